Context: an optimization exercise on an open-source flow, tuned for small area and a short achievable clock period. The choices shown serve that exercise and are no tape-out recipe. At most, simulation tests tie the RTL to the original design; equivalence was not proved. Runs are listed by start time; runs that overlapped did not see each other's results, and the first one shown may already differ from the original design. Not every run is shown, and edits may drop behaviour that the tests do not exercise. Only the layout flow was run in runs 5 to 9, 13, 14, 16, 17, 22, 23 and 26; the RTL was not checked for function there.

### run.sh
#!/bin/bash
# synth_recipe.tcl (not shown) runs the flow's synth.tcl, then flattens the netlist and writes it again
# the make line also repeats each setting of config.mk as NAME=value (left out here)
make -C /OpenROAD-flow-scripts/flow DESIGN_CONFIG=/design/flow/config.mk WORK_HOME=/design/flow/orfs CLKGATE_MAP_FILE= SYNTH_SCRIPT=/design/flow/synth_recipe.tcl finish
### config.mk
export PLATFORM = sky130hd
export DESIGN_NAME = UART_TRANSMITTER
export DESIGN_NICKNAME = UART_TRANSMITTER
export VERILOG_FILES = /design/flow/design.v
export SDC_FILE = /design/flow/constraint.sdc
export NUM_CORES = 4
export LEC_CHECK = 0
export CAP_MARGIN = 20
export CORE_MARGIN = 2
export CORE_UTILIZATION = 40
export SLEW_MARGIN = 20
### constraint.sdc
create_clock -name core_clock -period 6.0 [get_ports {clock_i}]
set_input_delay 1.2000 -clock core_clock [delete_from_list [all_inputs] [get_ports {clock_i}]]
set_output_delay 1.2000 -clock core_clock [all_outputs]
set_load 0.01 [all_outputs]
### design.v
module FIFO (
	input clock, reset_n, write_enable, read_enable,
	input [7:0] data_in,
	input [5:0] full_thres,
	output [7:0] data_out,
	output reg empty, output reg full 
);
reg wr_en_mem;
reg [4:0]write_ptr;
always@(posedge clock)
	write_ptr <= reset_n ? wr_en_mem ? write_ptr + 1 : write_ptr : 0;
reg rd_en_mem;
reg [4:0]read_ptr;
always@(posedge clock)
	read_ptr <= reset_n ? rd_en_mem ? read_ptr + 1 : read_ptr : 0;
reg [5:0] fifo_cnt;
always@(posedge clock) begin
	fifo_cnt <= reset_n ? fifo_cnt + (wr_en_mem ? 1 : 0) + (rd_en_mem ? -1 : 0) : 0;
end
always@(*) begin
	empty = fifo_cnt == 0;
	full = fifo_cnt == full_thres;
	wr_en_mem = write_enable & ~full;
	rd_en_mem = read_enable & ~empty;
end
reg [7:0] mem [0:31];
always@(posedge clock) begin
	mem[write_ptr] <= wr_en_mem ? data_in : mem[write_ptr];
end
assign data_out = mem[read_ptr];	
endmodule
module TX_BAUD_GEN (
	input clock,
	input reset_n,
	input [1:0] baudrate_select,
	output tx_baud
);
reg [7:0] num;
reg w;
always@(posedge clock)
	num <= reset_n ? w ? 0 : num + 1 : 0;
always@(*)
case (baudrate_select)
	0: w = num[4];
	1: w = num[5];
	2: w = num[6];
	3: w = num[7];
	default: w = 1;
endcase
assign tx_baud = reset_n & w;
endmodule
module UART_TX (
	input clock, reset_n, tx_start, tx_baud, 
	input [7:0] data_in,
	output reg tx_done, output reg tx
); 
localparam STATE_IDLE = 2'b00;
localparam STATE_START = 2'b01;
localparam STATE_DATA = 2'b10;
localparam STATE_STOP = 2'b11;
reg [1:0] state, state_next;
always@(posedge clock)
	state <= reset_n ? state_next : STATE_IDLE;
reg [4:0] bit_counter;
always@(posedge clock)
	bit_counter <= tx_baud ? state == STATE_IDLE ? 0 : bit_counter + (state == STATE_DATA) : bit_counter;
always@(*) begin
	state_next = state;
	case (state)
		STATE_IDLE: state_next = tx_start & tx_baud ? STATE_START : STATE_IDLE;
		STATE_START: state_next = tx_baud ? STATE_DATA : STATE_START;
		STATE_DATA: state_next = bit_counter == 8 & tx_baud ? STATE_STOP : STATE_DATA;
		STATE_STOP: state_next = tx_baud ? STATE_IDLE : STATE_STOP;
	endcase
end
reg [8:0] aux;
always@(*) begin
	tx_done = 0;
	aux = {^data_in, data_in};
	if (state == STATE_IDLE)
		tx = 1;
	else if (state == STATE_START)
		tx = 0;
	else if (state == STATE_DATA) begin
		tx = aux[bit_counter];
		end
	else begin
		tx_done = tx_baud;
		tx = 1;
	end
end
endmodule
module UART_TRANSMITTER (
	input clock_i, reset_n_i, data_write_i,
	input [7:0] data_i,
	input [5:0] data_buffer_full_thres_i,
	input [1:0] baudrate_select_i,
	output data_buffer_full_o,
	output uart_tx_o
);
wire [7:0] data;
wire fifo_empty, fifo_read;
FIFO dut_0 (
	.clock(clock_i),
	.reset_n(reset_n_i),
	.write_enable(data_write_i),
	.data_in(data_i),
	.full_thres(data_buffer_full_thres_i),
	.full(data_buffer_full_o),
	.data_out(data),
	.empty(fifo_empty),
	.read_enable(fifo_read)
);
wire tx_baud;
TX_BAUD_GEN dut_1 (
	.clock(clock_i),
	.reset_n(reset_n_i),
	.baudrate_select(baudrate_select_i),
	.tx_baud(tx_baud)
);
UART_TX dut_2 (
	.clock(clock_i),
	.reset_n(reset_n_i),
	.tx_start(~fifo_empty),
	.tx_baud(tx_baud),
	.data_in(data),
	.tx(uart_tx_o),
	.tx_done(fifo_read)
);
endmodule
==> results of run 1 <==
-- worst max-delay path by stage --
stage	endpoint	depth (start not counted)
after floorplan	uart_tx_o	9
after global placement	uart_tx_o	10
after detailed placement	uart_tx_o	10
after CTS	uart_tx_o	10
after global routing	uart_tx_o	8
final	uart_tx_o	8
-- cell usage in the layout, fill, tap and decap left out, types with 4 or more instances in the layout --
master,count
o211ai_1,4
dfxtp_1,29
clkinvlp_4,4
and2_1,17
o21ai_0,10
buf_4,15
bufinv_16,5
nand3_1,9
buf_2,5
mux2i_1,29
clkinv_2,8
nor2_1,54
mux4_2,34
nand4_1,4
mux4_1,21
edfxtp_1,261
xnor2_1,21
clkdlybuf4s50_1,15
ha_1,12
nand2_1,21
nor2b_1,9
a221oi_1,14
a22oi_1,11
xor2_1,12
clkbuf_16,31
inv_1,15
a21oi_1,6
-- kinds of logic after synthesis --
group                    count (synthesis)  share of synthesized area, %
XOR/XNOR                                34                          2.60
buffers and inverters                   45                          2.09
AND/OR/NAND/NOR                        132                          5.32
flip-flops                             292                          70.6
AO/OA/AOI/OAI                           67                          4.14
multiplexers                            86                          13.6
adder cells (fa/ha/maj)                 14                          1.59
-- routing by layer --
| metal | share of wire [%] | vias up | track usage [%] |
|---|---|---|---|
| li1 | - | 2738 | - |
| met1 | 42 | 3223 | 23.6 |
| met2 | 49 | 206 | 28.8 |
| met3 | 6.1 | 44 | 2.64 |
| met4 | 2.5 | 0 | 5.30 |
| met5 | 0 | - | 0 |
-- Yosys cell counts, types with 4 or more instances --
| cell | instances |
|---|---|
| a21oi_1 | 6 |
| a221oi_1 | 14 |
| a22oi_1 | 11 |
| and2_1 | 17 |
| buf_2 | 9 |
| buf_6 | 4 |
| clkbuf_1 | 12 |
| dfxtp_1 | 31 |
| edfxtp_1 | 261 |
| ha_1 | 12 |
| inv_1 | 15 |
| mux2i_1 | 29 |
| mux4_1 | 21 |
| mux4_2 | 34 |
| nand2_1 | 21 |
| nand3_1 | 9 |
| nand4_1 | 4 |
| nor2_1 | 54 |
| nor2b_1 | 9 |
| o211ai_1 | 4 |
| o21ai_0 | 10 |
| xnor2_1 | 21 |
| xor2_1 | 12 |
-- state kept, by name (all words and copies together), names as in the netlist, named ones only --
register	cells
dut_0.mem	256
dut_1.num	8
dut_0.fifo_cnt	6
dut_0.read_ptr	5
dut_0.write_ptr	5
dut_2.bit_counter	5
dut_2.state	2
-- area by class of cell --
type                       instances  area, µm²  area share (%)
sequential                       292       8470            62.2
clock inverter                    21        245            1.80
timing repair buffer              35        288            2.11
clock buffer                      35        811            5.95
multi-input combinational        333       3260            24.0
inverter                          15       56.3           0.413
tap                              390        488            3.58
-- per-stage QoR --
| step | cell area [µm²] | worst slack, ns | std cells | hold WS [ns] | util, % |
|---|---|---|---|---|---|
| 2_1_floorplan | 12000 | 2.37 | 670 | 0.426 | - |
| 6_report | 13600 | 0.386 | 1121 | 0.485 | 46.1 |
| 4_1_cts | 13600 | 0.329 | 1121 | 0.490 | 46.1 |
| 3_3_place_gp | 12600 | 0.971 | 1065 | 0.441 | 42.6 |
| 5_1_grt | 13600 | 0.123 | 1121 | 0.519 | 46.1 |
| 3_5_place_dp | 12600 | 0.929 | 1065 | 0.474 | 42.5 |
-- worst max-delay path: stages, from the launching register on --
cell and delay (ns):
dfxtp_4 0.86, mux4_1 0.67, a221oi_1 0.52, a31oi_1 0.11
o21ai_0 0.27, xnor2_1 0.19, xnor3_1 0.36, o221ai_2 0.26
clkdlybuf4s50_1 0.59
==> reports/results.env, run 1 <==
OUTCOME='complete, no violations'
SYNTH.YOSYS.WARNINGS=3
SYNTHESIS.AREA_MM2=0.0120
DIE_HEIGHT_UM=177
REPORT.FINAL.SETUP_VIOL=0
WIRE_PER_INST_UM=23.6
GRT_SETUP_UNREPAIRED='no'
SYNTH-ASYNC-RESET-RATIO_PCT=0
WORST_R2R_PATH_DEPTH=12
NUMBER_OF_INSERTED_FILLER_CELLS_IN_THE_FINAL_LAYOUT=2466
SYNTH-MAIN-FF-CELL='edfxtp_1'
NETLIST-CELL-TYPE-COUNT=53
TIMING.FINAL.MAX_SLEW_VIOLATIONS=0
YOSYS.AREA.TOP_TYPE_SHARE_PCT=65.5
SYNTH_NETS=703
GRT_PASS1_WL_UM=39800
FIRST_PASS_ITERS=5
CTS-ROOT-TO-SINK-BUFFERS=3
TIMING.FINAL.CRIT_PERIOD_NS=5.61
NETS=740
YS_SEQ_ELEMENTS=292
CTS-BUFFERS-INSERTED=30
RRSETUPSLACK_NS=2.92
REG2REG_TO='dut_0.fifo_cnt[4]'
AVGSYNTHCELLAREA_UM2=17.9
FULL_DIE_AREA_MM2=0.0313
CLOCK-SKEW-FINAL_NS=0.00878
VIAS=6211
TIMING.FINAL.HOLD_VIOLATIONS=0
HTREE_NUM_LEVELS=1
CRIT_TYPE='reg2out'
DIE_W_UM=177
CTS.REPAIR.RESIZED=0
WORST_R2R_STARTPOINT='dut_0.fifo_cnt[2]'
HOLD_DEPTH=1
SYNTH.TOP_CELLS.BY_AREA='edfxtp_1 65%, mux4_2 6.4%, dfxtp_1 5.2%'
HOLD_CRITICAL_PATH_ENDPOINT='dut_1.num[0]'
VIAS_IN_THE_FIRST_GLOBAL_ROUTE=6418
CAP_VIOLATIONS=0
CTS_TREE='built'
CRITICAL_PATH.ENDPOINT_TYPE='primary output'
DRIVE_GT1_SHARE_PCT=16.0
FIN_TNS_SETUP_NS=0
FIN_CRIT_SH_PCT=93.6
GRT-OVFL-TOTAL=0
POST_DETAILED_ROUTE_DRC_MARKER_COUNT=0
CTS_POST_SETUP_BUFFERS_INSERTED=0
CLKTRANSATPATHREGS_NS=0.06
WORST_PIN_SLEW_NS=0.908
TIMING.SLEW.HEADROOM_PCT=39.2
WORSTHOLDSTART='dut_1.num[0]'
CTS_HOLD_BUFFERS=0
SYN_INST=670
SYNTH-EDFF-COUNT=261
PLACE_HPWL_UM=17200
POST-SYNTH-TOP-AREA-CELL='edfxtp_1'
CRIT_FANOUT=41
CLOCK_TREE.ROOT_CELL='clkbuf_16'
SYNTH_SEQUENTIAL_AREA_RATIO_PCT=70.6
FLOORPLAN.IO_PINS=21
SYN_TO_FINAL_GROWTH_PCT=13.7
GROUTE.USAGE.OVERALL_PCT=17.3
GRT_ANTENNA_BEFORE_REPAIR=0
N_ANTENNA_CELL=0
WORSTPATHREQUIRED_NS=4.80
FINALWIRELENGTH_UM=26500
GRT_MAX_DEGREE=42
POST_DRT_VIA_CELL_RATIO=5.54
PORTBUFFERS=20
FIRST_ITER_VIOLATIONS=547
ROUTE.ANTENNA.REMAINING_NETS=0
HOLD_CLASS='reg2reg'
FLOORPLAN.INITIALDENSITY_PCT=40.5
INSERTION_DELAY_NS=0.55
MAX_FREQ_MHz=178
GLOBALPLACE.CONGESTION=0.910
START_KIND='flip-flop'
CORE_AREA_MM2=0.0296
NUM_ROWS=63
CTS_SINKS=292
CP_DATA_ARRIVAL_TIME_NS=4.41
Power of run 1 is not shown: the default activity estimate is doubtful for this run.
==> run 2: changes to the inputs <==
==> design.v (replaced) <==
module UART_TRANSMITTER (
	input clock_i, reset_n_i, data_write_i,
	input [7:0] data_i,
	input [5:0] data_buffer_full_thres_i,
	input [1:0] baudrate_select_i,
	output data_buffer_full_o,
	output uart_tx_o
);
reg [7:0] num;
reg w;
always @(*)
	case (baudrate_select_i)
		2'd0: w = num[4];
		2'd1: w = num[5];
		2'd2: w = num[6];
		default: w = num[7];
	endcase
always @(posedge clock_i)
	num <= reset_n_i ? (w ? 8'd0 : num + 8'd1) : 8'd0;
wire tick = reset_n_i & w;
reg [3:0] ph;
reg [5:0] cnt;
wire nonempty = cnt != 6'd0;
wire done = tick & (ph == 4'd11);
assign data_buffer_full_o = cnt == data_buffer_full_thres_i;
wire wr = data_write_i & ~data_buffer_full_o & reset_n_i;
always @(posedge clock_i)
	cnt <= reset_n_i ? cnt + {5'd0, wr} - {5'd0, done} : 6'd0;
always @(posedge clock_i)
	if (!reset_n_i)
		ph <= 4'd0;
	else if (tick)
		ph <= (ph == 4'd0) ? {3'd0, nonempty} : (ph == 4'd11) ? 4'd0 : ph + 4'd1;
reg [7:0] H;
reg hv, par, txq;
wire shift = tick & (ph >= 4'd1) & (ph <= 4'd8);
always @(posedge clock_i)
	if (!reset_n_i)
		txq <= 1'b1;
	else if (tick)
		txq <= (ph == 4'd0) ? ~nonempty :
		       (ph <= 4'd8) ? H[0] :
		       (ph == 4'd9) ? par : 1'b1;
always @(posedge clock_i)
	if (shift)
		par <= (ph == 4'd1 ? 1'b0 : par) ^ H[0];
assign uart_tx_o = txq;
reg [255:0] R;             
reg [4:0] sw, sr;          
reg cm;                    
wire rempty = sw == sr;
wire ld = ~hv & ~rempty & (sr == 5'd0);
wire direct = wr & ~hv & rempty;
wire rw = wr & ~direct;
wire clr = ~reset_n_i | ld | (cm & (sr != 5'd0));
wire [7:0] tapv = ~R[255:248];
always @(posedge clock_i)
	if (!reset_n_i) begin
		sw <= 5'd1;
		sr <= 5'd1;
		cm <= 1'b1;
	end else begin
		sw <= sw + {4'd0, ~rw};
		sr <= sr + {4'd0, ~ld};
		cm <= cm & (sr != 5'd0);
	end
always @(posedge clock_i) begin
	if (ld)
		H <= tapv;
	else if (direct)
		H <= data_i;
	else if (shift)
		H <= {1'b0, H[7:1]};
end
always @(posedge clock_i)
	if (!reset_n_i)
		hv <= 1'b0;
	else if (ld | direct)
		hv <= 1'b1;
	else if (shift & (ph == 4'd8))
		hv <= 1'b0;
genvar p;
generate
	for (p = 0; p < 32; p = p + 1) begin : stage
		wire sel = rw & (sw == p);
		wire [7:0] ins = {8{sel}} & data_i;
		if (p == 0) begin : tap
			always @(posedge clock_i)
				R[7:0] <= (tapv & {8{~clr}}) | ins;
		end else if (p % 2 == 1) begin : inv
			always @(posedge clock_i)
				R[8*p +: 8] <= ~(R[8*(p-1) +: 8] | ins);
		end else begin : noninv
			always @(posedge clock_i)
				R[8*p +: 8] <= ~(R[8*(p-1) +: 8] & ~ins);
		end
	end
endgenerate
endmodule
==> run 2 against run 1 <==
  * Sequential cell count is 4 higher
  * Critical path depth is 3 lower
  * Synthesized area is 20% lower
  * Maximum frequency is 33% higher
  * First-iteration DRC count is 26% lower
  * Worst hold slack worse by 0.11 ns
  * Non-clock buffer count is 5 lower
  * Synthesized cell count is 31% higher
  * Clock skew is 0.0014 ns lower
  * Via count is 3.5% higher
  * Final cell count is 9.4% higher
==> reports/results.env, run 2 <==
OUTCOME='complete, no violations'
GRT_MAX_DEGREE=34  # -19%
WORST_R2R_PATH_DEPTH=12  # unchanged
GRT_ANTENNA_BEFORE_REPAIR=0  # unchanged
MAX_FREQ_MHz=238  # +33%
CTS-BUFFERS-INSERTED=29  # -3.3%
WIRE_PER_INST_UM=17.7  # -25%
CTS_SINKS=296  # +1.4%
VIAS=6429  # +3.5%
SYNTH-EDFF-COUNT=9  # -97%
SYNTHESIS.AREA_MM2=0.00958  # -20%
FULL_DIE_AREA_MM2=0.0252  # -20%
N_ANTENNA_CELL=0  # unchanged
NETS=922  # +25%
SYNTH-ASYNC-RESET-RATIO_PCT=0  # unchanged
FINALWIRELENGTH_UM=21600  # -18%
HOLD_DEPTH=1  # unchanged
POST_DETAILED_ROUTE_DRC_MARKER_COUNT=0  # unchanged
WORST_PIN_SLEW_NS=0.990  # +0.0820 ns
VIAS_IN_THE_FIRST_GLOBAL_ROUTE=6267  # -2.4%
LARGEST_REGISTER_FFS=256  # unchanged
CTS.REPAIR.RESIZED=0  # unchanged
TIMING.FINAL.CRIT_PERIOD_NS=4.21  # -1.40 ns
POST_DRT_VIA_CELL_RATIO=5.24  # -5.4%
WORST_R2R_STARTPOINT='cnt[1]'
REPORT.FINAL.SETUP_VIOL=0  # unchanged
FIRST_ITER_VIOLATIONS=403  # -26%
FLOORPLAN.INITIALDENSITY_PCT=40.8  # +0.32 points
AVGSYNTHCELLAREA_UM2=10.9  # -39%
CRIT_TYPE='in2out'
START_KIND='input pin'
NUM_ROWS=56  # -11%
TIMING.FINAL.HOLD_VIOLATIONS=0  # unchanged
GRT-OVFL-TOTAL=0  # unchanged
HOLD_CLASS='reg2reg'
CTS-ROOT-TO-SINK-BUFFERS=3  # unchanged
REG2REG_TO='cnt[5]'
CAP_VIOLATIONS=0  # unchanged
WORSTHOLDSTART='R[92]'
YOSYSMOSTFREQUENTCELL='dfxtp_1'
WORSTPATHREQUIRED_NS=4.80  # about the same
HOLD_CRITICAL_PATH_ENDPOINT='R[100]'
MOST_USED_CELLS_IN_THE_LAYOUT_EXCLUDING_FILL_AND_TAP_CELLS='287 x dfxtp_1, 102 x a21oi_1, 80 x o21ai_0'
YS_SEQ_ELEMENTS=296  # +1.4%
CLOCK-SKEW-FINAL_NS=0.00742  # -0.00136 ns
GLOBALPLACE.CONGESTION=0.748  # -18%
TIMING.SLEW.HEADROOM_PCT=33.7  # -5.5 points
CRIT_FANOUT=3  # -93%
FIN_CRIT_SH_PCT=70.2  # -23 points
GRT_SETUP_UNREPAIRED='no'
FLOORPLAN.IO_PINS=21  # unchanged
TIMING.FINAL.MAX_SLEW_VIOLATIONS=0  # unchanged
ROUTE.ANTENNA.REMAINING_NETS=0  # unchanged
CLOCK_TREE.ROOT_CELL='clkbuf_16'
PLACE_HPWL_UM=12200  # -29%
YOSYS.AREA.TOP_TYPE_SHARE_PCT=60.0  # -5.5 points
SYNTH.TOP_CELLS.BY_AREA='dfxtp_1 60%, a21oi_1 5.3%, o21ai_0 4.2%'
NETLIST_TOP_CELLS_COUNT='287 x dfxtp_1, 102 x a21oi_1, 80 x o21ai_0'
CTS_HOLD_BUFFERS=0  # unchanged
NETLIST-CELL-TYPE-COUNT=59  # +11%
LAYOUT_TOP_REGISTERS='R: 256 flops, H: 8 flops, num: 8 flops'
FIN_TNS_SETUP_NS=0  # unchanged
SYNTH_SEQUENTIAL_AREA_RATIO_PCT=62.8  # -7.9 points
LARGEST-REGISTER='R'
SYNTH_NETS=914  # +30%
SYN_TO_FINAL_GROWTH_PCT=15.6
SYNTH-MAIN-FF-CELL='dfxtp_1'
SYN_INST=878  # +31%
PORTBUFFERS=20  # unchanged
CP_DATA_ARRIVAL_TIME_NS=3.01  # -1.40 ns
GROUTE.USAGE.OVERALL_PCT=17.0  # -0.35 points
FIRST_PASS_ITERS=5  # unchanged
RRSETUPSLACK_NS=2.51  # -0.41 ns
HTREE_NUM_LEVELS=1  # unchanged
CRITICAL_PATH.ENDPOINT_TYPE='primary output'
GRT_PASS1_WL_UM=34600  # -13%
INSERTION_DELAY_NS=0.56  # about the same
CORE_AREA_MM2=0.0235  # -21%
DRIVE_GT1_SHARE_PCT=10.6  # -5.4 points
CLKTRANSATPATHREGS_NS=0.06  # about the same
POST-SYNTH-TOP-AREA-CELL='dfxtp_1'
DIE_HEIGHT_UM=159  # -10%
COMMONEST_NON_FILL_NON_TAP_CELL_IN_THE_LAYOUT='dfxtp_1'
CTS_POST_SETUP_BUFFERS_INSERTED=0  # unchanged
CTS_TREE='built'
NUMBER_OF_INSERTED_FILLER_CELLS_IN_THE_FINAL_LAYOUT=2186  # -11%
DIE_W_UM=159  # -10%
SYNTH.YOSYS.WARNINGS=1  # -2
-- run 2: cell types whose count changed in the layout (fill, tap and decap cells not counted), moves of 37 or more --
cell      before  now
a21oi_1        6  102
nor2_1        54   14
a31oi_1        3   40
o21ai_0       10   80
dfxtp_1       29  287
edfxtp_1     261    9
-- run 2: critical path: stages --
cell and delay [ns]:
clkdlybuf4s50_1 0.42, xor2_1 0.17, nor4_2 0.46, and2_2 0.22, clkdlybuf4s50_1 0.53
-- run 2: through the flow --
step	std cells	util [%]	area, µm²	hold WS, ns	setup slack, ns
finish	1226	47.2	11100	0.370	1.79
global route	1226	47.2	11100	0.377	1.55
CTS	1226	47.2	11100	0.366	1.77
detailed placement	1174	42.6	10000	0.358	1.26
global placement	1174	42.6	10000	0.354	1.32
floorplan	878	-	9580	0.353	2.06
-- run 2: worst max-delay path by stage --
stage                                startpoint                 end  slack [ns]  cells past startpoint
floorplan           data_buffer_full_thres_i[2]              cnt[5]        2.06                     13
global placement    data_buffer_full_thres_i[2]              cnt[5]        1.32                     13
detailed placement  data_buffer_full_thres_i[1]              cnt[5]        1.26                     13
CTS                 data_buffer_full_thres_i[1]  data_buffer_full_o        1.77                      5
global route        data_buffer_full_thres_i[1]              cnt[5]        1.55                     13
finish              data_buffer_full_thres_i[1]  data_buffer_full_o        1.79                      5
-- run 2: routing by layer --
metal	vias to the layer above	track usage, %	routed length [µm]
li1	3150	-	-
met1	3145	23.3	10600
met2	103	28.3	9940
met3	31	2.22	785
met4	0	4.17	359
met5	-	0	0
-- run 2: cell families (layout without fill, tap and decap cells) --
kind of cell / after synthesis / in the layout / share of synthesized area (%)
XOR/XNOR: 25 / 25 / 2.29
AND/OR/NAND/NOR: 178 / 178 / 11.3
flip-flops: 296 / 296 / 62.8
adder cells (fa/ha/maj): 17 / 17 / 2.30
buffers and inverters: 69 / 98 / 3.29
multiplexers: 2 / 2 / 0.340
AO/OA/AOI/OAI: 291 / 291 / 17.7
-- run 2: area by class of cell --
type | count | area [µm²] | area share, %
Clock buffer | 44 | 903 | 8.16
Timing Repair Buffer | 30 | 275 | 2.49
Multi-Input combinational cell | 513 | 3260 | 29.4
Tap cell | 319 | 399 | 3.60
Sequential cell | 296 | 6020 | 54.3
Clock inverter | 8 | 159 | 1.44
Inverter | 16 | 60.1 | 0.542
Power of run 2 is not shown: the default activity estimate is doubtful for this run.
==> run 3: changes to the inputs <==
--- a/config.mk
+++ b/config.mk
@@ -7,5 +7,8 @@
 export LEC_CHECK = 0
 export CAP_MARGIN = 20
 export CORE_MARGIN = 2
-export CORE_UTILIZATION = 40
+export CORE_UTILIZATION = 60
+export CTS_BUF_LIST = sky130_fd_sc_hd__clkbuf_4
+export CTS_CLUSTER_SIZE = 30
+export SETUP_SLACK_MARGIN = 2.6
 export SLEW_MARGIN = 20
==> run 3 against run 2 <==
  * Non-clock buffer count up 11
  * Worst hold slack worse by 0.017 ns
  * Still clean on timing, DRC and antenna
  * First-iteration DRC count down 14%
  * Final cell count down 2.0%
  * Critical path depth unchanged
  * Clock skew up 0.028 ns
  * Register-to-register slack better by 0.59 ns
  * Synthesized cell count unchanged
  * Synthesized area unchanged
  * Critical path type unchanged
==> reports/results.env, run 3 <==
CRIT_TYPE='in2out'
CRIT_FANOUT=2  # -1
GRT_ANTENNA_BEFORE_REPAIR=1  # +1
YOSYSMOSTFREQUENTCELL='dfxtp_1'
FINALWIRELENGTH_UM=22200  # +2.5%
NETS=977  # +6.0%
SYNTH-COMPOUND-AREA-SHARE_PCT=17.7  # unchanged
SIMPLE_GATE_PORTION_OF_THE_SYNTHESIZED_AREA_PCT=11.3  # unchanged
SYN_INST=878  # unchanged
SYNTH.YOSYS.WARNINGS=1  # unchanged
FLOORPLAN.INITIALDENSITY_PCT=60.8  # +20 points
CRITICAL_PATH.ENDPOINT_TYPE='primary output'
CTS-ROOT-TO-SINK-BUFFERS=3  # unchanged
AVGSYNTHCELLAREA_UM2=10.9  # unchanged
GRT_SETUP_UNREPAIRED='no'
RRSETUPSLACK_NS=3.10  # +0.59 ns
POST_SYNTH_FA_HA_MAJ_AREA_FRACTION_PCT=2.30  # unchanged
SYNTH-ASYNC-RESET-RATIO_PCT=0  # unchanged
VIAS=6916  # +7.6%
GRT-OVFL-TOTAL=0  # unchanged
SYN_TO_FINAL_GROWTH_PCT=14.2
CP_DATA_ARRIVAL_TIME_NS=2.16  # -0.85 ns
WORSTPATHREQUIRED_NS=4.80  # about the same
CTS_SINKS=296  # unchanged
HOLD_DEPTH=1  # unchanged
SYNTH.MUX.AREA_FRACTION_PCT=0.340  # unchanged
DIE_W_UM=130  # -18%
WORST_PIN_SLEW_NS=1.08  # +0.0881 ns
NETLIST_TOP_CELLS_COUNT='287 x dfxtp_1, 102 x a21oi_1, 80 x o21ai_0'
FIN_TNS_SETUP_NS=0  # unchanged
LAYOUT_TOP_REGISTERS='R: 256 flops, H: 8 flops, num: 8 flops'
POST_DETAILED_ROUTE_DRC_MARKER_COUNT=0  # unchanged
SYNTH_XOR_AREA_SHARE_PCT=2.29  # unchanged
NUM_ROWS=46  # -18%
GRT_PASS1_WL_UM=35000  # +1.0%
NETLIST-CELL-TYPE-COUNT=59  # unchanged
GLOBALPLACE.CONGESTION=0.806  # +7.8%
SYNTH_NETS=914  # unchanged
CLKTRANSATPATHREGS_NS=0.07  # about the same
FULL_DIE_AREA_MM2=0.0170  # -33%
HTREE_NUM_LEVELS=3  # +2
WIRE_PER_INST_UM=18.4  # +4.5%
REPORT.FINAL.SETUP_VIOL=0  # unchanged
CTS-BUFFERS-INSERTED=73  # +150%
START_KIND='input pin'
LARGEST_REGISTER_FFS=256  # unchanged
HOLD_CLASS='reg2reg'
GROUTE.USAGE.OVERALL_PCT=27.1  # +10 points
INSERTION_DELAY_NS=0.67  # +0.11 ns
REG2REG_TO='cnt[4]'
PORTBUFFERS=20  # unchanged
LARGEST-REGISTER='R'
POST_DRT_VIA_CELL_RATIO=5.75  # +9.7%
ROUTE.ANTENNA.REMAINING_NETS=0  # unchanged
SYNTH-EDFF-COUNT=9  # unchanged
SYNTH-MAIN-FF-CELL='dfxtp_1'
WORST_R2R_PATH_DEPTH=16  # +4
CORE_AREA_MM2=0.0158  # -33%
POST-SYNTH-TOP-AREA-CELL='dfxtp_1'
OUTCOME='complete, no violations'
SYNTH_SEQUENTIAL_AREA_RATIO_PCT=62.8  # unchanged
FIN_CRIT_SH_PCT=56.1  # -14 points
TIMING.FINAL.CRIT_PERIOD_NS=3.36  # -0.846 ns
CLOCK-SKEW-FINAL_NS=0.0355  # +0.0281 ns
TIMING.SLEW.HEADROOM_PCT=27.6  # -6.1 points
PLACE_HPWL_UM=12600  # +3.1%
WORST_R2R_STARTPOINT='cnt[1]'
DIE_HEIGHT_UM=130  # -18%
SYNTH.TOP_CELLS.BY_AREA='dfxtp_1 60%, a21oi_1 5.3%, o21ai_0 4.2%'
FIRST_PASS_ITERS=5  # unchanged
CAP_VIOLATIONS=0  # unchanged
MAX_FREQ_MHz=297  # +25%
TIMING.FINAL.MAX_SLEW_VIOLATIONS=0  # unchanged
MOST_USED_CELLS_IN_THE_LAYOUT_EXCLUDING_FILL_AND_TAP_CELLS='287 x dfxtp_1, 107 x clkbuf_4, 100 x a21oi_1'
CTS_TREE='built'
CLOCK_TREE.ROOT_CELL='clkbuf_4'
MAIN_COMBINATIONAL_CELL_FAMILY_BY_AREA_AFTER_SYNTHESIS='compound AO/OA/AOI/OAI gates'
FIRST_ITER_VIOLATIONS=347  # -14%
YOSYS.AREA.TOP_TYPE_SHARE_PCT=60.0  # unchanged
WORSTHOLDSTART='R[56]'
HOLD_CRITICAL_PATH_ENDPOINT='R[64]'
TIMING.FINAL.HOLD_VIOLATIONS=0  # unchanged
DRIVE_GT1_SHARE_PCT=18.2  # +7.6 points
GRT_MAX_DEGREE=34  # unchanged
SYNTHESIS.AREA_MM2=0.00958  # unchanged
FLOORPLAN.IO_PINS=21  # unchanged
COMMONEST_NON_FILL_NON_TAP_CELL_IN_THE_LAYOUT='dfxtp_1'
YS_SEQ_ELEMENTS=296  # unchanged
VIAS_IN_THE_FIRST_GLOBAL_ROUTE=6857  # +9.4%
run 3: cell counts after synthesis:
Identical to the previous run, type by type.
run 3: worst max-delay path by stage:
stage,from,endpoint,slack [ns],depth (start not counted)
2_1_floorplan,data_buffer_full_thres_i[4],cnt[5],2.36,13
3_3_place_gp,data_buffer_full_thres_i[4],cnt[5],1.65,13
3_5_place_dp,data_buffer_full_thres_i[4],cnt[5],1.54,13
4_1_cts,data_buffer_full_thres_i[2],data_buffer_full_o,2.57,5
5_1_grt,data_buffer_full_thres_i[4],data_buffer_full_o,2.60,5
6_report,data_buffer_full_thres_i[0],data_buffer_full_o,2.64,5
run 3: critical path, cell delays in order:
cell	delay, ns
clkdlybuf4s50_1	0.47
xor2_1	0.18
nor2_2	0.07
and2_4	0.14
buf_6	0.11
run 3: kinds of logic (layout without fill, tap and decap cells):
kind of cell / Yosys count / after routing
flops: 296 / 296
compound gates: 291 / 291
simple gates: 178 / 178
buf+inv: 69 / 176
xor+xnor: 25 / 25
fa+ha+maj: 17 / 17
mux: 2 / 2
other cells: 0 / 1
run 3: what timing repair did:
item | in CTS | in global routing
setup endpoints to repair | 41 | 28
hold buffers | 0 | 0
setup buffers | 5 | 6
endpoints found under the hold margin | 0 | 0
pin swaps | 9 | 9
gates cloned | 0 | 0
gates resized for setup | 19 | 11
run 3: layout make-up:
type	count	area, µm²
fillers	1242	4830
diodes	1	2.50
clock inverters	12	71.3
repair buffers	41	374
flip-flops and latches	296	6020
inverters	16	67.6
multi-input cells	513	3330
clock buffers	107	803
well taps	216	270
run 3: per-stage QoR:
| stage | area [µm²] | worst slack [ns] | hold WS, ns | utilization, % | instances |
|---|---|---|---|---|---|
| after floorplan | 9630 | 2.36 | 0.353 | - | 878 |
| after global placement | 9890 | 1.65 | 0.355 | 62.7 | 1070 |
| after detailed placement | 9890 | 1.54 | 0.359 | 62.7 | 1070 |
| after CTS | 10800 | 2.57 | 0.356 | 68.8 | 1194 |
| after global routing | 10900 | 2.60 | 0.374 | 69.4 | 1202 |
| final | 10900 | 2.64 | 0.353 | 69.4 | 1202 |
run 3: metal layers:
| metal | track usage, % | wire [µm] | vias to the layer above |
|---|---|---|---|
| met3 | 6.07 | 1160 | 48 |
| met2 | 43.9 | 10500 | 214 |
| met1 | 35.1 | 10000 | 3378 |
| li1 | - | - | 3276 |
| met5 | 0 | 0 | - |
| met4 | 12.1 | 522 | 0 |
Power of run 3 is not shown: the default activity estimate is doubtful for this run.
==> run 4: changes to the inputs <==
--- a/config.mk
+++ b/config.mk
@@ -7,8 +7,6 @@
 export LEC_CHECK = 0
 export CAP_MARGIN = 20
 export CORE_MARGIN = 2
-export CORE_UTILIZATION = 60
-export CTS_BUF_LIST = sky130_fd_sc_hd__clkbuf_4
-export CTS_CLUSTER_SIZE = 30
+export CORE_UTILIZATION = 40
 export SETUP_SLACK_MARGIN = 2.6
 export SLEW_MARGIN = 20
==> run 4 against run 3 <==
  * Still clean
  * Via count shrank 6.0%
  * Register-to-register slack is essentially flat
  * Global-route usage shrank 9.6 points
  * Maximum frequency shrank 0.28%
  * Worst hold slack gained 0.020 ns
  * Final cell count grew 3.7%
  * Sequential share of layout area shrank 1.6 points
  * Core utilization shrank 21 points
  * Worst setup slack lost 0.0096 ns
  * Sequential cell count is the same
  * Largest cell class unchanged
==> reports/results.env, run 4 <==
SERIES_OF_CELL_INSTANCES_ALONG_THE_CRITICAL_PATH='dlygate4sd2_1 > xor2_2 > nor4_4 > and2_4 > buf_6'
GRT-OVFL-TOTAL=0  # unchanged
POSTLAYOUTSETUPSLACKWORST_NS=2.63  # -0.00957 ns
DPL_WORST_SLACK_NS=1.47  # -0.0746 ns
CLOCK-SKEW-FINAL_NS=0.00856  # -0.0269 ns
LAYOUT_TOP_REGISTERS='R: 256 flops, H: 8 flops, num: 8 flops'
DPL_CELL_AREA_MM2=0.0100  # +1.4%
CTS_SINKS=296  # unchanged
START_KIND='input pin'
POST_DRT_VIA_CELL_RATIO=5.22  # -9.3%
INSERTION_DELAY_NS=0.54  # -0.13 ns
CLOCK_TREE.ROOT_CELL='clkbuf_16'
FIRST_ITER_VIOLATIONS=399  # +15%
TIMING.FINAL.CRIT_PERIOD_NS=3.37  # +0.00957 ns
HOLD_DEPTH=1  # unchanged
TIMING.FINAL.MAX_SLEW_VIOLATIONS=0  # unchanged
CTS_HOLD_BUFFERS=0  # unchanged
VIAS=6502  # -6.0%
WORST_PIN_SLEW_NS=0.971  # -0.107 ns
AVGSYNTHCELLAREA_UM2=10.9  # unchanged
VIAS_IN_THE_FIRST_GLOBAL_ROUTE=6511  # -5.0%
SYNTHESIS.AREA_MM2=0.00958  # unchanged
POST_DETAILED_ROUTE_DRC_MARKER_COUNT=0  # unchanged
SYNTH.TOP_CELLS.BY_AREA='dfxtp_1 60%, a21oi_1 5.3%, o21ai_0 4.2%'
CRIT_PATH_TOP_DELAY_CELL='nor4_4'
CP.DEPTH=5  # unchanged
FULL_DIE_AREA_MM2=0.0252  # +48%
SYNTH-EDFF-COUNT=9  # unchanged
NUM_ROWS=56  # +22%
NETLIST_TOP_CELLS_COUNT='287 x dfxtp_1, 102 x a21oi_1, 80 x o21ai_0'
GRT_SETUP_UNREPAIRED='yes'
SYNTH-MAIN-FF-CELL='dfxtp_1'
FIN_CRIT_SH_PCT=56.2  # +0.16 points
HOLD_CLASS='reg2reg'
DIE_W_UM=159  # +22%
NETLIST-CELL-TYPE-COUNT=59  # unchanged
N_ANTENNA_CELL=0  # -1
CRIT_FANOUT=2  # unchanged
REPORT.FINAL.SETUP_VIOL=0  # unchanged
SYNTH_NETS=914  # unchanged
RRSETUPSLACK_NS=3.10  # about the same
GROUTE.USAGE.OVERALL_PCT=17.5  # -9.6 points
CP_NUM_BUF_INV=2  # unchanged
PORTBUFFERS=20  # unchanged
COMMONEST_NON_FILL_NON_TAP_CELL_IN_THE_LAYOUT='dfxtp_1'
CP_DATA_ARRIVAL_TIME_NS=2.17  # about the same
FLOORPLAN.INITIALDENSITY_PCT=40.8  # -20 points
TIMING.FINAL.HOLD_VIOLATIONS=0  # unchanged
CRIT_FAMILY='simple AND/OR/NAND/NOR gates'
SYNTH-ASYNC-RESET-RATIO_PCT=0  # unchanged
POST-SYNTH-TOP-AREA-CELL='dfxtp_1'
YOSYSMOSTFREQUENTCELL='dfxtp_1'
LARGEST-REGISTER='R'
CRITICAL_PATH.ENDPOINT_TYPE='primary output'
DIE_HEIGHT_UM=159  # +22%
FLOORPLAN.IO_PINS=21  # unchanged
WORST_R2R_PATH_DEPTH=7  # -9
CORE_AREA_MM2=0.0235  # +49%
MOST_USED_CELLS_IN_THE_LAYOUT_EXCLUDING_FILL_AND_TAP_CELLS='287 x dfxtp_1, 100 x a21oi_1, 80 x o21ai_0'
CRITICAL-PATH-MAX-STAGE-DELAY_NS=0.28  # -0.19 ns
ROUTE.ANTENNA.REMAINING_NETS=0  # unchanged
WIRE_PER_INST_UM=17.7  # -4.0%
NETS=940  # -3.8%
GRT_MAX_DEGREE=41  # +21%
MAX_FREQ_MHz=296  # -0.28%
TIMING.SLEW.HEADROOM_PCT=34.7  # +7.2 points
FINALINSTANCEAREA_MM2=0.0113  # +3.1%
WORSTPATHREQUIRED_NS=4.80  # about the same
SYNTH_SEQUENTIAL_AREA_RATIO_PCT=62.8  # unchanged
SYNTH.YOSYS.WARNINGS=1  # unchanged
LARGEST_REGISTER_FFS=256  # unchanged
YS_SEQ_ELEMENTS=296  # unchanged
FIRST_PASS_ITERS=5  # unchanged
CTS-BUFFERS-INSERTED=30  # -59%
GRT_ANTENNA_BEFORE_REPAIR=0  # -1
OUTCOME='complete, no violations'
YOSYS.AREA.TOP_TYPE_SHARE_PCT=60.0  # unchanged
HTREE_NUM_LEVELS=1  # -2
CAP_VIOLATIONS=0  # unchanged
FIN_TNS_SETUP_NS=0  # unchanged
WORST_R2R_STARTPOINT='sw[2]'
PLACE_HPWL_UM=12500  # -0.88%
SYN_TO_FINAL_GROWTH_PCT=17.7
CP-ENDPOINT='data_buffer_full_o'
FINALWIRELENGTH_UM=22100  # -0.50%
WORST_SETUP_PATH_STARTPOINT='data_buffer_full_thres_i[4]'
CTS_TREE='built'
GRT_PASS1_WL_UM=35700  # +2.0%
GLOBALPLACE.CONGESTION=0.767  # -4.9%
CRIT_TYPE='in2out'
CLKTRANSATPATHREGS_NS=0.06  # about the same
DRIVE_GT1_SHARE_PCT=13.5  # -4.7 points
CTS-ROOT-TO-SINK-BUFFERS=3  # unchanged
REG2REG_TO='R[4]'
SYN_INST=878  # unchanged
[run 4: how the worst min path moves through the flow]
stage | start | end | slack (ns)
floorplan | R[92] | R[100] | 0.35
global placement | R[219] | R[227] | 0.35
detailed placement | R[111] | R[119] | 0.36
CTS | R[219] | R[227] | 0.37
global route | R[68] | R[76] | 0.38
finish | R[204] | R[212] | 0.37
[run 4: cells by family (layout without fill, tap and decap cells)]
group	Yosys count	after routing	synth area share [%]
fa+ha+maj	17	17	2.30
flops	296	296	62.8
mux	2	2	0.340
buf+inv	69	118	3.29
xor+xnor	25	25	2.29
compound gates	291	291	17.7
simple gates	178	178	11.3
[run 4: area by class of cell]
type | count | area [µm²]
clock buffers | 41 | 873
inverters | 16 | 67.6
well taps | 319 | 399
clock inverters | 14 | 154
fillers | 2169 | 12200
repair inverters | 1 | 6.26
multi-input cells | 513 | 3340
flip-flops and latches | 296 | 6020
repair buffers | 46 | 420
[run 4: routing by layer]
metal | global-route usage, % | wire length, µm | vias to the layer above
li1 | - | - | 3175
met1 | 23.9 | 10600 | 3173
met2 | 28.8 | 10100 | 111
met5 | 0 | 0 | -
met3 | 2.46 | 793 | 43
met4 | 5.38 | 512 | 0
[run 4: worst reg2reg max path, delay by kind of cell (launching register included)]
family / cells / cell delay [ns]
xor gates and xnor gates: 1 / 0.16
buffers and inverters: 2 / 0.64
AOI/OAI and AO/OA: 1 / 0.14
DFF: 1 / 0.50
and+or+nand+nor: 3 / 1.32
[run 4: what timing repair did]
action	4_1_cts	5_1_grt
gates cloned	0	1
pin swaps	10	11
endpoints found under the setup margin	85	13
endpoints found under the hold margin	0	0
resized for setup	22	12
setup buffers	8	7
[run 4: per-stage QoR]
step	cells	utilization [%]	hold WS, ns
after global placement	1174	42.7	0.355
after global routing	1246	48.0	0.382
after floorplan	878	-	0.353
after CTS	1237	47.6	0.373
after detailed placement	1174	42.7	0.359
final	1246	48.0	0.373
Power of run 4 is not shown: the default activity estimate is doubtful for this run.
==> run 5: changes to the inputs <==
--- a/design.v
+++ b/design.v
@@ -79,21 +79,39 @@
 		hv <= 1'b1;
 	else if (shift & (ph == 4'd8))
 		hv <= 1'b0;
+wire [7:0] nd = ~data_i;
 genvar p;
 generate
 	for (p = 0; p < 32; p = p + 1) begin : stage
 		wire sel = rw & (sw == p);
-		wire [7:0] ins = {8{sel}} & data_i;
 		if (p == 0) begin : tap
 			always @(posedge clock_i)
-				R[7:0] <= (tapv & {8{~clr}}) | ins;
+				R[7:0] <= (tapv & {8{~clr}}) | ({8{sel}} & data_i);
 		end else if (p % 2 == 1) begin : inv
+			wire [7:0] d;
+			RING_AOI g (.a(R[8*(p-1) +: 8]), .d(data_i), .s(sel), .y(d));
 			always @(posedge clock_i)
-				R[8*p +: 8] <= ~(R[8*(p-1) +: 8] | ins);
+				R[8*p +: 8] <= d;
 		end else begin : noninv
+			wire [7:0] d;
+			RING_OAI g (.a(R[8*(p-1) +: 8]), .nd(nd), .ns(~sel), .y(d));
 			always @(posedge clock_i)
-				R[8*p +: 8] <= ~(R[8*(p-1) +: 8] & ~ins);
+				R[8*p +: 8] <= d;
 		end
 	end
 endgenerate
 endmodule
+module RING_AOI (
+	input [7:0] a, d,
+	input s,
+	output [7:0] y
+);
+assign y = ~(a | ({8{s}} & d));
+endmodule
+module RING_OAI (
+	input [7:0] a, nd,
+	input ns,
+	output [7:0] y
+);
+assign y = ~(a & ({8{ns}} | nd));
+endmodule
--- a/config.mk
+++ b/config.mk
@@ -10,3 +10,5 @@
 export CORE_UTILIZATION = 40
 export SETUP_SLACK_MARGIN = 2.6
 export SLEW_MARGIN = 20
+export SYNTH_HIERARCHICAL = 1
+export SYNTH_MINIMUM_KEEP_SIZE = 0
==> run 5 against run 4 <==
  * Core utilization is 0.58 points lower
  * Count of clock-buffer cells in the layout stayed put
  * Final cell count is 5.7% lower
  * Critical path type unchanged
  * Critical path depth stayed put
  * Synthesized area is 3.2% lower
  * Via count is 7.3% lower
  * Synthesized cell count is 6.2% lower
  * Routed wire length is 8.1% lower
  * Cell area is 4.4% lower
  * Still clean
  * Maximum frequency is 1.0% higher
==> reports/results.env, run 5 <==
GRT_SETUP_UNREPAIRED='no'
POST_DETAILED_ROUTE_DRC_MARKER_COUNT=0  # unchanged
WORSTPATHREQUIRED_NS=4.80  # about the same
SYNTH.YOSYS.WARNINGS=7  # +6
SYNTH-MAIN-FF-CELL='dfxtp_1'
NETS=905  # -3.7%
NUM_ROWS=55  # -1.8%
ROUTE.ANTENNA.REMAINING_NETS=0  # unchanged
GRT_ANTENNA_BEFORE_REPAIR=0  # unchanged
HTREE_NUM_LEVELS=1  # unchanged
CLOCK-SKEW-FINAL_NS=0.0121  # +0.00358 ns
CP_NUM_BUF_INV=2  # unchanged
FULL_DIE_AREA_MM2=0.0244  # -3.1%
NUMBER_OF_INSERTED_FILLER_CELLS_IN_THE_FINAL_LAYOUT=2109  # -2.8%
SYNTH-EDFF-COUNT=9  # unchanged
CLOCK_TREE.ROOT_CELL='clkbuf_16'
CRIT_TYPE='in2out'
OUTCOME='complete, no violations'
CAP_VIOLATIONS=0  # unchanged
SYNTH_NETS=860  # -5.9%
FLOORPLAN.IO_PINS=21  # unchanged
GRT_PASS1_WL_UM=32900  # -7.8%
SYNTH.TOP_CELLS.BY_AREA='dfxtp_1 62%, o21ai_0 6.9%, a21oi_1 6.3%'
YOSYS.AREA.TOP_TYPE_SHARE_PCT=61.9  # +2.0 points
LARGEST-REGISTER='R'
FIRST_ITER_VIOLATIONS=298  # -25%
FIRST_PASS_ITERS=4  # -1
TIMING.FINAL.CRIT_PERIOD_NS=3.34  # -0.0338 ns
TIMING.SLEW.HEADROOM_PCT=33.6  # -1.2 points
GRT-OVFL-TOTAL=0  # unchanged
GROUTE.USAGE.OVERALL_PCT=17.0  # -0.52 points
AVGSYNTHCELLAREA_UM2=11.3  # +3.2%
CLKTRANSATPATHREGS_NS=0.06  # about the same
PORTBUFFERS=20  # unchanged
CRIT_FANOUT=2  # unchanged
POST_DRT_VIA_CELL_RATIO=5.13  # -1.7%
DPL_WORST_SLACK_NS=1.77  # +0.304 ns
N_ANTENNA_CELL=0  # unchanged
CRITICAL_PATH.ENDPOINT_TYPE='primary output'
LAYOUT_TOP_REGISTERS='R: 256 flops, H: 8 flops, num: 8 flops'
FIN_TNS_SETUP_NS=0  # unchanged
FIN_CRIT_SH_PCT=55.7  # -0.56 points
CRIT_FAMILY='buffers and inverters'
CTS_SINKS=296  # unchanged
CTS-BUFFERS-INSERTED=28  # -6.7%
VIAS=6030  # -7.3%
GRT_MAX_DEGREE=33  # -20%
YOSYSMOSTFREQUENTCELL='dfxtp_1'
FINALWIRELENGTH_UM=20300  # -8.1%
SYNTH-ASYNC-RESET-RATIO_PCT=0  # unchanged
NETLIST_TOP_CELLS_COUNT='287 x dfxtp_1, 128 x o21ai_0, 116 x a21oi_1'
NETLIST-CELL-TYPE-COUNT=50  # -15%
CTS-ROOT-TO-SINK-BUFFERS=3  # unchanged
DIE_HEIGHT_UM=156  # -1.6%
WORST_PIN_SLEW_NS=0.993  # +0.0219 ns
POST-ROUTE-UTIL_PCT=47.5  # -0.58 points
COMMONEST_NON_FILL_NON_TAP_CELL_IN_THE_LAYOUT='dfxtp_1'
LARGEST_REGISTER_FFS=256  # unchanged
DRIVE_GT1_SHARE_PCT=12.1  # -1.3 points
POST-SYNTH-TOP-AREA-CELL='dfxtp_1'
YS_SEQ_ELEMENTS=296  # unchanged
CORE_AREA_MM2=0.0227  # -3.3%
FLOORPLAN.INITIALDENSITY_PCT=40.8  # about the same
VIAS_IN_THE_FIRST_GLOBAL_ROUTE=5940  # -8.8%
MAX_FREQ_MHz=299  # +1.0%
WIRE_PER_INST_UM=17.3  # -2.6%
CP_DATA_ARRIVAL_TIME_NS=2.14  # -0.03 ns
DIE_W_UM=156  # -1.6%
TIMING.FINAL.MAX_SLEW_VIOLATIONS=0  # unchanged
INSERTION_DELAY_NS=0.53  # about the same
SYNTHESIS.AREA_MM2=0.00928  # -3.2%
HOLD_CLASS='reg2reg'
POSTLAYOUTSETUPSLACKWORST_NS=2.66  # +0.0338 ns
MOST_USED_CELLS_IN_THE_LAYOUT_EXCLUDING_FILL_AND_TAP_CELLS='287 x dfxtp_1, 128 x o21ai_0, 115 x a21oi_1'
SERIES_OF_CELL_INSTANCES_ALONG_THE_CRITICAL_PATH='clkdlybuf4s50_1 > xor2_1 > nor2_1 > and2_1 > buf_2'
REPORT.FINAL.SETUP_VIOL=0  # unchanged
TIMING.FINAL.HOLD_VIOLATIONS=0  # unchanged
CRIT_PATH_TOP_DELAY_CELL='clkdlybuf4s50_1'
SYN_TO_FINAL_GROWTH_PCT=16.2
SYNTH_SEQUENTIAL_AREA_RATIO_PCT=64.9  # +2.1 points
SYN_INST=824  # -6.2%
CRITICAL-PATH-MAX-STAGE-DELAY_NS=0.41  # +0.13 ns
GLOBALPLACE.CONGESTION=0.773  # +0.82%
CTS_TREE='built'
START_KIND='input pin'
PLACE_HPWL_UM=11900  # -4.6%
run 5: worst register-to-register path, stage by stage, from the launching register on:
cell and delay (ns):
dfxtp_1 0.77, xnor2_1 0.22, nand2_1 0.09, or3_1 0.48, nand2b_4 0.34, ha_1 0.24, ha_1 0.19, nand3_1 0.10
xnor2_1 0.14, and2_1 0.15
run 5: what timing repair did:
item / CTS / global route
hold endpoints to repair: 0 / 0
hold buffers: 0 / 0
endpoints found under the setup margin: 6 / 4
setup buffers: 3 / 2
pin swaps: 4 / 4
resized for setup: 12 / 10
run 5: area by class of cell:
type                            count  area, µm²  share of cell area (%)
Timing Repair Buffer               47        398                    3.69
Multi-Input combinational cell    472       2910                    27.0
Inverter                           24       90.1                   0.836
Clock buffer                       41        893                    8.29
Tap cell                          285        357                    3.31
Clock inverter                     10        110                    1.02
Sequential cell                   296       6020                    55.8
run 5: stage by stage:
step	hold WS, ns	cells	instance area (µm²)
after floorplan	0.354	824	9280
after global placement	0.355	1119	9720
after detailed placement	0.361	1119	9720
after CTS	0.372	1173	10700
after global routing	0.380	1175	10800
final	0.372	1175	10800
run 5: kinds of logic (layout without fill, tap and decap cells):
group,Yosys count,after routing,synth area share (%)
multiplexers,1,1,0.243
flip-flops,296,296,64.9
XOR/XNOR,25,25,2.44
buffers and inverters,56,122,4.02
AO/OA/AOI/OAI,293,293,17.4
AND/OR/NAND/NOR,136,136,8.70
adder cells (fa/ha/maj),17,17,2.37
run 5: modules after synthesis (local to each module, per instance):
| module | area, µm² | flops+latches | cells |
|---|---|---|---|
| UART_TRANSMITTER | 7790 | 296 | 560 |
| RING_AOI | 55.1 | 0 | 9 |
| RING_OAI | 40.0 | 0 | 8 |
run 5: worst paths after layout:
check                                    from            endpoint  slack (ns)  cells past startpoint
setup / recovery  data_buffer_full_thres_i[4]  data_buffer_full_o        2.66                      5
hold reg to reg                         R[58]               R[66]        0.37                      1
hold / removal                          R[58]               R[66]        0.37                      1
setup reg to reg                        sw[0]               sw[4]        3.18                      9
run 5: metal layers:
layer | part of all wire (%) | wire (µm) | global-route usage (%) | up-vias
li1 | - | - | - | 3009
met1 | 49 | 9940 | 24.2 | 2888
met2 | 44 | 9000 | 26.7 | 102
met3 | 4.9 | 992 | 2.96 | 31
met4 | 1.7 | 344 | 4.46 | 0
met5 | 0 | 0 | 0 | -
Power of run 5 is not shown: the default activity estimate is doubtful for this run.
==> run 6: changes to the inputs <==
--- a/design.v
+++ b/design.v
@@ -48,20 +48,32 @@
 reg [255:0] R;             
 reg [4:0] sw, sr;          
 reg cm;                    
+reg [7:0] D1;              
+reg v1;                    
 wire rempty = sw == sr;
-wire ld = ~hv & ~rempty & (sr == 5'd0);
+wire [4:0] sw1 = sw + 5'd1;
+wire [3:0] E = sw1[4:1];   
+wire blk = v1 & (E == 4'd0);
+wire ld = ~hv & ~rempty & (sr == 5'd0) & ~blk;
 wire direct = wr & ~hv & rempty;
 wire rw = wr & ~direct;
+wire ins = (rw & ~sw[0]) | (v1 & reset_n_i);
+wire [7:0] idata = v1 ? D1 : data_i;
+wire [7:0] nidata = ~idata;
 wire clr = ~reset_n_i | ld | (cm & (sr != 5'd0));
 wire [7:0] tapv = ~R[255:248];
+always @(posedge clock_i) begin
+	D1 <= data_i;
+	v1 <= rw & sw[0];
+end
 always @(posedge clock_i)
 	if (!reset_n_i) begin
 		sw <= 5'd1;
 		sr <= 5'd1;
 		cm <= 1'b1;
 	end else begin
-		sw <= sw + {4'd0, ~rw};
-		sr <= sr + {4'd0, ~ld};
+		sw <= rw ? sw : sw1;
+		sr <= ld ? sr : sr + 5'd1;
 		cm <= cm & (sr != 5'd0);
 	end
 always @(posedge clock_i) begin
@@ -79,25 +91,26 @@
 		hv <= 1'b1;
 	else if (shift & (ph == 4'd8))
 		hv <= 1'b0;
-wire [7:0] nd = ~data_i;
-genvar p;
+genvar m;
 generate
-	for (p = 0; p < 32; p = p + 1) begin : stage
-		wire sel = rw & (sw == p);
-		if (p == 0) begin : tap
+	for (m = 0; m < 16; m = m + 1) begin : stage
+		wire sel = ins & (E == m);
+		if (m == 0) begin : tap
 			always @(posedge clock_i)
-				R[7:0] <= (tapv & {8{~clr}}) | ({8{sel}} & data_i);
-		end else if (p % 2 == 1) begin : inv
+				R[7:0] <= (tapv & {8{~clr}}) | ({8{sel}} & idata);
+		end else if (m % 2 == 1) begin : inv
 			wire [7:0] d;
-			RING_AOI g (.a(R[8*(p-1) +: 8]), .d(data_i), .s(sel), .y(d));
+			RING_AOI g (.a(R[16*m-8 +: 8]), .d(idata), .s(sel), .y(d));
 			always @(posedge clock_i)
-				R[8*p +: 8] <= d;
+				R[16*m +: 8] <= d;
 		end else begin : noninv
 			wire [7:0] d;
-			RING_OAI g (.a(R[8*(p-1) +: 8]), .nd(nd), .ns(~sel), .y(d));
+			RING_OAI g (.a(R[16*m-8 +: 8]), .nd(nidata), .ns(~sel), .y(d));
 			always @(posedge clock_i)
-				R[8*p +: 8] <= d;
+				R[16*m +: 8] <= d;
 		end
+		always @(posedge clock_i)
+			R[16*m+8 +: 8] <= R[16*m +: 8];
 	end
 endgenerate
 endmodule
--- a/config.mk
+++ b/config.mk
@@ -8,6 +8,8 @@
 export CAP_MARGIN = 20
 export CORE_MARGIN = 2
 export CORE_UTILIZATION = 40
+export CTS_CLUSTER_DIAMETER = 50
+export CTS_CLUSTER_SIZE = 32
 export SETUP_SLACK_MARGIN = 2.6
 export SLEW_MARGIN = 20
 export SYNTH_HIERARCHICAL = 1
==> run 6 against run 5 <==
  * Count of clock-buffer cells in the layout down 16
  * Worst hold slack lost 0.057 ns
  * Sequential cell count is 9 higher
  * Still clean
  * Worst setup slack gained 0.12 ns
  * Synthesized area is 4.4% lower
  * Clock skew is 0.0085 ns higher
  * Global-route usage decreased by 2.9 points
  * Non-clock buffer count shrank 18
  * First-iteration DRC count shrank 12%
  * Critical endpoint is now cnt[4]
==> reports/results.env, run 6 <==
GRT_SETUP_UNREPAIRED='no'
CRIT_FANOUT=21  # +19
WORST_PIN_SLEW_NS=0.932  # -0.0619 ns
LARGEST_REGISTER_FFS=256  # unchanged
CAP_VIOLATIONS=0  # unchanged
TIMING.SLEW.HEADROOM_PCT=37.9  # +4.3 points
MET2_WIRE_LEN_UM=7140  # -21%
FIN_CRIT_SH_PCT=53.7  # -2.0 points
CP_DATA_ARRIVAL_TIME_NS=3.60  # +1.46 ns
YOSYSMOSTFREQUENTCELL='dfxtp_1'
NETLIST_TOP_CELLS_COUNT='296 x dfxtp_1, 70 x o21ai_0, 68 x a21oi_1'
DR.MAX_LAYER_USED='met4'
CRIT_TYPE='in2reg'
CLOCK_TREE.ROOT_CELL='clkbuf_16'
SYNTH.YOSYS.WARNINGS=7  # unchanged
SYN_TO_FINAL_GROWTH_PCT=14.1
POST_DRT_VIA_CELL_RATIO=4.86  # -5.2%
DETAILROUTE.WIRELENGTH.MET3_UM=625  # -37%
CTS_SINKS=305  # +3.0%
CLKTRANSATPATHREGS_NS=0.08  # +0.02 ns
CRITICAL-PATH-MAX-STAGE-DELAY_NS=0.46  # +0.05 ns
MAX_FREQ_MHz=311  # +3.7%
FIRST_ITER_VIOLATIONS=262  # -12%
PLACE_HPWL_UM=10800  # -9.1%
AVGSYNTHCELLAREA_UM2=12.2  # +8.5%
DIE_W_UM=153  # -2.2%
NETLIST-CELL-TYPE-COUNT=56  # +12%
M1WIRELENGTH_UM=8320  # -16%
NUM_ROWS=54  # -1.8%
LARGEST-REGISTER='R'
GROUTE.USAGE.OVERALL_PCT=14.1  # -2.9 points
YS_SEQ_ELEMENTS=305  # +3.0%
DRIVE_GT1_SHARE_PCT=10.9  # -1.3 points
TIMING.CRITICAL_PATH.MODE_CELL='nor2_1'
GRT_MAX_DEGREE=25  # -24%
CP-ENDPOINT='cnt[4]'
SYNTH-MAIN-FF-CELL='dfxtp_1'
FLOORPLAN.INITIALDENSITY_PCT=40.6  # -0.20 points
SYNTH.TOP_CELLS.BY_AREA='dfxtp_1 67%, o21ai_0 3.9%, a21oi_1 3.8%'
REPORT.FINAL.SETUP_VIOL=0  # unchanged
SYNTH_SEQUENTIAL_AREA_RATIO_PCT=69.8  # +5.0 points
VIAS_IN_THE_FIRST_GLOBAL_ROUTE=5022  # -15%
WORST_R2R_STARTPOINT='sw[0]'
CTS_HOLD_BUFFERS=0  # unchanged
CTS_TREE='built'
HTREE_NUM_LEVELS=1  # unchanged
GRT_PASS1_WL_UM=26800  # -19%
POST_DETAILED_ROUTE_DRC_MARKER_COUNT=0  # unchanged
N_ANTENNA_CELL=0  # unchanged
CLOCK-SKEW-FINAL_NS=0.0207  # +0.00852 ns
CRITICAL_PATH.ENDPOINT_TYPE='flip-flop'
GRT_ANTENNA_BEFORE_REPAIR=0  # unchanged
SYNTH-EDFF-COUNT=9  # unchanged
RRSETUPSLACK_NS=2.98  # -0.20 ns
GLOBALPLACE.CONGESTION=0.792  # +2.5%
CTS-BUFFERS-INSERTED=22  # -21%
SERIES_OF_CELL_INSTANCES_ALONG_THE_CRITICAL_PATH='clkdlybuf4s50_1 > buf_4 > o211a_4 > clkinv_4 > ha_1 > inv_1 > ha_2 > fa_2 > a21oi_2 > nor2_1 > nor2_1 > xor2_1 > nor2_1'
NETS=791  # -13%
TIMING.FINAL.HOLD_VIOLATIONS=0  # unchanged
CRIT_PATH_TOP_DELAY_CELL='clkdlybuf4s50_1'
SYNTH-ASYNC-RESET-RATIO_PCT=0  # unchanged
START_KIND='input pin'
FINALWIRELENGTH_UM=16400  # -19%
DIE_HEIGHT_UM=153  # -2.2%
FULL_DIE_AREA_MM2=0.0234  # -4.3%
CTS-ROOT-TO-SINK-BUFFERS=3  # unchanged
FIN_TNS_SETUP_NS=0  # unchanged
SYNTHESIS.AREA_MM2=0.00887  # -4.4%
CORE_AREA_MM2=0.0218  # -3.9%
TIMING.FINAL.MAX_SLEW_VIOLATIONS=0  # unchanged
WORSTHOLDSTART='R[231]'
FLOORPLAN.IO_PINS=21  # unchanged
INSERTION_DELAY_NS=0.51  # -0.02 ns
TIMING.FINAL.CRIT_PERIOD_NS=3.22  # -0.120 ns
PORTBUFFERS=20  # unchanged
POST-SYNTH-TOP-AREA-CELL='dfxtp_1'
WORSTPATHREQUIRED_NS=6.38  # +1.58 ns
GRT-OVFL-TOTAL=0  # unchanged
HOLD_CLASS='reg2reg'
ROUTE.ANTENNA.REMAINING_NETS=0  # unchanged
REG2REG_TO='R[48]'
OUTCOME='complete, no violations'
SYN_INST=726  # -12%
COMMONEST_NON_FILL_NON_TAP_CELL_IN_THE_LAYOUT='dfxtp_1'
WORST_SETUP_PATH_STARTPOINT='reset_n_i'
FIRST_PASS_ITERS=4  # unchanged
MOST_USED_CELLS_IN_THE_LAYOUT_EXCLUDING_FILL_AND_TAP_CELLS='296 x dfxtp_1, 70 x o21ai_0, 66 x a21oi_1'
YOSYS.AREA.TOP_TYPE_SHARE_PCT=66.8  # +4.9 points
WORST_R2R_PATH_DEPTH=7  # -2
WIRE_PER_INST_UM=15.6  # -9.8%
VIAS=5117  # -15%
SYNTH_NETS=761  # -12%
-- run 6: cell count changes in the layout (fill, tap and decap cells not counted), moves of 9 or more --
cell and delta:
a21oi_1 -49, and2_1 -17, buf_4 -17, dfxtp_1 +9, mux2_2 +9, mux2i_1 +20
nand3_1 +25, nor2_1 +20, nor4_1 -15, o21ai_0 -58, or4_1 -16
-- run 6: how the worst min path moves through the flow --
stage	endpoint	slack [ns]	depth (start not counted)
floorplan	R[104]	0.31	0
global placement	R[11]	0.31	0
detailed placement	R[124]	0.31	0
CTS	R[239]	0.32	0
global route	R[104]	0.33	0
finish	R[239]	0.32	0
-- run 6: modules after synthesis (local to each module, per instance) --
module / cells / times used
UART_TRANSMITTER: 598 / 1
RING_AOI: 9 / 8
RING_OAI: 8 / 7
-- run 6: logic make-up after synthesis --
kind of cell	Yosys count	synth area share (%)
buf+inv	49	3.07
simple gates	122	6.88
fa+ha+maj	16	2.34
xor+xnor	24	2.37
flops	305	69.8
mux	30	3.65
compound gates	180	11.8
-- run 6: repair_timing --
action | 4_1_cts | 5_1_grt
buffers inserted | 3 | 5
setup endpoints to repair | 18 | 37
resized for setup | 8 | 13
hold endpoints to repair | 0 | 0
pin swaps | 3 | 17
-- run 6: metal layers --
metal,vias up,global-route usage [%]
met5,-,0
met4,0,3.09
met3,24,2.27
met2,82,22.3
met1,2447,20.5
li1,2564,-
-- run 6: through the flow --
step	setup slack, ns	area, µm²	cells	util [%]	hold WS, ns
floorplan	2.63	8870	726	-	0.310
global placement	1.96	9250	1004	42.4	0.310
detailed placement	1.94	9250	1004	42.4	0.312
CTS	2.61	10000	1047	46.0	0.321
global route	2.66	10100	1052	46.4	0.325
finish	2.78	10100	1052	46.4	0.316
-- run 6: final cells by class --
| cell class | instances | area [µm²] |
|---|---|---|
| Clock buffer | 25 | 593 |
| Clock inverter | 15 | 166 |
| Fill cell | 2009 | 11700 |
| Inverter | 26 | 103 |
| Multi-Input combinational cell | 372 | 2430 |
| Sequential cell | 305 | 6200 |
| Tap cell | 280 | 350 |
| Timing Repair Buffer | 29 | 280 |
-- run 6: worst max-delay path, delay by kind of cell --
family          cells  cell delay (ns)
xor+xnor            1             0.14
compound gates      2             0.40
simple gates        3             0.22
buf+inv             4             0.81
fa+ha+maj           3             0.82
Power of run 6 is not shown: the default activity estimate is doubtful for this run.
==> run 7: changes to the inputs <==
--- a/config.mk
+++ b/config.mk
@@ -8,8 +8,7 @@
 export CAP_MARGIN = 20
 export CORE_MARGIN = 2
 export CORE_UTILIZATION = 40
-export CTS_CLUSTER_DIAMETER = 50
-export CTS_CLUSTER_SIZE = 32
+export CTS_CLUSTER_SIZE = 25
 export SETUP_SLACK_MARGIN = 2.6
 export SLEW_MARGIN = 20
 export SYNTH_HIERARCHICAL = 1
==> run 7 against run 6 <==
  * Critical path depth unchanged
  * Sequential cell count unchanged
  * Routed wire length increased by 0.65%
  * Core utilization rose by 1.1 points
  * Via count grew 0.47%
  * Count of clock-buffer cells in the layout up 12
  * Worst hold slack improved by 0.0078 ns
  * Sequential share of layout area fell by 1.5 points
  * Final cell count up 0.86%
  * Synthesized cell count stayed put
==> reports/results.env, run 7 <==
TIMING.SLEW.HEADROOM_PCT=36.7  # -1.2 points
DPL_CELL_AREA_MM2=0.00925  # unchanged
CP_DATA_ARRIVAL_TIME_NS=3.63  # +0.03 ns
CTS-ROOT-TO-SINK-BUFFERS=3  # unchanged
WORSTPATHREQUIRED_NS=6.40  # +0.02 ns
SYNTH-EDFF-COUNT=9  # unchanged
GRT_ANTENNA_BEFORE_REPAIR=0  # unchanged
NETLIST_TOP_CELLS_COUNT='296 x dfxtp_1, 70 x o21ai_0, 68 x a21oi_1'
LARGEST-REGISTER='R'
CAP_VIOLATIONS=0  # unchanged
INSERTION_DELAY_NS=0.53  # +0.02 ns
VIAS=5141  # +0.47%
HOLD_DEPTH=0  # unchanged
SYNTH_SEQUENTIAL_AREA_RATIO_PCT=69.8  # unchanged
ROUTE.ANTENNA.REMAINING_NETS=0  # unchanged
CRIT_PATH_TOP_DELAY_CELL='clkdlybuf4s50_1'
PLACE_HPWL_UM=10800  # unchanged
YOSYSMOSTFREQUENTCELL='dfxtp_1'
TIMING.FINAL.CRIT_PERIOD_NS=3.22  # +0.00325 ns
FIN_TNS_SETUP_NS=0  # unchanged
CLKTRANSATPATHREGS_NS=0.07  # about the same
HOLD_CRITICAL_PATH_ENDPOINT='R[185]'
GRT_SETUP_UNREPAIRED='no'
VIAS_IN_THE_FIRST_GLOBAL_ROUTE=5136  # +2.3%
N_ANTENNA_CELL=0  # unchanged
WORSTHOLDSTART='R[177]'
FIRST_PASS_ITERS=4  # unchanged
TIMING.FINAL.MAX_SLEW_VIOLATIONS=0  # unchanged
FINALWIRELENGTH_UM=16500  # +0.65%
WIRE_PER_INST_UM=15.5  # -0.20%
WORST_R2R_STARTPOINT='sw[0]'
SYNTH-MAIN-FF-CELL='dfxtp_1'
PORTBUFFERS=20  # unchanged
DIE_HEIGHT_UM=153  # unchanged
SYNTH.TOP_CELLS.BY_AREA='dfxtp_1 67%, o21ai_0 3.9%, a21oi_1 3.8%'
REG2REG_TO='R[48]'
YS_SEQ_ELEMENTS=305  # unchanged
FIN_CRIT_SH_PCT=53.7  # +0.054 points
SYNTH.YOSYS.WARNINGS=7  # unchanged
TIMING.CRITICAL_PATH.MODE_CELL='nor2_1'
FLOORPLAN.INITIALDENSITY_PCT=40.6  # unchanged
CRIT_TYPE='in2reg'
YOSYS.AREA.TOP_TYPE_SHARE_PCT=66.8  # unchanged
LARGEST_REGISTER_FFS=256  # unchanged
SYNTH-ASYNC-RESET-RATIO_PCT=0  # unchanged
HTREE_NUM_LEVELS=1  # unchanged
POST-SYNTH-TOP-AREA-CELL='dfxtp_1'
CTS_TREE='built'
RRSETUPSLACK_NS=2.98  # about the same
SERIES_OF_CELL_INSTANCES_ALONG_THE_CRITICAL_PATH='clkdlybuf4s50_1 > buf_4 > o211a_4 > clkinv_4 > ha_1 > inv_1 > ha_2 > fa_2 > a21oi_2 > nor2_1 > nor2_1 > xor2_1 > nor2_1'
GLOBALPLACE.CONGESTION=0.792  # unchanged
DRIVE_GT1_SHARE_PCT=11.4  # +0.51 points
SYNTHESIS.AREA_MM2=0.00887  # unchanged
SYNTH_NETS=761  # unchanged
CRIT_FAMILY='adder cells'
CP.DEPTH=13  # unchanged
CORE_AREA_MM2=0.0218  # unchanged
SYN_TO_FINAL_GROWTH_PCT=16.9
SYN_INST=726  # unchanged
CTS-BUFFERS-INSERTED=28  # +27%
MOST_USED_CELLS_IN_THE_LAYOUT_EXCLUDING_FILL_AND_TAP_CELLS='296 x dfxtp_1, 70 x o21ai_0, 66 x a21oi_1'
START_KIND='input pin'
WORST_R2R_PATH_DEPTH=7  # unchanged
GRT_MAX_DEGREE=22  # -12%
MAX_FREQ_MHz=310  # -0.10%
GRT_PASS1_WL_UM=27100  # +1.1%
GROUTE.USAGE.OVERALL_PCT=14.2  # +0.12 points
CLOCK_TREE.ROOT_CELL='clkbuf_16'
AVGSYNTHCELLAREA_UM2=12.2  # unchanged
COMMONEST_NON_FILL_NON_TAP_CELL_IN_THE_LAYOUT='dfxtp_1'
OUTCOME='complete, no violations'
HOLD_CLASS='reg2reg'
POST_DRT_VIA_CELL_RATIO=4.85  # -0.38%
DIE_W_UM=153  # unchanged
CLOCK-SKEW-FINAL_NS=0.0181  # -0.00255 ns
REPORT.FINAL.SETUP_VIOL=0  # unchanged
TIMING.FINAL.HOLD_VIOLATIONS=0  # unchanged
CRITICAL_PATH.ENDPOINT_TYPE='flip-flop'
CTS_HOLD_BUFFERS=0  # unchanged
GRT-OVFL-TOTAL=0  # unchanged
FIRST_ITER_VIOLATIONS=294  # +12%
FLOORPLAN.IO_PINS=21  # unchanged
CRITICAL-PATH-MAX-STAGE-DELAY_NS=0.46  # about the same
NETS=794  # +0.38%
NUM_ROWS=54  # unchanged
FINALINSTANCEAREA_MM2=0.0104  # +2.5%
POST_DETAILED_ROUTE_DRC_MARKER_COUNT=0  # unchanged
CRIT_FANOUT=21  # unchanged
FULL_DIE_AREA_MM2=0.0234  # unchanged
CP_NUM_BUF_INV=4  # unchanged
WORST_PIN_SLEW_NS=0.949  # +0.0177 ns
CTS_SINKS=305  # unchanged
NETLIST-CELL-TYPE-COUNT=56  # unchanged
[run 7: cell counts after synthesis]
Identical to the previous run, type by type.
[run 7: Yosys stat by module, one instance, submodules excluded]
module	times used	flip-flops and latches	area (µm²)	cells
RING_OAI	7	0	40.0	8
UART_TRANSMITTER	1	305	8150	598
RING_AOI	8	0	55.1	9
[run 7: worst max path at each step]
stage	startpoint	endpoint
2_1_floorplan	baudrate_select_i[1]	cnt[4]
3_3_place_gp	baudrate_select_i[1]	cnt[4]
3_5_place_dp	reset_n_i	cnt[4]
4_1_cts	data_buffer_full_thres_i[1]	data_buffer_full_o
5_1_grt	sw[0]	R[48]
6_report	reset_n_i	cnt[4]
[run 7: logic make-up after synthesis]
kind of cell | count (synthesis) | share of synthesized area [%]
xor+xnor | 24 | 2.37
mux | 30 | 3.65
compound gates | 180 | 11.8
buf+inv | 49 | 3.07
simple gates | 122 | 6.88
fa+ha+maj | 16 | 2.34
flops | 305 | 69.8
[run 7: metrics by stage]
step	hold WS (ns)	utilization, %	cells	setup WS [ns]
3_3_place_gp	0.310	42.4	1004	1.96
6_report	0.323	47.5	1061	2.78
2_1_floorplan	0.310	-	726	2.63
5_1_grt	0.330	47.5	1061	2.66
3_5_place_dp	0.312	42.4	1004	1.94
4_1_cts	0.323	47.2	1059	2.62
[run 7: final cells by class]
| type | instances | area (µm²) |
|---|---|---|
| inverters | 26 | 103 |
| multi-input cells | 372 | 2430 |
| clock inverters | 15 | 246 |
| well taps | 280 | 350 |
| clock buffers | 37 | 786 |
| flip-flops and latches | 305 | 6200 |
| fillers | 1969 | 11500 |
| repair buffers | 26 | 258 |
[run 7: worst reg2reg max path, stage by stage, from the launching register on]
cell	delay, ns
dfxtp_1	0.38
ha_1	0.37
nand2b_1	0.21
mux2_2	0.29
o22ai_1	0.72
nand3_1	0.14
nor2_1	0.61
a21oi_1	0.16
[run 7: per-layer routing]
metal  wire length [µm]  vias up  GRT usage (%)
li1                   -     2576              -
met1               8370     2465           20.2
met2               7260       73           22.6
met3                520       27           2.38
met4                327        0           3.92
met5                  0        -              0
[run 7: what timing repair did]
action | CTS | global route
resized for setup | 7 | 14
setup buffers | 3 | 2
setup endpoints to repair | 17 | 32
pin swaps | 3 | 14
endpoints found under the hold margin | 0 | 0
Power of run 7 is not shown: the default activity estimate is doubtful for this run.
==> run 8: changes to the inputs <==
--- a/design.v
+++ b/design.v
@@ -23,9 +23,11 @@
 wire nonempty = cnt != 6'd0;
 wire done = tick & (ph == 4'd11);
 assign data_buffer_full_o = cnt == data_buffer_full_thres_i;
-wire wr = data_write_i & ~data_buffer_full_o & reset_n_i;
+wire wr = data_write_i & ~data_buffer_full_o;
+wire [5:0] cnt_up = done ? cnt : cnt + 6'd1;
+wire [5:0] cnt_kp = done ? cnt - 6'd1 : cnt;
 always @(posedge clock_i)
-	cnt <= reset_n_i ? cnt + {5'd0, wr} - {5'd0, done} : 6'd0;
+	cnt <= reset_n_i ? (wr ? cnt_up : cnt_kp) : 6'd0;
 always @(posedge clock_i)
 	if (!reset_n_i)
 		ph <= 4'd0;
@@ -57,14 +59,14 @@
 wire ld = ~hv & ~rempty & (sr == 5'd0) & ~blk;
 wire direct = wr & ~hv & rempty;
 wire rw = wr & ~direct;
-wire ins = (rw & ~sw[0]) | (v1 & reset_n_i);
+wire ins = ((rw & ~sw[0]) | v1) & reset_n_i;
 wire [7:0] idata = v1 ? D1 : data_i;
 wire [7:0] nidata = ~idata;
 wire clr = ~reset_n_i | ld | (cm & (sr != 5'd0));
 wire [7:0] tapv = ~R[255:248];
 always @(posedge clock_i) begin
 	D1 <= data_i;
-	v1 <= rw & sw[0];
+	v1 <= rw & sw[0] & reset_n_i;
 end
 always @(posedge clock_i)
 	if (!reset_n_i) begin
==> run 8 against run 7 <==
  * Still clean
  * Core utilization shrank 0.080 points
  * Worst setup slack lost 0.16 ns
  * Routed wire length grew 12%
  * Non-clock buffer count grew 3
  * Synthesized cell count shrank 1.4%
  * Global-route usage grew 1.4 points
  * Maximum frequency shrank 4.8%
  * Sequential cell count is the same
  * Cell area shrank 0.17%
  * Synthesized area grew 0.28%
  * Worst hold slack lost 0.0019 ns
  * Largest cell class unchanged
==> reports/results.env, run 8 <==
TIMING.SLEW.HEADROOM_PCT=36.0  # -0.77 points
CRIT_TYPE='in2reg'
HOLD_CLASS='reg2reg'
CTS-BUFFERS-INSERTED=29  # +3.6%
GRT-OVFL-TOTAL=0  # unchanged
FINALWIRELENGTH_UM=18500  # +12%
SYNTHESIS.AREA_MM2=0.00890  # +0.28%
CTS_TREE='built'
COMMONEST_NON_FILL_NON_TAP_CELL_IN_THE_LAYOUT='dfxtp_1'
TIMING.FINAL.HOLD_VIOLATIONS=0  # unchanged
MOST_USED_CELLS_IN_THE_LAYOUT_EXCLUDING_FILL_AND_TAP_CELLS='296 x dfxtp_1, 70 x o21ai_0, 66 x a21oi_1'
FIRST_ITER_VIOLATIONS=432  # +47%
FULL_DIE_AREA_MM2=0.0234  # +0.27%
POST_DRT_VIA_CELL_RATIO=5.00  # +3.2%
CTS_SINKS=305  # unchanged
DIE_W_UM=153  # +0.14%
HTREE_NUM_LEVELS=1  # unchanged
CRITICAL_PATH.ENDPOINT_TYPE='flip-flop'
OUTCOME='complete, no violations'
YOSYS.AREA.TOP_TYPE_SHARE_PCT=66.6  # -0.19 points
NUMBER_OF_INSERTED_FILLER_CELLS_IN_THE_FINAL_LAYOUT=1934  # -1.8%
SYNTH-ASYNC-RESET-RATIO_PCT=0  # unchanged
VIAS=5287  # +2.8%
TIMING.FINAL.CRIT_PERIOD_NS=3.38  # +0.162 ns
PLACE_HPWL_UM=11500  # +6.6%
SYNTH-EDFF-COUNT=9  # unchanged
LARGEST_REGISTER_FFS=256  # unchanged
POST-SYNTH-TOP-AREA-CELL='dfxtp_1'
REPORT.FINAL.SETUP_VIOL=0  # unchanged
FIN_CRIT_SH_PCT=56.4  # +2.7 points
FLOORPLAN.IO_PINS=21  # unchanged
FLOORPLAN.INITIALDENSITY_PCT=40.8  # +0.11 points
SYNTH.YOSYS.WARNINGS=7  # unchanged
GRT_PASS1_WL_UM=29000  # +7.2%
SYNTH-MAIN-FF-CELL='dfxtp_1'
MAX_FREQ_MHz=295  # -4.8%
GRT_ANTENNA_BEFORE_REPAIR=0  # unchanged
WORSTPATHREQUIRED_NS=6.40  # about the same
TIMING.FINAL.MAX_SLEW_VIOLATIONS=0  # unchanged
FIRST_PASS_ITERS=5  # +1
CTS-ROOT-TO-SINK-BUFFERS=3  # unchanged
GRT_SETUP_UNREPAIRED='yes'
CORE_AREA_MM2=0.0218  # unchanged
NUM_ROWS=54  # unchanged
AVGSYNTHCELLAREA_UM2=12.4  # +1.7%
SYNTH_NETS=747  # -1.8%
VIAS_IN_THE_FIRST_GLOBAL_ROUTE=5330  # +3.8%
CLKTRANSATPATHREGS_NS=0.06  # about the same
GRT_MAX_DEGREE=31  # +41%
POST_DETAILED_ROUTE_DRC_MARKER_COUNT=0  # unchanged
CRIT_FANOUT=30  # +43%
CAP_VIOLATIONS=0  # unchanged
NETLIST-CELL-TYPE-COUNT=63  # +13%
ROUTE.ANTENNA.REMAINING_NETS=0  # unchanged
WIRE_PER_INST_UM=17.5  # +12%
LARGEST-REGISTER='R'
FIN_TNS_SETUP_NS=0  # unchanged
GROUTE.USAGE.OVERALL_PCT=15.6  # +1.4 points
YOSYSMOSTFREQUENTCELL='dfxtp_1'
GLOBALPLACE.CONGESTION=0.791  # -0.16%
WORST_PIN_SLEW_NS=0.934  # -0.0152 ns
CLOCK-SKEW-FINAL_NS=0.00836  # -0.00975 ns
CP_DATA_ARRIVAL_TIME_NS=3.78  # +0.15 ns
YS_SEQ_ELEMENTS=305  # unchanged
SYNTH.TOP_CELLS.BY_AREA='dfxtp_1 67%, o21ai_0 3.9%, a21oi_1 3.7%'
SYN_TO_FINAL_GROWTH_PCT=16.4
INSERTION_DELAY_NS=0.55  # +0.02 ns
START_KIND='input pin'
SYNTH_SEQUENTIAL_AREA_RATIO_PCT=69.6  # -0.20 points
NETS=786  # -1.0%
SYN_INST=716  # -1.4%
DRIVE_GT1_SHARE_PCT=11.8  # +0.44 points
NETLIST_TOP_CELLS_COUNT='296 x dfxtp_1, 70 x o21ai_0, 66 x a21oi_1'
N_ANTENNA_CELL=0  # unchanged
CLOCK_TREE.ROOT_CELL='clkbuf_16'
DIE_HEIGHT_UM=153  # +0.14%
PORTBUFFERS=20  # unchanged
CTS_HOLD_BUFFERS=0  # unchanged
run 8: changes by cell type after synthesis, sizes merged, moves of 3 or more:
| cell | delta |
|---|---|
| nand3 | -16 |
| mux2i | +14 |
| nor2 | -10 |
| mux2 | -9 |
| nand2 | +8 |
| inv | -6 |
| ha | -4 |
| nor3 | +4 |
| xnor2 | -4 |
| and3 | +3 |
| xor2 | +3 |
run 8: worst max-delay path, stage by stage:
cell	delay [ns]
clkdlybuf4s50_1	0.40
buf_4	0.23
inv_1	0.31
nor2_1	0.13
a32oi_2	0.79
or3_1	0.51
o21ai_0	0.19
run 8: modules after synthesis (local to each module, per instance):
| module | copies in the design | area, µm² | cells |
|---|---|---|---|
| UART_TRANSMITTER | 1 | 8180 | 588 |
| RING_AOI | 8 | 55.1 | 9 |
| RING_OAI | 7 | 40.0 | 8 |
run 8: path summary, 6_finish.rpt:
check,startpoint,endpoint,slack (ns),cells past startpoint
max,reset_n_i,R[67],2.62,7
min,R[6],R[14],0.32,0
max reg2reg,sw[4],R[67],2.94,6
min reg2reg,R[6],R[14],0.32,0
run 8: repair_timing:
action / 4_1_cts / 5_1_grt
resized for setup: 4 / 11
endpoints found under the setup margin: 5 / 46
pin swaps: 1 / 6
setup buffers: 1 / 1
run 8: per-stage QoR:
stage / hold slack [ns] / utilization, % / instances / cell area (µm²) / setup WS [ns]
floorplan: 0.310 / - / 716 / 8900 / 2.85
global placement: 0.310 / 42.8 / 1002 / 9350 / 1.91
detailed placement: 0.312 / 42.9 / 1002 / 9360 / 1.92
CTS: 0.324 / 47.3 / 1056 / 10300 / 2.51
global route: 0.330 / 47.4 / 1057 / 10400 / 2.49
finish: 0.321 / 47.4 / 1057 / 10400 / 2.62
run 8: layout make-up:
type                    instances  area (µm²)  area share [%]
flip-flops and latches        305        6200            59.9
multi-input cells             371        2510            24.3
clock buffers                  43         868            8.39
well taps                     280         350            3.38
repair buffers                 29         273            2.64
clock inverters                10        76.3           0.737
inverters                      19        72.6           0.701
run 8: kinds of logic after synthesis:
family / share of synthesized area, %
AND/OR/NAND/NOR: 6.85
AO/OA/AOI/OAI: 12.5
buffers and inverters: 2.55
flip-flops: 69.6
adder cells (fa/ha/maj): 1.77
multiplexers: 4.22
XOR/XNOR: 2.43
run 8: metal layers:
layer	routed length [µm]	share of wire, %	vias to the layer above	GRT usage, %
met5	0	0	-	0
met4	493	2.7	0	5.25
met3	730	4.0	36	2.44
met2	8500	46	83	24.7
met1	8740	47	2598	21.9
li1	-	-	2570	-
Power of run 8 is not shown: the default activity estimate is doubtful for this run.
==> run 9: changes to the inputs <==
==> flow/run.sh (new file) <==
#!/bin/bash
# The standard layout, with the ports buffered by plain buffers instead of
# ORFS's default choice (a delay cell that repair cannot resize out of its
# footprint). Everything else is standard.sh unchanged.
set -euo pipefail
export BUFFER_PORTS_ARGS="-buffer_cell sky130_fd_sc_hd__buf_2"
bash standard.sh > standard.log 2>&1
==> standard.sh (new file) <==
#!/bin/bash
# synth_recipe.tcl (not shown) runs the flow's synth.tcl, then flattens the netlist and writes it again
# the make line also repeats each setting of config.mk as NAME=value (left out here)
make -C /OpenROAD-flow-scripts/flow DESIGN_CONFIG=/design/flow/config.mk WORK_HOME=/design/flow/orfs CLKGATE_MAP_FILE= SYNTH_SCRIPT=/design/flow/synth_recipe.tcl "${@:-finish}"
removed: run.sh
==> run 9 against run 8 <==
  * Global-route usage shrank 0.17 points
  * First-iteration DRC count shrank 50%
  * Sequential cell count is the same
  * Clock skew is essentially flat
  * Critical path type is now in2out
  * Critical endpoint is now data_buffer_full_o
==> reports/results.env, run 9 <==
FLOORPLAN.IO_PINS=21  # unchanged
CTS_HOLD_BUFFERS=0  # unchanged
PLACE_HPWL_UM=11700  # +1.3%
FINALINSTANCEAREA_MM2=0.0102  # -1.5%
GRT-OVFL-TOTAL=0  # unchanged
CLOCK-SKEW-FINAL_NS=0.00823  # -0.000133 ns
HOLD-WORST-SLACK_NS=0.319  # -0.00239 ns
FIN_TNS_SETUP_NS=0  # unchanged
CRITICAL_PATH.ENDPOINT_TYPE='primary output'
CRITICAL-PATH-MAX-STAGE-DELAY_NS=0.20  # -0.59 ns
CRIT_TYPE='in2out'
COMMONEST_NON_FILL_NON_TAP_CELL_IN_THE_LAYOUT='dfxtp_1'
FULL_DIE_AREA_MM2=0.0234  # unchanged
DIE_HEIGHT_UM=153  # unchanged
WORSTPATHREQUIRED_NS=4.80  # -1.60 ns
TOP_USAGE_LAYER='met2'
SYNTH-ASYNC-RESET-RATIO_PCT=0  # unchanged
NETLIST-CELL-TYPE-COUNT=63  # unchanged
RRSETUPSLACK_NS=3.04  # +0.10 ns
LARGEST-REGISTER='R'
TIMING.SLEW.HEADROOM_PCT=35.0  # -0.93 points
NETLIST_TOP_CELLS_COUNT='296 x dfxtp_1, 70 x o21ai_0, 66 x a21oi_1'
CRIT_FANOUT=3  # -90%
POST_DRT_VIA_CELL_RATIO=4.96  # -0.74%
FIN_CRIT_SH_PCT=52.1  # -4.3 points
DPL_CELL_AREA_MM2=0.00926  # -1.1%
CP_DATA_ARRIVAL_TIME_NS=1.93  # -1.85 ns
LARGEST_REGISTER_FFS=256  # unchanged
MAX_FREQ_MHz=320  # +8.2%
CTS_TREE='built'
MULTI_INPUT_AREA_MM2=0.00250  # -0.60%
POST-SYNTH-TOP-AREA-CELL='dfxtp_1'
GRT_PASS1_WL_UM=28700  # -1.1%
NUM_ROWS=54  # unchanged
CTS_SINKS=305  # unchanged
CTS-ROOT-TO-SINK-BUFFERS=3  # unchanged
SYNTH-EDFF-COUNT=9  # unchanged
START_KIND='input pin'
DRIVE_GT1_SHARE_PCT=13.4  # +1.5 points
ROUTE.ANTENNA.REMAINING_NETS=0  # unchanged
AVGSYNTHCELLAREA_UM2=12.4  # unchanged
REPORT.FINAL.SETUP_VIOL=0  # unchanged
FIRST_PASS_ITERS=4  # -1
CRIT_PATH_TOP_DELAY_CELL='nand4_1'
OUTCOME='complete, no violations'
GRT_MAX_DEGREE=31  # unchanged
SYNTHESIS.AREA_MM2=0.00890  # unchanged
TIMING.FINAL.CRIT_PERIOD_NS=3.13  # -0.257 ns
NUMBER_OF_INSERTED_FILLER_CELLS_IN_THE_FINAL_LAYOUT=1959  # +1.3%
REGISTER_AREA_MM2=0.00620  # unchanged
YS_SEQ_ELEMENTS=305  # unchanged
YOSYS.AREA.TOP_TYPE_SHARE_PCT=66.6  # unchanged
DIE_W_UM=153  # unchanged
GRTUSAGEMET3_PCT=2.55  # +0.11 points
GR-USAGE-MET1_PCT=21.2  # -0.69 points
CLKTRANSATPATHREGS_NS=0.06  # about the same
MOST_USED_CELLS_IN_THE_LAYOUT_EXCLUDING_FILL_AND_TAP_CELLS='296 x dfxtp_1, 70 x o21ai_0, 66 x a21oi_1'
POST-ROUTE-UTIL_PCT=46.7  # -0.71 points
CORE_AREA_MM2=0.0218  # unchanged
WORST_PIN_SLEW_NS=0.948  # +0.0135 ns
TIMING.CRITICAL_PATH.MODE_CELL='buf_2'
CTS-BUFFERS-INSERTED=29  # unchanged
TIMING.FINAL.MAX_SLEW_VIOLATIONS=0  # unchanged
INSERTION_DELAY_NS=0.55  # about the same
CP-ENDPOINT='data_buffer_full_o'
VIAS_IN_THE_FIRST_GLOBAL_ROUTE=5284  # -0.86%
NETS=784  # -0.25%
WORST_R2R_PATH_DEPTH=6  # unchanged
PORTBUFFERS=20  # unchanged
SYN_INST=716  # unchanged
POST_DETAILED_ROUTE_DRC_MARKER_COUNT=0  # unchanged
WIRE_PER_INST_UM=17.2  # -1.5%
SYNTH_SEQUENTIAL_AREA_RATIO_PCT=69.6  # unchanged
HTREE_NUM_LEVELS=1  # unchanged
WORST_R2R_STARTPOINT='sw[4]'
GRT_ANTENNA_BEFORE_REPAIR=1  # +1
FIRST_ITER_VIOLATIONS=216  # -50%
SYNTH_NETS=747  # unchanged
GROUTE.USAGE.OVERALL_PCT=15.4  # -0.17 points
FLOORPLAN.INITIALDENSITY_PCT=40.8  # unchanged
CAP_VIOLATIONS=0  # unchanged
GLOBALPLACE.CONGESTION=0.813  # +2.8%
GRT_SETUP_UNREPAIRED='no'
GROUTE.LAYER.MET2.USAGE_PCT=24.7  # about the same
FINALWIRELENGTH_UM=18100  # -2.0%
SYN_TO_FINAL_GROWTH_PCT=14.6
SYNTH.TOP_CELLS.BY_AREA='dfxtp_1 67%, o21ai_0 3.9%, a21oi_1 3.7%'
SYNTH.YOSYS.WARNINGS=7  # unchanged
REG2REG_TO='R[192]'
CLOCK_TREE.ROOT_CELL='clkbuf_16'
WORST_SETUP_PATH_STARTPOINT='data_buffer_full_thres_i[0]'
YOSYSMOSTFREQUENTCELL='dfxtp_1'
TIMING.FINAL.HOLD_VIOLATIONS=0  # unchanged
SERIES_OF_CELL_INSTANCES_ALONG_THE_CRITICAL_PATH='buf_2 > xnor2_1 > nand4_1 > nor2_1 > buf_2'
SYNTH-MAIN-FF-CELL='dfxtp_1'
N_ANTENNA_CELL=0  # unchanged
VIAS=5218  # -1.3%
HOLD_CLASS='reg2reg'
## run 9: cell counts after synthesis
Identical to the previous run, type by type.
## run 9: layout make-up
| type | instances | share of cell area, % |
|---|---|---|
| Clock inverter | 11 | 0.945 |
| Timing Repair Buffer | 27 | 1.50 |
| Multi-Input combinational cell | 371 | 24.5 |
| Tap cell | 280 | 3.44 |
| Sequential cell | 305 | 60.8 |
| Inverter | 19 | 0.699 |
| Clock buffer | 38 | 8.14 |
## run 9: cells by family (layout without fill, tap and decap cells)
group	Yosys count	count (layout)	synth area share (%)
compound gates	185	185	12.5
xor+xnor	23	23	2.43
fa+ha+maj	12	12	1.77
buf+inv	40	95	2.55
flops	305	305	69.6
mux	35	35	4.22
simple gates	116	116	6.85
## run 9: worst min path at each step
stage | startpoint | endpoint | cells past startpoint
floorplan | R[96] | R[104] | 0
finish | R[193] | R[201] | 0
CTS | R[193] | R[201] | 0
global placement | R[229] | R[237] | 0
detailed placement | R[5] | R[13] | 0
global route | R[164] | R[172] | 0
## run 9: through the flow
stage                     setup slack (ns)  instances
final                                 2.87       1051
after global routing                  2.70       1051
after CTS                             2.61       1051
after detailed placement              2.03       1002
after global placement                2.22       1002
after floorplan                       2.85        716
## run 9: layer usage
| metal | vias up | part of all wire [%] |
|---|---|---|
| met5 | - | 0 |
| met4 | 0 | 2.7 |
| met3 | 34 | 5.0 |
| met2 | 81 | 45 |
| met1 | 2546 | 47 |
| li1 | 2557 | - |
## run 9: modules after synthesis (local to each module, per instance)
module	flops+latches	copies in the design	cells	area, µm²
RING_OAI	0	7	8	40.0
UART_TRANSMITTER	305	1	588	8180
RING_AOI	0	8	9	55.1
## run 9: critical path, delay by kind of cell
family / cells / cell delay [ns]
xor gates and xnor gates: 1 / 0.14
buffers and inverters: 2 / 0.24
and+or+nand+nor: 2 / 0.34
## run 9: repair_timing
action	4_1_cts	5_1_grt
resized for setup	0	1
endpoints found under the setup margin	0	1
buffers inserted	0	0
Power of run 9 is not shown: the default activity estimate is doubtful for this run.
==> run 10: changes to the inputs <==
--- a/design.v
+++ b/design.v
@@ -59,14 +59,14 @@
 wire ld = ~hv & ~rempty & (sr == 5'd0) & ~blk;
 wire direct = wr & ~hv & rempty;
 wire rw = wr & ~direct;
-wire ins = ((rw & ~sw[0]) | v1) & reset_n_i;
+wire ins = (rw & ~sw[0]) | v1;
 wire [7:0] idata = v1 ? D1 : data_i;
 wire [7:0] nidata = ~idata;
 wire clr = ~reset_n_i | ld | (cm & (sr != 5'd0));
 wire [7:0] tapv = ~R[255:248];
 always @(posedge clock_i) begin
 	D1 <= data_i;
-	v1 <= rw & sw[0] & reset_n_i;
+	v1 <= rw & sw[0];
 end
 always @(posedge clock_i)
 	if (!reset_n_i) begin
@@ -99,7 +99,7 @@
 		wire sel = ins & (E == m);
 		if (m == 0) begin : tap
 			always @(posedge clock_i)
-				R[7:0] <= (tapv & {8{~clr}}) | ({8{sel}} & idata);
+				R[7:0] <= (tapv & {8{~clr}}) | ({8{sel & reset_n_i}} & idata);
 		end else if (m % 2 == 1) begin : inv
 			wire [7:0] d;
 			RING_AOI g (.a(R[16*m-8 +: 8]), .d(idata), .s(sel), .y(d));
--- a/config.mk
+++ b/config.mk
@@ -8,8 +8,9 @@
 export CAP_MARGIN = 20
 export CORE_MARGIN = 2
 export CORE_UTILIZATION = 40
-export CTS_CLUSTER_SIZE = 25
-export SETUP_SLACK_MARGIN = 2.6
+export CTS_CLUSTER_DIAMETER = 50
+export CTS_CLUSTER_SIZE = 32
+export SETUP_SLACK_MARGIN = 2.9
 export SLEW_MARGIN = 20
 export SYNTH_HIERARCHICAL = 1
 export SYNTH_MINIMUM_KEEP_SIZE = 0
==> run 10 against run 9 <==
  * Routed wire length shrank 7.0%
  * Via count is 3.2% lower
  * Worst hold slack lost 0.0099 ns
  * Global-route usage is 0.97 points lower
  * Core utilization shrank 0.89 points
  * Final cell count is 0.29% lower
  * Sequential share of layout area rose by 0.80 points
  * Critical path type unchanged
  * Largest cell class unchanged
==> reports/results.env, run 10 <==
FIN_TNS_SETUP_NS=0  # unchanged
DRIVE_GT1_SHARE_PCT=12.4  # -0.99 points
SYNTH-EDFF-COUNT=9  # unchanged
WORST_R2R_PATH_DEPTH=6  # unchanged
GRT_MAX_DEGREE=38  # +23%
CRIT_PATH_TOP_DELAY_CELL='nand4_1'
CAP_VIOLATIONS=0  # unchanged
CRIT_TYPE='in2out'
AVGSYNTHCELLAREA_UM2=12.3  # -1.2%
WORST_PIN_SLEW_NS=1.01  # +0.0599 ns
NETLIST-CELL-TYPE-COUNT=64  # +1.6%
CTS_HOLD_BUFFERS=0  # unchanged
VIAS=5051  # -3.2%
MULTI_INPUT_AREA_MM2=0.00254  # +1.8%
YOSYSMOSTFREQUENTCELL='dfxtp_1'
GROUTE.USAGE.OVERALL_PCT=14.4  # -0.97 points
POST_DRT_VIA_CELL_RATIO=4.82  # -2.9%
SYNTH.TOP_CELLS.BY_AREA='dfxtp_1 66%, a21oi_1 4.1%, o21ai_0 3.8%'
CTS_SINKS=305  # unchanged
GRT_PASS1_WL_UM=27300  # -5.0%
SYN_INST=732  # +2.2%
CORE_AREA_MM2=0.0220  # +0.62%
ROUTE.ANTENNA.REMAINING_NETS=0  # unchanged
VIAS_IN_THE_FIRST_GLOBAL_ROUTE=4961  # -6.1%
CRIT_FANOUT=3  # unchanged
SYNTH_SEQUENTIAL_AREA_RATIO_PCT=69.0  # -0.70 points
SYN_TO_FINAL_GROWTH_PCT=12.0
SYNTH-MAIN-FF-CELL='dfxtp_1'
SERIES_OF_CELL_INSTANCES_ALONG_THE_CRITICAL_PATH='buf_2 > xnor2_1 > nand4_1 > nor2_1 > buf_2'
FLOORPLAN.INITIALDENSITY_PCT=40.9  # +0.16 points
WIRE_PER_INST_UM=16.1  # -6.7%
FIRST_PASS_ITERS=4  # unchanged
SYNTH_NETS=763  # +2.1%
NUM_ROWS=54  # unchanged
POST_DETAILED_ROUTE_DRC_MARKER_COUNT=0  # unchanged
FINALWIRELENGTH_UM=16800  # -7.0%
HOLD_DEPTH=0  # unchanged
MAX_FREQ_MHz=328  # +2.5%
WORSTPATHREQUIRED_NS=4.80  # about the same
DIE_HEIGHT_UM=154  # +0.49%
FLOORPLAN.IO_PINS=21  # unchanged
MOST_USED_CELLS_IN_THE_LAYOUT_EXCLUDING_FILL_AND_TAP_CELLS='296 x dfxtp_1, 73 x a21oi_1, 68 x o21ai_0'
START_KIND='input pin'
SYNTHESIS.AREA_MM2=0.00899  # +1.0%
PLACE_HPWL_UM=10700  # -8.5%
SYNTH-ASYNC-RESET-RATIO_PCT=0  # unchanged
N_ANTENNA_CELL=0  # unchanged
YS_SEQ_ELEMENTS=305  # unchanged
NUMBER_OF_INSERTED_FILLER_CELLS_IN_THE_FINAL_LAYOUT=1986  # +1.4%
CRITICAL_PATH.ENDPOINT_TYPE='primary output'
PORTBUFFERS=20  # unchanged
TIMING.FINAL.MAX_SLEW_VIOLATIONS=0  # unchanged
LARGEST_REGISTER_FFS=256  # unchanged
INSERTION_DELAY_NS=0.53  # -0.02 ns
NETS=783  # -0.13%
TIMING.FINAL.CRIT_PERIOD_NS=3.05  # -0.0761 ns
REPORT.FINAL.SETUP_VIOL=0  # unchanged
REGISTER_AREA_MM2=0.00620  # unchanged
CLKTRANSATPATHREGS_NS=0.10  # +0.04 ns
OUTCOME='complete, no violations'
CP_DATA_ARRIVAL_TIME_NS=1.85  # -0.08 ns
TIMING.SLEW.HEADROOM_PCT=32.7  # -2.3 points
POST-SYNTH-TOP-AREA-CELL='dfxtp_1'
TIMING.FINAL.HOLD_VIOLATIONS=0  # unchanged
GRT_SETUP_UNREPAIRED='no'
CTS-BUFFERS-INSERTED=22  # -24%
NETLIST_TOP_CELLS_COUNT='296 x dfxtp_1, 73 x a21oi_1, 68 x o21ai_0'
FIRST_ITER_VIOLATIONS=250  # +16%
CLOCK-SKEW-FINAL_NS=0.0372  # +0.0289 ns
COMMONEST_NON_FILL_NON_TAP_CELL_IN_THE_LAYOUT='dfxtp_1'
YOSYS.AREA.TOP_TYPE_SHARE_PCT=65.9  # -0.67 points
CRITICAL-PATH-MAX-STAGE-DELAY_NS=0.17  # -0.03 ns
DIE_W_UM=154  # +0.49%
CTS-ROOT-TO-SINK-BUFFERS=3  # unchanged
HTREE_NUM_LEVELS=1  # unchanged
HOLD_CLASS='reg2reg'
GLOBALPLACE.CONGESTION=0.806  # -0.82%
CTS_TREE='built'
GRT_ANTENNA_BEFORE_REPAIR=0  # -1
SYNTH.YOSYS.WARNINGS=7  # unchanged
GRT-OVFL-TOTAL=0  # unchanged
LARGEST-REGISTER='R'
CLOCK_TREE.ROOT_CELL='clkbuf_16'
FULL_DIE_AREA_MM2=0.0237  # +0.99%
TIMING.CRITICAL_PATH.MODE_CELL='buf_2'
FIN_CRIT_SH_PCT=50.9  # -1.3 points
==> run 10: changes by cell type in the layout (fill, tap and decap cells not counted), moves of 4 or more <==
cell       delta
o22ai_1      +10
mux2_2        +9
clkbuf_8      -7
nand3_1       +4
a21oi_1       +7
nor2_1        -4
mux2i_1       -7
buf_4         -6
clkbuf_16     -6
and4_1        +4
o32ai_1       -8
nor3_1        +4
==> run 10: what timing repair did <==
item                                   in CTS  in global routing
endpoints found under the hold margin       0                  0
resized for setup                           0                  1
buffers inserted                            0                  1
setup endpoints to repair                   0                 26
==> run 10: cell type report <==
cell class,instances,area share (%)
inverters,21,0.808
repair buffers,21,1.07
well taps,280,3.48
clock inverters,16,2.03
multi-input cells,381,25.3
clock buffers,24,5.76
flip-flops and latches,305,61.6
==> run 10: per-stage QoR <==
stage          util, %  hold slack (ns)  worst slack, ns  cells  instance area, µm²
3_3_place_gp      42.2            0.310             2.49   1007                9260
6_report          45.8            0.309             2.95   1048               10100
5_1_grt           45.8            0.311             2.91   1048               10100
3_5_place_dp      42.2            0.312             2.52   1007                9270
4_1_cts           45.8            0.309             2.91   1047               10000
2_1_floorplan        -            0.310             2.97    732                8990
==> run 10: path summary, 6_finish.rpt <==
check,start,end,slack [ns]
worst min-delay path,R[35],R[43],0.31
worst min register to register,R[35],R[43],0.31
worst max-delay path,data_buffer_full_thres_i[2],data_buffer_full_o,2.95
worst max register to register,sw[0],H[2],3.24
==> run 10: worst max-delay path: cells and delay by family <==
family / cells / cell delay [ns]
and+or+nand+nor: 2 / 0.29
buffers and inverters: 2 / 0.23
xor gates and xnor gates: 1 / 0.13
==> run 10: cells by family after synthesis <==
| kind of cell | Yosys count | synth area share, % |
|---|---|---|
| DFF | 305 | 69.0 |
| AOI/OAI and AO/OA | 185 | 11.9 |
| and+or+nand+nor | 124 | 7.67 |
| buffers and inverters | 46 | 2.85 |
| muxes | 36 | 4.27 |
| xor gates and xnor gates | 24 | 2.55 |
| adders and majority gates | 12 | 1.75 |
==> run 10: per-module statistics from Yosys, one instance, submodules excluded <==
module | copies in the design | flops+latches | cells inside | cell area, µm²
RING_OAI | 7 | 0 | 8 | 40.0
UART_TRANSMITTER | 1 | 305 | 604 | 8270
RING_AOI | 8 | 0 | 9 | 55.1
==> run 10: metal layers <==
layer	global-route usage (%)	up-vias	wire length (µm)
li1	-	2566	-
met1	20.9	2402	8690
met2	22.8	61	7360
met3	2.31	22	501
met4	3.38	0	282
met5	0	-	0
Power of run 10 is not shown: the default activity estimate is doubtful for this run.
==> run 11: changes to the inputs <==
--- a/config.mk
+++ b/config.mk
@@ -7,9 +7,9 @@
 export LEC_CHECK = 0
 export CAP_MARGIN = 20
 export CORE_MARGIN = 2
-export CORE_UTILIZATION = 40
-export CTS_CLUSTER_DIAMETER = 50
-export CTS_CLUSTER_SIZE = 32
+export CORE_UTILIZATION = 60
+export CTS_CLUSTER_DIAMETER = 40
+export CTS_CLUSTER_SIZE = 50
 export SETUP_SLACK_MARGIN = 2.9
 export SLEW_MARGIN = 20
 export SYNTH_HIERARCHICAL = 1
==> run 11 against run 10 <==
  * Largest cell class unchanged
  * Highest routed layer unchanged
  * Register-to-register slack worse by 0.02 ns
  * Synthesized cell count stayed put
  * Critical path depth did not move
  * Worst setup slack gained 0.040 ns
  * Synthesized area stayed put
  * Routed wire length is 0.49% lower
  * Global-route usage is 7.1 points higher
  * Cell area increased by 0.95%
  * Count of clock-buffer cells in the layout increased by 7
==> reports/results.env, run 11 <==
YS_SEQ_ELEMENTS=305  # unchanged
GRT_MAX_DEGREE=38  # unchanged
START_KIND='input pin'
VIAS=5291  # +4.8%
SYNTH-EDFF-COUNT=9  # unchanged
PLACE.DETAILED.INSTANCES=911  # -9.5%
LARGEST_REGISTER_FFS=256  # unchanged
MAX_FREQ_MHz=332  # +1.3%
CTS_SINKS=305  # unchanged
CTS_TREE='built'
FIRST_PASS_ITERS=4  # unchanged
POST_DETAILED_ROUTE_DRC_MARKER_COUNT=0  # unchanged
FIRST_ITER_VIOLATIONS=299  # +20%
CTS-BUFFERS-INSERTED=29  # +32%
CRIT_FANOUT=2  # -1
SYN_TO_FINAL_GROWTH_PCT=13.0
AVGSYNTHCELLAREA_UM2=12.3  # unchanged
WIRE_PER_INST_UM=17.3  # +8.0%
PORTBUFFERS=20  # unchanged
REG2REG_TO='H[7]'
POST-SYNTH-TOP-AREA-CELL='dfxtp_1'
FLOORPLAN.IO_PINS=21  # unchanged
CRITICAL_PATH.ENDPOINT_TYPE='primary output'
OUTCOME='complete, no violations'
NETLIST-CELL-TYPE-COUNT=64  # unchanged
VIAS_IN_THE_FIRST_GLOBAL_ROUTE=5287  # +6.6%
DPL_CELL_AREA_MM2=0.00915  # -1.3%
FINALINSTANCEAREA_MM2=0.0102  # +0.95%
DIE_HEIGHT_UM=126  # -18%
LARGEST-REGISTER='R'
HOLD_CLASS='reg2reg'
N_ANTENNA_CELL=0  # unchanged
DRIVE_GT1_SHARE_PCT=14.1  # +1.7 points
FLOORPLAN.INITIALDENSITY_PCT=61.6  # +21 points
SYNTH-MAIN-FF-CELL='dfxtp_1'
WORST_R2R_PATH_DEPTH=6  # unchanged
YOSYS.AREA.TOP_TYPE_SHARE_PCT=65.9  # unchanged
WORST_PIN_SLEW_NS=0.693  # -0.314 ns
CAP_VIOLATIONS=0  # unchanged
NUM_ROWS=44  # -19%
FULL_DIE_AREA_MM2=0.0160  # -33%
INSERTION_DELAY_NS=0.54  # about the same
SYNTHESIS.AREA_MM2=0.00899  # unchanged
TIMING.FINAL.MAX_SLEW_VIOLATIONS=0  # unchanged
GRT_ANTENNA_BEFORE_REPAIR=0  # unchanged
TIMING.FINAL.CRIT_PERIOD_NS=3.01  # -0.0400 ns
HTREE_NUM_LEVELS=1  # unchanged
ROUTE.ANTENNA.REMAINING_NETS=0  # unchanged
CRIT_TYPE='in2out'
NETLIST_TOP_CELLS_COUNT='296 x dfxtp_1, 73 x a21oi_1, 68 x o21ai_0'
COMMONEST_NON_FILL_NON_TAP_CELL_IN_THE_LAYOUT='dfxtp_1'
FINALWIRELENGTH_UM=16700  # -0.49%
POST_DRT_VIA_CELL_RATIO=5.48  # +14%
SYNTH_NETS=763  # unchanged
GRT_SETUP_UNREPAIRED='no'
GRT_PASS1_WL_UM=27700  # +1.6%
CLOCK_TREE.ROOT_CELL='clkbuf_16'
CP-ENDPOINT='data_buffer_full_o'
FIN_CRIT_SH_PCT=50.2  # -0.67 points
GLOBALPLACE.CONGESTION=0.790  # -2.0%
WORST_SETUP_PATH_STARTPOINT='data_buffer_full_thres_i[1]'
GRT-OVFL-TOTAL=0  # unchanged
WORSTPATHREQUIRED_NS=4.80  # about the same
SYNTH-ASYNC-RESET-RATIO_PCT=0  # unchanged
FIN_TNS_SETUP_NS=0  # unchanged
RRSETUPSLACK_NS=3.22  # -0.02 ns
HOLD_DEPTH=0  # unchanged
CORE_AREA_MM2=0.0146  # -34%
CTS-ROOT-TO-SINK-BUFFERS=3  # unchanged
NETS=790  # +0.89%
WORST_R2R_STARTPOINT='sw[0]'
GROUTE.USAGE.OVERALL_PCT=21.6  # +7.1 points
YOSYSMOSTFREQUENTCELL='dfxtp_1'
TIMING.FINAL.HOLD_VIOLATIONS=0  # unchanged
TIMING.SLEW.HEADROOM_PCT=53.6  # +21 points
CLOCK-SKEW-FINAL_NS=0.0147  # -0.0225 ns
INSTANCES_NO_FILL=966  # -7.8%
REPORT.FINAL.SETUP_VIOL=0  # unchanged
DIE_W_UM=126  # -18%
PLACE_HPWL_UM=10900  # +2.0%
CP_DATA_ARRIVAL_TIME_NS=1.81  # -0.04 ns
SYNTH.TOP_CELLS.BY_AREA='dfxtp_1 66%, a21oi_1 4.1%, o21ai_0 3.8%'
CLKTRANSATPATHREGS_NS=0.07  # -0.03 ns
SYNTH_SEQUENTIAL_AREA_RATIO_PCT=69.0  # unchanged
SYNTH.YOSYS.WARNINGS=7  # unchanged
MOST_USED_CELLS_IN_THE_LAYOUT_EXCLUDING_FILL_AND_TAP_CELLS='296 x dfxtp_1, 73 x a21oi_1, 68 x o21ai_0'
SYN_INST=732  # unchanged
run 11: cell counts after synthesis:
Identical to the previous run, type by type.
run 11: metal layers:
metal	wire, µm	vias up	global-route usage (%)
li1	-	2600	-
met1	8450	2572	32.2
met2	7360	84	33.3
met3	546	35	3.21
met4	382	0	5.49
met5	0	-	0
run 11: cell families (layout without fill, tap and decap cells):
family,Yosys count,in the layout,synth area share (%)
adders and majority gates,12,12,1.75
xor gates and xnor gates,24,24,2.55
and+or+nand+nor,124,124,7.67
DFF,305,305,69.0
buffers and inverters,46,96,2.85
muxes,36,36,4.27
AOI/OAI and AO/OA,185,185,11.9
run 11: how the worst min path moves through the flow:
| stage | from | slack (ns) | end |
|---|---|---|---|
| 3_5_place_dp | R[96] | 0.31 | R[104] |
| 3_3_place_gp | R[82] | 0.31 | R[90] |
| 2_1_floorplan | R[96] | 0.31 | R[104] |
| 5_1_grt | R[229] | 0.33 | R[237] |
| 6_report | R[33] | 0.32 | R[41] |
| 4_1_cts | R[33] | 0.32 | R[41] |
run 11: repair_timing:
item / 4_1_cts / 5_1_grt
buffers inserted: 0 / 1
setup endpoints to repair: 0 / 17
hold buffers: 0 / 0
resized for setup: 0 / 1
run 11: stage by stage:
step	util [%]	setup WS, ns	hold WS, ns
final	69.6	2.99	0.321
after floorplan	-	2.97	0.310
after global placement	62.7	2.54	0.310
after CTS	69.5	2.92	0.320
after global routing	69.6	2.92	0.330
after detailed placement	62.7	2.51	0.312
run 11: cell type report:
| cell class | instances | area (µm²) |
|---|---|---|
| flip-flops and latches | 305 | 6200 |
| fillers | 1054 | 4430 |
| multi-input cells | 381 | 2550 |
| clock buffers | 31 | 733 |
| clock inverters | 23 | 260 |
| well taps | 184 | 230 |
| repair buffers | 21 | 108 |
| inverters | 21 | 81.3 |
run 11: Yosys stat by module (local to each module, per instance):
module            times used  cell area, µm²  cells
RING_OAI                   7            40.0      8
UART_TRANSMITTER           1            8270    604
RING_AOI                   8            55.1      9
run 11: worst max-delay path, stage by stage:
cell	delay, ns
buf_2	0.10
xnor2_1	0.14
nand4_1	0.13
nor2_1	0.11
buf_2	0.13
Power of run 11 is not shown: the default activity estimate is doubtful for this run.
==> run 12: changes to the inputs <==
--- a/config.mk
+++ b/config.mk
@@ -8,8 +8,8 @@
 export CAP_MARGIN = 20
 export CORE_MARGIN = 2
 export CORE_UTILIZATION = 60
-export CTS_CLUSTER_DIAMETER = 40
-export CTS_CLUSTER_SIZE = 50
+export CTS_CLUSTER_DIAMETER = 100
+export CTS_CLUSTER_SIZE = 36
 export SETUP_SLACK_MARGIN = 2.9
 export SLEW_MARGIN = 20
 export SYNTH_HIERARCHICAL = 1
==> run 12 against run 11 <==
  * Maximum frequency barely moved
  * Core utilization decreased by 4.4 points
  * Synthesized area is the same
  * Global-route usage down 0.94 points
  * Count of clock-buffer cells in the layout shrank 16
  * Die area is the same
  * Worst setup slack better by 0.00056 ns
  * Sequential share of layout area rose by 4.1 points
  * Critical path depth did not move
  * Non-clock buffer count is the same
  * Register-to-register slack barely moved
  * Critical path type unchanged
  * Largest cell class unchanged
  * Highest routed layer unchanged
==> reports/results.env, run 12 <==
CTS-ROOT-TO-SINK-BUFFERS=3  # unchanged
SYNTH.YOSYS.WARNINGS=7  # unchanged
FINALWIRELENGTH_UM=16100  # -4.1%
SYNTH_SEQUENTIAL_AREA_RATIO_PCT=69.0  # unchanged
DIE_HEIGHT_UM=126  # unchanged
TIMING.SLEW.HEADROOM_PCT=54.4  # +0.87 points
CLKTRANSATPATHREGS_NS=0.12  # +0.05 ns
SYN_TO_FINAL_GROWTH_PCT=5.97
REPORT.FINAL.SETUP_VIOL=0  # unchanged
WORST_PIN_SLEW_NS=0.683  # -0.0101 ns
HTREE_NUM_LEVELS=1  # unchanged
DIE_W_UM=126  # unchanged
WIRE_PER_INST_UM=17.3  # -0.30%
SYNTH-EDFF-COUNT=9  # unchanged
CRITICAL_PATH.ENDPOINT_TYPE='primary output'
SYNTH-ASYNC-RESET-RATIO_PCT=0  # unchanged
YS_SEQ_ELEMENTS=305  # unchanged
OUTCOME='complete, no violations'
SYNTH.TOP_CELLS.BY_AREA='dfxtp_1 66%, a21oi_1 4.1%, o21ai_0 3.8%'
FIRST_PASS_ITERS=5  # +1
FIN_TNS_SETUP_NS=0  # unchanged
CTS-BUFFERS-INSERTED=12  # -59%
CTS_SINKS=305  # unchanged
CLOCK-SKEW-FINAL_NS=0.0219  # +0.00721 ns
FLOORPLAN.INITIALDENSITY_PCT=61.6  # unchanged
CRIT_FANOUT=2  # unchanged
CRIT_TYPE='in2out'
GRT_ANTENNA_BEFORE_REPAIR=0  # unchanged
START_KIND='input pin'
FIN_CRIT_SH_PCT=50.2  # about the same
SERIES_OF_CELL_INSTANCES_ALONG_THE_CRITICAL_PATH='buf_2 > xnor2_1 > nand4_1 > nor2_1 > buf_2'
REGISTER_AREA_MM2=0.00620  # unchanged
LARGEST-REGISTER='R'
GRT_SETUP_UNREPAIRED='yes'
GRT-OVFL-TOTAL=0  # unchanged
CORE_AREA_MM2=0.0146  # unchanged
AVGSYNTHCELLAREA_UM2=12.3  # unchanged
NETLIST_TOP_CELLS_COUNT='296 x dfxtp_1, 73 x a21oi_1, 68 x o21ai_0'
MOST_USED_CELLS_IN_THE_LAYOUT_EXCLUDING_FILL_AND_TAP_CELLS='296 x dfxtp_1, 73 x a21oi_1, 68 x o21ai_0'
MULTI_INPUT_AREA_MM2=0.00255  # unchanged
NUM_ROWS=44  # unchanged
POST-SYNTH-TOP-AREA-CELL='dfxtp_1'
VIAS=5130  # -3.0%
YOSYS.AREA.TOP_TYPE_SHARE_PCT=65.9  # unchanged
FLOORPLAN.IO_PINS=21  # unchanged
TIMING.CRITICAL_PATH.MODE_CELL='buf_2'
NETLIST-CELL-TYPE-COUNT=64  # unchanged
GRT_MAX_DEGREE=38  # unchanged
PORTBUFFERS=20  # unchanged
CTS_HOLD_BUFFERS=0  # unchanged
MAX_FREQ_MHz=332  # about the same
SYNTHESIS.AREA_MM2=0.00899  # unchanged
CTS_TREE='built'
TIMING.FINAL.CRIT_PERIOD_NS=3.01  # -0.000560 ns
CRIT_FAMILY='simple AND/OR/NAND/NOR gates'
CP_NUM_BUF_INV=2  # unchanged
CRIT_PATH_TOP_DELAY_CELL='xnor2_1'
DRIVE_GT1_SHARE_PCT=9.80  # -4.3 points
GROUTE.USAGE.OVERALL_PCT=20.6  # -0.94 points
VIAS_IN_THE_FIRST_GLOBAL_ROUTE=4989  # -5.6%
INSERTION_DELAY_NS=0.48  # -0.06 ns
GRT_PASS1_WL_UM=26700  # -3.9%
POST_DETAILED_ROUTE_DRC_MARKER_COUNT=0  # unchanged
POST_DRT_VIA_CELL_RATIO=5.52  # +0.82%
ROUTE.ANTENNA.REMAINING_NETS=0  # unchanged
SYNTH-MAIN-FF-CELL='dfxtp_1'
CLOCK_TREE.ROOT_CELL='clkbuf_16'
CP_DATA_ARRIVAL_TIME_NS=1.81  # about the same
TIMING.FINAL.MAX_SLEW_VIOLATIONS=0  # unchanged
HOLD_CLASS='reg2reg'
N_ANTENNA_CELL=0  # unchanged
FULL_DIE_AREA_MM2=0.0160  # unchanged
CAP_VIOLATIONS=0  # unchanged
SYN_INST=732  # unchanged
WORSTPATHREQUIRED_NS=4.80  # about the same
LARGEST_REGISTER_FFS=256  # unchanged
GLOBALPLACE.CONGESTION=0.790  # unchanged
PLACE_HPWL_UM=10900  # unchanged
CRITICAL-PATH-MAX-STAGE-DELAY_NS=0.14  # about the same
YOSYSMOSTFREQUENTCELL='dfxtp_1'
FIRST_ITER_VIOLATIONS=323  # +8.0%
COMMONEST_NON_FILL_NON_TAP_CELL_IN_THE_LAYOUT='dfxtp_1'
TIMING.FINAL.HOLD_VIOLATIONS=0  # unchanged
NUMBER_OF_INSERTED_FILLER_CELLS_IN_THE_FINAL_LAYOUT=1113  # +5.6%
NETS=773  # -2.2%
SYNTH_NETS=763  # unchanged
## run 12: cell counts after synthesis
Identical to the previous run, type by type.
## run 12: modules after synthesis (local to each module, per instance)
module	cell area, µm²	cells
UART_TRANSMITTER	8270	604
RING_AOI	55.1	9
RING_OAI	40.0	8
## run 12: final timing paths
check	from	to	slack, ns	cells past startpoint
worst max-delay path	data_buffer_full_thres_i[1]	data_buffer_full_o	2.99	5
worst min-delay path	R[208]	R[216]	0.33	0
worst max register to register	sw[0]	H[5]	3.22	6
worst min register to register	R[208]	R[216]	0.33	0
## run 12: kinds of logic after synthesis
group	after synthesis	share of synthesized area [%]
mux	36	4.27
xor+xnor	24	2.55
compound gates	185	11.9
simple gates	124	7.67
buf+inv	46	2.85
fa+ha+maj	12	1.75
flops	305	69.0
## run 12: worst register-to-register path, cell delays in order (launching register included)
cell and delay (ns):
dfxtp_1 0.53, ha_1 0.43, xor2_1 0.23, nor3b_2 0.38
o21a_4 0.28, nor2_8 0.09, or3_1 0.55
## run 12: layer usage
metal | wire [µm] | track usage, % | vias to the layer above
met5 | 0 | 0 | -
met4 | 186 | 3.23 | 0
met3 | 438 | 2.28 | 16
met2 | 7020 | 32.0 | 69
met1 | 8410 | 32.1 | 2509
li1 | - | - | 2536
## run 12: cell type report
type | count | area share (%)
clock inverters | 2 | 0.263
repair buffers | 21 | 1.13
flip-flops and latches | 305 | 65.1
inverters | 21 | 0.854
clock buffers | 15 | 3.49
well taps | 184 | 2.42
multi-input cells | 381 | 26.8
## run 12: through the flow
stage	hold slack (ns)	cells	utilization, %	setup WS [ns]	cell area [µm²]
final	0.326	929	65.3	2.99	9520
after global routing	0.339	929	65.3	2.89	9520
after CTS	0.326	928	65.1	2.92	9500
after detailed placement	0.312	911	62.7	2.51	9150
after global placement	0.310	911	62.7	2.54	9140
after floorplan	0.310	732	-	2.97	8990
## run 12: what timing repair did
item | in CTS | in global routing
gates resized for setup | 0 | 1
setup buffers | 0 | 1
endpoints found under the setup margin | 0 | 20
Power of run 12 is not shown: the default activity estimate is doubtful for this run.
==> run 13: changes to the inputs <==
--- a/design.v
+++ b/design.v
@@ -22,8 +22,9 @@
 reg [5:0] cnt;
 wire nonempty = cnt != 6'd0;
 wire done = tick & (ph == 4'd11);
-assign data_buffer_full_o = cnt == data_buffer_full_thres_i;
-wire wr = data_write_i & ~data_buffer_full_o;
+EQ6 full_out (.a(cnt), .b(data_buffer_full_thres_i), .eq(data_buffer_full_o));
+wire full = cnt == data_buffer_full_thres_i;
+wire wr = data_write_i & ~full;
 wire [5:0] cnt_up = done ? cnt : cnt + 6'd1;
 wire [5:0] cnt_kp = done ? cnt - 6'd1 : cnt;
 always @(posedge clock_i)
@@ -130,3 +131,9 @@
 );
 assign y = ~(a & ({8{ns}} | nd));
 endmodule
+module EQ6 (
+	input [5:0] a, b,
+	output eq
+);
+assign eq = a == b;
+endmodule
--- a/config.mk
+++ b/config.mk
@@ -7,9 +7,9 @@
 export LEC_CHECK = 0
 export CAP_MARGIN = 20
 export CORE_MARGIN = 2
-export CORE_UTILIZATION = 60
-export CTS_CLUSTER_DIAMETER = 100
-export CTS_CLUSTER_SIZE = 36
+export CORE_UTILIZATION = 40
+export CTS_CLUSTER_DIAMETER = 50
+export CTS_CLUSTER_SIZE = 32
 export SETUP_SLACK_MARGIN = 2.9
 export SLEW_MARGIN = 20
 export SYNTH_HIERARCHICAL = 1
==> run 13 against run 12 <==
  * Still clean
  * Synthesized cell count is 0.14% lower
  * Sequential cell count stayed put
  * Routed wire length is 0.92% higher
  * Sequential share of layout area is 3.9 points lower
  * Cell area is 6.4% higher
  * Critical path type unchanged
==> reports/results.env, run 13 <==
REPORT.FINAL.SETUP_VIOL=0  # unchanged
OUTCOME='complete, no violations'
DPL_CELL_AREA_MM2=0.00928  # +1.5%
CRIT_FANOUT=2  # unchanged
NETS=785  # +1.6%
GRT_ANTENNA_BEFORE_REPAIR=0  # unchanged
DPL_WORST_SLACK_NS=2.58  # +0.0725 ns
FIRST_PASS_ITERS=4  # -1
FLOORPLAN.INITIALDENSITY_PCT=41.0  # -21 points
SYNTH.YOSYS.WARNINGS=7  # unchanged
GLOBALPLACE.CONGESTION=0.762  # -3.5%
SYNTH.TOP_CELLS.BY_AREA='dfxtp_1 66%, a21oi_1 4.1%, o21ai_0 3.4%'
GRT_SETUP_UNREPAIRED='yes'
WORST_PIN_SLEW_NS=0.685  # +0.00143 ns
FIN_TNS_SETUP_NS=0  # unchanged
GRT_MAX_DEGREE=38  # unchanged
CAP_VIOLATIONS=0  # unchanged
FINALWIRELENGTH_UM=16200  # +0.92%
VIAS_IN_THE_FIRST_GLOBAL_ROUTE=4855  # -2.7%
SYNTHESIS.AREA_MM2=0.00899  # about the same
NETLIST_TOP_CELLS_COUNT='296 x dfxtp_1, 73 x a21oi_1, 62 x o21ai_0'
DIE_W_UM=154  # +22%
TIMING.FINAL.HOLD_VIOLATIONS=0  # unchanged
YS_SEQ_ELEMENTS=305  # unchanged
CRITICAL_PATH.ENDPOINT_TYPE='primary output'
CORE_AREA_MM2=0.0220  # +51%
TIMING.SLEW.HEADROOM_PCT=54.4  # -0.095 points
GRT_PASS1_WL_UM=26500  # -0.75%
CRIT_TYPE='in2out'
POSTLAYOUTSETUPSLACKWORST_NS=2.93  # -0.0544 ns
CTS_SINKS=305  # unchanged
VIAS=5064  # -1.3%
MOST_USED_CELLS_IN_THE_LAYOUT_EXCLUDING_FILL_AND_TAP_CELLS='296 x dfxtp_1, 73 x a21oi_1, 62 x o21ai_0'
FLOORPLAN.IO_PINS=21  # unchanged
FINALINSTANCEAREA_MM2=0.0101  # +6.4%
AVGSYNTHCELLAREA_UM2=12.3  # +0.23%
CLKTRANSATPATHREGS_NS=0.10  # -0.02 ns
PORTBUFFERS=20  # unchanged
FIN_CRIT_SH_PCT=51.1  # +0.91 points
LARGEST_REGISTER_FFS=256  # unchanged
POST-ROUTE-UTIL_PCT=46.1  # -19 points
FULL_DIE_AREA_MM2=0.0237  # +48%
COMMONEST_NON_FILL_NON_TAP_CELL_IN_THE_LAYOUT='dfxtp_1'
SYN_TO_FINAL_GROWTH_PCT=12.6
TIMING.FINAL.MAX_SLEW_VIOLATIONS=0  # unchanged
HOLD_CLASS='reg2reg'
SYNTH-ASYNC-RESET-RATIO_PCT=0  # unchanged
SYN_INST=731  # -0.14%
CTS_POST_SETUP_BUFFERS_INSERTED=0  # unchanged
YOSYS.AREA.TOP_TYPE_SHARE_PCT=65.9  # about the same
CTS-BUFFERS-INSERTED=24  # +12
POST_DETAILED_ROUTE_DRC_MARKER_COUNT=0  # unchanged
START_KIND='input pin'
FIRST_ITER_VIOLATIONS=326  # +0.93%
NETLIST-CELL-TYPE-COUNT=62  # -3.1%
SYNTH_SEQUENTIAL_AREA_RATIO_PCT=68.9  # about the same
PLACE_HPWL_UM=10800  # -0.62%
INSERTION_DELAY_NS=0.53  # +0.05 ns
CLOCK-SKEW-FINAL_NS=0.0320  # +0.0101 ns
DRIVE_GT1_SHARE_PCT=12.5  # +2.7 points
DIE_HEIGHT_UM=154  # +22%
SYNTH_NETS=762  # -0.13%
CTS_TREE='built'
HTREE_NUM_LEVELS=1  # unchanged
POST_DRT_VIA_CELL_RATIO=4.82  # -13%
ROUTE.ANTENNA.REMAINING_NETS=0  # unchanged
CLOCK_TREE.ROOT_CELL='clkbuf_16'
WORSTPATHREQUIRED_NS=4.80  # about the same
NUM_ROWS=54  # +23%
YOSYSMOSTFREQUENTCELL='dfxtp_1'
CTS-ROOT-TO-SINK-BUFFERS=3  # unchanged
CP_DATA_ARRIVAL_TIME_NS=1.87  # +0.06 ns
WIRE_PER_INST_UM=15.4  # -11%
GROUTE.USAGE.OVERALL_PCT=14.0  # -6.7 points
SYNTH-EDFF-COUNT=9  # unchanged
N_ANTENNA_CELL=0  # unchanged
LARGEST-REGISTER='R'
GRT-OVFL-TOTAL=0  # unchanged
MAX_FREQ_MHz=326  # -1.8%
TIMING.FINAL.CRIT_PERIOD_NS=3.07  # +0.0544 ns
POST-SYNTH-TOP-AREA-CELL='dfxtp_1'
SYNTH-MAIN-FF-CELL='dfxtp_1'
[run 13: critical path, cell delays in order]
cell,delay (ns)
buf_2,0.12
xnor2_1,0.16
nand4_1,0.14
nor3_2,0.11
buf_2,0.14
[run 13: metrics by stage]
stage,cells,hold slack [ns]
6_report,1051,0.302
3_5_place_dp,1008,0.312
5_1_grt,1051,0.307
4_1_cts,1051,0.305
2_1_floorplan,731,0.310
3_3_place_gp,1008,0.310
[run 13: per-module statistics from Yosys (local to each module, per instance)]
module,times used,flops+latches,cells,cell area (µm²)
EQ6,1,0,8,68.8
RING_AOI,8,0,9,55.1
RING_OAI,7,0,8,40.0
UART_TRANSMITTER,1,305,595,8210
[run 13: cell families (layout without fill, tap and decap cells)]
family | count (synthesis) | in the layout | share of synthesized area, %
xor gates and xnor gates | 29 | 29 | 2.99
buffers and inverters | 44 | 84 | 2.67
AOI/OAI and AO/OA | 188 | 188 | 12.4
and+or+nand+nor | 118 | 118 | 7.16
DFF | 305 | 305 | 68.9
muxes | 35 | 35 | 4.19
adders and majority gates | 12 | 12 | 1.75
[run 13: timing repair]
action	CTS	global route
hold endpoints to repair	0	0
setup endpoints to repair	0	2
gates resized for setup	0	0
hold buffers	0	0
[run 13: final timing paths]
path / startpoint / end / slack, ns / cells past startpoint
setup / recovery: data_buffer_full_thres_i[0] / data_buffer_full_o / 2.93 / 5
hold / removal: R[167] / R[175] / 0.30 / 0
setup reg to reg: sw[0] / H[0] / 3.21 / 6
hold reg to reg: R[167] / R[175] / 0.30 / 0
[run 13: area by class of cell]
type,instances,area (µm²)
clock inverters,18,219
well taps,280,350
flip-flops and latches,305,6200
multi-input cells,382,2560
repair buffers,20,100
fillers,1999,11800
clock buffers,25,626
inverters,21,78.8
[run 13: metal layers]
metal / track usage, % / vias up / share of wire, %
li1: - / 2601 / -
met1: 20.8 / 2365 / 53
met2: 20.8 / 71 / 42
met3: 2.23 / 27 / 3.3
met4: 4.23 / 0 / 2.3
met5: 0 / - / 0
Power of run 13 is not shown: the default activity estimate is doubtful for this run.
==> run 14: changes to the inputs <==
--- a/design.v
+++ b/design.v
@@ -22,9 +22,8 @@
 reg [5:0] cnt;
 wire nonempty = cnt != 6'd0;
 wire done = tick & (ph == 4'd11);
-EQ6 full_out (.a(cnt), .b(data_buffer_full_thres_i), .eq(data_buffer_full_o));
-wire full = cnt == data_buffer_full_thres_i;
-wire wr = data_write_i & ~full;
+assign data_buffer_full_o = cnt == data_buffer_full_thres_i;
+wire wr = data_write_i & ~data_buffer_full_o;
 wire [5:0] cnt_up = done ? cnt : cnt + 6'd1;
 wire [5:0] cnt_kp = done ? cnt - 6'd1 : cnt;
 always @(posedge clock_i)
@@ -35,7 +34,7 @@
 	else if (tick)
 		ph <= (ph == 4'd0) ? {3'd0, nonempty} : (ph == 4'd11) ? 4'd0 : ph + 4'd1;
 reg [7:0] H;
-reg hv, par, txq;
+reg hv, txq;
 wire shift = tick & (ph >= 4'd1) & (ph <= 4'd8);
 always @(posedge clock_i)
 	if (!reset_n_i)
@@ -43,10 +42,7 @@
 	else if (tick)
 		txq <= (ph == 4'd0) ? ~nonempty :
 		       (ph <= 4'd8) ? H[0] :
-		       (ph == 4'd9) ? par : 1'b1;
-always @(posedge clock_i)
-	if (shift)
-		par <= (ph == 4'd1 ? 1'b0 : par) ^ H[0];
+		       (ph == 4'd9) ? H[6] : 1'b1;
 assign uart_tx_o = txq;
 reg [255:0] R;             
 reg [4:0] sw, sr;          
@@ -85,14 +81,14 @@
 	else if (direct)
 		H <= data_i;
 	else if (shift)
-		H <= {1'b0, H[7:1]};
+		H <= {H[7] ^ H[0], H[7:1]};
 end
 always @(posedge clock_i)
 	if (!reset_n_i)
 		hv <= 1'b0;
 	else if (ld | direct)
 		hv <= 1'b1;
-	else if (shift & (ph == 4'd8))
+	else if (tick & (ph == 4'd9))
 		hv <= 1'b0;
 genvar m;
 generate
@@ -131,9 +127,3 @@
 );
 assign y = ~(a & ({8{ns}} | nd));
 endmodule
-module EQ6 (
-	input [5:0] a, b,
-	output eq
-);
-assign eq = a == b;
-endmodule
--- a/config.mk
+++ b/config.mk
@@ -7,10 +7,10 @@
 export LEC_CHECK = 0
 export CAP_MARGIN = 20
 export CORE_MARGIN = 2
-export CORE_UTILIZATION = 40
-export CTS_CLUSTER_DIAMETER = 50
-export CTS_CLUSTER_SIZE = 32
-export SETUP_SLACK_MARGIN = 2.9
+export CORE_UTILIZATION = 60
+export CTS_CLUSTER_DIAMETER = 100
+export CTS_CLUSTER_SIZE = 30
+export SETUP_SLACK_MARGIN = 3.0
 export SLEW_MARGIN = 20
 export SYNTH_HIERARCHICAL = 1
 export SYNTH_MINIMUM_KEEP_SIZE = 0
==> run 14 against run 13 <==
  * Still clean on timing, DRC and antenna
  * Sequential cell count fell by 1
  * First-iteration DRC count fell by 10%
  * Cell area fell by 5.3%
  * Sequential share of layout area rose by 3.1 points
  * Count of clock-buffer cells in the layout fell by 9
  * Maximum frequency rose by 2.5%
  * Synthesized cell count rose by 2.3%
  * Critical path depth did not move
  * Synthesized area fell by 0.32%
  * Die area fell by 33%
  * Worst hold slack got worse by 0.0024 ns
  * Worst setup slack improved by 0.075 ns
  * Largest cell class unchanged
  * Highest routed layer unchanged
==> reports/results.env, run 14 <==
POST_SYNTH_FA_HA_MAJ_AREA_FRACTION_PCT=1.76  # +0.0056 points
REPORT.FINAL.SETUP_VIOL=0  # unchanged
POST-ROUTE-UTIL_PCT=65.7  # +20 points
TIMING.FINAL.CRIT_PERIOD_NS=2.99  # -0.0747 ns
INSERTION_DELAY_NS=0.50  # -0.03 ns
TIMING.SLEW.HEADROOM_PCT=55.1  # +0.73 points
CLOCK-SKEW-FINAL_NS=0.0265  # -0.00552 ns
RRSETUPSLACK_NS=3.29  # +0.08 ns
TIMING.FINAL.HOLD_VIOLATIONS=0  # unchanged
HOLD_DEPTH=0  # unchanged
WORST_R2R_STARTPOINT='sw[1]'
DIE_W_UM=126  # -18%
PORTBUFFERS=20  # unchanged
DRIVE_GT1_SHARE_PCT=10.6  # -1.9 points
SYNTH_SEQUENTIAL_AREA_RATIO_PCT=68.8  # -0.11 points
FULL_DIE_AREA_MM2=0.0159  # -33%
SIMPLE_GATE_PORTION_OF_THE_SYNTHESIZED_AREA_PCT=8.26  # +1.1 points
SYNTH-MAIN-FF-CELL='dfxtp_1'
GRT_ANTENNA_BEFORE_REPAIR=0  # unchanged
REG2REG_TO='H[3]'
SYNTH_NETS=779  # +2.2%
CTS_SINKS=304  # -0.33%
NETLIST-CELL-TYPE-COUNT=61  # -1.6%
POST_DRT_VIA_CELL_RATIO=5.55  # +15%
GROUTE.USAGE.OVERALL_PCT=21.7  # +7.7 points
WORSTHOLDSTART='R[133]'
CTS_HOLD_BUFFERS=0  # unchanged
FIRST_PASS_ITERS=4  # unchanged
FIN_CRIT_SH_PCT=49.8  # -1.2 points
SYNTH-EDFF-COUNT=8  # -1
YS_SEQ_ELEMENTS=304  # -0.33%
GRT-OVFL-TOTAL=0  # unchanged
CTS-BUFFERS-INSERTED=14  # -42%
ROUTE.ANTENNA.REMAINING_NETS=0  # unchanged
CRIT_FANOUT=2  # unchanged
CORE_AREA_MM2=0.0146  # -34%
HTREE_NUM_LEVELS=1  # unchanged
CP_DATA_ARRIVAL_TIME_NS=1.79  # -0.08 ns
CRIT_TYPE='in2out'
GRT_PASS1_WL_UM=27600  # +4.3%
YOSYSMOSTFREQUENTCELL='dfxtp_1'
WORST_PIN_SLEW_NS=0.674  # -0.0110 ns
NUM_ROWS=44  # -19%
SYNTH-ASYNC-RESET-RATIO_PCT=0  # unchanged
SYNTHESIS.AREA_MM2=0.00897  # -0.32%
POST-SYNTH-TOP-AREA-CELL='dfxtp_1'
PLACE.DETAILED.INSTANCES=923  # -8.4%
YOSYS.AREA.TOP_TYPE_SHARE_PCT=66.1  # +0.21 points
INSTANCES_NO_FILL=942  # -10%
SYN_TO_FINAL_GROWTH_PCT=6.96
VIAS=5227  # +3.2%
SYNTH_XOR_AREA_SHARE_PCT=2.43  # -0.56 points
HOLD_CLASS='reg2reg'
MAIN_COMBINATIONAL_CELL_FAMILY_BY_AREA_AFTER_SYNTHESIS='compound AO/OA/AOI/OAI gates'
CLOCK_TREE.ROOT_CELL='clkbuf_16'
CRITICAL_PATH.ENDPOINT_TYPE='primary output'
LARGEST_REGISTER_FFS=256  # unchanged
FLOORPLAN.IO_PINS=21  # unchanged
CAP_VIOLATIONS=0  # unchanged
VIAS_IN_THE_FIRST_GLOBAL_ROUTE=5280  # +8.8%
GLOBALPLACE.CONGESTION=0.811  # +6.4%
MOST_USED_CELLS_IN_THE_LAYOUT_EXCLUDING_FILL_AND_TAP_CELLS='295 x dfxtp_1, 74 x o21ai_0, 69 x a21oi_1'
N_ANTENNA_CELL=0  # unchanged
HOLD_CRITICAL_PATH_ENDPOINT='R[141]'
MAX_FREQ_MHz=334  # +2.5%
SYNTH.MUX.AREA_FRACTION_PCT=2.83  # -1.4 points
CTS_TREE='built'
TIMING.FINAL.MAX_SLEW_VIOLATIONS=0  # unchanged
AVGSYNTHCELLAREA_UM2=12.0  # -2.6%
OUTCOME='complete, no violations'
SYNTH.YOSYS.WARNINGS=7  # unchanged
COMMONEST_NON_FILL_NON_TAP_CELL_IN_THE_LAYOUT='dfxtp_1'
FINALWIRELENGTH_UM=17200  # +6.3%
CLKTRANSATPATHREGS_NS=0.10  # about the same
FLOORPLAN.INITIALDENSITY_PCT=61.5  # +20 points
DIE_HEIGHT_UM=126  # -18%
POST_DETAILED_ROUTE_DRC_MARKER_COUNT=0  # unchanged
NETLIST_TOP_CELLS_COUNT='296 x dfxtp_1, 75 x o21ai_0, 69 x a21oi_1'
GRT_MAX_DEGREE=37  # -2.6%
GRT_SETUP_UNREPAIRED='yes'
NETS=787  # +0.25%
SYNTH.TOP_CELLS.BY_AREA='dfxtp_1 66%, o21ai_0 4.2%, a21oi_1 3.9%'
PLACE_HPWL_UM=11500  # +6.2%
CTS-ROOT-TO-SINK-BUFFERS=3  # unchanged
SYNTH-COMPOUND-AREA-SHARE_PCT=13.0  # +0.65 points
SYN_INST=748  # +2.3%
LARGEST-REGISTER='R'
WIRE_PER_INST_UM=18.3  # +19%
WORST_R2R_PATH_DEPTH=6  # unchanged
WORSTPATHREQUIRED_NS=4.80  # about the same
START_KIND='input pin'
FIRST_ITER_VIOLATIONS=292  # -10%
FIN_TNS_SETUP_NS=0  # unchanged
[run 14: cell count changes after synthesis, sizes merged, moves of 7 or more]
cell	delta
and3	+7
o21ai	+7
a31oi	+9
mux2i	-13
nor3	+7
xnor2	-8
nand3	+8
nand4	-9
[run 14: worst max-delay path by stage]
stage / cells after the start / start / end
global placement: 8 / data_buffer_full_thres_i[0] / R[115]
CTS: 5 / data_buffer_full_thres_i[0] / data_buffer_full_o
floorplan: 11 / data_buffer_full_thres_i[0] / cnt[5]
finish: 5 / data_buffer_full_thres_i[0] / data_buffer_full_o
detailed placement: 8 / data_buffer_full_thres_i[5] / R[119]
global route: 5 / data_buffer_full_thres_i[2] / data_buffer_full_o
[run 14: cell families (layout without fill, tap and decap cells)]
group | after synthesis | after routing
flip-flops | 304 | 304
AO/OA/AOI/OAI | 198 | 198
AND/OR/NAND/NOR | 139 | 139
buffers and inverters | 48 | 58
XOR/XNOR | 24 | 24
multiplexers | 23 | 23
adder cells (fa/ha/maj) | 12 | 12
[run 14: final cells by class]
class / instances / area [µm²]
clock buffer: 16 / 358
clock inverter: 2 / 46.3
fill: 1108 / 5000
inverter: 19 / 78.8
multi-input combinational: 396 / 2590
sequential: 304 / 6170
tap: 184 / 230
timing repair buffer: 21 / 120
[run 14: repair_timing]
item,4_1_cts,5_1_grt
pin swaps,0,0
buffers inserted,0,1
endpoints found under the setup margin,33,46
resized for setup,3,8
[run 14: metrics by stage]
step | worst slack [ns] | instance area, µm² | hold WS (ns)
floorplan | 3.01 | 8990 | 0.310
global placement | 2.24 | 9120 | 0.310
detailed placement | 2.08 | 9120 | 0.312
CTS | 3.00 | 9540 | 0.303
global route | 2.95 | 9590 | 0.308
finish | 3.01 | 9590 | 0.300
[run 14: modules after synthesis, one instance, submodules excluded]
| module | flip-flops and latches | area (µm²) | cells |
|---|---|---|---|
| UART_TRANSMITTER | 304 | 8250 | 620 |
| RING_OAI | 0 | 40.0 | 8 |
| RING_AOI | 0 | 55.1 | 9 |
[run 14: worst max-delay path: stages]
cell and delay, ns:
buf_2 0.10, xnor2_1 0.13, nand4_1 0.14, nor2_1 0.10, buf_2 0.13
[run 14: metal layers]
layer | vias to the layer above | global-route usage [%] | wire length [µm]
met5 | - | 0 | 0
met4 | 0 | 7.18 | 449
met3 | 28 | 2.68 | 670
met2 | 91 | 36.7 | 8200
met1 | 2529 | 29.2 | 7900
li1 | 2579 | - | -
Power of run 14 is not shown: the default activity estimate is doubtful for this run.
==> run 15: changes to the inputs <==
--- a/design.v
+++ b/design.v
@@ -34,7 +34,7 @@
 	else if (tick)
 		ph <= (ph == 4'd0) ? {3'd0, nonempty} : (ph == 4'd11) ? 4'd0 : ph + 4'd1;
 reg [7:0] H;
-reg hv, txq;
+reg hv, par, txq;
 wire shift = tick & (ph >= 4'd1) & (ph <= 4'd8);
 always @(posedge clock_i)
 	if (!reset_n_i)
@@ -42,7 +42,10 @@
 	else if (tick)
 		txq <= (ph == 4'd0) ? ~nonempty :
 		       (ph <= 4'd8) ? H[0] :
-		       (ph == 4'd9) ? H[6] : 1'b1;
+		       (ph == 4'd9) ? par : 1'b1;
+always @(posedge clock_i)
+	if (shift)
+		par <= (ph == 4'd1 ? 1'b0 : par) ^ H[0];
 assign uart_tx_o = txq;
 reg [255:0] R;             
 reg [4:0] sw, sr;          
@@ -81,14 +84,14 @@
 	else if (direct)
 		H <= data_i;
 	else if (shift)
-		H <= {H[7] ^ H[0], H[7:1]};
+		H <= {1'b0, H[7:1]};
 end
 always @(posedge clock_i)
 	if (!reset_n_i)
 		hv <= 1'b0;
 	else if (ld | direct)
 		hv <= 1'b1;
-	else if (tick & (ph == 4'd9))
+	else if (shift & (ph == 4'd8))
 		hv <= 1'b0;
 genvar m;
 generate
--- a/config.mk
+++ b/config.mk
@@ -10,7 +10,7 @@
 export CORE_UTILIZATION = 60
 export CTS_CLUSTER_DIAMETER = 100
 export CTS_CLUSTER_SIZE = 30
-export SETUP_SLACK_MARGIN = 3.0
+export SETUP_SLACK_MARGIN = 2.9
 export SLEW_MARGIN = 20
 export SYNTH_HIERARCHICAL = 1
 export SYNTH_MINIMUM_KEEP_SIZE = 0
==> run 15 against run 14 <==
  * Still clean
  * Non-clock buffer count unchanged
  * Register-to-register slack got worse by 0.12 ns
  * Count of clock-buffer cells in the layout increased by 2
  * Global-route usage decreased by 0.94 points
  * Via count decreased by 2.5%
  * Core utilization increased by 0.086 points
  * Worst hold slack improved by 0.032 ns
  * Largest cell class unchanged
  * Highest routed layer unchanged
==> reports/results.env, run 15 <==
GROUTE.USAGE.OVERALL_PCT=20.7  # -0.94 points
CP_DATA_ARRIVAL_TIME_NS=1.81  # +0.02 ns
HOLD_CLASS='reg2reg'
FLOORPLAN.INITIALDENSITY_PCT=61.6  # +0.14 points
DRIVE_GT1_SHARE_PCT=10.0  # -0.51 points
POST-SYNTH-TOP-AREA-CELL='dfxtp_1'
FIN_TNS_SETUP_NS=0  # unchanged
CRITICAL_PATH.ENDPOINT_TYPE='primary output'
CLOCK-SKEW-FINAL_NS=0.0219  # -0.00458 ns
N_ANTENNA_CELL=0  # unchanged
SYN_TO_FINAL_GROWTH_PCT=6.86  # about the same
START_KIND='input pin'
LARGEST-REGISTER='R'
CAP_VIOLATIONS=0  # unchanged
OUTCOME='complete, no violations'
INSERTION_DELAY_NS=0.50  # about the same
REPORT.FINAL.SETUP_VIOL=0  # unchanged
MOST_USED_CELLS_IN_THE_LAYOUT_EXCLUDING_FILL_AND_TAP_CELLS='296 x dfxtp_1, 73 x a21oi_1, 68 x o21ai_0'
SYNTH.YOSYS.WARNINGS=7  # unchanged
NETLIST-CELL-TYPE-COUNT=64  # +4.9%
GRT_SETUP_UNREPAIRED='no'
CTS-ROOT-TO-SINK-BUFFERS=3  # unchanged
NETS=775  # -1.5%
WIRE_PER_INST_UM=17.4  # -4.8%
FULL_DIE_AREA_MM2=0.0160  # +0.21%
COMMONEST_NON_FILL_NON_TAP_CELL_IN_THE_LAYOUT='dfxtp_1'
DIE_W_UM=126  # +0.11%
CTS_HOLD_BUFFERS=0  # unchanged
SYNTH-EDFF-COUNT=9  # +1
MAX_FREQ_MHz=332  # -0.72%
GRT_ANTENNA_BEFORE_REPAIR=0  # unchanged
DIE_HEIGHT_UM=126  # +0.11%
WORSTPATHREQUIRED_NS=4.80  # about the same
GRT_MAX_DEGREE=38  # +2.7%
FIN_CRIT_SH_PCT=50.2  # +0.36 points
CTS_SINKS=305  # +0.33%
CORE_AREA_MM2=0.0146  # unchanged
WORST_PIN_SLEW_NS=0.691  # +0.0170 ns
AVGSYNTHCELLAREA_UM2=12.3  # +2.4%
HTREE_NUM_LEVELS=1  # unchanged
GLOBALPLACE.CONGESTION=0.790  # -2.6%
FIRST_ITER_VIOLATIONS=312  # +6.8%
CTS-BUFFERS-INSERTED=14  # unchanged
FIRST_PASS_ITERS=6  # +2
POST_DRT_VIA_CELL_RATIO=5.47  # -1.3%
POST_DETAILED_ROUTE_DRC_MARKER_COUNT=0  # unchanged
PORTBUFFERS=20  # unchanged
GRT-OVFL-TOTAL=0  # unchanged
ROUTE.ANTENNA.REMAINING_NETS=0  # unchanged
SYN_INST=732  # -2.1%
CRIT_FANOUT=2  # unchanged
YOSYSMOSTFREQUENTCELL='dfxtp_1'
CTS_TREE='built'
SYNTH_NETS=763  # -2.1%
CRIT_TYPE='in2out'
YOSYS.AREA.TOP_TYPE_SHARE_PCT=65.9  # -0.15 points
NETLIST_TOP_CELLS_COUNT='296 x dfxtp_1, 73 x a21oi_1, 68 x o21ai_0'
FLOORPLAN.IO_PINS=21  # unchanged
CLOCK_TREE.ROOT_CELL='clkbuf_16'
VIAS=5097  # -2.5%
SYNTHESIS.AREA_MM2=0.00899  # +0.22%
PLACE_HPWL_UM=10900  # -5.2%
SYNTH_SEQUENTIAL_AREA_RATIO_PCT=69.0  # +0.18 points
NUM_ROWS=44  # unchanged
TIMING.FINAL.HOLD_VIOLATIONS=0  # unchanged
CLKTRANSATPATHREGS_NS=0.10  # about the same
TIMING.FINAL.CRIT_PERIOD_NS=3.01  # +0.0217 ns
TIMING.FINAL.MAX_SLEW_VIOLATIONS=0  # unchanged
SYNTH.TOP_CELLS.BY_AREA='dfxtp_1 66%, a21oi_1 4.1%, o21ai_0 3.8%'
TIMING.SLEW.HEADROOM_PCT=53.7  # -1.3 points
FINALWIRELENGTH_UM=16200  # -5.9%
SYNTH-ASYNC-RESET-RATIO_PCT=0  # unchanged
VIAS_IN_THE_FIRST_GLOBAL_ROUTE=4999  # -5.3%
YS_SEQ_ELEMENTS=305  # +0.33%
GRT_PASS1_WL_UM=26600  # -3.5%
SYNTH-MAIN-FF-CELL='dfxtp_1'
LARGEST_REGISTER_FFS=256  # unchanged
[run 15: critical path, cell delays in order]
cell	delay, ns
buf_2	0.10
xnor2_1	0.14
nand4_1	0.13
nor2_1	0.11
buf_2	0.13
[run 15: repair_timing]
item / CTS / global route
setup buffers: 0 / 1
resized for setup: 0 / 1
endpoints found under the setup margin: 0 / 22
hold endpoints to repair: 0 / 0
[run 15: per-module statistics from Yosys, one instance, submodules excluded]
module / flops+latches / copies in the design / area (µm²) / cells inside
UART_TRANSMITTER: 305 / 1 / 8270 / 604
RING_AOI: 0 / 8 / 55.1 / 9
RING_OAI: 0 / 7 / 40.0 / 8
[run 15: cell type report]
| type | count | area, µm² |
|---|---|---|
| fill | 1111 | 4990 |
| sequential | 305 | 6200 |
| tap | 184 | 230 |
| inverter | 21 | 81.3 |
| clock buffer | 18 | 408 |
| timing repair buffer | 21 | 108 |
| clock inverter | 1 | 30.0 |
| multi-input combinational | 381 | 2550 |
[run 15: logic make-up (layout without fill, tap and decap cells)]
family	count (synthesis)	in the layout	synth area share (%)
flip-flops	305	305	69.0
AO/OA/AOI/OAI	185	185	11.9
AND/OR/NAND/NOR	124	124	7.67
buffers and inverters	46	61	2.85
multiplexers	36	36	4.27
XOR/XNOR	24	24	2.55
adder cells (fa/ha/maj)	12	12	1.75
[run 15: worst paths after layout]
path | endpoint | depth (start not counted) | slack (ns) | from
min | R[120] | 0 | 0.33 | R[112]
max | data_buffer_full_o | 5 | 2.99 | data_buffer_full_thres_i[1]
max reg2reg | H[4] | 6 | 3.17 | sw[0]
min reg2reg | R[120] | 0 | 0.33 | R[112]
[run 15: through the flow]
| step | setup slack (ns) | hold WS [ns] | std cells | utilization, % | area [µm²] |
|---|---|---|---|---|---|
| after floorplan | 2.97 | 0.310 | 732 | - | 8990 |
| after global placement | 2.54 | 0.310 | 911 | 62.7 | 9140 |
| after detailed placement | 2.51 | 0.312 | 911 | 62.7 | 9150 |
| after CTS | 2.92 | 0.335 | 930 | 65.7 | 9580 |
| after global routing | 2.91 | 0.341 | 931 | 65.8 | 9600 |
| final | 2.99 | 0.332 | 931 | 65.8 | 9600 |
[run 15: layer usage]
metal  track usage (%)  routed length (µm)  vias up
met5                 0                   0        -
met4              4.27                 277        0
met3              2.87                 627       23
met2              31.7                7010       75
met1              31.9                8290     2462
li1                  -                   -     2537
Power of run 15 is not shown: the default activity estimate is doubtful for this run.
==> run 16: changes to the inputs <==
--- a/design.v
+++ b/design.v
@@ -33,73 +33,60 @@
 		ph <= 4'd0;
 	else if (tick)
 		ph <= (ph == 4'd0) ? {3'd0, nonempty} : (ph == 4'd11) ? 4'd0 : ph + 4'd1;
-reg [7:0] H;
-reg hv, par, txq;
-wire shift = tick & (ph >= 4'd1) & (ph <= 4'd8);
-always @(posedge clock_i)
-	if (!reset_n_i)
-		txq <= 1'b1;
-	else if (tick)
-		txq <= (ph == 4'd0) ? ~nonempty :
-		       (ph <= 4'd8) ? H[0] :
-		       (ph == 4'd9) ? par : 1'b1;
-always @(posedge clock_i)
-	if (shift)
-		par <= (ph == 4'd1 ? 1'b0 : par) ^ H[0];
-assign uart_tx_o = txq;
 reg [255:0] R;             
 reg [4:0] sw, sr;          
 reg cm;                    
+reg hc;                    
 reg [7:0] D1;              
 reg v1;                    
-wire rempty = sw == sr;
 wire [4:0] sw1 = sw + 5'd1;
 wire [3:0] E = sw1[4:1];   
-wire blk = v1 & (E == 4'd0);
-wire ld = ~hv & ~rempty & (sr == 5'd0) & ~blk;
-wire direct = wr & ~hv & rempty;
-wire rw = wr & ~direct;
-wire ins = (rw & ~sw[0]) | v1;
+wire ins = (wr & ~sw[0]) | v1;
 wire [7:0] idata = v1 ? D1 : data_i;
 wire [7:0] nidata = ~idata;
-wire clr = ~reset_n_i | ld | (cm & (sr != 5'd0));
-wire [7:0] tapv = ~R[255:248];
+wire hclr = (ph >= 4'd9) & ~hc & (sr == 5'd0);
+wire clr = ~reset_n_i | hclr | (cm & (sr != 5'd0));
+wire [7:0] tapa = ~R[255:248];    
+wire [7:0] tapb = ~R[127:120];    
 always @(posedge clock_i) begin
 	D1 <= data_i;
-	v1 <= rw & sw[0];
+	v1 <= wr & sw[0];
 end
 always @(posedge clock_i)
 	if (!reset_n_i) begin
 		sw <= 5'd1;
 		sr <= 5'd1;
 		cm <= 1'b1;
+		hc <= 1'b0;
 	end else begin
-		sw <= rw ? sw : sw1;
-		sr <= ld ? sr : sr + 5'd1;
+		sw <= wr ? sw : sw1;
+		sr <= hclr ? sr : sr + 5'd1;
 		cm <= cm & (sr != 5'd0);
+		hc <= done ? 1'b0 : (hc | hclr);
 	end
-always @(posedge clock_i) begin
-	if (ld)
-		H <= tapv;
-	else if (direct)
-		H <= data_i;
-	else if (shift)
-		H <= {1'b0, H[7:1]};
-end
+reg nb, par, txq;
+wire [2:0] k = ph[2:0] - 3'd1;    
+always @(posedge clock_i)
+	if (sr[3:0] == 4'd0)
+		nb <= sr[4] ? tapb[k] : tapa[k];
+always @(posedge clock_i)
+	if (tick & (ph >= 4'd1) & (ph <= 4'd8))
+		par <= (ph == 4'd1 ? 1'b0 : par) ^ nb;
 always @(posedge clock_i)
 	if (!reset_n_i)
-		hv <= 1'b0;
-	else if (ld | direct)
-		hv <= 1'b1;
-	else if (shift & (ph == 4'd8))
-		hv <= 1'b0;
+		txq <= 1'b1;
+	else if (tick)
+		txq <= (ph == 4'd0) ? ~nonempty :
+		       (ph <= 4'd8) ? nb :
+		       (ph == 4'd9) ? par : 1'b1;
+assign uart_tx_o = txq;
 genvar m;
 generate
 	for (m = 0; m < 16; m = m + 1) begin : stage
 		wire sel = ins & (E == m);
 		if (m == 0) begin : tap
 			always @(posedge clock_i)
-				R[7:0] <= (tapv & {8{~clr}}) | ({8{sel & reset_n_i}} & idata);
+				R[7:0] <= (tapa & {8{~clr}}) | ({8{sel & reset_n_i}} & idata);
 		end else if (m % 2 == 1) begin : inv
 			wire [7:0] d;
 			RING_AOI g (.a(R[16*m-8 +: 8]), .d(idata), .s(sel), .y(d));
--- a/config.mk
+++ b/config.mk
@@ -10,7 +10,7 @@
 export CORE_UTILIZATION = 60
 export CTS_CLUSTER_DIAMETER = 100
 export CTS_CLUSTER_SIZE = 30
-export SETUP_SLACK_MARGIN = 2.9
+export SETUP_SLACK_MARGIN = 3.0
 export SLEW_MARGIN = 20
 export SYNTH_HIERARCHICAL = 1
 export SYNTH_MINIMUM_KEEP_SIZE = 0
==> run 16 against run 15 <==
  * Still clean
  * Global-route usage up 1.1 points
  * Register-to-register slack better by 0.02 ns
  * Sequential cell count down 7
  * Core utilization down 0.24 points
  * Cell area down 5.6%
  * Critical endpoint unchanged
==> reports/results.env, run 16 <==
OUTCOME='complete, no violations'
SYNTH_SEQUENTIAL_AREA_RATIO_PCT=71.0  # +2.0 points
TIMING.SLEW.HEADROOM_PCT=30.8  # -23 points
CRIT_TYPE='in2out'
NUM_ROWS=43  # -2.3%
AVGSYNTHCELLAREA_UM2=12.4  # +1.3%
POST_DRT_VIA_CELL_RATIO=5.43  # -0.79%
FLOORPLAN.INITIALDENSITY_PCT=61.0  # -0.61 points
CLKTRANSATPATHREGS_NS=0.12  # +0.02 ns
CTS_TREE='built'
WORSTPATHREQUIRED_NS=4.80  # about the same
GRT_ANTENNA_BEFORE_REPAIR=0  # unchanged
SYNTH.TOP_CELLS.BY_AREA='dfxtp_1 70%, a21oi_1 3.9%, o21ai_0 3.9%'
VIAS_IN_THE_FIRST_GLOBAL_ROUTE=4557  # -8.8%
ROUTE.ANTENNA.REMAINING_NETS=0  # unchanged
START_KIND='input pin'
SERIES_OF_CELL_INSTANCES_ALONG_THE_CRITICAL_PATH='buf_2 > xor2_1 > nor4_4 > and2_1 > buf_2'
SIMPLE_GATE_PORTION_OF_THE_SYNTHESIZED_AREA_PCT=6.74  # -0.94 points
SYNTH-ASYNC-RESET-RATIO_PCT=0  # unchanged
INSTANCES_NO_FILL=871  # -6.4%
SYNTH-COMPOUND-AREA-SHARE_PCT=11.1  # -0.86 points
TIMING.FINAL.CRIT_PERIOD_NS=3.25  # +0.239 ns
FLOORPLAN.IO_PINS=21  # unchanged
WIRE_PER_INST_UM=18.5  # +6.4%
FIN_TNS_SETUP_NS=0  # unchanged
GLOBALPLACE.CONGESTION=0.796  # +0.71%
PLACE.DETAILED.INSTANCES=856  # -6.0%
NETLIST-CELL-TYPE-COUNT=49  # -23%
FINALWIRELENGTH_UM=16100  # -0.49%
LAYOUT_TOP_REGISTERS='R: 256 flops, D1: 8 flops, num: 8 flops'
INSERTION_DELAY_NS=0.48  # -0.02 ns
POST_DETAILED_ROUTE_DRC_MARKER_COUNT=0  # unchanged
WORST_PIN_SLEW_NS=1.04  # +0.346 ns
SYN_INST=678  # -7.4%
MAX_FREQ_MHz=308  # -7.3%
CLOCK-SKEW-FINAL_NS=0.0164  # -0.00546 ns
CTS_SINKS=298  # -2.3%
YOSYSMOSTFREQUENTCELL='dfxtp_1'
SYNTH-MAIN-FF-CELL='dfxtp_1'
HTREE_NUM_LEVELS=1  # unchanged
NETS=724  # -6.6%
GRT_MAX_DEGREE=31  # -18%
LARGEST_REGISTER_FFS=256  # unchanged
SYN_TO_FINAL_GROWTH_PCT=7.55
CRITICAL_PATH.ENDPOINT_TYPE='primary output'
CTS-ROOT-TO-SINK-BUFFERS=3  # unchanged
MOST_USED_CELLS_IN_THE_LAYOUT_EXCLUDING_FILL_AND_TAP_CELLS='296 x dfxtp_1, 66 x a21oi_1, 64 x o21ai_0'
FIN_CRIT_SH_PCT=54.2  # +4.0 points
PORTBUFFERS=20  # unchanged
CAP_VIOLATIONS=0  # unchanged
SYNTH.YOSYS.WARNINGS=7  # unchanged
CRIT_FANOUT=3  # +1
NETLIST_TOP_CELLS_COUNT='296 x dfxtp_1, 66 x a21oi_1, 66 x o21ai_0'
DIE_HEIGHT_UM=123  # -3.0%
COMMONEST_NON_FILL_NON_TAP_CELL_IN_THE_LAYOUT='dfxtp_1'
SYNTHESIS.AREA_MM2=0.00843  # -6.2%
POST_SYNTH_FA_HA_MAJ_AREA_FRACTION_PCT=2.02  # +0.26 points
HOLD_CLASS='reg2reg'
SYNTH_XOR_AREA_SHARE_PCT=2.18  # -0.37 points
CRIT_PATH_TOP_DELAY_CELL='nor4_4'
YS_SEQ_ELEMENTS=298  # -2.3%
SYNTH.MUX.AREA_FRACTION_PCT=4.11  # -0.16 points
FULL_DIE_AREA_MM2=0.0150  # -6.0%
CTS_HOLD_BUFFERS=0  # unchanged
PLACE_HPWL_UM=10200  # -6.1%
GRT-OVFL-TOTAL=0  # unchanged
CTS-BUFFERS-INSERTED=13  # -1
YOSYS.AREA.TOP_TYPE_SHARE_PCT=70.3  # +4.3 points
TIMING.FINAL.MAX_SLEW_VIOLATIONS=0  # unchanged
CP_NUM_BUF_INV=2  # unchanged
CORE_AREA_MM2=0.0138  # -5.2%
DIE_W_UM=123  # -3.0%
VIAS=4731  # -7.2%
LARGEST-REGISTER='R'
CP_DATA_ARRIVAL_TIME_NS=2.05  # +0.24 ns
FIRST_ITER_VIOLATIONS=312  # unchanged
FIRST_PASS_ITERS=4  # -2
DRIVE_GT1_SHARE_PCT=10.9  # +0.81 points
MAIN_COMBINATIONAL_CELL_FAMILY_BY_AREA_AFTER_SYNTHESIS='compound AO/OA/AOI/OAI gates'
TIMING.FINAL.HOLD_VIOLATIONS=0  # unchanged
CRITICAL-PATH-MAX-STAGE-DELAY_NS=0.30  # +0.16 ns
POST-SYNTH-TOP-AREA-CELL='dfxtp_1'
GROUTE.USAGE.OVERALL_PCT=21.9  # +1.1 points
REPORT.FINAL.SETUP_VIOL=0  # unchanged
CRIT_FAMILY='simple AND/OR/NAND/NOR gates'
TIMING.CRITICAL_PATH.MODE_CELL='buf_2'
N_ANTENNA_CELL=0  # unchanged
SYNTH_NETS=710  # -6.9%
CLOCK_TREE.ROOT_CELL='clkbuf_16'
SYNTH-EDFF-COUNT=2  # -7
GRT_PASS1_WL_UM=24700  # -7.3%
GRT_SETUP_UNREPAIRED='yes'
run 16: changes by cell type in the layout (fill, tap and decap cells not counted), sizes merged, moves of 5 or more:
cell / change
nand3: -10
mux2: -8
edfxtp: -7
a21oi: -6
mux2i: -6
or4: +6
mux4: +5
xnor2: -5
run 16: cell families (layout without fill, tap and decap cells):
kind of cell               after synthesis  count (layout)
muxes                                   27              27
adders and majority gates               13              13
xor gates and xnor gates                21              21
buffers and inverters                   44              57
DFF                                    298             298
and+or+nand+nor                        106             106
AOI/OAI and AO/OA                      169             169
run 16: repair_timing:
| item | in CTS | in global routing |
|---|---|---|
| buffers inserted | 0 | 1 |
| pin swaps | 2 | 1 |
| endpoints found under the setup margin | 59 | 9 |
| gates resized for setup | 3 | 2 |
run 16: layout make-up:
cell class	count	area (µm²)
clock buffer	14	339
inverter	18	72.6
sequential	298	5990
tap	180	225
multi-input combinational	336	2300
fill	1048	4760
timing repair buffer	25	144
run 16: final timing paths:
check	from	end	slack, ns	cells past startpoint
setup / recovery	data_buffer_full_thres_i[3]	data_buffer_full_o	2.75	5
hold / removal	R[195]	R[203]	0.33	0
setup reg to reg	cnt[0]	cnt[5]	3.19	11
hold reg to reg	R[195]	R[203]	0.33	0
run 16: metrics by stage:
step	worst slack, ns	hold WS [ns]	util, %	instance area (µm²)
2_1_floorplan	2.92	0.310	-	8490
3_3_place_gp	2.41	0.309	62.9	8690
3_5_place_dp	2.33	0.312	62.9	8690
6_report	2.75	0.326	65.6	9070
4_1_cts	2.72	0.323	65.4	9050
5_1_grt	2.71	0.330	65.6	9070
run 16: Yosys stat by module (local to each module, per instance):
module | area, µm² | flip-flops and latches
UART_TRANSMITTER | 7710 | 298
RING_AOI | 55.1 | 0
RING_OAI | 40.0 | 0
run 16: metal layers:
layer / global-route usage [%] / vias to the layer above / wire length, µm
li1: - / 2333 / -
met1: 30.7 / 2319 / 7890
met2: 36.8 / 59 / 7600
met3: 2.46 / 20 / 405
met4: 4.96 / 0 / 222
met5: 0 / - / 0
Power of run 16 is not shown: the default activity estimate is doubtful for this run.
==> run 17: changes to the inputs <==
--- a/config.mk
+++ b/config.mk
@@ -5,6 +5,7 @@
 export SDC_FILE = /design/flow/constraint.sdc
 export NUM_CORES = 4
 export LEC_CHECK = 0
+export ABC_AREA = 1
 export CAP_MARGIN = 20
 export CORE_MARGIN = 2
 export CORE_UTILIZATION = 60
==> run 17 against run 16 <==
  * Cell area up 1.6%
  * Maximum frequency up 9.6%
  * Count of clock-buffer cells in the layout up 1
  * Sequential share of layout area down 1.1 points
  * Non-clock buffer count up 4
  * Final cell count up 11%
  * Die area up 0.79%
  * Clock skew down 0.0013 ns
  * Register-to-register slack better by 0.30 ns
==> reports/results.env, run 17 <==
FIN_TNS_SETUP_NS=0  # unchanged
CRIT_TYPE='in2out'
VIAS_IN_THE_FIRST_GLOBAL_ROUTE=4736  # +3.9%
CRITICAL-PATH-MAX-STAGE-DELAY_NS=0.12  # -0.18 ns
YS_SEQ_ELEMENTS=298  # unchanged
RRSETUPSLACK_NS=3.49  # +0.30 ns
SYNTH.YOSYS.WARNINGS=7  # unchanged
GROUTE.USAGE.OVERALL_PCT=20.5  # -1.4 points
FIRST_ITER_VIOLATIONS=300  # -3.8%
FIRST_PASS_ITERS=4  # unchanged
TIMING.FINAL.MAX_SLEW_VIOLATIONS=0  # unchanged
DIE_HEIGHT_UM=123  # +0.40%
START_KIND='input pin'
SYNTHESIS.AREA_MM2=0.00850  # +0.82%
HOLD_CLASS='reg2reg'
DR.MAX_LAYER_USED='met4'
CRIT_PATH_TOP_DELAY_CELL='nor2_4'
MOST_USED_CELLS_IN_THE_LAYOUT_EXCLUDING_FILL_AND_TAP_CELLS='296 x dfxtp_1, 84 x a21oi_1, 82 x o21ai_0'
CTS-BUFFERS-INSERTED=13  # unchanged
POST_DRT_VIA_CELL_RATIO=5.15  # -5.2%
NETLIST_TOP_CELLS_COUNT='296 x dfxtp_1, 84 x a21oi_1, 82 x o21ai_0'
REGISTER_AREA_MM2=0.00599  # unchanged
CTS-ROOT-TO-SINK-BUFFERS=3  # unchanged
DETAILROUTE.WIRELENGTH.MET3_UM=620  # +53%
FLOORPLAN.IO_PINS=21  # unchanged
MULTI_INPUT_AREA_MM2=0.00219  # -4.9%
PORTBUFFERS=20  # unchanged
WORSTPATHREQUIRED_NS=4.80  # about the same
YOSYSMOSTFREQUENTCELL='dfxtp_1'
CRIT_FANOUT=2  # -1
WORSTHOLDSTART='R[116]'
DIE_W_UM=123  # +0.40%
CLKTRANSATPATHREGS_NS=0.11  # about the same
YOSYS.AREA.TOP_TYPE_SHARE_PCT=69.7  # -0.57 points
LAYOUT_TOP_REGISTERS='R: 256 flops, D1: 8 flops, num: 8 flops'
NETS=823  # +14%
CP_DATA_ARRIVAL_TIME_NS=1.77  # -0.28 ns
LARGEST_REGISTER_FFS=256  # unchanged
ROUTE.ANTENNA.REMAINING_NETS=0  # unchanged
CORE_AREA_MM2=0.0139  # +0.39%
VIAS=5002  # +5.7%
CP_NUM_BUF_INV=4  # +2
GLOBALPLACE.CONGESTION=0.853  # +7.2%
TIMING.SLEW.HEADROOM_PCT=28.4  # -2.4 points
MET2_WIRE_LEN_UM=6650  # -12%
SYN_TO_FINAL_GROWTH_PCT=8.43
M1WIRELENGTH_UM=7620  # -3.5%
POST_DETAILED_ROUTE_DRC_MARKER_COUNT=0  # unchanged
SYNTH-ASYNC-RESET-RATIO_PCT=0  # unchanged
POST-SYNTH-TOP-AREA-CELL='dfxtp_1'
WORST_R2R_PATH_DEPTH=17  # +6
COMMONEST_NON_FILL_NON_TAP_CELL_IN_THE_LAYOUT='dfxtp_1'
LARGEST-REGISTER='R'
GRT_ANTENNA_BEFORE_REPAIR=0  # unchanged
FINALWIRELENGTH_UM=15000  # -6.7%
SYN_INST=760  # +12%
SYNTH-EDFF-COUNT=2  # unchanged
CRIT_FAMILY='simple AND/OR/NAND/NOR gates'
TIMING.FINAL.HOLD_VIOLATIONS=0  # unchanged
N_ANTENNA_CELL=0  # unchanged
OUTCOME='complete, no violations'
GRT_PASS1_WL_UM=24200  # -2.0%
CTS_SINKS=298  # unchanged
SYNTH_NETS=792  # +12%
HOLD_DEPTH=0  # unchanged
FIN_CRIT_SH_PCT=49.4  # -4.8 points
WORST_PIN_SLEW_NS=1.06  # +0.0259 ns
REPORT.FINAL.SETUP_VIOL=0  # unchanged
DRIVE_GT1_SHARE_PCT=14.7  # +3.8 points
FLOORPLAN.INITIALDENSITY_PCT=61.2  # +0.26 points
GRT_MAX_DEGREE=32  # +3.2%
MAX_FREQ_MHz=337  # +9.6%
PLACE_HPWL_UM=10300  # +0.53%
CAP_VIOLATIONS=0  # unchanged
CRITICAL_PATH.ENDPOINT_TYPE='primary output'
WORST_R2R_STARTPOINT='cnt[1]'
NUM_ROWS=43  # unchanged
FULL_DIE_AREA_MM2=0.0151  # +0.79%
SYNTH.TOP_CELLS.BY_AREA='dfxtp_1 70%, a21oi_1 4.9%, o21ai_0 4.8%'
SYNTH-MAIN-FF-CELL='dfxtp_1'
HTREE_NUM_LEVELS=1  # unchanged
CTS_TREE='built'
NETLIST-CELL-TYPE-COUNT=40  # -18%
SERIES_OF_CELL_INSTANCES_ALONG_THE_CRITICAL_PATH='buf_6 > inv_2 > nand2_1 > nand2_2 > nor2_4 > nand3_4 > inv_2 > buf_6'
TIMING.FINAL.CRIT_PERIOD_NS=2.97  # -0.285 ns
CLOCK-SKEW-FINAL_NS=0.0151  # -0.00132 ns
GRT_SETUP_UNREPAIRED='yes'
AVGSYNTHCELLAREA_UM2=11.2  # -10%
NUMBER_OF_INSERTED_FILLER_CELLS_IN_THE_FINAL_LAYOUT=1098  # +4.8%
WIRE_PER_INST_UM=15.5  # -16%
CLOCK_TREE.ROOT_CELL='clkbuf_16'
REG2REG_TO='cnt[5]'
INSERTION_DELAY_NS=0.47  # about the same
HOLD_CRITICAL_PATH_ENDPOINT='R[124]'
GRT-OVFL-TOTAL=0  # unchanged
SYNTH_SEQUENTIAL_AREA_RATIO_PCT=70.4  # -0.57 points
==> run 17: cells by family (layout without fill, tap and decap cells) <==
kind of cell               after synthesis  count (layout)  share of synthesized area, %
AOI/OAI and AO/OA                      195             195                          12.5
xor gates and xnor gates                10              10                          1.21
adders and majority gates               13              13                          2.00
buffers and inverters                   81             112                          4.43
DFF                                    298             298                          70.4
and+or+nand+nor                        163             163                          9.48
==> run 17: what timing repair did <==
action	4_1_cts	5_1_grt
setup buffers	1	1
hold buffers	0	0
pin swaps	6	9
hold endpoints to repair	0	0
setup endpoints to repair	1	1
gates resized for setup	9	21
==> run 17: worst reg2reg max path, delay by kind of cell (launching register included) <==
family          cells  cell delay, ns
compound gates      1            0.20
flops               1            0.49
simple gates       10            0.95
buf+inv             5            0.50
fa+ha+maj           1            0.33
==> run 17: per-module statistics from Yosys, one instance, submodules excluded <==
module | cells | flip-flops and latches | copies in the design
UART_TRANSMITTER | 632 | 298 | 1
RING_AOI | 9 | 0 | 8
RING_OAI | 8 | 0 | 7
==> run 17: worst max-delay path by stage <==
stage          slack [ns]                   startpoint            endpoint  cells past startpoint
4_1_cts              3.00  data_buffer_full_thres_i[5]  data_buffer_full_o                      8
5_1_grt              2.99  data_buffer_full_thres_i[1]  data_buffer_full_o                      8
3_5_place_dp         2.88  data_buffer_full_thres_i[2]  data_buffer_full_o                      8
6_report             3.03  data_buffer_full_thres_i[4]  data_buffer_full_o                      8
3_3_place_gp         2.90  data_buffer_full_thres_i[1]  data_buffer_full_o                      8
2_1_floorplan        3.12  data_buffer_full_thres_i[2]  data_buffer_full_o                      6
==> run 17: cell type report <==
class                   count  area share, %
clock buffers              15           3.72
well taps                 180           2.44
multi-input cells         381           23.7
inverters                  68           2.82
repair buffers             29           2.33
flip-flops and latches    298           64.9
==> run 17: metrics by stage <==
stage | std cells | setup WS [ns] | utilization (%) | cell area [µm²] | hold slack (ns)
after floorplan | 760 | 3.12 | - | 8500 | 0.310
after global placement | 954 | 2.90 | 63.1 | 8760 | 0.310
after detailed placement | 954 | 2.88 | 63.1 | 8760 | 0.312
after CTS | 970 | 3.00 | 65.8 | 9140 | 0.333
after global routing | 971 | 2.99 | 66.4 | 9220 | 0.336
final | 971 | 3.03 | 66.4 | 9220 | 0.329
==> run 17: metal layers <==
layer | track usage [%] | vias to the layer above
met3 | 2.81 | 12
li1 | - | 2544
met2 | 32.7 | 83
met1 | 30.4 | 2363
met4 | 3.41 | 0
met5 | 0 | -
Power of run 17 is not shown: the default activity estimate is doubtful for this run.
==> run 18: changes to the inputs <==
--- a/design.v
+++ b/design.v
@@ -22,8 +22,19 @@
 reg [5:0] cnt;
 wire nonempty = cnt != 6'd0;
 wire done = tick & (ph == 4'd11);
-assign data_buffer_full_o = cnt == data_buffer_full_thres_i;
-wire wr = data_write_i & ~data_buffer_full_o;
+wire [5:0] match;
+wire [1:0] miss;
+genvar i;
+generate
+	for (i = 0; i < 6; i = i + 1) begin : cmp
+		G_XNOR2 x (.a(cnt[i]), .b(data_buffer_full_thres_i[i]), .y(match[i]));
+	end
+endgenerate
+G_NAND3 n0 (.a(match[0]), .b(match[1]), .c(match[2]), .y(miss[0]));
+G_NAND3 n1 (.a(match[3]), .b(match[4]), .c(match[5]), .y(miss[1]));
+G_NOR2 n2 (.a(miss[0]), .b(miss[1]), .y(data_buffer_full_o));
+wire full = cnt == data_buffer_full_thres_i;
+wire wr = data_write_i & ~full;
 wire [5:0] cnt_up = done ? cnt : cnt + 6'd1;
 wire [5:0] cnt_kp = done ? cnt - 6'd1 : cnt;
 always @(posedge clock_i)
@@ -117,3 +128,12 @@
 );
 assign y = ~(a & ({8{ns}} | nd));
 endmodule
+module G_XNOR2 (input a, b, output y);
+assign y = ~(a ^ b);
+endmodule
+module G_NAND3 (input a, b, c, output y);
+assign y = ~(a & b & c);
+endmodule
+module G_NOR2 (input a, b, output y);
+assign y = ~(a | b);
+endmodule
--- a/config.mk
+++ b/config.mk
@@ -5,13 +5,12 @@
 export SDC_FILE = /design/flow/constraint.sdc
 export NUM_CORES = 4
 export LEC_CHECK = 0
-export ABC_AREA = 1
 export CAP_MARGIN = 20
 export CORE_MARGIN = 2
 export CORE_UTILIZATION = 60
 export CTS_CLUSTER_DIAMETER = 100
 export CTS_CLUSTER_SIZE = 30
-export SETUP_SLACK_MARGIN = 3.0
+export SETUP_SLACK_MARGIN = 3.2
 export SLEW_MARGIN = 20
 export SYNTH_HIERARCHICAL = 1
 export SYNTH_MINIMUM_KEEP_SIZE = 0
==> run 18 against run 17 <==
  * Clock skew increased by 0.012 ns
  * Sequential cell count unchanged
  * Synthesized area down 1.4%
  * Cell area hardly changed
  * Highest routed layer unchanged
  * Worst hold slack hardly changed
  * Die area shrank 1.4%
  * Count of clock-buffer cells in the layout is the same
  * Sequential share of layout area hardly changed
  * First-iteration DRC count up 2.3%
  * Maximum frequency decreased by 0.35%
  * Global-route usage rose by 1.5 points
==> reports/results.env, run 18 <==
NETLIST_TOP_CELLS_COUNT='296 x dfxtp_1, 65 x a21oi_1, 65 x o21ai_0'
GRT_PASS1_WL_UM=24800  # +2.7%
AVGSYNTHCELLAREA_UM2=12.5  # +12%
CRIT_PATH_TOP_DELAY_CELL='buf_2'
N_ANTENNA_CELL=0  # unchanged
GLOBALPLACE.CONGESTION=0.785  # -8.0%
WORSTHOLDSTART='R[197]'
FIRST_ITER_VIOLATIONS=307  # +2.3%
REPORT.FINAL.SETUP_VIOL=0  # unchanged
CP_DATA_ARRIVAL_TIME_NS=1.78  # about the same
FULL_DIE_AREA_MM2=0.0149  # -1.4%
NUMBER_OF_INSERTED_FILLER_CELLS_IN_THE_FINAL_LAYOUT=1059  # -3.6%
FLOORPLAN.INITIALDENSITY_PCT=60.8  # -0.39 points
FLOORPLAN.IO_PINS=21  # unchanged
WORST_SETUP_PATH_STARTPOINT='data_buffer_full_thres_i[1]'
DR.MAX_LAYER_USED='met4'
YOSYSMOSTFREQUENTCELL='dfxtp_1'
LARGEST-REGISTER='R'
FINALWIRELENGTH_UM=16000  # +6.3%
MET2_WIRE_LEN_UM=7140  # +7.3%
VIAS=4699  # -6.1%
TIMING.FINAL.MAX_SLEW_VIOLATIONS=0  # unchanged
WIRE_PER_INST_UM=18.2  # +18%
FIRST_PASS_ITERS=4  # unchanged
MAX_FREQ_MHz=336  # -0.35%
CTS_HOLD_BUFFERS=0  # unchanged
CORE_AREA_MM2=0.0138  # -0.78%
HOLD_CLASS='reg2reg'
GRT_ANTENNA_BEFORE_REPAIR=0  # unchanged
CRITICAL_PATH.ENDPOINT_TYPE='primary output'
SYNTH-MAIN-FF-CELL='dfxtp_1'
LARGEST_REGISTER_FFS=256  # unchanged
MULTI_INPUT_AREA_MM2=0.00235  # +7.5%
CTS_SINKS=298  # unchanged
NETS=729  # -11%
DIE_HEIGHT_UM=122  # -0.69%
HTREE_NUM_LEVELS=1  # unchanged
GRT-OVFL-TOTAL=0  # unchanged
GRT_SETUP_UNREPAIRED='yes'
CLOCK-SKEW-FINAL_NS=0.0274  # +0.0122 ns
WORST_R2R_STARTPOINT='sw[2]'
SYNTH.TOP_CELLS.BY_AREA='dfxtp_1 71%, a21oi_1 3.9%, o21ai_0 3.9%'
FIN_TNS_SETUP_NS=0  # unchanged
SYNTH.YOSYS.WARNINGS=7  # unchanged
SERIES_OF_CELL_INSTANCES_ALONG_THE_CRITICAL_PATH='buf_8 > xnor2_2 > nand3_1 > nor2_1 > buf_2'
CLOCK_TREE.ROOT_CELL='clkbuf_16'
VIAS_IN_THE_FIRST_GLOBAL_ROUTE=4496  # -5.1%
POST-SYNTH-TOP-AREA-CELL='dfxtp_1'
DRIVE_GT1_SHARE_PCT=13.0  # -1.6 points
NETLIST-CELL-TYPE-COUNT=48  # +20%
WORST_PIN_SLEW_NS=0.909  # -0.154 ns
DIE_W_UM=122  # -0.69%
TIMING.FINAL.CRIT_PERIOD_NS=2.98  # +0.0104 ns
REGISTER_AREA_MM2=0.00599  # unchanged
CRIT_TYPE='in2out'
WORSTPATHREQUIRED_NS=4.80  # about the same
CTS-BUFFERS-INSERTED=13  # unchanged
COMMONEST_NON_FILL_NON_TAP_CELL_IN_THE_LAYOUT='dfxtp_1'
PORTBUFFERS=20  # unchanged
SYNTH-ASYNC-RESET-RATIO_PCT=0  # unchanged
SYNTH-EDFF-COUNT=2  # unchanged
SYN_INST=669  # -12%
INSERTION_DELAY_NS=0.49  # +0.02 ns
POST_DETAILED_ROUTE_DRC_MARKER_COUNT=0  # unchanged
SYN_TO_FINAL_GROWTH_PCT=9.93
SYNTHESIS.AREA_MM2=0.00838  # -1.4%
SYNTH_NETS=701  # -11%
TIMING.FINAL.HOLD_VIOLATIONS=0  # unchanged
CRITICAL-PATH-MAX-STAGE-DELAY_NS=0.13  # about the same
CTS_TREE='built'
YS_SEQ_ELEMENTS=298  # unchanged
GRT_MAX_DEGREE=32  # unchanged
PLACE_HPWL_UM=10100  # -1.6%
CRIT_FANOUT=2  # unchanged
CAP_VIOLATIONS=0  # unchanged
POST_DRT_VIA_CELL_RATIO=5.35  # +3.9%
TIMING.SLEW.HEADROOM_PCT=37.7  # +9.3 points
ROUTE.ANTENNA.REMAINING_NETS=0  # unchanged
DETAILROUTE.WIRELENGTH.MET3_UM=792  # +28%
FIN_CRIT_SH_PCT=49.6  # +0.17 points
NUM_ROWS=43  # unchanged
LAYOUT_TOP_REGISTERS='R: 256 flops, D1: 8 flops, num: 8 flops'
MOST_USED_CELLS_IN_THE_LAYOUT_EXCLUDING_FILL_AND_TAP_CELLS='296 x dfxtp_1, 65 x a21oi_1, 63 x o21ai_0'
START_KIND='input pin'
YOSYS.AREA.TOP_TYPE_SHARE_PCT=70.7  # +1.0 points
CTS-ROOT-TO-SINK-BUFFERS=3  # unchanged
M1WIRELENGTH_UM=7670  # +0.68%
SYNTH_SEQUENTIAL_AREA_RATIO_PCT=71.4  # +1.0 points
OUTCOME='complete, no violations'
GROUTE.USAGE.OVERALL_PCT=22.0  # +1.5 points
CLKTRANSATPATHREGS_NS=0.10  # about the same
run 18: logic make-up after synthesis:
logic type | Yosys count | share of synthesized area, %
AO/OA/AOI/OAI | 166 | 11.1
XOR/XNOR | 31 | 3.46
adder cells (fa/ha/maj) | 13 | 2.03
buffers and inverters | 37 | 2.37
flip-flops | 298 | 71.4
multiplexers | 23 | 3.66
AND/OR/NAND/NOR | 101 | 5.93
run 18: final cells by class:
type,instances,share of cell area (%)
clock buffers,15,3.72
flip-flops and latches,298,65.0
multi-input cells,334,25.5
well taps,180,2.44
inverters,20,0.869
repair buffers,30,2.35
clock inverters,1,0.0951
run 18: layer usage:
| metal | vias up | global-route usage (%) |
|---|---|---|
| li1 | 2322 | - |
| met1 | 2259 | 32.3 |
| met2 | 96 | 34.5 |
| met3 | 22 | 3.00 |
| met4 | 0 | 5.68 |
| met5 | - | 0 |
run 18: per-module statistics from Yosys (local to each module, per instance):
module | flops+latches | cell area [µm²] | cells | times used
G_XNOR2 | 0 | 8.76 | 1 | 6
RING_AOI | 0 | 55.1 | 9 | 8
RING_OAI | 0 | 40.0 | 8 | 7
G_NOR2 | 0 | 3.75 | 1 | 1
UART_TRANSMITTER | 298 | 7590 | 532 | 1
G_NAND3 | 0 | 5.00 | 1 | 2
run 18: repair_timing:
item | 4_1_cts | 5_1_grt
resized for setup | 17 | 12
setup endpoints to repair | 6 | 62
buffers inserted | 1 | 5
cloned | 0 | 0
pin swaps | 10 | 1
run 18: path summary, 6_finish.rpt:
| check | end | slack, ns | cells past startpoint |
|---|---|---|---|
| setup reg to reg | R[178] | 3.50 | 6 |
| hold / removal | R[205] | 0.33 | 0 |
| setup / recovery | data_buffer_full_o | 3.02 | 5 |
| hold reg to reg | R[205] | 0.33 | 0 |
run 18: per-stage QoR:
| step | area (µm²) | utilization (%) | instances | hold slack [ns] | setup WS (ns) |
|---|---|---|---|---|---|
| 6_report | 9210 | 66.9 | 878 | 0.329 | 3.02 |
| 5_1_grt | 9210 | 66.9 | 878 | 0.337 | 2.96 |
| 4_1_cts | 9140 | 66.3 | 873 | 0.331 | 3.07 |
| 3_5_place_dp | 8680 | 63.0 | 856 | 0.312 | 2.58 |
| 3_3_place_gp | 8660 | 62.9 | 855 | 0.311 | 2.46 |
| 2_1_floorplan | 8430 | - | 669 | 0.310 | 2.90 |
run 18: worst max-delay path: cells and delay by family:
family | cells | cell delay (ns)
xor gates and xnor gates | 1 | 0.12
buffers and inverters | 2 | 0.23
and+or+nand+nor | 2 | 0.21
Power of run 18 is not shown: the default activity estimate is doubtful for this run.
==> run 19: changes to the inputs <==
--- a/config.mk
+++ b/config.mk
@@ -5,6 +5,7 @@
 export SDC_FILE = /design/flow/constraint.sdc
 export NUM_CORES = 4
 export LEC_CHECK = 0
+export ABC_AREA = 1
 export CAP_MARGIN = 20
 export CORE_MARGIN = 2
 export CORE_UTILIZATION = 60
==> run 19 against run 18 <==
  * Synthesized area up 2.1%
  * Global-route usage is 0.13 points higher
  * Cell area rose by 0.46%
  * Via count increased by 9.9%
  * Die area rose by 2.0%
  * Highest routed layer unchanged
==> reports/results.env, run 19 <==
OUTCOME='complete, no violations'
NETLIST_TOP_CELLS_COUNT='296 x dfxtp_1, 88 x o21ai_0, 85 x a21oi_1'
DR.MAX_LAYER_USED='met4'
DETAILROUTE.WIRELENGTH.MET3_UM=705  # -11%
HOLD_DEPTH=0  # unchanged
TIMING.FINAL.CRIT_PERIOD_NS=2.92  # -0.0618 ns
INSERTION_DELAY_NS=0.47  # -0.02 ns
SYNTH.TOP_CELLS.BY_AREA='dfxtp_1 69%, o21ai_0 5.1%, a21oi_1 5.0%'
FLOORPLAN.IO_PINS=21  # unchanged
VIAS_IN_THE_FIRST_GLOBAL_ROUTE=4890  # +8.8%
GRT_PASS1_WL_UM=25700  # +3.3%
TIMING.FINAL.MAX_SLEW_VIOLATIONS=0  # unchanged
SERIES_OF_CELL_INSTANCES_ALONG_THE_CRITICAL_PATH='buf_6 > inv_2 > nand2_1 > nand2_1 > nand3_1 > nor2_1 > buf_2'
DIE_W_UM=123  # +1.0%
FIN_CRIT_SH_PCT=48.6  # -1.0 points
LAYOUT_TOP_REGISTERS='R: 256 flops, D1: 8 flops, num: 8 flops'
RRSETUPSLACK_NS=3.54  # +0.04 ns
DIE_HEIGHT_UM=123  # +1.0%
POST_DETAILED_ROUTE_DRC_MARKER_COUNT=0  # unchanged
TIMING.SLEW.HEADROOM_PCT=51.3  # +14 points
SYNTHESIS.AREA_MM2=0.00856  # +2.1%
FULL_DIE_AREA_MM2=0.0152  # +2.0%
GRT_ANTENNA_BEFORE_REPAIR=0  # unchanged
SYN_TO_FINAL_GROWTH_PCT=8.17
NETS=854  # +17%
GRT-OVFL-TOTAL=0  # unchanged
GLOBALPLACE.CONGESTION=0.876  # +12%
FIN_TNS_SETUP_NS=0  # unchanged
DRIVE_GT1_SHARE_PCT=11.1  # -2.0 points
GRT_SETUP_UNREPAIRED='yes'
SYNTH_NETS=825  # +18%
CORE_AREA_MM2=0.0139  # +0.78%
HOLD_CLASS='reg2reg'
N_ANTENNA_CELL=0  # unchanged
SYNTH-EDFF-COUNT=2  # unchanged
SYNTH.YOSYS.WARNINGS=7  # unchanged
TIMING.CRITICAL_PATH.MODE_CELL='nand2_1'
CP_DATA_ARRIVAL_TIME_NS=1.72  # -0.06 ns
FIRST_PASS_ITERS=6  # +2
COMMONEST_NON_FILL_NON_TAP_CELL_IN_THE_LAYOUT='dfxtp_1'
CTS_TREE='built'
LARGEST-REGISTER='R'
CTS-ROOT-TO-SINK-BUFFERS=3  # unchanged
CRIT_TYPE='in2out'
REPORT.FINAL.SETUP_VIOL=0  # unchanged
START_KIND='input pin'
FIRST_ITER_VIOLATIONS=350  # +14%
NETLIST-CELL-TYPE-COUNT=40  # -17%
CTS_SINKS=298  # unchanged
SYNTH-ASYNC-RESET-RATIO_PCT=0  # unchanged
CAP_VIOLATIONS=0  # unchanged
CTS_POST_SETUP_BUFFERS_INSERTED=0  # -1
CRITICAL_PATH.ENDPOINT_TYPE='primary output'
CRIT_FANOUT=4  # +2
CLOCK_TREE.ROOT_CELL='clkbuf_16'
GROUTE.USAGE.OVERALL_PCT=22.1  # +0.13 points
FLOORPLAN.INITIALDENSITY_PCT=61.6  # +0.79 points
GRT_MAX_DEGREE=32  # unchanged
MAX_FREQ_MHz=343  # +2.1%
NUMBER_OF_INSERTED_FILLER_CELLS_IN_THE_FINAL_LAYOUT=1067  # +0.76%
CRITICAL-PATH-MAX-STAGE-DELAY_NS=0.13  # about the same
WIRE_PER_INST_UM=16.2  # -11%
MET2_WIRE_LEN_UM=7580  # +6.1%
WORSTPATHREQUIRED_NS=4.80  # about the same
MOST_USED_CELLS_IN_THE_LAYOUT_EXCLUDING_FILL_AND_TAP_CELLS='296 x dfxtp_1, 88 x o21ai_0, 85 x a21oi_1'
SYNTH-MAIN-FF-CELL='dfxtp_1'
YOSYS.AREA.TOP_TYPE_SHARE_PCT=69.3  # -1.4 points
CRIT_PATH_TOP_DELAY_CELL='buf_2'
CLKTRANSATPATHREGS_NS=0.12  # +0.02 ns
VIAS=5165  # +9.9%
CLOCK-SKEW-FINAL_NS=0.0187  # -0.00870 ns
POST-SYNTH-TOP-AREA-CELL='dfxtp_1'
CTS-BUFFERS-INSERTED=13  # unchanged
FINALWIRELENGTH_UM=16200  # +1.4%
PORTBUFFERS=20  # unchanged
ROUTE.ANTENNA.REMAINING_NETS=0  # unchanged
PLACE_HPWL_UM=11000  # +9.0%
POST_DRT_VIA_CELL_RATIO=5.15  # -3.7%
SYNTH_SEQUENTIAL_AREA_RATIO_PCT=70.0  # -1.5 points
LARGEST_REGISTER_FFS=256  # unchanged
HTREE_NUM_LEVELS=1  # unchanged
TIMING.FINAL.HOLD_VIOLATIONS=0  # unchanged
NUM_ROWS=43  # unchanged
SYN_INST=793  # +19%
CTS_HOLD_BUFFERS=0  # unchanged
YS_SEQ_ELEMENTS=298  # unchanged
M1WIRELENGTH_UM=7710  # +0.56%
YOSYSMOSTFREQUENTCELL='dfxtp_1'
WORST_PIN_SLEW_NS=0.723  # -0.186 ns
AVGSYNTHCELLAREA_UM2=10.8  # -14%
WORST_R2R_PATH_DEPTH=9  # +3
run 19: cell types whose count changed after synthesis, moves of 9 or more:
cell	delta
nor2_1	+9
or2_2	+9
o21ai_0	+23
inv_1	+56
nand2_1	+57
xnor2_1	-10
mux2i_1	-16
xor2_1	-12
nand3_1	+20
a21oi_1	+20
run 19: area by class of cell:
cell class	instances	area (µm²)	share of cell area, %
multi-input combinational	402	2200	23.8
sequential	298	5990	64.7
clock buffer	15	343	3.70
timing repair buffer	28	198	2.14
inverter	79	299	3.23
tap	180	225	2.43
run 19: repair_timing:
item	in CTS	in global routing
setup endpoints to repair	8	57
resized for setup	13	6
pin swaps	3	2
run 19: per-stage QoR:
stage | instance area (µm²) | setup WS, ns | hold slack [ns] | cells | util, %
global placement | 8860 | 2.73 | 0.310 | 987 | 63.8
CTS | 9240 | 3.08 | 0.321 | 1002 | 66.6
global route | 9260 | 3.04 | 0.327 | 1002 | 66.7
detailed placement | 8860 | 2.67 | 0.312 | 987 | 63.8
floorplan | 8590 | 3.20 | 0.310 | 793 | -
finish | 9260 | 3.08 | 0.319 | 1002 | 66.7
run 19: worst max-delay path, delay by kind of cell:
family                 cells  cell delay [ns]
buffers and inverters      3             0.26
AND/OR/NAND/NOR            4             0.25
run 19: worst paths after layout:
check	start	to
max	data_buffer_full_thres_i[4]	data_buffer_full_o
min	R[114]	R[122]
max reg2reg	cnt[2]	R[149]
min reg2reg	R[114]	R[122]
run 19: Yosys stat by module (local to each module, per instance):
module / cells inside / cell area [µm²]
UART_TRANSMITTER: 632 / 7710
RING_AOI: 9 / 55.1
RING_OAI: 8 / 40.0
G_XNOR2: 5 / 18.8
G_NAND3: 1 / 5.00
G_NOR2: 1 / 3.75
run 19: routing by layer:
metal | GRT usage [%] | vias to the layer above
met2 | 37.0 | 108
met3 | 2.81 | 16
met1 | 31.3 | 2408
met5 | 0 | -
li1 | - | 2633
met4 | 3.98 | 0
run 19: kinds of logic after synthesis:
family | Yosys count | synth area share [%]
xor gates and xnor gates | 10 | 1.20
adders and majority gates | 13 | 1.99
AOI/OAI and AO/OA | 196 | 12.3
DFF | 298 | 70.0
buffers and inverters | 93 | 4.88
and+or+nand+nor | 183 | 9.71
Power of run 19 is not shown: the default activity estimate is doubtful for this run.
==> run 20: changes to the inputs <==
--- a/config.mk
+++ b/config.mk
@@ -8,7 +8,7 @@
 export ABC_AREA = 1
 export CAP_MARGIN = 20
 export CORE_MARGIN = 2
-export CORE_UTILIZATION = 60
+export CORE_UTILIZATION = 70
 export CTS_CLUSTER_DIAMETER = 100
 export CTS_CLUSTER_SIZE = 30
 export SETUP_SLACK_MARGIN = 3.2
==> run 20 against run 19 <==
  * Still clean on timing, DRC and antenna
  * Non-clock buffer count unchanged
  * First-iteration DRC count increased by 9.4%
  * Worst setup slack got worse by 0.022 ns
  * Critical path depth unchanged
  * Die area decreased by 14%
  * Register-to-register slack improved by 0.06 ns
  * Sequential share of layout area increased by 0.16 points
  * Worst hold slack improved by 0.0066 ns
  * Largest cell class unchanged
==> reports/results.env, run 20 <==
PLACE_HPWL_UM=11200  # +1.4%
REPORT.FINAL.SETUP_VIOL=0  # unchanged
NETLIST_TOP_CELLS_COUNT='296 x dfxtp_1, 88 x o21ai_0, 85 x a21oi_1'
SYN_TO_FINAL_GROWTH_PCT=7.91
YOSYS.AREA.TOP_TYPE_SHARE_PCT=69.3  # unchanged
HTREE_NUM_LEVELS=1  # unchanged
MOST_USED_CELLS_IN_THE_LAYOUT_EXCLUDING_FILL_AND_TAP_CELLS='296 x dfxtp_1, 88 x o21ai_0, 85 x a21oi_1'
FLOORPLAN.INITIALDENSITY_PCT=71.5  # +9.9 points
CLOCK-SKEW-FINAL_NS=0.0134  # -0.00525 ns
CTS-ROOT-TO-SINK-BUFFERS=3  # unchanged
GROUTE.USAGE.OVERALL_PCT=25.9  # +3.8 points
FULL_DIE_AREA_MM2=0.0131  # -14%
PORTBUFFERS=20  # unchanged
WORSTHOLDSTART='R[103]'
GRT-OVFL-TOTAL=0  # unchanged
FIN_TNS_SETUP_NS=0  # unchanged
SYNTHESIS.AREA_MM2=0.00856  # unchanged
CLOCK_TREE.ROOT_CELL='clkbuf_16'
POST-SYNTH-TOP-AREA-CELL='dfxtp_1'
DIE_HEIGHT_UM=115  # -7.2%
CTS-BUFFERS-INSERTED=13  # unchanged
CRIT_FANOUT=4  # unchanged
TIMING.FINAL.HOLD_VIOLATIONS=0  # unchanged
CLKTRANSATPATHREGS_NS=0.11  # about the same
CTS_SINKS=298  # unchanged
FIN_CRIT_SH_PCT=48.9  # +0.36 points
SYNTH_SEQUENTIAL_AREA_RATIO_PCT=70.0  # unchanged
WORST_SETUP_PATH_STARTPOINT='data_buffer_full_thres_i[5]'
CAP_VIOLATIONS=0  # unchanged
ROUTE.ANTENNA.REMAINING_NETS=0  # unchanged
GROUTE.LAYER.MET2.USAGE_PCT=45.0  # +8.1 points
YS_SEQ_ELEMENTS=298  # unchanged
CP_DATA_ARRIVAL_TIME_NS=1.74  # +0.02 ns
POST_DETAILED_ROUTE_DRC_MARKER_COUNT=0  # unchanged
SYN_INST=793  # unchanged
GRT_ANTENNA_BEFORE_REPAIR=3  # +3
CTS_TREE='built'
MAX_FREQ_MHz=340  # -0.75%
FIRST_ITER_VIOLATIONS=383  # +9.4%
POST_DRT_VIA_CELL_RATIO=5.53  # +7.2%
CORE_AREA_MM2=0.0120  # -14%
SYNTH.TOP_CELLS.BY_AREA='dfxtp_1 69%, o21ai_0 5.1%, a21oi_1 5.0%'
NETLIST-CELL-TYPE-COUNT=40  # unchanged
TIMING.SLEW.HEADROOM_PCT=64.8  # +13 points
GRT_PASS1_WL_UM=26100  # +1.6%
FINALWIRELENGTH_UM=16800  # +3.3%
YOSYSMOSTFREQUENTCELL='dfxtp_1'
VIAS=5368  # +3.9%
FINALINSTANCEAREA_MM2=0.00923  # -0.24%
TIMING.FINAL.MAX_SLEW_VIOLATIONS=0  # unchanged
FIRST_PASS_ITERS=5  # -1
GRTUSAGEMET3_PCT=4.08  # +1.3 points
OUTCOME='complete, no violations'
DIE_W_UM=115  # -7.2%
SYNTH_NETS=825  # unchanged
WIRE_PER_INST_UM=17.3  # +6.6%
DPL_CELL_AREA_MM2=0.00882  # -0.47%
SYNTH.YOSYS.WARNINGS=7  # unchanged
CRITICAL_PATH.ENDPOINT_TYPE='primary output'
LARGEST-REGISTER='R'
GLOBALPLACE.CONGESTION=0.879  # +0.37%
VIAS_IN_THE_FIRST_GLOBAL_ROUTE=5382  # +10%
NETS=854  # unchanged
CRIT_TYPE='in2out'
GR-USAGE-MET1_PCT=32.9  # +1.6 points
SYNTH-ASYNC-RESET-RATIO_PCT=0  # unchanged
CTS_POST_SETUP_BUFFERS_INSERTED=0  # unchanged
CTS_HOLD_BUFFERS=0  # unchanged
HOLD_CLASS='reg2reg'
SYNTH-MAIN-FF-CELL='dfxtp_1'
SYNTH-EDFF-COUNT=2  # unchanged
FLOORPLAN.IO_PINS=21  # unchanged
AVGSYNTHCELLAREA_UM2=10.8  # unchanged
LAYOUT_TOP_REGISTERS='R: 256 flops, D1: 8 flops, num: 8 flops'
GRT_SETUP_UNREPAIRED='yes'
WORST_R2R_STARTPOINT='cnt[1]'
START_KIND='input pin'
WORSTPATHREQUIRED_NS=4.80  # about the same
COMMONEST_NON_FILL_NON_TAP_CELL_IN_THE_LAYOUT='dfxtp_1'
GRT_MAX_DEGREE=32  # unchanged
TIMING.FINAL.CRIT_PERIOD_NS=2.94  # +0.0219 ns
INSERTION_DELAY_NS=0.47  # about the same
LARGEST_REGISTER_FFS=256  # unchanged
WORST_PIN_SLEW_NS=0.526  # -0.196 ns
NUM_ROWS=40  # -7.0%
DRIVE_GT1_SHARE_PCT=11.4  # +0.36 points
TOP_USAGE_LAYER='met2'
## run 20: cell counts after synthesis
No cell type changed its count.
## run 20: final timing paths
kind / to / slack, ns / cells past startpoint
worst max register to register: R[21] / 3.60 / 9
worst min register to register: R[111] / 0.33 / 0
worst max-delay path: data_buffer_full_o / 3.06 / 7
worst min-delay path: R[111] / 0.33 / 0
## run 20: critical path, cell delays in order
cell	delay (ns)
buf_8	0.10
inv_2	0.03
nand2_1	0.04
nand2_1	0.06
nand3_1	0.08
nor2_1	0.09
buf_2	0.13
## run 20: final cells by class
cell class              count  area [µm²]
flip-flops and latches    298        5990
fillers                   765        2730
multi-input cells         402        2210
clock buffers              15         343
inverters                  79         299
repair buffers             28         201
well taps                 147         184
diodes                      2        5.00
## run 20: per-layer routing
layer  up-vias  routed length [µm]
met5         -                   0
met4         0                 517
met3        42                 759
met2       136                8200
met1      2569                7270
li1       2621                   -
## run 20: logic make-up (layout without fill, tap and decap cells)
logic type,Yosys count,count (layout),share of synthesized area [%]
xor gates and xnor gates,10,10,1.20
other,0,2,0
DFF,298,298,70.0
and+or+nand+nor,183,183,9.71
buffers and inverters,93,122,4.88
AOI/OAI and AO/OA,196,196,12.3
adders and majority gates,13,13,1.99
## run 20: repair_timing
item	4_1_cts	5_1_grt
resized for setup	13	9
setup endpoints to repair	17	46
pin swaps	4	5
## run 20: per-stage QoR
step / utilization [%] / hold WS (ns) / worst slack [ns] / std cells
3_5_place_dp: 73.7 / 0.312 / 2.63 / 954
4_1_cts: 77.0 / 0.327 / 3.07 / 969
2_1_floorplan: - / 0.310 / 3.20 / 793
3_3_place_gp: 73.7 / 0.310 / 2.71 / 954
6_report: 77.2 / 0.326 / 3.06 / 971
5_1_grt: 77.2 / 0.334 / 3.01 / 970
## run 20: Yosys stat by module (local to each module, per instance)
module | cells | times used | area, µm² | flops+latches
RING_OAI | 8 | 7 | 40.0 | 0
G_NAND3 | 1 | 2 | 5.00 | 0
G_NOR2 | 1 | 1 | 3.75 | 0
RING_AOI | 9 | 8 | 55.1 | 0
G_XNOR2 | 5 | 6 | 18.8 | 0
UART_TRANSMITTER | 632 | 1 | 7710 | 298
Power of run 20 is not shown: the default activity estimate is doubtful for this run.
==> run 21: changes to the inputs <==
--- a/config.mk
+++ b/config.mk
@@ -8,10 +8,10 @@
 export ABC_AREA = 1
 export CAP_MARGIN = 20
 export CORE_MARGIN = 2
-export CORE_UTILIZATION = 70
+export CORE_UTILIZATION = 60
 export CTS_CLUSTER_DIAMETER = 100
 export CTS_CLUSTER_SIZE = 30
-export SETUP_SLACK_MARGIN = 3.2
+export SETUP_SLACK_MARGIN = 3.4
 export SLEW_MARGIN = 20
 export SYNTH_HIERARCHICAL = 1
 export SYNTH_MINIMUM_KEEP_SIZE = 0
==> run 21 against run 20 <==
  * Still clean on timing, DRC and antenna
  * First-iteration DRC count decreased by 19%
  * Die area increased by 16%
  * Core utilization decreased by 8.1 points
  * Sequential share of layout area decreased by 2.4 points
  * Maximum frequency decreased by 1.4%
  * Via count increased by 0.26%
  * Routed wire length increased by 2.5%
  * Worst setup slack got worse by 0.042 ns
  * Count of clock-buffer cells in the layout unchanged
  * Worst hold slack about the same
  * Register-to-register slack improved by 0.09 ns
  * Cell area increased by 3.9%
  * Critical path type unchanged
  * Highest routed layer unchanged
==> reports/results.env, run 21 <==
OUTCOME='complete, no violations'
LARGEST_REGISTER_FFS=256  # unchanged
SYNTH-ASYNC-RESET-RATIO_PCT=0  # unchanged
YS_SEQ_ELEMENTS=298  # unchanged
CTS-ROOT-TO-SINK-BUFFERS=3  # unchanged
GR-USAGE-MET1_PCT=30.8  # -2.0 points
WORST_PIN_SLEW_NS=0.550  # +0.0241 ns
HOLD_CLASS='reg2reg'
POST_DETAILED_ROUTE_DRC_MARKER_COUNT=0  # unchanged
DRIVE_GT1_SHARE_PCT=16.2  # +4.8 points
TIMING.FINAL.HOLD_VIOLATIONS=0  # unchanged
FIN_TNS_SETUP_NS=0  # unchanged
START_KIND='input pin'
FULL_DIE_AREA_MM2=0.0152  # +16%
SYN_TO_FINAL_GROWTH_PCT=12.1
FIRST_ITER_VIOLATIONS=312  # -19%
FLOORPLAN.INITIALDENSITY_PCT=61.6  # -9.9 points
FLOORPLAN.IO_PINS=21  # unchanged
SYNTH.TOP_CELLS.BY_AREA='dfxtp_1 69%, o21ai_0 5.1%, a21oi_1 5.0%'
SERIES_OF_CELL_INSTANCES_ALONG_THE_CRITICAL_PATH='buf_8 > inv_2 > nand2_1 > nand2_1 > nand3_2 > nor2_2 > buf_2'
HTREE_NUM_LEVELS=1  # unchanged
CP_DATA_ARRIVAL_TIME_NS=1.78  # +0.04 ns
YOSYS.AREA.TOP_TYPE_SHARE_PCT=69.3  # unchanged
PLACE_HPWL_UM=11100  # -0.55%
ROUTE.ANTENNA.REMAINING_NETS=0  # unchanged
CTS_HOLD_BUFFERS=0  # unchanged
CRITICAL_PATH.ENDPOINT_TYPE='primary output'
GROUTE.USAGE.OVERALL_PCT=22.5  # -3.4 points
DIE_HEIGHT_UM=123  # +7.7%
VIAS_IN_THE_FIRST_GLOBAL_ROUTE=5059  # -6.0%
TIMING.FINAL.CRIT_PERIOD_NS=2.98  # +0.0416 ns
GRTUSAGEMET3_PCT=3.74  # -0.34 points
MAX_FREQ_MHz=336  # -1.4%
GRT_ANTENNA_BEFORE_REPAIR=2  # -1
POST-SYNTH-TOP-AREA-CELL='dfxtp_1'
CP_NUM_BUF_INV=3  # unchanged
GLOBALPLACE.CONGESTION=0.839  # -4.6%
SYN_INST=793  # unchanged
TOP_USAGE_LAYER='met2'
WIRE_PER_INST_UM=16.9  # -2.2%
YOSYSMOSTFREQUENTCELL='dfxtp_1'
CORE_AREA_MM2=0.0139  # +16%
COMMONEST_NON_FILL_NON_TAP_CELL_IN_THE_LAYOUT='dfxtp_1'
CTS_TREE='built'
LAYOUT_TOP_REGISTERS='R: 256 flops, D1: 8 flops, num: 8 flops'
NETS=869  # +1.8%
DIE_W_UM=123  # +7.7%
SYNTHESIS.AREA_MM2=0.00856  # unchanged
CLOCK-SKEW-FINAL_NS=0.0145  # +0.00111 ns
POSTLAYOUTSETUPSLACKWORST_NS=3.02  # -0.0416 ns
SYNTH-EDFF-COUNT=2  # unchanged
NUM_ROWS=43  # +7.5%
GRT_SETUP_UNREPAIRED='yes'
CTS_SINKS=298  # unchanged
LARGEST-REGISTER='R'
REPORT.FINAL.SETUP_VIOL=0  # unchanged
GRT_MAX_DEGREE=32  # unchanged
CAP_VIOLATIONS=0  # unchanged
VIAS=5382  # +0.26%
FIRST_PASS_ITERS=5  # unchanged
CRIT_FAMILY='simple AND/OR/NAND/NOR gates'
NETLIST_TOP_CELLS_COUNT='296 x dfxtp_1, 88 x o21ai_0, 85 x a21oi_1'
PORTBUFFERS=20  # unchanged
FINALWIRELENGTH_UM=17200  # +2.5%
MOST_USED_CELLS_IN_THE_LAYOUT_EXCLUDING_FILL_AND_TAP_CELLS='296 x dfxtp_1, 86 x o21ai_0, 84 x a21oi_1'
CLOCK_TREE.ROOT_CELL='clkbuf_16'
POST_DRT_VIA_CELL_RATIO=5.29  # -4.4%
DPL_WORST_SLACK_NS=2.58  # -0.0499 ns
CRIT_FANOUT=3  # -1
AVGSYNTHCELLAREA_UM2=10.8  # unchanged
SYNTH_NETS=825  # unchanged
SYNTH.YOSYS.WARNINGS=7  # unchanged
TIMING.CRITICAL_PATH.MODE_CELL='nand2_1'
CTS-BUFFERS-INSERTED=13  # unchanged
CRIT_PATH_TOP_DELAY_CELL='buf_2'
WORSTPATHREQUIRED_NS=4.80  # about the same
GROUTE.LAYER.MET2.USAGE_PCT=36.6  # -8.4 points
NUMBER_OF_INSERTED_FILLER_CELLS_IN_THE_FINAL_LAYOUT=1058  # +38%
INSTANCES_NO_FILL=1018  # +4.8%
SYNTH_SEQUENTIAL_AREA_RATIO_PCT=70.0  # unchanged
TIMING.FINAL.MAX_SLEW_VIOLATIONS=0  # unchanged
CRITICAL-PATH-MAX-STAGE-DELAY_NS=0.13  # about the same
CRIT_TYPE='in2out'
PLACE.DETAILED.INSTANCES=987  # +3.5%
NETLIST-CELL-TYPE-COUNT=40  # unchanged
INSERTION_DELAY_NS=0.47  # about the same
GRT_PASS1_WL_UM=25900  # -0.45%
GRT-OVFL-TOTAL=0  # unchanged
CLKTRANSATPATHREGS_NS=0.11  # about the same
SYNTH-MAIN-FF-CELL='dfxtp_1'
TIMING.SLEW.HEADROOM_PCT=63.2  # -1.6 points
FIN_CRIT_SH_PCT=49.6  # +0.69 points
-- run 21: cell types whose count changed in the layout (fill, tap and decap cells not counted), moves of 3 or more --
cell and change:
buf_4 +11, inv_1 -7, inv_8 +4, nand2_1 -9
nand2_2 +9, nand3_1 -6, nand3_2 +3, nand3_4 +3
nor2_2 -6, nor2_4 +8
-- run 21: cell type report --
| class | instances | area [µm²] | area share (%) |
|---|---|---|---|
| flip-flops and latches | 298 | 5990 | 62.4 |
| multi-input cells | 405 | 2390 | 24.9 |
| clock buffers | 15 | 343 | 3.57 |
| inverters | 79 | 334 | 3.48 |
| repair buffers | 40 | 313 | 3.26 |
| well taps | 180 | 225 | 2.35 |
| diodes | 1 | 2.50 | 0.0261 |
-- run 21: repair_timing --
action	CTS	global route
gates resized for setup	27	27
buffers inserted	1	11
gates cloned	0	3
endpoints found under the setup margin	74	93
pin swaps	4	9
-- run 21: through the flow --
stage / util, % / hold WS [ns] / area (µm²)
after floorplan: - / 0.310 / 8660
after global placement: 64.3 / 0.310 / 8920
after detailed placement: 64.3 / 0.312 / 8920
after CTS: 67.5 / 0.326 / 9360
after global routing: 69.1 / 0.339 / 9590
final: 69.1 / 0.326 / 9590
-- run 21: logic make-up (layout without fill, tap and decap cells) --
logic type / count (synthesis) / in the layout / synth area share (%)
other: 0 / 1 / 0
and+or+nand+nor: 183 / 185 / 9.71
buffers and inverters: 93 / 134 / 4.88
DFF: 298 / 298 / 70.0
adders and majority gates: 13 / 13 / 1.99
AOI/OAI and AO/OA: 196 / 197 / 12.3
xor gates and xnor gates: 10 / 10 / 1.20
-- run 21: final timing paths --
kind                          startpoint            endpoint  slack [ns]  cells after the start
max reg2reg                        sw[0]               R[34]        3.69                      7
min                               R[240]              R[248]        0.33                      0
min reg2reg                       R[240]              R[248]        0.33                      0
max          data_buffer_full_thres_i[3]  data_buffer_full_o        3.02                      7
-- run 21: Yosys stat by module, one instance, submodules excluded --
| module | area [µm²] | copies in the design | cells inside |
|---|---|---|---|
| UART_TRANSMITTER | 7710 | 1 | 632 |
| G_XNOR2 | 18.8 | 6 | 5 |
| RING_OAI | 40.0 | 7 | 8 |
| G_NAND3 | 5.00 | 2 | 1 |
| RING_AOI | 55.1 | 8 | 9 |
| G_NOR2 | 3.75 | 1 | 1 |
-- run 21: layer usage --
| metal | vias to the layer above | share of wire [%] |
|---|---|---|
| li1 | 2672 | - |
| met1 | 2530 | 47 |
| met2 | 149 | 46 |
| met3 | 31 | 5.5 |
| met4 | 0 | 2.2 |
| met5 | - | 0 |
Power of run 21 is not shown: the default activity estimate is doubtful for this run.
==> run 22: changes to the inputs <==
--- a/design.v
+++ b/design.v
@@ -18,16 +18,19 @@
 always @(posedge clock_i)
 	num <= reset_n_i ? (w ? 8'd0 : num + 8'd1) : 8'd0;
 wire tick = reset_n_i & w;
+localparam IDLE = 4'd3, START = 4'd8, PARITY = 4'd1, STOP = 4'd2;
 reg [3:0] ph;
 reg [5:0] cnt;
 wire nonempty = cnt != 6'd0;
-wire done = tick & (ph == 4'd11);
-wire [5:0] match;
+wire done = tick & (ph == STOP);
+wire [5:0] match, nthr;
 wire [1:0] miss;
 genvar i;
 generate
 	for (i = 0; i < 6; i = i + 1) begin : cmp
-		G_XNOR2 x (.a(cnt[i]), .b(data_buffer_full_thres_i[i]), .y(match[i]));
+		G_INV t (.a(data_buffer_full_thres_i[i]), .y(nthr[i]));
+		G_A22OI x (.a1(data_buffer_full_thres_i[i]), .a2(~cnt[i]),
+		           .b1(nthr[i]), .b2(cnt[i]), .y(match[i]));
 	end
 endgenerate
 G_NAND3 n0 (.a(match[0]), .b(match[1]), .c(match[2]), .y(miss[0]));
@@ -41,9 +44,9 @@
 	cnt <= reset_n_i ? (wr ? cnt_up : cnt_kp) : 6'd0;
 always @(posedge clock_i)
 	if (!reset_n_i)
-		ph <= 4'd0;
-	else if (tick)
-		ph <= (ph == 4'd0) ? {3'd0, nonempty} : (ph == 4'd11) ? 4'd0 : ph + 4'd1;
+		ph <= IDLE;
+	else if (tick & (ph != IDLE | nonempty))
+		ph <= (ph == IDLE) ? START : ph + 4'd1;
 reg [255:0] R;             
 reg [4:0] sw, sr;          
 reg cm;                    
@@ -53,9 +56,10 @@
 wire [4:0] sw1 = sw + 5'd1;
 wire [3:0] E = sw1[4:1];   
 wire ins = (wr & ~sw[0]) | v1;
-wire [7:0] idata = v1 ? D1 : data_i;
-wire [7:0] nidata = ~idata;
-wire hclr = (ph >= 4'd9) & ~hc & (sr == 5'd0);
+wire [7:0] nidata;
+G_MUX2I8 dmux (.a(data_i), .b(D1), .s(v1), .y(nidata));
+wire [7:0] idata = ~nidata;
+wire hclr = (ph[3:2] == 2'd0) & (ph != IDLE) & ~hc & (sr == 5'd0);
 wire clr = ~reset_n_i | hclr | (cm & (sr != 5'd0));
 wire [7:0] tapa = ~R[255:248];    
 wire [7:0] tapb = ~R[127:120];    
@@ -76,20 +80,20 @@
 		hc <= done ? 1'b0 : (hc | hclr);
 	end
 reg nb, par, txq;
-wire [2:0] k = ph[2:0] - 3'd1;    
+wire [2:0] k = ph[2:0];    
 always @(posedge clock_i)
 	if (sr[3:0] == 4'd0)
 		nb <= sr[4] ? tapb[k] : tapa[k];
 always @(posedge clock_i)
-	if (tick & (ph >= 4'd1) & (ph <= 4'd8))
-		par <= (ph == 4'd1 ? 1'b0 : par) ^ nb;
+	if (tick & ph[3])
+		par <= (ph == START ? 1'b0 : par) ^ nb;
 always @(posedge clock_i)
 	if (!reset_n_i)
 		txq <= 1'b1;
 	else if (tick)
-		txq <= (ph == 4'd0) ? ~nonempty :
-		       (ph <= 4'd8) ? nb :
-		       (ph == 4'd9) ? par : 1'b1;
+		txq <= (ph == IDLE) ? ~nonempty :
+		       ph[3] ? nb :
+		       (ph == 4'd0) ? par : 1'b1;
 assign uart_tx_o = txq;
 genvar m;
 generate
@@ -128,8 +132,11 @@
 );
 assign y = ~(a & ({8{ns}} | nd));
 endmodule
-module G_XNOR2 (input a, b, output y);
-assign y = ~(a ^ b);
+module G_INV (input a, output y);
+assign y = ~a;
+endmodule
+module G_A22OI (input a1, a2, b1, b2, output y);
+assign y = ~((a1 & a2) | (b1 & b2));
 endmodule
 module G_NAND3 (input a, b, c, output y);
 assign y = ~(a & b & c);
@@ -137,3 +144,6 @@
 module G_NOR2 (input a, b, output y);
 assign y = ~(a | b);
 endmodule
+module G_MUX2I8 (input [7:0] a, b, input s, output [7:0] y);
+assign y = ~(s ? b : a);
+endmodule
--- a/config.mk
+++ b/config.mk
@@ -5,13 +5,12 @@
 export SDC_FILE = /design/flow/constraint.sdc
 export NUM_CORES = 4
 export LEC_CHECK = 0
-export ABC_AREA = 1
 export CAP_MARGIN = 20
 export CORE_MARGIN = 2
 export CORE_UTILIZATION = 60
 export CTS_CLUSTER_DIAMETER = 100
 export CTS_CLUSTER_SIZE = 30
-export SETUP_SLACK_MARGIN = 3.4
+export SETUP_SLACK_MARGIN = 3.2
 export SLEW_MARGIN = 20
 export SYNTH_HIERARCHICAL = 1
 export SYNTH_MINIMUM_KEEP_SIZE = 0
==> run 22 against run 21 <==
  * Still clean
  * Final cell count fell by 13%
  * Critical path depth is 2 lower
  * Global-route usage is 0.29 points lower
  * Core utilization decreased by 2.2 points
  * First-iteration DRC count shrank 3.2%
  * Synthesized cell count decreased by 15%
  * Synthesized area shrank 1.1%
  * Critical path type unchanged
==> reports/results.env, run 22 <==
SYNTH_SEQUENTIAL_AREA_RATIO_PCT=70.7  # +0.77 points
RRSETUPSLACK_NS=3.36  # -0.33 ns
DRIVE_GT1_SHARE_PCT=14.4  # -1.8 points
FIN_CRIT_SH_PCT=51.1  # +1.5 points
CLKTRANSATPATHREGS_NS=0.12  # about the same
CTS_SINKS=298  # unchanged
CAP_VIOLATIONS=0  # unchanged
LAYOUT_TOP_REGISTERS='R: 256 flops, D1: 8 flops, num: 8 flops'
NETLIST-CELL-TYPE-COUNT=51  # +28%
CTS_TREE='built'
MOST_USED_CELLS_IN_THE_LAYOUT_EXCLUDING_FILL_AND_TAP_CELLS='293 x dfxtp_1, 63 x a21oi_1, 62 x o21ai_0'
LARGEST_REGISTER_FFS=256  # unchanged
CTS_HOLD_BUFFERS=0  # unchanged
POSTLAYOUTSETUPSLACKWORST_NS=2.93  # -0.0890 ns
OUTCOME='complete, no violations'
REPORT.FINAL.SETUP_VIOL=0  # unchanged
VIAS_IN_THE_FIRST_GLOBAL_ROUTE=4691  # -7.3%
SYN_INST=674  # -15%
GRT-OVFL-TOTAL=0  # unchanged
AVGSYNTHCELLAREA_UM2=12.6  # +16%
SYNTH-EDFF-COUNT=2  # unchanged
CRIT_TYPE='in2out'
FIRST_PASS_ITERS=4  # -1
START_KIND='input pin'
NETLIST_TOP_CELLS_COUNT='296 x dfxtp_1, 64 x a21oi_1, 63 x o21ai_0'
TIMING.FINAL.HOLD_VIOLATIONS=0  # unchanged
FIRST_ITER_VIOLATIONS=302  # -3.2%
YS_SEQ_ELEMENTS=298  # unchanged
INSERTION_DELAY_NS=0.49  # +0.02 ns
CLOCK_TREE.ROOT_CELL='clkbuf_16'
CORE_AREA_MM2=0.0138  # -0.39%
HOLD_CLASS='reg2reg'
WIRE_PER_INST_UM=18.3  # +8.6%
POST_SYNTH_FA_HA_MAJ_AREA_FRACTION_PCT=1.86  # -0.13 points
FINALWIRELENGTH_UM=16100  # -6.0%
LARGEST-REGISTER='R'
SYNTH.MUX.AREA_FRACTION_PCT=3.71  # +3.7 points
POST_DRT_VIA_CELL_RATIO=5.43  # +2.7%
SYNTH-ASYNC-RESET-RATIO_PCT=0  # unchanged
DIE_W_UM=123  # -0.53%
SYNTH-COMPOUND-AREA-SHARE_PCT=12.2  # -0.014 points
TIMING.SLEW.HEADROOM_PCT=33.4  # -30 points
SYNTHESIS.AREA_MM2=0.00846  # -1.1%
SYNTH-MAIN-FF-CELL='dfxtp_1'
CLOCK-SKEW-FINAL_NS=0.0301  # +0.0156 ns
GRT_ANTENNA_BEFORE_REPAIR=0  # -2
COMMONEST_NON_FILL_NON_TAP_CELL_IN_THE_LAYOUT='dfxtp_1'
SYNTH.YOSYS.WARNINGS=7  # unchanged
PLACE_HPWL_UM=10300  # -7.4%
POST_DETAILED_ROUTE_DRC_MARKER_COUNT=0  # unchanged
SYN_TO_FINAL_GROWTH_PCT=9.37
ROUTE.ANTENNA.REMAINING_NETS=0  # unchanged
VIAS=4782  # -11%
WORST_PIN_SLEW_NS=0.993  # +0.443 ns
NUM_ROWS=43  # unchanged
CTS-BUFFERS-INSERTED=13  # unchanged
SYNTH_XOR_AREA_SHARE_PCT=2.68  # +1.5 points
GRT_MAX_DEGREE=31  # -3.1%
TIMING.FINAL.CRIT_PERIOD_NS=3.07  # +0.0890 ns
FLOORPLAN.INITIALDENSITY_PCT=61.2  # -0.43 points
POST-SYNTH-TOP-AREA-CELL='dfxtp_1'
GRT_PASS1_WL_UM=25400  # -2.0%
FULL_DIE_AREA_MM2=0.0151  # -1.1%
SIMPLE_GATE_PORTION_OF_THE_SYNTHESIZED_AREA_PCT=5.85  # -3.9 points
CTS-ROOT-TO-SINK-BUFFERS=3  # unchanged
SYNTH_NETS=705  # -15%
GRT_SETUP_UNREPAIRED='yes'
HTREE_NUM_LEVELS=1  # unchanged
FIN_TNS_SETUP_NS=0  # unchanged
DPL_WORST_SLACK_NS=2.35  # -0.231 ns
WORSTPATHREQUIRED_NS=4.80  # about the same
CRIT_FANOUT=3  # unchanged
TIMING.FINAL.MAX_SLEW_VIOLATIONS=0  # unchanged
MAIN_COMBINATIONAL_CELL_FAMILY_BY_AREA_AFTER_SYNTHESIS='compound AO/OA/AOI/OAI gates'
YOSYSMOSTFREQUENTCELL='dfxtp_1'
GLOBALPLACE.CONGESTION=0.760  # -9.4%
FLOORPLAN.IO_PINS=21  # unchanged
PORTBUFFERS=20  # unchanged
CRITICAL_PATH.ENDPOINT_TYPE='primary output'
HOLD-WORST-SLACK_NS=0.319  # -0.00650 ns
YOSYS.AREA.TOP_TYPE_SHARE_PCT=70.0  # +0.76 points
N_ANTENNA_CELL=0  # -1
GROUTE.USAGE.OVERALL_PCT=22.2  # -0.29 points
CP_DATA_ARRIVAL_TIME_NS=1.87  # +0.09 ns
DIE_HEIGHT_UM=123  # -0.53%
SYNTH.TOP_CELLS.BY_AREA='dfxtp_1 70%, a21oi_1 3.8%, o21ai_0 3.7%'
MAX_FREQ_MHz=326  # -2.9%
NETS=731  # -16%
==> run 22: cell types whose count changed after synthesis, sizes merged, moves of 19 or more <==
cell	delta
inv	-49
mux2i	+19
nand2	-62
nand3	-22
o21ai	-33
a21oi	-20
==> run 22: worst paths after layout <==
| path | startpoint | cells past startpoint | to |
|---|---|---|---|
| worst max-delay path | data_buffer_full_thres_i[5] | 5 | data_buffer_full_o |
| worst min-delay path | R[246] | 0 | R[254] |
| worst max register to register | cnt[3] | 8 | R[112] |
| worst min register to register | R[246] | 0 | R[254] |
==> run 22: layer usage <==
metal	track usage, %	vias up	wire, µm
met5	0	-	0
li1	-	2339	-
met1	33.2	2319	8090
met2	33.6	90	6940
met4	7.76	0	564
met3	2.56	34	554
==> run 22: layout make-up <==
type,count,area [µm²]
Clock buffer,15,333
Clock inverter,1,8.76
Fill cell,1056,4570
Inverter,30,120
Multi-Input combinational cell,330,2370
Sequential cell,298,5990
Tap cell,180,225
Timing Repair Buffer,27,206
==> run 22: timing repair <==
| item | in CTS | in global routing |
|---|---|---|
| buffers inserted | 0 | 4 |
| setup endpoints to repair | 11 | 31 |
| hold endpoints to repair | 0 | 0 |
| resized for setup | 19 | 9 |
| pin swaps | 9 | 8 |
==> run 22: per-stage QoR <==
| step | util [%] | instance area (µm²) | cells |
|---|---|---|---|
| after floorplan | - | 8570 | 674 |
| after global placement | 63.6 | 8790 | 861 |
| after detailed placement | 63.6 | 8790 | 861 |
| after CTS | 66.4 | 9190 | 877 |
| after global routing | 66.9 | 9260 | 881 |
| final | 66.9 | 9260 | 881 |
==> run 22: worst max-delay path, cell delays in order <==
cell,delay (ns)
buf_4,0.12
a22oi_2,0.17
nand3_1,0.13
nor2_2,0.11
buf_2,0.13
==> run 22: kinds of logic (layout without fill, tap and decap cells) <==
group	Yosys count	count (layout)
xor+xnor	25	25
compound gates	169	169
flops	298	298
buf+inv	46	73
mux	25	25
fa+ha+maj	12	12
simple gates	99	99
==> run 22: Yosys stat by module, one instance, submodules excluded <==
| module | cells inside | flops+latches |
|---|---|---|
| G_A22OI | 1 | 0 |
| RING_AOI | 9 | 0 |
| UART_TRANSMITTER | 522 | 298 |
| G_INV | 1 | 0 |
| RING_OAI | 8 | 0 |
| G_NOR2 | 1 | 0 |
| G_NAND3 | 1 | 0 |
| G_MUX2I8 | 9 | 0 |
Power of run 22 is not shown: the default activity estimate is doubtful for this run.
==> run 23: changes to the inputs <==
--- a/design.v
+++ b/design.v
@@ -23,14 +23,12 @@
 reg [5:0] cnt;
 wire nonempty = cnt != 6'd0;
 wire done = tick & (ph == STOP);
-wire [5:0] match, nthr;
+wire [5:0] match;
 wire [1:0] miss;
 genvar i;
 generate
 	for (i = 0; i < 6; i = i + 1) begin : cmp
-		G_INV t (.a(data_buffer_full_thres_i[i]), .y(nthr[i]));
-		G_A22OI x (.a1(data_buffer_full_thres_i[i]), .a2(~cnt[i]),
-		           .b1(nthr[i]), .b2(cnt[i]), .y(match[i]));
+		G_XNOR2 x (.a(cnt[i]), .b(data_buffer_full_thres_i[i]), .y(match[i]));
 	end
 endgenerate
 G_NAND3 n0 (.a(match[0]), .b(match[1]), .c(match[2]), .y(miss[0]));
@@ -132,11 +130,8 @@
 );
 assign y = ~(a & ({8{ns}} | nd));
 endmodule
-module G_INV (input a, output y);
-assign y = ~a;
-endmodule
-module G_A22OI (input a1, a2, b1, b2, output y);
-assign y = ~((a1 & a2) | (b1 & b2));
+module G_XNOR2 (input a, b, output y);
+assign y = ~(a ^ b);
 endmodule
 module G_NAND3 (input a, b, c, output y);
 assign y = ~(a & b & c);
==> run 23 against run 22 <==
  * Register-to-register slack better by 0.06 ns
  * Clock skew shrank 0.0095 ns
  * Worst setup slack improved by 0.10 ns
  * Sequential share of layout area rose by 0.065 points
  * Worst hold slack improved by 0.0083 ns
  * Count of clock-buffer cells in the layout unchanged
  * Sequential cell count did not move
  * Cell area shrank 0.16%
  * Global-route usage decreased by 0.22 points
  * Via count decreased by 0.75%
  * Synthesized cell count fell by 2.2%
  * Critical path type unchanged
==> reports/results.env, run 23 <==
INSTANCES_NO_FILL=868  # -1.5%
FULL_DIE_AREA_MM2=0.0149  # -1.2%
SYNTH-EDFF-COUNT=2  # unchanged
ROUTE.ANTENNA.REMAINING_NETS=0  # unchanged
FIN_CRIT_SH_PCT=49.4  # -1.7 points
SYNTH_NETS=690  # -2.1%
HTREE_NUM_LEVELS=1  # unchanged
GRT_PASS1_WL_UM=25000  # -1.5%
SYNTH_SEQUENTIAL_AREA_RATIO_PCT=71.6  # +0.88 points
WORSTPATHREQUIRED_NS=4.80  # about the same
FIRST_ITER_VIOLATIONS=292  # -3.3%
SYNTH-MAIN-FF-CELL='dfxtp_1'
CTS_SINKS=298  # unchanged
CTS-BUFFERS-INSERTED=13  # unchanged
YOSYSMOSTFREQUENTCELL='dfxtp_1'
REPORT.FINAL.SETUP_VIOL=0  # unchanged
AVGSYNTHCELLAREA_UM2=12.7  # +1.0%
CRIT_TYPE='in2out'
DRIVE_GT1_SHARE_PCT=13.8  # -0.60 points
DIE_W_UM=122  # -0.59%
SYN_INST=659  # -2.2%
DIE_HEIGHT_UM=122  # -0.59%
CORE_AREA_MM2=0.0137  # -0.78%
SYNTH-ASYNC-RESET-RATIO_PCT=0  # unchanged
TIMING.FINAL.CRIT_PERIOD_NS=2.97  # -0.101 ns
TIMING.SLEW.HEADROOM_PCT=36.7  # +3.3 points
YOSYS.AREA.TOP_TYPE_SHARE_PCT=70.9  # +0.87 points
POST_DRT_VIA_CELL_RATIO=5.47  # +0.73%
GRT_MAX_DEGREE=32  # +3.2%
CLOCK_TREE.ROOT_CELL='clkbuf_16'
VIAS_IN_THE_FIRST_GLOBAL_ROUTE=4675  # -0.34%
POST-SYNTH-TOP-AREA-CELL='dfxtp_1'
GRT_SETUP_UNREPAIRED='yes'
GRT_ANTENNA_BEFORE_REPAIR=0  # unchanged
VIAS=4746  # -0.75%
TIMING.FINAL.MAX_SLEW_VIOLATIONS=0  # unchanged
HOLD_CLASS='reg2reg'
REG2REG_TO='cnt[5]'
CLOCK-SKEW-FINAL_NS=0.0206  # -0.00945 ns
FLOORPLAN.IO_PINS=21  # unchanged
SYN_TO_FINAL_GROWTH_PCT=10.6
OUTCOME='complete, no violations'
WIRE_PER_INST_UM=18.3  # about the same
CP-ENDPOINT='data_buffer_full_o'
START_KIND='input pin'
SERIES_OF_CELL_INSTANCES_ALONG_THE_CRITICAL_PATH='buf_6 > xnor2_2 > nand3_1 > nor2_1 > buf_2'
POST_DETAILED_ROUTE_DRC_MARKER_COUNT=0  # unchanged
WORST_R2R_STARTPOINT='cnt[1]'
PORTBUFFERS=20  # unchanged
PLACE_HPWL_UM=9990  # -3.0%
YS_SEQ_ELEMENTS=298  # unchanged
LAYOUT_TOP_REGISTERS='R: 256 flops, D1: 8 flops, num: 8 flops'
GLOBALPLACE.CONGESTION=0.843  # +11%
N_ANTENNA_CELL=0  # unchanged
WORST_R2R_PATH_DEPTH=10  # +2
CTS_TREE='built'
INSERTION_DELAY_NS=0.48  # about the same
TIMING.FINAL.HOLD_VIOLATIONS=0  # unchanged
SYNTH.TOP_CELLS.BY_AREA='dfxtp_1 71%, o21ai_0 3.9%, a21oi_1 3.8%'
CTS_HOLD_BUFFERS=0  # unchanged
RRSETUPSLACK_NS=3.42  # +0.06 ns
SYNTHESIS.AREA_MM2=0.00836  # -1.2%
GRT-OVFL-TOTAL=0  # unchanged
CLKTRANSATPATHREGS_NS=0.10  # -0.02 ns
NUM_ROWS=43  # unchanged
FINALWIRELENGTH_UM=15900  # -1.6%
CRITICAL-PATH-MAX-STAGE-DELAY_NS=0.15  # -0.02 ns
WORST_SETUP_PATH_STARTPOINT='data_buffer_full_thres_i[5]'
WORST_PIN_SLEW_NS=0.948  # -0.0451 ns
CAP_VIOLATIONS=0  # unchanged
CRIT_PATH_TOP_DELAY_CELL='xnor2_2'
CTS-ROOT-TO-SINK-BUFFERS=3  # unchanged
SYNTH.YOSYS.WARNINGS=7  # unchanged
LARGEST_REGISTER_FFS=256  # unchanged
CRITICAL_PATH.ENDPOINT_TYPE='primary output'
FIRST_PASS_ITERS=4  # unchanged
NETLIST_TOP_CELLS_COUNT='296 x dfxtp_1, 65 x o21ai_0, 63 x a21oi_1'
MOST_USED_CELLS_IN_THE_LAYOUT_EXCLUDING_FILL_AND_TAP_CELLS='296 x dfxtp_1, 64 x o21ai_0, 62 x a21oi_1'
NETS=718  # -1.8%
MAX_FREQ_MHz=337  # +3.4%
CP_DATA_ARRIVAL_TIME_NS=1.77  # -0.10 ns
LARGEST-REGISTER='R'
FIN_TNS_SETUP_NS=0  # unchanged
NETLIST-CELL-TYPE-COUNT=48  # -5.9%
GROUTE.USAGE.OVERALL_PCT=22.0  # -0.22 points
FLOORPLAN.INITIALDENSITY_PCT=60.9  # -0.28 points
CRIT_FANOUT=2  # -1
COMMONEST_NON_FILL_NON_TAP_CELL_IN_THE_LAYOUT='dfxtp_1'
PLACE.DETAILED.INSTANCES=848  # -1.5%
run 23: cell types whose count changed after synthesis, sizes merged, moves of 2 or more:
cell,previous run,this run
a22oi,6,0
inv,30,18
nand2,24,21
nand4,2,0
o21ai,64,67
xnor2,7,14
run 23: stage by stage:
stage | hold WS, ns | worst slack (ns) | util (%) | area [µm²]
2_1_floorplan | 0.310 | 2.92 | - | 8480
3_3_place_gp | 0.310 | 2.49 | 63.5 | 8710
3_5_place_dp | 0.312 | 2.42 | 63.5 | 8710
4_1_cts | 0.319 | 3.04 | 66.8 | 9160
5_1_grt | 0.319 | 3.02 | 67.4 | 9240
6_report | 0.328 | 3.03 | 67.4 | 9240
run 23: worst min path at each step:
stage	start	endpoint	slack, ns	cells after the start
after global routing	R[118]	R[126]	0.32	0
after floorplan	R[96]	R[104]	0.31	0
final	R[39]	R[47]	0.33	0
after global placement	R[52]	R[60]	0.31	0
after detailed placement	R[176]	R[184]	0.31	0
after CTS	R[118]	R[126]	0.32	0
run 23: repair_timing:
item | in CTS | in global routing
setup buffers | 1 | 3
hold endpoints to repair | 0 | 0
gates resized for setup | 18 | 15
gates cloned | 0 | 0
pin swaps | 9 | 7
setup endpoints to repair | 11 | 61
run 23: kinds of logic after synthesis:
| family | count (synthesis) | share of synthesized area [%] |
|---|---|---|
| flip-flops | 298 | 71.6 |
| AO/OA/AOI/OAI | 165 | 11.3 |
| AND/OR/NAND/NOR | 95 | 5.70 |
| buffers and inverters | 33 | 2.38 |
| XOR/XNOR | 31 | 3.34 |
| multiplexers | 25 | 3.77 |
| adder cells (fa/ha/maj) | 12 | 1.89 |
run 23: cell type report:
type / count / area [µm²]
Clock inverter: 1 / 8.76
Tap cell: 180 / 225
Inverter: 18 / 75.1
Clock buffer: 15 / 343
Multi-Input combinational cell: 328 / 2400
Timing Repair Buffer: 28 / 205
Sequential cell: 298 / 5990
Fill cell: 1064 / 4480
run 23: worst max-delay path, delay by kind of cell:
kind	cells	cell delay [ns]
and+or+nand+nor	2	0.18
xor gates and xnor gates	1	0.15
buffers and inverters	2	0.23
run 23: per-layer routing:
metal	wire length [µm]	vias up	global-route usage, %
met3	695	22	3.23
li1	-	2287	-
met4	256	0	5.32
met1	7710	2331	31.7
met2	7240	106	35.4
met5	0	-	0
run 23: per-module statistics from Yosys (local to each module, per instance):
module	cells	flops+latches
G_MUX2I8	9	0
G_NAND3	1	0
G_NOR2	1	0
G_XNOR2	1	0
RING_AOI	9	0
RING_OAI	8	0
UART_TRANSMITTER	513	298
Power of run 23 is not shown: the default activity estimate is doubtful for this run.
==> run 24: changes to the inputs <==
--- a/design.v
+++ b/design.v
@@ -23,12 +23,16 @@
 reg [5:0] cnt;
 wire nonempty = cnt != 6'd0;
 wire done = tick & (ph == STOP);
-wire [5:0] match;
+wire [5:0] match, nthr, ncnt, x1, x2;
 wire [1:0] miss;
 genvar i;
 generate
 	for (i = 0; i < 6; i = i + 1) begin : cmp
-		G_XNOR2 x (.a(cnt[i]), .b(data_buffer_full_thres_i[i]), .y(match[i]));
+		G_INV t (.a(data_buffer_full_thres_i[i]), .y(nthr[i]));
+		G_INV c (.a(cnt[i]), .y(ncnt[i]));
+		G_NAND2 p (.a(data_buffer_full_thres_i[i]), .b(cnt[i]), .y(x1[i]));
+		G_NAND2 q (.a(nthr[i]), .b(ncnt[i]), .y(x2[i]));
+		G_NAND2 m (.a(x1[i]), .b(x2[i]), .y(match[i]));
 	end
 endgenerate
 G_NAND3 n0 (.a(match[0]), .b(match[1]), .c(match[2]), .y(miss[0]));
@@ -130,8 +134,11 @@
 );
 assign y = ~(a & ({8{ns}} | nd));
 endmodule
-module G_XNOR2 (input a, b, output y);
-assign y = ~(a ^ b);
+module G_INV (input a, output y);
+assign y = ~a;
+endmodule
+module G_NAND2 (input a, b, output y);
+assign y = ~(a & b);
 endmodule
 module G_NAND3 (input a, b, c, output y);
 assign y = ~(a & b & c);
--- a/config.mk
+++ b/config.mk
@@ -9,7 +9,7 @@
 export CORE_MARGIN = 2
 export CORE_UTILIZATION = 60
 export CTS_CLUSTER_DIAMETER = 100
-export CTS_CLUSTER_SIZE = 30
+export CTS_CLUSTER_SIZE = 33
 export SETUP_SLACK_MARGIN = 3.2
 export SLEW_MARGIN = 20
 export SYNTH_HIERARCHICAL = 1
==> run 24 against run 23 <==
  * Register-to-register slack got worse by 0.11 ns
  * Final cell count rose by 2.6%
  * Critical path type unchanged
  * Cell area barely moved
  * Global-route usage fell by 0.42 points
  * Critical path depth rose by 2
  * Via count rose by 1.6%
  * Count of clock-buffer cells in the layout fell by 1
  * Core utilization fell by 0.56 points
==> reports/results.env, run 24 <==
CRIT_TYPE='in2out'
FIN_CRIT_SH_PCT=48.9  # -0.52 points
SYNTH.TOP_CELLS.BY_AREA='dfxtp_1 70%, a21oi_1 3.8%, o21ai_0 3.7%'
GRT-OVFL-TOTAL=0  # unchanged
AVGSYNTHCELLAREA_UM2=12.3  # -2.8%
CORE_AREA_MM2=0.0138  # +0.78%
DR.MAX_LAYER_USED='met4'
SYNTH.YOSYS.WARNINGS=7  # unchanged
VIAS_IN_THE_FIRST_GLOBAL_ROUTE=4642  # -0.71%
CLKTRANSATPATHREGS_NS=0.11  # about the same
RRSETUPSLACK_NS=3.31  # -0.11 ns
CTS-ROOT-TO-SINK-BUFFERS=3  # unchanged
CLOCK_TREE.ROOT_CELL='clkbuf_16'
DIE_W_UM=123  # +0.57%
FIN_TNS_SETUP_NS=0  # unchanged
MOST_USED_CELLS_IN_THE_LAYOUT_EXCLUDING_FILL_AND_TAP_CELLS='296 x dfxtp_1, 63 x a21oi_1, 62 x o21ai_0'
ROUTE.ANTENNA.REMAINING_NETS=0  # unchanged
YOSYS.AREA.TOP_TYPE_SHARE_PCT=70.1  # -0.83 points
GRT_MAX_DEGREE=35  # +9.4%
SYNTH-ASYNC-RESET-RATIO_PCT=0  # unchanged
SERIES_OF_CELL_INSTANCES_ALONG_THE_CRITICAL_PATH='buf_8 > inv_2 > nand2_1 > nand2_1 > nand3_1 > nor2_1 > buf_2'
WORSTHOLDSTART='R[160]'
CTS-BUFFERS-INSERTED=13  # unchanged
MAX_FREQ_MHz=341  # +1.1%
WIRE_PER_INST_UM=17.8  # -3.0%
WORSTPATHREQUIRED_NS=4.80  # about the same
NETLIST-CELL-TYPE-COUNT=48  # unchanged
FINALWIRELENGTH_UM=15800  # -0.38%
FLOORPLAN.INITIALDENSITY_PCT=61.2  # +0.24 points
HTREE_NUM_LEVELS=1  # unchanged
M1WIRELENGTH_UM=7740  # +0.42%
GRT_PASS1_WL_UM=24900  # -0.66%
FIRST_PASS_ITERS=4  # unchanged
POST_DRT_VIA_CELL_RATIO=5.41  # -1.0%
WORST_R2R_STARTPOINT='cnt[1]'
DIE_HEIGHT_UM=123  # +0.57%
TIMING.SLEW.HEADROOM_PCT=30.5  # -6.2 points
OUTCOME='complete, no violations'
GROUTE.USAGE.OVERALL_PCT=21.6  # -0.42 points
WORST_SETUP_PATH_STARTPOINT='data_buffer_full_thres_i[5]'
CP_DATA_ARRIVAL_TIME_NS=1.74  # -0.03 ns
CP_NUM_BUF_INV=3  # +1
WORST_PIN_SLEW_NS=1.04  # +0.0888 ns
MET2_WIRE_LEN_UM=6880  # -5.0%
PORTBUFFERS=20  # unchanged
POST_DETAILED_ROUTE_DRC_MARKER_COUNT=0  # unchanged
CTS_TREE='built'
SYN_INST=686  # +4.1%
WORST_R2R_PATH_DEPTH=7  # -3
TIMING.FINAL.MAX_SLEW_VIOLATIONS=0  # unchanged
FLOORPLAN.IO_PINS=21  # unchanged
NETS=741  # +3.2%
CAP_VIOLATIONS=0  # unchanged
HOLD_CRITICAL_PATH_ENDPOINT='R[168]'
TIMING.FINAL.CRIT_PERIOD_NS=2.94  # -0.0312 ns
LARGEST-REGISTER='R'
CTS_SINKS=298  # unchanged
TIMING.FINAL.HOLD_VIOLATIONS=0  # unchanged
YOSYSMOSTFREQUENTCELL='dfxtp_1'
FIRST_ITER_VIOLATIONS=400  # +37%
REG2REG_TO='R[69]'
POST-SYNTH-TOP-AREA-CELL='dfxtp_1'
CTS_HOLD_BUFFERS=0  # unchanged
COMMONEST_NON_FILL_NON_TAP_CELL_IN_THE_LAYOUT='dfxtp_1'
CRITICAL-PATH-MAX-STAGE-DELAY_NS=0.13  # -0.02 ns
START_KIND='input pin'
PLACE_HPWL_UM=10100  # +0.66%
GLOBALPLACE.CONGESTION=0.781  # -7.4%
DETAILROUTE.WIRELENGTH.MET3_UM=846  # +22%
NETLIST_TOP_CELLS_COUNT='296 x dfxtp_1, 64 x a21oi_1, 63 x o21ai_0'
CRIT_PATH_TOP_DELAY_CELL='buf_2'
YS_SEQ_ELEMENTS=298  # unchanged
CRITICAL_PATH.ENDPOINT_TYPE='primary output'
TIMING.CRITICAL_PATH.MODE_CELL='nand2_1'
CLOCK-SKEW-FINAL_NS=0.0303  # +0.00970 ns
HOLD_CLASS='reg2reg'
SYNTH_SEQUENTIAL_AREA_RATIO_PCT=70.8  # -0.84 points
GRT_ANTENNA_BEFORE_REPAIR=0  # unchanged
VIAS=4822  # +1.6%
LARGEST_REGISTER_FFS=256  # unchanged
GRT_SETUP_UNREPAIRED='yes'
CRIT_FANOUT=3  # +1
SYNTH-MAIN-FF-CELL='dfxtp_1'
LAYOUT_TOP_REGISTERS='R: 256 flops, D1: 8 flops, num: 8 flops'
FULL_DIE_AREA_MM2=0.0151  # +1.1%
SYNTH-EDFF-COUNT=2  # unchanged
N_ANTENNA_CELL=0  # unchanged
INSERTION_DELAY_NS=0.48  # about the same
CRIT_FAMILY='simple AND/OR/NAND/NOR gates'
REPORT.FINAL.SETUP_VIOL=0  # unchanged
SYN_TO_FINAL_GROWTH_PCT=9.20
HOLD_DEPTH=0  # unchanged
NUM_ROWS=43  # unchanged
SYNTHESIS.AREA_MM2=0.00846  # +1.2%
DRIVE_GT1_SHARE_PCT=12.1  # -1.7 points
SYNTH_NETS=717  # +3.9%
[run 24: cell types whose count changed after synthesis, moves of 2 or more]
cell / delta
o21ai_0: -2
nand2_1: +19
nand2b_1: +2
xnor2_1: -7
inv_1: +12
[run 24: kinds of logic (layout without fill, tap and decap cells)]
| family | count (synthesis) | in the layout | synth area share (%) |
|---|---|---|---|
| muxes | 25 | 25 | 3.71 |
| and+or+nand+nor | 117 | 117 | 6.69 |
| xor gates and xnor gates | 25 | 25 | 2.68 |
| buffers and inverters | 46 | 71 | 2.93 |
| AOI/OAI and AO/OA | 163 | 163 | 11.4 |
| adders and majority gates | 12 | 12 | 1.86 |
| DFF | 298 | 298 | 70.8 |
[run 24: modules after synthesis, one instance, submodules excluded]
module            flops+latches  times used  cells  area, µm²
G_MUX2I8                      0           1      9       91.3
UART_TRANSMITTER            298           1    516       7520
RING_OAI                      0           7      8       40.0
G_NAND3                       0           2      1       5.00
G_NOR2                        0           1      1       3.75
G_INV                         0          12      1       3.75
G_NAND2                       0          18      1       3.75
RING_AOI                      0           8      9       55.1
[run 24: repair_timing]
action                                  in CTS  in global routing
endpoints found under the setup margin       5                 15
resized for setup                           16                  7
cloned                                       0                  0
pin swaps                                    7                  6
buffers inserted                             0                  1
[run 24: per-stage QoR]
step | instance area (µm²) | util (%) | std cells | hold slack [ns] | setup WS (ns)
global route | 9240 | 66.8 | 891 | 0.323 | 3.02
CTS | 9200 | 66.5 | 889 | 0.322 | 3.07
global placement | 8780 | 63.5 | 873 | 0.310 | 2.48
floorplan | 8560 | - | 686 | 0.310 | 2.87
detailed placement | 8780 | 63.5 | 873 | 0.312 | 2.41
finish | 9240 | 66.8 | 891 | 0.314 | 3.06
[run 24: worst max-delay path by stage]
stage                    endpoint  slack, ns  cells past startpoint
2_1_floorplan              cnt[5]       2.87                     11
3_3_place_gp               cnt[5]       2.48                     11
3_5_place_dp               cnt[5]       2.41                     11
4_1_cts        data_buffer_full_o       3.07                      7
5_1_grt        data_buffer_full_o       3.02                      7
6_report       data_buffer_full_o       3.06                      7
[run 24: area by class of cell]
cell class / instances / area, µm²
inverters: 30 / 120
repair buffers: 25 / 186
flip-flops and latches: 298 / 5990
fillers: 1035 / 4590
well taps: 180 / 225
clock buffers: 14 / 329
clock inverters: 2 / 41.3
multi-input cells: 342 / 2350
[run 24: worst register-to-register path, cell delays in order, from the launching register on]
cell and delay (ns):
dfxtp_1 0.58, xor2_2 0.23, nor4_4 0.09, buf_4 0.15, a21oi_4 0.23, o21ai_2 0.15, or4_1 0.84, o21ai_0 0.32
[run 24: metal layers]
metal  up-vias  GRT usage (%)
met5         -              0
met4         0           5.39
met3        29           2.79
met2        99           33.3
met1      2330           32.3
li1       2364              -
Power of run 24 is not shown: the default activity estimate is doubtful for this run.
==> run 25: changes to the inputs <==
--- a/config.mk
+++ b/config.mk
@@ -9,7 +9,9 @@
 export CORE_MARGIN = 2
 export CORE_UTILIZATION = 60
 export CTS_CLUSTER_DIAMETER = 100
-export CTS_CLUSTER_SIZE = 33
+export CTS_CLUSTER_SIZE = 30
+export GPL_ROUTABILITY_DRIVEN = 0
+export GPL_TIMING_DRIVEN = 0
 export SETUP_SLACK_MARGIN = 3.2
 export SLEW_MARGIN = 20
 export SYNTH_HIERARCHICAL = 1
==> run 25 against run 24 <==
  * Still clean
  * Maximum frequency decreased by 0.47%
  * Sequential cell count unchanged
  * Critical path depth unchanged
  * Global-route usage increased by 0.21 points
  * Clock skew decreased by 0.014 ns
  * Core utilization increased by 1.2 points
  * Die area unchanged
  * Routed wire length increased by 0.92%
  * Synthesized area unchanged
  * Worst setup slack got worse by 0.014 ns
  * Synthesized cell count unchanged
  * Highest routed layer unchanged
==> reports/results.env, run 25 <==
SYNTH-MAIN-FF-CELL='dfxtp_1'
LARGEST_REGISTER_FFS=256  # unchanged
TIMING.FINAL.CRIT_PERIOD_NS=2.95  # +0.0138 ns
GRT_MAX_DEGREE=32  # -8.6%
WORST_R2R_STARTPOINT='cnt[2]'
FIRST_ITER_VIOLATIONS=268  # -33%
GROUTE.USAGE.OVERALL_PCT=21.8  # +0.21 points
WORST_SETUP_PATH_STARTPOINT='data_buffer_full_thres_i[5]'
GRT_SETUP_UNREPAIRED='yes'
NETS=761  # +2.7%
N_ANTENNA_CELL=0  # unchanged
SYNTH_NETS=717  # unchanged
FIRST_PASS_ITERS=5  # +1
HTREE_NUM_LEVELS=1  # unchanged
POST_DRT_VIA_CELL_RATIO=5.37  # -0.80%
CTS-ROOT-TO-SINK-BUFFERS=3  # unchanged
PLACE.DETAILED.INSTANCES=886  # +1.5%
SYNTH.MUX.AREA_FRACTION_PCT=3.71  # unchanged
WORSTPATHREQUIRED_NS=4.80  # about the same
CP-ENDPOINT='data_buffer_full_o'
SYNTH_XOR_AREA_SHARE_PCT=2.68  # unchanged
FLOORPLAN.IO_PINS=21  # unchanged
CLOCK_TREE.ROOT_CELL='clkbuf_16'
CTS_TREE='built'
SYNTH.YOSYS.WARNINGS=7  # unchanged
INSERTION_DELAY_NS=0.48  # about the same
CLOCK-SKEW-FINAL_NS=0.0166  # -0.0137 ns
INSTANCES_NO_FILL=912  # +2.4%
GRT-OVFL-TOTAL=0  # unchanged
VIAS_IN_THE_FIRST_GLOBAL_ROUTE=4564  # -1.7%
CRIT_FANOUT=3  # unchanged
DPL_WORST_SLACK_NS=2.46  # +0.0556 ns
WORST_R2R_PATH_DEPTH=11  # +4
DIE_W_UM=123  # unchanged
HOLD_CLASS='reg2reg'
AVGSYNTHCELLAREA_UM2=12.3  # unchanged
YOSYS.AREA.TOP_TYPE_SHARE_PCT=70.1  # unchanged
WORST_PIN_SLEW_NS=0.758  # -0.279 ns
GRT_ANTENNA_BEFORE_REPAIR=0  # unchanged
FINALINSTANCEAREA_MM2=0.00940  # +1.8%
SYN_TO_FINAL_GROWTH_PCT=11.2
CRITICAL_PATH.ENDPOINT_TYPE='primary output'
CTS_SINKS=298  # unchanged
ROUTE.ANTENNA.REMAINING_NETS=0  # unchanged
START_KIND='input pin'
POST_SYNTH_FA_HA_MAJ_AREA_FRACTION_PCT=1.86  # unchanged
POST-SYNTH-TOP-AREA-CELL='dfxtp_1'
DPL_CELL_AREA_MM2=0.00888  # +1.2%
PLACE_HPWL_UM=10100  # about the same
NETLIST-CELL-TYPE-COUNT=48  # unchanged
CRIT_TYPE='in2out'
SYNTHESIS.AREA_MM2=0.00846  # unchanged
VIAS=4896  # +1.5%
POSTLAYOUTSETUPSLACKWORST_NS=3.05  # -0.0138 ns
YOSYSMOSTFREQUENTCELL='dfxtp_1'
DIE_HEIGHT_UM=123  # unchanged
MOST_USED_CELLS_IN_THE_LAYOUT_EXCLUDING_FILL_AND_TAP_CELLS='296 x dfxtp_1, 63 x a21oi_1, 62 x o21ai_0'
TIMING.FINAL.HOLD_VIOLATIONS=0  # unchanged
SYNTH.TOP_CELLS.BY_AREA='dfxtp_1 70%, a21oi_1 3.8%, o21ai_0 3.7%'
MAX_FREQ_MHz=339  # -0.47%
GRT_PASS1_WL_UM=24800  # -0.25%
CORE_AREA_MM2=0.0138  # unchanged
NETLIST_TOP_CELLS_COUNT='296 x dfxtp_1, 64 x a21oi_1, 63 x o21ai_0'
RRSETUPSLACK_NS=3.39  # +0.08 ns
WIRE_PER_INST_UM=17.5  # -1.4%
NUM_ROWS=43  # unchanged
LARGEST-REGISTER='R'
CTS-BUFFERS-INSERTED=13  # unchanged
MAIN_COMBINATIONAL_CELL_FAMILY_BY_AREA_AFTER_SYNTHESIS='compound AO/OA/AOI/OAI gates'
FIN_CRIT_SH_PCT=49.2  # +0.23 points
PORTBUFFERS=20  # unchanged
TIMING.FINAL.MAX_SLEW_VIOLATIONS=0  # unchanged
OUTCOME='complete, no violations'
CAP_VIOLATIONS=0  # unchanged
SYNTH-COMPOUND-AREA-SHARE_PCT=11.4  # unchanged
DRIVE_GT1_SHARE_PCT=14.6  # +2.5 points
POST_DETAILED_ROUTE_DRC_MARKER_COUNT=0  # unchanged
SYN_INST=686  # unchanged
REG2REG_TO='cnt[5]'
FULL_DIE_AREA_MM2=0.0151  # unchanged
FIN_TNS_SETUP_NS=0  # unchanged
CLKTRANSATPATHREGS_NS=0.11  # about the same
SYNTH_SEQUENTIAL_AREA_RATIO_PCT=70.8  # unchanged
REPORT.FINAL.SETUP_VIOL=0  # unchanged
SYNTH-EDFF-COUNT=2  # unchanged
SYNTH-ASYNC-RESET-RATIO_PCT=0  # unchanged
SIMPLE_GATE_PORTION_OF_THE_SYNTHESIZED_AREA_PCT=6.69  # unchanged
CP_DATA_ARRIVAL_TIME_NS=1.75  # about the same
COMMONEST_NON_FILL_NON_TAP_CELL_IN_THE_LAYOUT='dfxtp_1'
CTS_HOLD_BUFFERS=0  # unchanged
FINALWIRELENGTH_UM=16000  # +0.92%
LAYOUT_TOP_REGISTERS='R: 256 flops, D1: 8 flops, num: 8 flops'
TIMING.SLEW.HEADROOM_PCT=48.0  # +18 points
YS_SEQ_ELEMENTS=298  # unchanged
FLOORPLAN.INITIALDENSITY_PCT=61.2  # unchanged
[run 25: cells by family after synthesis]
family	Yosys count
buffers and inverters	46
multiplexers	25
XOR/XNOR	25
AO/OA/AOI/OAI	163
AND/OR/NAND/NOR	117
flip-flops	298
adder cells (fa/ha/maj)	12
[run 25: critical path, cell delays in order]
cell and delay (ns):
buf_6 0.10, inv_2 0.03, nand2_1 0.05, nand2_2 0.07
nand3_2 0.07, nor2_1 0.10, buf_2 0.13
[run 25: worst min-delay path by stage]
stage,from,endpoint,depth (start not counted)
floorplan,R[96],R[104],0
global placement,R[165],R[173],0
CTS,R[82],R[90],0
finish,R[114],R[122],0
detailed placement,R[118],R[126],0
global route,R[102],R[110],0
[run 25: area by class of cell]
class / count / area [µm²]
Sequential cell: 298 / 5990
Fill cell: 1029 / 4430
Multi-Input combinational cell: 342 / 2360
Clock buffer: 16 / 347
Tap cell: 180 / 225
Timing Repair Buffer: 29 / 213
Buffer: 16 / 135
Inverter: 30 / 125
Clock inverter: 1 / 8.76
[run 25: metal layers]
metal | wire length [µm] | global-route usage [%]
met1 | 7720 | 32.2
met2 | 7280 | 33.5
met3 | 632 | 2.93
met4 | 345 | 6.61
met5 | 0 | 0
[run 25: per-stage QoR]
step | utilization (%) | hold slack (ns)
after floorplan | - | 0.310
after global placement | 64.3 | 0.310
after detailed placement | 64.3 | 0.312
after CTS | 67.2 | 0.323
after global routing | 68.0 | 0.339
final | 68.0 | 0.327
[run 25: what timing repair did]
item,in CTS,in global routing
endpoints found under the setup margin,5,42
setup buffers,2,7
pin swaps,9,10
gates resized for setup,16,17
[run 25: Yosys stat by module (local to each module, per instance)]
| module | times used | cells inside | cell area, µm² | flops+latches |
|---|---|---|---|---|
| RING_OAI | 7 | 8 | 40.0 | 0 |
| RING_AOI | 8 | 9 | 55.1 | 0 |
| G_MUX2I8 | 1 | 9 | 91.3 | 0 |
| G_INV | 12 | 1 | 3.75 | 0 |
| UART_TRANSMITTER | 1 | 516 | 7520 | 298 |
| G_NOR2 | 1 | 1 | 3.75 | 0 |
| G_NAND3 | 2 | 1 | 5.00 | 0 |
| G_NAND2 | 18 | 1 | 3.75 | 0 |
Power of run 25 is not shown: the default activity estimate is doubtful for this run.
==> run 26: changes to the inputs <==
--- a/design.v
+++ b/design.v
@@ -38,12 +38,15 @@
 G_NAND3 n0 (.a(match[0]), .b(match[1]), .c(match[2]), .y(miss[0]));
 G_NAND3 n1 (.a(match[3]), .b(match[4]), .c(match[5]), .y(miss[1]));
 G_NOR2 n2 (.a(miss[0]), .b(miss[1]), .y(data_buffer_full_o));
-wire full = cnt == data_buffer_full_thres_i;
+reg full;
 wire wr = data_write_i & ~full;
 wire [5:0] cnt_up = done ? cnt : cnt + 6'd1;
 wire [5:0] cnt_kp = done ? cnt - 6'd1 : cnt;
-always @(posedge clock_i)
-	cnt <= reset_n_i ? (wr ? cnt_up : cnt_kp) : 6'd0;
+wire [5:0] cnt_nx = reset_n_i ? (wr ? cnt_up : cnt_kp) : 6'd0;
+always @(posedge clock_i) begin
+	cnt <= cnt_nx;
+	full <= cnt_nx == data_buffer_full_thres_i;
+end
 always @(posedge clock_i)
 	if (!reset_n_i)
 		ph <= IDLE;
--- a/config.mk
+++ b/config.mk
@@ -10,8 +10,6 @@
 export CORE_UTILIZATION = 60
 export CTS_CLUSTER_DIAMETER = 100
 export CTS_CLUSTER_SIZE = 30
-export GPL_ROUTABILITY_DRIVEN = 0
-export GPL_TIMING_DRIVEN = 0
 export SETUP_SLACK_MARGIN = 3.2
 export SLEW_MARGIN = 20
 export SYNTH_HIERARCHICAL = 1
==> run 26 against run 25 <==
  * Still clean
  * First-iteration DRC count increased by 26%
  * Synthesized cell count increased by 8.6%
  * Critical path depth unchanged
  * Via count increased by 6.2%
  * Sequential share of layout area decreased by 0.25 points
  * Cell area increased by 0.73%
  * Count of clock-buffer cells in the layout unchanged
  * Non-clock buffer count decreased by 18
  * Register-to-register slack improved by 0.13 ns
  * Critical path type unchanged
  * Critical endpoint unchanged
==> reports/results.env, run 26 <==
OUTCOME='complete, no violations'
FIRST_PASS_ITERS=6  # +1
CTS_SINKS=299  # +0.34%
CRITICAL_PATH.ENDPOINT_TYPE='primary output'
GRT_SETUP_UNREPAIRED='yes'
CRIT_PATH_TOP_DELAY_CELL='buf_2'
YS_SEQ_ELEMENTS=299  # +0.34%
GRT_MAX_DEGREE=31  # -3.1%
LARGEST-REGISTER='R'
CRIT_TYPE='in2out'
REPORT.FINAL.SETUP_VIOL=0  # unchanged
FIN_CRIT_SH_PCT=48.9  # -0.24 points
HOLD_DEPTH=0  # unchanged
MOST_USED_CELLS_IN_THE_LAYOUT_EXCLUDING_FILL_AND_TAP_CELLS='297 x dfxtp_1, 68 x o21ai_0, 66 x a21oi_1'
SYNTH-MAIN-FF-CELL='dfxtp_1'
CLOCK_TREE.ROOT_CELL='clkbuf_16'
VIAS_IN_THE_FIRST_GLOBAL_ROUTE=5067  # +11%
SYNTH-ASYNC-RESET-RATIO_PCT=0  # unchanged
MAIN_COMBINATIONAL_CELL_FAMILY_BY_AREA_AFTER_SYNTHESIS='compound AO/OA/AOI/OAI gates'
SYNTH.MUX.AREA_FRACTION_PCT=2.82  # -0.90 points
POST_SYNTH_FA_HA_MAJ_AREA_FRACTION_PCT=1.55  # -0.31 points
M1WIRELENGTH_UM=8380  # +8.5%
TIMING.CRITICAL_PATH.MODE_CELL='nand2_1'
MET2_WIRE_LEN_UM=7810  # +7.3%
NUMBER_OF_INSERTED_FILLER_CELLS_IN_THE_FINAL_LAYOUT=1123  # +9.1%
WORST_R2R_STARTPOINT='ph[0]'
YOSYSMOSTFREQUENTCELL='dfxtp_1'
LARGEST_REGISTER_FFS=256  # unchanged
FIN_TNS_SETUP_NS=0  # unchanged
SYNTH_NETS=774  # +7.9%
FLOORPLAN.INITIALDENSITY_PCT=60.6  # -0.56 points
CP_NUM_BUF_INV=3  # unchanged
SYN_TO_FINAL_GROWTH_PCT=8.73
SYNTH.YOSYS.WARNINGS=7  # unchanged
FLOORPLAN.IO_PINS=21  # unchanged
GRT_PASS1_WL_UM=27500  # +11%
NETLIST-CELL-TYPE-COUNT=63  # +31%
ROUTE.ANTENNA.REMAINING_NETS=0  # unchanged
CTS_TREE='built'
CRITICAL-PATH-MAX-STAGE-DELAY_NS=0.13  # about the same
SYN_INST=745  # +8.6%
INSERTION_DELAY_NS=0.48  # about the same
PLACE_HPWL_UM=11300  # +13%
HOLD_CLASS='reg2reg'
RRSETUPSLACK_NS=3.52  # +0.13 ns
DRIVE_GT1_SHARE_PCT=12.7  # -1.9 points
GLOBALPLACE.CONGESTION=0.836
SIMPLE_GATE_PORTION_OF_THE_SYNTHESIZED_AREA_PCT=9.11  # +2.4 points
TIMING.FINAL.MAX_SLEW_VIOLATIONS=0  # unchanged
MULTI_INPUT_AREA_MM2=0.00245  # +3.7%
FULL_DIE_AREA_MM2=0.0155  # +2.9%
DIE_W_UM=124  # +1.4%
COMMONEST_NON_FILL_NON_TAP_CELL_IN_THE_LAYOUT='dfxtp_1'
POST_DETAILED_ROUTE_DRC_MARKER_COUNT=0  # unchanged
GRT-OVFL-TOTAL=0  # unchanged
WORSTHOLDSTART='R[70]'
DETAILROUTE.WIRELENGTH.MET3_UM=595  # -5.9%
DR.MAX_LAYER_USED='met4'
POST-ROUTE-UTIL_PCT=65.9  # -2.1 points
FIRST_ITER_VIOLATIONS=338  # +26%
MAX_FREQ_MHz=341  # +0.49%
CAP_VIOLATIONS=0  # unchanged
CTS-ROOT-TO-SINK-BUFFERS=3  # unchanged
WORSTPATHREQUIRED_NS=4.80  # about the same
CORE_AREA_MM2=0.0144  # +3.9%
POST-SYNTH-TOP-AREA-CELL='dfxtp_1'
FINALWIRELENGTH_UM=17100  # +6.8%
HTREE_NUM_LEVELS=1  # unchanged
CLOCK-SKEW-FINAL_NS=0.0206  # +0.00403 ns
SYNTH.TOP_CELLS.BY_AREA='dfxtp_1 68%, o21ai_0 3.9%, a21oi_1 3.8%'
GRT_ANTENNA_BEFORE_REPAIR=0  # unchanged
SYNTHESIS.AREA_MM2=0.00871  # +3.0%
WIRE_PER_INST_UM=18.0  # +2.8%
REG2REG_TO='full'
SYNTH_SEQUENTIAL_AREA_RATIO_PCT=69.0  # -1.8 points
SYNTH_XOR_AREA_SHARE_PCT=2.11  # -0.57 points
REGISTER_AREA_MM2=0.00601  # +0.33%
YOSYS.AREA.TOP_TYPE_SHARE_PCT=68.3  # -1.8 points
NETLIST_TOP_CELLS_COUNT='297 x dfxtp_1, 68 x o21ai_0, 66 x a21oi_1'
CP_DATA_ARRIVAL_TIME_NS=1.74  # about the same
CRIT_FAMILY='simple AND/OR/NAND/NOR gates'
SERIES_OF_CELL_INSTANCES_ALONG_THE_CRITICAL_PATH='buf_8 > inv_2 > nand2_1 > nand2_1 > nand3_2 > nor2_1 > buf_2'
TIMING.FINAL.CRIT_PERIOD_NS=2.94  # -0.0144 ns
AVGSYNTHCELLAREA_UM2=11.7  # -5.2%
NETS=791  # +3.9%
N_ANTENNA_CELL=0  # unchanged
LAYOUT_TOP_REGISTERS='R: 256 flops, D1: 8 flops, num: 8 flops'
CRIT_FANOUT=3  # unchanged
DIE_HEIGHT_UM=124  # +1.4%
WORST_R2R_PATH_DEPTH=8  # -3
VIAS=5201  # +6.2%
CLKTRANSATPATHREGS_NS=0.10  # about the same
TIMING.SLEW.HEADROOM_PCT=37.6  # -10 points
GROUTE.USAGE.OVERALL_PCT=22.3  # +0.50 points
TIMING.FINAL.HOLD_VIOLATIONS=0  # unchanged
NUM_ROWS=44  # +2.3%
POST_DRT_VIA_CELL_RATIO=5.49  # +2.2%
CTS-BUFFERS-INSERTED=14  # +1
PORTBUFFERS=20  # unchanged
SYNTH-COMPOUND-AREA-SHARE_PCT=11.8  # +0.46 points
WORST_PIN_SLEW_NS=0.933  # +0.175 ns
SYNTH-EDFF-COUNT=2  # unchanged
START_KIND='input pin'
HOLD_CRITICAL_PATH_ENDPOINT='R[78]'
run 26: cell types whose count changed after synthesis, moves of 4 or more:
cell,previous run,this run
nand2_1,40,45
inv_1,30,35
o21ai_0,63,68
nand4_1,1,5
nand3_1,12,18
nor2_1,29,43
mux2i_1,19,11
xor2_1,17,9
clkbuf_1,6,13
xnor2_1,7,12
run 26: logic make-up after synthesis:
kind of cell             Yosys count
AO/OA/AOI/OAI                    178
XOR/XNOR                          21
flip-flops                       299
buffers and inverters             62
AND/OR/NAND/NOR                  157
adder cells (fa/ha/maj)           11
multiplexers                      17
run 26: final cells by class:
cell class | instances | area share (%)
flip-flops and latches | 299 | 63.4
clock buffers | 16 | 4.23
multi-input cells | 384 | 25.9
repair buffers | 27 | 2.17
clock inverters | 2 | 0.344
well taps | 184 | 2.43
inverters | 36 | 1.55
run 26: per-layer routing:
metal	up-vias	global-route usage, %
li1	2552	-
met1	2537	32.6
met2	89	35.8
met3	23	3.09
met4	0	4.63
met5	-	0
run 26: worst register-to-register path, cell delays in order, from the launching register on:
cell and delay, ns:
dfxtp_1 0.64, inv_1 0.13, ha_1 0.21, nor3b_4 0.19, a221o_1 0.37, a221oi_2 0.32, xnor2_1 0.17, nand3_1 0.11
nor4_2 0.26
run 26: through the flow:
| step | hold slack [ns] | cell area (µm²) | instances | setup slack, ns |
|---|---|---|---|---|
| after floorplan | 0.310 | 8710 | 745 | 3.19 |
| after global placement | 0.310 | 8870 | 925 | 2.73 |
| after detailed placement | 0.312 | 8870 | 925 | 2.69 |
| after CTS | 0.322 | 9380 | 945 | 3.05 |
| after global routing | 0.330 | 9470 | 948 | 2.99 |
| final | 0.321 | 9470 | 948 | 3.06 |
run 26: how the worst max path moves through the flow:
stage	startpoint	end	slack, ns	depth (start not counted)
3_3_place_gp	reset_n_i	full	2.73	6
5_1_grt	data_buffer_full_thres_i[3]	data_buffer_full_o	2.99	7
3_5_place_dp	data_write_i	full	2.69	7
2_1_floorplan	baudrate_select_i[1]	full	3.19	6
6_report	data_buffer_full_thres_i[3]	data_buffer_full_o	3.06	7
4_1_cts	data_buffer_full_thres_i[2]	data_buffer_full_o	3.05	7
run 26: modules after synthesis, one instance, submodules excluded:
module            times used  flip-flops and latches
UART_TRANSMITTER           1                     299
G_MUX2I8                   1                       0
RING_AOI                   8                       0
RING_OAI                   7                       0
G_NAND3                    2                       0
G_INV                     12                       0
G_NAND2                   18                       0
G_NOR2                     1                       0
run 26: timing repair:
item                       CTS  global route
hold buffers                 0             0
gates resized for setup     21            22
pin swaps                   10            10
setup buffers                2             3
setup endpoints to repair    2            25
Power of run 26 is not shown: the default activity estimate is doubtful for this run.
==> run 27: changes to the inputs <==
--- a/design.v
+++ b/design.v
@@ -38,15 +38,12 @@
 G_NAND3 n0 (.a(match[0]), .b(match[1]), .c(match[2]), .y(miss[0]));
 G_NAND3 n1 (.a(match[3]), .b(match[4]), .c(match[5]), .y(miss[1]));
 G_NOR2 n2 (.a(miss[0]), .b(miss[1]), .y(data_buffer_full_o));
-reg full;
+wire full = cnt == data_buffer_full_thres_i;
 wire wr = data_write_i & ~full;
 wire [5:0] cnt_up = done ? cnt : cnt + 6'd1;
 wire [5:0] cnt_kp = done ? cnt - 6'd1 : cnt;
-wire [5:0] cnt_nx = reset_n_i ? (wr ? cnt_up : cnt_kp) : 6'd0;
-always @(posedge clock_i) begin
-	cnt <= cnt_nx;
-	full <= cnt_nx == data_buffer_full_thres_i;
-end
+always @(posedge clock_i)
+	cnt <= reset_n_i ? (wr ? cnt_up : cnt_kp) : 6'd0;
 always @(posedge clock_i)
 	if (!reset_n_i)
 		ph <= IDLE;
--- a/config.mk
+++ b/config.mk
@@ -5,6 +5,7 @@
 export SDC_FILE = /design/flow/constraint.sdc
 export NUM_CORES = 4
 export LEC_CHECK = 0
+export ABC_AREA = 1
 export CAP_MARGIN = 20
 export CORE_MARGIN = 2
 export CORE_UTILIZATION = 60
==> run 27 against run 26 <==
  * Critical path depth stayed put
  * First-iteration DRC count down 26%
  * Clock skew fell by 0.0068 ns
  * Routed wire length is 9.8% lower
  * Final cell count is 7.3% higher
  * Register-to-register slack improved by 0.16 ns
==> reports/results.env, run 27 <==
CTS_SINKS=298  # -0.33%
GRT_MAX_DEGREE=32  # +3.2%
ROUTE.ANTENNA.REMAINING_NETS=0  # unchanged
CRIT_PATH_TOP_DELAY_CELL='buf_2'
TIMING.FINAL.MAX_SLEW_VIOLATIONS=0  # unchanged
CTS_TREE='built'
CLOCK-SKEW-FINAL_NS=0.0139  # -0.00675 ns
CRIT_TYPE='in2out'
FINALWIRELENGTH_UM=15400  # -9.8%
GROUTE.LAYER.MET2.USAGE_PCT=33.6  # -2.2 points
GR-USAGE-MET1_PCT=30.7  # -1.9 points
FIN_CRIT_SH_PCT=48.9  # about the same
AVGSYNTHCELLAREA_UM2=10.6  # -9.1%
MAX_FREQ_MHz=341  # about the same
CLOCK_TREE.ROOT_CELL='clkbuf_16'
SYNTHESIS.AREA_MM2=0.00866  # -0.60%
MULTI_INPUT_AREA_MM2=0.00221  # -9.9%
WORST_PIN_SLEW_NS=0.882  # -0.0509 ns
TIMING.FINAL.HOLD_VIOLATIONS=0  # unchanged
SYNTH_SEQUENTIAL_AREA_RATIO_PCT=69.1  # +0.19 points
COMMONEST_NON_FILL_NON_TAP_CELL_IN_THE_LAYOUT='dfxtp_1'
CRIT_FANOUT=4  # +1
POST-ROUTE-UTIL_PCT=66.2  # +0.32 points
WORSTPATHREQUIRED_NS=4.80  # about the same
FLOORPLAN.IO_PINS=21  # unchanged
OUTCOME='complete, no violations'
CTS-BUFFERS-INSERTED=13  # -1
SYNTH_NETS=846  # +9.3%
CTS_POST_SETUP_BUFFERS_INSERTED=0  # -2
TIMING.CRITICAL_PATH.MODE_CELL='nand2_2'
CRIT_FAMILY='buffers and inverters'
FIRST_PASS_ITERS=4  # -2
GRTUSAGEMET3_PCT=2.98  # -0.12 points
TIMING.SLEW.HEADROOM_PCT=41.0  # +3.4 points
NUM_ROWS=43  # -2.3%
NUMBER_OF_INSERTED_FILLER_CELLS_IN_THE_FINAL_LAYOUT=1126  # +0.27%
START_KIND='input pin'
HTREE_NUM_LEVELS=1  # unchanged
PORTBUFFERS=20  # unchanged
LARGEST_REGISTER_FFS=256  # unchanged
VIAS=5235  # +0.65%
CP_NUM_BUF_INV=3  # unchanged
POST-SYNTH-TOP-AREA-CELL='dfxtp_1'
LAYOUT_TOP_REGISTERS='R: 256 flops, D1: 8 flops, num: 8 flops'
GRT_ANTENNA_BEFORE_REPAIR=0  # unchanged
SYNTH-MAIN-FF-CELL='dfxtp_1'
CAP_VIOLATIONS=0  # unchanged
NETS=868  # +9.7%
REGISTER_AREA_MM2=0.00599  # -0.33%
NETLIST-CELL-TYPE-COUNT=39  # -38%
PLACE_HPWL_UM=10400  # -8.0%
INSERTION_DELAY_NS=0.48  # about the same
FLOORPLAN.INITIALDENSITY_PCT=61.9  # +1.3 points
DRIVE_GT1_SHARE_PCT=11.1  # -1.6 points
SERIES_OF_CELL_INSTANCES_ALONG_THE_CRITICAL_PATH='buf_6 > inv_2 > nand2_2 > nand2_2 > nand3_2 > nor2_1 > buf_2'
TOP_USAGE_LAYER='met2'
GRT_SETUP_UNREPAIRED='yes'
SYN_INST=815  # +9.4%
CRITICAL-PATH-MAX-STAGE-DELAY_NS=0.13  # about the same
REPORT.FINAL.SETUP_VIOL=0  # unchanged
SYNTH-EDFF-COUNT=2  # unchanged
POSTLAYOUTSETUPSLACKWORST_NS=3.06  # -0.000400 ns
CP_DATA_ARRIVAL_TIME_NS=1.74  # about the same
DPL_WORST_SLACK_NS=2.67  # -0.0211 ns
N_ANTENNA_CELL=0  # unchanged
SYNTH.TOP_CELLS.BY_AREA='dfxtp_1 68%, a21oi_1 4.8%, nand2_1 4.7%'
POST_DETAILED_ROUTE_DRC_MARKER_COUNT=0  # unchanged
GRT-OVFL-TOTAL=0  # unchanged
GRT_PASS1_WL_UM=25000  # -9.0%
CTS-ROOT-TO-SINK-BUFFERS=3  # unchanged
GLOBALPLACE.CONGESTION=0.823  # -1.6%
CORE_AREA_MM2=0.0140  # -2.6%
YOSYS.AREA.TOP_TYPE_SHARE_PCT=68.4  # +0.18 points
HOLD_CLASS='reg2reg'
CRITICAL_PATH.ENDPOINT_TYPE='primary output'
FIN_TNS_SETUP_NS=0  # unchanged
LARGEST-REGISTER='R'
SYN_TO_FINAL_GROWTH_PCT=7.01
YS_SEQ_ELEMENTS=298  # -0.33%
DIE_W_UM=124  # -0.29%
MOST_USED_CELLS_IN_THE_LAYOUT_EXCLUDING_FILL_AND_TAP_CELLS='296 x dfxtp_1, 104 x nand2_1, 83 x a21oi_1'
DIE_HEIGHT_UM=124  # -0.29%
VIAS_IN_THE_FIRST_GLOBAL_ROUTE=4999  # -1.3%
SYNTH-ASYNC-RESET-RATIO_PCT=0  # unchanged
YOSYSMOSTFREQUENTCELL='dfxtp_1'
TIMING.FINAL.CRIT_PERIOD_NS=2.94  # +0.000400 ns
SYNTH.YOSYS.WARNINGS=7  # unchanged
NETLIST_TOP_CELLS_COUNT='296 x dfxtp_1, 108 x nand2_1, 83 x a21oi_1'
POST_DRT_VIA_CELL_RATIO=5.15  # -6.2%
FULL_DIE_AREA_MM2=0.0154  # -0.58%
FIRST_ITER_VIOLATIONS=250  # -26%
CLKTRANSATPATHREGS_NS=0.11  # about the same
GROUTE.USAGE.OVERALL_PCT=21.0  # -1.3 points
WIRE_PER_INST_UM=15.1  # -16%
[run 27: cell types whose count changed after synthesis, sizes merged, moves of 11 or more]
cell / delta
nand2: +68
mux2i: -11
inv: +58
clkbuf: -11
nand3: +14
o21ai: +15
a21oi: +19
[run 27: path summary, 6_finish.rpt]
path                                from  slack [ns]  cells after the start                  to
min                               R[103]        0.33                      0              R[111]
min reg2reg                       R[103]        0.33                      0              R[111]
max          data_buffer_full_thres_i[3]        3.06                      7  data_buffer_full_o
max reg2reg                       cnt[1]        3.68                     15              cnt[5]
[run 27: final cells by class]
class | instances | area share [%]
Sequential cell | 298 | 64.6
Tap cell | 180 | 2.43
Multi-Input combinational cell | 410 | 23.8
Inverter | 94 | 3.89
Timing Repair Buffer | 20 | 1.53
Clock buffer | 15 | 3.70
[run 27: through the flow]
| step | cell area, µm² | hold slack (ns) | std cells |
|---|---|---|---|
| detailed placement | 8850 | 0.312 | 1002 |
| CTS | 9240 | 0.327 | 1017 |
| finish | 9260 | 0.326 | 1017 |
| global route | 9260 | 0.333 | 1017 |
| floorplan | 8660 | 0.310 | 815 |
| global placement | 8850 | 0.310 | 1002 |
[run 27: metal layers]
layer | share of wire, % | vias to the layer above | wire length, µm
li1 | - | 2646 | -
met1 | 50 | 2485 | 7750
met2 | 45 | 86 | 6860
met3 | 3.7 | 18 | 564
met4 | 1.5 | 0 | 225
met5 | 0 | - | 0
[run 27: per-module statistics from Yosys (local to each module, per instance)]
| module | flip-flops and latches | cells |
|---|---|---|
| RING_AOI | 0 | 9 |
| G_NAND3 | 0 | 1 |
| G_MUX2I8 | 0 | 42 |
| RING_OAI | 0 | 8 |
| G_INV | 0 | 1 |
| G_NAND2 | 0 | 1 |
| G_NOR2 | 0 | 1 |
| UART_TRANSMITTER | 298 | 612 |
[run 27: timing repair]
action | in CTS | in global routing
setup endpoints to repair | 2 | 7
hold buffers | 0 | 0
gates resized for setup | 12 | 7
pin swaps | 8 | 5
[run 27: cells by family (layout without fill, tap and decap cells)]
kind of cell | Yosys count | in the layout | synth area share, %
compound gates | 183 | 183 | 11.6
xor+xnor | 11 | 11 | 1.29
fa+ha+maj | 12 | 12 | 1.82
buf+inv | 107 | 129 | 5.64
flops | 298 | 298 | 69.1
simple gates | 204 | 204 | 10.6
Power of run 27 is not shown: the default activity estimate is doubtful for this run.
==> run 28: changes to the inputs <==
--- a/config.mk
+++ b/config.mk
@@ -5,13 +5,12 @@
 export SDC_FILE = /design/flow/constraint.sdc
 export NUM_CORES = 4
 export LEC_CHECK = 0
-export ABC_AREA = 1
-export CAP_MARGIN = 20
+export CAP_MARGIN = 5
 export CORE_MARGIN = 2
 export CORE_UTILIZATION = 60
 export CTS_CLUSTER_DIAMETER = 100
 export CTS_CLUSTER_SIZE = 30
 export SETUP_SLACK_MARGIN = 3.2
-export SLEW_MARGIN = 20
+export SLEW_MARGIN = 5
 export SYNTH_HIERARCHICAL = 1
 export SYNTH_MINIMUM_KEEP_SIZE = 0
==> run 28 against run 27 <==
  * Still clean
  * Via count is 8.6% lower
  * Die area is 2.2% lower
  * Routed wire length is 2.7% higher
  * Core utilization is 0.37 points higher
  * First-iteration DRC count is 42% higher
  * Register-to-register slack worse by 0.24 ns
  * Cell area is 0.61% lower
  * Non-clock buffer count is 5 higher
  * Critical path depth stayed put
  * Critical path type unchanged
  * Critical endpoint unchanged
  * Highest routed layer unchanged
==> reports/results.env, run 28 <==
SYNTH_XOR_AREA_SHARE_PCT=2.68  # +1.4 points
DIE_W_UM=123  # -1.1%
OUTCOME='complete, no violations'
MAX_FREQ_MHz=340  # -0.11%
DRIVE_GT1_SHARE_PCT=12.1  # +1.0 points
CLKTRANSATPATHREGS_NS=0.11  # about the same
SYNTH_SEQUENTIAL_AREA_RATIO_PCT=70.8  # +1.6 points
TIMING.CRITICAL_PATH.MODE_CELL='nand2_1'
NETLIST_TOP_CELLS_COUNT='296 x dfxtp_1, 64 x a21oi_1, 63 x o21ai_0'
START_KIND='input pin'
GROUTE.USAGE.OVERALL_PCT=21.7  # +0.72 points
POST_DETAILED_ROUTE_DRC_MARKER_COUNT=0  # unchanged
FIN_CRIT_SH_PCT=49.0  # +0.055 points
FINALWIRELENGTH_UM=15800  # +2.7%
GRT_PASS1_WL_UM=25000  # about the same
GLOBALPLACE.CONGESTION=0.781  # -5.1%
CRIT_PATH_TOP_DELAY_CELL='buf_2'
YS_SEQ_ELEMENTS=298  # unchanged
YOSYSMOSTFREQUENTCELL='dfxtp_1'
GRT-OVFL-TOTAL=0  # unchanged
VIAS=4783  # -8.6%
TIMING.FINAL.CRIT_PERIOD_NS=2.94  # +0.00332 ns
TIMING.FINAL.HOLD_VIOLATIONS=0  # unchanged
VIAS_IN_THE_FIRST_GLOBAL_ROUTE=4676  # -6.5%
POST_DRT_VIA_CELL_RATIO=5.37  # +4.4%
CRITICAL_PATH.ENDPOINT_TYPE='primary output'
PORTBUFFERS=20  # unchanged
POST-SYNTH-TOP-AREA-CELL='dfxtp_1'
DIE_HEIGHT_UM=123  # -1.1%
N_ANTENNA_CELL=0  # unchanged
CRIT_TYPE='in2out'
SIMPLE_GATE_PORTION_OF_THE_SYNTHESIZED_AREA_PCT=6.69  # -3.9 points
SYN_TO_FINAL_GROWTH_PCT=8.86
LARGEST_REGISTER_FFS=256  # unchanged
MAIN_COMBINATIONAL_CELL_FAMILY_BY_AREA_AFTER_SYNTHESIS='compound AO/OA/AOI/OAI gates'
GRT_ANTENNA_BEFORE_REPAIR=0  # unchanged
AVGSYNTHCELLAREA_UM2=12.3  # +16%
CRITICAL-PATH-MAX-STAGE-DELAY_NS=0.13  # about the same
GRT_MAX_DEGREE=32  # unchanged
WIRE_PER_INST_UM=17.8  # +17%
REPORT.FINAL.SETUP_VIOL=0  # unchanged
CRIT_FANOUT=3  # -1
CTS-BUFFERS-INSERTED=13  # unchanged
CAP_VIOLATIONS=0  # unchanged
FIRST_PASS_ITERS=4  # unchanged
ROUTE.ANTENNA.REMAINING_NETS=0  # unchanged
SYNTH-MAIN-FF-CELL='dfxtp_1'
SYNTH.MUX.AREA_FRACTION_PCT=3.71  # +3.7 points
YOSYS.AREA.TOP_TYPE_SHARE_PCT=70.1  # +1.6 points
FULL_DIE_AREA_MM2=0.0151  # -2.2%
FIRST_ITER_VIOLATIONS=356  # +42%
CLOCK_TREE.ROOT_CELL='clkbuf_16'
HOLD_CLASS='reg2reg'
SYNTHESIS.AREA_MM2=0.00846  # -2.3%
TIMING.FINAL.MAX_SLEW_VIOLATIONS=0  # unchanged
CTS_SINKS=298  # unchanged
SERIES_OF_CELL_INSTANCES_ALONG_THE_CRITICAL_PATH='buf_8 > inv_2 > nand2_1 > nand2_1 > nand3_1 > nor2_1 > buf_2'
INSERTION_DELAY_NS=0.48  # about the same
CORE_AREA_MM2=0.0138  # -1.2%
WORST_PIN_SLEW_NS=1.00  # +0.117 ns
HTREE_NUM_LEVELS=1  # unchanged
LAYOUT_TOP_REGISTERS='R: 256 flops, D1: 8 flops, num: 8 flops'
SYNTH_NETS=717  # -15%
CLOCK-SKEW-FINAL_NS=0.0212  # +0.00734 ns
PLACE_HPWL_UM=10100  # -3.4%
NETLIST-CELL-TYPE-COUNT=48  # +23%
NUM_ROWS=43  # unchanged
CP_DATA_ARRIVAL_TIME_NS=1.74  # about the same
CTS_TREE='built'
SYNTH-COMPOUND-AREA-SHARE_PCT=11.4  # -0.20 points
SYN_INST=686  # -16%
MOST_USED_CELLS_IN_THE_LAYOUT_EXCLUDING_FILL_AND_TAP_CELLS='296 x dfxtp_1, 63 x a21oi_1, 62 x o21ai_0'
GRT_SETUP_UNREPAIRED='yes'
NUMBER_OF_INSERTED_FILLER_CELLS_IN_THE_FINAL_LAYOUT=1044  # -7.3%
SYNTH-EDFF-COUNT=2  # unchanged
TIMING.SLEW.HEADROOM_PCT=33.0  # -8.0 points
CTS-ROOT-TO-SINK-BUFFERS=3  # unchanged
POST_SYNTH_FA_HA_MAJ_AREA_FRACTION_PCT=1.86  # +0.043 points
SYNTH.YOSYS.WARNINGS=7  # unchanged
WORSTPATHREQUIRED_NS=4.80  # about the same
FIN_TNS_SETUP_NS=0  # unchanged
NETS=741  # -15%
SYNTH.TOP_CELLS.BY_AREA='dfxtp_1 70%, a21oi_1 3.8%, o21ai_0 3.7%'
COMMONEST_NON_FILL_NON_TAP_CELL_IN_THE_LAYOUT='dfxtp_1'
FLOORPLAN.IO_PINS=21  # unchanged
SYNTH-ASYNC-RESET-RATIO_PCT=0  # unchanged
FLOORPLAN.INITIALDENSITY_PCT=61.2  # -0.72 points
LARGEST-REGISTER='R'
run 28: cell count changes after synthesis, sizes merged, moves of 19 or more:
cell and change:
o21ai -19, a21oi -20, inv -63, nand3 -21, nand2 -74, mux2i +19
run 28: kinds of logic after synthesis:
| group | Yosys count |
|---|---|
| and+or+nand+nor | 117 |
| muxes | 25 |
| buffers and inverters | 46 |
| xor gates and xnor gates | 25 |
| AOI/OAI and AO/OA | 163 |
| adders and majority gates | 12 |
| DFF | 298 |
run 28: modules after synthesis (local to each module, per instance):
module,flip-flops and latches,cells,copies in the design
G_MUX2I8,0,9,1
G_INV,0,1,12
UART_TRANSMITTER,298,516,1
G_NAND3,0,1,2
RING_OAI,0,8,7
G_NAND2,0,1,18
G_NOR2,0,1,1
RING_AOI,0,9,8
run 28: worst paths after layout:
| check | startpoint | end | slack [ns] | depth (start not counted) |
|---|---|---|---|---|
| max | data_buffer_full_thres_i[5] | data_buffer_full_o | 3.06 | 7 |
| min | R[242] | R[250] | 0.32 | 0 |
| max reg2reg | cnt[1] | cnt[5] | 3.44 | 10 |
| min reg2reg | R[242] | R[250] | 0.32 | 0 |
run 28: what timing repair did:
action,4_1_cts,5_1_grt
pin swaps,7,7
hold buffers,0,0
endpoints found under the setup margin,6,19
resized for setup,17,7
hold endpoints to repair,0,0
gates cloned,0,0
setup buffers,0,2
run 28: cell type report:
type / instances / area, µm² / share of cell area, %
Timing Repair Buffer: 25 / 183 / 1.98
Sequential cell: 298 / 5990 / 65.0
Clock buffer: 15 / 343 / 3.72
Inverter: 30 / 120 / 1.30
Multi-Input combinational cell: 342 / 2350 / 25.5
Tap cell: 180 / 225 / 2.45
run 28: worst max-delay path, delay by kind of cell:
| family | cells | cell delay (ns) |
|---|---|---|
| buffers and inverters | 3 | 0.26 |
| AND/OR/NAND/NOR | 4 | 0.27 |
run 28: routing by layer:
metal | share of wire [%] | wire (µm) | vias to the layer above | track usage [%]
met1 | 50 | 7840 | 2327 | 32.4
met3 | 4.4 | 698 | 21 | 2.79
li1 | - | - | 2350 | -
met5 | 0 | 0 | - | 0
met4 | 2.4 | 381 | 0 | 4.96
met2 | 44 | 6900 | 85 | 33.7
run 28: per-stage QoR:
| stage | cells | setup slack, ns | area [µm²] | hold WS (ns) | util (%) |
|---|---|---|---|---|---|
| floorplan | 686 | 2.87 | 8560 | 0.310 | - |
| global placement | 873 | 2.48 | 8780 | 0.310 | 63.5 |
| detailed placement | 873 | 2.41 | 8780 | 0.312 | 63.5 |
| CTS | 888 | 3.07 | 9180 | 0.325 | 66.4 |
| global route | 890 | 3.02 | 9210 | 0.334 | 66.6 |
| finish | 890 | 3.06 | 9210 | 0.323 | 66.6 |
Power of run 28 is not shown: the default activity estimate is doubtful for this run.
==> run 29: changes to the inputs <==
--- a/config.mk
+++ b/config.mk
@@ -5,12 +5,12 @@
 export SDC_FILE = /design/flow/constraint.sdc
 export NUM_CORES = 4
 export LEC_CHECK = 0
-export CAP_MARGIN = 5
+export CAP_MARGIN = 20
 export CORE_MARGIN = 2
 export CORE_UTILIZATION = 60
 export CTS_CLUSTER_DIAMETER = 100
 export CTS_CLUSTER_SIZE = 30
-export SETUP_SLACK_MARGIN = 3.2
-export SLEW_MARGIN = 5
+export SETUP_SLACK_MARGIN = 2.9
+export SLEW_MARGIN = 20
 export SYNTH_HIERARCHICAL = 1
 export SYNTH_MINIMUM_KEEP_SIZE = 0
==> run 29 against run 28 <==
  * First-iteration DRC count fell by 17%
  * Routed wire length up 1.6%
  * Sequential share of layout area increased by 0.68 points
  * Sequential cell count stayed put
  * Largest cell class unchanged
  * Critical path depth unchanged
  * Critical endpoint unchanged
==> reports/results.env, run 29 <==
FINALWIRELENGTH_UM=16100  # +1.6%
POST-SYNTH-TOP-AREA-CELL='dfxtp_1'
CRITICAL_PATH.ENDPOINT_TYPE='primary output'
GRT-OVFL-TOTAL=0  # unchanged
VIAS_IN_THE_FIRST_GLOBAL_ROUTE=4661  # -0.32%
SYNTH.YOSYS.WARNINGS=7  # unchanged
REG2REG_TO='R[149]'
CTS-ROOT-TO-SINK-BUFFERS=3  # unchanged
POST_DRT_VIA_CELL_RATIO=5.36  # -0.19%
SYNTH-ASYNC-RESET-RATIO_PCT=0  # unchanged
CLOCK_TREE.ROOT_CELL='clkbuf_16'
FIN_TNS_SETUP_NS=0  # unchanged
RRSETUPSLACK_NS=3.32  # -0.12 ns
WORSTPATHREQUIRED_NS=4.80  # about the same
INSTANCES_NO_FILL=888  # -0.22%
NUM_ROWS=43  # unchanged
GRT_MAX_DEGREE=32  # unchanged
SYNTH.TOP_CELLS.BY_AREA='dfxtp_1 70%, a21oi_1 3.8%, o21ai_0 3.7%'
CP_DATA_ARRIVAL_TIME_NS=1.81  # +0.07 ns
LARGEST-REGISTER='R'
PORTBUFFERS=20  # unchanged
WORST_SETUP_PATH_STARTPOINT='data_buffer_full_thres_i[3]'
SYN_INST=686  # unchanged
MOST_USED_CELLS_IN_THE_LAYOUT_EXCLUDING_FILL_AND_TAP_CELLS='296 x dfxtp_1, 64 x a21oi_1, 62 x o21ai_0'
GROUTE.USAGE.OVERALL_PCT=22.0  # +0.32 points
CTS-BUFFERS-INSERTED=13  # unchanged
REPORT.FINAL.SETUP_VIOL=0  # unchanged
HOLD-WORST-SLACK_NS=0.317  # -0.00670 ns
DRIVE_GT1_SHARE_PCT=10.0  # -2.1 points
DPL_CELL_AREA_MM2=0.00876  # -0.23%
TIMING.FINAL.CRIT_PERIOD_NS=3.01  # +0.0707 ns
SYNTH_NETS=717  # unchanged
YS_SEQ_ELEMENTS=298  # unchanged
YOSYSMOSTFREQUENTCELL='dfxtp_1'
FIRST_ITER_VIOLATIONS=296  # -17%
GRT_ANTENNA_BEFORE_REPAIR=0  # unchanged
SYN_TO_FINAL_GROWTH_PCT=7.74
NETS=739  # -0.27%
CP_NUM_BUF_INV=3  # unchanged
OUTCOME='complete, no violations'
SYNTH_SEQUENTIAL_AREA_RATIO_PCT=70.8  # unchanged
DIE_HEIGHT_UM=123  # unchanged
FLOORPLAN.INITIALDENSITY_PCT=61.2  # unchanged
CRIT_PATH_TOP_DELAY_CELL='buf_2'
CORE_AREA_MM2=0.0138  # unchanged
FIRST_PASS_ITERS=5  # +1
GRT_PASS1_WL_UM=25100  # +0.53%
WORST_PIN_SLEW_NS=1.07  # +0.0713 ns
YOSYS.AREA.TOP_TYPE_SHARE_PCT=70.1  # unchanged
SYNTHESIS.AREA_MM2=0.00846  # unchanged
CLOCK-SKEW-FINAL_NS=0.0217  # +0.000502 ns
VIAS=4763  # -0.42%
FULL_DIE_AREA_MM2=0.0151  # unchanged
CAP_VIOLATIONS=0  # unchanged
PLACE_HPWL_UM=10300  # +2.3%
POST_DETAILED_ROUTE_DRC_MARKER_COUNT=0  # unchanged
CP.DEPTH=7  # unchanged
CP-ENDPOINT='data_buffer_full_o'
CTS_POST_SETUP_BUFFERS_INSERTED=0  # unchanged
NETLIST_TOP_CELLS_COUNT='296 x dfxtp_1, 64 x a21oi_1, 63 x o21ai_0'
SERIES_OF_CELL_INSTANCES_ALONG_THE_CRITICAL_PATH='buf_2 > inv_1 > nand2_1 > nand2_1 > nand3_1 > nor2_1 > buf_2'
CRIT_TYPE='in2out'
CRIT_FANOUT=3  # unchanged
HTREE_NUM_LEVELS=1  # unchanged
HOLD_CLASS='reg2reg'
CLKTRANSATPATHREGS_NS=0.11  # about the same
SYNTH-EDFF-COUNT=2  # unchanged
INSERTION_DELAY_NS=0.48  # about the same
FINALINSTANCEAREA_MM2=0.00911  # -1.0%
START_KIND='input pin'
NETLIST-CELL-TYPE-COUNT=48  # unchanged
GLOBALPLACE.CONGESTION=0.770  # -1.4%
GRT_SETUP_UNREPAIRED='no'
N_ANTENNA_CELL=0  # unchanged
WORST_R2R_PATH_DEPTH=5  # -5
CTS_SINKS=298  # unchanged
DIE_W_UM=123  # unchanged
CRITICAL-PATH-MAX-STAGE-DELAY_NS=0.13  # about the same
ROUTE.ANTENNA.REMAINING_NETS=0  # unchanged
AVGSYNTHCELLAREA_UM2=12.3  # unchanged
MAX_FREQ_MHz=332  # -2.3%
LAYOUT_TOP_REGISTERS='R: 256 flops, D1: 8 flops, num: 8 flops'
TIMING.FINAL.HOLD_VIOLATIONS=0  # unchanged
WORST_R2R_STARTPOINT='sw[2]'
PLACE.DETAILED.INSTANCES=873  # unchanged
TIMING.SLEW.HEADROOM_PCT=28.3  # -4.7 points
CTS_TREE='built'
LARGEST_REGISTER_FFS=256  # unchanged
FIN_CRIT_SH_PCT=50.2  # +1.2 points
CRIT_FAMILY='simple AND/OR/NAND/NOR gates'
TIMING.FINAL.MAX_SLEW_VIOLATIONS=0  # unchanged
NUMBER_OF_INSERTED_FILLER_CELLS_IN_THE_FINAL_LAYOUT=1020  # -2.3%
COMMONEST_NON_FILL_NON_TAP_CELL_IN_THE_LAYOUT='dfxtp_1'
SYNTH-MAIN-FF-CELL='dfxtp_1'
WIRE_PER_INST_UM=18.1  # +1.8%
FLOORPLAN.IO_PINS=21  # unchanged
## run 29: kinds of logic after synthesis
kind of cell    count (synthesis)  share of synthesized area, %
flops                         298                          70.8
compound gates                163                          11.4
simple gates                  117                          6.69
buf+inv                        46                          2.93
xor+xnor                       25                          2.68
mux                            25                          3.71
fa+ha+maj                      12                          1.86
## run 29: metrics by stage
step,setup slack (ns),utilization (%)
floorplan,2.87,-
global placement,2.45,63.4
detailed placement,2.39,63.4
CTS,2.99,65.9
global route,2.93,65.9
finish,2.99,65.9
## run 29: how the worst min path moves through the flow
stage / start / end / cells past startpoint
floorplan: R[96] / R[104] / 0
global placement: R[182] / R[190] / 0
detailed placement: R[179] / R[187] / 0
CTS: R[2] / R[10] / 0
global route: R[48] / R[56] / 0
finish: R[113] / R[121] / 0
## run 29: cell type report
class / instances / area, µm² / area share [%]
repair buffers: 23 / 123 / 1.35
multi-input cells: 342 / 2320 / 25.4
flip-flops and latches: 298 / 5990 / 65.7
well taps: 180 / 225 / 2.47
clock buffers: 15 / 343 / 3.76
inverters: 30 / 120 / 1.32
## run 29: metal layers
metal / routed length [µm] / vias up / global-route usage [%]
met1: 7490 / 2335 / 29.6
met5: 0 / - / 0
li1: - / 2348 / -
met2: 7880 / 67 / 38.6
met3: 530 / 13 / 2.74
met4: 170 / 0 / 3.74
## run 29: timing repair
action / in CTS / in global routing
hold buffers: 0 / 0
setup endpoints to repair: 1 / 0
gates resized for setup: 1 / 0
endpoints found under the hold margin: 0 / 0
## run 29: per-module statistics from Yosys, one instance, submodules excluded
module	area [µm²]	flops+latches	copies in the design
G_NAND3	5.00	0	2
UART_TRANSMITTER	7520	298	1
G_MUX2I8	91.3	0	1
G_INV	3.75	0	12
RING_AOI	55.1	0	8
G_NOR2	3.75	0	1
RING_OAI	40.0	0	7
G_NAND2	3.75	0	18
Power of run 29 is not shown: the default activity estimate is doubtful for this run.
==> run 30: changes to the inputs <==
--- a/config.mk
+++ b/config.mk
@@ -10,7 +10,7 @@
 export CORE_UTILIZATION = 60
 export CTS_CLUSTER_DIAMETER = 100
 export CTS_CLUSTER_SIZE = 30
-export SETUP_SLACK_MARGIN = 2.9
+export SETUP_SLACK_MARGIN = 3.05
 export SLEW_MARGIN = 20
 export SYNTH_HIERARCHICAL = 1
 export SYNTH_MINIMUM_KEEP_SIZE = 0
==> run 30 against run 29 <==
  * Via count grew 2.4%
  * Still clean on timing, DRC and antenna
  * Critical path depth unchanged
  * Clock skew down 0.0022 ns
  * Worst hold slack gained 0.0050 ns
  * Core utilization grew 0.41 points
  * First-iteration DRC count is 0.68% higher
  * Sequential share of layout area down 0.40 points
  * Final cell count rose by 0.34%
  * Critical endpoint unchanged
  * Synthesized cell count is the same
  * Global-route usage grew 0.081 points
==> reports/results.env, run 30 <==
GROUTE.USAGE.OVERALL_PCT=22.1  # +0.081 points
FINALWIRELENGTH_UM=15900  # -0.88%
FLOORPLAN.IO_PINS=21  # unchanged
DIE_W_UM=123  # unchanged
WORST_PIN_SLEW_NS=1.18  # +0.114 ns
SYNTH_NETS=717  # unchanged
HOLD_CLASS='reg2reg'
GRT-OVFL-TOTAL=0  # unchanged
POST-SYNTH-TOP-AREA-CELL='dfxtp_1'
FIRST_ITER_VIOLATIONS=298  # +0.68%
VIAS=4876  # +2.4%
NUM_ROWS=43  # unchanged
YOSYSMOSTFREQUENTCELL='dfxtp_1'
YOSYS.AREA.TOP_TYPE_SHARE_PCT=70.1  # unchanged
SERIES_OF_CELL_INSTANCES_ALONG_THE_CRITICAL_PATH='buf_8 > inv_2 > nand2_1 > nand2_1 > nand3_1 > nor2_1 > buf_2'
CTS-BUFFERS-INSERTED=13  # unchanged
CRIT_FANOUT=3  # unchanged
HTREE_NUM_LEVELS=1  # unchanged
CTS_HOLD_BUFFERS=0  # unchanged
GRT_SETUP_UNREPAIRED='yes'
NETLIST-CELL-TYPE-COUNT=48  # unchanged
MOST_USED_CELLS_IN_THE_LAYOUT_EXCLUDING_FILL_AND_TAP_CELLS='296 x dfxtp_1, 63 x a21oi_1, 62 x o21ai_0'
TIMING.CRITICAL_PATH.MODE_CELL='nand2_1'
FIRST_PASS_ITERS=4  # -1
TIMING.FINAL.MAX_SLEW_VIOLATIONS=0  # unchanged
LAYOUT_TOP_REGISTERS='R: 256 flops, D1: 8 flops, num: 8 flops'
SYNTH_SEQUENTIAL_AREA_RATIO_PCT=70.8  # unchanged
CTS_SINKS=298  # unchanged
SYNTH-ASYNC-RESET-RATIO_PCT=0  # unchanged
TIMING.SLEW.HEADROOM_PCT=20.7  # -7.6 points
GLOBALPLACE.CONGESTION=0.770  # about the same
NETLIST_TOP_CELLS_COUNT='296 x dfxtp_1, 64 x a21oi_1, 63 x o21ai_0'
SYNTH.TOP_CELLS.BY_AREA='dfxtp_1 70%, a21oi_1 3.8%, o21ai_0 3.7%'
OUTCOME='complete, no violations'
CRITICAL_PATH.ENDPOINT_TYPE='primary output'
DRIVE_GT1_SHARE_PCT=11.1  # +1.1 points
ROUTE.ANTENNA.REMAINING_NETS=0  # unchanged
GRT_PASS1_WL_UM=25500  # +1.6%
PLACE_HPWL_UM=10200  # -0.86%
SYNTH-EDFF-COUNT=2  # unchanged
NETS=741  # +0.27%
YS_SEQ_ELEMENTS=298  # unchanged
FLOORPLAN.INITIALDENSITY_PCT=61.2  # unchanged
TIMING.FINAL.CRIT_PERIOD_NS=2.97  # -0.0358 ns
SYN_TO_FINAL_GROWTH_PCT=8.40
LARGEST-REGISTER='R'
N_ANTENNA_CELL=0  # unchanged
LARGEST_REGISTER_FFS=256  # unchanged
FIN_CRIT_SH_PCT=49.6  # -0.60 points
REPORT.FINAL.SETUP_VIOL=0  # unchanged
CORE_AREA_MM2=0.0138  # unchanged
POST_DRT_VIA_CELL_RATIO=5.47  # +2.0%
CP_DATA_ARRIVAL_TIME_NS=1.77  # -0.04 ns
SYN_INST=686  # unchanged
SYNTH-MAIN-FF-CELL='dfxtp_1'
CTS-ROOT-TO-SINK-BUFFERS=3  # unchanged
DIE_HEIGHT_UM=123  # unchanged
WIRE_PER_INST_UM=17.9  # -1.2%
FULL_DIE_AREA_MM2=0.0151  # unchanged
CTS_TREE='built'
CRITICAL-PATH-MAX-STAGE-DELAY_NS=0.13  # about the same
MAX_FREQ_MHz=336  # +1.2%
CLOCK_TREE.ROOT_CELL='clkbuf_16'
CLOCK-SKEW-FINAL_NS=0.0195  # -0.00219 ns
VIAS_IN_THE_FIRST_GLOBAL_ROUTE=4764  # +2.2%
GRT_MAX_DEGREE=31  # -3.1%
POST_DETAILED_ROUTE_DRC_MARKER_COUNT=0  # unchanged
FIN_TNS_SETUP_NS=0  # unchanged
START_KIND='input pin'
INSERTION_DELAY_NS=0.48  # about the same
CAP_VIOLATIONS=0  # unchanged
CRIT_PATH_TOP_DELAY_CELL='buf_2'
PORTBUFFERS=20  # unchanged
AVGSYNTHCELLAREA_UM2=12.3  # unchanged
WORSTPATHREQUIRED_NS=4.80  # about the same
SYNTHESIS.AREA_MM2=0.00846  # unchanged
TIMING.FINAL.HOLD_VIOLATIONS=0  # unchanged
COMMONEST_NON_FILL_NON_TAP_CELL_IN_THE_LAYOUT='dfxtp_1'
CRIT_TYPE='in2out'
GRT_ANTENNA_BEFORE_REPAIR=0  # unchanged
CLKTRANSATPATHREGS_NS=0.10  # about the same
SYNTH.YOSYS.WARNINGS=7  # unchanged
[run 30: layout make-up]
cell class,instances,area (µm²)
multi-input combinational,342,2320
timing repair buffer,25,179
clock inverter,1,8.76
clock buffer,15,333
sequential,298,5990
inverter,30,120
tap,180,225
fill,1037,4660
[run 30: worst max-delay path, delay by kind of cell]
family	cells	cell delay, ns
buf+inv	3	0.27
simple gates	4	0.30
[run 30: final timing paths]
check | to | startpoint | slack [ns] | cells past startpoint
setup / recovery | data_buffer_full_o | data_buffer_full_thres_i[4] | 3.03 | 7
hold / removal | R[233] | R[225] | 0.32 | 0
setup reg to reg | cnt[5] | cnt[0] | 3.27 | 10
hold reg to reg | R[233] | R[225] | 0.32 | 0
[run 30: cell families (layout without fill, tap and decap cells)]
kind of cell               count (synthesis)  after routing  share of synthesized area (%)
muxes                                     25             25                           3.71
adders and majority gates                 12             12                           1.86
xor gates and xnor gates                  25             25                           2.68
buffers and inverters                     46             71                           2.93
AOI/OAI and AO/OA                        163            163                           11.4
and+or+nand+nor                          117            117                           6.69
DFF                                      298            298                           70.8
[run 30: per-layer routing]
layer | global-route usage (%) | wire, µm | vias to the layer above
li1 | - | - | 2352
met2 | 35.2 | 7280 | 104
met1 | 31.8 | 7530 | 2394
met4 | 6.75 | 394 | 0
met5 | 0 | 0 | -
met3 | 2.56 | 732 | 26
[run 30: metrics by stage]
stage | area (µm²) | hold slack [ns] | setup WS (ns) | cells | util [%]
6_report | 9170 | 0.322 | 3.03 | 891 | 66.3
5_1_grt | 9170 | 0.325 | 3.00 | 891 | 66.3
4_1_cts | 9160 | 0.324 | 3.05 | 890 | 66.3
3_5_place_dp | 8770 | 0.312 | 2.38 | 874 | 63.4
3_3_place_gp | 8770 | 0.310 | 2.46 | 874 | 63.4
2_1_floorplan | 8550 | 0.310 | 2.87 | 686 | -
[run 30: modules after synthesis, one instance, submodules excluded]
module / times used / cells inside / area (µm²)
G_MUX2I8: 1 / 9 / 91.3
UART_TRANSMITTER: 1 / 516 / 7520
G_NOR2: 1 / 1 / 3.75
G_NAND2: 18 / 1 / 3.75
RING_OAI: 7 / 8 / 40.0
G_NAND3: 2 / 1 / 5.00
G_INV: 12 / 1 / 3.75
RING_AOI: 8 / 9 / 55.1
[run 30: repair_timing]
| item | 4_1_cts | 5_1_grt |
|---|---|---|
| setup endpoints to repair | 3 | 2 |
| pin swaps | 5 | 4 |
| buffers inserted | 0 | 1 |
| resized for setup | 18 | 0 |
| cloned | 0 | 0 |
Power of run 30 is not shown: the default activity estimate is doubtful for this run.
==> run 31: changes to the inputs <==
--- a/config.mk
+++ b/config.mk
@@ -8,9 +8,9 @@
 export CAP_MARGIN = 20
 export CORE_MARGIN = 2
 export CORE_UTILIZATION = 60
-export CTS_CLUSTER_DIAMETER = 100
-export CTS_CLUSTER_SIZE = 30
-export SETUP_SLACK_MARGIN = 3.05
+export CTS_CLUSTER_DIAMETER = 50
+export CTS_CLUSTER_SIZE = 36
+export SETUP_SLACK_MARGIN = 3.2
 export SLEW_MARGIN = 20
 export SYNTH_HIERARCHICAL = 1
 export SYNTH_MINIMUM_KEEP_SIZE = 0
==> run 31 against run 30 <==
  * Still clean
  * Die area stayed put
  * Global-route usage hardly changed
  * Via count is 0.98% higher
  * Worst setup slack better by 0.026 ns
  * Largest cell class unchanged
==> reports/results.env, run 31 <==
OUTCOME='complete, no violations'
CRITICAL-PATH-MAX-STAGE-DELAY_NS=0.13  # about the same
HOLD_CRITICAL_PATH_ENDPOINT='R[91]'
CTS_TREE='built'
ROUTE.ANTENNA.REMAINING_NETS=0  # unchanged
SYNTH.YOSYS.WARNINGS=7  # unchanged
REGISTER_AREA_MM2=0.00599  # unchanged
MOST_USED_CELLS_IN_THE_LAYOUT_EXCLUDING_FILL_AND_TAP_CELLS='296 x dfxtp_1, 63 x a21oi_1, 62 x o21ai_0'
GRT_MAX_DEGREE=27  # -13%
FLOORPLAN.INITIALDENSITY_PCT=61.2  # unchanged
WORST_SETUP_PATH_STARTPOINT='data_buffer_full_thres_i[5]'
YOSYS.AREA.TOP_TYPE_SHARE_PCT=70.1  # unchanged
YOSYSMOSTFREQUENTCELL='dfxtp_1'
MAX_FREQ_MHz=339  # +0.86%
START_KIND='input pin'
DRIVE_GT1_SHARE_PCT=15.0  # +3.9 points
SYNTH-ASYNC-RESET-RATIO_PCT=0  # unchanged
CRIT_TYPE='in2out'
POST_DETAILED_ROUTE_DRC_MARKER_COUNT=0  # unchanged
CTS_SINKS=298  # unchanged
FIRST_ITER_VIOLATIONS=393  # +32%
CTS-ROOT-TO-SINK-BUFFERS=3  # unchanged
FIRST_PASS_ITERS=4  # unchanged
FINALINSTANCEAREA_MM2=0.00962  # +4.9%
DPL_WORST_SLACK_NS=2.41  # +0.0267 ns
CP_DATA_ARRIVAL_TIME_NS=1.75  # -0.02 ns
COMMONEST_NON_FILL_NON_TAP_CELL_IN_THE_LAYOUT='dfxtp_1'
NETS=751  # +1.3%
MULTI_INPUT_AREA_MM2=0.00235  # +1.5%
RRSETUPSLACK_NS=3.48  # +0.21 ns
REG2REG_TO='cnt[5]'
SYNTH_NETS=717  # unchanged
CORE_AREA_MM2=0.0138  # unchanged
POST-SYNTH-TOP-AREA-CELL='dfxtp_1'
POST_DRT_VIA_CELL_RATIO=5.39  # -1.6%
REPORT.FINAL.SETUP_VIOL=0  # unchanged
SYN_TO_FINAL_GROWTH_PCT=13.7
TIMING.FINAL.CRIT_PERIOD_NS=2.95  # -0.0255 ns
GRT_SETUP_UNREPAIRED='yes'
FLOORPLAN.IO_PINS=21  # unchanged
HTREE_NUM_LEVELS=1  # unchanged
SYNTHESIS.AREA_MM2=0.00846  # unchanged
PLACE_HPWL_UM=10100  # -1.4%
DIE_W_UM=123  # unchanged
LARGEST_REGISTER_FFS=256  # unchanged
VIAS=4924  # +0.98%
N_ANTENNA_CELL=0  # unchanged
DIE_HEIGHT_UM=123  # unchanged
GRT_ANTENNA_BEFORE_REPAIR=0  # unchanged
TIMING.SLEW.HEADROOM_PCT=33.0  # +12 points
GRT-OVFL-TOTAL=0  # unchanged
HOLD_DEPTH=0  # unchanged
TIMING.CRITICAL_PATH.MODE_CELL='nand2_1'
CRITICAL_PATH.ENDPOINT_TYPE='primary output'
CAP_VIOLATIONS=0  # unchanged
WIRE_PER_INST_UM=17.6  # -1.4%
AVGSYNTHCELLAREA_UM2=12.3  # unchanged
LARGEST-REGISTER='R'
HOLD_CLASS='reg2reg'
TIMING.FINAL.MAX_SLEW_VIOLATIONS=0  # unchanged
LAYOUT_TOP_REGISTERS='R: 256 flops, D1: 8 flops, num: 8 flops'
TIMING.FINAL.HOLD_VIOLATIONS=0  # unchanged
SYNTH.TOP_CELLS.BY_AREA='dfxtp_1 70%, a21oi_1 3.8%, o21ai_0 3.7%'
DPL_CELL_AREA_MM2=0.00878  # +0.13%
NETLIST-CELL-TYPE-COUNT=48  # unchanged
PORTBUFFERS=20  # unchanged
WORSTPATHREQUIRED_NS=4.80  # about the same
SYN_INST=686  # unchanged
NUM_ROWS=43  # unchanged
GRT_PASS1_WL_UM=25400  # -0.27%
WORST_PIN_SLEW_NS=0.999  # -0.186 ns
FIN_TNS_SETUP_NS=0  # unchanged
SERIES_OF_CELL_INSTANCES_ALONG_THE_CRITICAL_PATH='buf_8 > inv_2 > nand2_1 > nand2_1 > nand3_1 > nor2_1 > buf_2'
WORSTHOLDSTART='R[83]'
PLACE.DETAILED.INSTANCES=873  # -0.11%
SYNTH_SEQUENTIAL_AREA_RATIO_PCT=70.8  # unchanged
FULL_DIE_AREA_MM2=0.0151  # unchanged
GROUTE.USAGE.OVERALL_PCT=22.1  # +0.026 points
CRIT_FANOUT=3  # unchanged
WORST_R2R_STARTPOINT='cnt[1]'
CLKTRANSATPATHREGS_NS=0.09  # about the same
YS_SEQ_ELEMENTS=298  # unchanged
NUMBER_OF_INSERTED_FILLER_CELLS_IN_THE_FINAL_LAYOUT=1004  # -3.2%
GLOBALPLACE.CONGESTION=0.781  # +1.4%
INSERTION_DELAY_NS=0.52  # +0.04 ns
FIN_CRIT_SH_PCT=49.1  # -0.43 points
SYNTH-MAIN-FF-CELL='dfxtp_1'
NETLIST_TOP_CELLS_COUNT='296 x dfxtp_1, 64 x a21oi_1, 63 x o21ai_0'
CTS-BUFFERS-INSERTED=21  # +8
CLOCK_TREE.ROOT_CELL='clkbuf_16'
POSTLAYOUTSETUPSLACKWORST_NS=3.05  # +0.0255 ns
FINALWIRELENGTH_UM=16100  # +1.1%
WORST_R2R_PATH_DEPTH=10  # unchanged
VIAS_IN_THE_FIRST_GLOBAL_ROUTE=4780  # +0.34%
CTS_HOLD_BUFFERS=0  # unchanged
CLOCK-SKEW-FINAL_NS=0.0283  # +0.00883 ns
SYNTH-EDFF-COUNT=2  # unchanged
INSTANCES_NO_FILL=914  # +2.6%
CRIT_PATH_TOP_DELAY_CELL='buf_2'
run 31: cell counts after synthesis:
Identical to the previous run, type by type.
run 31: layout make-up:
type	instances	share of cell area, %
clock inverter	15	2.11
timing repair buffer	27	2.13
tap	180	2.34
clock buffer	22	5.50
multi-input combinational	342	24.5
sequential	298	62.2
inverter	30	1.25
run 31: worst max-delay path: cells and delay by family:
family        cells  cell delay [ns]
simple gates      4             0.29
buf+inv           3             0.26
run 31: cells by family after synthesis:
logic type / after synthesis / synth area share (%)
AO/OA/AOI/OAI: 163 / 11.4
XOR/XNOR: 25 / 2.68
adder cells (fa/ha/maj): 12 / 1.86
buffers and inverters: 46 / 2.93
flip-flops: 298 / 70.8
multiplexers: 25 / 3.71
AND/OR/NAND/NOR: 117 / 6.69
run 31: metal layers:
metal  GRT usage [%]  routed length, µm
met1            33.0               8020
met2            33.7               7050
met3            3.16                645
met4            6.25                394
met5               0                  0
run 31: worst max-delay path by stage:
stage,endpoint
2_1_floorplan,cnt[5]
3_3_place_gp,cnt[5]
3_5_place_dp,cnt[5]
4_1_cts,data_buffer_full_o
5_1_grt,data_buffer_full_o
6_report,data_buffer_full_o
run 31: per-module statistics from Yosys (local to each module, per instance), excerpt:
module | cell area [µm²] | times used
G_INV | 3.75 | 12
RING_OAI | 40.0 | 7
RING_AOI | 55.1 | 8
G_NAND3 | 5.00 | 2
G_MUX2I8 | 91.3 | 1
G_NAND2 | 3.75 | 18
UART_TRANSMITTER | 7520 | 1
run 31: metrics by stage:
stage,utilization (%),hold slack [ns]
4_1_cts,69.2,0.316
5_1_grt,69.6,0.327
6_report,69.6,0.317
3_5_place_dp,63.5,0.312
2_1_floorplan,-,0.310
3_3_place_gp,63.5,0.310
run 31: what timing repair did:
action                                  in CTS  in global routing
endpoints found under the setup margin       4                 23
resized for setup                           18                  7
setup buffers                                1                  2
gates cloned                                 0                  0
pin swaps                                    8                  5
Power of run 31 is not shown: the default activity estimate is doubtful for this run.
==> run 32: changes to the inputs <==
--- a/config.mk
+++ b/config.mk
@@ -8,8 +8,8 @@
 export CAP_MARGIN = 20
 export CORE_MARGIN = 2
 export CORE_UTILIZATION = 60
-export CTS_CLUSTER_DIAMETER = 50
-export CTS_CLUSTER_SIZE = 36
+export CTS_CLUSTER_DIAMETER = 40
+export CTS_CLUSTER_SIZE = 40
 export SETUP_SLACK_MARGIN = 3.2
 export SLEW_MARGIN = 20
 export SYNTH_HIERARCHICAL = 1
==> run 32 against run 31 <==
  * Synthesized area did not move
  * Clock skew fell by 0.0069 ns
  * Maximum frequency barely moved
  * Sequential share of layout area fell by 2.4 points
  * Critical endpoint unchanged
  * Largest cell class unchanged
  * Global-route usage rose by 0.52 points
  * Register-to-register slack barely moved
  * Critical path depth did not move
==> reports/results.env, run 32 <==
RRSETUPSLACK_NS=3.47  # about the same
WORSTPATHREQUIRED_NS=4.80  # about the same
SYNTH-MAIN-FF-CELL='dfxtp_1'
SYNTH_NETS=717  # unchanged
SYNTH.TOP_CELLS.BY_AREA='dfxtp_1 70%, a21oi_1 3.8%, o21ai_0 3.7%'
DIE_W_UM=123  # unchanged
NUMBER_OF_INSERTED_FILLER_CELLS_IN_THE_FINAL_LAYOUT=939  # -6.5%
SYNTHESIS.AREA_MM2=0.00846  # unchanged
SYNTH_XOR_AREA_SHARE_PCT=2.68  # unchanged
CRIT_PATH_TOP_DELAY_CELL='buf_2'
CP_DATA_ARRIVAL_TIME_NS=1.75  # about the same
CP_NUM_BUF_INV=3  # unchanged
CRITICAL-PATH-MAX-STAGE-DELAY_NS=0.13  # about the same
GROUTE.LAYER.MET2.USAGE_PCT=34.9  # +1.2 points
WIRE_PER_INST_UM=17.6  # -0.39%
GRT-OVFL-TOTAL=0  # unchanged
LARGEST-REGISTER='R'
FULL_DIE_AREA_MM2=0.0151  # unchanged
GLOBALPLACE.CONGESTION=0.781  # unchanged
NUM_ROWS=43  # unchanged
TIMING.FINAL.MAX_SLEW_VIOLATIONS=0  # unchanged
PORTBUFFERS=20  # unchanged
FIRST_PASS_ITERS=4  # unchanged
CTS-BUFFERS-INSERTED=31  # +48%
GRTUSAGEMET3_PCT=3.67  # +0.51 points
POST_DETAILED_ROUTE_DRC_MARKER_COUNT=0  # unchanged
SERIES_OF_CELL_INSTANCES_ALONG_THE_CRITICAL_PATH='buf_8 > inv_2 > nand2_1 > nand2_1 > nand3_1 > nor2_1 > buf_2'
AVGSYNTHCELLAREA_UM2=12.3  # unchanged
YOSYS.AREA.TOP_TYPE_SHARE_PCT=70.1  # unchanged
YS_SEQ_ELEMENTS=298  # unchanged
TIMING.FINAL.CRIT_PERIOD_NS=2.95  # +0.000650 ns
VIAS_IN_THE_FIRST_GLOBAL_ROUTE=4919  # +2.9%
CTS_SINKS=298  # unchanged
TIMING.FINAL.HOLD_VIOLATIONS=0  # unchanged
REPORT.FINAL.SETUP_VIOL=0  # unchanged
LAYOUT_TOP_REGISTERS='R: 256 flops, D1: 8 flops, num: 8 flops'
MAX_FREQ_MHz=339  # about the same
SYN_INST=686  # unchanged
MULTI_INPUT_AREA_MM2=0.00234  # -0.48%
LARGEST_REGISTER_FFS=256  # unchanged
NETS=761  # +1.3%
SYNTH_SEQUENTIAL_AREA_RATIO_PCT=70.8  # unchanged
SYNTH.MUX.AREA_FRACTION_PCT=3.71  # unchanged
CRIT_TYPE='in2out'
OUTCOME='complete, no violations'
YOSYSMOSTFREQUENTCELL='dfxtp_1'
TIMING.SLEW.HEADROOM_PCT=31.9  # -1.1 points
FLOORPLAN.INITIALDENSITY_PCT=61.2  # unchanged
SYNTH-ASYNC-RESET-RATIO_PCT=0  # unchanged
GROUTE.USAGE.OVERALL_PCT=22.6  # +0.52 points
POSTLAYOUTSETUPSLACKWORST_NS=3.05  # -0.000650 ns
FIRST_ITER_VIOLATIONS=372  # -5.3%
VIAS=4946  # +0.45%
CORE_AREA_MM2=0.0138  # unchanged
SYNTH-EDFF-COUNT=2  # unchanged
CRITICAL_PATH.ENDPOINT_TYPE='primary output'
NETLIST_TOP_CELLS_COUNT='296 x dfxtp_1, 64 x a21oi_1, 63 x o21ai_0'
MOST_USED_CELLS_IN_THE_LAYOUT_EXCLUDING_FILL_AND_TAP_CELLS='296 x dfxtp_1, 63 x a21oi_1, 62 x o21ai_0'
GRT_ANTENNA_BEFORE_REPAIR=0  # unchanged
INSERTION_DELAY_NS=0.55  # +0.03 ns
N_ANTENNA_CELL=0  # unchanged
HTREE_NUM_LEVELS=1  # unchanged
ROUTE.ANTENNA.REMAINING_NETS=0  # unchanged
SYNTH.YOSYS.WARNINGS=7  # unchanged
SYNTH-COMPOUND-AREA-SHARE_PCT=11.4  # unchanged
CRIT_FAMILY='simple AND/OR/NAND/NOR gates'
START_KIND='input pin'
TOP_USAGE_LAYER='met2'
CTS_TREE='built'
FLOORPLAN.IO_PINS=21  # unchanged
GRT_PASS1_WL_UM=26200  # +2.8%
CTS-ROOT-TO-SINK-BUFFERS=3  # unchanged
POST-SYNTH-TOP-AREA-CELL='dfxtp_1'
SYN_TO_FINAL_GROWTH_PCT=18.4
COMMONEST_NON_FILL_NON_TAP_CELL_IN_THE_LAYOUT='dfxtp_1'
PLACE_HPWL_UM=10100  # unchanged
FIN_TNS_SETUP_NS=0  # unchanged
CLOCK_TREE.ROOT_CELL='clkbuf_16'
GR-USAGE-MET1_PCT=32.9  # -0.10 points
MAIN_COMBINATIONAL_CELL_FAMILY_BY_AREA_AFTER_SYNTHESIS='compound AO/OA/AOI/OAI gates'
NETLIST-CELL-TYPE-COUNT=48  # unchanged
CRIT_FANOUT=3  # unchanged
CLKTRANSATPATHREGS_NS=0.06  # -0.03 ns
POST_SYNTH_FA_HA_MAJ_AREA_FRACTION_PCT=1.86  # unchanged
HOLD-WORST-SLACK_NS=0.321  # +0.00393 ns
CLOCK-SKEW-FINAL_NS=0.0214  # -0.00695 ns
WORST_PIN_SLEW_NS=1.02  # +0.0162 ns
FINALWIRELENGTH_UM=16400  # +1.9%
CAP_VIOLATIONS=0  # unchanged
GRT_SETUP_UNREPAIRED='yes'
REGISTER_AREA_MM2=0.00599  # unchanged
HOLD_CLASS='reg2reg'
DIE_HEIGHT_UM=123  # unchanged
POST_DRT_VIA_CELL_RATIO=5.29  # -1.8%
DRIVE_GT1_SHARE_PCT=17.0  # +2.0 points
SIMPLE_GATE_PORTION_OF_THE_SYNTHESIZED_AREA_PCT=6.69  # unchanged
FIN_CRIT_SH_PCT=49.1  # about the same
DPL_WORST_SLACK_NS=2.41  # unchanged
TIMING.CRITICAL_PATH.MODE_CELL='nand2_1'
CTS_HOLD_BUFFERS=0  # unchanged
GRT_MAX_DEGREE=25  # -7.4%
==> run 32: modules after synthesis, one instance, submodules excluded <==
module            cell area, µm²  cells inside  flops+latches  copies in the design
G_NAND3                     5.00             1              0                     2
G_NOR2                      3.75             1              0                     1
UART_TRANSMITTER            7520           516            298                     1
RING_OAI                    40.0             8              0                     7
G_INV                       3.75             1              0                    12
RING_AOI                    55.1             9              0                     8
G_NAND2                     3.75             1              0                    18
G_MUX2I8                    91.3             9              0                     1
==> run 32: timing repair <==
action                                  CTS  global route
endpoints found under the setup margin    3             6
gates cloned                              0             0
pin swaps                                 8             5
buffers inserted                          1             2
resized for setup                        18             4
==> run 32: worst paths after layout <==
| kind | from | to | cells past startpoint |
|---|---|---|---|
| worst max-delay path | data_buffer_full_thres_i[5] | data_buffer_full_o | 7 |
| worst min-delay path | R[243] | R[251] | 0 |
| worst max register to register | cnt[1] | cnt[5] | 10 |
| worst min register to register | R[243] | R[251] | 0 |
==> run 32: final cells by class <==
| type | instances | area share [%] |
|---|---|---|
| multi-input combinational | 342 | 23.4 |
| timing repair buffer | 27 | 2.05 |
| tap | 180 | 2.25 |
| inverter | 30 | 1.20 |
| clock inverter | 22 | 3.01 |
| clock buffer | 36 | 8.33 |
| sequential | 298 | 59.8 |
==> run 32: per-layer routing <==
layer  wire length (µm)  vias up
li1                   -     2426
met1               8030     2403
met2               7370       90
met3                615       27
met4                396        0
met5                  0        -
==> run 32: kinds of logic (layout without fill, tap and decap cells) <==
| family | Yosys count | count (layout) |
|---|---|---|
| compound gates | 163 | 163 |
| xor+xnor | 25 | 25 |
| flops | 298 | 298 |
| simple gates | 117 | 117 |
| mux | 25 | 25 |
| fa+ha+maj | 12 | 12 |
| buf+inv | 46 | 115 |
==> run 32: through the flow <==
stage	utilization, %	cells	instance area, µm²
floorplan	-	686	8560
global route	72.4	935	10000
CTS	72.2	932	9980
finish	72.4	935	10000
global placement	63.5	873	8780
detailed placement	63.5	873	8780
Power of run 32 is not shown: the default activity estimate is doubtful for this run.
==> run 33: changes to the inputs <==
--- a/config.mk
+++ b/config.mk
@@ -8,8 +8,8 @@
 export CAP_MARGIN = 20
 export CORE_MARGIN = 2
 export CORE_UTILIZATION = 60
-export CTS_CLUSTER_DIAMETER = 40
-export CTS_CLUSTER_SIZE = 40
+export CTS_CLUSTER_DIAMETER = 100
+export CTS_CLUSTER_SIZE = 30
 export SETUP_SLACK_MARGIN = 3.2
 export SLEW_MARGIN = 20
 export SYNTH_HIERARCHICAL = 1
==> run 33 against run 32 <==
  * Critical path type unchanged
  * Worst hold slack hardly changed
  * Cell area decreased by 8.0%
  * Critical path depth unchanged
  * Synthesized cell count unchanged
  * Sequential cell count did not move
  * Routed wire length shrank 3.6%
  * First-iteration DRC count shrank 8.9%
  * Die area unchanged
  * Global-route usage decreased by 0.95 points
  * Non-clock buffer count decreased by 2
  * Via count decreased by 3.1%
  * Register-to-register slack worse by 0.15 ns
  * Largest cell class unchanged
==> reports/results.env, run 33 <==
GRT_MAX_DEGREE=32  # +28%
CLOCK-SKEW-FINAL_NS=0.0217  # +0.000327 ns
AVGSYNTHCELLAREA_UM2=12.3  # unchanged
LARGEST-REGISTER='R'
GRT_SETUP_UNREPAIRED='yes'
TIMING.FINAL.MAX_SLEW_VIOLATIONS=0  # unchanged
SYNTH_SEQUENTIAL_AREA_RATIO_PCT=70.8  # unchanged
YS_SEQ_ELEMENTS=298  # unchanged
VIAS_IN_THE_FIRST_GLOBAL_ROUTE=4676  # -4.9%
NETS=741  # -2.6%
FULL_DIE_AREA_MM2=0.0151  # unchanged
LARGEST_REGISTER_FFS=256  # unchanged
GRT-OVFL-TOTAL=0  # unchanged
SYNTH-ASYNC-RESET-RATIO_PCT=0  # unchanged
SYNTH.TOP_CELLS.BY_AREA='dfxtp_1 70%, a21oi_1 3.8%, o21ai_0 3.7%'
GLOBALPLACE.CONGESTION=0.781  # unchanged
SYNTHESIS.AREA_MM2=0.00846  # unchanged
CLOCK_TREE.ROOT_CELL='clkbuf_16'
SYNTH_NETS=717  # unchanged
CLKTRANSATPATHREGS_NS=0.12  # +0.06 ns
SYNTH-MAIN-FF-CELL='dfxtp_1'
CRITICAL_PATH.ENDPOINT_TYPE='primary output'
FIN_CRIT_SH_PCT=48.9  # -0.23 points
GROUTE.USAGE.OVERALL_PCT=21.7  # -0.95 points
CRIT_PATH_TOP_DELAY_CELL='buf_2'
DRIVE_GT1_SHARE_PCT=12.0  # -5.0 points
WIRE_PER_INST_UM=17.8  # +1.3%
CRITICAL-PATH-MAX-STAGE-DELAY_NS=0.13  # about the same
FIN_TNS_SETUP_NS=0  # unchanged
FINALWIRELENGTH_UM=15800  # -3.6%
MOST_USED_CELLS_IN_THE_LAYOUT_EXCLUDING_FILL_AND_TAP_CELLS='296 x dfxtp_1, 63 x a21oi_1, 62 x o21ai_0'
POST_DETAILED_ROUTE_DRC_MARKER_COUNT=0  # unchanged
TIMING.CRITICAL_PATH.MODE_CELL='nand2_1'
POST_DRT_VIA_CELL_RATIO=5.38  # +1.8%
DIE_W_UM=123  # unchanged
WORST_R2R_STARTPOINT='cnt[0]'
CORE_AREA_MM2=0.0138  # unchanged
POST-SYNTH-TOP-AREA-CELL='dfxtp_1'
YOSYSMOSTFREQUENTCELL='dfxtp_1'
SYNTH-EDFF-COUNT=2  # unchanged
MAX_FREQ_MHz=341  # +0.47%
GRT_ANTENNA_BEFORE_REPAIR=0  # unchanged
PLACE_HPWL_UM=10100  # unchanged
HOLD_CLASS='reg2reg'
YOSYS.AREA.TOP_TYPE_SHARE_PCT=70.1  # unchanged
CAP_VIOLATIONS=0  # unchanged
NUM_ROWS=43  # unchanged
SYNTH.YOSYS.WARNINGS=7  # unchanged
SERIES_OF_CELL_INSTANCES_ALONG_THE_CRITICAL_PATH='buf_8 > inv_2 > nand2_1 > nand2_1 > nand3_1 > nor2_1 > buf_2'
CTS-ROOT-TO-SINK-BUFFERS=3  # unchanged
FLOORPLAN.IO_PINS=21  # unchanged
WORSTPATHREQUIRED_NS=4.80  # about the same
CTS-BUFFERS-INSERTED=13  # -58%
SYN_TO_FINAL_GROWTH_PCT=8.88
FIRST_PASS_ITERS=4  # unchanged
VIAS=4791  # -3.1%
LAYOUT_TOP_REGISTERS='R: 256 flops, D1: 8 flops, num: 8 flops'
FLOORPLAN.INITIALDENSITY_PCT=61.2  # unchanged
FIRST_ITER_VIOLATIONS=339  # -8.9%
TIMING.FINAL.HOLD_VIOLATIONS=0  # unchanged
PORTBUFFERS=20  # unchanged
ROUTE.ANTENNA.REMAINING_NETS=0  # unchanged
TIMING.FINAL.CRIT_PERIOD_NS=2.93  # -0.0139 ns
INSERTION_DELAY_NS=0.47  # -0.08 ns
NETLIST_TOP_CELLS_COUNT='296 x dfxtp_1, 64 x a21oi_1, 63 x o21ai_0'
CTS_TREE='built'
WORSTHOLDSTART='R[242]'
N_ANTENNA_CELL=0  # unchanged
OUTCOME='complete, no violations'
CTS_SINKS=298  # unchanged
CRIT_FANOUT=3  # unchanged
SYN_INST=686  # unchanged
START_KIND='input pin'
CRIT_TYPE='in2out'
COMMONEST_NON_FILL_NON_TAP_CELL_IN_THE_LAYOUT='dfxtp_1'
HTREE_NUM_LEVELS=1  # unchanged
DIE_HEIGHT_UM=123  # unchanged
WORST_SETUP_PATH_STARTPOINT='data_buffer_full_thres_i[5]'
NETLIST-CELL-TYPE-COUNT=48  # unchanged
WORST_PIN_SLEW_NS=1.01  # -0.00390 ns
GRT_PASS1_WL_UM=25000  # -4.5%
REPORT.FINAL.SETUP_VIOL=0  # unchanged
CP_DATA_ARRIVAL_TIME_NS=1.73  # -0.02 ns
TIMING.SLEW.HEADROOM_PCT=32.2  # +0.26 points
CTS_HOLD_BUFFERS=0  # unchanged
==> run 33: cell types whose count changed in the layout (fill, tap and decap cells not counted), sizes merged <==
| cell | before | now |
|---|---|---|
| clkbuf | 36 | 15 |
| clkinv | 7 | 0 |
| clkinvlp | 3 | 0 |
| buf | 27 | 25 |
| bufinv | 5 | 0 |
| inv | 37 | 30 |
==> run 33: Yosys stat by module (local to each module, per instance) <==
| module | cells | area (µm²) | flip-flops and latches | times used |
|---|---|---|---|---|
| G_INV | 1 | 3.75 | 0 | 12 |
| G_MUX2I8 | 9 | 91.3 | 0 | 1 |
| G_NAND2 | 1 | 3.75 | 0 | 18 |
| G_NAND3 | 1 | 5.00 | 0 | 2 |
| G_NOR2 | 1 | 3.75 | 0 | 1 |
| RING_AOI | 9 | 55.1 | 0 | 8 |
| RING_OAI | 8 | 40.0 | 0 | 7 |
| UART_TRANSMITTER | 516 | 7520 | 298 | 1 |
==> run 33: cell type report <==
class / instances / area (µm²)
fillers: 1040 / 4620
flip-flops and latches: 298 / 5990
well taps: 180 / 225
multi-input cells: 342 / 2350
inverters: 30 / 120
clock buffers: 15 / 343
repair buffers: 25 / 186
==> run 33: worst paths after layout <==
kind,to,depth (start not counted),slack (ns)
max,data_buffer_full_o,7,3.07
min,R[250],0,0.32
max reg2reg,cnt[5],10,3.32
min reg2reg,R[250],0,0.32
==> run 33: worst max-delay path: cells and delay by family <==
| family | cells | cell delay [ns] |
|---|---|---|
| and+or+nand+nor | 4 | 0.27 |
| buffers and inverters | 3 | 0.26 |
==> run 33: stage by stage <==
stage | instances | hold slack [ns] | utilization (%) | worst slack, ns | instance area (µm²)
after floorplan | 686 | 0.310 | - | 2.87 | 8560
after global placement | 873 | 0.310 | 63.5 | 2.48 | 8780
after detailed placement | 873 | 0.312 | 63.5 | 2.41 | 8780
after CTS | 888 | 0.325 | 66.4 | 3.07 | 9180
after global routing | 890 | 0.334 | 66.6 | 3.02 | 9210
final | 890 | 0.321 | 66.6 | 3.07 | 9210
==> run 33: what timing repair did <==
action	4_1_cts	5_1_grt
pin swaps	7	6
gates resized for setup	17	6
endpoints found under the setup margin	6	11
setup buffers	0	1
==> run 33: kinds of logic (layout without fill, tap and decap cells) <==
kind of cell / Yosys count / in the layout / synth area share (%)
fa+ha+maj: 12 / 12 / 1.86
simple gates: 117 / 117 / 6.69
compound gates: 163 / 163 / 11.4
buf+inv: 46 / 70 / 2.93
xor+xnor: 25 / 25 / 2.68
flops: 298 / 298 / 70.8
mux: 25 / 25 / 3.71
==> run 33: per-layer routing <==
layer / global-route usage [%] / routed length, µm
met3: 2.79 / 713
met2: 33.7 / 6990
met1: 32.4 / 7790
met4: 4.96 / 333
met5: 0 / 0
Power of run 33 is not shown: the default activity estimate is doubtful for this run.
==> run 34: changes to the inputs <==
--- a/design.v
+++ b/design.v
@@ -23,16 +23,13 @@
 reg [5:0] cnt;
 wire nonempty = cnt != 6'd0;
 wire done = tick & (ph == STOP);
-wire [5:0] match, nthr, ncnt, x1, x2;
+wire [5:0] match, x1;
 wire [1:0] miss;
 genvar i;
 generate
 	for (i = 0; i < 6; i = i + 1) begin : cmp
-		G_INV t (.a(data_buffer_full_thres_i[i]), .y(nthr[i]));
-		G_INV c (.a(cnt[i]), .y(ncnt[i]));
 		G_NAND2 p (.a(data_buffer_full_thres_i[i]), .b(cnt[i]), .y(x1[i]));
-		G_NAND2 q (.a(nthr[i]), .b(ncnt[i]), .y(x2[i]));
-		G_NAND2 m (.a(x1[i]), .b(x2[i]), .y(match[i]));
+		G_O21AI m (.a1(data_buffer_full_thres_i[i]), .a2(cnt[i]), .b1(x1[i]), .y(match[i]));
 	end
 endgenerate
 G_NAND3 n0 (.a(match[0]), .b(match[1]), .c(match[2]), .y(miss[0]));
@@ -134,8 +131,8 @@
 );
 assign y = ~(a & ({8{ns}} | nd));
 endmodule
-module G_INV (input a, output y);
-assign y = ~a;
+module G_O21AI (input a1, a2, b1, output y);
+assign y = ~((a1 | a2) & b1);
 endmodule
 module G_NAND2 (input a, b, output y);
 assign y = ~(a & b);
==> run 34 against run 33 <==
  * Synthesized cell count is 2.6% lower
  * Sequential cell count unchanged
  * Worst setup slack worse by 0.0069 ns
  * Critical path depth is 1 lower
  * Register-to-register slack got worse by 0.08 ns
  * Critical path type unchanged
==> reports/results.env, run 34 <==
OUTCOME='complete, no violations'
VIAS=4810  # +0.40%
N_ANTENNA_CELL=0  # unchanged
COMMONEST_NON_FILL_NON_TAP_CELL_IN_THE_LAYOUT='dfxtp_1'
AVGSYNTHCELLAREA_UM2=12.6  # +2.0%
CTS_HOLD_BUFFERS=0  # unchanged
MAX_FREQ_MHz=340  # -0.24%
SYN_TO_FINAL_GROWTH_PCT=9.09
CTS-ROOT-TO-SINK-BUFFERS=3  # unchanged
GROUTE.USAGE.OVERALL_PCT=21.9  # +0.20 points
GRT-OVFL-TOTAL=0  # unchanged
SYNTHESIS.AREA_MM2=0.00840  # -0.71%
GRT_PASS1_WL_UM=24900  # -0.38%
DIE_W_UM=122  # -0.35%
FULL_DIE_AREA_MM2=0.0150  # -0.69%
FIRST_ITER_VIOLATIONS=386  # +14%
ROUTE.ANTENNA.REMAINING_NETS=0  # unchanged
PLACE_HPWL_UM=10400  # +3.0%
POST_DRT_VIA_CELL_RATIO=5.51  # +2.4%
CAP_VIOLATIONS=0  # unchanged
CRIT_FANOUT=3  # unchanged
FLOORPLAN.INITIALDENSITY_PCT=61.0  # -0.20 points
CLOCK_TREE.ROOT_CELL='clkbuf_16'
NETS=724  # -2.3%
CLKTRANSATPATHREGS_NS=0.12  # about the same
LARGEST_REGISTER_FFS=256  # unchanged
GLOBALPLACE.CONGESTION=0.807  # +3.4%
FIRST_PASS_ITERS=4  # unchanged
MULTI_INPUT_AREA_MM2=0.00234  # -0.27%
WORSTPATHREQUIRED_NS=4.80  # about the same
SYNTH-MAIN-FF-CELL='dfxtp_1'
CRIT_TYPE='in2out'
SYNTH-EDFF-COUNT=2  # unchanged
TIMING.SLEW.HEADROOM_PCT=29.3  # -2.9 points
MOST_USED_CELLS_IN_THE_LAYOUT_EXCLUDING_FILL_AND_TAP_CELLS='296 x dfxtp_1, 63 x a21oi_1, 62 x o21ai_0'
YOSYSMOSTFREQUENTCELL='dfxtp_1'
SYNTH.TOP_CELLS.BY_AREA='dfxtp_1 71%, a21oi_1 3.8%, o21ai_0 3.8%'
YOSYS.AREA.TOP_TYPE_SHARE_PCT=70.6  # +0.50 points
FLOORPLAN.IO_PINS=21  # unchanged
GRT_MAX_DEGREE=32  # unchanged
TIMING.FINAL.MAX_SLEW_VIOLATIONS=0  # unchanged
REPORT.FINAL.SETUP_VIOL=0  # unchanged
POST_DETAILED_ROUTE_DRC_MARKER_COUNT=0  # unchanged
DRIVE_GT1_SHARE_PCT=12.1  # +0.15 points
FIN_CRIT_SH_PCT=49.0  # +0.12 points
CTS-BUFFERS-INSERTED=13  # unchanged
START_KIND='input pin'
GROUTE.LAYER.MET2.USAGE_PCT=35.5  # +1.8 points
NETLIST-CELL-TYPE-COUNT=49  # +2.1%
CTS_TREE='built'
NUMBER_OF_INSERTED_FILLER_CELLS_IN_THE_FINAL_LAYOUT=1075  # +3.4%
HOLD_CLASS='reg2reg'
YS_SEQ_ELEMENTS=298  # unchanged
REGISTER_AREA_MM2=0.00599  # unchanged
GRT_ANTENNA_BEFORE_REPAIR=0  # unchanged
NETLIST_TOP_CELLS_COUNT='296 x dfxtp_1, 64 x a21oi_1, 63 x o21ai_0'
PORTBUFFERS=20  # unchanged
WORST_PIN_SLEW_NS=1.06  # +0.0454 ns
GRTUSAGEMET3_PCT=3.44  # +0.65 points
GR-USAGE-MET1_PCT=30.8  # -1.5 points
INSERTION_DELAY_NS=0.48  # about the same
LARGEST-REGISTER='R'
TIMING.FINAL.HOLD_VIOLATIONS=0  # unchanged
TOP_USAGE_LAYER='met2'
DIE_HEIGHT_UM=122  # -0.35%
WIRE_PER_INST_UM=18.2  # +2.4%
POST-SYNTH-TOP-AREA-CELL='dfxtp_1'
TIMING.FINAL.CRIT_PERIOD_NS=2.94  # +0.00692 ns
CP_DATA_ARRIVAL_TIME_NS=1.74  # about the same
SYN_INST=668  # -2.6%
SYNTH.YOSYS.WARNINGS=7  # unchanged
CTS_SINKS=298  # unchanged
GRT_SETUP_UNREPAIRED='yes'
NUM_ROWS=43  # unchanged
FINALWIRELENGTH_UM=15900  # +0.42%
SYNTH_SEQUENTIAL_AREA_RATIO_PCT=71.3  # +0.51 points
SYNTH-ASYNC-RESET-RATIO_PCT=0  # unchanged
CRITICAL_PATH.ENDPOINT_TYPE='primary output'
CORE_AREA_MM2=0.0138  # -0.39%
VIAS_IN_THE_FIRST_GLOBAL_ROUTE=4699  # +0.49%
SYNTH_NETS=699  # -2.5%
LAYOUT_TOP_REGISTERS='R: 256 flops, D1: 8 flops, num: 8 flops'
CLOCK-SKEW-FINAL_NS=0.0250  # +0.00323 ns
HTREE_NUM_LEVELS=1  # unchanged
FIN_TNS_SETUP_NS=0  # unchanged
## run 34: cell count changes in the layout (fill, tap and decap cells not counted), sizes merged
cell / change
nand2: -12
o21ai: +6
inv: -12
buf: +1
## run 34: final timing paths
path                                                   from                 end  slack [ns]  cells past startpoint
worst min register to register                        R[35]               R[43]        0.31                      0
worst max-delay path            data_buffer_full_thres_i[2]  data_buffer_full_o        3.06                      6
worst min-delay path                                  R[35]               R[43]        0.31                      0
worst max register to register                       cnt[0]              cnt[5]        3.24                     10
## run 34: per-layer routing
layer  part of all wire (%)  vias up
met1                     48     2354
met3                    4.4       31
met5                      0        -
li1                       -     2322
met2                     45      103
met4                    2.2        0
## run 34: cells by family (layout without fill, tap and decap cells)
| group | Yosys count | in the layout | share of synthesized area [%] |
|---|---|---|---|
| XOR/XNOR | 25 | 25 | 2.70 |
| AO/OA/AOI/OAI | 169 | 169 | 11.8 |
| AND/OR/NAND/NOR | 105 | 105 | 6.20 |
| adder cells (fa/ha/maj) | 12 | 12 | 1.88 |
| multiplexers | 25 | 25 | 3.74 |
| flip-flops | 298 | 298 | 71.3 |
| buffers and inverters | 34 | 59 | 2.41 |
## run 34: per-stage QoR
stage | hold WS [ns] | util (%) | cell area [µm²] | std cells | setup slack (ns)
4_1_cts | 0.315 | 66.4 | 9140 | 872 | 3.07
3_3_place_gp | 0.310 | 63.4 | 8730 | 857 | 2.48
3_5_place_dp | 0.312 | 63.4 | 8730 | 857 | 2.34
5_1_grt | 0.323 | 66.5 | 9160 | 873 | 3.01
2_1_floorplan | 0.310 | - | 8500 | 668 | 2.87
6_report | 0.314 | 66.5 | 9160 | 873 | 3.06
## run 34: per-module statistics from Yosys (local to each module, per instance)
module | times used | cell area, µm²
RING_AOI | 8 | 55.1
G_O21AI | 6 | 5.00
G_NAND3 | 2 | 5.00
UART_TRANSMITTER | 1 | 7520
RING_OAI | 7 | 40.0
G_MUX2I8 | 1 | 91.3
G_NOR2 | 1 | 3.75
G_NAND2 | 6 | 3.75
## run 34: what timing repair did
action | CTS | global route
buffers inserted | 0 | 1
endpoints found under the setup margin | 4 | 29
pin swaps | 4 | 1
gates resized for setup | 19 | 4
## run 34: cell type report
class / instances / share of cell area [%]
multi-input cells: 336 / 25.6
well taps: 180 / 2.46
repair buffers: 26 / 2.08
inverters: 18 / 0.819
flip-flops and latches: 298 / 65.3
clock buffers: 15 / 3.74
## run 34: critical path, cell delays in order
cell and delay, ns:
buf_8 0.09, nand2_2 0.05, o21ai_2 0.08, nand3_1 0.08, nor2_1 0.10, buf_2 0.13
Power of run 34 is not shown: the default activity estimate is doubtful for this run.
==> run 35: changes to the inputs <==
--- a/config.mk
+++ b/config.mk
@@ -10,6 +10,7 @@
 export CORE_UTILIZATION = 60
 export CTS_CLUSTER_DIAMETER = 100
 export CTS_CLUSTER_SIZE = 30
+export PLACE_DENSITY = 0.8
 export SETUP_SLACK_MARGIN = 3.2
 export SLEW_MARGIN = 20
 export SYNTH_HIERARCHICAL = 1
==> run 35 against run 34 <==
  * Still clean on timing, DRC and antenna
  * Non-clock buffer count down 1
  * Synthesized area did not move
  * Core utilization grew 0.47 points
  * Via count up 2.1%
  * First-iteration DRC count is 24% lower
  * Routed wire length rose by 3.8%
  * Cell area grew 0.71%
  * Count of clock-buffer cells in the layout unchanged
  * Maximum frequency decreased by 1.3%
  * Synthesized cell count unchanged
==> reports/results.env, run 35 <==
N_ANTENNA_CELL=0  # unchanged
SYNTH.TOP_CELLS.BY_AREA='dfxtp_1 71%, a21oi_1 3.8%, o21ai_0 3.8%'
FINALWIRELENGTH_UM=16500  # +3.8%
MOST_USED_CELLS_IN_THE_LAYOUT_EXCLUDING_FILL_AND_TAP_CELLS='296 x dfxtp_1, 63 x a21oi_1, 62 x o21ai_0'
SYN_INST=668  # unchanged
POST-SYNTH-TOP-AREA-CELL='dfxtp_1'
NUMBER_OF_INSERTED_FILLER_CELLS_IN_THE_FINAL_LAYOUT=1024  # -4.7%
HOLD_CRITICAL_PATH_ENDPOINT='R[250]'
CLKTRANSATPATHREGS_NS=0.11  # about the same
CTS_SINKS=298  # unchanged
SYNTH-ASYNC-RESET-RATIO_PCT=0  # unchanged
WORSTPATHREQUIRED_NS=4.80  # about the same
WORST_PIN_SLEW_NS=0.946  # -0.111 ns
GRT_MAX_DEGREE=32  # unchanged
WORSTHOLDSTART='R[242]'
NETLIST-CELL-TYPE-COUNT=49  # unchanged
TIMING.FINAL.HOLD_VIOLATIONS=0  # unchanged
START_KIND='input pin'
CRIT_FANOUT=3  # unchanged
CRIT_PATH_TOP_DELAY_CELL='buf_2'
TIMING.SLEW.HEADROOM_PCT=36.9  # +7.6 points
NUM_ROWS=43  # unchanged
WORST_R2R_PATH_DEPTH=5  # -5
CTS_HOLD_BUFFERS=0  # unchanged
CRITICAL_PATH.ENDPOINT_TYPE='primary output'
FLOORPLAN.IO_PINS=21  # unchanged
LAYOUT_TOP_REGISTERS='R: 256 flops, D1: 8 flops, num: 8 flops'
GLOBALPLACE.CONGESTION=0.764  # -5.4%
SYNTHESIS.AREA_MM2=0.00840  # unchanged
DIE_HEIGHT_UM=122  # unchanged
CRITICAL-PATH-MAX-STAGE-DELAY_NS=0.13  # about the same
FIRST_PASS_ITERS=5  # +1
GROUTE.USAGE.OVERALL_PCT=23.1  # +1.2 points
REPORT.FINAL.SETUP_VIOL=0  # unchanged
FULL_DIE_AREA_MM2=0.0150  # unchanged
HTREE_NUM_LEVELS=1  # unchanged
WORST_R2R_STARTPOINT='sw[2]'
CTS_TREE='built'
LARGEST_REGISTER_FFS=256  # unchanged
CP_NUM_BUF_INV=2  # unchanged
TIMING.FINAL.CRIT_PERIOD_NS=2.98  # +0.0375 ns
LARGEST-REGISTER='R'
CTS-ROOT-TO-SINK-BUFFERS=3  # unchanged
FLOORPLAN.INITIALDENSITY_PCT=61.0  # unchanged
HOLD_DEPTH=0  # unchanged
RRSETUPSLACK_NS=3.36  # +0.12 ns
SERIES_OF_CELL_INSTANCES_ALONG_THE_CRITICAL_PATH='buf_4 > o21ai_2 > nand3_2 > nor2_2 > buf_2'
VIAS=4910  # +2.1%
SYNTH-EDFF-COUNT=2  # unchanged
SYNTH-MAIN-FF-CELL='dfxtp_1'
INSERTION_DELAY_NS=0.49  # about the same
SYNTH_SEQUENTIAL_AREA_RATIO_PCT=71.3  # unchanged
PORTBUFFERS=20  # unchanged
YOSYSMOSTFREQUENTCELL='dfxtp_1'
REG2REG_TO='R[135]'
VIAS_IN_THE_FIRST_GLOBAL_ROUTE=5119  # +8.9%
AVGSYNTHCELLAREA_UM2=12.6  # unchanged
YOSYS.AREA.TOP_TYPE_SHARE_PCT=70.6  # unchanged
GRT_ANTENNA_BEFORE_REPAIR=0  # unchanged
NETLIST_TOP_CELLS_COUNT='296 x dfxtp_1, 64 x a21oi_1, 63 x o21ai_0'
CRIT_TYPE='in2out'
WIRE_PER_INST_UM=18.9  # +3.8%
GRT_SETUP_UNREPAIRED='yes'
POST_DRT_VIA_CELL_RATIO=5.62  # +2.1%
FIRST_ITER_VIOLATIONS=292  # -24%
GRT-OVFL-TOTAL=0  # unchanged
NETS=723  # -0.14%
CRIT_FAMILY='buffers and inverters'
CTS-BUFFERS-INSERTED=13  # unchanged
MAX_FREQ_MHz=336  # -1.3%
CAP_VIOLATIONS=0  # unchanged
POST_DETAILED_ROUTE_DRC_MARKER_COUNT=0  # unchanged
SYNTH_NETS=699  # unchanged
CORE_AREA_MM2=0.0138  # unchanged
PLACE_HPWL_UM=10400  # +0.13%
DIE_W_UM=122  # unchanged
SYNTH.YOSYS.WARNINGS=7  # unchanged
CLOCK-SKEW-FINAL_NS=0.0212  # -0.00372 ns
TIMING.FINAL.MAX_SLEW_VIOLATIONS=0  # unchanged
ROUTE.ANTENNA.REMAINING_NETS=0  # unchanged
HOLD_CLASS='reg2reg'
CLOCK_TREE.ROOT_CELL='clkbuf_16'
SYN_TO_FINAL_GROWTH_PCT=9.86
FIN_CRIT_SH_PCT=49.7  # +0.62 points
CP_DATA_ARRIVAL_TIME_NS=1.78  # +0.04 ns
OUTCOME='complete, no violations'
COMMONEST_NON_FILL_NON_TAP_CELL_IN_THE_LAYOUT='dfxtp_1'
FIN_TNS_SETUP_NS=0  # unchanged
YS_SEQ_ELEMENTS=298  # unchanged
DRIVE_GT1_SHARE_PCT=13.4  # +1.3 points
GRT_PASS1_WL_UM=26600  # +7.0%
run 35: cell counts after synthesis:
No cell type changed its count.
run 35: logic make-up after synthesis:
kind of cell,count (synthesis),synth area share (%)
flip-flops,298,71.3
adder cells (fa/ha/maj),12,1.88
multiplexers,25,3.74
AND/OR/NAND/NOR,105,6.20
buffers and inverters,34,2.41
AO/OA/AOI/OAI,169,11.8
XOR/XNOR,25,2.70
run 35: per-stage QoR:
step	instances	util (%)	hold WS, ns	area [µm²]	worst slack [ns]
floorplan	668	-	0.310	8500	2.87
global placement	855	63.3	0.310	8720	2.48
detailed placement	855	63.3	0.312	8720	2.38
CTS	872	66.3	0.328	9130	3.01
global route	873	67.0	0.325	9230	2.99
finish	873	67.0	0.329	9230	3.02
run 35: per-module statistics from Yosys, one instance, submodules excluded:
module / copies in the design / cell area [µm²] / cells
RING_AOI: 8 / 55.1 / 9
RING_OAI: 7 / 40.0 / 8
UART_TRANSMITTER: 1 / 7520 / 516
G_NOR2: 1 / 3.75 / 1
G_NAND3: 2 / 5.00 / 1
G_O21AI: 6 / 5.00 / 1
G_MUX2I8: 1 / 91.3 / 9
G_NAND2: 6 / 3.75 / 1
run 35: timing repair:
| action | 4_1_cts | 5_1_grt |
|---|---|---|
| setup buffers | 1 | 1 |
| hold endpoints to repair | 0 | 0 |
| cloned | 0 | 0 |
| setup endpoints to repair | 4 | 57 |
| resized for setup | 16 | 21 |
| pin swaps | 5 | 5 |
run 35: worst max path at each step:
stage                                 from                  to  slack, ns  depth (start not counted)
3_3_place_gp   data_buffer_full_thres_i[2]              cnt[5]       2.48                         11
6_report       data_buffer_full_thres_i[5]  data_buffer_full_o       3.02                          5
4_1_cts        data_buffer_full_thres_i[4]  data_buffer_full_o       3.01                          5
5_1_grt        data_buffer_full_thres_i[5]  data_buffer_full_o       2.99                          5
3_5_place_dp   data_buffer_full_thres_i[1]              cnt[5]       2.38                         11
2_1_floorplan  data_buffer_full_thres_i[2]              cnt[5]       2.87                         11
run 35: area by class of cell:
cell class                      instances  area (µm²)  area share (%)
Clock inverter                          1        8.76          0.0949
Multi-Input combinational cell        336        2410            26.1
Timing Repair Buffer                   25         183            1.98
Clock buffer                           15         343            3.72
Inverter                               18        75.1           0.814
Tap cell                              180         225            2.44
Sequential cell                       298        5990            64.9
run 35: metal layers:
layer	global-route usage [%]	routed length, µm
met1	31.1	7500
met2	39.0	7930
met3	2.60	645
met4	8.05	428
met5	0	0
Power of run 35 is not shown: the default activity estimate is doubtful for this run.
==> run 36: changes to the inputs <==
--- a/config.mk
+++ b/config.mk
@@ -9,7 +9,7 @@
 export CORE_MARGIN = 2
 export CORE_UTILIZATION = 60
 export CTS_CLUSTER_DIAMETER = 100
-export CTS_CLUSTER_SIZE = 30
+export CTS_CLUSTER_SIZE = 34
 export PLACE_DENSITY = 0.8
 export SETUP_SLACK_MARGIN = 3.2
 export SLEW_MARGIN = 20
==> run 36 against run 35 <==
  * Still clean on timing, DRC and antenna
  * Worst hold slack lost 0.0064 ns
  * Critical path depth rose by 1
  * Synthesized area stayed put
  * Non-clock buffer count is the same
  * Critical path type unchanged
==> reports/results.env, run 36 <==
WORSTPATHREQUIRED_NS=4.80  # about the same
SERIES_OF_CELL_INSTANCES_ALONG_THE_CRITICAL_PATH='buf_8 > nand2_1 > o21ai_1 > nand3_1 > nor2_2 > buf_2'
ROUTE.ANTENNA.REMAINING_NETS=0  # unchanged
CRIT_FAMILY='simple AND/OR/NAND/NOR gates'
CRIT_FANOUT=3  # unchanged
SYNTH-EDFF-COUNT=2  # unchanged
VIAS=4873  # -0.75%
SYNTH.YOSYS.WARNINGS=7  # unchanged
POST_DRT_VIA_CELL_RATIO=5.58  # -0.75%
CLOCK-SKEW-FINAL_NS=0.0242  # +0.00298 ns
CTS-BUFFERS-INSERTED=12  # -1
FIN_TNS_SETUP_NS=0  # unchanged
DIE_HEIGHT_UM=122  # unchanged
TIMING.SLEW.HEADROOM_PCT=38.4  # +1.6 points
YS_SEQ_ELEMENTS=298  # unchanged
CORE_AREA_MM2=0.0138  # unchanged
INSERTION_DELAY_NS=0.49  # about the same
LARGEST_REGISTER_FFS=256  # unchanged
REPORT.FINAL.SETUP_VIOL=0  # unchanged
MAX_FREQ_MHz=335  # -0.20%
HOLD_CLASS='reg2reg'
SYNTH.TOP_CELLS.BY_AREA='dfxtp_1 71%, a21oi_1 3.8%, o21ai_0 3.8%'
MOST_USED_CELLS_IN_THE_LAYOUT_EXCLUDING_FILL_AND_TAP_CELLS='296 x dfxtp_1, 63 x a21oi_1, 62 x o21ai_0'
TIMING.FINAL.CRIT_PERIOD_NS=2.99  # +0.00599 ns
CTS-ROOT-TO-SINK-BUFFERS=3  # unchanged
FINALWIRELENGTH_UM=16300  # -1.1%
HTREE_NUM_LEVELS=1  # unchanged
WIRE_PER_INST_UM=18.7  # -1.1%
GRT-OVFL-TOTAL=0  # unchanged
LAYOUT_TOP_REGISTERS='R: 256 flops, D1: 8 flops, num: 8 flops'
YOSYSMOSTFREQUENTCELL='dfxtp_1'
CLOCK_TREE.ROOT_CELL='clkbuf_16'
GRT_SETUP_UNREPAIRED='yes'
GRT_MAX_DEGREE=36  # +13%
FLOORPLAN.IO_PINS=21  # unchanged
SYNTH-MAIN-FF-CELL='dfxtp_1'
COMMONEST_NON_FILL_NON_TAP_CELL_IN_THE_LAYOUT='dfxtp_1'
WORST_PIN_SLEW_NS=0.920  # -0.0254 ns
SYN_TO_FINAL_GROWTH_PCT=9.83  # about the same
CTS_HOLD_BUFFERS=0  # unchanged
NETLIST-CELL-TYPE-COUNT=49  # unchanged
CP_NUM_BUF_INV=2  # unchanged
CRIT_TYPE='in2out'
FIN_CRIT_SH_PCT=49.8  # +0.10 points
SYNTH_SEQUENTIAL_AREA_RATIO_PCT=71.3  # unchanged
START_KIND='input pin'
CTS_TREE='built'
OUTCOME='complete, no violations'
SYN_INST=668  # unchanged
FIRST_PASS_ITERS=4  # -1
YOSYS.AREA.TOP_TYPE_SHARE_PCT=70.6  # unchanged
DPL_CELL_AREA_MM2=0.00872  # unchanged
CRITICAL_PATH.ENDPOINT_TYPE='primary output'
SYNTHESIS.AREA_MM2=0.00840  # unchanged
FINALINSTANCEAREA_MM2=0.00922  # about the same
POST-SYNTH-TOP-AREA-CELL='dfxtp_1'
NUM_ROWS=43  # unchanged
CAP_VIOLATIONS=0  # unchanged
SYNTH_NETS=699  # unchanged
HOLD-WORST-SLACK_NS=0.323  # -0.00641 ns
CRITICAL-PATH-MAX-STAGE-DELAY_NS=0.13  # about the same
VIAS_IN_THE_FIRST_GLOBAL_ROUTE=5034  # -1.7%
PORTBUFFERS=20  # unchanged
FULL_DIE_AREA_MM2=0.0150  # unchanged
PLACE_HPWL_UM=10400  # unchanged
NETLIST_TOP_CELLS_COUNT='296 x dfxtp_1, 64 x a21oi_1, 63 x o21ai_0'
GRT_ANTENNA_BEFORE_REPAIR=0  # unchanged
GROUTE.USAGE.OVERALL_PCT=22.8  # -0.34 points
FLOORPLAN.INITIALDENSITY_PCT=61.0  # unchanged
PLACE.DETAILED.INSTANCES=855  # unchanged
INSTANCES_NO_FILL=873  # unchanged
POST_DETAILED_ROUTE_DRC_MARKER_COUNT=0  # unchanged
TIMING.FINAL.MAX_SLEW_VIOLATIONS=0  # unchanged
CLKTRANSATPATHREGS_NS=0.12  # about the same
CP_DATA_ARRIVAL_TIME_NS=1.79  # about the same
CRIT_PATH_TOP_DELAY_CELL='buf_2'
SYNTH-ASYNC-RESET-RATIO_PCT=0  # unchanged
GLOBALPLACE.CONGESTION=0.764  # unchanged
LARGEST-REGISTER='R'
DRIVE_GT1_SHARE_PCT=13.3  # -0.14 points
N_ANTENNA_CELL=0  # unchanged
CTS_SINKS=298  # unchanged
DIE_W_UM=122  # unchanged
NETS=722  # -0.14%
FIRST_ITER_VIOLATIONS=236  # -19%
TIMING.FINAL.HOLD_VIOLATIONS=0  # unchanged
AVGSYNTHCELLAREA_UM2=12.6  # unchanged
GRT_PASS1_WL_UM=26200  # -1.5%
## run 36: layout make-up
cell class                 count  area (µm²)
clock buffer                  15         343
clock inverter                 1        8.76
fill                        1020        4550
inverter                      18        75.1
multi-input combinational    336        2400
sequential                   298        5990
tap                          180         225
timing repair buffer          25         183
## run 36: stage by stage
step / setup slack, ns / util (%)
finish: 3.01 / 67.0
floorplan: 2.87 / -
global route: 2.99 / 67.0
CTS: 3.01 / 66.3
detailed placement: 2.38 / 63.3
global placement: 2.48 / 63.3
## run 36: worst paths after layout
path	start	slack (ns)	cells after the start	to
max	data_buffer_full_thres_i[2]	3.01	6	data_buffer_full_o
min reg2reg	R[66]	0.32	0	R[74]
max reg2reg	cnt[1]	3.34	10	cnt[5]
min	R[66]	0.32	0	R[74]
## run 36: repair_timing
action / 4_1_cts / 5_1_grt
gates cloned: 0 / 0
endpoints found under the setup margin: 3 / 55
gates resized for setup: 16 / 20
pin swaps: 5 / 5
buffers inserted: 1 / 1
## run 36: per-layer routing
metal / track usage (%) / vias up / wire, µm
met5: 0 / - / 0
met4: 8.19 / 0 / 462
met3: 2.70 / 32 / 627
met2: 38.3 / 100 / 7820
met1: 30.5 / 2422 / 7400
li1: - / 2319 / -
## run 36: logic make-up (layout without fill, tap and decap cells)
| family | Yosys count | in the layout | share of synthesized area [%] |
|---|---|---|---|
| buf+inv | 34 | 59 | 2.41 |
| flops | 298 | 298 | 71.3 |
| xor+xnor | 25 | 25 | 2.70 |
| compound gates | 169 | 169 | 11.8 |
| simple gates | 105 | 105 | 6.20 |
| mux | 25 | 25 | 3.74 |
| fa+ha+maj | 12 | 12 | 1.88 |
## run 36: Yosys stat by module, one instance, submodules excluded
module,cell area (µm²),flops+latches
G_NAND3,5.00,0
UART_TRANSMITTER,7520,298
G_O21AI,5.00,0
RING_OAI,40.0,0
G_MUX2I8,91.3,0
RING_AOI,55.1,0
G_NOR2,3.75,0
G_NAND2,3.75,0
Power of run 36 is not shown: the default activity estimate is doubtful for this run.
==> run 37: changes to the inputs <==
--- a/config.mk
+++ b/config.mk
@@ -8,9 +8,9 @@
 export CAP_MARGIN = 20
 export CORE_MARGIN = 2
 export CORE_UTILIZATION = 60
+export CTS_BUF_LIST = sky130_fd_sc_hd__clkbuf_8
 export CTS_CLUSTER_DIAMETER = 100
-export CTS_CLUSTER_SIZE = 34
-export PLACE_DENSITY = 0.8
+export CTS_CLUSTER_SIZE = 16
 export SETUP_SLACK_MARGIN = 3.2
 export SLEW_MARGIN = 20
 export SYNTH_HIERARCHICAL = 1
==> run 37 against run 36 <==
  * Count of clock-buffer cells in the layout rose by 8
  * Routed wire length shrank 1.7%
  * Clock skew shrank 0.0025 ns
  * Sequential cell count unchanged
  * Via count decreased by 0.84%
  * Final cell count rose by 1.0%
  * Critical path depth is 1 lower
  * Worst setup slack improved by 0.052 ns
  * Critical path type unchanged
==> reports/results.env, run 37 <==
OUTCOME='complete, no violations'
CORE_AREA_MM2=0.0138  # unchanged
GRT_PASS1_WL_UM=25300  # -3.4%
GROUTE.LAYER.MET2.USAGE_PCT=35.6  # -2.7 points
DRIVE_GT1_SHARE_PCT=13.4  # +0.11 points
CRIT_FANOUT=3  # unchanged
LAYOUT_TOP_REGISTERS='R: 256 flops, D1: 8 flops, num: 8 flops'
NETS=732  # +1.4%
INSTANCES_NO_FILL=882  # +1.0%
TIMING.FINAL.HOLD_VIOLATIONS=0  # unchanged
WORST_R2R_PATH_DEPTH=10  # unchanged
GRT_MAX_DEGREE=25  # -31%
HTREE_NUM_LEVELS=1  # unchanged
SYNTH.YOSYS.WARNINGS=7  # unchanged
WORST_PIN_SLEW_NS=1.05  # +0.131 ns
NETLIST-CELL-TYPE-COUNT=49  # unchanged
PLACE.DETAILED.INSTANCES=857  # +0.23%
ROUTE.ANTENNA.REMAINING_NETS=0  # unchanged
SYNTH-ASYNC-RESET-RATIO_PCT=0  # unchanged
SYN_INST=668  # unchanged
CRITICAL_PATH.ENDPOINT_TYPE='primary output'
NETLIST_TOP_CELLS_COUNT='296 x dfxtp_1, 64 x a21oi_1, 63 x o21ai_0'
REG2REG_TO='cnt[5]'
GROUTE.USAGE.OVERALL_PCT=22.3  # -0.46 points
GRT-OVFL-TOTAL=0  # unchanged
SIMPLE_GATE_PORTION_OF_THE_SYNTHESIZED_AREA_PCT=6.20  # unchanged
CRIT_TYPE='in2out'
MAX_FREQ_MHz=341  # +1.8%
TOP_USAGE_LAYER='met2'
CTS-BUFFERS-INSERTED=22  # +10
CP_DATA_ARRIVAL_TIME_NS=1.73  # -0.06 ns
DPL_CELL_AREA_MM2=0.00873  # +0.11%
POST-ROUTE-UTIL_PCT=66.4  # -0.56 points
SYNTH_SEQUENTIAL_AREA_RATIO_PCT=71.3  # unchanged
SERIES_OF_CELL_INSTANCES_ALONG_THE_CRITICAL_PATH='buf_6 > o21ai_2 > nand3_1 > nor2_1 > buf_2'
FULL_DIE_AREA_MM2=0.0150  # unchanged
GRT_SETUP_UNREPAIRED='yes'
WORST_R2R_STARTPOINT='cnt[0]'
WORST_SETUP_PATH_STARTPOINT='data_buffer_full_thres_i[5]'
SYNTH-EDFF-COUNT=2  # unchanged
HOLD_DEPTH=0  # unchanged
COMMONEST_NON_FILL_NON_TAP_CELL_IN_THE_LAYOUT='dfxtp_1'
GRT_ANTENNA_BEFORE_REPAIR=0  # unchanged
RRSETUPSLACK_NS=3.25  # -0.09 ns
SYNTH_XOR_AREA_SHARE_PCT=2.70  # unchanged
GLOBALPLACE.CONGESTION=0.807  # +5.7%
FINALINSTANCEAREA_MM2=0.00915  # -0.84%
CLOCK_TREE.ROOT_CELL='clkbuf_8'
PORTBUFFERS=20  # unchanged
CTS_HOLD_BUFFERS=0  # unchanged
PLACE_HPWL_UM=10400  # -0.13%
REPORT.FINAL.SETUP_VIOL=0  # unchanged
TIMING.SLEW.HEADROOM_PCT=29.7  # -8.7 points
HOLD_CLASS='reg2reg'
SYNTH.TOP_CELLS.BY_AREA='dfxtp_1 71%, a21oi_1 3.8%, o21ai_0 3.8%'
CTS_POST_SETUP_BUFFERS_INSERTED=0  # -1
GRTUSAGEMET3_PCT=4.41  # +1.7 points
N_ANTENNA_CELL=0  # unchanged
CP-ENDPOINT='data_buffer_full_o'
CTS-ROOT-TO-SINK-BUFFERS=3  # unchanged
SYNTH.MUX.AREA_FRACTION_PCT=3.74  # unchanged
MAIN_COMBINATIONAL_CELL_FAMILY_BY_AREA_AFTER_SYNTHESIS='compound AO/OA/AOI/OAI gates'
CRIT_PATH_TOP_DELAY_CELL='o21ai_2'
CLKTRANSATPATHREGS_NS=0.11  # about the same
SYNTHESIS.AREA_MM2=0.00840  # unchanged
CP.DEPTH=5  # -1
FLOORPLAN.IO_PINS=21  # unchanged
CLOCK-SKEW-FINAL_NS=0.0217  # -0.00251 ns
MULTI_INPUT_AREA_MM2=0.00234  # -2.4%
TIMING.FINAL.MAX_SLEW_VIOLATIONS=0  # unchanged
FIRST_PASS_ITERS=5  # +1
VIAS_IN_THE_FIRST_GLOBAL_ROUTE=4802  # -4.6%
GR-USAGE-MET1_PCT=31.4  # +0.86 points
FINALWIRELENGTH_UM=16000  # -1.7%
CTS_SINKS=298  # unchanged
DIE_W_UM=122  # unchanged
TIMING.FINAL.CRIT_PERIOD_NS=2.93  # -0.0524 ns
FIN_CRIT_SH_PCT=48.9  # -0.87 points
SYNTH-COMPOUND-AREA-SHARE_PCT=11.8  # unchanged
AVGSYNTHCELLAREA_UM2=12.6  # unchanged
YOSYS.AREA.TOP_TYPE_SHARE_PCT=70.6  # unchanged
SYNTH-MAIN-FF-CELL='dfxtp_1'
SYN_TO_FINAL_GROWTH_PCT=8.91
CAP_VIOLATIONS=0  # unchanged
INSERTION_DELAY_NS=0.52  # +0.03 ns
MOST_USED_CELLS_IN_THE_LAYOUT_EXCLUDING_FILL_AND_TAP_CELLS='296 x dfxtp_1, 63 x a21oi_1, 62 x o21ai_0'
START_KIND='input pin'
CP_NUM_BUF_INV=2  # unchanged
WORSTPATHREQUIRED_NS=4.80  # about the same
FIN_TNS_SETUP_NS=0  # unchanged
FLOORPLAN.INITIALDENSITY_PCT=61.0  # unchanged
CTS_TREE='built'
CRITICAL-PATH-MAX-STAGE-DELAY_NS=0.13  # about the same
YOSYSMOSTFREQUENTCELL='dfxtp_1'
REGISTER_AREA_MM2=0.00599  # unchanged
SYNTH_NETS=699  # unchanged
VIAS=4832  # -0.84%
POST_DETAILED_ROUTE_DRC_MARKER_COUNT=0  # unchanged
CRIT_FAMILY='buffers and inverters'
NUM_ROWS=43  # unchanged
POST_DRT_VIA_CELL_RATIO=5.48  # -1.9%
YS_SEQ_ELEMENTS=298  # unchanged
WIRE_PER_INST_UM=18.2  # -2.7%
POST-SYNTH-TOP-AREA-CELL='dfxtp_1'
FIRST_ITER_VIOLATIONS=384  # +63%
NUMBER_OF_INSERTED_FILLER_CELLS_IN_THE_FINAL_LAYOUT=1083  # +6.2%
DIE_HEIGHT_UM=122  # unchanged
LARGEST_REGISTER_FFS=256  # unchanged
POST_SYNTH_FA_HA_MAJ_AREA_FRACTION_PCT=1.88  # unchanged
LARGEST-REGISTER='R'
==> run 37: logic make-up (layout without fill, tap and decap cells) <==
logic type | after synthesis | after routing
flip-flops | 298 | 298
AO/OA/AOI/OAI | 169 | 169
AND/OR/NAND/NOR | 105 | 105
buffers and inverters | 34 | 68
XOR/XNOR | 25 | 25
multiplexers | 25 | 25
adder cells (fa/ha/maj) | 12 | 12
==> run 37: Yosys stat by module, one instance, submodules excluded <==
module            flip-flops and latches  area, µm²  copies in the design
G_O21AI                                0       5.00                     6
G_NAND2                                0       3.75                     6
RING_OAI                               0       40.0                     7
G_NOR2                                 0       3.75                     1
RING_AOI                               0       55.1                     8
G_NAND3                                0       5.00                     2
G_MUX2I8                               0       91.3                     1
UART_TRANSMITTER                     298       7520                     1
==> run 37: final cells by class <==
type,count,area share [%]
flip-flops and latches,298,65.4
multi-input cells,336,25.6
clock buffers,23,3.46
well taps,180,2.46
repair buffers,25,2.04
inverters,18,0.821
clock inverters,2,0.137
==> run 37: how the worst min path moves through the flow <==
stage | from | end | slack (ns)
after detailed placement | R[112] | R[120] | 0.31
after floorplan | R[96] | R[104] | 0.31
final | R[230] | R[238] | 0.32
after global placement | R[192] | R[200] | 0.31
after global routing | R[230] | R[238] | 0.32
after CTS | R[230] | R[238] | 0.32
==> run 37: metal layers <==
layer / vias to the layer above / routed length, µm
met4: 0 / 258
met1: 2357 / 7700
met5: - / 0
li1: 2335 / -
met2: 119 / 7290
met3: 21 / 781
==> run 37: stage by stage <==
stage	hold slack, ns	setup WS [ns]
floorplan	0.310	2.87
global placement	0.310	2.48
detailed placement	0.312	2.34
CTS	0.317	3.07
global route	0.320	3.05
finish	0.317	3.07
==> run 37: repair_timing <==
item                                    4_1_cts  5_1_grt
resized for setup                            19        6
endpoints found under the setup margin        4       21
pin swaps                                     4        3
Power of run 37 is not shown: the default activity estimate is doubtful for this run.
==> run 38: changes to the inputs <==
--- a/config.mk
+++ b/config.mk
@@ -9,8 +9,8 @@
 export CORE_MARGIN = 2
 export CORE_UTILIZATION = 60
 export CTS_BUF_LIST = sky130_fd_sc_hd__clkbuf_8
-export CTS_CLUSTER_DIAMETER = 100
-export CTS_CLUSTER_SIZE = 16
+export CTS_CLUSTER_DIAMETER = 60
+export CTS_CLUSTER_SIZE = 18
 export SETUP_SLACK_MARGIN = 3.2
 export SLEW_MARGIN = 20
 export SYNTH_HIERARCHICAL = 1
==> run 38 against run 37 <==
  * Sequential share of layout area hardly changed
  * Clock skew is 0.0050 ns higher
  * Synthesized area stayed put
  * Critical path depth stayed put
  * Cell area hardly changed
==> reports/results.env, run 38 <==
FIN_CRIT_SH_PCT=48.9  # about the same
CLOCK-SKEW-FINAL_NS=0.0267  # +0.00501 ns
YOSYS.AREA.TOP_TYPE_SHARE_PCT=70.6  # unchanged
HOLD_DEPTH=0  # unchanged
NETS=732  # unchanged
SYNTH-EDFF-COUNT=2  # unchanged
GROUTE.USAGE.OVERALL_PCT=22.0  # -0.26 points
INSTANCES_NO_FILL=883  # +0.11%
POST-SYNTH-TOP-AREA-CELL='dfxtp_1'
VIAS=4819  # -0.27%
HTREE_NUM_LEVELS=1  # unchanged
CAP_VIOLATIONS=0  # unchanged
CTS_SINKS=298  # unchanged
CRITICAL_PATH.ENDPOINT_TYPE='primary output'
SYNTH.TOP_CELLS.BY_AREA='dfxtp_1 71%, a21oi_1 3.8%, o21ai_0 3.8%'
GRT_ANTENNA_BEFORE_REPAIR=0  # unchanged
SERIES_OF_CELL_INSTANCES_ALONG_THE_CRITICAL_PATH='buf_6 > o21ai_2 > nand3_1 > nor2_1 > buf_2'
FINALINSTANCEAREA_MM2=0.00915  # about the same
CTS-ROOT-TO-SINK-BUFFERS=3  # unchanged
GRT_MAX_DEGREE=25  # unchanged
SYNTH_NETS=699  # unchanged
CP_DATA_ARRIVAL_TIME_NS=1.73  # about the same
SYN_TO_FINAL_GROWTH_PCT=8.97  # about the same
TIMING.FINAL.HOLD_VIOLATIONS=0  # unchanged
POST_DRT_VIA_CELL_RATIO=5.46  # -0.38%
PORTBUFFERS=20  # unchanged
FIRST_PASS_ITERS=4  # -1
WORSTPATHREQUIRED_NS=4.80  # about the same
GRT_SETUP_UNREPAIRED='yes'
CLKTRANSATPATHREGS_NS=0.11  # about the same
FLOORPLAN.IO_PINS=21  # unchanged
DRIVE_GT1_SHARE_PCT=13.5  # +0.12 points
DPL_CELL_AREA_MM2=0.00873  # unchanged
GLOBALPLACE.CONGESTION=0.807  # unchanged
SYNTH.YOSYS.WARNINGS=7  # unchanged
PLACE.DETAILED.INSTANCES=857  # unchanged
LAYOUT_TOP_REGISTERS='R: 256 flops, D1: 8 flops, num: 8 flops'
GRT_PASS1_WL_UM=25100  # -0.96%
VIAS_IN_THE_FIRST_GLOBAL_ROUTE=4753  # -1.0%
CRIT_FANOUT=3  # unchanged
CLOCK_TREE.ROOT_CELL='clkbuf_8'
REPORT.FINAL.SETUP_VIOL=0  # unchanged
FLOORPLAN.INITIALDENSITY_PCT=61.0  # unchanged
CTS-BUFFERS-INSERTED=21  # -4.5%
FULL_DIE_AREA_MM2=0.0150  # unchanged
AVGSYNTHCELLAREA_UM2=12.6  # unchanged
FIN_TNS_SETUP_NS=0  # unchanged
LARGEST_REGISTER_FFS=256  # unchanged
CTS_TREE='built'
SYN_INST=668  # unchanged
CRITICAL-PATH-MAX-STAGE-DELAY_NS=0.13  # about the same
COMMONEST_NON_FILL_NON_TAP_CELL_IN_THE_LAYOUT='dfxtp_1'
CTS_HOLD_BUFFERS=0  # unchanged
YOSYSMOSTFREQUENTCELL='dfxtp_1'
CORE_AREA_MM2=0.0138  # unchanged
CP.DEPTH=5  # unchanged
FIRST_ITER_VIOLATIONS=307  # -20%
NETLIST-CELL-TYPE-COUNT=49  # unchanged
NUMBER_OF_INSERTED_FILLER_CELLS_IN_THE_FINAL_LAYOUT=1080  # -0.28%
FINALWIRELENGTH_UM=16100  # +0.14%
SYNTH-ASYNC-RESET-RATIO_PCT=0  # unchanged
YS_SEQ_ELEMENTS=298  # unchanged
START_KIND='input pin'
WIRE_PER_INST_UM=18.2  # about the same
SYNTH_SEQUENTIAL_AREA_RATIO_PCT=71.3  # unchanged
INSERTION_DELAY_NS=0.52  # about the same
DIE_HEIGHT_UM=122  # unchanged
DIE_W_UM=122  # unchanged
CRIT_TYPE='in2out'
ROUTE.ANTENNA.REMAINING_NETS=0  # unchanged
CRIT_PATH_TOP_DELAY_CELL='o21ai_2'
WORST_R2R_PATH_DEPTH=10  # unchanged
MAX_FREQ_MHz=341  # about the same
LARGEST-REGISTER='R'
NETLIST_TOP_CELLS_COUNT='296 x dfxtp_1, 64 x a21oi_1, 63 x o21ai_0'
CRIT_FAMILY='buffers and inverters'
CP_NUM_BUF_INV=2  # unchanged
TIMING.SLEW.HEADROOM_PCT=30.6  # +0.93 points
SYNTH-MAIN-FF-CELL='dfxtp_1'
WORST_PIN_SLEW_NS=1.04  # -0.0140 ns
NUM_ROWS=43  # unchanged
OUTCOME='complete, no violations'
GRT-OVFL-TOTAL=0  # unchanged
MOST_USED_CELLS_IN_THE_LAYOUT_EXCLUDING_FILL_AND_TAP_CELLS='296 x dfxtp_1, 63 x a21oi_1, 62 x o21ai_0'
POST_DETAILED_ROUTE_DRC_MARKER_COUNT=0  # unchanged
HOLD_CLASS='reg2reg'
SYNTHESIS.AREA_MM2=0.00840  # unchanged
N_ANTENNA_CELL=0  # unchanged
PLACE_HPWL_UM=10400  # unchanged
TIMING.FINAL.CRIT_PERIOD_NS=2.93  # +0.000440 ns
TIMING.FINAL.MAX_SLEW_VIOLATIONS=0  # unchanged
==> run 38: cell types whose count changed in the layout (fill, tap and decap cells not counted) <==
cell	before	now
clkbuf_8	23	21
buf_4	5	6
clkinv_4	1	2
clkinv_8	0	1
==> run 38: logic make-up (layout without fill, tap and decap cells) <==
| kind of cell | after synthesis | count (layout) | share of synthesized area (%) |
|---|---|---|---|
| AO/OA/AOI/OAI | 169 | 169 | 11.8 |
| adder cells (fa/ha/maj) | 12 | 12 | 1.88 |
| buffers and inverters | 34 | 69 | 2.41 |
| flip-flops | 298 | 298 | 71.3 |
| XOR/XNOR | 25 | 25 | 2.70 |
| AND/OR/NAND/NOR | 105 | 105 | 6.20 |
| multiplexers | 25 | 25 | 3.74 |
==> run 38: worst reg2reg max path, cell delays in order (launching register included) <==
cell	delay (ns)
dfxtp_1	0.61
xor2_1	0.19
nor2_1	0.12
a21boi_4	0.43
inv_8	0.08
ha_4	0.31
o21ai_2	0.08
o21a_1	0.20
a311o_1	0.27
mux2i_1	0.20
mux2i_1	0.20
==> run 38: worst paths after layout <==
path	slack, ns	to	from
worst max-delay path	3.07	data_buffer_full_o	data_buffer_full_thres_i[5]
worst min register to register	0.32	R[43]	R[35]
worst min-delay path	0.32	R[43]	R[35]
worst max register to register	3.26	cnt[5]	cnt[0]
==> run 38: cell type report <==
class                   instances  area [µm²]  share of cell area, %
clock buffers                  21         289                   3.16
well taps                     180         225                   2.46
multi-input cells             336        2340                   25.6
repair buffers                 26         194                   2.12
clock inverters                 4        37.5                  0.410
flip-flops and latches        298        5990                   65.4
inverters                      18        75.1                  0.820
==> run 38: metal layers <==
layer / track usage, % / up-vias / part of all wire (%)
li1: - / 2333 / -
met4: 6.11 / 0 / 2.0
met1: 31.2 / 2364 / 48
met5: 0 / - / 0
met2: 35.0 / 94 / 45
met3: 4.18 / 28 / 4.4
==> run 38: through the flow <==
| step | setup slack (ns) | hold slack [ns] | utilization (%) |
|---|---|---|---|
| 2_1_floorplan | 2.87 | 0.310 | - |
| 3_3_place_gp | 2.48 | 0.310 | 63.4 |
| 3_5_place_dp | 2.34 | 0.312 | 63.4 |
| 4_1_cts | 3.07 | 0.322 | 66.2 |
| 5_1_grt | 3.05 | 0.336 | 66.4 |
| 6_report | 3.07 | 0.322 | 66.4 |
==> run 38: Yosys stat by module (local to each module, per instance) <==
module	cell area, µm²	flops+latches
G_MUX2I8	91.3	0
G_NAND2	3.75	0
G_NAND3	5.00	0
G_NOR2	3.75	0
G_O21AI	5.00	0
RING_AOI	55.1	0
RING_OAI	40.0	0
UART_TRANSMITTER	7520	298
==> run 38: repair_timing <==
action,in CTS,in global routing
endpoints found under the setup margin,4,14
pin swaps,4,3
resized for setup,19,6
setup buffers,0,1
Power of run 38 is not shown: the default activity estimate is doubtful for this run.
==> run 39: changes to the inputs <==
--- a/config.mk
+++ b/config.mk
@@ -9,7 +9,7 @@
 export CORE_MARGIN = 2
 export CORE_UTILIZATION = 60
 export CTS_BUF_LIST = sky130_fd_sc_hd__clkbuf_8
-export CTS_CLUSTER_DIAMETER = 60
+export CTS_CLUSTER_DIAMETER = 100
 export CTS_CLUSTER_SIZE = 18
 export SETUP_SLACK_MARGIN = 3.2
 export SLEW_MARGIN = 20
==> run 39 against run 38 <==
  * Still clean
  * Global-route usage fell by 0.068 points
  * Synthesized cell count did not move
  * Critical path depth did not move
==> reports/results.env, run 39 <==
OUTCOME='complete, no violations'
SYNTH-EDFF-COUNT=2  # unchanged
CRIT_PATH_TOP_DELAY_CELL='o21ai_2'
HTREE_NUM_LEVELS=1  # unchanged
VIAS=4823  # +0.083%
FIRST_PASS_ITERS=4  # unchanged
RRSETUPSLACK_NS=3.30  # +0.04 ns
ROUTE.ANTENNA.REMAINING_NETS=0  # unchanged
YS_SEQ_ELEMENTS=298  # unchanged
CRIT_FAMILY='buffers and inverters'
CTS_SINKS=298  # unchanged
CP_NUM_BUF_INV=2  # unchanged
SYNTH_NETS=699  # unchanged
CAP_VIOLATIONS=0  # unchanged
WORST_PIN_SLEW_NS=1.03  # -0.00424 ns
NUM_ROWS=43  # unchanged
FIN_CRIT_SH_PCT=48.9  # about the same
LAYOUT_TOP_REGISTERS='R: 256 flops, D1: 8 flops, num: 8 flops'
WIRE_PER_INST_UM=18.0  # -0.88%
CTS_HOLD_BUFFERS=0  # unchanged
CLOCK-SKEW-FINAL_NS=0.0411  # +0.0143 ns
FIRST_ITER_VIOLATIONS=384  # +25%
FINALWIRELENGTH_UM=15900  # -1.1%
SYNTH_SEQUENTIAL_AREA_RATIO_PCT=71.3  # unchanged
GLOBALPLACE.CONGESTION=0.807  # unchanged
MOST_USED_CELLS_IN_THE_LAYOUT_EXCLUDING_FILL_AND_TAP_CELLS='296 x dfxtp_1, 63 x a21oi_1, 62 x o21ai_0'
GRT-OVFL-TOTAL=0  # unchanged
DRIVE_GT1_SHARE_PCT=13.3  # -0.25 points
MAX_FREQ_MHz=341  # about the same
WORST_R2R_PATH_DEPTH=10  # unchanged
WORST_R2R_STARTPOINT='cnt[0]'
TIMING.FINAL.MAX_SLEW_VIOLATIONS=0  # unchanged
CRITICAL-PATH-MAX-STAGE-DELAY_NS=0.13  # about the same
VIAS_IN_THE_FIRST_GLOBAL_ROUTE=4741  # -0.25%
YOSYS.AREA.TOP_TYPE_SHARE_PCT=70.6  # unchanged
HOLD-WORST-SLACK_NS=0.304  # -0.0180 ns
NETLIST_TOP_CELLS_COUNT='296 x dfxtp_1, 64 x a21oi_1, 63 x o21ai_0'
FULL_DIE_AREA_MM2=0.0150  # unchanged
FIN_TNS_SETUP_NS=0  # unchanged
N_ANTENNA_CELL=0  # unchanged
FLOORPLAN.INITIALDENSITY_PCT=61.0  # unchanged
CTS-BUFFERS-INSERTED=20  # -4.8%
POST-SYNTH-TOP-AREA-CELL='dfxtp_1'
SYNTH.TOP_CELLS.BY_AREA='dfxtp_1 71%, a21oi_1 3.8%, o21ai_0 3.8%'
CP_DATA_ARRIVAL_TIME_NS=1.73  # about the same
HOLD_DEPTH=0  # unchanged
POST_DETAILED_ROUTE_DRC_MARKER_COUNT=0  # unchanged
INSERTION_DELAY_NS=0.52  # about the same
SYNTH-ASYNC-RESET-RATIO_PCT=0  # unchanged
DPL_CELL_AREA_MM2=0.00873  # unchanged
GROUTE.USAGE.OVERALL_PCT=22.0  # -0.068 points
GRT_PASS1_WL_UM=25000  # -0.41%
CRIT_TYPE='in2out'
NETS=731  # -0.14%
SYN_TO_FINAL_GROWTH_PCT=8.67
GRT_MAX_DEGREE=25  # unchanged
SYNTH-MAIN-FF-CELL='dfxtp_1'
FINALINSTANCEAREA_MM2=0.00913  # -0.27%
SYNTH.YOSYS.WARNINGS=7  # unchanged
DIE_HEIGHT_UM=122  # unchanged
LARGEST-REGISTER='R'
SYN_INST=668  # unchanged
CORE_AREA_MM2=0.0138  # unchanged
CTS-ROOT-TO-SINK-BUFFERS=3  # unchanged
START_KIND='input pin'
TIMING.FINAL.HOLD_VIOLATIONS=0  # unchanged
INSTANCES_NO_FILL=881  # -0.23%
CLOCK_TREE.ROOT_CELL='clkbuf_8'
NETLIST-CELL-TYPE-COUNT=49  # unchanged
NUMBER_OF_INSERTED_FILLER_CELLS_IN_THE_FINAL_LAYOUT=1091  # +1.0%
REG2REG_TO='cnt[5]'
TIMING.FINAL.CRIT_PERIOD_NS=2.93  # +0.00132 ns
PLACE_HPWL_UM=10400  # unchanged
CRITICAL_PATH.ENDPOINT_TYPE='primary output'
COMMONEST_NON_FILL_NON_TAP_CELL_IN_THE_LAYOUT='dfxtp_1'
WORSTPATHREQUIRED_NS=4.80  # about the same
PORTBUFFERS=20  # unchanged
HOLD_CRITICAL_PATH_ENDPOINT='R[43]'
FLOORPLAN.IO_PINS=21  # unchanged
SYNTHESIS.AREA_MM2=0.00840  # unchanged
TIMING.SLEW.HEADROOM_PCT=30.9  # +0.28 points
CP.DEPTH=5  # unchanged
PLACE.DETAILED.INSTANCES=857  # unchanged
CTS_TREE='built'
REPORT.FINAL.SETUP_VIOL=0  # unchanged
POST_DRT_VIA_CELL_RATIO=5.47  # +0.31%
YOSYSMOSTFREQUENTCELL='dfxtp_1'
CLKTRANSATPATHREGS_NS=0.12  # about the same
LARGEST_REGISTER_FFS=256  # unchanged
CRIT_FANOUT=3  # unchanged
WORSTHOLDSTART='R[35]'
AVGSYNTHCELLAREA_UM2=12.6  # unchanged
GRT_SETUP_UNREPAIRED='yes'
GRT_ANTENNA_BEFORE_REPAIR=0  # unchanged
DIE_W_UM=122  # unchanged
HOLD_CLASS='reg2reg'
SERIES_OF_CELL_INSTANCES_ALONG_THE_CRITICAL_PATH='buf_6 > o21ai_2 > nand3_1 > nor2_1 > buf_2'
run 39: cell counts after synthesis:
No cell type changed its count.
run 39: final cells by class:
class                   instances  area [µm²]  area share [%]
clock inverters                 2        12.5           0.137
clock buffers                  21         289            3.17
flip-flops and latches        298        5990            65.6
multi-input cells             336        2340            25.7
repair buffers                 26         194            2.13
well taps                     180         225            2.47
inverters                      18        75.1           0.823
run 39: worst max-delay path by stage:
| stage | endpoint | slack, ns | from |
|---|---|---|---|
| 4_1_cts | data_buffer_full_o | 3.07 | data_buffer_full_thres_i[0] |
| 3_3_place_gp | cnt[5] | 2.48 | data_buffer_full_thres_i[2] |
| 5_1_grt | data_buffer_full_o | 3.05 | data_buffer_full_thres_i[4] |
| 3_5_place_dp | cnt[5] | 2.34 | data_buffer_full_thres_i[1] |
| 2_1_floorplan | cnt[5] | 2.87 | data_buffer_full_thres_i[2] |
| 6_report | data_buffer_full_o | 3.07 | data_buffer_full_thres_i[5] |
run 39: per-module statistics from Yosys, one instance, submodules excluded:
module,flip-flops and latches,cell area (µm²),times used,cells inside
G_O21AI,0,5.00,6,1
RING_OAI,0,40.0,7,8
G_NAND3,0,5.00,2,1
G_NAND2,0,3.75,6,1
RING_AOI,0,55.1,8,9
G_MUX2I8,0,91.3,1,9
UART_TRANSMITTER,298,7520,1,516
G_NOR2,0,3.75,1,1
run 39: timing repair:
action | 4_1_cts | 5_1_grt
buffers inserted | 0 | 1
gates cloned | 0 | 0
pin swaps | 4 | 3
endpoints found under the setup margin | 4 | 22
gates resized for setup | 19 | 6
run 39: layer usage:
| layer | GRT usage (%) | share of wire [%] | vias up |
|---|---|---|---|
| met5 | 0 | 0 | - |
| met4 | 6.47 | 1.7 | 0 |
| met3 | 3.81 | 5.1 | 21 |
| met2 | 35.0 | 45 | 102 |
| met1 | 31.0 | 48 | 2365 |
| li1 | - | - | 2335 |
run 39: through the flow:
stage,utilization [%],setup WS [ns]
2_1_floorplan,-,2.87
3_3_place_gp,63.4,2.48
3_5_place_dp,63.4,2.34
4_1_cts,66.1,3.07
5_1_grt,66.3,3.05
6_report,66.3,3.07
run 39: logic make-up (layout without fill, tap and decap cells):
kind of cell / Yosys count / after routing / synth area share [%]
buffers and inverters: 34 / 67 / 2.41
adders and majority gates: 12 / 12 / 1.88
xor gates and xnor gates: 25 / 25 / 2.70
AOI/OAI and AO/OA: 169 / 169 / 11.8
and+or+nand+nor: 105 / 105 / 6.20
muxes: 25 / 25 / 3.74
DFF: 298 / 298 / 71.3
Power of run 39 is not shown: the default activity estimate is doubtful for this run.
==> run 40: changes to the inputs <==
--- a/config.mk
+++ b/config.mk
@@ -5,6 +5,7 @@
 export SDC_FILE = /design/flow/constraint.sdc
 export NUM_CORES = 4
 export LEC_CHECK = 0
+export ABC_AREA = 1
 export CAP_MARGIN = 20
 export CORE_MARGIN = 2
 export CORE_UTILIZATION = 60
==> run 40 against run 39 <==
  * Still clean
  * Synthesized area is 2.4% higher
  * Worst hold slack improved by 0.015 ns
  * Global-route usage is 0.74 points lower
  * First-iteration DRC count decreased by 24%
  * Sequential share of layout area fell by 0.63 points
  * Critical path depth did not move
  * Count of clock-buffer cells in the layout stayed put
  * Synthesized cell count grew 19%
  * Critical endpoint unchanged
  * Highest routed layer unchanged
==> reports/results.env, run 40 <==
OUTCOME='complete, no violations'
SYNTH-COMPOUND-AREA-SHARE_PCT=12.0  # +0.19 points
SYNTH.MUX.AREA_FRACTION_PCT=0  # -3.7 points
GRTUSAGEMET3_PCT=3.11  # -0.70 points
MAIN_COMBINATIONAL_CELL_FAMILY_BY_AREA_AFTER_SYNTHESIS='compound AO/OA/AOI/OAI gates'
CTS-BUFFERS-INSERTED=20  # unchanged
GRT_SETUP_UNREPAIRED='yes'
SYNTH_XOR_AREA_SHARE_PCT=1.30  # -1.4 points
POSTLAYOUTSETUPSLACKWORST_NS=3.06  # -0.00116 ns
CLOCK_TREE.ROOT_CELL='clkbuf_8'
YOSYS.AREA.TOP_TYPE_SHARE_PCT=68.9  # -1.6 points
SYNTH-MAIN-FF-CELL='dfxtp_1'
GRT_MAX_DEGREE=20  # -20%
DRIVE_GT1_SHARE_PCT=12.9  # -0.36 points
PLACE_HPWL_UM=10600  # +2.1%
NETS=859  # +18%
TIMING.FINAL.HOLD_VIOLATIONS=0  # unchanged
GRT_PASS1_WL_UM=25100  # +0.41%
CTS_TREE='built'
SYNTHESIS.AREA_MM2=0.00860  # +2.4%
SYNTH_SEQUENTIAL_AREA_RATIO_PCT=69.6  # -1.6 points
SYNTH.TOP_CELLS.BY_AREA='dfxtp_1 69%, a21oi_1 4.8%, o21ai_0 4.2%'
FIRST_PASS_ITERS=4  # unchanged
SYNTH.YOSYS.WARNINGS=7  # unchanged
LARGEST_REGISTER_FFS=256  # unchanged
GR-USAGE-MET1_PCT=31.1  # +0.032 points
VIAS_IN_THE_FIRST_GLOBAL_ROUTE=5012  # +5.7%
CLKTRANSATPATHREGS_NS=0.11  # about the same
SYN_TO_FINAL_GROWTH_PCT=7.19
VIAS=5242  # +8.7%
NETLIST_TOP_CELLS_COUNT='296 x dfxtp_1, 96 x nand2_1, 83 x a21oi_1'
LAYOUT_TOP_REGISTERS='R: 256 flops, D1: 8 flops, num: 8 flops'
COMMONEST_NON_FILL_NON_TAP_CELL_IN_THE_LAYOUT='dfxtp_1'
MOST_USED_CELLS_IN_THE_LAYOUT_EXCLUDING_FILL_AND_TAP_CELLS='296 x dfxtp_1, 90 x nand2_1, 83 x a21oi_1'
CTS-ROOT-TO-SINK-BUFFERS=3  # unchanged
TIMING.FINAL.MAX_SLEW_VIOLATIONS=0  # unchanged
CRIT_FANOUT=4  # +1
LARGEST-REGISTER='R'
TOP_USAGE_LAYER='met2'
DIE_HEIGHT_UM=124  # +1.1%
FLOORPLAN.IO_PINS=21  # unchanged
GRT-OVFL-TOTAL=0  # unchanged
POST-ROUTE-UTIL_PCT=66.1  # -0.13 points
ROUTE.ANTENNA.REMAINING_NETS=0  # unchanged
POST_DETAILED_ROUTE_DRC_MARKER_COUNT=0  # unchanged
POST-SYNTH-TOP-AREA-CELL='dfxtp_1'
NETLIST-CELL-TYPE-COUNT=39  # -20%
DPL_WORST_SLACK_NS=2.83  # +0.482 ns
CAP_VIOLATIONS=0  # unchanged
TIMING.FINAL.CRIT_PERIOD_NS=2.94  # +0.00116 ns
FIN_TNS_SETUP_NS=0  # unchanged
POST_DRT_VIA_CELL_RATIO=5.20  # -5.1%
DIE_W_UM=124  # +1.1%
SYNTH-ASYNC-RESET-RATIO_PCT=0  # unchanged
SIMPLE_GATE_PORTION_OF_THE_SYNTHESIZED_AREA_PCT=10.1  # +3.9 points
INSERTION_DELAY_NS=0.53  # about the same
FINALWIRELENGTH_UM=15600  # -2.0%
GROUTE.USAGE.OVERALL_PCT=21.2  # -0.74 points
WORSTPATHREQUIRED_NS=4.80  # about the same
WORST_PIN_SLEW_NS=0.844  # -0.189 ns
TIMING.SLEW.HEADROOM_PCT=43.5  # +13 points
N_ANTENNA_CELL=0  # unchanged
FIN_CRIT_SH_PCT=48.9  # about the same
NUM_ROWS=43  # unchanged
YOSYSMOSTFREQUENTCELL='dfxtp_1'
CRIT_TYPE='in2out'
GRT_ANTENNA_BEFORE_REPAIR=0  # unchanged
SYNTH-EDFF-COUNT=2  # unchanged
PORTBUFFERS=20  # unchanged
SYN_INST=797  # +19%
FIRST_ITER_VIOLATIONS=293  # -24%
CLOCK-SKEW-FINAL_NS=0.0271  # -0.0139 ns
HOLD_CLASS='reg2reg'
CP_DATA_ARRIVAL_TIME_NS=1.74  # about the same
MAX_FREQ_MHz=341  # about the same
CRITICAL_PATH.ENDPOINT_TYPE='primary output'
FLOORPLAN.INITIALDENSITY_PCT=61.7  # +0.72 points
POST_SYNTH_FA_HA_MAJ_AREA_FRACTION_PCT=1.83  # -0.043 points
WIRE_PER_INST_UM=15.4  # -14%
AVGSYNTHCELLAREA_UM2=10.8  # -14%
CORE_AREA_MM2=0.0139  # +1.2%
NUMBER_OF_INSERTED_FILLER_CELLS_IN_THE_FINAL_LAYOUT=1118  # +2.5%
YS_SEQ_ELEMENTS=298  # unchanged
SYNTH_NETS=828  # +18%
HTREE_NUM_LEVELS=1  # unchanged
START_KIND='input pin'
GROUTE.LAYER.MET2.USAGE_PCT=33.1  # -1.9 points
GLOBALPLACE.CONGESTION=0.825  # +2.2%
CTS_SINKS=298  # unchanged
REPORT.FINAL.SETUP_VIOL=0  # unchanged
FULL_DIE_AREA_MM2=0.0153  # +2.3%
-- run 40: cell count changes after synthesis, sizes merged, moves of 5 or more --
cell,previous run,this run
nand2,28,102
xor2,18,9
nand3,12,33
nor2,29,44
a21oi,73,93
inv,18,81
o21ai,70,89
o22ai,9,0
mux2i,19,0
xnor2,7,2
nand2b,9,0
mux4,5,0
-- run 40: what timing repair did --
item / in CTS / in global routing
setup buffers: 1 / 0
resized for setup: 14 / 13
hold buffers: 0 / 0
pin swaps: 5 / 4
setup endpoints to repair: 1 / 21
-- run 40: worst paths after layout --
check,slack (ns),start,endpoint,cells after the start
max,3.06,data_buffer_full_thres_i[3],data_buffer_full_o,5
min reg2reg,0.32,R[150],R[158],0
min,0.32,R[150],R[158],0
max reg2reg,3.59,cnt[0],R[55],9
-- run 40: cell families (layout without fill, tap and decap cells) --
kind of cell,Yosys count,after routing
and+or+nand+nor,192,192
AOI/OAI and AO/OA,189,189
DFF,298,298
buffers and inverters,95,127
xor gates and xnor gates,11,11
adders and majority gates,12,12
-- run 40: final cells by class --
type                            instances  area (µm²)  area share (%)
Clock inverter                          2        12.5           0.136
Tap cell                              180         225            2.44
Clock buffer                           21         289            3.14
Multi-Input combinational cell        404        2230            24.2
Inverter                               82         315            3.42
Sequential cell                       298        5990            65.0
Timing Repair Buffer                   22         160            1.74
-- run 40: routing by layer --
layer / up-vias / share of wire (%) / wire length (µm)
met1: 2504 / 51 / 7930
met4: 0 / 1.3 / 204
li1: 2636 / - / -
met5: - / 0 / 0
met2: 86 / 44 / 6880
met3: 16 / 3.5 / 550
-- run 40: through the flow --
step           hold WS (ns)  instances  area [µm²]
3_3_place_gp          0.310        984        8790
5_1_grt               0.326       1009        9220
4_1_cts               0.317       1009        9170
2_1_floorplan         0.310        797        8600
3_5_place_dp          0.312        985        8800
6_report              0.319       1009        9220
-- run 40: Yosys stat by module, one instance, submodules excluded, excerpt --
module	flip-flops and latches	area, µm²
G_NOR2	0	3.75
G_MUX2I8	0	173
G_NAND2	0	3.75
G_NAND3	0	5.00
UART_TRANSMITTER	298	7640
RING_OAI	0	40.0
-- run 40: critical path, cell delays in order --
cell and delay, ns:
buf_6 0.10, o21ai_2 0.11, nand3_1 0.09, nor2_1 0.10, buf_2 0.13
Power of run 40 is not shown: the default activity estimate is doubtful for this run.
==> run 41: changes to the inputs <==
--- a/config.mk
+++ b/config.mk
@@ -5,14 +5,13 @@
 export SDC_FILE = /design/flow/constraint.sdc
 export NUM_CORES = 4
 export LEC_CHECK = 0
-export ABC_AREA = 1
 export CAP_MARGIN = 20
 export CORE_MARGIN = 2
 export CORE_UTILIZATION = 60
 export CTS_BUF_LIST = sky130_fd_sc_hd__clkbuf_8
 export CTS_CLUSTER_DIAMETER = 100
 export CTS_CLUSTER_SIZE = 18
-export SETUP_SLACK_MARGIN = 3.2
+export SETUP_SLACK_MARGIN = 3.1
 export SLEW_MARGIN = 20
 export SYNTH_HIERARCHICAL = 1
 export SYNTH_MINIMUM_KEEP_SIZE = 0
==> run 41 against run 40 <==
  * Critical endpoint unchanged
  * Critical path type unchanged
  * Final cell count decreased by 13%
  * Via count decreased by 7.7%
  * Global-route usage increased by 0.74 points
  * Maximum frequency about the same
==> reports/results.env, run 41 <==
OUTCOME='complete, no violations'
SYNTH-MAIN-FF-CELL='dfxtp_1'
REG2REG_TO='cnt[5]'
SYNTH-EDFF-COUNT=2  # unchanged
CTS-ROOT-TO-SINK-BUFFERS=3  # unchanged
WORSTPATHREQUIRED_NS=4.80  # about the same
TIMING.SLEW.HEADROOM_PCT=30.4  # -13 points
TIMING.FINAL.CRIT_PERIOD_NS=2.93  # -0.00256 ns
MULTI_INPUT_AREA_MM2=0.00233  # +4.8%
GRT_MAX_DEGREE=25  # +25%
CLOCK_TREE.ROOT_CELL='clkbuf_8'
LARGEST_REGISTER_FFS=256  # unchanged
GRT_ANTENNA_BEFORE_REPAIR=0  # unchanged
AVGSYNTHCELLAREA_UM2=12.6  # +17%
NETS=731  # -15%
POST_DRT_VIA_CELL_RATIO=5.49  # +5.7%
CP_DATA_ARRIVAL_TIME_NS=1.73  # about the same
SYNTH_NETS=699  # -16%
HOLD_DEPTH=0  # unchanged
FIRST_PASS_ITERS=4  # unchanged
FLOORPLAN.INITIALDENSITY_PCT=61.0  # -0.72 points
SYNTH-ASYNC-RESET-RATIO_PCT=0  # unchanged
CTS_SINKS=298  # unchanged
CTS-BUFFERS-INSERTED=20  # unchanged
START_KIND='input pin'
SYN_INST=668  # -16%
GRT-OVFL-TOTAL=0  # unchanged
NETLIST-CELL-TYPE-COUNT=49  # +26%
ROUTE.ANTENNA.REMAINING_NETS=0  # unchanged
CORE_AREA_MM2=0.0138  # -1.2%
WORST_PIN_SLEW_NS=1.04  # +0.195 ns
DIE_W_UM=122  # -1.1%
CLOCK-SKEW-FINAL_NS=0.0446  # +0.0175 ns
CRIT_TYPE='in2out'
FLOORPLAN.IO_PINS=21  # unchanged
CRIT_FANOUT=3  # -1
CRITICAL_PATH.ENDPOINT_TYPE='primary output'
POST-SYNTH-TOP-AREA-CELL='dfxtp_1'
N_ANTENNA_CELL=0  # unchanged
HOLD-WORST-SLACK_NS=0.302  # -0.0180 ns
REPORT.FINAL.SETUP_VIOL=0  # unchanged
SYNTH.YOSYS.WARNINGS=7  # unchanged
NUM_ROWS=43  # unchanged
FIN_CRIT_SH_PCT=48.9  # about the same
SYN_TO_FINAL_GROWTH_PCT=8.55
MAX_FREQ_MHz=341  # about the same
SYNTHESIS.AREA_MM2=0.00840  # -2.3%
HOLD_CRITICAL_PATH_ENDPOINT='R[43]'
PLACE_HPWL_UM=10400  # -2.1%
DPL_CELL_AREA_MM2=0.00873  # -0.85%
FINALWIRELENGTH_UM=15800  # +1.8%
YOSYSMOSTFREQUENTCELL='dfxtp_1'
TIMING.FINAL.MAX_SLEW_VIOLATIONS=0  # unchanged
VIAS_IN_THE_FIRST_GLOBAL_ROUTE=4741  # -5.4%
FIN_TNS_SETUP_NS=0  # unchanged
MOST_USED_CELLS_IN_THE_LAYOUT_EXCLUDING_FILL_AND_TAP_CELLS='296 x dfxtp_1, 63 x a21oi_1, 62 x o21ai_0'
HTREE_NUM_LEVELS=1  # unchanged
GROUTE.USAGE.OVERALL_PCT=22.0  # +0.74 points
CTS_HOLD_BUFFERS=0  # unchanged
POST_DETAILED_ROUTE_DRC_MARKER_COUNT=0  # unchanged
FINALINSTANCEAREA_MM2=0.00912  # -1.1%
DRIVE_GT1_SHARE_PCT=12.8  # -0.068 points
WORSTHOLDSTART='R[35]'
TIMING.FINAL.HOLD_VIOLATIONS=0  # unchanged
GRT_PASS1_WL_UM=25000  # -0.41%
GLOBALPLACE.CONGESTION=0.807  # -2.1%
CTS_TREE='built'
PORTBUFFERS=20  # unchanged
CLKTRANSATPATHREGS_NS=0.11  # about the same
LARGEST-REGISTER='R'
SYNTH_SEQUENTIAL_AREA_RATIO_PCT=71.3  # +1.6 points
REGISTER_AREA_MM2=0.00599  # unchanged
FIRST_ITER_VIOLATIONS=334  # +14%
SYNTH.TOP_CELLS.BY_AREA='dfxtp_1 71%, a21oi_1 3.8%, o21ai_0 3.8%'
YS_SEQ_ELEMENTS=298  # unchanged
LAYOUT_TOP_REGISTERS='R: 256 flops, D1: 8 flops, num: 8 flops'
WORST_R2R_STARTPOINT='cnt[0]'
HOLD_CLASS='reg2reg'
CAP_VIOLATIONS=0  # unchanged
DIE_HEIGHT_UM=122  # -1.1%
VIAS=4836  # -7.7%
NETLIST_TOP_CELLS_COUNT='296 x dfxtp_1, 64 x a21oi_1, 63 x o21ai_0'
RRSETUPSLACK_NS=3.30  # -0.29 ns
COMMONEST_NON_FILL_NON_TAP_CELL_IN_THE_LAYOUT='dfxtp_1'
INSERTION_DELAY_NS=0.52  # about the same
FULL_DIE_AREA_MM2=0.0150  # -2.2%
WIRE_PER_INST_UM=18.0  # +17%
NUMBER_OF_INSERTED_FILLER_CELLS_IN_THE_FINAL_LAYOUT=1091  # -2.4%
GRT_SETUP_UNREPAIRED='yes'
WORST_R2R_PATH_DEPTH=10  # +1
YOSYS.AREA.TOP_TYPE_SHARE_PCT=70.6  # +1.6 points
-- run 41: critical path: stages --
cell	delay, ns
buf_8	0.10
o21ai_1	0.13
nand3_1	0.09
nor2_1	0.08
buf_2	0.13
-- run 41: how the worst max path moves through the flow --
stage,start,endpoint,depth (start not counted)
after detailed placement,data_buffer_full_thres_i[1],cnt[5],11
after CTS,data_buffer_full_thres_i[0],data_buffer_full_o,6
after global placement,data_buffer_full_thres_i[2],cnt[5],11
after floorplan,data_buffer_full_thres_i[2],cnt[5],11
after global routing,data_buffer_full_thres_i[4],data_buffer_full_o,6
final,data_buffer_full_thres_i[1],data_buffer_full_o,5
-- run 41: kinds of logic (layout without fill, tap and decap cells) --
family / Yosys count / in the layout / share of synthesized area [%]
DFF: 298 / 298 / 71.3
AOI/OAI and AO/OA: 169 / 169 / 11.8
and+or+nand+nor: 105 / 105 / 6.20
buffers and inverters: 34 / 67 / 2.41
xor gates and xnor gates: 25 / 25 / 2.70
muxes: 25 / 25 / 3.74
adders and majority gates: 12 / 12 / 1.88
-- run 41: repair_timing --
item | 4_1_cts | 5_1_grt
endpoints found under the setup margin | 2 | 3
pin swaps | 4 | 3
gates resized for setup | 19 | 3
buffers inserted | 0 | 1
-- run 41: area by class of cell --
type | count | area share, %
flip-flops and latches | 298 | 65.7
multi-input cells | 336 | 25.6
clock buffers | 21 | 3.17
well taps | 180 | 2.47
repair buffers | 26 | 2.13
inverters | 18 | 0.823
clock inverters | 2 | 0.137
-- run 41: per-stage QoR --
stage,instances,setup WS (ns),util [%]
2_1_floorplan,668,2.87,-
4_1_cts,880,3.07,66.1
6_report,881,3.07,66.2
5_1_grt,881,3.05,66.2
3_5_place_dp,857,2.34,63.4
3_3_place_gp,857,2.48,63.4
-- run 41: Yosys stat by module (local to each module, per instance) --
module	times used	cells
G_NAND3	2	1
G_NOR2	1	1
RING_AOI	8	9
G_NAND2	6	1
G_O21AI	6	1
RING_OAI	7	8
G_MUX2I8	1	9
UART_TRANSMITTER	1	516
-- run 41: layer usage --
layer  vias to the layer above  global-route usage [%]  wire length, µm
li1                       2336                       -                -
met1                      2358                    31.0             7690
met2                       109                    35.0             7040
met3                        33                    3.81              750
met4                         0                    6.47              366
met5                         -                       0                0
Power of run 41 is not shown: the default activity estimate is doubtful for this run.

-- static timing again, ports no longer ideal --
The flow's constraints put no driver on any port. The routed layouts listed below were extracted and timed again, unchanged, in two steps. Step 1, drivers: a clkbuf_16 drives clock_i and a buf_2 each remaining input, both assumed. Step 2 times the ports against the registers' clock, not the clock port: input delays grow and output delays shrink by t, the midpoint of the rising clock arrivals with the driver on. a / b / c = ideal ports / drivers / drivers and shift; a / b = the first two.
run | t (ns) | setup slack, ns | worst setup path after step 2
run 1 | 0.595 | 0.386 / 0.336 / 0.930 | register to output
run 2 | 0.600 | 1.790 / 1.770 / 1.266 | input to register
run 3 | 0.700 | 2.636 / 2.611 / 2.037 | input to register
run 4 | 0.588 | 2.626 / 2.607 / 2.147 | input to register
run 5 | 0.573 | 2.660 / 2.638 / 2.178 | input to register
run 6 | 0.548 | 2.780 / 2.802 / 2.254 | input to register
run 7 | 0.569 | 2.777 / 2.796 / 2.228 | input to register
run 8 | 0.595 | 2.615 / 2.637 / 2.042 | input to register
run 9 | 0.588 | 2.872 / 2.852 / 2.354 | input to register
run 10 | 0.561 | 2.948 / 2.927 / 2.603 | input to register
run 11 | 0.571 | 2.988 / 2.969 / 2.522 | input to register
run 12 | 0.514 | 2.989 / 2.969 / 2.549 | input to register
run 13 | 0.559 | 2.935 / 2.911 / 2.574 | input to register
run 14 | 0.524 | 3.009 / 2.988 / 2.561 | input to register
run 15 | 0.525 | 2.987 / 2.968 / 2.542 | input to register
run 16 | 0.514 | 2.749 / 2.713 / 2.435 | input to register
run 17 | 0.505 | 3.034 / 2.980 / 2.720 | input to register
run 18 | 0.513 | 3.023 / 2.981 / 2.796 | input to register
run 19 | 0.506 | 3.085 / 3.052 / 2.753 | input to register
run 20 | 0.504 | 3.063 / 3.022 / 2.802 | input to register
run 21 | 0.512 | 3.021 / 2.978 / 2.870 | input to register
run 22 | 0.516 | 2.932 / 2.905 / 2.576 | input to register
run 23 | 0.510 | 3.033 / 3.000 / 2.690 | input to register
run 24 | 0.508 | 3.064 / 3.024 / 2.618 | input to register
run 25 | 0.516 | 3.050 / 2.997 / 2.637 | input to register
run 26 | 0.516 | 3.065 / 3.026 / 2.732 | input to register
run 27 | 0.513 | 3.064 / 3.034 / 2.886 | input to register
run 28 | 0.508 | 3.061 / 3.021 / 2.681 | input to register
run 29 | 0.504 | 2.990 / 2.970 / 2.617 | input to register
run 30 | 0.514 | 3.026 / 2.987 / 2.569 | input to register
run 31 | 0.544 | 3.052 / 3.011 / 2.689 | input to register
run 32 | 0.581 | 3.051 / 3.011 / 2.681 | input to register
run 33 | 0.507 | 3.065 / 3.024 / 2.631 | input to register
run 34 | 0.510 | 3.058 / 3.004 / 2.597 | input to register
run 35 | 0.516 | 3.021 / 2.960 / 2.637 | input to register
run 36 | 0.516 | 3.015 / 2.951 / 2.642 | input to register
run 37 | 0.549 | 3.067 / 3.019 / 2.582 | input to register
run 38 | 0.542 | 3.067 / 3.022 / 2.545 | input to register
run 39 | 0.538 | 3.065 / 3.017 / 2.634 | input to register
run 40 | 0.549 | 3.064 / 3.010 / 2.733 | input to register
run 41 | 0.538 | 3.067 / 3.019 / 2.638 | input to register
After both steps every run listed still meets setup and hold. For run 3, which loses most, drivers alone change the setup slack by -0.025 ns; drivers and shift together by -0.599 ns.
